From an optimization exercise on the open Yosys and OpenROAD flow, aimed at small area and a short achievable clock period; shortcuts taken in it are not production practice. Where RTL was checked, it was by simulation tests only, not by an equivalence proof against the original. Runs are listed by start time; runs that overlapped did not see each other's results, and the first one shown may already differ from the original design. Not every run is shown, and edits may drop behaviour that the tests do not exercise. Function not checked in runs 2 to 12, 14, 16 and 24 to 33: the RTL went through the layout flow alone. No activity file was given, so power comes from the tool's default toggle rates.

==> flow/design.v <==
module halfAdder
(
    input logic x,
    input logic y,
    output logic sum,
    output logic cout
);
assign sum = x ^ y;
assign cout = (x & y);
endmodule
module fullAdder
(
    input logic x,
    input logic y,
    input logic cin,
    output logic sum,
    output logic cout
);
assign sum = x ^ y ^ cin;
assign cout = (x & y) | (x & cin) | (y & cin);
endmodule
module compressor_42
(
    input logic x1,
    input logic x2,
    input logic x3,
    input logic x4,
    input logic cin,
    output logic sum,  
    output logic carry,  
    output logic cout  
);
logic xor12;
logic xor34;
logic xor1234;
assign xor12 = x1 ^ x2;
assign xor34 = x3 ^ x4;
assign xor1234 = xor12 ^ xor34;
assign cout = (xor12) ? x3 : x1;    
assign carry = (xor1234) ? cin : x4;
assign sum = xor1234 ^ cin;
endmodule
module boothRecoder3 
(
    input logic [2:0] in,
    output logic zero,
    output logic neg,
    output logic two
);
always_comb
begin
    case (in)
        3'b000 : begin  zero = 1;  neg = 0;  two = 0; end
        3'b001 : begin  zero = 0;  neg = 0;  two = 0; end
        3'b010 : begin  zero = 0;  neg = 0;  two = 0; end
        3'b011 : begin  zero = 0;  neg = 0;  two = 1; end
        3'b100 : begin  zero = 0;  neg = 1;  two = 1; end
        3'b101 : begin  zero = 0;  neg = 1;  two = 0; end
        3'b110 : begin  zero = 0;  neg = 1;  two = 0; end
        3'b111 : begin  zero = 1;  neg = 1;  two = 0; end
    endcase
end
endmodule
module pProd
#(parameter INPUT_SIZE = 16, parameter OUTPUT_SIZE = INPUT_SIZE + 2)
(
	input logic signedFlag,
	input logic [INPUT_SIZE - 1 : 0] in,
	output logic [OUTPUT_SIZE - 1 : 0] out,
	output logic signLow,
	input logic zero,
	input logic neg,
	input logic two
);
logic [OUTPUT_SIZE - 1 : 0] res;
always_comb
begin
	if (zero == 1)
	begin
		out = {OUTPUT_SIZE {1'b0}};
		res = {OUTPUT_SIZE {1'b0}};		
		signLow = 1'b0;
	end
	else
	begin
		if (two == 1)
			res = {{OUTPUT_SIZE - INPUT_SIZE - 1 {signedFlag & in[INPUT_SIZE - 1]}}, in[INPUT_SIZE - 1 : 0], 1'b0};
		else
			res = {{OUTPUT_SIZE - INPUT_SIZE {signedFlag & in[INPUT_SIZE - 1]}}, in}; 
		if (neg == 1)
			res[OUTPUT_SIZE - 1 : 0] = ~res[OUTPUT_SIZE - 1 : 0];
		else
			res[OUTPUT_SIZE - 1 : 0] = res[OUTPUT_SIZE - 1 : 0];
		out[OUTPUT_SIZE - 2 : 0] = res[OUTPUT_SIZE - 2 : 0];
		if (signedFlag == 1)
			out[OUTPUT_SIZE - 1] = neg != in[INPUT_SIZE - 1];
		else
			out[OUTPUT_SIZE - 1] = res[OUTPUT_SIZE - 1];
		signLow = neg;
	end
end
endmodule
module pProdsGen
#(parameter M = 16, parameter N = 16, parameter NPP = N / 2 + 1)
(
	input logic signedFlag,
	input logic [M - 1 : 0] multiplicand,
	input logic [N - 1 : 0] multiplier,
	output logic [0 : NPP - 1][M + 2 - 1 : 0] pprods,
	output logic [0 : NPP - 1] signsLow
);
	localparam msbZeroPadding = 2 - (N % 2);
	logic [N + msbZeroPadding : 0] paddedMultiplier;
	assign paddedMultiplier = {{msbZeroPadding{multiplier[N - 1] && (N % 2 == 1)}}, multiplier, 1'b0};
	genvar i;
	generate
	for (i = 0; i < NPP; i = i + 1)
	begin: pps
		logic zero, neg, two;
		boothRecoder3 br(paddedMultiplier[2 * (i + 1) : 2 * i], zero, neg, two);
		pProd #(.INPUT_SIZE(M), .OUTPUT_SIZE(M + 2)) pp_i (.signedFlag(signedFlag),.in(multiplicand), 
			.out(pprods[i]), .signLow(signsLow[i]), .zero(zero | ((i == (NPP - 1)) & signedFlag & (N % 2 == 0))), .neg(neg), .two(two));
	end
	endgenerate
	endmodule
module claAddSubGen
#(parameter M = 32)
(
    input logic sub,
    input logic cin,
    input logic [M - 1 : 0] x,
    input logic [M - 1 : 0] y,
    output logic [M - 1 : 0] out,
    output logic cout,
    output logic v,
    output logic g,
    output logic p
);
logic [M - 1 : 0] ys;
logic [M : 0] s;
assign ys = y ^ {M{sub}};
assign s = {1'b0, x} + {1'b0, ys} + {{M{1'b0}}, sub | cin};
assign out = s[M - 1 : 0];
assign cout = s[M];
assign v = (x[M - 1] == ys[M - 1]) && (out[M - 1] != x[M - 1]);
assign g = s[M];
assign p = &(x ^ ys);
endmodule
module PipelinedRadix4BoothWallace32
(
    input logic clk,
    input logic run,
    input logic signedFlag,  
    input logic [32 - 1 : 0] multiplicand,
    input logic [32 - 1 : 0] multiplier,
    output logic [64 - 1 : 0] out
);
localparam M = 32;
localparam NPP = M / 2 + 1;
logic [0 : NPP - 1][M + 2 - 1 : 0] pprods;  
logic [0 : NPP - 1][M + 4 - 1 : 0] pprodsExt;
logic [0 : NPP - 1] signsLow;
logic [0 : NPP /4][2 * M - 1 : 0] sum_0;
logic [0 : NPP /4][2 * M - 1 : 0] sum_0_reg;
logic [0 : NPP / 4][2 * M - 1  : 0] carry_0;
logic [0 : NPP / 4][2 * M - 1  : 0] carry_0_reg;
logic [0 : NPP / 4][2 * M - 2 : 0] hor_cout_0;
logic [0 : NPP / 8][2 * M - 1 : 0] sum_1;
logic [0 : NPP / 8][2 * M - 1 : 0] sum_1_reg;
logic [0 : NPP / 8][2 * M - 1  : 0] carry_1;
logic [0 : NPP / 8][2 * M - 1  : 0] carry_1_reg;
logic [0 : NPP / 8][2 * M - 2 : 0] hor_cout_1;
logic [0 : NPP / 16][2 * M - 1 : 0] sum_2;
logic [0 : NPP / 16][2 * M - 1 : 0] sum_2_reg;
logic [0 : NPP / 16][2 * M - 1  : 0] carry_2;
logic [0 : NPP / 16][2 * M - 1  : 0] carry_2_reg;
logic [0 : NPP / 16][2 * M - 2 : 6] hor_cout_2;
logic [0 : NPP / M][2 * M - 1 : 0] sum_3;
logic [0 : NPP / M][2 * M - 1 : 0] sum_3_reg;
logic [0 : NPP / M][2 * M - 1  : 0] carry_3;
logic [0 : NPP / M][2 * M - 1  : 0] carry_3_reg;
logic [0 : NPP / M][M - 3 : 14] hor_cout_3;
logic [2 * M - 1 : 0] out_t;
logic [2 * M - 1 : 0] out_reg;
pProdsGen #(.M(M), .N(M), .NPP(NPP)) pProdsGen(.signedFlag(signedFlag), .multiplicand(multiplicand), 
.multiplier(multiplier), .pprods(pprods), .signsLow(signsLow));
assign pprodsExt[0] = {~pprods[0][M + 1], pprods[0][M + 1], pprods[0][M + 1 : 0]};
genvar i;
generate
for(i = 1; i < NPP; i = i + 1)
begin: pProdsExtGenLoop
    assign pprodsExt[i] = {1'b1, ~pprods[i][M + 1], pprods[i][M : 0]}; 
end
assign out = out_reg;
always_ff @(posedge clk)
begin: pipeline
    if(run)
    begin
        sum_0_reg <= sum_0;
        carry_0_reg <= carry_0;
        sum_1_reg <= sum_1;
        carry_1_reg <= carry_1;
        sum_2_reg <= sum_2;
        carry_2_reg <= carry_2;
        sum_3_reg <= sum_3;
        carry_3_reg <= carry_3;
        out_reg <= out_t;
    end
end
genvar row_0;
for (row_0 = 0; row_0 < NPP / 4; row_0 = row_0 + 1)
begin: row_0_for
    halfAdder ha_row0_0(.x(pprodsExt[row_0 * 4][0]), .y(signsLow[row_0 * 4]), 
        .sum(sum_0[row_0][row_0 * 8]), 
    .cout(carry_0[row_0][row_0 * 8]));
    assign sum_0[row_0][row_0 * 8 + 1] = pprodsExt[row_0 * 4][1];
    fullAdder fa0_2(.x(pprodsExt[row_0 * 4][2]), 
        .y(pprodsExt[row_0 * 4 + 1][0]), .cin(signsLow[row_0 * 4 + 1]), 
        .sum(sum_0[row_0][row_0 * 8 + 2]), 
    .cout(carry_0[row_0][row_0 * 8 + 2]));
    halfAdder ha_row0_3(.x(pprodsExt[row_0 * 4][3]), 
        .y(pprodsExt[row_0 * 4 + 1][1]), 
        .sum(sum_0[row_0][row_0 * 8 + 3]),
    .cout(carry_0[row_0][row_0 * 8 + 3]));
    compressor_42 comp_0_4(.x1(pprodsExt[row_0 * 4][4]), 
        .x2(pprodsExt[row_0 * 4 + 1][2]), 
        .x3(pprodsExt[row_0 * 4 + 2][0]), 
        .x4(signsLow[row_0 * 4 + 2]), .cin(1'b0), 
        .sum(sum_0[row_0][row_0 * 8 + 4]), 
        .carry(carry_0[row_0][row_0 * 8 + 4]), 
    .cout(hor_cout_0[row_0][row_0 * 8 + 4]));
    compressor_42 comp_0_5(.x1(pprodsExt[row_0 * 4][5]), 
        .x2(pprodsExt[row_0 * 4 + 1][3]),
        .x3(pprodsExt[row_0 * 4 + 2][1]), .x4(1'b0), 
        .cin(hor_cout_0[row_0][row_0 * 8 + 4]), 
        .sum(sum_0[row_0][row_0 * 8 + 5]),
        .carry(carry_0[row_0][row_0 * 8 + 5]), 
    .cout(hor_cout_0[row_0][row_0 * 8 + 5]));
    genvar col;
    for (col = 6; col <= M + 3 - row_0 * 8; col = col + 1)
    begin: middle
        compressor_42 comp_mid_col(.x1(pprodsExt[row_0 * 4][col]), 
            .x2(pprodsExt[row_0 * 4 + 1][col - 2]),
            .x3(pprodsExt[row_0 * 4 + 2][col - 4]), 
            .x4(pprodsExt[row_0 * 4 + 3][col - 6]), 
            .cin(hor_cout_0[row_0][row_0 * 8 + col - 1]), 
            .sum(sum_0[row_0][row_0 * 8 + col]),
            .carry(carry_0[row_0][row_0 * 8 + col]), 
        .cout(hor_cout_0[row_0][row_0 * 8 + col]));
    end
    compressor_42 comp_0_0_M_4(
        .x1(pprodsExt[row_0 * 4 + 1][M + 2 - row_0 * 8]), 
        .x2(pprodsExt[row_0 * 4 + 2][M + 2 - row_0 * 8 - 2]), 
        .x3(pprodsExt[row_0 * 4 + 3][M + 2 - row_0 * 8 - 4]), 
        .x4(pprodsExt[row_0 * 4 + 4][M + 2 - row_0 * 8 - 6]), 
        .cin(hor_cout_0[row_0][M + 3]), 
        .sum(sum_0[row_0][M + 4]), 
        .carry(carry_0[row_0][M + 4]),
    .cout(hor_cout_0[row_0][M + 4]));
    genvar j;
    for (j = row_0 * 4 + 2; j <= NPP - 4; j = j + 1)
    begin: comp_tail_level_0_0
        compressor_42 comp_0_2j(.x1(pprodsExt[j][M + 1 - row_0 * 8]), 
            .x2(pprodsExt[j + 1][M + 1 - row_0 * 8 - 2]),
            .x3(pprodsExt[j + 2][M + 1 - row_0 * 8 - 4]), 
            .x4(pprodsExt[j + 3][M + 1 - row_0 * 8 - 6]),
            .cin(hor_cout_0[row_0][M + 5 + ((j - (row_0 * 4 + 2)) * 2) - 1]), 
            .sum(sum_0[row_0][M + 5 + ((j - (row_0 * 4 + 2)) * 2)]), 
            .carry(carry_0[row_0][M + 5 + ((j - (row_0 * 4 + 2)) * 2)]), 
        .cout(hor_cout_0[row_0][M + 5 + ((j - (row_0 * 4 + 2)) * 2)]));
        compressor_42 comp_0_2j_1(.x1(pprodsExt[j][M + 1 - row_0 * 8 + 1]), 
            .x2(pprodsExt[j + 1][M + 1 - row_0 * 8 + 1 - 2]), 
            .x3(pprodsExt[j + 2][M + 1 - row_0 * 8 + 1 - 4]), 
            .x4(pprodsExt[j + 3][M + 1 - row_0 * 8 + 1 - 6]), 
            .cin(hor_cout_0[row_0][M + 5 + ((j - (row_0 * 4 + 2)) * 2)]), 
            .sum(sum_0[row_0][M + 5 + ((j - (row_0 * 4 + 2)) * 2) + 1]), 
            .carry(carry_0[row_0][M + 5 + ((j - (row_0 * 4 + 2)) * 2) + 1]), 
        .cout(hor_cout_0[row_0][M + 5 + ((j - (row_0 * 4 + 2)) * 2) + 1]));
    end
    compressor_42 comp_0_final_0(.x1(pprodsExt[NPP - 3][M + 1 - 8 * row_0]), 
        .x2(pprodsExt[NPP - 2][M + 1 - 8 * row_0 - 2]), 
        .x3(pprodsExt[NPP - 1][M + 1 - 8 * row_0 - 4]), 
        .x4(1'b0), .cin(hor_cout_0[row_0][2 * M - 4 - 8 * row_0]), 
        .sum(sum_0[row_0][2 * M - 3 - 8 * row_0]), 
        .carry(carry_0[row_0][2 * M - 3 - 8 * row_0]), 
    .cout(hor_cout_0[row_0][2 * M - 3 - 8 * row_0]));
    compressor_42 comp_0_final_1(.x1(pprodsExt[NPP - 3][M + 2 - 8 * row_0]), 
        .x2(pprodsExt[NPP - 2][M + 2 - 8 * row_0 - 2]), 
        .x3(pprodsExt[NPP - 1][M + 2 - 8 * row_0 - 4]), 
        .x4(1'b0), .cin(hor_cout_0[row_0][2 * M - 3 - 8 * row_0]), 
        .sum(sum_0[row_0][2 * M - 2 - 8 * row_0]), 
        .carry(carry_0[row_0][2 * M - 2 - 8 * row_0]), 
    .cout(hor_cout_0[row_0][2 * M - 2 - 8 * row_0]));
    fullAdder fa_0_final_0(.x(pprodsExt[NPP - 2][M + 1 - 8 * row_0]), 
        .y(pprodsExt[NPP - 1][M + 1 - 8 * row_0 - 2]), 
        .cin(hor_cout_0[row_0][2 * M - 2 - 8 * row_0]), 
        .sum(sum_0[row_0][2 * M - 1 - 8 * row_0]), 
    .cout(carry_0[row_0][2 * M - 1 - 8 * row_0])); 
    for(j = 0; j < (row_0); j = j + NPP / 4)  
    begin: fm
        halfAdder ha_0_final_0(.x(pprodsExt[NPP - 2][M + 2 - 8 * row_0]), 
            .y(pprodsExt[NPP - 1][M - 8 * (row_0)]),  
            .sum(sum_0[row_0][2 * M - 8 * (row_0)]), 
        .cout(carry_0[row_0][2 * M - 8 * row_0]));
        assign sum_0[row_0][2 * M + 1 - 8 * row_0] 
        = pprodsExt[NPP - 1][M - 7 - 8 * (row_0 - 1)] ;
        assign sum_0[row_0][2 * M + 2 - 8 * row_0] 
        = pprodsExt[NPP - 1][M - 6 - 8 * (row_0 - 1)];
        assign sum_0[row_0][6 + 8 * (row_0 - 1)] = signsLow[4 * row_0 - 1];
    end 
end  
assign carry_0[0][1] = 1'b0;  
assign sum_0[NPP / 4][M - 2] = signsLow[NPP - 2];
genvar j;
for(j = 0; j < 4; j = j + 1) 
begin: level_0_sumEndPassThroughs
    assign sum_0[NPP / 4][M + j] = pprodsExt[NPP - 1][j];
end
for(i = 0; i <= 5; i++)
begin: level_1_sumPassThroughs
    assign sum_1[0][i] = sum_0_reg[0][i];
end
for(i = 0; i <= 4; i++)
begin: level_1_carryPassThroughs
    assign carry_1[0][i] = carry_0_reg[0][i];
end
assign carry_1[0][5] = 1'b0;
genvar row_1;
for(row_1 = 1; row_1 < NPP / 8 ; row_1 = row_1 + 1)
begin: level_1_preambleLoop
    halfAdder ha_pre_row_1_1(.x(sum_0_reg[2 * row_1][16 * row_1 + 1]), 
        .y(carry_0_reg[2 * row_1][16 * row_1]), 
    .sum(sum_1[row_1][16 * row_1 + 1]), .cout(carry_1[row_1][16 * row_1 + 1]));
    for(j = 3; j <= 5; j = j + 1)
    begin: level_1_preambleHaLoop
        halfAdder ha_pre_row_1_3(.x(sum_0_reg[row_1 * 2][j + 16 * row_1]), 
            .y(carry_0_reg[row_1 * 2][j - 1 + 16 * row_1]), 
        .sum(sum_1[row_1][j + 16 * row_1]), .cout(carry_1[row_1][j + 16 * row_1]));
    end
    assign sum_1[row_1][14 + 16 * (row_1 - 1)] = sum_0_reg[2 * row_1][14 + 16 * (row_1 - 1)];  
    assign sum_1[row_1][16 + 16 * (row_1 - 1)] = sum_0_reg[2 * row_1][16 + 16 * (row_1 - 1)];
    assign sum_1[row_1][18 + 16 * (row_1 - 1)] = sum_0_reg[2 * row_1][18 + 16 * (row_1 - 1)];
    assign sum_1[row_1][2 * M - 14 - 16 * (row_1 - 1)] = sum_0_reg[2 * row_1][2 * M - 14 - 16 * (row_1 - 1)];
end
for(row_1 = 0; row_1 < NPP / 8; row_1 = row_1 + 1)
begin: level_1_preambleFaLoop
    fullAdder fa_pre_row_1_6(.x(sum_0_reg[row_1 * 2][6 + 16 * row_1]),
        .y(carry_0_reg[row_1 * 2][6 - 1 + 16 * row_1]), 
        .cin(sum_0_reg[row_1 * 2 + 1][6 + 16 * row_1]), 
        .sum(sum_1[row_1][6 + 16 * row_1]), 
    .cout(carry_1[row_1][6 + 16 * row_1]));
    halfAdder ha_pre_row_1_7(.x(sum_0_reg[row_1 * 2][7 + 16 * row_1]),
        .y(carry_0_reg[row_1 * 2][7 - 1 + 16 * row_1]), 
        .sum(sum_1[row_1][7 + 16 * row_1]), 
    .cout(carry_1[row_1][7 + 16 * row_1]));
    fullAdder fa_pre_row_1_8(.x(sum_0_reg[row_1 * 2][8 + 16 * row_1]),
        .y(carry_0_reg[row_1 * 2][8 - 1 + 16 * row_1]), 
        .cin(sum_0_reg[row_1 * 2 + 1][8 + 16 * row_1]), 
        .sum(sum_1[row_1][8 + 16 * row_1]), 
    .cout(carry_1[row_1][8 + 16 * row_1]));
    compressor_42 ca_pre_row_1_9(.x1(sum_0_reg[row_1 * 2][9 + 16 * row_1]), 
        .x2(carry_0_reg[row_1 * 2][9 - 1 + 16 * row_1]), 
        .x3(sum_0_reg[row_1 * 2 + 1][9 + 16 * row_1]),
        .x4(carry_0_reg[row_1 * 2 + 1][9 - 1 + 16 * row_1]),
        .cin(1'b0),
        .sum(sum_1[row_1][9 + 16 * row_1]), 
        .carry(carry_1[row_1][9 + 16 * row_1]),
    .cout(hor_cout_1[row_1][9 + 16 * row_1]));
    compressor_42 ca_pre_row_1_10(.x1(sum_0_reg[row_1 * 2][10 + 16 * row_1]), 
        .x2(carry_0_reg[row_1 * 2][10 - 1 + 16 * row_1]), 
        .x3(sum_0_reg[row_1 * 2 + 1][10 + 16 * row_1]),
        .x4(1'b0),
        .cin(hor_cout_1[row_1][10 - 1 + 16 * row_1]),
        .sum(sum_1[row_1][10 + 16 * row_1]), 
        .carry(carry_1[row_1][10 + 16 * row_1]),
    .cout(hor_cout_1[row_1][10 + 16 * row_1]));
    for(j = 11 + 16 * row_1; j <= 2 * M - 7 - 16 * row_1; j = j + 1)
    begin: level_1_middleLoop
        compressor_42 comp_1_middle(.x1(sum_0_reg[row_1 * 2][j]),
            .x2(carry_0_reg[row_1 * 2][j - 1]), 
            .x3(sum_0_reg[row_1 * 2 + 1][j]), 
            .x4(carry_0_reg[row_1 * 2 + 1][j - 1]), .cin(hor_cout_1[row_1][j - 1]), 
            .sum(sum_1[row_1][j]), 
        .carry(carry_1[row_1][j]), .cout(hor_cout_1[row_1][j]));
    end
    compressor_42 comp_1_middle_2_M_6(
        .x1(sum_0_reg[row_1 * 2][2 * M - 6 - 16 * row_1]), 
        .x2(carry_0_reg[row_1 * 2][2 * M - 6 - 16 * row_1 - 1]), 
        .x3(sum_0_reg[row_1 * 2 + 1][2 * M - 6 - 16 * row_1]), 
        .x4(1'b0), .cin(hor_cout_1[row_1][2 * M - 6 - 16 * row_1 - 1]), 
        .sum(sum_1[row_1][2 * M - 6 - 16 * row_1]), 
        .carry(carry_1[row_1][2 * M - 6 - 16 * row_1]), 
    .cout(hor_cout_1[row_1][2 * M - 6 - 16 * row_1]));
    fullAdder fa_1_tail_2_M_5(.x(sum_0_reg[row_1 * 2][2 * M - 5 - 16 * row_1]), 
        .y(carry_0_reg[row_1 * 2][2 * M - 5 - 16 * row_1 - 1]), 
        .cin(hor_cout_1[row_1][2 * M - 5 - 16 * row_1 - 1]), 
        .sum(sum_1[row_1][2 * M - 5 - 16 * row_1]), 
    .cout(carry_1[row_1][2 * M - 5 - 16 * row_1]));
    for(j = 2 * M - 4 - 16 * row_1; j <= 2 * M - 1 - 16 * row_1 + 2 * (row_1 > 0); j = j + 1)
    begin: level_1_row_1_loop
        halfAdder ha_1_tail(.x(sum_0_reg[row_1 * 2][j]), .y(carry_0_reg[row_1 * 2][j - 1]), 
            .sum(sum_1[row_1][j]), 
        .cout(carry_1[row_1][j]));
    end
end  
assign sum_1[NPP / 8][M - 2] = sum_0_reg[NPP / 4][M - 2];
for(j = 0; j < 4; j = j + 1) 
begin: level_1_endSumPassThroughs
    assign sum_1[NPP / 8][M + j] = sum_0_reg[NPP / 4][M + j];
end
for(i = 0; i <= 13; i++)
begin: level_2_sumPassThroughs
    assign sum_2[0][i] = sum_1_reg[0][i];
end
for(i = 0; i <= 12; i++)
begin: level_2_carryPassThroughs
    assign carry_2[0][i] = carry_1_reg[0][i];
end
assign carry_2[0][13] = 1'b0;
fullAdder fa_2_pre_14(.x(sum_1_reg[0][14]), .y(carry_1_reg[0][13]),
.cin(sum_1_reg[1][14]), .sum(sum_2[0][14]), .cout(carry_2[0][14]));
halfAdder ha_2_pre_15(.x(sum_1_reg[0][15]), .y(carry_1_reg[0][14]),
.sum(sum_2[0][15]), .cout(carry_2[0][15]));
fullAdder fa_2_pre_16(.x(sum_1_reg[0][16]), .y(carry_1_reg[0][15]),
.cin(sum_1_reg[1][16]), .sum(sum_2[0][16]), .cout(carry_2[0][16]));
fullAdder fa_2_pre_17(.x(sum_1_reg[0][17]), .y(carry_1_reg[0][16]),
.cin(sum_1_reg[1][17]), .sum(sum_2[0][17]), .cout(carry_2[0][17]));
compressor_42 comp_2_pre_18(.x1(sum_1_reg[0][18]), 
    .x2(carry_1_reg[0][17]),
    .x3(sum_1_reg[1][18]), 
    .x4(carry_1_reg[1][17]), 
    .cin(1'b0),
    .sum(sum_2[0][18]), 
    .carry(carry_2[0][18]), 
.cout(hor_cout_2[0][18]));
compressor_42 comp_2_pre_19(.x1(sum_1_reg[0][19]), 
    .x2(carry_1_reg[0][18]),
    .x3(sum_1_reg[1][19]), 
    .x4(1'b0), 
    .cin(hor_cout_2[0][18]),
    .sum(sum_2[0][19]), 
    .carry(carry_2[0][19]), 
.cout(hor_cout_2[0][19]));
for(i = 20; i <= 50; i = i + 1)
begin: comp_2_20_50
    compressor_42 comp_2(.x1(sum_1_reg[0][i]), .x2(carry_1_reg[0][i - 1]),
        .x3(sum_1_reg[1][i]), 
        .x4(carry_1_reg[1][i - 1]), 
        .cin(hor_cout_2[0][i - 1]),
    .sum(sum_2[0][i]), .carry(carry_2[0][i]), .cout(hor_cout_2[0][i]));
end
fullAdder fa_2_pre_51(.x(sum_1_reg[0][51]), .y(carry_1_reg[0][50]),
.cin(hor_cout_2[0][50]), .sum(sum_2[0][51]), .cout(carry_2[0][51]));
for(i = 52; i <= 63; i = i + 1)
begin: level_2_52_63
    halfAdder ha_2_pre_51(.x(sum_1_reg[0][i]), .y(carry_1_reg[0][i - 1]),
    .sum(sum_2[0][i]), .cout(carry_2[0][i]));
end
assign sum_2[NPP / 16][M - 2] = sum_1_reg[NPP / 8][M - 2];  
for(j = 0; j < 4; j = j + 1) 
begin: level_2_endSumPassThroughs
    assign sum_2[NPP / 16][M + j] = sum_1_reg[NPP / 8][M + j];
end
for(i = 0; i <= M - 3; i++)
begin: level_3_sumPassThroughs
    assign sum_3[0][i] = sum_2_reg[0][i];
end
for(i = 0; i <= M - 4; i++)
begin: level_3_carryPassThroughs
    assign carry_3[0][i] = carry_2_reg[0][i];
end
assign carry_3[0][M - 3] = 1'b0;
fullAdder fa_3_M_2(.x(sum_2_reg[0][M - 2]), .y(carry_2_reg[0][M - 3]), 
    .cin(sum_2_reg[1][M - 2]),
.sum(sum_3[0][M - 2]), .cout(carry_3[0][M - 2]));
halfAdder ha_3_M_1(.x(sum_2_reg[0][M - 1]), .y(carry_2_reg[0][M - 2]),
.sum(sum_3[0][M - 1]), .cout(carry_3[0][M - 1]));
for(i = M; i <= M + 3; i = i + 1)
begin: level_3_M_M3
    fullAdder fa_3_pre(.x(sum_2_reg[0][i]), .y(carry_2_reg[0][i - 1]), 
        .cin(sum_2_reg[1][i]),
    .sum(sum_3[0][i]), .cout(carry_3[0][i]));
end
for(i = M + 4; i <= 63; i = i + 1)
begin: level3_M_63
    halfAdder fa_3_pre(.x(sum_2_reg[0][i]), .y(carry_2_reg[0][i - 1]),
    .sum(sum_3[0][i]), .cout(carry_3[0][i]));
end
endgenerate
claAddSubGen #(.M(2 * M)) finalCLAadder64(.sub(1'b0), .cin(1'b0),
    .x({sum_3_reg[0][63 : 0]}), 
    .y({carry_3_reg[0][62 : 0], 1'b0}), 
    .out(out_t[63: 0]), .cout(), .v(),
.g(), .p());
endmodule
==> flow/run.sh <==
#!/bin/bash
# synth_recipe.tcl (not shown) runs the flow's synth.tcl, then flattens the netlist and writes it again
# the make line also repeats each setting of config.mk as NAME=value (left out here)
make -C /OpenROAD-flow-scripts/flow DESIGN_CONFIG=/design/flow/config.mk WORK_HOME=/design/flow/orfs CLKGATE_MAP_FILE= SYNTH_SCRIPT=/design/flow/synth_recipe.tcl finish
==> flow/config.mk <==
export PLATFORM = sky130hd
export DESIGN_NAME = PipelinedRadix4BoothWallace32
export DESIGN_NICKNAME = PipelinedRadix4BoothWallace32
export VERILOG_FILES = /design/flow/design.v
export SDC_FILE = /design/flow/constraint.sdc
export NUM_CORES = 4
export LEC_CHECK = 0
export CAP_MARGIN = 20
export CORE_MARGIN = 2
export CORE_UTILIZATION = 40
export PLACE_DENSITY = 0.6
export SLEW_MARGIN = 20
==> flow/constraint.sdc <==
create_clock -name core_clock -period 4.2 [get_ports {clk}]
set_input_delay 0.8400 -clock core_clock [delete_from_list [all_inputs] [get_ports {clk}]]
set_output_delay 0.8400 -clock core_clock [all_outputs]
set_load 0.01 [all_outputs]
==> run_summary.xml, run 1 <==
<?xml version="1.0" encoding="UTF-8"?>
<metrics>
  <group name="logic_synthesis">
    <metric name="postSynth.topFlopCell" unit="">sky130_fd_sc_hd__edfxtp_1</metric>
    <metric name="synth_seq_cells" unit="">849</metric>
    <metric name="netlist.top_cell.by_area" unit="">sky130_fd_sc_hd__edfxtp_1</metric>
    <metric name="synth_enable_flop_cells" unit="">849</metric>
    <metric name="synth_area_leaders" unit="">sky130_fd_sc_hd__edfxtp_1 (44%), sky130_fd_sc_hd__xnor2_1 (11%), sky130_fd_sc_hd__xor2_1 (11%)</metric>
    <metric name="postSynth.asyncResetShare" unit="">0</metric>
    <metric name="synth-seq-area-share" unit="">0.441</metric>
    <metric name="synth_cell_types" unit="">74</metric>
    <metric name="synth.cell_area" unit="µm²">57800</metric>
    <metric name="yosys_warnings" unit="">612</metric>
    <metric name="post-synth-top-count-cell" unit="">sky130_fd_sc_hd__edfxtp_1</metric>
    <metric name="netlist.area_leader.share" unit="">0.441</metric>
    <metric name="synth_area_per_cell" unit="µm²">10.6</metric>
    <metric name="post_synth_inst_count" unit="">5446</metric>
    <metric name="synth_cell_count_leaders" unit="">sky130_fd_sc_hd__edfxtp_1 (849), sky130_fd_sc_hd__xnor2_1 (750), sky130_fd_sc_hd__xor2_1 (734)</metric>
  </group>
  <group name="placed_design">
    <metric name="detailedPlacementHpwl" unit="µm">123000</metric>
    <metric name="io_buffer_count" unit="">130</metric>
    <metric name="place_worst_setup_slack" unit="ps">345</metric>
    <metric name="place_congestion" unit="">0.945</metric>
  </group>
  <group name="power_and_ir_drop">
    <metric name="pwr_density_cell" unit="nW/µm²">653</metric>
    <metric name="static_leakage" unit="nW">23.1</metric>
    <metric name="switching_power" unit="W">0.0160</metric>
    <metric name="share_comb_of_total_power" unit="">0.432</metric>
    <metric name="clkPwrFrac" unit="">0.199</metric>
    <metric name="cell_internal_power" unit="W">0.0264</metric>
    <metric name="swShare" unit="">0.377</metric>
    <metric name="vdd_ir_drop_max" unit="mV">0.394</metric>
    <metric name="seq_power_share" unit="">0.369</metric>
  </group>
  <group name="floorplan">
    <metric name="floorplan.core_area" unit="µm²">143000</metric>
    <metric name="die_y" unit="µm">384</metric>
    <metric name="rows" unit="">139</metric>
    <metric name="floorplan.initialDensity" unit="">0.403</metric>
    <metric name="ios" unit="">131</metric>
    <metric name="die_width" unit="µm">384</metric>
    <metric name="design.die.area" unit="µm²">148000</metric>
  </group>
  <group name="timing">
    <metric name="tmin_final" unit="ps">3620</metric>
    <metric name="slew_headroom" unit="">0.214</metric>
    <metric name="finalHoldViolations" unit="">0</metric>
    <metric name="finalSetupViolCount" unit="">0</metric>
    <metric name="worst_slew_pin_slew" unit="ps">1170</metric>
    <metric name="fin_crit_sh" unit="">0.862</metric>
    <metric name="tns" unit="ps">0</metric>
    <metric name="skew" unit="ps">40.8</metric>
    <metric name="achievable-frequency" unit="GHz">0.276</metric>
    <metric name="post-route-worst-setup-slack" unit="ps">582</metric>
    <metric name="final_max_slew_viol_count" unit="">0</metric>
    <metric name="rsz_0062_raised_after_global_routing" unit="">no</metric>
  </group>
  <group name="finish">
    <metric name="finalNetCount" unit="">5684</metric>
    <metric name="area_delta_synth_final" unit="%">12.4</metric>
    <metric name="largest_reg_flops" unit="">177</metric>
    <metric name="drive_gt1_frac" unit="">0.0849</metric>
  </group>
  <group name="drt">
    <metric name="drtIter0Drc" unit="">4444</metric>
    <metric name="highest_metal_layer_with_signal_wires" unit="">met5</metric>
    <metric name="finalWirelength" unit="µm">169000</metric>
    <metric name="routed_via_density" unit="">5.56</metric>
    <metric name="antenna_left" unit="">0</metric>
    <metric name="avgRoutedWirePerCell" unit="µm">22.7</metric>
    <metric name="routed-via-count" unit="">41376</metric>
    <metric name="route.met3.wl" unit="µm">14800</metric>
    <metric name="dr_wl_met2" unit="µm">72800</metric>
    <metric name="wl_met1" unit="µm">75100</metric>
    <metric name="drt_drc_violations_left" unit="">0</metric>
    <metric name="drt_pass1_iterations" unit="">8</metric>
  </group>
  <group name="clock_tree">
    <metric name="cts_made_buffers" unit="">95</metric>
    <metric name="clk_pin_slew" unit="ps">60</metric>
    <metric name="clk-insertion-delay-late" unit="ps">730</metric>
    <metric name="cts_root_buf" unit="">sky130_fd_sc_hd__clkbuf_16</metric>
    <metric name="post-cts-setup-buffer-count" unit="">0</metric>
    <metric name="clock_sinks" unit="">849</metric>
    <metric name="cts_tree" unit="">built</metric>
    <metric name="cts.path.max_buffers" unit="">3</metric>
    <metric name="clock_tree.htree_level_count" unit="">3</metric>
    <metric name="post_cts_hold_buffer_count" unit="">0</metric>
    <metric name="post_cts_resize_count" unit="">0</metric>
  </group>
  <group name="grt">
    <metric name="grt_usage" unit="">0.226</metric>
    <metric name="antenna_found_initial" unit="">19</metric>
    <metric name="first_global_vias" unit="">38983</metric>
    <metric name="grt-ovfl-total" unit="">0</metric>
    <metric name="grt_max_degree" unit="">130</metric>
    <metric name="grt_pass1_wl" unit="µm">252000</metric>
  </group>
  <group name="setup_path">
    <metric name="crit_path_largest_cell_delay" unit="ps">570</metric>
    <metric name="worstSetupPathType" unit="">reg -&gt; reg</metric>
    <metric name="worstPathMaxFanout" unit="">7</metric>
    <metric name="endpoint_kind" unit="">flop</metric>
    <metric name="timing.critical_path.required" unit="ps">4660</metric>
    <metric name="arrival" unit="ps">4080</metric>
    <metric name="worstPathCellList" unit="">ha_1 &gt; nand4_1 &gt; a211oi_1 &gt; o311ai_1 &gt; buf_4 &gt; a31oi_1 &gt; o2111ai_2 &gt; a21oi_1 &gt; nor2_1 &gt; o211a_1</metric>
    <metric name="crit_path_start_kind" unit="">flop</metric>
    <metric name="timing.critical_path.slowest_stage_cell" unit="">sky130_fd_sc_hd__a31oi_1</metric>
  </group>
  <group name="min_path">
    <metric name="min-delay-path-class" unit="">reg -&gt; reg</metric>
  </group>
  <group name="run">
    <metric name="timing.max_cap.violations" unit="">0</metric>
  </group>
  <group name="run_status">
    <metric name="run_status" unit="">finished clean</metric>
  </group>
</metrics>
## power by group through the flow
stage               registers, W  clock network [W]  logic (W)
finish                    0.0157            0.00842     0.0183
global route              0.0160            0.00897     0.0199
CTS                       0.0157            0.00864     0.0180
detailed placement        0.0159                  0     0.0180
global placement          0.0158                  0     0.0177
floorplan                 0.0153                  0     0.0122
## cell usage in the layout, fill, tap and decap left out, drive strengths merged, types with 32 or more instances in the layout
cell and count:
ha 127, o21ai 138, nor2b 37, mux2i 102, a221oi 307, a21oi 249
o22ai 32, nor2 633, a21o 41, xor2 734, nor3 41, maj3 233
a22oi 57, buf 284, edfxtp 849, clkdlybuf4s50 80, inv 78, nand2 251
a211oi 76, xnor2 750, clkbuf 117
## stage by stage
step	utilization	instances	area [µm²]	total power [W]	hold slack, ps
2_1_floorplan	-	5446	57800	0.0275	400
3_3_place_gp	0.431	7272	61800	0.0335	400
3_5_place_dp	0.431	7272	61800	0.0338	405
4_1_cts	0.453	7440	64900	0.0424	406
5_1_grt	0.453	7444	65000	0.0448	415
6_report	0.453	7446	65000	0.0424	409
## layout make-up
class                      instances  area (µm²)
sequential                       849       25500
clock buffer                     117        2460
inverter                          75         282
tap                             1903        2380
multi-input combinational       4083       30300
clock inverter                    51         672
fill                           13241       78500
timing repair buffer             364        3320
antenna                            4        10.0
## logic make-up (layout without fill, tap and decap cells)
logic type                 Yosys count  count (layout)  synth area share
AOI/OAI and AO/OA                 1008            1008             0.122
xor gates and xnor gates          1488            1488             0.226
adders and majority gates          382             382            0.0754
buffers and inverters              514             607            0.0367
DFF                                849             849             0.441
muxes                              103             103            0.0179
other                                0               4                 0
and+or+nand+nor                   1102            1102            0.0804
## routing by layer
metal / vias to the layer above / global-route usage
met5: - / 0
met4: 10 / 0.0822
met3: 303 / 0.0474
met2: 1617 / 0.337
met1: 19980 / 0.321
li1: 19466 / -
## worst paths after layout
check / startpoint / end / slack, ps / cells after the start
worst max-delay path: carry_3_reg[10]$_DFFE_PP_ / out_reg[54]$_DFFE_PP_ / 580 / 10
worst min-delay path: sum_2_reg[79]$_DFFE_PP_ / sum_3_reg[15]$_DFFE_PP_ / 410 / 0
worst max register to register: carry_3_reg[10]$_DFFE_PP_ / out_reg[54]$_DFFE_PP_ / 580 / 10
worst min register to register: sum_2_reg[79]$_DFFE_PP_ / sum_3_reg[15]$_DFFE_PP_ / 410 / 0
## critical path: cells and delay by family (launching register included)
family,cells,cell delay [ps]
AOI/OAI and AO/OA,6,2050
adders and majority gates,1,480
buffers and inverters,1,190
DFF,1,360
and+or+nand+nor,2,300
==> run 2: too many edits to list; what changed since run 1 <==
flow/design.v: 495 -> 2249 lines; modules unchanged: 2
  PipelinedRadix4BoothWallace32: edited, 347 -> 2228 lines, shown in part
  removed: compressor_42, boothRecoder3, pProd, pProdsGen, claAddSubGen
==> module PipelinedRadix4BoothWallace32 as of run 2, first 161 of 2228 lines <==
module PipelinedRadix4BoothWallace32
(
    input logic clk,
    input logic run,
    input logic signedFlag,  
    input logic [32 - 1 : 0] multiplicand,
    input logic [32 - 1 : 0] multiplier,
    output logic [64 - 1 : 0] out
);
wire s1;
wire c2;
wire s3;
wire c4;
wire s5;
wire c6;
wire s7;
wire c8;
wire s9;
wire c10;
wire s11;
wire c12;
wire s13;
wire c14;
wire s15;
wire c16;
wire s17;
wire c18;
wire s19;
wire c20;
wire s21;
wire c22;
wire s23;
wire c24;
wire s25;
wire c26;
wire s27;
wire c28;
wire s29;
wire c30;
wire s31;
wire c32;
wire s33;
wire c34;
wire s35;
wire c36;
wire s37;
wire c38;
wire s39;
wire c40;
wire s41;
wire c42;
wire s43;
wire c44;
wire s45;
wire c46;
wire s47;
wire c48;
wire s49;
wire c50;
wire s51;
wire c52;
wire s53;
wire c54;
wire s55;
wire c56;
wire s57;
wire c58;
wire s59;
wire c60;
wire s61;
wire c62;
wire s63;
wire c64;
wire s65;
wire c66;
wire s67;
wire c68;
wire s69;
wire c70;
wire s71;
wire c72;
wire s73;
wire c74;
wire s75;
wire c76;
wire s77;
wire c78;
wire s79;
wire c80;
wire s81;
wire c82;
wire s83;
wire c84;
wire s85;
wire c86;
wire s87;
wire c88;
wire s89;
wire c90;
wire s91;
wire c92;
wire s93;
wire c94;
wire s95;
wire c96;
wire s97;
wire c98;
wire s99;
wire c100;
wire s101;
wire c102;
wire s103;
wire c104;
wire s105;
wire c106;
wire s107;
wire c108;
wire s109;
wire c110;
wire s111;
wire c112;
wire s113;
wire c114;
wire s115;
wire c116;
wire s117;
wire c118;
wire s119;
wire c120;
wire s121;
wire c122;
wire s123;
wire c124;
wire s125;
wire c126;
wire s127;
wire c128;
wire s129;
wire c130;
wire s131;
wire c132;
wire s133;
wire c134;
wire s135;
wire c136;
wire s137;
wire c138;
wire s139;
wire c140;
wire s141;
wire c142;
wire s143;
wire c144;
wire s145;
wire c146;
wire s147;
wire c148;
wire s149;
wire c150;
wire s151;
wire c152;
==> run_summary.xml, run 2 <==
<?xml version="1.0" encoding="UTF-8"?>
<metrics>
  <group name="logic_synthesis">
    <metric name="postSynth.topFlopCell" unit="">sky130_fd_sc_hd__edfxtp_1</metric>
    <metric name="netlist.area_leader.share" unit="">0.381</metric>
    <metric name="yosys_warnings" unit="">1</metric>
    <metric name="postSynth.asyncResetShare" unit="">0</metric>
    <metric name="synth_enable_flop_cells" unit="">538</metric>
    <metric name="synth_area_per_cell" unit="µm²">11.7</metric>
    <metric name="synth-seq-area-share" unit="">0.381</metric>
    <metric name="post-synth-top-count-cell" unit="">sky130_fd_sc_hd__edfxtp_1</metric>
    <metric name="synth.cell_area" unit="µm²">42400</metric>
    <metric name="synth_cell_count_leaders" unit="">sky130_fd_sc_hd__edfxtp_1 (538), sky130_fd_sc_hd__inv_1 (472), sky130_fd_sc_hd__a22oi_1 (465)</metric>
    <metric name="synth_seq_cells" unit="">538</metric>
    <metric name="synth_cell_types" unit="">74</metric>
    <metric name="netlist.top_cell.by_area" unit="">sky130_fd_sc_hd__edfxtp_1</metric>
    <metric name="post_synth_inst_count" unit="">3624</metric>
    <metric name="synth_area_leaders" unit="">sky130_fd_sc_hd__edfxtp_1 (38%), sky130_fd_sc_hd__fa_1 (22%), sky130_fd_sc_hd__a22oi_1 (8.2%)</metric>
  </group>
  <group name="clock_tree">
    <metric name="cts.path.max_buffers" unit="">3</metric>
    <metric name="post_cts_resize_count" unit="">0</metric>
    <metric name="clk_pin_slew" unit="ps">60</metric>
    <metric name="cts_tree" unit="">built</metric>
    <metric name="clk-insertion-delay-late" unit="ps">640</metric>
    <metric name="post-cts-setup-buffer-count" unit="">0</metric>
    <metric name="clock_tree.htree_level_count" unit="">2</metric>
    <metric name="cts_root_buf" unit="">sky130_fd_sc_hd__clkbuf_16</metric>
    <metric name="clock_sinks" unit="">538</metric>
    <metric name="post_cts_hold_buffer_count" unit="">0</metric>
    <metric name="cts_made_buffers" unit="">57</metric>
  </group>
  <group name="placed_design">
    <metric name="detailedPlacementHpwl" unit="µm">84800</metric>
    <metric name="place_congestion" unit="">0.896</metric>
    <metric name="io_buffer_count" unit="">130</metric>
  </group>
  <group name="setup_path">
    <metric name="critical_path.reg2reg.startpoint" unit="">r2[12]$_DFFE_PP_</metric>
    <metric name="regToRegSetupSlack" unit="ps">630</metric>
    <metric name="crit_path_start_kind" unit="">input port</metric>
    <metric name="timing.critical_path.required" unit="ps">4530</metric>
    <metric name="worstPathMaxFanout" unit="">21</metric>
    <metric name="reg2reg_to" unit="">r3[59]$_DFFE_PP_</metric>
    <metric name="endpoint_kind" unit="">flop</metric>
    <metric name="worstSetupPathType" unit="">in -&gt; reg</metric>
    <metric name="rr_worst_depth" unit="">10</metric>
    <metric name="arrival" unit="ps">4090</metric>
  </group>
  <group name="drt">
    <metric name="drtIter0Drc" unit="">3123</metric>
    <metric name="drt_pass1_iterations" unit="">8</metric>
    <metric name="routed-via-count" unit="">28181</metric>
    <metric name="drt_drc_violations_left" unit="">0</metric>
    <metric name="avgRoutedWirePerCell" unit="µm">23.4</metric>
    <metric name="antenna_left" unit="">0</metric>
    <metric name="routed_via_density" unit="">5.47</metric>
    <metric name="finalWirelength" unit="µm">120000</metric>
  </group>
  <group name="floorplan">
    <metric name="rows" unit="">119</metric>
    <metric name="floorplan.core_area" unit="µm²">105000</metric>
    <metric name="ios" unit="">131</metric>
    <metric name="design.die.area" unit="µm²">109000</metric>
    <metric name="floorplan.initialDensity" unit="">0.403</metric>
    <metric name="die_width" unit="µm">330</metric>
    <metric name="die_y" unit="µm">330</metric>
  </group>
  <group name="run_status">
    <metric name="run_status" unit="">finished clean</metric>
  </group>
  <group name="power_and_ir_drop">
    <metric name="static_leakage" unit="nW">19.4</metric>
    <metric name="fin_total_pwr" unit="W">0.0354</metric>
    <metric name="vdd_ir_drop_max" unit="mV">0.392</metric>
    <metric name="pwr_density_cell" unit="nW/µm²">721</metric>
  </group>
  <group name="timing">
    <metric name="finalSetupViolCount" unit="">0</metric>
    <metric name="tmin_final" unit="ps">3760</metric>
    <metric name="slew_headroom" unit="">0.393</metric>
    <metric name="final_max_slew_viol_count" unit="">0</metric>
    <metric name="achievable-frequency" unit="GHz">0.266</metric>
    <metric name="finalHoldViolations" unit="">0</metric>
    <metric name="skew" unit="ps">19.0</metric>
    <metric name="fin_crit_sh" unit="">0.896</metric>
    <metric name="rsz_0062_raised_after_global_routing" unit="">no</metric>
    <metric name="worst_slew_pin_slew" unit="ps">911</metric>
  </group>
  <group name="run">
    <metric name="timing.max_cap.violations" unit="">0</metric>
  </group>
  <group name="grt">
    <metric name="grt_max_degree" unit="">89</metric>
    <metric name="grt_usage" unit="">0.223</metric>
    <metric name="grt-ovfl-total" unit="">0</metric>
    <metric name="grt_pass1_wl" unit="µm">183000</metric>
    <metric name="antenna_found_initial" unit="">1</metric>
    <metric name="first_global_vias" unit="">28629</metric>
  </group>
  <group name="min_path">
    <metric name="worst_hold_startpoint" unit="">r3[5]$_DFFE_PP_</metric>
    <metric name="min-delay-path-class" unit="">reg -&gt; reg</metric>
    <metric name="hold_path_cells" unit="">0</metric>
    <metric name="worst_hold_path.endpoint" unit="">r4[5]$_DFFE_PP_</metric>
  </group>
  <group name="finish">
    <metric name="commonest_non_fill_non_tap_cell_in_the_layout" unit="">sky130_fd_sc_hd__edfxtp_1</metric>
    <metric name="drive_gt1_frac" unit="">0.101</metric>
    <metric name="area_delta_synth_final" unit="%">15.9</metric>
    <metric name="largest_reg_flops" unit="">222</metric>
    <metric name="final_core_density" unit="">0.467</metric>
    <metric name="most-common-layout-cells" unit="">sky130_fd_sc_hd__edfxtp_1 (538), sky130_fd_sc_hd__inv_1 (472), sky130_fd_sc_hd__a22oi_1 (465)</metric>
    <metric name="finalNetCount" unit="">4368</metric>
    <metric name="antennaDiodeCount" unit="">0</metric>
  </group>
</metrics>
[run 2: cell count changes in the layout (fill, tap and decap cells not counted), moves of 124 or more]
cell                       previous run  this run
sky130_fd_sc_hd__nor2_1             623        55
sky130_fd_sc_hd__fa_1                22       461
sky130_fd_sc_hd__xnor2_1            747       309
sky130_fd_sc_hd__xor2_1             722       297
sky130_fd_sc_hd__a22oi_1             57       465
sky130_fd_sc_hd__inv_1               74       472
sky130_fd_sc_hd__edfxtp_1           849       538
sky130_fd_sc_hd__a221oi_1           304         5
sky130_fd_sc_hd__maj3_1             233         0
sky130_fd_sc_hd__a21oi_1            249        89
sky130_fd_sc_hd__nand2_1            251       127
[run 2: worst max-delay path by stage]
stage | startpoint | endpoint | slack (ps) | cells past startpoint
detailed placement | multiplier[11] | r1[84]$_DFFE_PP_ | -150 | 9
global route | multiplier[11] | r1[84]$_DFFE_PP_ | 340 | 9
CTS | multiplier[11] | r1[84]$_DFFE_PP_ | 530 | 9
finish | multiplier[11] | r1[84]$_DFFE_PP_ | 440 | 9
floorplan | multiplier[5] | r1[122]$_DFFE_PP_ | 260 | 10
global placement | multiplier[11] | r1[84]$_DFFE_PP_ | -120 | 9
[run 2: critical path, cell delays in order]
cell,delay (ps)
sky130_fd_sc_hd__clkdlybuf4s50_1,510
sky130_fd_sc_hd__ha_1,440
sky130_fd_sc_hd__buf_4,270
sky130_fd_sc_hd__a22oi_1,250
sky130_fd_sc_hd__xor2_1,190
sky130_fd_sc_hd__fa_1,450
sky130_fd_sc_hd__fa_1,490
sky130_fd_sc_hd__inv_1,50
sky130_fd_sc_hd__fa_1,570
[run 2: power by group]
part	internal (W)	switching, W	leakage, nW
Clock	0.00302	0.00215	0.930
Combinational	0.00790	0.0115	13.2
Sequential	0.0101	0.000792	5.27
Total	0.0210	0.0144	19.4
[run 2: area by class of cell]
| type | instances | area [µm²] |
|---|---|---|
| multi-input combinational | 2282 | 23300 |
| inverter | 474 | 1780 |
| sequential | 538 | 16200 |
| clock buffer | 63 | 1470 |
| fill | 9446 | 56100 |
| tap | 1391 | 1740 |
| clock inverter | 41 | 447 |
| timing repair buffer | 359 | 4240 |
[run 2: logic make-up (layout without fill, tap and decap cells)]
| group | after synthesis | after routing | synth area share |
|---|---|---|---|
| buffers and inverters | 804 | 937 | 0.0727 |
| adders and majority gates | 589 | 589 | 0.255 |
| and+or+nand+nor | 323 | 323 | 0.0375 |
| muxes | 8 | 8 | 0.00198 |
| xor gates and xnor gates | 606 | 606 | 0.125 |
| DFF | 538 | 538 | 0.381 |
| AOI/OAI and AO/OA | 756 | 756 | 0.126 |
[run 2: through the flow]
step                      worst slack, ps  TNS (ps)  std cells  hold slack, ps  instance area (µm²)
after global placement               -119     -1270       5044             401                47200
after detailed placement             -151     -2560       5044             405                47200
after CTS                             531         0       5148             400                49100
after floorplan                       259         0       3624             400                42400
after global routing                  342         0       5148             415                49100
final                                 438         0       5148             413                49100
[run 2: layer usage]
| layer | vias up | track usage | share of wire |
|---|---|---|---|
| met3 | 219 | 0.0640 | 0.12 |
| met2 | 1555 | 0.314 | 0.41 |
| met4 | 2 | 0.0541 | 0.023 |
| met5 | - | 0 | 0.000083 |
| met1 | 13965 | 0.336 | 0.45 |
| li1 | 12440 | - | - |
==> run 3: too many edits to list; what changed since run 2 <==
flow/design.v: 2249 -> 2265 lines; modules unchanged: 0
  halfAdder: edited, 10 -> 10 lines
  fullAdder: edited, 11 -> 11 lines
  PipelinedRadix4BoothWallace32: edited, 2228 -> 2244 lines, shown in part
==> module halfAdder as of run 3 <==
module halfAdder
(
    input logic x,
    input logic y,
    output logic sum,
    output logic cout
);
assign sum = ~(~x ^ y);
assign cout = ~(~x | ~y);
endmodule
==> module fullAdder as of run 3 <==
module fullAdder
(
    input logic x,
    input logic y,
    input logic cin,
    output logic sum,
    output logic cout
);
assign sum = ~(~x ^ y ^ cin);
assign cout = ~((~x & ~y) | (~x & ~cin) | (~y & ~cin));
endmodule
==> module PipelinedRadix4BoothWallace32 as of run 3, first 161 of 2244 lines <==
module PipelinedRadix4BoothWallace32
(
    input logic clk,
    input logic run,
    input logic signedFlag,  
    input logic [32 - 1 : 0] multiplicand,
    input logic [32 - 1 : 0] multiplier,
    output logic [64 - 1 : 0] out
);
wire s1;
wire c2;
wire s3;
wire c4;
wire s5;
wire c6;
wire s7;
wire c8;
wire s9;
wire c10;
wire s11;
wire c12;
wire s13;
wire c14;
wire s15;
wire c16;
wire s17;
wire c18;
wire s19;
wire c20;
wire s21;
wire c22;
wire s23;
wire c24;
wire s25;
wire c26;
wire s27;
wire c28;
wire s29;
wire c30;
wire s31;
wire c32;
wire s33;
wire c34;
wire s35;
wire c36;
wire s37;
wire c38;
wire s39;
wire c40;
wire s41;
wire c42;
wire s43;
wire c44;
wire s45;
wire c46;
wire s47;
wire c48;
wire s49;
wire c50;
wire s51;
wire c52;
wire s53;
wire c54;
wire s55;
wire c56;
wire s57;
wire c58;
wire s59;
wire c60;
wire s61;
wire c62;
wire s63;
wire c64;
wire s65;
wire c66;
wire s67;
wire c68;
wire s69;
wire c70;
wire s71;
wire c72;
wire s73;
wire c74;
wire s75;
wire c76;
wire s77;
wire c78;
wire s79;
wire c80;
wire s81;
wire c82;
wire s83;
wire c84;
wire s85;
wire c86;
wire s87;
wire c88;
wire s89;
wire c90;
wire s91;
wire c92;
wire s93;
wire c94;
wire s95;
wire c96;
wire s97;
wire c98;
wire s99;
wire c100;
wire s101;
wire c102;
wire s103;
wire c104;
wire s105;
wire c106;
wire s107;
wire c108;
wire s109;
wire c110;
wire s111;
wire c112;
wire s113;
wire c114;
wire s115;
wire c116;
wire s117;
wire c118;
wire s119;
wire c120;
wire s121;
wire c122;
wire s123;
wire c124;
wire s125;
wire c126;
wire s127;
wire c128;
wire s129;
wire c130;
wire s131;
wire c132;
wire s133;
wire c134;
wire s135;
wire c136;
wire s137;
wire c138;
wire s139;
wire c140;
wire s141;
wire c142;
wire s143;
wire c144;
wire s145;
wire c146;
wire s147;
wire c148;
wire s149;
wire c150;
wire s151;
wire c152;
--- a/flow/config.mk
+++ b/flow/config.mk
@@ -5,8 +5,12 @@
 export SDC_FILE = /design/flow/constraint.sdc
 export NUM_CORES = 4
 export LEC_CHECK = 0
+export ABC_CLOCK_PERIOD_IN_PS = 2500
 export CAP_MARGIN = 20
 export CORE_MARGIN = 2
 export CORE_UTILIZATION = 40
 export PLACE_DENSITY = 0.6
+export SETUP_SLACK_MARGIN = 1.7
 export SLEW_MARGIN = 20
+export SYNTH_HIERARCHICAL = 1
+export SYNTH_MINIMUM_KEEP_SIZE = 0
==> run_summary.xml, run 3 <==
<?xml version="1.0" encoding="UTF-8"?>
<metrics>
  <group name="run_status">
    <metric name="run_status" unit="">finished clean</metric>
  </group>
  <group name="finish">
    <metric name="commonest_non_fill_non_tap_cell_in_the_layout" unit="">sky130_fd_sc_hd__edfxtp_1</metric>
    <metric name="ff_latch_area" unit="µm²">16200</metric>
    <metric name="final-instance-count-excl-fill" unit="">5102</metric>
    <metric name="largest_reg_flops" unit="">222</metric>
    <metric name="area_delta_synth_final" unit="%">48.3</metric>
    <metric name="nFillCells" unit="">7393</metric>
    <metric name="drive_gt1_frac" unit="">0.478</metric>
    <metric name="most-common-layout-cells" unit="">sky130_fd_sc_hd__edfxtp_1 (538), sky130_fd_sc_hd__buf_4 (268), sky130_fd_sc_hd__fa_2 (265)</metric>
    <metric name="multi_input_comb_area" unit="µm²">30500</metric>
    <metric name="finalNetCount" unit="">4421</metric>
  </group>
  <group name="setup_path">
    <metric name="worstPathMaxFanout" unit="">7</metric>
    <metric name="worst_path_most_repeated_cell" unit="">sky130_fd_sc_hd__fa_2</metric>
    <metric name="worstPathCellList" unit="">buf_6 &gt; buf_12 &gt; buf_4 &gt; nand2b_4 &gt; buf_12 &gt; clkinv_16 &gt; xnor2_1 &gt; o22ai_1 &gt; fa_2 &gt; fa_2 &gt; fa_2</metric>
    <metric name="rr_worst_depth" unit="">10</metric>
    <metric name="regToRegSetupSlack" unit="ps">1340</metric>
    <metric name="reg2reg_to" unit="">r3[61]$_DFFE_PP_</metric>
    <metric name="crit_path_start_kind" unit="">input port</metric>
    <metric name="worstSetupPathType" unit="">in -&gt; reg</metric>
    <metric name="critical_path.reg2reg.startpoint" unit="">r2[40]$_DFFE_PP_</metric>
    <metric name="crit_path_largest_cell_delay" unit="ps">580</metric>
    <metric name="arrival" unit="ps">3560</metric>
    <metric name="timing.critical_path.required" unit="ps">4590</metric>
    <metric name="timing.critical_path.slowest_stage_cell" unit="">sky130_fd_sc_hd__fa_2</metric>
    <metric name="endpoint_kind" unit="">flop</metric>
  </group>
  <group name="logic_synthesis">
    <metric name="yosys_warnings" unit="">7</metric>
    <metric name="synth_cell_types" unit="">75</metric>
    <metric name="netlist.area_leader.share" unit="">0.399</metric>
    <metric name="synth.cell_area" unit="µm²">40500</metric>
    <metric name="postSynth.topFlopCell" unit="">sky130_fd_sc_hd__edfxtp_1</metric>
    <metric name="synth_seq_cells" unit="">538</metric>
    <metric name="synth-seq-area-share" unit="">0.399</metric>
    <metric name="post_synth_inst_count" unit="">3233</metric>
    <metric name="post-synth-top-count-cell" unit="">sky130_fd_sc_hd__edfxtp_1</metric>
    <metric name="synth_enable_flop_cells" unit="">538</metric>
    <metric name="netlist.top_cell.by_area" unit="">sky130_fd_sc_hd__edfxtp_1</metric>
    <metric name="synth_simple_gate_area_share" unit="">0.0390</metric>
    <metric name="yosys.area_share.xor_xnor" unit="">0.127</metric>
    <metric name="synth_area_leaders" unit="">sky130_fd_sc_hd__edfxtp_1 (40%), sky130_fd_sc_hd__fa_1 (23%), sky130_fd_sc_hd__xnor2_1 (12%)</metric>
    <metric name="post_synth_fa_ha_maj_area_fraction" unit="">0.272</metric>
    <metric name="largest_family_of_logic_cells_by_synthesized_area" unit="">adder cells</metric>
    <metric name="synth.mux.area_fraction" unit="">0.000495</metric>
    <metric name="synth_area_per_cell" unit="µm²">12.5</metric>
    <metric name="synth_compound_gate_area_share" unit="">0.130</metric>
    <metric name="synth_cell_count_leaders" unit="">sky130_fd_sc_hd__edfxtp_1 (538), sky130_fd_sc_hd__xnor2_1 (534), sky130_fd_sc_hd__o22ai_1 (483)</metric>
    <metric name="postSynth.asyncResetShare" unit="">0</metric>
  </group>
  <group name="clock_tree">
    <metric name="cts.path.max_buffers" unit="">3</metric>
    <metric name="clock_tree.htree_level_count" unit="">2</metric>
    <metric name="cts_tree" unit="">built</metric>
    <metric name="clock_sinks" unit="">538</metric>
    <metric name="clk-insertion-delay-late" unit="ps">670</metric>
    <metric name="cts_made_buffers" unit="">60</metric>
    <metric name="cts_root_buf" unit="">sky130_fd_sc_hd__clkbuf_16</metric>
    <metric name="clk_pin_slew" unit="ps">60</metric>
    <metric name="post_cts_hold_buffer_count" unit="">0</metric>
  </group>
  <group name="placed_design">
    <metric name="place_worst_setup_slack" unit="ps">-156</metric>
    <metric name="detailedPlacementHpwl" unit="µm">91600</metric>
    <metric name="placedCellCount" unit="">4640</metric>
    <metric name="place_congestion" unit="">0.901</metric>
    <metric name="io_buffer_count" unit="">130</metric>
  </group>
  <group name="grt">
    <metric name="grt_usage" unit="">0.277</metric>
    <metric name="grt_pass1_wl" unit="µm">208000</metric>
    <metric name="first_global_vias" unit="">30493</metric>
    <metric name="grt_max_degree" unit="">95</metric>
    <metric name="antenna_found_initial" unit="">2</metric>
    <metric name="grt-ovfl-total" unit="">0</metric>
  </group>
  <group name="floorplan">
    <metric name="design.die.area" unit="µm²">104000</metric>
    <metric name="ios" unit="">131</metric>
    <metric name="rows" unit="">116</metric>
    <metric name="die_width" unit="µm">322</metric>
    <metric name="die_y" unit="µm">322</metric>
    <metric name="floorplan.core_area" unit="µm²">100000</metric>
    <metric name="floorplan.initialDensity" unit="">0.404</metric>
  </group>
  <group name="drt">
    <metric name="drtIter0Drc" unit="">3312</metric>
    <metric name="route.met3.wl" unit="µm">15100</metric>
    <metric name="finalWirelength" unit="µm">147000</metric>
    <metric name="dr_wl_met2" unit="µm">63500</metric>
    <metric name="wl_met1" unit="µm">57300</metric>
    <metric name="routed-via-count" unit="">30276</metric>
    <metric name="routed_via_density" unit="">5.93</metric>
    <metric name="drt_pass1_iterations" unit="">6</metric>
    <metric name="highest_metal_layer_with_signal_wires" unit="">met5</metric>
    <metric name="avgRoutedWirePerCell" unit="µm">28.8</metric>
    <metric name="antenna_left" unit="">0</metric>
    <metric name="drt_drc_violations_left" unit="">0</metric>
  </group>
  <group name="timing">
    <metric name="rsz_0062_raised_after_global_routing" unit="">yes</metric>
    <metric name="final_max_slew_viol_count" unit="">0</metric>
    <metric name="finalHoldViolations" unit="">0</metric>
    <metric name="finalSetupViolCount" unit="">0</metric>
    <metric name="slew_headroom" unit="">0.325</metric>
    <metric name="achievable-frequency" unit="GHz">0.315</metric>
    <metric name="hold-worst-slack" unit="ps">413</metric>
    <metric name="worst_slew_pin_slew" unit="ps">1010</metric>
    <metric name="skew" unit="ps">28.5</metric>
    <metric name="fin_crit_sh" unit="">0.756</metric>
    <metric name="tmin_final" unit="ps">3180</metric>
    <metric name="post-route-worst-setup-slack" unit="ps">1020</metric>
  </group>
  <group name="power_and_ir_drop">
    <metric name="static_leakage" unit="nW">22.2</metric>
    <metric name="fin_total_pwr" unit="W">0.0396</metric>
    <metric name="vdd_ir_drop_max" unit="mV">0.393</metric>
    <metric name="pwr_density_cell" unit="nW/µm²">660</metric>
  </group>
  <group name="min_path">
    <metric name="worst_hold_startpoint" unit="">r3[30]$_DFFE_PP_</metric>
    <metric name="min-delay-path-class" unit="">reg -&gt; reg</metric>
    <metric name="hold_path_cells" unit="">0</metric>
    <metric name="worst_hold_path.endpoint" unit="">r4[30]$_DFFE_PP_</metric>
  </group>
  <group name="run">
    <metric name="timing.max_cap.violations" unit="">0</metric>
  </group>
</metrics>
==> run 3: cell types whose count changed after synthesis, moves of 48 or more <==
cell	previous run	this run
sky130_fd_sc_hd__a22oi_1	465	2
sky130_fd_sc_hd__buf_1	31	79
sky130_fd_sc_hd__inv_1	472	87
sky130_fd_sc_hd__xor2_1	297	51
sky130_fd_sc_hd__o22ai_1	0	483
sky130_fd_sc_hd__clkbuf_1	273	155
sky130_fd_sc_hd__xnor2_1	309	534
==> run 3: worst max-delay path, delay by kind of cell <==
kind | cells | cell delay [ps]
AO/OA/AOI/OAI | 1 | 270
AND/OR/NAND/NOR | 1 | 120
buffers and inverters | 5 | 600
adder cells (fa/ha/maj) | 3 | 1550
XOR/XNOR | 1 | 150
==> run 3: kinds of logic (layout without fill, tap and decap cells) <==
family / Yosys count / count (layout)
simple gates: 336 / 336
compound gates: 825 / 825
fa+ha+maj: 598 / 598
buf+inv: 349 / 919
xor+xnor: 585 / 585
flops: 538 / 538
mux: 2 / 2
other cells: 0 / 1
==> run 3: per-module statistics from Yosys, one instance, submodules excluded <==
module / flip-flops and latches / times used
PipelinedRadix4BoothWallace32: 538 / 1
fullAdder: 0 / 470
halfAdder: 0 / 40
==> run 3: worst max path at each step <==
stage / start / endpoint / cells after the start
6_report: multiplier[15] / r1[41]$_DFFE_PP_ / 11
5_1_grt: multiplier[25] / r1[134]$_DFFE_PP_ / 11
4_1_cts: multiplier[15] / r1[105]$_DFFE_PP_ / 11
3_5_place_dp: multiplier[13] / r1[174]$_DFFE_PP_ / 9
3_3_place_gp: multiplier[13] / r1[174]$_DFFE_PP_ / 9
2_1_floorplan: multiplier[15] / r1[70]$_DFFE_PP_ / 9
==> run 3: routing by layer <==
metal / global-route usage / up-vias
li1: - / 12873
met1: 0.376 / 15223
met2: 0.406 / 1730
met3: 0.0675 / 448
met4: 0.158 / 2
met5: 0 / -
==> run 3: area by class of cell <==
class / instances / share of cell area
Multi-Input combinational cell: 2346 / 0.509
Sequential cell: 538 / 0.269
Timing Repair Buffer: 685 / 0.148
Tap cell: 1298 / 0.0271
Clock buffer: 73 / 0.0258
Inverter: 103 / 0.00948
Clock inverter: 36 / 0.00625
Timing Repair inverter: 22 / 0.00575
Antenna cell: 1 / 0.0000417
==> run 3: where the power goes <==
group	switching [W]	internal [W]
logic	0.0128	0.0109
registers	0.000983	0.00985
clock network	0.00221	0.00294
==> run 3: repair_timing <==
action,in CTS,in global routing
endpoints found under the setup margin,236,223
setup buffers,220,61
gates cloned,60,11
pin swaps,361,199
gates resized for setup,928,292
==> run 3: per-stage QoR <==
| stage | setup TNS, ps | area, µm² | utilization |
|---|---|---|---|
| after floorplan | 0 | 44800 | - |
| after global placement | -255 | 48500 | 0.484 |
| after detailed placement | -531 | 48500 | 0.484 |
| after CTS | 0 | 57700 | 0.576 |
| after global routing | 0 | 60000 | 0.599 |
| final | 0 | 60000 | 0.599 |
--- run 4: outline of the changes from run 3 ---
flow/design.v: 2265 -> 2280 lines; modules unchanged: 2
  PipelinedRadix4BoothWallace32: edited, 2244 -> 2259 lines, shown in part
==> module PipelinedRadix4BoothWallace32, changes in run 4, first 66 of 2374 lines <==
@@ -7,6 +7,11 @@
     input logic [32 - 1 : 0] multiplier,
     output logic [64 - 1 : 0] out
 );
+reg [15:0] r1_one;
+reg [15:0] r1_two;
+reg [15:0] r1_neg;
+reg [0:0] r1_u16;
+reg [32:0] r1_ax;
 wire s1;
 wire c2;
 wire s3;
@@ -609,6 +614,7 @@
 wire c600;
 wire s601;
 wire c602;
+reg [298:0] r2;
 wire s603;
 wire c604;
 wire s605;
@@ -773,7 +779,6 @@
 wire c764;
 wire s765;
 wire c766;
-reg [221:0] r1;
 wire s767;
 wire c768;
 wire s769;
@@ -966,6 +971,7 @@
 wire c956;
 wire s957;
 wire c958;
+reg [136:0] r3;
 wire s959;
 wire c960;
 wire s961;
@@ -1060,1185 +1066,1194 @@
 wire c1050;
 wire s1051;
 wire c1052;
-reg [123:0] r2;
-reg [63:0] r3;
-reg [63:0] r4;
+reg [32:0] r4_lo;
+reg [31:0] r4_hi;
 reg [63:0] r5;
 wire [32:0] ax = {signedFlag & multiplicand[31], multiplicand};
 wire [34:0] bx = {signedFlag & multiplier[31], signedFlag & multiplier[31], multiplier, 1'b0};
-wire one0 = bx[1] ^ bx[0];
-wire two0 = (bx[2] & ~bx[1] & ~bx[0]) | (~bx[2] & bx[1] & bx[0]);
-wire neg0 = bx[2] & ~(bx[1] & bx[0]);
+wire [15:0] one_e, two_e, neg_e;
+assign one_e[0] = bx[1] ^ bx[0];
+assign two_e[0] = (bx[2] & ~bx[1] & ~bx[0]) | (~bx[2] & bx[1] & bx[0]);
+assign neg_e[0] = bx[2] & ~(bx[1] & bx[0]);
+assign one_e[1] = bx[3] ^ bx[2];
+assign two_e[1] = (bx[4] & ~bx[3] & ~bx[2]) | (~bx[4] & bx[3] & bx[2]);
+assign neg_e[1] = bx[4] & ~(bx[3] & bx[2]);
+assign one_e[2] = bx[5] ^ bx[4];
+assign two_e[2] = (bx[6] & ~bx[5] & ~bx[4]) | (~bx[6] & bx[5] & bx[4]);
+assign neg_e[2] = bx[6] & ~(bx[5] & bx[4]);
+assign one_e[3] = bx[7] ^ bx[6];
+assign two_e[3] = (bx[8] & ~bx[7] & ~bx[6]) | (~bx[8] & bx[7] & bx[6]);
+assign neg_e[3] = bx[8] & ~(bx[7] & bx[6]);
+assign one_e[4] = bx[9] ^ bx[8];
+assign two_e[4] = (bx[10] & ~bx[9] & ~bx[8]) | (~bx[10] & bx[9] & bx[8]);
--- a/flow/config.mk
+++ b/flow/config.mk
@@ -5,12 +5,12 @@
 export SDC_FILE = /design/flow/constraint.sdc
 export NUM_CORES = 4
 export LEC_CHECK = 0
-export ABC_CLOCK_PERIOD_IN_PS = 2500
+export ABC_CLOCK_PERIOD_IN_PS = 2400
 export CAP_MARGIN = 20
 export CORE_MARGIN = 2
 export CORE_UTILIZATION = 40
 export PLACE_DENSITY = 0.6
-export SETUP_SLACK_MARGIN = 1.7
+export SETUP_SLACK_MARGIN = 1.2
 export SLEW_MARGIN = 20
 export SYNTH_HIERARCHICAL = 1
 export SYNTH_MINIMUM_KEEP_SIZE = 0
==> run_summary.xml, run 4 <==
<?xml version="1.0" encoding="UTF-8"?>
<metrics>
  <group name="run">
    <metric name="timing.max_cap.violations" unit="">0</metric>
  </group>
  <group name="clock_tree">
    <metric name="cts_tree" unit="">built</metric>
    <metric name="cts_made_buffers" unit="">73</metric>
    <metric name="clk_pin_slew" unit="ps">60</metric>
    <metric name="clock_sinks" unit="">647</metric>
    <metric name="cts_root_buf" unit="">sky130_fd_sc_hd__clkbuf_16</metric>
    <metric name="cts.path.max_buffers" unit="">3</metric>
    <metric name="clk-insertion-delay-late" unit="ps">650</metric>
    <metric name="clock_tree.htree_level_count" unit="">3</metric>
  </group>
  <group name="logic_synthesis">
    <metric name="netlist.top_cell.by_area" unit="">sky130_fd_sc_hd__edfxtp_1</metric>
    <metric name="synth_compound_gate_area_share" unit="">0.131</metric>
    <metric name="largest_family_of_logic_cells_by_synthesized_area" unit="">adder cells</metric>
    <metric name="synth_area_per_cell" unit="µm²">14.1</metric>
    <metric name="postSynth.asyncResetShare" unit="">0</metric>
    <metric name="synth_cell_count_leaders" unit="">sky130_fd_sc_hd__edfxtp_1 (647), sky130_fd_sc_hd__xor2_1 (564), sky130_fd_sc_hd__a22o_1 (522)</metric>
    <metric name="synth.cell_area" unit="µm²">44200</metric>
    <metric name="synth_cell_types" unit="">60</metric>
    <metric name="post-synth-top-count-cell" unit="">sky130_fd_sc_hd__edfxtp_1</metric>
    <metric name="synth_area_leaders" unit="">sky130_fd_sc_hd__edfxtp_1 (44%), sky130_fd_sc_hd__fa_1 (22%), sky130_fd_sc_hd__xor2_1 (11%)</metric>
    <metric name="synth_simple_gate_area_share" unit="">0.0316</metric>
    <metric name="post_synth_fa_ha_maj_area_fraction" unit="">0.249</metric>
    <metric name="yosys.area_share.xor_xnor" unit="">0.122</metric>
    <metric name="synth.mux.area_fraction" unit="">0</metric>
    <metric name="yosys_warnings" unit="">7</metric>
    <metric name="synth_seq_cells" unit="">647</metric>
    <metric name="synth_enable_flop_cells" unit="">647</metric>
    <metric name="postSynth.topFlopCell" unit="">sky130_fd_sc_hd__edfxtp_1</metric>
    <metric name="synth-seq-area-share" unit="">0.439</metric>
    <metric name="post_synth_inst_count" unit="">3146</metric>
    <metric name="netlist.area_leader.share" unit="">0.439</metric>
  </group>
  <group name="finish">
    <metric name="drive_gt1_frac" unit="">0.0961</metric>
    <metric name="finalNetCount" unit="">3889</metric>
    <metric name="area_delta_synth_final" unit="%">14.3</metric>
    <metric name="most-common-layout-cells" unit="">sky130_fd_sc_hd__edfxtp_1 (647), sky130_fd_sc_hd__xor2_1 (564), sky130_fd_sc_hd__a22o_1 (522)</metric>
    <metric name="commonest_non_fill_non_tap_cell_in_the_layout" unit="">sky130_fd_sc_hd__edfxtp_1</metric>
    <metric name="final-instance-count-excl-fill" unit="">4775</metric>
    <metric name="largest_reg_flops" unit="">299</metric>
    <metric name="antennaDiodeCount" unit="">0</metric>
  </group>
  <group name="power_and_ir_drop">
    <metric name="switching_power" unit="W">0.0156</metric>
    <metric name="pwr_density_cell" unit="nW/µm²">801</metric>
    <metric name="vdd_ir_drop_max" unit="mV">0.439</metric>
    <metric name="swShare" unit="">0.384</metric>
    <metric name="clkPwrFrac" unit="">0.165</metric>
    <metric name="cell_internal_power" unit="W">0.0250</metric>
    <metric name="share_comb_of_total_power" unit="">0.516</metric>
    <metric name="static_leakage" unit="nW">19.4</metric>
    <metric name="seq_power_share" unit="">0.319</metric>
  </group>
  <group name="min_path">
    <metric name="hold_path_cells" unit="">0</metric>
    <metric name="min-delay-path-class" unit="">reg -&gt; reg</metric>
  </group>
  <group name="placed_design">
    <metric name="io_buffer_count" unit="">130</metric>
    <metric name="detailedPlacementHpwl" unit="µm">83400</metric>
    <metric name="placedCellCount" unit="">4598</metric>
    <metric name="place_congestion" unit="">0.857</metric>
    <metric name="place_worst_setup_slack" unit="ps">713</metric>
  </group>
  <group name="floorplan">
    <metric name="design.die.area" unit="µm²">113000</metric>
    <metric name="die_width" unit="µm">337</metric>
    <metric name="floorplan.initialDensity" unit="">0.401</metric>
    <metric name="rows" unit="">122</metric>
    <metric name="die_y" unit="µm">337</metric>
    <metric name="floorplan.core_area" unit="µm²">110000</metric>
    <metric name="ios" unit="">131</metric>
  </group>
  <group name="setup_path">
    <metric name="worstPathCellList" unit="">fa_1 &gt; ha_2 &gt; nand2_1 &gt; o21ai_1 &gt; a2111o_1 &gt; a41o_1 &gt; a221oi_2 &gt; o21bai_1 &gt; xnor2_1</metric>
    <metric name="arrival" unit="ps">3410</metric>
    <metric name="endpoint_kind" unit="">flop</metric>
    <metric name="crit_path_start_kind" unit="">flop</metric>
    <metric name="rr_worst_depth" unit="">9</metric>
    <metric name="crit_path_largest_cell_delay" unit="ps">570</metric>
    <metric name="worstPathMaxFanout" unit="">6</metric>
    <metric name="worstSetupPathType" unit="">reg -&gt; reg</metric>
    <metric name="timing.critical_path.slowest_stage_cell" unit="">sky130_fd_sc_hd__fa_1</metric>
    <metric name="timing.critical_path.required" unit="ps">4600</metric>
  </group>
  <group name="timing">
    <metric name="finalHoldViolations" unit="">0</metric>
    <metric name="slew_headroom" unit="">0.350</metric>
    <metric name="post-route-worst-setup-slack" unit="ps">1190</metric>
    <metric name="fin_crit_sh" unit="">0.717</metric>
    <metric name="skew" unit="ps">36.9</metric>
    <metric name="tns" unit="ps">0</metric>
    <metric name="achievable-frequency" unit="GHz">0.332</metric>
    <metric name="finalSetupViolCount" unit="">0</metric>
    <metric name="final_max_slew_viol_count" unit="">0</metric>
    <metric name="tmin_final" unit="ps">3010</metric>
    <metric name="worst_slew_pin_slew" unit="ps">975</metric>
    <metric name="rsz_0062_raised_after_global_routing" unit="">yes</metric>
    <metric name="hold-worst-slack" unit="ps">416</metric>
  </group>
  <group name="grt">
    <metric name="first_global_vias" unit="">27067</metric>
    <metric name="grt_usage" unit="">0.195</metric>
    <metric name="grt_max_degree" unit="">84</metric>
    <metric name="grt_pass1_wl" unit="µm">168000</metric>
    <metric name="grt-ovfl-total" unit="">0</metric>
    <metric name="antenna_found_initial" unit="">1</metric>
  </group>
  <group name="drt">
    <metric name="finalWirelength" unit="µm">109000</metric>
    <metric name="drtIter0Drc" unit="">2348</metric>
    <metric name="routed_via_density" unit="">5.46</metric>
    <metric name="routed-via-count" unit="">26084</metric>
    <metric name="drt_drc_violations_left" unit="">0</metric>
    <metric name="antenna_left" unit="">0</metric>
    <metric name="drt_pass1_iterations" unit="">7</metric>
    <metric name="avgRoutedWirePerCell" unit="µm">22.9</metric>
  </group>
  <group name="run_status">
    <metric name="run_status" unit="">finished clean</metric>
  </group>
</metrics>
==> run 4: cell count changes in the layout (fill, tap and decap cells not counted), moves of 134 or more <==
cell	before	now
sky130_fd_sc_hd__a22o_1	3	522
sky130_fd_sc_hd__xor2_1	47	564
sky130_fd_sc_hd__fa_1	205	477
sky130_fd_sc_hd__fa_2	265	3
sky130_fd_sc_hd__o22ai_1	248	0
sky130_fd_sc_hd__o22ai_2	225	0
sky130_fd_sc_hd__xnor2_2	225	0
sky130_fd_sc_hd__xnor2_1	200	51
sky130_fd_sc_hd__buf_4	268	130
sky130_fd_sc_hd__buf_12	152	18
==> run 4: path summary, 6_finish.rpt <==
kind	from	to	slack [ps]
setup / recovery	r3[111]$_DFFE_PP_	r4_hi[26]$_DFFE_PP_	1190
hold / removal	r2[1]$_DFFE_PP_	r3[1]$_DFFE_PP_	420
setup reg to reg	r3[111]$_DFFE_PP_	r4_hi[26]$_DFFE_PP_	1190
hold reg to reg	r2[1]$_DFFE_PP_	r3[1]$_DFFE_PP_	420
==> run 4: cell type report <==
cell class              count  area [µm²]
clock buffers              84        1890
clock inverters            48         638
fillers                  9786       59600
inverters                  51         191
multi-input cells        2176       23900
flip-flops and latches    647       19400
well taps                1488        1860
repair buffers            281        2690
==> run 4: logic make-up (layout without fill, tap and decap cells) <==
group,Yosys count,count (layout)
AO/OA/AOI/OAI,715,715
XOR/XNOR,615,615
adder cells (fa/ha/maj),592,592
buffers and inverters,323,464
flip-flops,647,647
AND/OR/NAND/NOR,254,254
==> run 4: critical path: cells and delay by family (launching register included) <==
family	cells	cell delay, ps
AOI/OAI and AO/OA	5	1230
adders and majority gates	2	880
DFF	1	410
xor gates and xnor gates	1	130
and+or+nand+nor	1	110
==> run 4: power groups by stage <==
stage | registers, W | clock network, W | logic [W]
after floorplan | 0.0127 | 0 | 0.0132
after global placement | 0.0131 | 0 | 0.0198
after detailed placement | 0.0132 | 0 | 0.0200
after CTS | 0.0130 | 0.00687 | 0.0205
after global routing | 0.0132 | 0.00708 | 0.0234
final | 0.0129 | 0.00669 | 0.0209
==> run 4: layer usage <==
layer,share of wire,GRT usage
met4,0.020,0.0477
met2,0.44,0.291
met5,0,0
met1,0.48,0.296
met3,0.064,0.0302
==> run 4: per-module statistics from Yosys, one instance, submodules excluded <==
module	flip-flops and latches	cell area [µm²]	copies in the design	cells inside
fullAdder	0	20.0	479	1
PipelinedRadix4BoothWallace32	647	34300	1	2636
halfAdder	0	12.5	31	1
==> run 4: metrics by stage <==
stage	utilization	instance area [µm²]	total power [W]
after global placement	0.429	47300	0.0329
after global routing	0.459	50600	0.0437
after floorplan	-	44200	0.0259
after detailed placement	0.429	47300	0.0332
final	0.459	50600	0.0405
after CTS	0.456	50200	0.0404
==> run 4: repair_timing <==
| action | 4_1_cts | 5_1_grt |
|---|---|---|
| pin swaps | 7 | 17 |
| hold buffers | 0 | 0 |
| endpoints found under the hold margin | 0 | 0 |
| buffers inserted | 28 | 15 |
| gates resized for setup | 25 | 35 |
| setup endpoints to repair | 78 | 27 |
| cloned | 0 | 0 |
==> run 5: changes to the inputs <==
--- a/flow/config.mk
+++ b/flow/config.mk
@@ -10,7 +10,7 @@
 export CORE_MARGIN = 2
 export CORE_UTILIZATION = 40
 export PLACE_DENSITY = 0.6
-export SETUP_SLACK_MARGIN = 1.2
+export SETUP_SLACK_MARGIN = 1.8
 export SLEW_MARGIN = 20
 export SYNTH_HIERARCHICAL = 1
 export SYNTH_MINIMUM_KEEP_SIZE = 0
==> run_summary.xml, run 5 <==
<?xml version="1.0" encoding="UTF-8"?>
<metrics>
  <group name="logic_synthesis">
    <metric name="synth-seq-area-share" unit="">0.439</metric>
    <metric name="synth_area_leaders" unit="">sky130_fd_sc_hd__edfxtp_1 (44%), sky130_fd_sc_hd__fa_1 (22%), sky130_fd_sc_hd__xor2_1 (11%)</metric>
    <metric name="postSynth.topFlopCell" unit="">sky130_fd_sc_hd__edfxtp_1</metric>
    <metric name="yosys_warnings" unit="">7</metric>
    <metric name="synth_seq_cells" unit="">647</metric>
    <metric name="synth_area_per_cell" unit="µm²">14.1</metric>
    <metric name="synth_enable_flop_cells" unit="">647</metric>
    <metric name="synth_cell_count_leaders" unit="">sky130_fd_sc_hd__edfxtp_1 (647), sky130_fd_sc_hd__xor2_1 (564), sky130_fd_sc_hd__a22o_1 (522)</metric>
    <metric name="synth.cell_area" unit="µm²">44200</metric>
    <metric name="post-synth-top-count-cell" unit="">sky130_fd_sc_hd__edfxtp_1</metric>
    <metric name="post_synth_inst_count" unit="">3146</metric>
    <metric name="netlist.area_leader.share" unit="">0.439</metric>
    <metric name="netlist.top_cell.by_area" unit="">sky130_fd_sc_hd__edfxtp_1</metric>
    <metric name="postSynth.asyncResetShare" unit="">0</metric>
    <metric name="synth_cell_types" unit="">60</metric>
  </group>
  <group name="clock_tree">
    <metric name="clk-insertion-delay-late" unit="ps">650</metric>
    <metric name="cts_made_buffers" unit="">73</metric>
    <metric name="cts_tree" unit="">built</metric>
    <metric name="cts.path.max_buffers" unit="">3</metric>
    <metric name="clock_sinks" unit="">647</metric>
    <metric name="clk_pin_slew" unit="ps">60</metric>
    <metric name="post_cts_hold_buffer_count" unit="">0</metric>
    <metric name="clock_tree.htree_level_count" unit="">3</metric>
    <metric name="cts_root_buf" unit="">sky130_fd_sc_hd__clkbuf_16</metric>
  </group>
  <group name="power_and_ir_drop">
    <metric name="vdd_ir_drop_max" unit="mV">0.521</metric>
    <metric name="fin_total_pwr" unit="W">0.0439</metric>
    <metric name="static_leakage" unit="nW">21.0</metric>
    <metric name="pwr_density_cell" unit="nW/µm²">788</metric>
  </group>
  <group name="drt">
    <metric name="drtIter0Drc" unit="">2605</metric>
    <metric name="drt_pass1_iterations" unit="">6</metric>
    <metric name="avgRoutedWirePerCell" unit="µm">25.3</metric>
    <metric name="routed-via-count" unit="">27896</metric>
    <metric name="antenna_left" unit="">0</metric>
    <metric name="drt_drc_violations_left" unit="">0</metric>
    <metric name="finalWirelength" unit="µm">126000</metric>
    <metric name="routed_via_density" unit="">5.60</metric>
  </group>
  <group name="grt">
    <metric name="grt.met1_usage" unit="">0.332</metric>
    <metric name="globalRouteMet3Util" unit="">0.0455</metric>
    <metric name="busiest_layer_in_global_routing" unit="">met1</metric>
    <metric name="grt-ovfl-total" unit="">0</metric>
    <metric name="grt_use_met2" unit="">0.311</metric>
    <metric name="grt_pass1_wl" unit="µm">183000</metric>
    <metric name="antenna_found_initial" unit="">2</metric>
    <metric name="first_global_vias" unit="">28474</metric>
    <metric name="grt_usage" unit="">0.217</metric>
    <metric name="grt_max_degree" unit="">96</metric>
  </group>
  <group name="finish">
    <metric name="commonest_non_fill_non_tap_cell_in_the_layout" unit="">sky130_fd_sc_hd__edfxtp_1</metric>
    <metric name="most-common-layout-cells" unit="">sky130_fd_sc_hd__edfxtp_1 (647), sky130_fd_sc_hd__a22o_1 (522), sky130_fd_sc_hd__xor2_1 (454)</metric>
    <metric name="nFillCells" unit="">9363</metric>
    <metric name="final-instance-count-excl-fill" unit="">4978</metric>
    <metric name="area_delta_synth_final" unit="%">26.0</metric>
    <metric name="finalNetCount" unit="">4094</metric>
    <metric name="largest_reg_flops" unit="">299</metric>
    <metric name="antennaDiodeCount" unit="">0</metric>
    <metric name="drive_gt1_frac" unit="">0.263</metric>
  </group>
  <group name="timing">
    <metric name="achievable-frequency" unit="GHz">0.343</metric>
    <metric name="fin_crit_sh" unit="">0.694</metric>
    <metric name="tns" unit="ps">0</metric>
    <metric name="final_max_slew_viol_count" unit="">0</metric>
    <metric name="worst_slew_pin_slew" unit="ps">1030</metric>
    <metric name="rsz_0062_raised_after_global_routing" unit="">yes</metric>
    <metric name="slew_headroom" unit="">0.310</metric>
    <metric name="post-route-worst-setup-slack" unit="ps">1280</metric>
    <metric name="finalSetupViolCount" unit="">0</metric>
    <metric name="finalHoldViolations" unit="">0</metric>
    <metric name="tmin_final" unit="ps">2920</metric>
    <metric name="skew" unit="ps">34.5</metric>
  </group>
  <group name="placed_design">
    <metric name="placedCellCount" unit="">4604</metric>
    <metric name="io_buffer_count" unit="">130</metric>
    <metric name="place_congestion" unit="">0.880</metric>
    <metric name="place_worst_setup_slack" unit="ps">1150</metric>
    <metric name="detailedPlacementHpwl" unit="µm">85600</metric>
  </group>
  <group name="setup_path">
    <metric name="worstPathMaxFanout" unit="">3</metric>
    <metric name="timing.critical_path.slowest_stage_cell" unit="">sky130_fd_sc_hd__fa_1</metric>
    <metric name="endpoint_kind" unit="">flop</metric>
    <metric name="arrival" unit="ps">3300</metric>
    <metric name="crit_path_start_kind" unit="">flop</metric>
    <metric name="worstPathCellList" unit="">fa_1 &gt; ha_4 &gt; fa_2 &gt; a211oi_4 &gt; o21ai_2 &gt; nand3_2 &gt; nand2_4 &gt; a221oi_4 &gt; o21bai_1 &gt; xnor2_1</metric>
    <metric name="timing.critical_path.required" unit="ps">4580</metric>
    <metric name="regToRegSetupSlack" unit="ps">1280</metric>
    <metric name="worstSetupPathType" unit="">reg -&gt; reg</metric>
    <metric name="crit_path_largest_cell_delay" unit="ps">540</metric>
  </group>
  <group name="floorplan">
    <metric name="design.die.area" unit="µm²">113000</metric>
    <metric name="floorplan.initialDensity" unit="">0.401</metric>
    <metric name="ios" unit="">131</metric>
    <metric name="die_y" unit="µm">337</metric>
    <metric name="floorplan.core_area" unit="µm²">110000</metric>
    <metric name="die_width" unit="µm">337</metric>
    <metric name="rows" unit="">122</metric>
  </group>
  <group name="min_path">
    <metric name="min-delay-path-class" unit="">reg -&gt; reg</metric>
  </group>
  <group name="run_status">
    <metric name="run_status" unit="">finished clean</metric>
  </group>
  <group name="run">
    <metric name="timing.max_cap.violations" unit="">0</metric>
  </group>
</metrics>
[run 5: changes by cell type in the layout (fill, tap and decap cells not counted), moves of 31 or more]
cell | before | now
sky130_fd_sc_hd__buf_4 | 130 | 183
sky130_fd_sc_hd__fa_2 | 3 | 216
sky130_fd_sc_hd__buf_6 | 0 | 60
sky130_fd_sc_hd__fa_1 | 477 | 264
sky130_fd_sc_hd__xor2_2 | 0 | 93
sky130_fd_sc_hd__xor2_1 | 564 | 454
sky130_fd_sc_hd__buf_12 | 18 | 60
sky130_fd_sc_hd__buf_16 | 0 | 33
sky130_fd_sc_hd__clkdlybuf4s50_1 | 129 | 98
[run 5: repair_timing]
item,in CTS,in global routing
endpoints found under the hold margin,0,0
gates resized for setup,431,269
setup endpoints to repair,319,258
gates cloned,30,11
setup buffers,152,51
pin swaps,264,265
[run 5: Yosys stat by module (local to each module, per instance)]
module / times used / flip-flops and latches / cell area, µm²
PipelinedRadix4BoothWallace32: 1 / 647 / 34300
fullAdder: 479 / 0 / 20.0
halfAdder: 31 / 0 / 12.5
[run 5: path summary, 6_finish.rpt]
kind                                        from                   to  cells past startpoint
worst max register to register  r3[65]$_DFFE_PP_  r4_hi[26]$_DFFE_PP_                     10
worst min register to register  r2[33]$_DFFE_PP_     r3[22]$_DFFE_PP_                      0
worst min-delay path            r2[33]$_DFFE_PP_     r3[22]$_DFFE_PP_                      0
worst max-delay path            r3[65]$_DFFE_PP_  r4_hi[26]$_DFFE_PP_                     10
[run 5: routing by layer]
layer | vias to the layer above | routed length [µm]
li1 | 11956 | -
met1 | 14324 | 57000
met4 | 0 | 4230
met3 | 255 | 11900
met5 | - | 0
met2 | 1361 | 52900
[run 5: logic make-up (layout without fill, tap and decap cells)]
family	count (synthesis)	after routing	share of synthesized area
AND/OR/NAND/NOR	254	254	0.0316
flip-flops	647	647	0.439
adder cells (fa/ha/maj)	592	592	0.249
buffers and inverters	323	667	0.0277
AO/OA/AOI/OAI	715	715	0.131
XOR/XNOR	615	615	0.122
[run 5: stage by stage]
step	util	area [µm²]	hold WS [ps]
detailed placement	0.431	47500	405
floorplan	-	45000	400
global route	0.506	55700	427
CTS	0.487	53700	410
global placement	0.431	47500	401
finish	0.506	55700	412
[run 5: area by class of cell]
class | instances | area, µm² | area share
timing repair buffer | 486 | 5850 | 0.105
clock buffer | 84 | 1870 | 0.0335
tap | 1488 | 1860 | 0.0334
sequential | 647 | 19400 | 0.349
inverter | 51 | 194 | 0.00348
clock inverter | 46 | 359 | 0.00644
multi-input combinational | 2176 | 26200 | 0.470
[run 5: critical path: cells and delay by family (launching register included)]
family          cells  cell delay (ps)
compound gates      4              840
flops               1              400
xor+xnor            1              130
fa+ha+maj           3             1100
simple gates        2              200
[run 5: power by group]
part	internal (W)	total [W]	leakage (nW)	switching, W
clock	0.00340	0.00609	1.09	0.00269
combinational	0.0118	0.0248	13.6	0.0131
sequential	0.0116	0.0130	6.35	0.00137
## Run 6: large edit since run 5, in outline
flow/design.v: 2280 -> 2268 lines; modules unchanged: 2
  PipelinedRadix4BoothWallace32: edited, 2259 -> 2247 lines, shown in part
==> module PipelinedRadix4BoothWallace32, changes in run 6, first 60 of 1655 lines <==
@@ -7,11 +7,6 @@
     input logic [32 - 1 : 0] multiplier,
     output logic [64 - 1 : 0] out
 );
-reg [15:0] r1_one;
-reg [15:0] r1_two;
-reg [15:0] r1_neg;
-reg [0:0] r1_u16;
-reg [32:0] r1_ax;
 wire s1;
 wire c2;
 wire s3;
@@ -614,7 +609,7 @@
 wire c600;
 wire s601;
 wire c602;
-reg [298:0] r2;
+reg [298:0] r1;
 wire s603;
 wire c604;
 wire s605;
@@ -971,7 +966,6 @@
 wire c956;
 wire s957;
 wire c958;
-reg [136:0] r3;
 wire s959;
 wire c960;
 wire s961;
@@ -1066,8 +1060,9 @@
 wire c1050;
 wire s1051;
 wire c1052;
-reg [32:0] r4_lo;
-reg [31:0] r4_hi;
+reg [114:0] r2;
+reg [63:0] r3;
+reg [63:0] r4;
 reg [63:0] r5;
 wire [32:0] ax = {signedFlag & multiplicand[31], multiplicand};
 wire [34:0] bx = {signedFlag & multiplier[31], signedFlag & multiplier[31], multiplier, 1'b0};
@@ -1121,595 +1116,590 @@
 assign two_e[15] = (bx[32] & ~bx[31] & ~bx[30]) | (~bx[32] & bx[31] & bx[30]);
 assign neg_e[15] = bx[32] & ~(bx[31] & bx[30]);
 wire u16_e = multiplier[31] & ~signedFlag;
-always_ff @(posedge clk) if (run) r1_one <= one_e;
-always_ff @(posedge clk) if (run) r1_two <= two_e;
-always_ff @(posedge clk) if (run) r1_neg <= neg_e;
-always_ff @(posedge clk) if (run) r1_u16 <= u16_e;
-always_ff @(posedge clk) if (run) r1_ax <= ax;
-wire [33:0] y0 = {r1_ax ^ {33{r1_neg[0]}}, r1_neg[0]};
+wire [33:0] y0 = {ax ^ {33{neg_e[0]}}, neg_e[0]};
 wire [33:0] pp0;
-assign pp0[0] = (r1_one[0] & y0[1]) | (r1_two[0] & y0[0]);
-assign pp0[1] = (r1_one[0] & y0[2]) | (r1_two[0] & y0[1]);
-assign pp0[2] = (r1_one[0] & y0[3]) | (r1_two[0] & y0[2]);
-assign pp0[3] = (r1_one[0] & y0[4]) | (r1_two[0] & y0[3]);
-assign pp0[4] = (r1_one[0] & y0[5]) | (r1_two[0] & y0[4]);
-assign pp0[5] = (r1_one[0] & y0[6]) | (r1_two[0] & y0[5]);
-assign pp0[6] = (r1_one[0] & y0[7]) | (r1_two[0] & y0[6]);
--- a/flow/config.mk
+++ b/flow/config.mk
@@ -5,12 +5,12 @@
 export SDC_FILE = /design/flow/constraint.sdc
 export NUM_CORES = 4
 export LEC_CHECK = 0
-export ABC_CLOCK_PERIOD_IN_PS = 2400
+export ABC_CLOCK_PERIOD_IN_PS = 2900
 export CAP_MARGIN = 20
 export CORE_MARGIN = 2
 export CORE_UTILIZATION = 40
 export PLACE_DENSITY = 0.6
-export SETUP_SLACK_MARGIN = 1.8
+export SETUP_SLACK_MARGIN = 1.3
 export SLEW_MARGIN = 20
 export SYNTH_HIERARCHICAL = 1
 export SYNTH_MINIMUM_KEEP_SIZE = 0
==> run_summary.xml, run 6 <==
<?xml version="1.0" encoding="UTF-8"?>
<metrics>
  <group name="run_status">
    <metric name="run_status" unit="">finished clean</metric>
  </group>
  <group name="logic_synthesis">
    <metric name="post_synth_inst_count" unit="">3223</metric>
    <metric name="synth.cell_area" unit="µm²">42100</metric>
    <metric name="synth-seq-area-share" unit="">0.432</metric>
    <metric name="yosys_warnings" unit="">7</metric>
    <metric name="post-synth-top-count-cell" unit="">sky130_fd_sc_hd__edfxtp_1</metric>
    <metric name="synth_area_leaders" unit="">sky130_fd_sc_hd__edfxtp_1 (43%), sky130_fd_sc_hd__fa_1 (23%), sky130_fd_sc_hd__xnor2_1 (11%)</metric>
    <metric name="synth_enable_flop_cells" unit="">606</metric>
    <metric name="synth_area_per_cell" unit="µm²">13.1</metric>
    <metric name="synth_cell_types" unit="">72</metric>
    <metric name="synth_seq_cells" unit="">606</metric>
    <metric name="netlist.area_leader.share" unit="">0.432</metric>
    <metric name="postSynth.topFlopCell" unit="">sky130_fd_sc_hd__edfxtp_1</metric>
    <metric name="postSynth.asyncResetShare" unit="">0</metric>
    <metric name="synth_cell_count_leaders" unit="">sky130_fd_sc_hd__edfxtp_1 (606), sky130_fd_sc_hd__xnor2_1 (526), sky130_fd_sc_hd__o22ai_1 (485)</metric>
    <metric name="netlist.top_cell.by_area" unit="">sky130_fd_sc_hd__edfxtp_1</metric>
  </group>
  <group name="setup_path">
    <metric name="crit_path_largest_cell_delay" unit="ps">430</metric>
    <metric name="arrival" unit="ps">3370</metric>
    <metric name="crit_path_start_kind" unit="">flop</metric>
    <metric name="regToRegSetupSlack" unit="ps">1240</metric>
    <metric name="worstPathCellList" unit="">ha_4 &gt; o211ai_1 &gt; a211oi_2 &gt; nand3_1 &gt; a21boi_2 &gt; nor2_4 &gt; a21oi_4 &gt; o21ai_1 &gt; buf_4 &gt; o21a_1 &gt; o211a_1</metric>
    <metric name="worstPathMaxFanout" unit="">6</metric>
    <metric name="timing.critical_path.slowest_stage_cell" unit="">sky130_fd_sc_hd__edfxtp_1</metric>
    <metric name="endpoint_kind" unit="">flop</metric>
    <metric name="crit_family" unit="">compound AO/OA/AOI/OAI gates</metric>
    <metric name="worstSetupPathType" unit="">reg -&gt; reg</metric>
    <metric name="crit_buf_inv" unit="">1</metric>
    <metric name="timing.critical_path.required" unit="ps">4600</metric>
  </group>
  <group name="timing">
    <metric name="fin_crit_sh" unit="">0.706</metric>
    <metric name="worst_slew_pin_slew" unit="ps">741</metric>
    <metric name="finalSetupViolCount" unit="">0</metric>
    <metric name="skew" unit="ps">44.7</metric>
    <metric name="rsz_0062_raised_after_global_routing" unit="">yes</metric>
    <metric name="tmin_final" unit="ps">2960</metric>
    <metric name="hold-worst-slack" unit="ps">412</metric>
    <metric name="post-route-worst-setup-slack" unit="ps">1240</metric>
    <metric name="tns" unit="ps">0</metric>
    <metric name="finalHoldViolations" unit="">0</metric>
    <metric name="achievable-frequency" unit="GHz">0.337</metric>
    <metric name="slew_headroom" unit="">0.506</metric>
    <metric name="final_max_slew_viol_count" unit="">0</metric>
  </group>
  <group name="grt">
    <metric name="first_global_vias" unit="">28867</metric>
    <metric name="grt_usage" unit="">0.235</metric>
    <metric name="grt_pass1_wl" unit="µm">187000</metric>
    <metric name="grt-ovfl-total" unit="">0</metric>
    <metric name="grt_max_degree" unit="">137</metric>
    <metric name="antenna_found_initial" unit="">3</metric>
  </group>
  <group name="drt">
    <metric name="routed_via_density" unit="">5.81</metric>
    <metric name="drt_pass1_iterations" unit="">5</metric>
    <metric name="antenna_left" unit="">0</metric>
    <metric name="finalWirelength" unit="µm">128000</metric>
    <metric name="drtIter0Drc" unit="">3190</metric>
    <metric name="routed-via-count" unit="">28343</metric>
    <metric name="drt_drc_violations_left" unit="">0</metric>
    <metric name="avgRoutedWirePerCell" unit="µm">26.3</metric>
  </group>
  <group name="clock_tree">
    <metric name="cts_made_buffers" unit="">71</metric>
    <metric name="cts.path.max_buffers" unit="">3</metric>
    <metric name="clk_pin_slew" unit="ps">60</metric>
    <metric name="clock_sinks" unit="">606</metric>
    <metric name="clk-insertion-delay-late" unit="ps">670</metric>
    <metric name="cts_tree" unit="">built</metric>
    <metric name="clock_tree.htree_level_count" unit="">3</metric>
    <metric name="post_cts_hold_buffer_count" unit="">0</metric>
    <metric name="cts_root_buf" unit="">sky130_fd_sc_hd__clkbuf_16</metric>
  </group>
  <group name="finish">
    <metric name="commonest_non_fill_non_tap_cell_in_the_layout" unit="">sky130_fd_sc_hd__edfxtp_1</metric>
    <metric name="nFillCells" unit="">9037</metric>
    <metric name="drive_gt1_frac" unit="">0.204</metric>
    <metric name="largest_reg_flops" unit="">299</metric>
    <metric name="multi_input_comb_area" unit="µm²">24900</metric>
    <metric name="area_delta_synth_final" unit="%">23.8</metric>
    <metric name="ff_latch_area" unit="µm²">18200</metric>
    <metric name="most-common-layout-cells" unit="">sky130_fd_sc_hd__edfxtp_1 (606), sky130_fd_sc_hd__fa_1 (462), sky130_fd_sc_hd__o22ai_1 (445)</metric>
    <metric name="finalNetCount" unit="">4097</metric>
  </group>
  <group name="power_and_ir_drop">
    <metric name="fin_total_pwr" unit="W">0.0368</metric>
    <metric name="static_leakage" unit="nW">18.8</metric>
    <metric name="vdd_ir_drop_max" unit="mV">0.410</metric>
    <metric name="pwr_density_cell" unit="nW/µm²">705</metric>
  </group>
  <group name="min_path">
    <metric name="min-delay-path-class" unit="">reg -&gt; reg</metric>
  </group>
  <group name="floorplan">
    <metric name="design.die.area" unit="µm²">108000</metric>
    <metric name="rows" unit="">119</metric>
    <metric name="die_y" unit="µm">329</metric>
    <metric name="ios" unit="">131</metric>
    <metric name="floorplan.initialDensity" unit="">0.402</metric>
    <metric name="die_width" unit="µm">329</metric>
    <metric name="floorplan.core_area" unit="µm²">105000</metric>
  </group>
  <group name="run">
    <metric name="timing.max_cap.violations" unit="">0</metric>
  </group>
  <group name="placed_design">
    <metric name="detailedPlacementHpwl" unit="µm">88500</metric>
    <metric name="io_buffer_count" unit="">130</metric>
    <metric name="place_congestion" unit="">0.904</metric>
    <metric name="place_worst_setup_slack" unit="ps">174</metric>
  </group>
</metrics>
==> run 6: path summary, 6_finish.rpt <==
path,from,cells past startpoint,to
worst min register to register,r4[48]$_DFFE_PP_,0,r5[48]$_DFFE_PP_
worst max-delay path,r2[11]$_DFFE_PP_,11,r3[60]$_DFFE_PP_
worst min-delay path,r4[48]$_DFFE_PP_,0,r5[48]$_DFFE_PP_
worst max register to register,r2[11]$_DFFE_PP_,11,r3[60]$_DFFE_PP_
==> run 6: through the flow <==
step                utilization  area (µm²)  instances
floorplan                     -       43500       3223
global placement          0.442       46300       4629
detailed placement        0.442       46300       4629
CTS                       0.485       50800       4840
global route              0.498       52200       4882
finish                    0.498       52200       4882
==> run 6: power by group <==
group,switching (W),internal [W],leakage (nW)
combinational,0.0107,0.00857,11.9
clock,0.00255,0.00313,1.00
sequential,0.00110,0.0107,5.93
==> run 6: repair_timing <==
item / 4_1_cts / 5_1_grt
buffers inserted: 64 / 34
endpoints found under the setup margin: 267 / 220
gates resized for setup: 279 / 168
cloned: 25 / 7
pin swaps: 93 / 53
==> run 6: logic make-up (layout without fill, tap and decap cells) <==
| logic type | after synthesis | in the layout | share of synthesized area |
|---|---|---|---|
| compound gates | 802 | 802 | 0.122 |
| xor+xnor | 585 | 585 | 0.122 |
| fa+ha+maj | 589 | 589 | 0.260 |
| buf+inv | 349 | 616 | 0.0314 |
| flops | 606 | 606 | 0.432 |
| other cells | 0 | 1 | 0 |
| simple gates | 292 | 292 | 0.0330 |
==> run 6: per-layer routing <==
layer,vias up,track usage,wire (µm)
li1,12178,-,-
met1,14401,0.333,54000
met2,1448,0.357,56500
met3,314,0.0561,13400
met4,2,0.0736,4300
met5,-,0,8
==> run 6: final cells by class <==
| cell class | instances | area share |
|---|---|---|
| Timing Repair inverter | 20 | 0.00535 |
| Timing Repair Buffer | 370 | 0.0828 |
| Antenna cell | 1 | 0.0000480 |
| Clock buffer | 86 | 0.0351 |
| Multi-Input combinational cell | 2268 | 0.477 |
| Inverter | 104 | 0.0123 |
| Sequential cell | 606 | 0.349 |
| Tap cell | 1391 | 0.0334 |
| Clock inverter | 36 | 0.00485 |
==> run 6: per-module statistics from Yosys (local to each module, per instance) <==
| module | cells inside | copies in the design | flops+latches | area (µm²) |
|---|---|---|---|---|
| fullAdder | 1 | 479 | 0 | 20.0 |
| PipelinedRadix4BoothWallace32 | 2713 | 1 | 606 | 32100 |
| halfAdder | 1 | 31 | 0 | 12.5 |
--- run 7: outline of the changes from run 6 ---
flow/design.v: 2268 -> 3180 lines; modules unchanged: 2
  PipelinedRadix4BoothWallace32: edited, 2247 -> 3159 lines, shown in part
==> module PipelinedRadix4BoothWallace32, changes in run 7, first 87 of 1363 lines <==
@@ -7,6 +7,9 @@
     input logic [32 - 1 : 0] multiplier,
     output logic [64 - 1 : 0] out
 );
+reg [31:0] r1_a;
+reg [31:0] r1_b;
+reg [0:0] r1_s;
 wire s1;
 wire c2;
 wire s3;
@@ -609,7 +612,7 @@
 wire c600;
 wire s601;
 wire c602;
-reg [298:0] r1;
+reg [298:0] r2;
 wire s603;
 wire c604;
 wire s605;
@@ -966,6 +969,7 @@
 wire c956;
 wire s957;
 wire c958;
+reg [136:0] r3;
 wire s959;
 wire c960;
 wire s961;
@@ -1060,12 +1064,274 @@
 wire c1050;
 wire s1051;
 wire c1052;
-reg [114:0] r2;
-reg [63:0] r3;
-reg [63:0] r4;
+wire [31:0] adl_g, adl_p;
+wire adl_G1, adl_P1;
+wire adl_G2, adl_P2;
+wire adl_G3, adl_P3;
+wire adl_G4, adl_P4;
+wire adl_G5, adl_P5;
+wire adl_G6, adl_P6;
+wire adl_G7, adl_P7;
+wire adl_G8, adl_P8;
+wire adl_G9, adl_P9;
+wire adl_G10, adl_P10;
+wire adl_G11, adl_P11;
+wire adl_G12, adl_P12;
+wire adl_G13, adl_P13;
+wire adl_G14, adl_P14;
+wire adl_G15, adl_P15;
+wire adl_G16, adl_P16;
+wire adl_G17, adl_P17;
+wire adl_G18, adl_P18;
+wire adl_G19, adl_P19;
+wire adl_G20, adl_P20;
+wire adl_G21, adl_P21;
+wire adl_G22, adl_P22;
+wire adl_G23, adl_P23;
+wire adl_G24, adl_P24;
+wire adl_G25, adl_P25;
+wire adl_G26, adl_P26;
+wire adl_G27, adl_P27;
+wire adl_G28, adl_P28;
+wire adl_G29, adl_P29;
+wire adl_G30, adl_P30;
+wire adl_G31, adl_P31;
+wire adl_G32, adl_P32;
+wire adl_G33, adl_P33;
+wire adl_G34, adl_P34;
+wire adl_G35, adl_P35;
+wire adl_G36, adl_P36;
+wire adl_G37, adl_P37;
+wire adl_G38, adl_P38;
+wire adl_G39, adl_P39;
+wire adl_G40, adl_P40;
+wire adl_G41, adl_P41;
+wire adl_G42, adl_P42;
+wire adl_G43, adl_P43;
+wire adl_G44, adl_P44;
+wire adl_G45, adl_P45;
+wire adl_G46, adl_P46;
+wire adl_G47, adl_P47;
+wire adl_G48, adl_P48;
+wire adl_G49, adl_P49;
+wire adl_G50, adl_P50;
+wire adl_G51, adl_P51;
+wire adl_G52, adl_P52;
==> flow/config.mk (replaced) <==
export PLATFORM = sky130hd
export DESIGN_NAME = PipelinedRadix4BoothWallace32
export DESIGN_NICKNAME = PipelinedRadix4BoothWallace32
export VERILOG_FILES = /design/flow/design.v
export SDC_FILE = /design/flow/constraint.sdc
export NUM_CORES = 4
export LEC_CHECK = 0
export ABC_CLOCK_PERIOD_IN_PS = 2000
export CAP_MARGIN = 20
export CORE_MARGIN = 2
export CORE_UTILIZATION = 50
export PLACE_DENSITY = 0.65
export SETUP_SLACK_MARGIN = 1.7
export SLEW_MARGIN = 20
export SYNTH_HIERARCHICAL = 1
export SYNTH_MINIMUM_KEEP_SIZE = 0
==> run_summary.xml, run 7 <==
<?xml version="1.0" encoding="UTF-8"?>
<metrics>
  <group name="floorplan">
    <metric name="floorplan.initialDensity" unit="">0.504</metric>
    <metric name="rows" unit="">107</metric>
    <metric name="design.die.area" unit="µm²">88200</metric>
    <metric name="die_width" unit="µm">297</metric>
    <metric name="ios" unit="">131</metric>
    <metric name="die_y" unit="µm">297</metric>
    <metric name="floorplan.core_area" unit="µm²">85100</metric>
  </group>
  <group name="drt">
    <metric name="routed_via_density" unit="">6.96</metric>
    <metric name="drt_pass1_iterations" unit="">8</metric>
    <metric name="avgRoutedWirePerCell" unit="µm">35.8</metric>
    <metric name="drtIter0Drc" unit="">4543</metric>
    <metric name="drt_drc_violations_left" unit="">0</metric>
    <metric name="antenna_left" unit="">0</metric>
    <metric name="routed-via-count" unit="">34176</metric>
    <metric name="finalWirelength" unit="µm">176000</metric>
  </group>
  <group name="logic_synthesis">
    <metric name="synth_seq_cells" unit="">630</metric>
    <metric name="yosys_warnings" unit="">7</metric>
    <metric name="netlist.top_cell.by_area" unit="">sky130_fd_sc_hd__edfxtp_1</metric>
    <metric name="synth-seq-area-share" unit="">0.441</metric>
    <metric name="synth.cell_area" unit="µm²">42900</metric>
    <metric name="netlist.area_leader.share" unit="">0.441</metric>
    <metric name="postSynth.asyncResetShare" unit="">0</metric>
    <metric name="postSynth.topFlopCell" unit="">sky130_fd_sc_hd__edfxtp_1</metric>
    <metric name="post-synth-top-count-cell" unit="">sky130_fd_sc_hd__edfxtp_1</metric>
    <metric name="post_synth_inst_count" unit="">3239</metric>
    <metric name="synth_cell_types" unit="">68</metric>
    <metric name="synth_cell_count_leaders" unit="">sky130_fd_sc_hd__edfxtp_1 (630), sky130_fd_sc_hd__xnor2_1 (556), sky130_fd_sc_hd__o22ai_1 (484)</metric>
    <metric name="synth_area_leaders" unit="">sky130_fd_sc_hd__edfxtp_1 (44%), sky130_fd_sc_hd__fa_1 (22%), sky130_fd_sc_hd__xnor2_1 (11%)</metric>
    <metric name="synth_enable_flop_cells" unit="">630</metric>
    <metric name="synth_area_per_cell" unit="µm²">13.2</metric>
  </group>
  <group name="finish">
    <metric name="most-common-layout-cells" unit="">sky130_fd_sc_hd__edfxtp_1 (630), sky130_fd_sc_hd__fa_2 (264), sky130_fd_sc_hd__o22ai_2 (256)</metric>
    <metric name="largest_reg_flops" unit="">299</metric>
    <metric name="commonest_non_fill_non_tap_cell_in_the_layout" unit="">sky130_fd_sc_hd__edfxtp_1</metric>
    <metric name="drive_gt1_frac" unit="">0.467</metric>
    <metric name="antennaDiodeCount" unit="">0</metric>
    <metric name="finalNetCount" unit="">4370</metric>
    <metric name="post-route-cell-area" unit="µm²">63000</metric>
    <metric name="area_delta_synth_final" unit="%">46.9</metric>
  </group>
  <group name="setup_path">
    <metric name="worstPathMaxFanout" unit="">7</metric>
    <metric name="arrival" unit="ps">3670</metric>
    <metric name="crit_path_start_kind" unit="">flop</metric>
    <metric name="reg2reg_to" unit="">r2[152]$_DFFE_PP_</metric>
    <metric name="critical_path.reg2reg.startpoint" unit="">r1_b[3]$_DFFE_PP_</metric>
    <metric name="worstSetupPathType" unit="">reg -&gt; reg</metric>
    <metric name="rr_worst_depth" unit="">8</metric>
    <metric name="endpoint_kind" unit="">flop</metric>
    <metric name="timing.critical_path.required" unit="ps">4560</metric>
    <metric name="crit_start" unit="">r1_b[3]$_DFFE_PP_</metric>
    <metric name="regToRegSetupSlack" unit="ps">890</metric>
  </group>
  <group name="placed_design">
    <metric name="place_worst_setup_slack" unit="ps">948</metric>
    <metric name="detailedPlacementHpwl" unit="µm">89300</metric>
    <metric name="postPlaceCellArea" unit="µm²">48600</metric>
    <metric name="io_buffer_count" unit="">130</metric>
    <metric name="place_congestion" unit="">0.940</metric>
  </group>
  <group name="grt">
    <metric name="grt-ovfl-total" unit="">0</metric>
    <metric name="grt_usage" unit="">0.352</metric>
    <metric name="antenna_found_initial" unit="">6</metric>
    <metric name="first_global_vias" unit="">34200</metric>
    <metric name="grt_max_degree" unit="">96</metric>
    <metric name="grt_pass1_wl" unit="µm">227000</metric>
  </group>
  <group name="clock_tree">
    <metric name="clk_pin_slew" unit="ps">60</metric>
    <metric name="cts_made_buffers" unit="">70</metric>
    <metric name="cts_tree" unit="">built</metric>
    <metric name="post_cts_hold_buffer_count" unit="">0</metric>
    <metric name="clk-insertion-delay-late" unit="ps">660</metric>
    <metric name="cts.path.max_buffers" unit="">3</metric>
    <metric name="cts_root_buf" unit="">sky130_fd_sc_hd__clkbuf_16</metric>
    <metric name="clock_sinks" unit="">630</metric>
    <metric name="clock_tree.htree_level_count" unit="">3</metric>
  </group>
  <group name="min_path">
    <metric name="worst_hold_startpoint" unit="">r2[4]$_DFFE_PP_</metric>
    <metric name="worst_hold_path.endpoint" unit="">r3[4]$_DFFE_PP_</metric>
    <metric name="hold_path_cells" unit="">0</metric>
    <metric name="min-delay-path-class" unit="">reg -&gt; reg</metric>
  </group>
  <group name="timing">
    <metric name="tmin_final" unit="ps">3310</metric>
    <metric name="slew_headroom" unit="">0.353</metric>
    <metric name="skew" unit="ps">31.6</metric>
    <metric name="worst_slew_pin_slew" unit="ps">970</metric>
    <metric name="rsz_0062_raised_after_global_routing" unit="">yes</metric>
    <metric name="finalSetupViolCount" unit="">0</metric>
    <metric name="achievable-frequency" unit="GHz">0.302</metric>
    <metric name="finalHoldViolations" unit="">0</metric>
    <metric name="post-route-worst-setup-slack" unit="ps">890</metric>
    <metric name="fin_crit_sh" unit="">0.788</metric>
    <metric name="final_max_slew_viol_count" unit="">0</metric>
    <metric name="tns" unit="ps">0</metric>
  </group>
  <group name="power_and_ir_drop">
    <metric name="pwr_density_cell" unit="nW/µm²">762</metric>
    <metric name="vdd_ir_drop_max" unit="mV">0.617</metric>
    <metric name="static_leakage" unit="nW">22.7</metric>
  </group>
  <group name="run">
    <metric name="timing.max_cap.violations" unit="">0</metric>
  </group>
  <group name="run_status">
    <metric name="run_status" unit="">finished clean</metric>
  </group>
</metrics>
==> run 7: cell types whose count changed in the layout (fill, tap and decap cells not counted), sizes merged, moves of 9 or more <==
cell,change
a21oi,-13
buf,+196
clkdlybuf4s50,+32
dlygate4sd2,-13
dlymetal6s2s,-14
edfxtp,+24
inv,+27
nand2,-17
nand3,+12
o21ai,-9
xnor2,+30
==> run 7: timing repair <==
action | in CTS | in global routing
hold endpoints to repair | 0 | 0
pin swaps | 378 | 212
resized for setup | 1063 | 340
gates cloned | 80 | 3
setup endpoints to repair | 314 | 298
buffers inserted | 253 | 70
==> run 7: worst max-delay path by stage <==
| stage | end | slack (ps) | cells after the start |
|---|---|---|---|
| floorplan | r4_hi[30]$_DFFE_PP_ | 1290 | 10 |
| global placement | r4_hi[30]$_DFFE_PP_ | 960 | 10 |
| detailed placement | r4_hi[30]$_DFFE_PP_ | 950 | 10 |
| CTS | r4_hi[30]$_DFFE_PP_ | 990 | 10 |
| global route | r4_hi[30]$_DFFE_PP_ | 900 | 10 |
| finish | r2[152]$_DFFE_PP_ | 890 | 8 |
==> run 7: layer usage <==
| metal | routed length (µm) | vias to the layer above | global-route usage |
|---|---|---|---|
| li1 | - | 12811 | - |
| met1 | 59300 | 16938 | 0.457 |
| met2 | 74100 | 3135 | 0.507 |
| met3 | 26900 | 1268 | 0.144 |
| met4 | 15000 | 24 | 0.186 |
| met5 | 517 | - | 0.00162 |
==> run 7: cell type report <==
class	count	area [µm²]
Sequential cell	630	18900
Clock inverter	37	428
Inverter	106	728
Clock buffer	88	1840
Timing Repair Buffer	568	6800
Multi-Input combinational cell	2273	31700
Timing Repair inverter	62	1130
Tap cell	1144	1430
Fill cell	4758	22100
==> run 7: worst max-delay path, cell delays in order, from the launching register on <==
cell and delay (ps):
sky130_fd_sc_hd__edfxtp_1 480, sky130_fd_sc_hd__buf_6 200, sky130_fd_sc_hd__nand2b_4 150, sky130_fd_sc_hd__inv_16 70
sky130_fd_sc_hd__buf_4 210, sky130_fd_sc_hd__xnor2_2 530, sky130_fd_sc_hd__o22ai_4 170, sky130_fd_sc_hd__fa_2 750
sky130_fd_sc_hd__fa_2 480
==> run 7: logic make-up after synthesis <==
kind of cell,share of synthesized area
buffers and inverters,0.0302
AO/OA/AOI/OAI,0.113
XOR/XNOR,0.125
flip-flops,0.441
adder cells (fa/ha/maj),0.257
AND/OR/NAND/NOR,0.0336
==> run 7: stage by stage <==
| stage | std cells | hold WS (ps) | total power (W) | utilization |
|---|---|---|---|---|
| floorplan | 3239 | 400 | 0.0275 | - |
| global placement | 4377 | 403 | 0.0346 | 0.571 |
| detailed placement | 4377 | 405 | 0.0351 | 0.571 |
| CTS | 4835 | 417 | 0.0452 | 0.706 |
| global route | 4908 | 427 | 0.0506 | 0.740 |
| finish | 4908 | 416 | 0.0480 | 0.740 |
==> run 7: report_power, final <==
group,internal (W),switching (W),total (W)
Combinational,0.0131,0.0159,0.0290
Clock,0.00358,0.00267,0.00624
Sequential,0.0115,0.00130,0.0128
Total,0.0281,0.0199,0.0480
==> run 7: modules after synthesis, one instance, submodules excluded <==
module / flip-flops and latches / cells
PipelinedRadix4BoothWallace32: 630 / 2729
fullAdder: 0 / 1
halfAdder: 0 / 1
==> run 8: too many edits to list; what changed since run 7 <==
flow/design.v: 3180 -> 3184 lines; modules unchanged: 2
  PipelinedRadix4BoothWallace32: edited, 3159 -> 3163 lines, shown in part
==> module PipelinedRadix4BoothWallace32, changes in run 8, first 46 of 1251 lines <==
@@ -7,9 +7,11 @@
     input logic [32 - 1 : 0] multiplier,
     output logic [64 - 1 : 0] out
 );
-reg [31:0] r1_a;
-reg [31:0] r1_b;
-reg [0:0] r1_s;
+reg [15:0] r1_one;
+reg [15:0] r1_two;
+reg [15:0] r1_neg;
+reg [0:0] r1_u16;
+reg [32:0] r1_ax;
 wire s1;
 wire c2;
 wire s3;
@@ -1327,11 +1329,8 @@
 reg [32:0] r4_lo;
 reg [31:0] r4_hi;
 reg [63:0] r5;
-always_ff @(posedge clk) if (run) r1_a <= multiplicand;
-always_ff @(posedge clk) if (run) r1_b <= multiplier;
-always_ff @(posedge clk) if (run) r1_s <= signedFlag;
-wire [32:0] ax = {r1_s & r1_a[31], r1_a};
-wire [34:0] bx = {r1_s & r1_b[31], r1_s & r1_b[31], r1_b, 1'b0};
+wire [32:0] ax = {signedFlag & multiplicand[31], multiplicand};
+wire [34:0] bx = {signedFlag & multiplier[31], signedFlag & multiplier[31], multiplier, 1'b0};
 wire [15:0] one_e, two_e, neg_e;
 assign one_e[0] = bx[1] ^ bx[0];
 assign two_e[0] = (bx[2] & ~bx[1] & ~bx[0]) | (~bx[2] & bx[1] & bx[0]);
@@ -1381,591 +1380,596 @@
 assign one_e[15] = bx[31] ^ bx[30];
 assign two_e[15] = (bx[32] & ~bx[31] & ~bx[30]) | (~bx[32] & bx[31] & bx[30]);
 assign neg_e[15] = bx[32] & ~(bx[31] & bx[30]);
-wire u16_e = r1_b[31] & ~r1_s;
-wire [33:0] y0 = {ax ^ {33{neg_e[0]}}, neg_e[0]};
+wire u16_e = multiplier[31] & ~signedFlag;
+always_ff @(posedge clk) if (run) r1_one <= one_e;
+always_ff @(posedge clk) if (run) r1_two <= two_e;
+always_ff @(posedge clk) if (run) r1_neg <= neg_e;
+always_ff @(posedge clk) if (run) r1_u16 <= u16_e;
+always_ff @(posedge clk) if (run) r1_ax <= ax;
+wire [33:0] y0 = {r1_ax ^ {33{r1_neg[0]}}, r1_neg[0]};
 wire [33:0] pp0;
-assign pp0[0] = (one_e[0] & y0[1]) | (two_e[0] & y0[0]);
-assign pp0[1] = (one_e[0] & y0[2]) | (two_e[0] & y0[1]);
-assign pp0[2] = (one_e[0] & y0[3]) | (two_e[0] & y0[2]);
==> run_summary.xml, run 8 <==
<?xml version="1.0" encoding="UTF-8"?>
<metrics>
  <group name="placed_design">
    <metric name="io_buffer_count" unit="">130</metric>
    <metric name="place_congestion" unit="">0.890</metric>
    <metric name="detailedPlacementHpwl" unit="µm">82400</metric>
  </group>
  <group name="power_and_ir_drop">
    <metric name="swShare" unit="">0.387</metric>
    <metric name="pwr_density_cell" unit="nW/µm²">809</metric>
    <metric name="clkPwrFrac" unit="">0.151</metric>
    <metric name="static_leakage" unit="nW">20.1</metric>
    <metric name="switching_power" unit="W">0.0164</metric>
    <metric name="seq_power_share" unit="">0.306</metric>
    <metric name="share_comb_of_total_power" unit="">0.543</metric>
    <metric name="cell_internal_power" unit="W">0.0259</metric>
    <metric name="vdd_ir_drop_max" unit="mV">0.523</metric>
  </group>
  <group name="setup_path">
    <metric name="crit_path_start_kind" unit="">flop</metric>
    <metric name="worst_path_most_repeated_cell" unit="">sky130_fd_sc_hd__buf_4</metric>
    <metric name="timing.critical_path.required" unit="ps">4580</metric>
    <metric name="arrival" unit="ps">3600</metric>
    <metric name="endpoint_kind" unit="">flop</metric>
    <metric name="worstSetupPathType" unit="">reg -&gt; reg</metric>
    <metric name="crit_family" unit="">adder cells</metric>
    <metric name="timing.critical_path.slowest_stage_cell" unit="">sky130_fd_sc_hd__fa_1</metric>
    <metric name="crit_buf_inv" unit="">2</metric>
    <metric name="crit_path_largest_cell_delay" unit="ps">530</metric>
    <metric name="worstPathMaxFanout" unit="">4</metric>
    <metric name="worstPathCellList" unit="">fa_1 &gt; ha_4 &gt; fa_2 &gt; a211oi_2 &gt; o21a_1 &gt; o31ai_4 &gt; a221oi_4 &gt; buf_4 &gt; buf_4 &gt; o2111ai_1 &gt; nand2_1 &gt; xnor2_1</metric>
  </group>
  <group name="timing">
    <metric name="finalSetupViolCount" unit="">0</metric>
    <metric name="rsz_0062_raised_after_global_routing" unit="">yes</metric>
    <metric name="worst_slew_pin_slew" unit="ps">1050</metric>
    <metric name="tns" unit="ps">0</metric>
    <metric name="tmin_final" unit="ps">3220</metric>
    <metric name="fin_crit_sh" unit="">0.768</metric>
    <metric name="skew" unit="ps">18.6</metric>
    <metric name="final_max_slew_viol_count" unit="">0</metric>
    <metric name="hold-worst-slack" unit="ps">417</metric>
    <metric name="achievable-frequency" unit="GHz">0.310</metric>
    <metric name="slew_headroom" unit="">0.300</metric>
    <metric name="finalHoldViolations" unit="">0</metric>
  </group>
  <group name="grt">
    <metric name="grt-ovfl-total" unit="">0</metric>
    <metric name="grt_max_degree" unit="">90</metric>
    <metric name="first_global_vias" unit="">29408</metric>
    <metric name="antenna_found_initial" unit="">2</metric>
    <metric name="grt_usage" unit="">0.256</metric>
    <metric name="grt_pass1_wl" unit="µm">177000</metric>
  </group>
  <group name="clock_tree">
    <metric name="clock_tree.htree_level_count" unit="">3</metric>
    <metric name="post_cts_hold_buffer_count" unit="">0</metric>
    <metric name="clk_pin_slew" unit="ps">60</metric>
    <metric name="cts.path.max_buffers" unit="">3</metric>
    <metric name="cts_tree" unit="">built</metric>
    <metric name="cts_made_buffers" unit="">74</metric>
    <metric name="clk-insertion-delay-late" unit="ps">630</metric>
    <metric name="cts_root_buf" unit="">sky130_fd_sc_hd__clkbuf_16</metric>
    <metric name="clock_sinks" unit="">647</metric>
  </group>
  <group name="floorplan">
    <metric name="floorplan.initialDensity" unit="">0.503</metric>
    <metric name="die_y" unit="µm">301</metric>
    <metric name="design.die.area" unit="µm²">90900</metric>
    <metric name="die_width" unit="µm">301</metric>
    <metric name="rows" unit="">109</metric>
    <metric name="ios" unit="">131</metric>
    <metric name="floorplan.core_area" unit="µm²">88000</metric>
  </group>
  <group name="logic_synthesis">
    <metric name="synth_seq_cells" unit="">647</metric>
    <metric name="synth_area_per_cell" unit="µm²">14.1</metric>
    <metric name="synth-seq-area-share" unit="">0.439</metric>
    <metric name="synth_cell_count_leaders" unit="">sky130_fd_sc_hd__edfxtp_1 (647), sky130_fd_sc_hd__xor2_1 (554), sky130_fd_sc_hd__a22o_1 (522)</metric>
    <metric name="netlist.area_leader.share" unit="">0.439</metric>
    <metric name="synth_enable_flop_cells" unit="">647</metric>
    <metric name="postSynth.asyncResetShare" unit="">0</metric>
    <metric name="yosys_warnings" unit="">7</metric>
    <metric name="synth.cell_area" unit="µm²">44200</metric>
    <metric name="synth_area_leaders" unit="">sky130_fd_sc_hd__edfxtp_1 (44%), sky130_fd_sc_hd__fa_1 (22%), sky130_fd_sc_hd__xor2_1 (11%)</metric>
    <metric name="synth_cell_types" unit="">67</metric>
    <metric name="post_synth_inst_count" unit="">3137</metric>
    <metric name="postSynth.topFlopCell" unit="">sky130_fd_sc_hd__edfxtp_1</metric>
    <metric name="netlist.top_cell.by_area" unit="">sky130_fd_sc_hd__edfxtp_1</metric>
    <metric name="post-synth-top-count-cell" unit="">sky130_fd_sc_hd__edfxtp_1</metric>
  </group>
  <group name="drt">
    <metric name="drtIter0Drc" unit="">2980</metric>
    <metric name="antenna_left" unit="">0</metric>
    <metric name="routed-via-count" unit="">27767</metric>
    <metric name="drt_drc_violations_left" unit="">0</metric>
    <metric name="routed_via_density" unit="">6.11</metric>
    <metric name="drt_pass1_iterations" unit="">5</metric>
    <metric name="finalWirelength" unit="µm">119000</metric>
    <metric name="avgRoutedWirePerCell" unit="µm">26.2</metric>
  </group>
  <group name="finish">
    <metric name="most-common-layout-cells" unit="">sky130_fd_sc_hd__edfxtp_1 (647), sky130_fd_sc_hd__xor2_1 (538), sky130_fd_sc_hd__a22o_1 (522)</metric>
    <metric name="largest_reg_flops" unit="">299</metric>
    <metric name="drive_gt1_frac" unit="">0.147</metric>
    <metric name="commonest_non_fill_non_tap_cell_in_the_layout" unit="">sky130_fd_sc_hd__edfxtp_1</metric>
    <metric name="final_core_density" unit="">0.593</metric>
    <metric name="area_delta_synth_final" unit="%">18.0</metric>
    <metric name="finalNetCount" unit="">3980</metric>
  </group>
  <group name="run_status">
    <metric name="run_status" unit="">finished clean</metric>
  </group>
  <group name="min_path">
    <metric name="min-delay-path-class" unit="">reg -&gt; reg</metric>
  </group>
  <group name="run">
    <metric name="timing.max_cap.violations" unit="">0</metric>
  </group>
</metrics>
[run 8: changes by cell type after synthesis, sizes merged, moves of 17 or more]
| cell | previous run | this run |
|---|---|---|
| o22ai | 484 | 3 |
| a21oi | 92 | 39 |
| nand3b | 0 | 19 |
| inv | 104 | 57 |
| buf | 82 | 37 |
| edfxtp | 630 | 647 |
| clkbuf | 148 | 233 |
| o21ai | 82 | 59 |
| a22o | 0 | 522 |
| nand2 | 92 | 49 |
| xor2 | 57 | 554 |
| xnor2 | 556 | 59 |
| nor2 | 70 | 37 |
[run 8: final timing paths]
path	from	end	slack (ps)	cells past startpoint
worst max-delay path	r3[64]$_DFFE_PP_	r4_hi[30]$_DFFE_PP_	980	12
worst max register to register	r3[64]$_DFFE_PP_	r4_hi[30]$_DFFE_PP_	980	12
worst min-delay path	r4_lo[30]$_DFFE_PP_	r5[30]$_DFFE_PP_	420	0
worst min register to register	r4_lo[30]$_DFFE_PP_	r5[30]$_DFFE_PP_	420	0
[run 8: area by class of cell]
cell class | instances | area (µm²)
Clock inverter | 41 | 367
Tap cell | 1165 | 1460
Multi-Input combinational cell | 2163 | 24400
Sequential cell | 647 | 19400
Clock buffer | 92 | 2000
Timing Repair Buffer | 378 | 4300
Antenna cell | 1 | 2.50
Fill cell | 6695 | 35800
Inverter | 57 | 220
[run 8: stage by stage]
step                      power [W]  worst slack, ps  area (µm²)  instances
after floorplan              0.0264             1300       44600       3137
after CTS                    0.0417              976       51000       4479
after detailed placement     0.0337              907       47000       4264
after global placement       0.0332              923       47000       4263
final                        0.0423              976       52200       4544
after global routing         0.0454              835       52200       4543
[run 8: what timing repair did]
action                     in CTS  in global routing
setup endpoints to repair     283                136
gates resized for setup       147                 99
buffers inserted               79                 44
gates cloned                    3                 20
pin swaps                      63                183
[run 8: per-layer routing]
layer	vias to the layer above	wire length, µm	GRT usage
met3	266	11000	0.0499
met1	14243	49800	0.364
met2	1473	54600	0.400
met4	4	3730	0.0801
met5	-	25	0
li1	11781	-	-
[run 8: cells by family (layout without fill, tap and decap cells)]
family | count (synthesis) | after routing | share of synthesized area
AO/OA/AOI/OAI | 715 | 715 | 0.132
flip-flops | 647 | 647 | 0.439
XOR/XNOR | 613 | 613 | 0.121
adder cells (fa/ha/maj) | 592 | 592 | 0.249
buffers and inverters | 327 | 568 | 0.0282
AND/OR/NAND/NOR | 243 | 243 | 0.0300
other | 0 | 1 | 0
[run 8: power by group through the flow]
stage,registers (W),logic [W],clock network (W)
detailed placement,0.0132,0.0205,0
floorplan,0.0127,0.0137,0
global placement,0.0131,0.0201,0
global route,0.0132,0.0254,0.00675
finish,0.0129,0.0229,0.00638
CTS,0.0130,0.0223,0.00651
[run 8: per-module statistics from Yosys, one instance, submodules excluded]
module / flops+latches / area, µm² / cells inside
halfAdder: 0 / 12.5 / 1
fullAdder: 0 / 20.0 / 1
PipelinedRadix4BoothWallace32: 647 / 34300 / 2627
[run 8: worst register-to-register path: cells and delay by family, from the launching register on]
kind	cells	cell delay, ps
flops	1	390
buf+inv	2	260
simple gates	1	100
fa+ha+maj	3	1100
compound gates	5	1060
xor+xnor	1	60
==> run 9: changes to the inputs <==
--- a/flow/config.mk
+++ b/flow/config.mk
@@ -5,7 +5,7 @@
 export SDC_FILE = /design/flow/constraint.sdc
 export NUM_CORES = 4
 export LEC_CHECK = 0
-export ABC_CLOCK_PERIOD_IN_PS = 2000
+export ABC_CLOCK_PERIOD_IN_PS = 1000
 export CAP_MARGIN = 20
 export CORE_MARGIN = 2
 export CORE_UTILIZATION = 50
==> run_summary.xml, run 9 <==
<?xml version="1.0" encoding="UTF-8"?>
<metrics>
  <group name="logic_synthesis">
    <metric name="post_synth_fa_ha_maj_area_fraction" unit="">0.249</metric>
    <metric name="netlist.top_cell.by_area" unit="">sky130_fd_sc_hd__edfxtp_1</metric>
    <metric name="synth_cell_types" unit="">67</metric>
    <metric name="netlist.area_leader.share" unit="">0.439</metric>
    <metric name="synth_area_leaders" unit="">sky130_fd_sc_hd__edfxtp_1 (44%), sky130_fd_sc_hd__fa_1 (22%), sky130_fd_sc_hd__xor2_1 (11%)</metric>
    <metric name="synth_cell_count_leaders" unit="">sky130_fd_sc_hd__edfxtp_1 (647), sky130_fd_sc_hd__xor2_1 (554), sky130_fd_sc_hd__a22o_1 (522)</metric>
    <metric name="synth.cell_area" unit="µm²">44200</metric>
    <metric name="postSynth.topFlopCell" unit="">sky130_fd_sc_hd__edfxtp_1</metric>
    <metric name="yosys_warnings" unit="">7</metric>
    <metric name="postSynth.asyncResetShare" unit="">0</metric>
    <metric name="synth_compound_gate_area_share" unit="">0.132</metric>
    <metric name="largest_family_of_logic_cells_by_synthesized_area" unit="">adder cells</metric>
    <metric name="synth-seq-area-share" unit="">0.439</metric>
    <metric name="yosys.area_share.xor_xnor" unit="">0.121</metric>
    <metric name="post_synth_inst_count" unit="">3137</metric>
    <metric name="synth_enable_flop_cells" unit="">647</metric>
    <metric name="post-synth-top-count-cell" unit="">sky130_fd_sc_hd__edfxtp_1</metric>
    <metric name="synth.mux.area_fraction" unit="">0</metric>
    <metric name="synth_area_per_cell" unit="µm²">14.1</metric>
    <metric name="synth_seq_cells" unit="">647</metric>
    <metric name="synth_simple_gate_area_share" unit="">0.0300</metric>
  </group>
  <group name="placed_design">
    <metric name="detailedPlacementHpwl" unit="µm">82400</metric>
    <metric name="place_worst_setup_slack" unit="ps">907</metric>
    <metric name="io_buffer_count" unit="">130</metric>
    <metric name="postPlaceCellArea" unit="µm²">47000</metric>
    <metric name="place_congestion" unit="">0.890</metric>
  </group>
  <group name="timing">
    <metric name="rsz_0062_raised_after_global_routing" unit="">yes</metric>
    <metric name="finalSetupViolCount" unit="">0</metric>
    <metric name="worst_slew_pin_slew" unit="ps">1050</metric>
    <metric name="tmin_final" unit="ps">3220</metric>
    <metric name="post-route-worst-setup-slack" unit="ps">976</metric>
    <metric name="tns" unit="ps">0</metric>
    <metric name="final_max_slew_viol_count" unit="">0</metric>
    <metric name="slew_headroom" unit="">0.300</metric>
    <metric name="finalHoldViolations" unit="">0</metric>
    <metric name="fin_crit_sh" unit="">0.768</metric>
    <metric name="achievable-frequency" unit="GHz">0.310</metric>
    <metric name="skew" unit="ps">18.6</metric>
  </group>
  <group name="setup_path">
    <metric name="worstPathMaxFanout" unit="">4</metric>
    <metric name="reg2reg_to" unit="">r4_hi[30]$_DFFE_PP_</metric>
    <metric name="rr_worst_depth" unit="">12</metric>
    <metric name="critical_path.reg2reg.startpoint" unit="">r3[64]$_DFFE_PP_</metric>
    <metric name="crit_path_start_kind" unit="">flop</metric>
    <metric name="timing.critical_path.required" unit="ps">4580</metric>
    <metric name="endpoint_kind" unit="">flop</metric>
    <metric name="regToRegSetupSlack" unit="ps">980</metric>
    <metric name="arrival" unit="ps">3600</metric>
    <metric name="worstSetupPathType" unit="">reg -&gt; reg</metric>
  </group>
  <group name="drt">
    <metric name="routed-via-count" unit="">27767</metric>
    <metric name="antenna_left" unit="">0</metric>
    <metric name="finalWirelength" unit="µm">119000</metric>
    <metric name="avgRoutedWirePerCell" unit="µm">26.2</metric>
    <metric name="drt_drc_violations_left" unit="">0</metric>
    <metric name="routed_via_density" unit="">6.11</metric>
    <metric name="drt_pass1_iterations" unit="">5</metric>
    <metric name="drtIter0Drc" unit="">2980</metric>
  </group>
  <group name="finish">
    <metric name="drive_gt1_frac" unit="">0.147</metric>
    <metric name="area_delta_synth_final" unit="%">18.0</metric>
    <metric name="most-common-layout-cells" unit="">sky130_fd_sc_hd__edfxtp_1 (647), sky130_fd_sc_hd__xor2_1 (538), sky130_fd_sc_hd__a22o_1 (522)</metric>
    <metric name="final_core_density" unit="">0.593</metric>
    <metric name="nFillCells" unit="">6695</metric>
    <metric name="commonest_non_fill_non_tap_cell_in_the_layout" unit="">sky130_fd_sc_hd__edfxtp_1</metric>
    <metric name="finalNetCount" unit="">3980</metric>
    <metric name="largest_reg_flops" unit="">299</metric>
    <metric name="post-route-cell-area" unit="µm²">52200</metric>
  </group>
  <group name="floorplan">
    <metric name="design.die.area" unit="µm²">90900</metric>
    <metric name="floorplan.initialDensity" unit="">0.503</metric>
    <metric name="die_width" unit="µm">301</metric>
    <metric name="die_y" unit="µm">301</metric>
    <metric name="floorplan.core_area" unit="µm²">88000</metric>
    <metric name="rows" unit="">109</metric>
    <metric name="ios" unit="">131</metric>
  </group>
  <group name="min_path">
    <metric name="worst_hold_startpoint" unit="">r4_lo[30]$_DFFE_PP_</metric>
    <metric name="min-delay-path-class" unit="">reg -&gt; reg</metric>
    <metric name="worst_hold_path.endpoint" unit="">r5[30]$_DFFE_PP_</metric>
    <metric name="hold_path_cells" unit="">0</metric>
  </group>
  <group name="run">
    <metric name="timing.max_cap.violations" unit="">0</metric>
  </group>
  <group name="clock_tree">
    <metric name="cts.path.max_buffers" unit="">3</metric>
    <metric name="cts_tree" unit="">built</metric>
    <metric name="cts_root_buf" unit="">sky130_fd_sc_hd__clkbuf_16</metric>
    <metric name="post_cts_hold_buffer_count" unit="">0</metric>
    <metric name="clk_pin_slew" unit="ps">60</metric>
    <metric name="clock_sinks" unit="">647</metric>
    <metric name="clock_tree.htree_level_count" unit="">3</metric>
    <metric name="clk-insertion-delay-late" unit="ps">630</metric>
    <metric name="cts_made_buffers" unit="">74</metric>
  </group>
  <group name="grt">
    <metric name="first_global_vias" unit="">29408</metric>
    <metric name="antenna_found_initial" unit="">2</metric>
    <metric name="grt-ovfl-total" unit="">0</metric>
    <metric name="grt_pass1_wl" unit="µm">177000</metric>
    <metric name="grt_max_degree" unit="">90</metric>
    <metric name="grt_usage" unit="">0.256</metric>
  </group>
  <group name="run_status">
    <metric name="run_status" unit="">finished clean</metric>
  </group>
  <group name="power_and_ir_drop">
    <metric name="static_leakage" unit="nW">20.1</metric>
    <metric name="pwr_density_cell" unit="nW/µm²">809</metric>
    <metric name="vdd_ir_drop_max" unit="mV">0.523</metric>
    <metric name="fin_total_pwr" unit="W">0.0423</metric>
  </group>
</metrics>
[run 9: cell counts after synthesis]
Identical to the previous run, type by type.
[run 9: layout make-up]
cell class | count | area (µm²) | share of cell area
repair buffers | 378 | 4300 | 0.0824
multi-input cells | 2163 | 24400 | 0.468
diodes | 1 | 2.50 | 0.0000479
clock buffers | 92 | 2000 | 0.0384
flip-flops and latches | 647 | 19400 | 0.372
clock inverters | 41 | 367 | 0.00702
well taps | 1165 | 1460 | 0.0279
inverters | 57 | 220 | 0.00422
[run 9: how the worst max path moves through the flow]
stage | end | start
3_3_place_gp | r4_hi[29]$_DFFE_PP_ | r3[67]$_DFFE_PP_
5_1_grt | r4_hi[24]$_DFFE_PP_ | r3[64]$_DFFE_PP_
3_5_place_dp | r4_hi[29]$_DFFE_PP_ | r3[67]$_DFFE_PP_
4_1_cts | r4_hi[26]$_DFFE_PP_ | r3[64]$_DFFE_PP_
2_1_floorplan | r4_hi[24]$_DFFE_PP_ | r3[64]$_DFFE_PP_
6_report | r4_hi[30]$_DFFE_PP_ | r3[64]$_DFFE_PP_
[run 9: through the flow]
step | instances | hold slack [ps]
6_report | 4544 | 417
2_1_floorplan | 3137 | 400
3_3_place_gp | 4263 | 403
3_5_place_dp | 4264 | 405
5_1_grt | 4543 | 426
4_1_cts | 4479 | 417
[run 9: metal layers]
layer	part of all wire	vias to the layer above	global-route usage
met4	0.031	4	0.0801
met1	0.42	14243	0.364
li1	-	11781	-
met5	0.00021	-	0
met3	0.092	266	0.0499
met2	0.46	1473	0.400
[run 9: cells by family (layout without fill, tap and decap cells)]
group	Yosys count	in the layout
compound gates	715	715
simple gates	243	243
xor+xnor	613	613
flops	647	647
fa+ha+maj	592	592
other cells	0	1
buf+inv	327	568
[run 9: Yosys stat by module, one instance, submodules excluded]
module / flip-flops and latches / cell area (µm²) / times used / cells
PipelinedRadix4BoothWallace32: 647 / 34300 / 1 / 2627
fullAdder: 0 / 20.0 / 479 / 1
halfAdder: 0 / 12.5 / 31 / 1
[run 9: worst max-delay path, stage by stage (launching register included)]
cell	delay, ps
sky130_fd_sc_hd__edfxtp_1	390
sky130_fd_sc_hd__fa_1	530
sky130_fd_sc_hd__ha_4	190
sky130_fd_sc_hd__fa_2	370
sky130_fd_sc_hd__a211oi_2	230
sky130_fd_sc_hd__o21a_1	220
sky130_fd_sc_hd__o31ai_4	120
sky130_fd_sc_hd__a221oi_4	400
sky130_fd_sc_hd__buf_4	170
sky130_fd_sc_hd__buf_4	90
sky130_fd_sc_hd__o2111ai_1	90
sky130_fd_sc_hd__nand2_1	100
sky130_fd_sc_hd__xnor2_1	60
[run 9: what timing repair did]
| item | 4_1_cts | 5_1_grt |
|---|---|---|
| endpoints found under the setup margin | 283 | 136 |
| setup buffers | 79 | 44 |
| pin swaps | 63 | 183 |
| cloned | 3 | 20 |
| gates resized for setup | 147 | 99 |
[run 9: report_power, final]
| group | leakage [nW] | total (W) | switching [W] | internal, W |
|---|---|---|---|---|
| clock | 1.16 | 0.00638 | 0.00267 | 0.00371 |
| sequential | 6.35 | 0.0129 | 0.00130 | 0.0116 |
| combinational | 12.6 | 0.0229 | 0.0124 | 0.0105 |
==> run 10: changes to the inputs <==
--- a/flow/design.v
+++ b/flow/design.v
@@ -1087,268 +1087,8 @@
 wire c1050;
 wire s1051;
 wire c1052;
-wire [31:0] adl_g, adl_p;
-wire adl_G1, adl_P1;
-wire adl_G2, adl_P2;
-wire adl_G3, adl_P3;
-wire adl_G4, adl_P4;
-wire adl_G5, adl_P5;
-wire adl_G6, adl_P6;
-wire adl_G7, adl_P7;
-wire adl_G8, adl_P8;
-wire adl_G9, adl_P9;
-wire adl_G10, adl_P10;
-wire adl_G11, adl_P11;
-wire adl_G12, adl_P12;
-wire adl_G13, adl_P13;
-wire adl_G14, adl_P14;
-wire adl_G15, adl_P15;
-wire adl_G16, adl_P16;
-wire adl_G17, adl_P17;
-wire adl_G18, adl_P18;
-wire adl_G19, adl_P19;
-wire adl_G20, adl_P20;
-wire adl_G21, adl_P21;
-wire adl_G22, adl_P22;
-wire adl_G23, adl_P23;
-wire adl_G24, adl_P24;
-wire adl_G25, adl_P25;
-wire adl_G26, adl_P26;
-wire adl_G27, adl_P27;
-wire adl_G28, adl_P28;
-wire adl_G29, adl_P29;
-wire adl_G30, adl_P30;
-wire adl_G31, adl_P31;
-wire adl_G32, adl_P32;
-wire adl_G33, adl_P33;
-wire adl_G34, adl_P34;
-wire adl_G35, adl_P35;
-wire adl_G36, adl_P36;
-wire adl_G37, adl_P37;
-wire adl_G38, adl_P38;
-wire adl_G39, adl_P39;
-wire adl_G40, adl_P40;
-wire adl_G41, adl_P41;
-wire adl_G42, adl_P42;
-wire adl_G43, adl_P43;
-wire adl_G44, adl_P44;
-wire adl_G45, adl_P45;
-wire adl_G46, adl_P46;
-wire adl_G47, adl_P47;
-wire adl_G48, adl_P48;
-wire adl_G49, adl_P49;
-wire adl_G50, adl_P50;
-wire adl_G51, adl_P51;
-wire adl_G52, adl_P52;
-wire adl_G53, adl_P53;
-wire adl_G54, adl_P54;
-wire adl_G55, adl_P55;
-wire adl_G56, adl_P56;
-wire adl_G57, adl_P57;
-wire adl_G58, adl_P58;
-wire adl_G59, adl_P59;
-wire adl_G60, adl_P60;
-wire adl_G61, adl_P61;
-wire adl_G62, adl_P62;
-wire adl_G63, adl_P63;
-wire adl_G64, adl_P64;
-wire adl_G65, adl_P65;
-wire adl_G66, adl_P66;
-wire adl_G67, adl_P67;
-wire adl_G68, adl_P68;
-wire adl_G69, adl_P69;
-wire adl_G70, adl_P70;
-wire adl_G71, adl_P71;
-wire adl_G72, adl_P72;
-wire adl_G73, adl_P73;
-wire adl_G74, adl_P74;
-wire adl_G75, adl_P75;
-wire adl_G76, adl_P76;
-wire adl_G77, adl_P77;
-wire adl_G78, adl_P78;
-wire adl_G79, adl_P79;
-wire adl_G80, adl_P80;
-wire adl_G81, adl_P81;
-wire adl_G82, adl_P82;
-wire adl_G83, adl_P83;
-wire adl_G84, adl_P84;
-wire adl_G85, adl_P85;
-wire adl_G86, adl_P86;
-wire adl_G87, adl_P87;
-wire adl_G88, adl_P88;
-wire adl_G89, adl_P89;
-wire adl_G90, adl_P90;
-wire adl_G91, adl_P91;
-wire adl_G92, adl_P92;
-wire adl_G93, adl_P93;
-wire adl_G94, adl_P94;
-wire adl_G95, adl_P95;
-wire adl_G96, adl_P96;
-wire adl_G97, adl_P97;
-wire adl_G98, adl_P98;
-wire adl_G99, adl_P99;
-wire adl_G100, adl_P100;
-wire adl_G101, adl_P101;
-wire adl_G102, adl_P102;
-wire adl_G103, adl_P103;
-wire adl_G104, adl_P104;
-wire adl_G105, adl_P105;
-wire adl_G106, adl_P106;
-wire adl_G107, adl_P107;
-wire adl_G108, adl_P108;
-wire adl_G109, adl_P109;
-wire adl_G110, adl_P110;
-wire adl_G111, adl_P111;
-wire adl_G112, adl_P112;
-wire adl_G113, adl_P113;
-wire adl_G114, adl_P114;
-wire adl_G115, adl_P115;
-wire adl_G116, adl_P116;
-wire adl_G117, adl_P117;
-wire adl_G118, adl_P118;
-wire adl_G119, adl_P119;
-wire adl_G120, adl_P120;
-wire adl_G121, adl_P121;
-wire adl_G122, adl_P122;
-wire adl_G123, adl_P123;
-wire adl_G124, adl_P124;
-wire adl_G125, adl_P125;
-wire adl_G126, adl_P126;
-wire adl_G127, adl_P127;
-wire adl_G128, adl_P128;
-wire adl_G129, adl_P129;
-wire [31:0] adh_g, adh_p;
-wire adh_G1, adh_P1;
-wire adh_G2, adh_P2;
-wire adh_G3, adh_P3;
-wire adh_G4, adh_P4;
-wire adh_G5, adh_P5;
-wire adh_G6, adh_P6;
-wire adh_G7, adh_P7;
-wire adh_G8, adh_P8;
-wire adh_G9, adh_P9;
-wire adh_G10, adh_P10;
-wire adh_G11, adh_P11;
-wire adh_G12, adh_P12;
-wire adh_G13, adh_P13;
-wire adh_G14, adh_P14;
-wire adh_G15, adh_P15;
-wire adh_G16, adh_P16;
-wire adh_G17, adh_P17;
-wire adh_G18, adh_P18;
-wire adh_G19, adh_P19;
-wire adh_G20, adh_P20;
-wire adh_G21, adh_P21;
-wire adh_G22, adh_P22;
-wire adh_G23, adh_P23;
-wire adh_G24, adh_P24;
-wire adh_G25, adh_P25;
-wire adh_G26, adh_P26;
-wire adh_G27, adh_P27;
-wire adh_G28, adh_P28;
-wire adh_G29, adh_P29;
-wire adh_G30, adh_P30;
-wire adh_G31, adh_P31;
-wire adh_G32, adh_P32;
-wire adh_G33, adh_P33;
-wire adh_G34, adh_P34;
-wire adh_G35, adh_P35;
-wire adh_G36, adh_P36;
-wire adh_G37, adh_P37;
-wire adh_G38, adh_P38;
-wire adh_G39, adh_P39;
-wire adh_G40, adh_P40;
-wire adh_G41, adh_P41;
-wire adh_G42, adh_P42;
-wire adh_G43, adh_P43;
-wire adh_G44, adh_P44;
-wire adh_G45, adh_P45;
-wire adh_G46, adh_P46;
-wire adh_G47, adh_P47;
-wire adh_G48, adh_P48;
-wire adh_G49, adh_P49;
-wire adh_G50, adh_P50;
-wire adh_G51, adh_P51;
-wire adh_G52, adh_P52;
-wire adh_G53, adh_P53;
-wire adh_G54, adh_P54;
-wire adh_G55, adh_P55;
-wire adh_G56, adh_P56;
-wire adh_G57, adh_P57;
-wire adh_G58, adh_P58;
-wire adh_G59, adh_P59;
-wire adh_G60, adh_P60;
-wire adh_G61, adh_P61;
-wire adh_G62, adh_P62;
-wire adh_G63, adh_P63;
-wire adh_G64, adh_P64;
-wire adh_G65, adh_P65;
-wire adh_G66, adh_P66;
-wire adh_G67, adh_P67;
-wire adh_G68, adh_P68;
-wire adh_G69, adh_P69;
-wire adh_G70, adh_P70;
-wire adh_G71, adh_P71;
-wire adh_G72, adh_P72;
-wire adh_G73, adh_P73;
-wire adh_G74, adh_P74;
-wire adh_G75, adh_P75;
-wire adh_G76, adh_P76;
-wire adh_G77, adh_P77;
-wire adh_G78, adh_P78;
-wire adh_G79, adh_P79;
-wire adh_G80, adh_P80;
-wire adh_G81, adh_P81;
-wire adh_G82, adh_P82;
-wire adh_G83, adh_P83;
-wire adh_G84, adh_P84;
-wire adh_G85, adh_P85;
-wire adh_G86, adh_P86;
-wire adh_G87, adh_P87;
-wire adh_G88, adh_P88;
-wire adh_G89, adh_P89;
-wire adh_G90, adh_P90;
-wire adh_G91, adh_P91;
-wire adh_G92, adh_P92;
-wire adh_G93, adh_P93;
-wire adh_G94, adh_P94;
-wire adh_G95, adh_P95;
-wire adh_G96, adh_P96;
-wire adh_G97, adh_P97;
-wire adh_G98, adh_P98;
-wire adh_G99, adh_P99;
-wire adh_G100, adh_P100;
-wire adh_G101, adh_P101;
-wire adh_G102, adh_P102;
-wire adh_G103, adh_P103;
-wire adh_G104, adh_P104;
-wire adh_G105, adh_P105;
-wire adh_G106, adh_P106;
-wire adh_G107, adh_P107;
-wire adh_G108, adh_P108;
-wire adh_G109, adh_P109;
-wire adh_G110, adh_P110;
-wire adh_G111, adh_P111;
-wire adh_G112, adh_P112;
-wire adh_G113, adh_P113;
-wire adh_G114, adh_P114;
-wire adh_G115, adh_P115;
-wire adh_G116, adh_P116;
-wire adh_G117, adh_P117;
-wire adh_G118, adh_P118;
-wire adh_G119, adh_P119;
-wire adh_G120, adh_P120;
-wire adh_G121, adh_P121;
-wire adh_G122, adh_P122;
-wire adh_G123, adh_P123;
-wire adh_G124, adh_P124;
-wire adh_G125, adh_P125;
-wire adh_G126, adh_P126;
-wire adh_G127, adh_P127;
-wire adh_G128, adh_P128;
-wire adh_G129, adh_P129;
-reg [32:0] r4_lo;
-reg [31:0] r4_hi;
+reg [63:0] r4_s;
+reg [6:0] r4_c;
 reg [63:0] r5;
 wire [32:0] ax = {signedFlag & multiplicand[31], multiplicand};
 wire [34:0] bx = {signedFlag & multiplier[31], signedFlag & multiplier[31], multiplier, 1'b0};
@@ -2530,655 +2270,26 @@
 fullAdder fa_l6_479 (.x(r3[124]), .y(r3[125]), .cin(r3[126]), .sum(s1051), .cout(c1052));
 wire [63:0] opx = {r3[135], r3[134], r3[132], r3[131], r3[129], r3[128], c1052, s1051, c1050, s1049, c1048, s1047, c1046, c1044, c1042, c1040, c1038, c1036, c1034, c1032, c1030, c1028, c1026, c1024, c1022, c1020, c1018, c1016, c1014, c1012, c1010, c1008, c1006, c1004, c1002, c1000, c998, c996, c994, c992, c990, c988, c986, c984, c982, c980, c978, c976, c974, c972, c970, c968, c966, c964, c962, c960, s959, r3[7], r3[6], r3[5], r3[4], r3[3], r3[2], r3[0]};
 wire [63:0] opy = {r3[136], 1'b0, r3[133], 1'b0, r3[130], 1'b0, r3[127], 1'b0, r3[123], 1'b0, r3[119], 1'b0, r3[115], s1045, s1043, s1041, s1039, s1037, s1035, s1033, s1031, s1029, s1027, s1025, s1023, s1021, s1019, s1017, s1015, s1013, s1011, s1009, s1007, s1005, s1003, s1001, s999, s997, s995, s993, s991, s989, s987, s985, s983, s981, s979, s977, s975, s973, s971, s969, s967, s965, s963, s961, 1'b0, 1'b0, 1'b0, 1'b0, 1'b0, 1'b0, 1'b0, r3[1]};
-assign adl_g[0] = opx[0] & opy[0];
-assign adl_p[0] = opx[0] ^ opy[0];
-assign adl_g[1] = opx[1] & opy[1];
-assign adl_p[1] = opx[1] ^ opy[1];
-assign adl_g[2] = opx[2] & opy[2];
-assign adl_p[2] = opx[2] ^ opy[2];
-assign adl_g[3] = opx[3] & opy[3];
-assign adl_p[3] = opx[3] ^ opy[3];
-assign adl_g[4] = opx[4] & opy[4];
-assign adl_p[4] = opx[4] ^ opy[4];
-assign adl_g[5] = opx[5] & opy[5];
-assign adl_p[5] = opx[5] ^ opy[5];
-assign adl_g[6] = opx[6] & opy[6];
-assign adl_p[6] = opx[6] ^ opy[6];
-assign adl_g[7] = opx[7] & opy[7];
-assign adl_p[7] = opx[7] ^ opy[7];
-assign adl_g[8] = opx[8] & opy[8];
-assign adl_p[8] = opx[8] ^ opy[8];
-assign adl_g[9] = opx[9] & opy[9];
-assign adl_p[9] = opx[9] ^ opy[9];
-assign adl_g[10] = opx[10] & opy[10];
-assign adl_p[10] = opx[10] ^ opy[10];
-assign adl_g[11] = opx[11] & opy[11];
-assign adl_p[11] = opx[11] ^ opy[11];
-assign adl_g[12] = opx[12] & opy[12];
-assign adl_p[12] = opx[12] ^ opy[12];
-assign adl_g[13] = opx[13] & opy[13];
-assign adl_p[13] = opx[13] ^ opy[13];
-assign adl_g[14] = opx[14] & opy[14];
-assign adl_p[14] = opx[14] ^ opy[14];
-assign adl_g[15] = opx[15] & opy[15];
-assign adl_p[15] = opx[15] ^ opy[15];
-assign adl_g[16] = opx[16] & opy[16];
-assign adl_p[16] = opx[16] ^ opy[16];
-assign adl_g[17] = opx[17] & opy[17];
-assign adl_p[17] = opx[17] ^ opy[17];
-assign adl_g[18] = opx[18] & opy[18];
-assign adl_p[18] = opx[18] ^ opy[18];
-assign adl_g[19] = opx[19] & opy[19];
-assign adl_p[19] = opx[19] ^ opy[19];
-assign adl_g[20] = opx[20] & opy[20];
-assign adl_p[20] = opx[20] ^ opy[20];
-assign adl_g[21] = opx[21] & opy[21];
-assign adl_p[21] = opx[21] ^ opy[21];
-assign adl_g[22] = opx[22] & opy[22];
-assign adl_p[22] = opx[22] ^ opy[22];
-assign adl_g[23] = opx[23] & opy[23];
-assign adl_p[23] = opx[23] ^ opy[23];
-assign adl_g[24] = opx[24] & opy[24];
-assign adl_p[24] = opx[24] ^ opy[24];
-assign adl_g[25] = opx[25] & opy[25];
-assign adl_p[25] = opx[25] ^ opy[25];
-assign adl_g[26] = opx[26] & opy[26];
-assign adl_p[26] = opx[26] ^ opy[26];
-assign adl_g[27] = opx[27] & opy[27];
-assign adl_p[27] = opx[27] ^ opy[27];
-assign adl_g[28] = opx[28] & opy[28];
-assign adl_p[28] = opx[28] ^ opy[28];
-assign adl_g[29] = opx[29] & opy[29];
-assign adl_p[29] = opx[29] ^ opy[29];
-assign adl_g[30] = opx[30] & opy[30];
-assign adl_p[30] = opx[30] ^ opy[30];
-assign adl_g[31] = opx[31] & opy[31];
-assign adl_p[31] = opx[31] ^ opy[31];
-assign adl_G1 = adl_g[1] | (adl_p[1] & adl_g[0]);
-assign adl_P1 = adl_p[1] & adl_p[0];
-assign adl_G2 = adl_g[2] | (adl_p[2] & adl_g[1]);
-assign adl_P2 = adl_p[2] & adl_p[1];
-assign adl_G3 = adl_g[3] | (adl_p[3] & adl_g[2]);
-assign adl_P3 = adl_p[3] & adl_p[2];
-assign adl_G4 = adl_g[4] | (adl_p[4] & adl_g[3]);
-assign adl_P4 = adl_p[4] & adl_p[3];
-assign adl_G5 = adl_g[5] | (adl_p[5] & adl_g[4]);
-assign adl_P5 = adl_p[5] & adl_p[4];
-assign adl_G6 = adl_g[6] | (adl_p[6] & adl_g[5]);
-assign adl_P6 = adl_p[6] & adl_p[5];
-assign adl_G7 = adl_g[7] | (adl_p[7] & adl_g[6]);
-assign adl_P7 = adl_p[7] & adl_p[6];
-assign adl_G8 = adl_g[8] | (adl_p[8] & adl_g[7]);
-assign adl_P8 = adl_p[8] & adl_p[7];
-assign adl_G9 = adl_g[9] | (adl_p[9] & adl_g[8]);
-assign adl_P9 = adl_p[9] & adl_p[8];
-assign adl_G10 = adl_g[10] | (adl_p[10] & adl_g[9]);
-assign adl_P10 = adl_p[10] & adl_p[9];
-assign adl_G11 = adl_g[11] | (adl_p[11] & adl_g[10]);
-assign adl_P11 = adl_p[11] & adl_p[10];
-assign adl_G12 = adl_g[12] | (adl_p[12] & adl_g[11]);
-assign adl_P12 = adl_p[12] & adl_p[11];
-assign adl_G13 = adl_g[13] | (adl_p[13] & adl_g[12]);
-assign adl_P13 = adl_p[13] & adl_p[12];
-assign adl_G14 = adl_g[14] | (adl_p[14] & adl_g[13]);
-assign adl_P14 = adl_p[14] & adl_p[13];
-assign adl_G15 = adl_g[15] | (adl_p[15] & adl_g[14]);
-assign adl_P15 = adl_p[15] & adl_p[14];
-assign adl_G16 = adl_g[16] | (adl_p[16] & adl_g[15]);
-assign adl_P16 = adl_p[16] & adl_p[15];
-assign adl_G17 = adl_g[17] | (adl_p[17] & adl_g[16]);
-assign adl_P17 = adl_p[17] & adl_p[16];
-assign adl_G18 = adl_g[18] | (adl_p[18] & adl_g[17]);
-assign adl_P18 = adl_p[18] & adl_p[17];
-assign adl_G19 = adl_g[19] | (adl_p[19] & adl_g[18]);
-assign adl_P19 = adl_p[19] & adl_p[18];
-assign adl_G20 = adl_g[20] | (adl_p[20] & adl_g[19]);
-assign adl_P20 = adl_p[20] & adl_p[19];
-assign adl_G21 = adl_g[21] | (adl_p[21] & adl_g[20]);
-assign adl_P21 = adl_p[21] & adl_p[20];
-assign adl_G22 = adl_g[22] | (adl_p[22] & adl_g[21]);
-assign adl_P22 = adl_p[22] & adl_p[21];
-assign adl_G23 = adl_g[23] | (adl_p[23] & adl_g[22]);
-assign adl_P23 = adl_p[23] & adl_p[22];
-assign adl_G24 = adl_g[24] | (adl_p[24] & adl_g[23]);
-assign adl_P24 = adl_p[24] & adl_p[23];
-assign adl_G25 = adl_g[25] | (adl_p[25] & adl_g[24]);
-assign adl_P25 = adl_p[25] & adl_p[24];
-assign adl_G26 = adl_g[26] | (adl_p[26] & adl_g[25]);
-assign adl_P26 = adl_p[26] & adl_p[25];
-assign adl_G27 = adl_g[27] | (adl_p[27] & adl_g[26]);
-assign adl_P27 = adl_p[27] & adl_p[26];
-assign adl_G28 = adl_g[28] | (adl_p[28] & adl_g[27]);
-assign adl_P28 = adl_p[28] & adl_p[27];
-assign adl_G29 = adl_g[29] | (adl_p[29] & adl_g[28]);
-assign adl_P29 = adl_p[29] & adl_p[28];
-assign adl_G30 = adl_g[30] | (adl_p[30] & adl_g[29]);
-assign adl_P30 = adl_p[30] & adl_p[29];
-assign adl_G31 = adl_g[31] | (adl_p[31] & adl_g[30]);
-assign adl_P31 = adl_p[31] & adl_p[30];
-assign adl_G32 = adl_G2 | (adl_P2 & adl_g[0]);
-assign adl_P32 = adl_P2 & adl_p[0];
-assign adl_G33 = adl_G3 | (adl_P3 & adl_G1);
-assign adl_P33 = adl_P3 & adl_P1;
-assign adl_G34 = adl_G4 | (adl_P4 & adl_G2);
-assign adl_P34 = adl_P4 & adl_P2;
-assign adl_G35 = adl_G5 | (adl_P5 & adl_G3);
-assign adl_P35 = adl_P5 & adl_P3;
-assign adl_G36 = adl_G6 | (adl_P6 & adl_G4);
-assign adl_P36 = adl_P6 & adl_P4;
-assign adl_G37 = adl_G7 | (adl_P7 & adl_G5);
-assign adl_P37 = adl_P7 & adl_P5;
-assign adl_G38 = adl_G8 | (adl_P8 & adl_G6);
-assign adl_P38 = adl_P8 & adl_P6;
-assign adl_G39 = adl_G9 | (adl_P9 & adl_G7);
-assign adl_P39 = adl_P9 & adl_P7;
-assign adl_G40 = adl_G10 | (adl_P10 & adl_G8);
-assign adl_P40 = adl_P10 & adl_P8;
-assign adl_G41 = adl_G11 | (adl_P11 & adl_G9);
-assign adl_P41 = adl_P11 & adl_P9;
-assign adl_G42 = adl_G12 | (adl_P12 & adl_G10);
-assign adl_P42 = adl_P12 & adl_P10;
-assign adl_G43 = adl_G13 | (adl_P13 & adl_G11);
-assign adl_P43 = adl_P13 & adl_P11;
-assign adl_G44 = adl_G14 | (adl_P14 & adl_G12);
-assign adl_P44 = adl_P14 & adl_P12;
-assign adl_G45 = adl_G15 | (adl_P15 & adl_G13);
-assign adl_P45 = adl_P15 & adl_P13;
-assign adl_G46 = adl_G16 | (adl_P16 & adl_G14);
-assign adl_P46 = adl_P16 & adl_P14;
-assign adl_G47 = adl_G17 | (adl_P17 & adl_G15);
-assign adl_P47 = adl_P17 & adl_P15;
-assign adl_G48 = adl_G18 | (adl_P18 & adl_G16);
-assign adl_P48 = adl_P18 & adl_P16;
-assign adl_G49 = adl_G19 | (adl_P19 & adl_G17);
-assign adl_P49 = adl_P19 & adl_P17;
-assign adl_G50 = adl_G20 | (adl_P20 & adl_G18);
-assign adl_P50 = adl_P20 & adl_P18;
-assign adl_G51 = adl_G21 | (adl_P21 & adl_G19);
-assign adl_P51 = adl_P21 & adl_P19;
-assign adl_G52 = adl_G22 | (adl_P22 & adl_G20);
-assign adl_P52 = adl_P22 & adl_P20;
-assign adl_G53 = adl_G23 | (adl_P23 & adl_G21);
-assign adl_P53 = adl_P23 & adl_P21;
-assign adl_G54 = adl_G24 | (adl_P24 & adl_G22);
-assign adl_P54 = adl_P24 & adl_P22;
-assign adl_G55 = adl_G25 | (adl_P25 & adl_G23);
-assign adl_P55 = adl_P25 & adl_P23;
-assign adl_G56 = adl_G26 | (adl_P26 & adl_G24);
-assign adl_P56 = adl_P26 & adl_P24;
-assign adl_G57 = adl_G27 | (adl_P27 & adl_G25);
-assign adl_P57 = adl_P27 & adl_P25;
-assign adl_G58 = adl_G28 | (adl_P28 & adl_G26);
-assign adl_P58 = adl_P28 & adl_P26;
-assign adl_G59 = adl_G29 | (adl_P29 & adl_G27);
-assign adl_P59 = adl_P29 & adl_P27;
-assign adl_G60 = adl_G30 | (adl_P30 & adl_G28);
-assign adl_P60 = adl_P30 & adl_P28;
-assign adl_G61 = adl_G31 | (adl_P31 & adl_G29);
-assign adl_P61 = adl_P31 & adl_P29;
-assign adl_G62 = adl_G34 | (adl_P34 & adl_g[0]);
-assign adl_P62 = adl_P34 & adl_p[0];
-assign adl_G63 = adl_G35 | (adl_P35 & adl_G1);
-assign adl_P63 = adl_P35 & adl_P1;
-assign adl_G64 = adl_G36 | (adl_P36 & adl_G32);
-assign adl_P64 = adl_P36 & adl_P32;
-assign adl_G65 = adl_G37 | (adl_P37 & adl_G33);
-assign adl_P65 = adl_P37 & adl_P33;
-assign adl_G66 = adl_G38 | (adl_P38 & adl_G34);
-assign adl_P66 = adl_P38 & adl_P34;
-assign adl_G67 = adl_G39 | (adl_P39 & adl_G35);
-assign adl_P67 = adl_P39 & adl_P35;
-assign adl_G68 = adl_G40 | (adl_P40 & adl_G36);
-assign adl_P68 = adl_P40 & adl_P36;
-assign adl_G69 = adl_G41 | (adl_P41 & adl_G37);
-assign adl_P69 = adl_P41 & adl_P37;
-assign adl_G70 = adl_G42 | (adl_P42 & adl_G38);
-assign adl_P70 = adl_P42 & adl_P38;
-assign adl_G71 = adl_G43 | (adl_P43 & adl_G39);
-assign adl_P71 = adl_P43 & adl_P39;
-assign adl_G72 = adl_G44 | (adl_P44 & adl_G40);
-assign adl_P72 = adl_P44 & adl_P40;
-assign adl_G73 = adl_G45 | (adl_P45 & adl_G41);
-assign adl_P73 = adl_P45 & adl_P41;
-assign adl_G74 = adl_G46 | (adl_P46 & adl_G42);
-assign adl_P74 = adl_P46 & adl_P42;
-assign adl_G75 = adl_G47 | (adl_P47 & adl_G43);
-assign adl_P75 = adl_P47 & adl_P43;
-assign adl_G76 = adl_G48 | (adl_P48 & adl_G44);
-assign adl_P76 = adl_P48 & adl_P44;
-assign adl_G77 = adl_G49 | (adl_P49 & adl_G45);
-assign adl_P77 = adl_P49 & adl_P45;
-assign adl_G78 = adl_G50 | (adl_P50 & adl_G46);
-assign adl_P78 = adl_P50 & adl_P46;
-assign adl_G79 = adl_G51 | (adl_P51 & adl_G47);
-assign adl_P79 = adl_P51 & adl_P47;
-assign adl_G80 = adl_G52 | (adl_P52 & adl_G48);
-assign adl_P80 = adl_P52 & adl_P48;
-assign adl_G81 = adl_G53 | (adl_P53 & adl_G49);
-assign adl_P81 = adl_P53 & adl_P49;
-assign adl_G82 = adl_G54 | (adl_P54 & adl_G50);
-assign adl_P82 = adl_P54 & adl_P50;
-assign adl_G83 = adl_G55 | (adl_P55 & adl_G51);
-assign adl_P83 = adl_P55 & adl_P51;
-assign adl_G84 = adl_G56 | (adl_P56 & adl_G52);
-assign adl_P84 = adl_P56 & adl_P52;
-assign adl_G85 = adl_G57 | (adl_P57 & adl_G53);
-assign adl_P85 = adl_P57 & adl_P53;
-assign adl_G86 = adl_G58 | (adl_P58 & adl_G54);
-assign adl_P86 = adl_P58 & adl_P54;
-assign adl_G87 = adl_G59 | (adl_P59 & adl_G55);
-assign adl_P87 = adl_P59 & adl_P55;
-assign adl_G88 = adl_G60 | (adl_P60 & adl_G56);
-assign adl_P88 = adl_P60 & adl_P56;
-assign adl_G89 = adl_G61 | (adl_P61 & adl_G57);
-assign adl_P89 = adl_P61 & adl_P57;
-assign adl_G90 = adl_G66 | (adl_P66 & adl_g[0]);
-assign adl_P90 = adl_P66 & adl_p[0];
-assign adl_G91 = adl_G67 | (adl_P67 & adl_G1);
-assign adl_P91 = adl_P67 & adl_P1;
-assign adl_G92 = adl_G68 | (adl_P68 & adl_G32);
-assign adl_P92 = adl_P68 & adl_P32;
-assign adl_G93 = adl_G69 | (adl_P69 & adl_G33);
-assign adl_P93 = adl_P69 & adl_P33;
-assign adl_G94 = adl_G70 | (adl_P70 & adl_G62);
-assign adl_P94 = adl_P70 & adl_P62;
-assign adl_G95 = adl_G71 | (adl_P71 & adl_G63);
-assign adl_P95 = adl_P71 & adl_P63;
-assign adl_G96 = adl_G72 | (adl_P72 & adl_G64);
-assign adl_P96 = adl_P72 & adl_P64;
-assign adl_G97 = adl_G73 | (adl_P73 & adl_G65);
-assign adl_P97 = adl_P73 & adl_P65;
-assign adl_G98 = adl_G74 | (adl_P74 & adl_G66);
-assign adl_P98 = adl_P74 & adl_P66;
-assign adl_G99 = adl_G75 | (adl_P75 & adl_G67);
-assign adl_P99 = adl_P75 & adl_P67;
-assign adl_G100 = adl_G76 | (adl_P76 & adl_G68);
-assign adl_P100 = adl_P76 & adl_P68;
-assign adl_G101 = adl_G77 | (adl_P77 & adl_G69);
-assign adl_P101 = adl_P77 & adl_P69;
-assign adl_G102 = adl_G78 | (adl_P78 & adl_G70);
-assign adl_P102 = adl_P78 & adl_P70;
-assign adl_G103 = adl_G79 | (adl_P79 & adl_G71);
-assign adl_P103 = adl_P79 & adl_P71;
-assign adl_G104 = adl_G80 | (adl_P80 & adl_G72);
-assign adl_P104 = adl_P80 & adl_P72;
-assign adl_G105 = adl_G81 | (adl_P81 & adl_G73);
-assign adl_P105 = adl_P81 & adl_P73;
-assign adl_G106 = adl_G82 | (adl_P82 & adl_G74);
-assign adl_P106 = adl_P82 & adl_P74;
-assign adl_G107 = adl_G83 | (adl_P83 & adl_G75);
-assign adl_P107 = adl_P83 & adl_P75;
-assign adl_G108 = adl_G84 | (adl_P84 & adl_G76);
-assign adl_P108 = adl_P84 & adl_P76;
-assign adl_G109 = adl_G85 | (adl_P85 & adl_G77);
-assign adl_P109 = adl_P85 & adl_P77;
-assign adl_G110 = adl_G86 | (adl_P86 & adl_G78);
-assign adl_P110 = adl_P86 & adl_P78;
-assign adl_G111 = adl_G87 | (adl_P87 & adl_G79);
-assign adl_P111 = adl_P87 & adl_P79;
-assign adl_G112 = adl_G88 | (adl_P88 & adl_G80);
-assign adl_P112 = adl_P88 & adl_P80;
-assign adl_G113 = adl_G89 | (adl_P89 & adl_G81);
-assign adl_P113 = adl_P89 & adl_P81;
-assign adl_G114 = adl_G98 | (adl_P98 & adl_g[0]);
-assign adl_P114 = adl_P98 & adl_p[0];
-assign adl_G115 = adl_G99 | (adl_P99 & adl_G1);
-assign adl_P115 = adl_P99 & adl_P1;
-assign adl_G116 = adl_G100 | (adl_P100 & adl_G32);
-assign adl_P116 = adl_P100 & adl_P32;
-assign adl_G117 = adl_G101 | (adl_P101 & adl_G33);
-assign adl_P117 = adl_P101 & adl_P33;
-assign adl_G118 = adl_G102 | (adl_P102 & adl_G62);
-assign adl_P118 = adl_P102 & adl_P62;
-assign adl_G119 = adl_G103 | (adl_P103 & adl_G63);
-assign adl_P119 = adl_P103 & adl_P63;
-assign adl_G120 = adl_G104 | (adl_P104 & adl_G64);
-assign adl_P120 = adl_P104 & adl_P64;
-assign adl_G121 = adl_G105 | (adl_P105 & adl_G65);
-assign adl_P121 = adl_P105 & adl_P65;
-assign adl_G122 = adl_G106 | (adl_P106 & adl_G90);
-assign adl_P122 = adl_P106 & adl_P90;
-assign adl_G123 = adl_G107 | (adl_P107 & adl_G91);
-assign adl_P123 = adl_P107 & adl_P91;
-assign adl_G124 = adl_G108 | (adl_P108 & adl_G92);
-assign adl_P124 = adl_P108 & adl_P92;
-assign adl_G125 = adl_G109 | (adl_P109 & adl_G93);
-assign adl_P125 = adl_P109 & adl_P93;
-assign adl_G126 = adl_G110 | (adl_P110 & adl_G94);
-assign adl_P126 = adl_P110 & adl_P94;
-assign adl_G127 = adl_G111 | (adl_P111 & adl_G95);
-assign adl_P127 = adl_P111 & adl_P95;
-assign adl_G128 = adl_G112 | (adl_P112 & adl_G96);
-assign adl_P128 = adl_P112 & adl_P96;
-assign adl_G129 = adl_G113 | (adl_P113 & adl_G97);
-assign adl_P129 = adl_P113 & adl_P97;
-wire [32:0] sum_lo = {adl_G129, (adl_p[31] ^ adl_G128), (adl_p[30] ^ adl_G127), (adl_p[29] ^ adl_G126), (adl_p[28] ^ adl_G125), (adl_p[27] ^ adl_G124), (adl_p[26] ^ adl_G123), (adl_p[25] ^ adl_G122), (adl_p[24] ^ adl_G121), (adl_p[23] ^ adl_G120), (adl_p[22] ^ adl_G119), (adl_p[21] ^ adl_G118), (adl_p[20] ^ adl_G117), (adl_p[19] ^ adl_G116), (adl_p[18] ^ adl_G115), (adl_p[17] ^ adl_G114), (adl_p[16] ^ adl_G97), (adl_p[15] ^ adl_G96), (adl_p[14] ^ adl_G95), (adl_p[13] ^ adl_G94), (adl_p[12] ^ adl_G93), (adl_p[11] ^ adl_G92), (adl_p[10] ^ adl_G91), (adl_p[9] ^ adl_G90), (adl_p[8] ^ adl_G65), (adl_p[7] ^ adl_G64), (adl_p[6] ^ adl_G63), (adl_p[5] ^ adl_G62), (adl_p[4] ^ adl_G33), (adl_p[3] ^ adl_G32), (adl_p[2] ^ adl_G1), (adl_p[1] ^ adl_g[0]), adl_p[0]};
-assign adh_g[0] = opx[32] & opy[32];
-assign adh_p[0] = opx[32] ^ opy[32];
-assign adh_g[1] = opx[33] & opy[33];
-assign adh_p[1] = opx[33] ^ opy[33];
-assign adh_g[2] = opx[34] & opy[34];
-assign adh_p[2] = opx[34] ^ opy[34];
-assign adh_g[3] = opx[35] & opy[35];
-assign adh_p[3] = opx[35] ^ opy[35];
-assign adh_g[4] = opx[36] & opy[36];
-assign adh_p[4] = opx[36] ^ opy[36];
-assign adh_g[5] = opx[37] & opy[37];
-assign adh_p[5] = opx[37] ^ opy[37];
-assign adh_g[6] = opx[38] & opy[38];
-assign adh_p[6] = opx[38] ^ opy[38];
-assign adh_g[7] = opx[39] & opy[39];
-assign adh_p[7] = opx[39] ^ opy[39];
-assign adh_g[8] = opx[40] & opy[40];
-assign adh_p[8] = opx[40] ^ opy[40];
-assign adh_g[9] = opx[41] & opy[41];
-assign adh_p[9] = opx[41] ^ opy[41];
-assign adh_g[10] = opx[42] & opy[42];
-assign adh_p[10] = opx[42] ^ opy[42];
-assign adh_g[11] = opx[43] & opy[43];
-assign adh_p[11] = opx[43] ^ opy[43];
-assign adh_g[12] = opx[44] & opy[44];
-assign adh_p[12] = opx[44] ^ opy[44];
-assign adh_g[13] = opx[45] & opy[45];
-assign adh_p[13] = opx[45] ^ opy[45];
-assign adh_g[14] = opx[46] & opy[46];
-assign adh_p[14] = opx[46] ^ opy[46];
-assign adh_g[15] = opx[47] & opy[47];
-assign adh_p[15] = opx[47] ^ opy[47];
-assign adh_g[16] = opx[48] & opy[48];
-assign adh_p[16] = opx[48] ^ opy[48];
-assign adh_g[17] = opx[49] & opy[49];
-assign adh_p[17] = opx[49] ^ opy[49];
-assign adh_g[18] = opx[50] & opy[50];
-assign adh_p[18] = opx[50] ^ opy[50];
-assign adh_g[19] = opx[51] & opy[51];
-assign adh_p[19] = opx[51] ^ opy[51];
-assign adh_g[20] = opx[52] & opy[52];
-assign adh_p[20] = opx[52] ^ opy[52];
-assign adh_g[21] = opx[53] & opy[53];
-assign adh_p[21] = opx[53] ^ opy[53];
-assign adh_g[22] = opx[54] & opy[54];
-assign adh_p[22] = opx[54] ^ opy[54];
-assign adh_g[23] = opx[55] & opy[55];
-assign adh_p[23] = opx[55] ^ opy[55];
-assign adh_g[24] = opx[56] & opy[56];
-assign adh_p[24] = opx[56] ^ opy[56];
-assign adh_g[25] = opx[57] & opy[57];
-assign adh_p[25] = opx[57] ^ opy[57];
-assign adh_g[26] = opx[58] & opy[58];
-assign adh_p[26] = opx[58] ^ opy[58];
-assign adh_g[27] = opx[59] & opy[59];
-assign adh_p[27] = opx[59] ^ opy[59];
-assign adh_g[28] = opx[60] & opy[60];
-assign adh_p[28] = opx[60] ^ opy[60];
-assign adh_g[29] = opx[61] & opy[61];
-assign adh_p[29] = opx[61] ^ opy[61];
-assign adh_g[30] = opx[62] & opy[62];
-assign adh_p[30] = opx[62] ^ opy[62];
-assign adh_g[31] = opx[63] & opy[63];
-assign adh_p[31] = opx[63] ^ opy[63];
-assign adh_G1 = adh_g[1] | (adh_p[1] & adh_g[0]);
-assign adh_P1 = adh_p[1] & adh_p[0];
-assign adh_G2 = adh_g[2] | (adh_p[2] & adh_g[1]);
-assign adh_P2 = adh_p[2] & adh_p[1];
-assign adh_G3 = adh_g[3] | (adh_p[3] & adh_g[2]);
-assign adh_P3 = adh_p[3] & adh_p[2];
-assign adh_G4 = adh_g[4] | (adh_p[4] & adh_g[3]);
-assign adh_P4 = adh_p[4] & adh_p[3];
-assign adh_G5 = adh_g[5] | (adh_p[5] & adh_g[4]);
-assign adh_P5 = adh_p[5] & adh_p[4];
-assign adh_G6 = adh_g[6] | (adh_p[6] & adh_g[5]);
-assign adh_P6 = adh_p[6] & adh_p[5];
-assign adh_G7 = adh_g[7] | (adh_p[7] & adh_g[6]);
-assign adh_P7 = adh_p[7] & adh_p[6];
-assign adh_G8 = adh_g[8] | (adh_p[8] & adh_g[7]);
-assign adh_P8 = adh_p[8] & adh_p[7];
-assign adh_G9 = adh_g[9] | (adh_p[9] & adh_g[8]);
-assign adh_P9 = adh_p[9] & adh_p[8];
-assign adh_G10 = adh_g[10] | (adh_p[10] & adh_g[9]);
-assign adh_P10 = adh_p[10] & adh_p[9];
-assign adh_G11 = adh_g[11] | (adh_p[11] & adh_g[10]);
-assign adh_P11 = adh_p[11] & adh_p[10];
-assign adh_G12 = adh_g[12] | (adh_p[12] & adh_g[11]);
-assign adh_P12 = adh_p[12] & adh_p[11];
-assign adh_G13 = adh_g[13] | (adh_p[13] & adh_g[12]);
-assign adh_P13 = adh_p[13] & adh_p[12];
-assign adh_G14 = adh_g[14] | (adh_p[14] & adh_g[13]);
-assign adh_P14 = adh_p[14] & adh_p[13];
-assign adh_G15 = adh_g[15] | (adh_p[15] & adh_g[14]);
-assign adh_P15 = adh_p[15] & adh_p[14];
-assign adh_G16 = adh_g[16] | (adh_p[16] & adh_g[15]);
-assign adh_P16 = adh_p[16] & adh_p[15];
-assign adh_G17 = adh_g[17] | (adh_p[17] & adh_g[16]);
-assign adh_P17 = adh_p[17] & adh_p[16];
-assign adh_G18 = adh_g[18] | (adh_p[18] & adh_g[17]);
-assign adh_P18 = adh_p[18] & adh_p[17];
-assign adh_G19 = adh_g[19] | (adh_p[19] & adh_g[18]);
-assign adh_P19 = adh_p[19] & adh_p[18];
-assign adh_G20 = adh_g[20] | (adh_p[20] & adh_g[19]);
-assign adh_P20 = adh_p[20] & adh_p[19];
-assign adh_G21 = adh_g[21] | (adh_p[21] & adh_g[20]);
-assign adh_P21 = adh_p[21] & adh_p[20];
-assign adh_G22 = adh_g[22] | (adh_p[22] & adh_g[21]);
-assign adh_P22 = adh_p[22] & adh_p[21];
-assign adh_G23 = adh_g[23] | (adh_p[23] & adh_g[22]);
-assign adh_P23 = adh_p[23] & adh_p[22];
-assign adh_G24 = adh_g[24] | (adh_p[24] & adh_g[23]);
-assign adh_P24 = adh_p[24] & adh_p[23];
-assign adh_G25 = adh_g[25] | (adh_p[25] & adh_g[24]);
-assign adh_P25 = adh_p[25] & adh_p[24];
-assign adh_G26 = adh_g[26] | (adh_p[26] & adh_g[25]);
-assign adh_P26 = adh_p[26] & adh_p[25];
-assign adh_G27 = adh_g[27] | (adh_p[27] & adh_g[26]);
-assign adh_P27 = adh_p[27] & adh_p[26];
-assign adh_G28 = adh_g[28] | (adh_p[28] & adh_g[27]);
-assign adh_P28 = adh_p[28] & adh_p[27];
-assign adh_G29 = adh_g[29] | (adh_p[29] & adh_g[28]);
-assign adh_P29 = adh_p[29] & adh_p[28];
-assign adh_G30 = adh_g[30] | (adh_p[30] & adh_g[29]);
-assign adh_P30 = adh_p[30] & adh_p[29];
-assign adh_G31 = adh_g[31] | (adh_p[31] & adh_g[30]);
-assign adh_P31 = adh_p[31] & adh_p[30];
-assign adh_G32 = adh_G2 | (adh_P2 & adh_g[0]);
-assign adh_P32 = adh_P2 & adh_p[0];
-assign adh_G33 = adh_G3 | (adh_P3 & adh_G1);
-assign adh_P33 = adh_P3 & adh_P1;
-assign adh_G34 = adh_G4 | (adh_P4 & adh_G2);
-assign adh_P34 = adh_P4 & adh_P2;
-assign adh_G35 = adh_G5 | (adh_P5 & adh_G3);
-assign adh_P35 = adh_P5 & adh_P3;
-assign adh_G36 = adh_G6 | (adh_P6 & adh_G4);
-assign adh_P36 = adh_P6 & adh_P4;
-assign adh_G37 = adh_G7 | (adh_P7 & adh_G5);
-assign adh_P37 = adh_P7 & adh_P5;
-assign adh_G38 = adh_G8 | (adh_P8 & adh_G6);
-assign adh_P38 = adh_P8 & adh_P6;
-assign adh_G39 = adh_G9 | (adh_P9 & adh_G7);
-assign adh_P39 = adh_P9 & adh_P7;
-assign adh_G40 = adh_G10 | (adh_P10 & adh_G8);
-assign adh_P40 = adh_P10 & adh_P8;
-assign adh_G41 = adh_G11 | (adh_P11 & adh_G9);
-assign adh_P41 = adh_P11 & adh_P9;
-assign adh_G42 = adh_G12 | (adh_P12 & adh_G10);
-assign adh_P42 = adh_P12 & adh_P10;
-assign adh_G43 = adh_G13 | (adh_P13 & adh_G11);
-assign adh_P43 = adh_P13 & adh_P11;
-assign adh_G44 = adh_G14 | (adh_P14 & adh_G12);
-assign adh_P44 = adh_P14 & adh_P12;
-assign adh_G45 = adh_G15 | (adh_P15 & adh_G13);
-assign adh_P45 = adh_P15 & adh_P13;
-assign adh_G46 = adh_G16 | (adh_P16 & adh_G14);
-assign adh_P46 = adh_P16 & adh_P14;
-assign adh_G47 = adh_G17 | (adh_P17 & adh_G15);
-assign adh_P47 = adh_P17 & adh_P15;
-assign adh_G48 = adh_G18 | (adh_P18 & adh_G16);
-assign adh_P48 = adh_P18 & adh_P16;
-assign adh_G49 = adh_G19 | (adh_P19 & adh_G17);
-assign adh_P49 = adh_P19 & adh_P17;
-assign adh_G50 = adh_G20 | (adh_P20 & adh_G18);
-assign adh_P50 = adh_P20 & adh_P18;
-assign adh_G51 = adh_G21 | (adh_P21 & adh_G19);
-assign adh_P51 = adh_P21 & adh_P19;
-assign adh_G52 = adh_G22 | (adh_P22 & adh_G20);
-assign adh_P52 = adh_P22 & adh_P20;
-assign adh_G53 = adh_G23 | (adh_P23 & adh_G21);
-assign adh_P53 = adh_P23 & adh_P21;
-assign adh_G54 = adh_G24 | (adh_P24 & adh_G22);
-assign adh_P54 = adh_P24 & adh_P22;
-assign adh_G55 = adh_G25 | (adh_P25 & adh_G23);
-assign adh_P55 = adh_P25 & adh_P23;
-assign adh_G56 = adh_G26 | (adh_P26 & adh_G24);
-assign adh_P56 = adh_P26 & adh_P24;
-assign adh_G57 = adh_G27 | (adh_P27 & adh_G25);
-assign adh_P57 = adh_P27 & adh_P25;
-assign adh_G58 = adh_G28 | (adh_P28 & adh_G26);
-assign adh_P58 = adh_P28 & adh_P26;
-assign adh_G59 = adh_G29 | (adh_P29 & adh_G27);
-assign adh_P59 = adh_P29 & adh_P27;
-assign adh_G60 = adh_G30 | (adh_P30 & adh_G28);
-assign adh_P60 = adh_P30 & adh_P28;
-assign adh_G61 = adh_G31 | (adh_P31 & adh_G29);
-assign adh_P61 = adh_P31 & adh_P29;
-assign adh_G62 = adh_G34 | (adh_P34 & adh_g[0]);
-assign adh_P62 = adh_P34 & adh_p[0];
-assign adh_G63 = adh_G35 | (adh_P35 & adh_G1);
-assign adh_P63 = adh_P35 & adh_P1;
-assign adh_G64 = adh_G36 | (adh_P36 & adh_G32);
-assign adh_P64 = adh_P36 & adh_P32;
-assign adh_G65 = adh_G37 | (adh_P37 & adh_G33);
-assign adh_P65 = adh_P37 & adh_P33;
-assign adh_G66 = adh_G38 | (adh_P38 & adh_G34);
-assign adh_P66 = adh_P38 & adh_P34;
-assign adh_G67 = adh_G39 | (adh_P39 & adh_G35);
-assign adh_P67 = adh_P39 & adh_P35;
-assign adh_G68 = adh_G40 | (adh_P40 & adh_G36);
-assign adh_P68 = adh_P40 & adh_P36;
-assign adh_G69 = adh_G41 | (adh_P41 & adh_G37);
-assign adh_P69 = adh_P41 & adh_P37;
-assign adh_G70 = adh_G42 | (adh_P42 & adh_G38);
-assign adh_P70 = adh_P42 & adh_P38;
-assign adh_G71 = adh_G43 | (adh_P43 & adh_G39);
-assign adh_P71 = adh_P43 & adh_P39;
-assign adh_G72 = adh_G44 | (adh_P44 & adh_G40);
-assign adh_P72 = adh_P44 & adh_P40;
-assign adh_G73 = adh_G45 | (adh_P45 & adh_G41);
-assign adh_P73 = adh_P45 & adh_P41;
-assign adh_G74 = adh_G46 | (adh_P46 & adh_G42);
-assign adh_P74 = adh_P46 & adh_P42;
-assign adh_G75 = adh_G47 | (adh_P47 & adh_G43);
-assign adh_P75 = adh_P47 & adh_P43;
-assign adh_G76 = adh_G48 | (adh_P48 & adh_G44);
-assign adh_P76 = adh_P48 & adh_P44;
-assign adh_G77 = adh_G49 | (adh_P49 & adh_G45);
-assign adh_P77 = adh_P49 & adh_P45;
-assign adh_G78 = adh_G50 | (adh_P50 & adh_G46);
-assign adh_P78 = adh_P50 & adh_P46;
-assign adh_G79 = adh_G51 | (adh_P51 & adh_G47);
-assign adh_P79 = adh_P51 & adh_P47;
-assign adh_G80 = adh_G52 | (adh_P52 & adh_G48);
-assign adh_P80 = adh_P52 & adh_P48;
-assign adh_G81 = adh_G53 | (adh_P53 & adh_G49);
-assign adh_P81 = adh_P53 & adh_P49;
-assign adh_G82 = adh_G54 | (adh_P54 & adh_G50);
-assign adh_P82 = adh_P54 & adh_P50;
-assign adh_G83 = adh_G55 | (adh_P55 & adh_G51);
-assign adh_P83 = adh_P55 & adh_P51;
-assign adh_G84 = adh_G56 | (adh_P56 & adh_G52);
-assign adh_P84 = adh_P56 & adh_P52;
-assign adh_G85 = adh_G57 | (adh_P57 & adh_G53);
-assign adh_P85 = adh_P57 & adh_P53;
-assign adh_G86 = adh_G58 | (adh_P58 & adh_G54);
-assign adh_P86 = adh_P58 & adh_P54;
-assign adh_G87 = adh_G59 | (adh_P59 & adh_G55);
-assign adh_P87 = adh_P59 & adh_P55;
-assign adh_G88 = adh_G60 | (adh_P60 & adh_G56);
-assign adh_P88 = adh_P60 & adh_P56;
-assign adh_G89 = adh_G61 | (adh_P61 & adh_G57);
-assign adh_P89 = adh_P61 & adh_P57;
-assign adh_G90 = adh_G66 | (adh_P66 & adh_g[0]);
-assign adh_P90 = adh_P66 & adh_p[0];
-assign adh_G91 = adh_G67 | (adh_P67 & adh_G1);
-assign adh_P91 = adh_P67 & adh_P1;
-assign adh_G92 = adh_G68 | (adh_P68 & adh_G32);
-assign adh_P92 = adh_P68 & adh_P32;
-assign adh_G93 = adh_G69 | (adh_P69 & adh_G33);
-assign adh_P93 = adh_P69 & adh_P33;
-assign adh_G94 = adh_G70 | (adh_P70 & adh_G62);
-assign adh_P94 = adh_P70 & adh_P62;
-assign adh_G95 = adh_G71 | (adh_P71 & adh_G63);
-assign adh_P95 = adh_P71 & adh_P63;
-assign adh_G96 = adh_G72 | (adh_P72 & adh_G64);
-assign adh_P96 = adh_P72 & adh_P64;
-assign adh_G97 = adh_G73 | (adh_P73 & adh_G65);
-assign adh_P97 = adh_P73 & adh_P65;
-assign adh_G98 = adh_G74 | (adh_P74 & adh_G66);
-assign adh_P98 = adh_P74 & adh_P66;
-assign adh_G99 = adh_G75 | (adh_P75 & adh_G67);
-assign adh_P99 = adh_P75 & adh_P67;
-assign adh_G100 = adh_G76 | (adh_P76 & adh_G68);
-assign adh_P100 = adh_P76 & adh_P68;
-assign adh_G101 = adh_G77 | (adh_P77 & adh_G69);
-assign adh_P101 = adh_P77 & adh_P69;
-assign adh_G102 = adh_G78 | (adh_P78 & adh_G70);
-assign adh_P102 = adh_P78 & adh_P70;
-assign adh_G103 = adh_G79 | (adh_P79 & adh_G71);
-assign adh_P103 = adh_P79 & adh_P71;
-assign adh_G104 = adh_G80 | (adh_P80 & adh_G72);
-assign adh_P104 = adh_P80 & adh_P72;
-assign adh_G105 = adh_G81 | (adh_P81 & adh_G73);
-assign adh_P105 = adh_P81 & adh_P73;
-assign adh_G106 = adh_G82 | (adh_P82 & adh_G74);
-assign adh_P106 = adh_P82 & adh_P74;
-assign adh_G107 = adh_G83 | (adh_P83 & adh_G75);
-assign adh_P107 = adh_P83 & adh_P75;
-assign adh_G108 = adh_G84 | (adh_P84 & adh_G76);
-assign adh_P108 = adh_P84 & adh_P76;
-assign adh_G109 = adh_G85 | (adh_P85 & adh_G77);
-assign adh_P109 = adh_P85 & adh_P77;
-assign adh_G110 = adh_G86 | (adh_P86 & adh_G78);
-assign adh_P110 = adh_P86 & adh_P78;
-assign adh_G111 = adh_G87 | (adh_P87 & adh_G79);
-assign adh_P111 = adh_P87 & adh_P79;
-assign adh_G112 = adh_G88 | (adh_P88 & adh_G80);
-assign adh_P112 = adh_P88 & adh_P80;
-assign adh_G113 = adh_G89 | (adh_P89 & adh_G81);
-assign adh_P113 = adh_P89 & adh_P81;
-assign adh_G114 = adh_G98 | (adh_P98 & adh_g[0]);
-assign adh_P114 = adh_P98 & adh_p[0];
-assign adh_G115 = adh_G99 | (adh_P99 & adh_G1);
-assign adh_P115 = adh_P99 & adh_P1;
-assign adh_G116 = adh_G100 | (adh_P100 & adh_G32);
-assign adh_P116 = adh_P100 & adh_P32;
-assign adh_G117 = adh_G101 | (adh_P101 & adh_G33);
-assign adh_P117 = adh_P101 & adh_P33;
-assign adh_G118 = adh_G102 | (adh_P102 & adh_G62);
-assign adh_P118 = adh_P102 & adh_P62;
-assign adh_G119 = adh_G103 | (adh_P103 & adh_G63);
-assign adh_P119 = adh_P103 & adh_P63;
-assign adh_G120 = adh_G104 | (adh_P104 & adh_G64);
-assign adh_P120 = adh_P104 & adh_P64;
-assign adh_G121 = adh_G105 | (adh_P105 & adh_G65);
-assign adh_P121 = adh_P105 & adh_P65;
-assign adh_G122 = adh_G106 | (adh_P106 & adh_G90);
-assign adh_P122 = adh_P106 & adh_P90;
-assign adh_G123 = adh_G107 | (adh_P107 & adh_G91);
-assign adh_P123 = adh_P107 & adh_P91;
-assign adh_G124 = adh_G108 | (adh_P108 & adh_G92);
-assign adh_P124 = adh_P108 & adh_P92;
-assign adh_G125 = adh_G109 | (adh_P109 & adh_G93);
-assign adh_P125 = adh_P109 & adh_P93;
-assign adh_G126 = adh_G110 | (adh_P110 & adh_G94);
-assign adh_P126 = adh_P110 & adh_P94;
-assign adh_G127 = adh_G111 | (adh_P111 & adh_G95);
-assign adh_P127 = adh_P111 & adh_P95;
-assign adh_G128 = adh_G112 | (adh_P112 & adh_G96);
-assign adh_P128 = adh_P112 & adh_P96;
-assign adh_G129 = adh_G113 | (adh_P113 & adh_G97);
-assign adh_P129 = adh_P113 & adh_P97;
-wire [31:0] sum_hi = {(adh_p[31] ^ adh_G128), (adh_p[30] ^ adh_G127), (adh_p[29] ^ adh_G126), (adh_p[28] ^ adh_G125), (adh_p[27] ^ adh_G124), (adh_p[26] ^ adh_G123), (adh_p[25] ^ adh_G122), (adh_p[24] ^ adh_G121), (adh_p[23] ^ adh_G120), (adh_p[22] ^ adh_G119), (adh_p[21] ^ adh_G118), (adh_p[20] ^ adh_G117), (adh_p[19] ^ adh_G116), (adh_p[18] ^ adh_G115), (adh_p[17] ^ adh_G114), (adh_p[16] ^ adh_G97), (adh_p[15] ^ adh_G96), (adh_p[14] ^ adh_G95), (adh_p[13] ^ adh_G94), (adh_p[12] ^ adh_G93), (adh_p[11] ^ adh_G92), (adh_p[10] ^ adh_G91), (adh_p[9] ^ adh_G90), (adh_p[8] ^ adh_G65), (adh_p[7] ^ adh_G64), (adh_p[6] ^ adh_G63), (adh_p[5] ^ adh_G62), (adh_p[4] ^ adh_G33), (adh_p[3] ^ adh_G32), (adh_p[2] ^ adh_G1), (adh_p[1] ^ adh_g[0]), adh_p[0]};
-always_ff @(posedge clk) if (run) r4_lo <= sum_lo;
-always_ff @(posedge clk) if (run) r4_hi <= sum_hi;
-wire [63:0] prod = {r4_hi + {31'b0, r4_lo[32]}, r4_lo[31:0]};
+wire [8:0] bs0 = {1'b0, opx[7:0]} + {1'b0, opy[7:0]};
+wire [8:0] bs1 = {1'b0, opx[15:8]} + {1'b0, opy[15:8]};
+wire [8:0] bs2 = {1'b0, opx[23:16]} + {1'b0, opy[23:16]};
+wire [8:0] bs3 = {1'b0, opx[31:24]} + {1'b0, opy[31:24]};
+wire [8:0] bs4 = {1'b0, opx[39:32]} + {1'b0, opy[39:32]};
+wire [8:0] bs5 = {1'b0, opx[47:40]} + {1'b0, opy[47:40]};
+wire [8:0] bs6 = {1'b0, opx[55:48]} + {1'b0, opy[55:48]};
+wire [8:0] bs7 = {1'b0, opx[63:56]} + {1'b0, opy[63:56]};
+always_ff @(posedge clk) if (run) r4_s <= {bs7[7:0], bs6[7:0], bs5[7:0], bs4[7:0], bs3[7:0], bs2[7:0], bs1[7:0], bs0[7:0]};
+always_ff @(posedge clk) if (run) r4_c <= {bs6[8], bs5[8], bs4[8], bs3[8], bs2[8], bs1[8], bs0[8]};
+wire [7:0] bcin;
+assign bcin[0] = 1'b0;
+assign bcin[1] = r4_c[0] | ((&r4_s[7:0]) & bcin[0]);
+assign bcin[2] = r4_c[1] | ((&r4_s[15:8]) & bcin[1]);
+assign bcin[3] = r4_c[2] | ((&r4_s[23:16]) & bcin[2]);
+assign bcin[4] = r4_c[3] | ((&r4_s[31:24]) & bcin[3]);
+assign bcin[5] = r4_c[4] | ((&r4_s[39:32]) & bcin[4]);
+assign bcin[6] = r4_c[5] | ((&r4_s[47:40]) & bcin[5]);
+assign bcin[7] = r4_c[6] | ((&r4_s[55:48]) & bcin[6]);
+wire [63:0] prod = {(r4_s[63:56] + {7'b0, bcin[7]}), (r4_s[55:48] + {7'b0, bcin[6]}), (r4_s[47:40] + {7'b0, bcin[5]}), (r4_s[39:32] + {7'b0, bcin[4]}), (r4_s[31:24] + {7'b0, bcin[3]}), (r4_s[23:16] + {7'b0, bcin[2]}), (r4_s[15:8] + {7'b0, bcin[1]}), (r4_s[7:0] + {7'b0, bcin[0]})};
 always_ff @(posedge clk) if (run) r5 <= prod;
 assign out = r5;
 endmodule
--- a/flow/config.mk
+++ b/flow/config.mk
@@ -5,7 +5,6 @@
 export SDC_FILE = /design/flow/constraint.sdc
 export NUM_CORES = 4
 export LEC_CHECK = 0
-export ABC_CLOCK_PERIOD_IN_PS = 1000
 export CAP_MARGIN = 20
 export CORE_MARGIN = 2
 export CORE_UTILIZATION = 50
==> run_summary.xml, run 10 <==
<?xml version="1.0" encoding="UTF-8"?>
<metrics>
  <group name="power_and_ir_drop">
    <metric name="fin_total_pwr" unit="W">0.0375</metric>
    <metric name="pwr_density_cell" unit="nW/µm²">730</metric>
    <metric name="vdd_ir_drop_max" unit="mV">0.426</metric>
    <metric name="static_leakage" unit="nW">19.9</metric>
  </group>
  <group name="grt">
    <metric name="antenna_found_initial" unit="">7</metric>
    <metric name="first_global_vias" unit="">28405</metric>
    <metric name="grt_pass1_wl" unit="µm">169000</metric>
    <metric name="grt_max_degree" unit="">100</metric>
    <metric name="grt-ovfl-total" unit="">0</metric>
    <metric name="grt_usage" unit="">0.244</metric>
  </group>
  <group name="logic_synthesis">
    <metric name="postSynth.topFlopCell" unit="">sky130_fd_sc_hd__edfxtp_1</metric>
    <metric name="synth_enable_flop_cells" unit="">653</metric>
    <metric name="synth.cell_area" unit="µm²">44100</metric>
    <metric name="synth_area_per_cell" unit="µm²">14.4</metric>
    <metric name="post-synth-top-count-cell" unit="">sky130_fd_sc_hd__edfxtp_1</metric>
    <metric name="synth.mux.area_fraction" unit="">0.000227</metric>
    <metric name="netlist.top_cell.by_area" unit="">sky130_fd_sc_hd__edfxtp_1</metric>
    <metric name="synth_area_leaders" unit="">sky130_fd_sc_hd__edfxtp_1 (44%), sky130_fd_sc_hd__fa_1 (22%), sky130_fd_sc_hd__xor2_1 (11%)</metric>
    <metric name="postSynth.asyncResetShare" unit="">0</metric>
    <metric name="synth_cell_types" unit="">46</metric>
    <metric name="largest_family_of_logic_cells_by_synthesized_area" unit="">adder cells</metric>
    <metric name="netlist.area_leader.share" unit="">0.445</metric>
    <metric name="post_synth_inst_count" unit="">3054</metric>
    <metric name="post_synth_fa_ha_maj_area_fraction" unit="">0.256</metric>
    <metric name="synth_compound_gate_area_share" unit="">0.121</metric>
    <metric name="yosys_warnings" unit="">7</metric>
    <metric name="synth_seq_cells" unit="">653</metric>
    <metric name="synth_cell_count_leaders" unit="">sky130_fd_sc_hd__edfxtp_1 (653), sky130_fd_sc_hd__xor2_1 (548), sky130_fd_sc_hd__a22o_1 (522)</metric>
    <metric name="synth_simple_gate_area_share" unit="">0.0258</metric>
    <metric name="yosys.area_share.xor_xnor" unit="">0.121</metric>
    <metric name="synth-seq-area-share" unit="">0.445</metric>
  </group>
  <group name="finish">
    <metric name="finalNetCount" unit="">3912</metric>
    <metric name="area_delta_synth_final" unit="%">16.4</metric>
    <metric name="drive_gt1_frac" unit="">0.132</metric>
    <metric name="most-common-layout-cells" unit="">sky130_fd_sc_hd__edfxtp_1 (653), sky130_fd_sc_hd__xor2_1 (524), sky130_fd_sc_hd__a22o_1 (522)</metric>
    <metric name="antennaDiodeCount" unit="">0</metric>
    <metric name="largest_reg_flops" unit="">299</metric>
    <metric name="commonest_non_fill_non_tap_cell_in_the_layout" unit="">sky130_fd_sc_hd__edfxtp_1</metric>
  </group>
  <group name="timing">
    <metric name="finalHoldViolations" unit="">0</metric>
    <metric name="fin_crit_sh" unit="">0.671</metric>
    <metric name="worst_slew_pin_slew" unit="ps">1040</metric>
    <metric name="slew_headroom" unit="">0.305</metric>
    <metric name="tns" unit="ps">0</metric>
    <metric name="tmin_final" unit="ps">2820</metric>
    <metric name="achievable-frequency" unit="GHz">0.355</metric>
    <metric name="finalSetupViolCount" unit="">0</metric>
    <metric name="rsz_0062_raised_after_global_routing" unit="">yes</metric>
    <metric name="skew" unit="ps">29.9</metric>
    <metric name="post-route-worst-setup-slack" unit="ps">1380</metric>
    <metric name="final_max_slew_viol_count" unit="">0</metric>
  </group>
  <group name="setup_path">
    <metric name="worstPathMaxFanout" unit="">3</metric>
    <metric name="crit_path_start_kind" unit="">flop</metric>
    <metric name="crit_buf_inv" unit="">1</metric>
    <metric name="crit_family" unit="">compound AO/OA/AOI/OAI gates</metric>
    <metric name="crit_cells" unit="">11</metric>
    <metric name="crit_path_largest_cell_delay" unit="ps">400</metric>
    <metric name="arrival" unit="ps">3190</metric>
    <metric name="timing.critical_path.slowest_stage_cell" unit="">sky130_fd_sc_hd__o31ai_4</metric>
    <metric name="timing.critical_path.required" unit="ps">4570</metric>
    <metric name="worstSetupPathType" unit="">reg -&gt; reg</metric>
    <metric name="worst_path_most_repeated_cell" unit="">sky130_fd_sc_hd__and3_4</metric>
    <metric name="endpoint_kind" unit="">flop</metric>
    <metric name="worstPathCellList" unit="">and3_4 &gt; a31oi_4 &gt; a211oi_4 &gt; buf_12 &gt; a21oi_4 &gt; o31ai_4 &gt; ha_4 &gt; and3_4 &gt; nand3_2 &gt; or2_4 &gt; xnor2_1</metric>
    <metric name="rr_worst_depth" unit="">11</metric>
  </group>
  <group name="clock_tree">
    <metric name="clock_tree.htree_level_count" unit="">3</metric>
    <metric name="cts.path.max_buffers" unit="">3</metric>
    <metric name="clk-insertion-delay-late" unit="ps">630</metric>
    <metric name="cts_root_buf" unit="">sky130_fd_sc_hd__clkbuf_16</metric>
    <metric name="clock_sinks" unit="">653</metric>
    <metric name="cts_made_buffers" unit="">76</metric>
    <metric name="post_cts_hold_buffer_count" unit="">0</metric>
    <metric name="clk_pin_slew" unit="ps">60</metric>
    <metric name="cts_tree" unit="">built</metric>
  </group>
  <group name="placed_design">
    <metric name="io_buffer_count" unit="">130</metric>
    <metric name="place_congestion" unit="">0.904</metric>
    <metric name="place_worst_setup_slack" unit="ps">557</metric>
    <metric name="detailedPlacementHpwl" unit="µm">77700</metric>
  </group>
  <group name="run_status">
    <metric name="run_status" unit="">finished clean</metric>
  </group>
  <group name="min_path">
    <metric name="hold_path_cells" unit="">0</metric>
    <metric name="min-delay-path-class" unit="">reg -&gt; reg</metric>
  </group>
  <group name="floorplan">
    <metric name="design.die.area" unit="µm²">90600</metric>
    <metric name="die_width" unit="µm">301</metric>
    <metric name="floorplan.core_area" unit="µm²">87000</metric>
    <metric name="ios" unit="">131</metric>
    <metric name="floorplan.initialDensity" unit="">0.507</metric>
    <metric name="die_y" unit="µm">301</metric>
    <metric name="rows" unit="">108</metric>
  </group>
  <group name="drt">
    <metric name="drt_drc_violations_left" unit="">0</metric>
    <metric name="drtIter0Drc" unit="">2448</metric>
    <metric name="finalWirelength" unit="µm">114000</metric>
    <metric name="avgRoutedWirePerCell" unit="µm">25.6</metric>
    <metric name="antenna_left" unit="">0</metric>
    <metric name="routed-via-count" unit="">26935</metric>
    <metric name="drt_pass1_iterations" unit="">5</metric>
    <metric name="routed_via_density" unit="">6.06</metric>
  </group>
  <group name="run">
    <metric name="timing.max_cap.violations" unit="">0</metric>
  </group>
</metrics>
-- run 10: cell types whose count changed after synthesis, sizes merged, moves of 11 or more --
cell,delta
o21ai,-12
clkbuf,-131
ha,+13
a21o,-11
a21oi,-24
inv,+20
nand2,-24
buf,+122
-- run 10: power by group --
group	internal [W]	switching (W)	total, W	leakage, nW
combinational	0.00854	0.00954	0.0181	12.4
clock	0.00368	0.00261	0.00628	1.14
sequential	0.0118	0.00137	0.0131	6.41
-- run 10: final cells by class --
class                      instances  area (µm²)
fill                            6712       35700
multi-input combinational       2063       23500
sequential                       653       19600
timing repair buffer             364        4100
clock buffer                      93        1990
tap                             1155        1450
clock inverter                    41         367
inverter                          77         289
-- run 10: cell families after synthesis --
logic type      after synthesis
compound gates              640
buf+inv                     338
mux                           1
fa+ha+maj                   610
xor+xnor                    607
flops                       653
simple gates                205
-- run 10: per-stage QoR --
step	utilization	area, µm²	instances	hold slack, ps
after CTS	0.574	50000	4390	416
after detailed placement	0.536	46600	4183	408
after global placement	0.536	46600	4183	404
after floorplan	-	44100	3054	400
final	0.590	51300	4446	418
after global routing	0.590	51300	4446	421
-- run 10: metal layers --
metal / wire length, µm / vias up / track usage
met3: 9970 / 282 / 0.0504
met5: 80 / - / 0
met2: 52900 / 1279 / 0.385
met1: 47200 / 13977 / 0.341
met4: 3730 / 12 / 0.0791
li1: - / 11385 / -
-- run 10: worst paths after layout --
| path | startpoint | endpoint | slack (ps) |
|---|---|---|---|
| setup reg to reg | r4_s[14]$_DFFE_PP_ | r5[63]$_DFFE_PP_ | 1380 |
| setup / recovery | r4_s[14]$_DFFE_PP_ | r5[63]$_DFFE_PP_ | 1380 |
| hold reg to reg | r4_s[4]$_DFFE_PP_ | r5[4]$_DFFE_PP_ | 420 |
| hold / removal | r4_s[4]$_DFFE_PP_ | r5[4]$_DFFE_PP_ | 420 |
-- run 10: timing repair --
item                                    CTS  global route
resized for setup                        68           129
gates cloned                              1            20
endpoints found under the setup margin  280           123
hold endpoints to repair                  0             0
setup buffers                            72            36
pin swaps                                23           145
-- run 10: Yosys stat by module (local to each module, per instance) --
module,cells,cell area [µm²]
fullAdder,1,20.0
PipelinedRadix4BoothWallace32,2544,34100
halfAdder,1,12.5
==> run 11: changes to the inputs <==
--- a/flow/design.v
+++ b/flow/design.v
@@ -1088,7 +1088,7 @@
 wire s1051;
 wire c1052;
 reg [63:0] r4_s;
-reg [6:0] r4_c;
+reg [2:0] r4_c;
 reg [63:0] r5;
 wire [32:0] ax = {signedFlag & multiplicand[31], multiplicand};
 wire [34:0] bx = {signedFlag & multiplier[31], signedFlag & multiplier[31], multiplier, 1'b0};
@@ -2270,26 +2270,18 @@
 fullAdder fa_l6_479 (.x(r3[124]), .y(r3[125]), .cin(r3[126]), .sum(s1051), .cout(c1052));
 wire [63:0] opx = {r3[135], r3[134], r3[132], r3[131], r3[129], r3[128], c1052, s1051, c1050, s1049, c1048, s1047, c1046, c1044, c1042, c1040, c1038, c1036, c1034, c1032, c1030, c1028, c1026, c1024, c1022, c1020, c1018, c1016, c1014, c1012, c1010, c1008, c1006, c1004, c1002, c1000, c998, c996, c994, c992, c990, c988, c986, c984, c982, c980, c978, c976, c974, c972, c970, c968, c966, c964, c962, c960, s959, r3[7], r3[6], r3[5], r3[4], r3[3], r3[2], r3[0]};
 wire [63:0] opy = {r3[136], 1'b0, r3[133], 1'b0, r3[130], 1'b0, r3[127], 1'b0, r3[123], 1'b0, r3[119], 1'b0, r3[115], s1045, s1043, s1041, s1039, s1037, s1035, s1033, s1031, s1029, s1027, s1025, s1023, s1021, s1019, s1017, s1015, s1013, s1011, s1009, s1007, s1005, s1003, s1001, s999, s997, s995, s993, s991, s989, s987, s985, s983, s981, s979, s977, s975, s973, s971, s969, s967, s965, s963, s961, 1'b0, 1'b0, 1'b0, 1'b0, 1'b0, 1'b0, 1'b0, r3[1]};
-wire [8:0] bs0 = {1'b0, opx[7:0]} + {1'b0, opy[7:0]};
-wire [8:0] bs1 = {1'b0, opx[15:8]} + {1'b0, opy[15:8]};
-wire [8:0] bs2 = {1'b0, opx[23:16]} + {1'b0, opy[23:16]};
-wire [8:0] bs3 = {1'b0, opx[31:24]} + {1'b0, opy[31:24]};
-wire [8:0] bs4 = {1'b0, opx[39:32]} + {1'b0, opy[39:32]};
-wire [8:0] bs5 = {1'b0, opx[47:40]} + {1'b0, opy[47:40]};
-wire [8:0] bs6 = {1'b0, opx[55:48]} + {1'b0, opy[55:48]};
-wire [8:0] bs7 = {1'b0, opx[63:56]} + {1'b0, opy[63:56]};
-always_ff @(posedge clk) if (run) r4_s <= {bs7[7:0], bs6[7:0], bs5[7:0], bs4[7:0], bs3[7:0], bs2[7:0], bs1[7:0], bs0[7:0]};
-always_ff @(posedge clk) if (run) r4_c <= {bs6[8], bs5[8], bs4[8], bs3[8], bs2[8], bs1[8], bs0[8]};
-wire [7:0] bcin;
+wire [16:0] bs0 = {1'b0, opx[15:0]} + {1'b0, opy[15:0]};
+wire [16:0] bs1 = {1'b0, opx[31:16]} + {1'b0, opy[31:16]};
+wire [16:0] bs2 = {1'b0, opx[47:32]} + {1'b0, opy[47:32]};
+wire [16:0] bs3 = {1'b0, opx[63:48]} + {1'b0, opy[63:48]};
+always_ff @(posedge clk) if (run) r4_s <= {bs3[15:0], bs2[15:0], bs1[15:0], bs0[15:0]};
+always_ff @(posedge clk) if (run) r4_c <= {bs2[16], bs1[16], bs0[16]};
+wire [3:0] bcin;
 assign bcin[0] = 1'b0;
-assign bcin[1] = r4_c[0] | ((&r4_s[7:0]) & bcin[0]);
-assign bcin[2] = r4_c[1] | ((&r4_s[15:8]) & bcin[1]);
-assign bcin[3] = r4_c[2] | ((&r4_s[23:16]) & bcin[2]);
-assign bcin[4] = r4_c[3] | ((&r4_s[31:24]) & bcin[3]);
-assign bcin[5] = r4_c[4] | ((&r4_s[39:32]) & bcin[4]);
-assign bcin[6] = r4_c[5] | ((&r4_s[47:40]) & bcin[5]);
-assign bcin[7] = r4_c[6] | ((&r4_s[55:48]) & bcin[6]);
-wire [63:0] prod = {(r4_s[63:56] + {7'b0, bcin[7]}), (r4_s[55:48] + {7'b0, bcin[6]}), (r4_s[47:40] + {7'b0, bcin[5]}), (r4_s[39:32] + {7'b0, bcin[4]}), (r4_s[31:24] + {7'b0, bcin[3]}), (r4_s[23:16] + {7'b0, bcin[2]}), (r4_s[15:8] + {7'b0, bcin[1]}), (r4_s[7:0] + {7'b0, bcin[0]})};
+assign bcin[1] = r4_c[0] | ((&r4_s[15:0]) & bcin[0]);
+assign bcin[2] = r4_c[1] | ((&r4_s[31:16]) & bcin[1]);
+assign bcin[3] = r4_c[2] | ((&r4_s[47:32]) & bcin[2]);
+wire [63:0] prod = {(r4_s[63:48] + {15'b0, bcin[3]}), (r4_s[47:32] + {15'b0, bcin[2]}), (r4_s[31:16] + {15'b0, bcin[1]}), (r4_s[15:0] + {15'b0, bcin[0]})};
 always_ff @(posedge clk) if (run) r5 <= prod;
 assign out = r5;
 endmodule
==> run_summary.xml, run 11 <==
<?xml version="1.0" encoding="UTF-8"?>
<metrics>
  <group name="finish">
    <metric name="largest_reg_flops" unit="">299</metric>
    <metric name="final_core_density" unit="">0.603</metric>
    <metric name="multi_input_comb_area" unit="µm²">24200</metric>
    <metric name="finalNetCount" unit="">4019</metric>
    <metric name="drive_gt1_frac" unit="">0.167</metric>
    <metric name="most-common-layout-cells" unit="">sky130_fd_sc_hd__edfxtp_1 (649), sky130_fd_sc_hd__xor2_1 (531), sky130_fd_sc_hd__a22o_1 (522)</metric>
    <metric name="commonest_non_fill_non_tap_cell_in_the_layout" unit="">sky130_fd_sc_hd__edfxtp_1</metric>
    <metric name="ff_latch_area" unit="µm²">19500</metric>
    <metric name="area_delta_synth_final" unit="%">19.1</metric>
    <metric name="nFillCells" unit="">6505</metric>
  </group>
  <group name="logic_synthesis">
    <metric name="post-synth-top-count-cell" unit="">sky130_fd_sc_hd__edfxtp_1</metric>
    <metric name="synth_cell_types" unit="">52</metric>
    <metric name="synth_enable_flop_cells" unit="">649</metric>
    <metric name="synth_area_leaders" unit="">sky130_fd_sc_hd__edfxtp_1 (44%), sky130_fd_sc_hd__fa_1 (22%), sky130_fd_sc_hd__xor2_1 (11%)</metric>
    <metric name="postSynth.topFlopCell" unit="">sky130_fd_sc_hd__edfxtp_1</metric>
    <metric name="postSynth.asyncResetShare" unit="">0</metric>
    <metric name="synth_simple_gate_area_share" unit="">0.0275</metric>
    <metric name="synth_seq_cells" unit="">649</metric>
    <metric name="post_synth_inst_count" unit="">3098</metric>
    <metric name="synth-seq-area-share" unit="">0.441</metric>
    <metric name="netlist.area_leader.share" unit="">0.441</metric>
    <metric name="synth_area_per_cell" unit="µm²">14.3</metric>
    <metric name="synth_cell_count_leaders" unit="">sky130_fd_sc_hd__edfxtp_1 (649), sky130_fd_sc_hd__xor2_1 (557), sky130_fd_sc_hd__a22o_1 (522)</metric>
    <metric name="yosys_warnings" unit="">7</metric>
    <metric name="largest_family_of_logic_cells_by_synthesized_area" unit="">adder cells</metric>
    <metric name="synth.mux.area_fraction" unit="">0</metric>
    <metric name="netlist.top_cell.by_area" unit="">sky130_fd_sc_hd__edfxtp_1</metric>
    <metric name="yosys.area_share.xor_xnor" unit="">0.124</metric>
    <metric name="synth_compound_gate_area_share" unit="">0.127</metric>
    <metric name="post_synth_fa_ha_maj_area_fraction" unit="">0.252</metric>
    <metric name="synth.cell_area" unit="µm²">44200</metric>
  </group>
  <group name="timing">
    <metric name="worst_slew_pin_slew" unit="ps">844</metric>
    <metric name="final_max_slew_viol_count" unit="">0</metric>
    <metric name="slew_headroom" unit="">0.438</metric>
    <metric name="rsz_0062_raised_after_global_routing" unit="">yes</metric>
    <metric name="tns" unit="ps">0</metric>
    <metric name="finalHoldViolations" unit="">0</metric>
    <metric name="finalSetupViolCount" unit="">0</metric>
    <metric name="fin_crit_sh" unit="">0.664</metric>
    <metric name="post-route-worst-setup-slack" unit="ps">1410</metric>
    <metric name="tmin_final" unit="ps">2790</metric>
    <metric name="skew" unit="ps">26.5</metric>
    <metric name="achievable-frequency" unit="GHz">0.359</metric>
  </group>
  <group name="drt">
    <metric name="drt_pass1_iterations" unit="">6</metric>
    <metric name="drt_drc_violations_left" unit="">0</metric>
    <metric name="avgRoutedWirePerCell" unit="µm">26.0</metric>
    <metric name="routed_via_density" unit="">6.11</metric>
    <metric name="antenna_left" unit="">0</metric>
    <metric name="finalWirelength" unit="µm">119000</metric>
    <metric name="routed-via-count" unit="">27869</metric>
    <metric name="drtIter0Drc" unit="">2768</metric>
  </group>
  <group name="clock_tree">
    <metric name="cts_made_buffers" unit="">74</metric>
    <metric name="cts_root_buf" unit="">sky130_fd_sc_hd__clkbuf_16</metric>
    <metric name="clock_tree.htree_level_count" unit="">3</metric>
    <metric name="clk_pin_slew" unit="ps">60</metric>
    <metric name="clock_sinks" unit="">649</metric>
    <metric name="cts_tree" unit="">built</metric>
    <metric name="clk-insertion-delay-late" unit="ps">630</metric>
    <metric name="cts.path.max_buffers" unit="">3</metric>
  </group>
  <group name="floorplan">
    <metric name="floorplan.core_area" unit="µm²">87200</metric>
    <metric name="ios" unit="">131</metric>
    <metric name="floorplan.initialDensity" unit="">0.507</metric>
    <metric name="die_width" unit="µm">301</metric>
    <metric name="die_y" unit="µm">301</metric>
    <metric name="design.die.area" unit="µm²">90700</metric>
    <metric name="rows" unit="">108</metric>
  </group>
  <group name="setup_path">
    <metric name="cp-endpoint" unit="">r4_s[46]$_DFFE_PP_</metric>
    <metric name="crit_path_start_kind" unit="">flop</metric>
    <metric name="arrival" unit="ps">3160</metric>
    <metric name="reg2reg_to" unit="">r4_s[46]$_DFFE_PP_</metric>
    <metric name="crit_start" unit="">r3[68]$_DFFE_PP_</metric>
    <metric name="critical_path.reg2reg.startpoint" unit="">r3[68]$_DFFE_PP_</metric>
    <metric name="timing.critical_path.slowest_stage_cell" unit="">sky130_fd_sc_hd__fa_1</metric>
    <metric name="worstSetupPathType" unit="">reg -&gt; reg</metric>
    <metric name="timing.critical_path.required" unit="ps">4570</metric>
    <metric name="crit_family" unit="">adder cells</metric>
    <metric name="crit_buf_inv" unit="">1</metric>
    <metric name="crit_path_largest_cell_delay" unit="ps">550</metric>
    <metric name="worstPathCellList" unit="">fa_1 &gt; buf_6 &gt; fa_2 &gt; a21o_1 &gt; a221oi_4 &gt; nand2_2 &gt; a31oi_4 &gt; a21oi_1 &gt; xor2_1</metric>
    <metric name="crit_cells" unit="">9</metric>
    <metric name="rr_worst_depth" unit="">9</metric>
    <metric name="worstPathMaxFanout" unit="">3</metric>
    <metric name="regToRegSetupSlack" unit="ps">1410</metric>
    <metric name="endpoint_kind" unit="">flop</metric>
  </group>
  <group name="power_and_ir_drop">
    <metric name="seq_power_share" unit="">0.326</metric>
    <metric name="switching_power" unit="W">0.0149</metric>
    <metric name="swShare" unit="">0.374</metric>
    <metric name="pwr_density_cell" unit="nW/µm²">759</metric>
    <metric name="share_comb_of_total_power" unit="">0.518</metric>
    <metric name="clkPwrFrac" unit="">0.156</metric>
    <metric name="vdd_ir_drop_max" unit="mV">0.455</metric>
    <metric name="static_leakage" unit="nW">20.4</metric>
    <metric name="cell_internal_power" unit="W">0.0250</metric>
  </group>
  <group name="min_path">
    <metric name="worst_hold_startpoint" unit="">r2[13]$_DFFE_PP_</metric>
    <metric name="min-delay-path-class" unit="">reg -&gt; reg</metric>
  </group>
  <group name="grt">
    <metric name="grt_usage" unit="">0.247</metric>
    <metric name="grt_max_degree" unit="">81</metric>
    <metric name="first_global_vias" unit="">29201</metric>
    <metric name="grt-ovfl-total" unit="">0</metric>
    <metric name="antenna_found_initial" unit="">10</metric>
    <metric name="grt_pass1_wl" unit="µm">172000</metric>
  </group>
  <group name="placed_design">
    <metric name="detailedPlacementHpwl" unit="µm">78000</metric>
    <metric name="io_buffer_count" unit="">130</metric>
    <metric name="place_congestion" unit="">0.869</metric>
    <metric name="place_worst_setup_slack" unit="ps">908</metric>
  </group>
  <group name="run_status">
    <metric name="run_status" unit="">finished clean</metric>
  </group>
  <group name="run">
    <metric name="timing.max_cap.violations" unit="">0</metric>
  </group>
</metrics>
[run 11: cell type report]
type | count | share of cell area
clock buffers | 90 | 0.0376
diodes | 2 | 0.0000952
well taps | 1155 | 0.0275
clock inverters | 40 | 0.00614
inverters | 56 | 0.00400
flip-flops and latches | 649 | 0.371
multi-input cells | 2127 | 0.460
repair buffers | 445 | 0.0940
[run 11: Yosys stat by module, one instance, submodules excluded]
module	flip-flops and latches	area, µm²
PipelinedRadix4BoothWallace32	649	34200
fullAdder	0	20.0
halfAdder	0	12.5
[run 11: routing by layer]
layer,routed length (µm),global-route usage
met5,75,0
met1,48400,0.341
met3,11000,0.0478
met2,54500,0.393
met4,4720,0.0873
[run 11: what timing repair did]
action                                  4_1_cts  5_1_grt
gates cloned                                  0       31
setup buffers                               109       71
pin swaps                                    59      199
endpoints found under the setup margin      291      126
hold buffers                                  0        0
gates resized for setup                     112      153
[run 11: cells by family (layout without fill, tap and decap cells)]
logic type	count (synthesis)	after routing
AO/OA/AOI/OAI	681	681
XOR/XNOR	623	623
adder cells (fa/ha/maj)	599	599
buffers and inverters	322	631
flip-flops	649	649
other	0	2
AND/OR/NAND/NOR	224	224
[run 11: power groups by stage]
stage,combinational [W],clock [W],sequential (W)
floorplan,0.0125,0,0.0128
global placement,0.0179,0,0.0133
detailed placement,0.0183,0,0.0134
CTS,0.0198,0.00634,0.0130
global route,0.0231,0.00659,0.0133
finish,0.0207,0.00621,0.0130
[run 11: worst min-delay path by stage]
stage	end	slack [ps]	cells past startpoint
floorplan	r3[0]$_DFFE_PP_	400	0
global placement	r5[14]$_DFFE_PP_	400	0
detailed placement	r3[10]$_DFFE_PP_	400	0
CTS	r3[10]$_DFFE_PP_	410	0
global route	r3[10]$_DFFE_PP_	420	0
finish	r3[10]$_DFFE_PP_	410	0
[run 11: through the flow]
stage	area (µm²)	instances	hold WS [ps]	total power (W)
2_1_floorplan	44200	3098	400	0.0253
3_3_place_gp	46700	4221	403	0.0312
3_5_place_dp	46700	4221	405	0.0317
4_1_cts	50700	4460	409	0.0391
5_1_grt	52600	4564	419	0.0430
6_report	52600	4564	409	0.0399
## Run 12: large edit since run 11, in outline
flow/design.v: 2287 -> 2352 lines; modules unchanged: 2
  PipelinedRadix4BoothWallace32: edited, 2266 -> 2331 lines, shown in part
==> module PipelinedRadix4BoothWallace32, changes in run 12, first 41 of 806 lines <==
@@ -12,6 +12,9 @@
 reg [15:0] r1_neg;
 reg [0:0] r1_u16;
 reg [32:0] r1_ax;
+reg [15:0] r1_one_n;
+reg [15:0] r1_two_n;
+reg [15:0] r1_neg_n;
 wire s1;
 wire c2;
 wire s3;
@@ -1067,7 +1070,21 @@
 wire s1051;
 wire c1052;
 reg [63:0] r4_s;
-reg [2:0] r4_c;
+reg [6:0] r4_c;
+wire bg1, bp1;
+wire bg2, bp2;
+wire bg3, bp3;
+wire bg4, bp4;
+wire bg5, bp5;
+wire bg6, bp6;
+wire bg7, bp7;
+wire bg8, bp8;
+wire bg9, bp9;
+wire bg10, bp10;
+wire bg11, bp11;
+wire bg12, bp12;
+wire bg13, bp13;
+wire bg14, bp14;
 reg [63:0] r5;
 wire [32:0] ax = {signedFlag & multiplicand[31], multiplicand};
 wire [34:0] bx = {signedFlag & multiplier[31], signedFlag & multiplier[31], multiplier, 1'b0};
@@ -1126,7 +1143,10 @@
 always_ff @(posedge clk) if (run) r1_neg <= neg_e;
 always_ff @(posedge clk) if (run) r1_u16 <= u16_e;
 always_ff @(posedge clk) if (run) r1_ax <= ax;
-wire [33:0] y0 = {r1_ax ^ {33{r1_neg[0]}}, r1_neg[0]};
+always_ff @(posedge clk) if (run) r1_one_n <= ~one_e;
+always_ff @(posedge clk) if (run) r1_two_n <= ~two_e;
+always_ff @(posedge clk) if (run) r1_neg_n <= ~neg_e;
==> run_summary.xml, run 12 <==
<?xml version="1.0" encoding="UTF-8"?>
<metrics>
  <group name="run_status">
    <metric name="run_status" unit="">finished clean</metric>
  </group>
  <group name="logic_synthesis">
    <metric name="postSynth.asyncResetShare" unit="">0</metric>
    <metric name="synth-seq-area-share" unit="">0.446</metric>
    <metric name="netlist.top_cell.by_area" unit="">sky130_fd_sc_hd__edfxtp_1</metric>
    <metric name="synth_area_leaders" unit="">sky130_fd_sc_hd__edfxtp_1 (45%), sky130_fd_sc_hd__fa_1 (21%), sky130_fd_sc_hd__xor2_1 (5.8%)</metric>
    <metric name="largest_family_of_logic_cells_by_synthesized_area" unit="">adder cells</metric>
    <metric name="post_synth_inst_count" unit="">3626</metric>
    <metric name="synth_cell_count_leaders" unit="">sky130_fd_sc_hd__edfxtp_1 (701), sky130_fd_sc_hd__fa_1 (485), sky130_fd_sc_hd__clkbuf_1 (344)</metric>
    <metric name="synth_area_per_cell" unit="µm²">13.0</metric>
    <metric name="synth_enable_flop_cells" unit="">701</metric>
    <metric name="synth_compound_gate_area_share" unit="">0.156</metric>
    <metric name="yosys_warnings" unit="">7</metric>
    <metric name="yosys.area_share.xor_xnor" unit="">0.0712</metric>
    <metric name="postSynth.topFlopCell" unit="">sky130_fd_sc_hd__edfxtp_1</metric>
    <metric name="synth_simple_gate_area_share" unit="">0.0460</metric>
    <metric name="synth_seq_cells" unit="">701</metric>
    <metric name="post-synth-top-count-cell" unit="">sky130_fd_sc_hd__edfxtp_1</metric>
    <metric name="post_synth_fa_ha_maj_area_fraction" unit="">0.237</metric>
    <metric name="synth.mux.area_fraction" unit="">0</metric>
    <metric name="netlist.area_leader.share" unit="">0.446</metric>
    <metric name="synth.cell_area" unit="µm²">47200</metric>
    <metric name="synth_cell_types" unit="">45</metric>
  </group>
  <group name="grt">
    <metric name="grt_usage" unit="">0.278</metric>
    <metric name="grt-ovfl-total" unit="">0</metric>
    <metric name="grt_max_degree" unit="">101</metric>
    <metric name="first_global_vias" unit="">32014</metric>
    <metric name="grt_pass1_wl" unit="µm">203000</metric>
    <metric name="antenna_found_initial" unit="">5</metric>
  </group>
  <group name="timing">
    <metric name="finalSetupViolCount" unit="">0</metric>
    <metric name="finalHoldViolations" unit="">0</metric>
    <metric name="tns" unit="ps">0</metric>
    <metric name="rsz_0062_raised_after_global_routing" unit="">yes</metric>
    <metric name="achievable-frequency" unit="GHz">0.388</metric>
    <metric name="fin_crit_sh" unit="">0.614</metric>
    <metric name="worst_slew_pin_slew" unit="ps">796</metric>
    <metric name="skew" unit="ps">37.8</metric>
    <metric name="slew_headroom" unit="">0.469</metric>
    <metric name="tmin_final" unit="ps">2580</metric>
    <metric name="final_max_slew_viol_count" unit="">0</metric>
  </group>
  <group name="placed_design">
    <metric name="detailedPlacementHpwl" unit="µm">93800</metric>
    <metric name="placedCellCount" unit="">4728</metric>
    <metric name="place_congestion" unit="">0.936</metric>
    <metric name="postPlaceCellArea" unit="µm²">49700</metric>
    <metric name="io_buffer_count" unit="">130</metric>
  </group>
  <group name="floorplan">
    <metric name="design.die.area" unit="µm²">97000</metric>
    <metric name="rows" unit="">112</metric>
    <metric name="floorplan.initialDensity" unit="">0.505</metric>
    <metric name="die_width" unit="µm">311</metric>
    <metric name="ios" unit="">131</metric>
    <metric name="floorplan.core_area" unit="µm²">93500</metric>
    <metric name="die_y" unit="µm">311</metric>
  </group>
  <group name="clock_tree">
    <metric name="cts_tree" unit="">built</metric>
    <metric name="post_cts_hold_buffer_count" unit="">0</metric>
    <metric name="clock_tree.htree_level_count" unit="">3</metric>
    <metric name="cts_root_buf" unit="">sky130_fd_sc_hd__clkbuf_16</metric>
    <metric name="clk-insertion-delay-late" unit="ps">680</metric>
    <metric name="clk_pin_slew" unit="ps">60</metric>
    <metric name="clock_sinks" unit="">701</metric>
    <metric name="cts.path.max_buffers" unit="">3</metric>
    <metric name="cts_made_buffers" unit="">79</metric>
  </group>
  <group name="finish">
    <metric name="finalNetCount" unit="">4439</metric>
    <metric name="nFillCells" unit="">7123</metric>
    <metric name="commonest_non_fill_non_tap_cell_in_the_layout" unit="">sky130_fd_sc_hd__edfxtp_1</metric>
    <metric name="final_core_density" unit="">0.604</metric>
    <metric name="most-common-layout-cells" unit="">sky130_fd_sc_hd__edfxtp_1 (701), sky130_fd_sc_hd__fa_1 (434), sky130_fd_sc_hd__xor2_1 (295)</metric>
    <metric name="area_delta_synth_final" unit="%">19.5</metric>
    <metric name="largest_reg_flops" unit="">299</metric>
    <metric name="post-route-cell-area" unit="µm²">56500</metric>
    <metric name="drive_gt1_frac" unit="">0.254</metric>
    <metric name="final-instance-count-excl-fill" unit="">5090</metric>
  </group>
  <group name="drt">
    <metric name="antenna_left" unit="">0</metric>
    <metric name="routed-via-count" unit="">32701</metric>
    <metric name="drt_drc_violations_left" unit="">0</metric>
    <metric name="avgRoutedWirePerCell" unit="µm">27.2</metric>
    <metric name="finalWirelength" unit="µm">139000</metric>
    <metric name="drt_pass1_iterations" unit="">6</metric>
    <metric name="drtIter0Drc" unit="">4616</metric>
    <metric name="routed_via_density" unit="">6.42</metric>
  </group>
  <group name="setup_path">
    <metric name="worstPathMaxFanout" unit="">2</metric>
    <metric name="critical_path.reg2reg.startpoint" unit="">r3[63]$_DFFE_PP_</metric>
    <metric name="regToRegSetupSlack" unit="ps">1620</metric>
    <metric name="crit_path_start_kind" unit="">flop</metric>
    <metric name="endpoint_kind" unit="">flop</metric>
    <metric name="worstSetupPathType" unit="">reg -&gt; reg</metric>
    <metric name="reg2reg_to" unit="">r4_c[4]$_DFFE_PP_</metric>
    <metric name="crit_path_largest_cell_delay" unit="ps">500</metric>
    <metric name="worstPathCellList" unit="">fa_2 &gt; ha_4 &gt; fa_2 &gt; a21o_1 &gt; a21oi_2 &gt; o21bai_1 &gt; a21oi_2 &gt; nor2b_1 &gt; o21ai_1 &gt; nand2b_1</metric>
    <metric name="timing.critical_path.required" unit="ps">4600</metric>
    <metric name="arrival" unit="ps">2980</metric>
    <metric name="rr_worst_depth" unit="">10</metric>
    <metric name="crit_family" unit="">adder cells</metric>
    <metric name="crit_buf_inv" unit="">0</metric>
    <metric name="timing.critical_path.slowest_stage_cell" unit="">sky130_fd_sc_hd__fa_2</metric>
  </group>
  <group name="min_path">
    <metric name="worst_hold_startpoint" unit="">r2[236]$_DFFE_PP_</metric>
    <metric name="hold_path_cells" unit="">0</metric>
    <metric name="min-delay-path-class" unit="">reg -&gt; reg</metric>
    <metric name="worst_hold_path.endpoint" unit="">r3[102]$_DFFE_PP_</metric>
  </group>
  <group name="power_and_ir_drop">
    <metric name="vdd_ir_drop_max" unit="mV">0.401</metric>
    <metric name="static_leakage" unit="nW">20.8</metric>
    <metric name="pwr_density_cell" unit="nW/µm²">702</metric>
  </group>
  <group name="run">
    <metric name="timing.max_cap.violations" unit="">0</metric>
  </group>
</metrics>
==> run 12: layout make-up <==
type / count / area, µm² / area share
Sequential cell: 701 / 21100 / 0.373
Antenna cell: 4 / 10.0 / 0.000177
Tap cell: 1254 / 1570 / 0.0278
Clock inverter: 54 / 582 / 0.0103
Timing Repair Buffer: 464 / 5020 / 0.0889
Timing Repair inverter: 4 / 30.0 / 0.000532
Multi-Input combinational cell: 2367 / 25500 / 0.451
Inverter: 152 / 674 / 0.0119
Clock buffer: 90 / 2060 / 0.0365
==> run 12: how the worst max path moves through the flow <==
stage                               from  slack [ps]  cells past startpoint                end
global route            r3[63]$_DFFE_PP_        1490                     10  r4_c[4]$_DFFE_PP_
floorplan            r1_one[8]$_DFFE_PP_        1700                      7   r2[70]$_DFFE_PP_
CTS                     r3[65]$_DFFE_PP_        1520                     10  r4_c[4]$_DFFE_PP_
detailed placement  r1_two[15]$_DFFE_PP_         760                      5  r2[212]$_DFFE_PP_
global placement    r1_two[15]$_DFFE_PP_         820                      5  r2[212]$_DFFE_PP_
finish                  r3[63]$_DFFE_PP_        1620                     10  r4_c[4]$_DFFE_PP_
==> run 12: where the power goes <==
part | total, W | switching, W | leakage (nW) | internal, W
Sequential | 0.0139 | 0.00165 | 6.88 | 0.0122
Clock | 0.00712 | 0.00296 | 1.27 | 0.00416
Combinational | 0.0186 | 0.0101 | 12.7 | 0.00855
==> run 12: cell families after synthesis <==
logic type                 after synthesis
AOI/OAI and AO/OA                      890
DFF                                    701
adders and majority gates              603
buffers and inverters                  558
and+or+nand+nor                        490
xor gates and xnor gates               384
==> run 12: per-module statistics from Yosys (local to each module, per instance) <==
module	flops+latches	area, µm²	times used	cells inside
halfAdder	0	12.5	31	1
PipelinedRadix4BoothWallace32	701	37300	1	3116
fullAdder	0	20.0	479	1
==> run 12: metrics by stage <==
| step | setup WS [ps] | power (W) | hold WS, ps |
|---|---|---|---|
| global route | 1490 | 0.0424 | 427 |
| CTS | 1520 | 0.0389 | 416 |
| finish | 1620 | 0.0396 | 417 |
| global placement | 817 | 0.0305 | 402 |
| detailed placement | 762 | 0.0310 | 405 |
| floorplan | 1700 | 0.0244 | 400 |
==> run 12: repair_timing <==
item,4_1_cts,5_1_grt
hold endpoints to repair,0,0
setup buffers,159,48
cloned,2,5
setup endpoints to repair,289,154
gates resized for setup,82,308
pin swaps,25,90
==> run 12: layer usage <==
metal | share of wire | up-vias | global-route usage
met5 | 0.00085 | - | 0.00840
met4 | 0.028 | 6 | 0.0711
met3 | 0.15 | 354 | 0.109
met2 | 0.42 | 2259 | 0.387
met1 | 0.40 | 16274 | 0.404
li1 | - | 13808 | -
## Run 13: large edit since run 12, in outline
flow/design.v: 2352 -> 2346 lines; modules unchanged: 2
  PipelinedRadix4BoothWallace32: edited, 2331 -> 2325 lines, shown in part
==> module PipelinedRadix4BoothWallace32, changes in run 13, first 25 of 708 lines <==
@@ -12,9 +12,6 @@
 reg [15:0] r1_neg;
 reg [0:0] r1_u16;
 reg [32:0] r1_ax;
-reg [15:0] r1_one_n;
-reg [15:0] r1_two_n;
-reg [15:0] r1_neg_n;
 wire s1;
 wire c2;
 wire s3;
@@ -1143,10 +1140,7 @@
 always_ff @(posedge clk) if (run) r1_neg <= neg_e;
 always_ff @(posedge clk) if (run) r1_u16 <= u16_e;
 always_ff @(posedge clk) if (run) r1_ax <= ax;
-always_ff @(posedge clk) if (run) r1_one_n <= ~one_e;
-always_ff @(posedge clk) if (run) r1_two_n <= ~two_e;
-always_ff @(posedge clk) if (run) r1_neg_n <= ~neg_e;
-wire [33:0] y0 = {~(r1_ax[32] ^ r1_neg_n[0]), ~(r1_ax[31] ^ r1_neg_n[0]), ~(r1_ax[30] ^ r1_neg_n[0]), ~(r1_ax[29] ^ r1_neg_n[0]), ~(r1_ax[28] ^ r1_neg_n[0]), ~(r1_ax[27] ^ r1_neg_n[0]), ~(r1_ax[26] ^ r1_neg_n[0]), ~(r1_ax[25] ^ r1_neg_n[0]), ~(r1_ax[24] ^ r1_neg_n[0]), ~(r1_ax[23] ^ r1_neg_n[0]), ~(r1_ax[22] ^ r1_neg_n[0]), ~(r1_ax[21] ^ r1_neg_n[0]), ~(r1_ax[20] ^ r1_neg_n[0]), ~(r1_ax[19] ^ r1_neg_n[0]), ~(r1_ax[18] ^ r1_neg_n[0]), ~(r1_ax[17] ^ r1_neg_n[0]), ~(r1_ax[16] ^ r1_neg_n[0]), (r1_ax[15] ^ r1_neg[0]), (r1_ax[14] ^ r1_neg[0]), (r1_ax[13] ^ r1_neg[0]), (r1_ax[12] ^ r1_neg[0]), (r1_ax[11] ^ r1_neg[0]), (r1_ax[10] ^ r1_neg[0]), (r1_ax[9] ^ r1_neg[0]), (r1_ax[8] ^ r1_neg[0]), (r1_ax[7] ^ r1_neg[0]), (r1_ax[6] ^ r1_neg[0]), (r1_ax[5] ^ r1_neg[0]), (r1_ax[4] ^ r1_neg[0]), (r1_ax[3] ^ r1_neg[0]), (r1_ax[2] ^ r1_neg[0]), (r1_ax[1] ^ r1_neg[0]), (r1_ax[0] ^ r1_neg[0]), r1_neg[0]};
+wire [33:0] y0 = {r1_ax ^ {33{r1_neg[0]}}, r1_neg[0]};
 wire [33:0] pp0;
 assign pp0[0] = (r1_one[0] & y0[1]) | (r1_two[0] & y0[0]);
 assign pp0[1] = (r1_one[0] & y0[2]) | (r1_two[0] & y0[1]);
@@ -1165,24 +1159,24 @@
 assign pp0[14] = (r1_one[0] & y0[15]) | (r1_two[0] & y0[14]);
 assign pp0[15] = (r1_one[0] & y0[16]) | (r1_two[0] & y0[15]);
==> run_summary.xml, run 13 <==
<?xml version="1.0" encoding="UTF-8"?>
<metrics>
  <group name="timing">
    <metric name="slew_headroom" unit="">0.479</metric>
    <metric name="tns" unit="ps">0</metric>
    <metric name="final_max_slew_viol_count" unit="">0</metric>
    <metric name="finalHoldViolations" unit="">0</metric>
    <metric name="worst_slew_pin_slew" unit="ps">781</metric>
    <metric name="post-route-worst-setup-slack" unit="ps">1660</metric>
    <metric name="fin_crit_sh" unit="">0.604</metric>
    <metric name="tmin_final" unit="ps">2540</metric>
    <metric name="rsz_0062_raised_after_global_routing" unit="">yes</metric>
    <metric name="finalSetupViolCount" unit="">0</metric>
    <metric name="achievable-frequency" unit="GHz">0.394</metric>
    <metric name="skew" unit="ps">34.6</metric>
  </group>
  <group name="placed_design">
    <metric name="place_congestion" unit="">0.881</metric>
    <metric name="place_worst_setup_slack" unit="ps">1100</metric>
    <metric name="io_buffer_count" unit="">130</metric>
    <metric name="postPlaceCellArea" unit="µm²">46500</metric>
    <metric name="detailedPlacementHpwl" unit="µm">78000</metric>
  </group>
  <group name="logic_synthesis">
    <metric name="post-synth-top-count-cell" unit="">sky130_fd_sc_hd__edfxtp_1</metric>
    <metric name="postSynth.asyncResetShare" unit="">0</metric>
    <metric name="synth_area_leaders" unit="">sky130_fd_sc_hd__edfxtp_1 (45%), sky130_fd_sc_hd__fa_1 (22%), sky130_fd_sc_hd__xor2_1 (11%)</metric>
    <metric name="synth_enable_flop_cells" unit="">653</metric>
    <metric name="synth_cell_count_leaders" unit="">sky130_fd_sc_hd__edfxtp_1 (653), sky130_fd_sc_hd__xor2_1 (562), sky130_fd_sc_hd__a22o_1 (522)</metric>
    <metric name="synth_cell_types" unit="">41</metric>
    <metric name="postSynth.topFlopCell" unit="">sky130_fd_sc_hd__edfxtp_1</metric>
    <metric name="yosys_warnings" unit="">7</metric>
    <metric name="netlist.top_cell.by_area" unit="">sky130_fd_sc_hd__edfxtp_1</metric>
    <metric name="netlist.area_leader.share" unit="">0.447</metric>
    <metric name="synth_seq_cells" unit="">653</metric>
    <metric name="synth.cell_area" unit="µm²">43900</metric>
    <metric name="synth_area_per_cell" unit="µm²">14.5</metric>
    <metric name="post_synth_inst_count" unit="">3028</metric>
    <metric name="synth-seq-area-share" unit="">0.447</metric>
  </group>
  <group name="grt">
    <metric name="globalRouteMet3Util" unit="">0.0464</metric>
    <metric name="grt_pass1_wl" unit="µm">165000</metric>
    <metric name="grt.met1_usage" unit="">0.346</metric>
    <metric name="busiest_layer_in_global_routing" unit="">met2</metric>
    <metric name="grt_usage" unit="">0.240</metric>
    <metric name="first_global_vias" unit="">27703</metric>
    <metric name="grt_use_met2" unit="">0.372</metric>
    <metric name="antenna_found_initial" unit="">7</metric>
    <metric name="grt-ovfl-total" unit="">0</metric>
    <metric name="grt_max_degree" unit="">93</metric>
  </group>
  <group name="setup_path">
    <metric name="endpoint_kind" unit="">flop</metric>
    <metric name="arrival" unit="ps">2920</metric>
    <metric name="regToRegSetupSlack" unit="ps">1660</metric>
    <metric name="critical_path.reg2reg.startpoint" unit="">r1_neg[14]$_DFFE_PP_</metric>
    <metric name="reg2reg_to" unit="">r2[191]$_DFFE_PP_</metric>
    <metric name="worst_path_most_repeated_cell" unit="">sky130_fd_sc_hd__fa_1</metric>
    <metric name="cp-endpoint" unit="">r2[191]$_DFFE_PP_</metric>
    <metric name="crit_path_start_kind" unit="">flop</metric>
    <metric name="crit_buf_inv" unit="">3</metric>
    <metric name="crit_path_largest_cell_delay" unit="ps">530</metric>
    <metric name="crit_family" unit="">adder cells</metric>
    <metric name="crit_start" unit="">r1_neg[14]$_DFFE_PP_</metric>
    <metric name="timing.critical_path.slowest_stage_cell" unit="">sky130_fd_sc_hd__fa_1</metric>
    <metric name="worstSetupPathType" unit="">reg -&gt; reg</metric>
    <metric name="rr_worst_depth" unit="">7</metric>
    <metric name="timing.critical_path.required" unit="ps">4590</metric>
    <metric name="worstPathMaxFanout" unit="">8</metric>
    <metric name="worstPathCellList" unit="">buf_6 &gt; clkbuf_16 &gt; buf_12 &gt; xor2_1 &gt; a22o_1 &gt; fa_1 &gt; fa_1</metric>
    <metric name="crit_cells" unit="">7</metric>
  </group>
  <group name="finish">
    <metric name="post-route-cell-area" unit="µm²">51300</metric>
    <metric name="area_delta_synth_final" unit="%">16.9</metric>
    <metric name="commonest_non_fill_non_tap_cell_in_the_layout" unit="">sky130_fd_sc_hd__edfxtp_1</metric>
    <metric name="final_core_density" unit="">0.590</metric>
    <metric name="multi_input_comb_area" unit="µm²">23400</metric>
    <metric name="nFillCells" unit="">6589</metric>
    <metric name="antennaDiodeCount" unit="">0</metric>
    <metric name="largest_reg_flops" unit="">299</metric>
    <metric name="most-common-layout-cells" unit="">sky130_fd_sc_hd__edfxtp_1 (653), sky130_fd_sc_hd__xor2_1 (542), sky130_fd_sc_hd__a22o_1 (521)</metric>
    <metric name="drive_gt1_frac" unit="">0.138</metric>
    <metric name="finalNetCount" unit="">3882</metric>
    <metric name="ff_latch_area" unit="µm²">19600</metric>
  </group>
  <group name="power_and_ir_drop">
    <metric name="cell_internal_power" unit="W">0.0241</metric>
    <metric name="swShare" unit="">0.354</metric>
    <metric name="vdd_ir_drop_max" unit="mV">0.387</metric>
    <metric name="pwr_density_cell" unit="nW/µm²">729</metric>
    <metric name="seq_power_share" unit="">0.353</metric>
    <metric name="static_leakage" unit="nW">20.0</metric>
    <metric name="share_comb_of_total_power" unit="">0.468</metric>
    <metric name="fin_total_pwr" unit="W">0.0374</metric>
    <metric name="switching_power" unit="W">0.0132</metric>
    <metric name="clkPwrFrac" unit="">0.178</metric>
  </group>
  <group name="clock_tree">
    <metric name="clock_tree.htree_level_count" unit="">3</metric>
    <metric name="cts_root_buf" unit="">sky130_fd_sc_hd__clkbuf_16</metric>
    <metric name="cts_made_buffers" unit="">75</metric>
    <metric name="cts_tree" unit="">built</metric>
    <metric name="clk-insertion-delay-late" unit="ps">650</metric>
    <metric name="clock_sinks" unit="">653</metric>
    <metric name="post_cts_hold_buffer_count" unit="">0</metric>
    <metric name="cts.path.max_buffers" unit="">3</metric>
    <metric name="clk_pin_slew" unit="ps">60</metric>
  </group>
  <group name="drt">
    <metric name="drt_drc_violations_left" unit="">0</metric>
    <metric name="avgRoutedWirePerCell" unit="µm">25.0</metric>
    <metric name="finalWirelength" unit="µm">111000</metric>
    <metric name="antenna_left" unit="">0</metric>
    <metric name="drtIter0Drc" unit="">2575</metric>
    <metric name="routed_via_density" unit="">5.96</metric>
    <metric name="routed-via-count" unit="">26364</metric>
    <metric name="drt_pass1_iterations" unit="">5</metric>
  </group>
  <group name="min_path">
    <metric name="min-delay-path-class" unit="">reg -&gt; reg</metric>
    <metric name="hold_path_cells" unit="">0</metric>
  </group>
  <group name="floorplan">
    <metric name="ios" unit="">131</metric>
    <metric name="floorplan.core_area" unit="µm²">86900</metric>
    <metric name="rows" unit="">108</metric>
    <metric name="die_width" unit="µm">300</metric>
    <metric name="floorplan.initialDensity" unit="">0.505</metric>
    <metric name="die_y" unit="µm">300</metric>
    <metric name="design.die.area" unit="µm²">90100</metric>
  </group>
  <group name="run_status">
    <metric name="run_status" unit="">finished clean</metric>
  </group>
  <group name="run">
    <metric name="timing.max_cap.violations" unit="">0</metric>
  </group>
</metrics>
run 13: cell types whose count changed in the layout (fill, tap and decap cells not counted), sizes merged, moves of 106 or more:
cell    previous run  this run
a22o               0       522
nor2             276        14
o22ai            254         0
xor2             313       562
a221oi           237         0
o221a            237         0
buf              333       227
run 13: logic make-up after synthesis:
kind of cell / after synthesis / synth area share
compound gates: 636 / 0.120
xor+xnor: 623 / 0.124
fa+ha+maj: 603 / 0.255
buf+inv: 327 / 0.0287
flops: 653 / 0.447
simple gates: 186 / 0.0244
run 13: timing repair:
action | 4_1_cts | 5_1_grt
pin swaps | 31 | 163
setup buffers | 63 | 53
setup endpoints to repair | 255 | 128
gates resized for setup | 75 | 113
gates cloned | 3 | 17
run 13: final cells by class:
type / count / share of cell area
well taps: 1155 / 0.0282
multi-input cells: 2048 / 0.456
clock buffers: 92 / 0.0395
repair buffers: 370 / 0.0796
inverters: 64 / 0.00469
clock inverters: 45 / 0.00957
flip-flops and latches: 653 / 0.383
run 13: worst min-delay path by stage:
stage / start / end / slack, ps
2_1_floorplan: r2[0]$_DFFE_PP_ / r3[0]$_DFFE_PP_ / 400
3_3_place_gp: r2[13]$_DFFE_PP_ / r3[10]$_DFFE_PP_ / 400
3_5_place_dp: r2[225]$_DFFE_PP_ / r3[97]$_DFFE_PP_ / 400
4_1_cts: r2[225]$_DFFE_PP_ / r3[97]$_DFFE_PP_ / 420
5_1_grt: r2[1]$_DFFE_PP_ / r3[1]$_DFFE_PP_ / 420
6_report: r2[225]$_DFFE_PP_ / r3[97]$_DFFE_PP_ / 420
run 13: metal layers:
metal | wire length [µm] | share of wire | up-vias
li1 | - | - | 11287
met2 | 49800 | 0.45 | 1264
met4 | 3330 | 0.030 | 12
met5 | 75 | 0.00068 | -
met1 | 47000 | 0.42 | 13558
met3 | 10600 | 0.096 | 243
run 13: Yosys stat by module (local to each module, per instance):
module	area, µm²	copies in the design	cells	flops+latches
fullAdder	20.0	479	1	0
halfAdder	12.5	31	1	0
PipelinedRadix4BoothWallace32	33900	1	2518	653
run 13: power groups by stage:
| stage | Clock [W] | Sequential (W) | Combinational, W |
|---|---|---|---|
| 6_report | 0.00667 | 0.0132 | 0.0175 |
| 5_1_grt | 0.00707 | 0.0135 | 0.0199 |
| 4_1_cts | 0.00681 | 0.0132 | 0.0172 |
| 3_5_place_dp | 0 | 0.0135 | 0.0164 |
| 3_3_place_gp | 0 | 0.0134 | 0.0161 |
| 2_1_floorplan | 0 | 0.0129 | 0.0112 |
run 13: metrics by stage:
step                hold WS [ps]  instances
detailed placement           405       4154
global route                 420       4427
CTS                          418       4357
finish                       418       4427
global placement             404       4154
floorplan                    400       3028
==> run 14: too many edits to list; what changed since run 13 <==
flow/design.v: 2346 -> 2357 lines; modules unchanged: 2
  boothSel: new, 10 lines
  PipelinedRadix4BoothWallace32: edited, 2325 -> 2326 lines, shown in part
==> module boothSel as of run 14 <==
module boothSel
(
    input logic onen,
    input logic twon,
    input logic yn1,
    input logic yn0,
    output logic pp
);
assign pp = ~((onen | yn1) & (twon | yn0));
endmodule
==> module PipelinedRadix4BoothWallace32, changes in run 14, first 32 of 1151 lines <==
@@ -1135,587 +1135,588 @@
 assign two_e[15] = (bx[32] & ~bx[31] & ~bx[30]) | (~bx[32] & bx[31] & bx[30]);
 assign neg_e[15] = bx[32] & ~(bx[31] & bx[30]);
 wire u16_e = multiplier[31] & ~signedFlag;
-always_ff @(posedge clk) if (run) r1_one <= one_e;
-always_ff @(posedge clk) if (run) r1_two <= two_e;
+wire [15:0] onen_e = ~one_e, twon_e = ~two_e;
+always_ff @(posedge clk) if (run) r1_one <= onen_e;
+always_ff @(posedge clk) if (run) r1_two <= twon_e;
 always_ff @(posedge clk) if (run) r1_neg <= neg_e;
 always_ff @(posedge clk) if (run) r1_u16 <= u16_e;
 always_ff @(posedge clk) if (run) r1_ax <= ax;
-wire [33:0] y0 = {r1_ax ^ {33{r1_neg[0]}}, r1_neg[0]};
+wire [33:0] yn0 = {~(r1_ax ^ {33{r1_neg[0]}}), ~r1_neg[0]};
 wire [33:0] pp0;
-assign pp0[0] = (r1_one[0] & y0[1]) | (r1_two[0] & y0[0]);
-assign pp0[1] = (r1_one[0] & y0[2]) | (r1_two[0] & y0[1]);
-assign pp0[2] = (r1_one[0] & y0[3]) | (r1_two[0] & y0[2]);
-assign pp0[3] = (r1_one[0] & y0[4]) | (r1_two[0] & y0[3]);
-assign pp0[4] = (r1_one[0] & y0[5]) | (r1_two[0] & y0[4]);
-assign pp0[5] = (r1_one[0] & y0[6]) | (r1_two[0] & y0[5]);
-assign pp0[6] = (r1_one[0] & y0[7]) | (r1_two[0] & y0[6]);
-assign pp0[7] = (r1_one[0] & y0[8]) | (r1_two[0] & y0[7]);
-assign pp0[8] = (r1_one[0] & y0[9]) | (r1_two[0] & y0[8]);
-assign pp0[9] = (r1_one[0] & y0[10]) | (r1_two[0] & y0[9]);
-assign pp0[10] = (r1_one[0] & y0[11]) | (r1_two[0] & y0[10]);
-assign pp0[11] = (r1_one[0] & y0[12]) | (r1_two[0] & y0[11]);
-assign pp0[12] = (r1_one[0] & y0[13]) | (r1_two[0] & y0[12]);
-assign pp0[13] = (r1_one[0] & y0[14]) | (r1_two[0] & y0[13]);
-assign pp0[14] = (r1_one[0] & y0[15]) | (r1_two[0] & y0[14]);
-assign pp0[15] = (r1_one[0] & y0[16]) | (r1_two[0] & y0[15]);
-assign pp0[16] = (r1_one[0] & y0[17]) | (r1_two[0] & y0[16]);
==> run_summary.xml, run 14 <==
<?xml version="1.0" encoding="UTF-8"?>
<metrics>
  <group name="setup_path">
    <metric name="timing.critical_path.required" unit="ps">4570</metric>
    <metric name="timing.critical_path.slowest_stage_cell" unit="">sky130_fd_sc_hd__fa_1</metric>
    <metric name="worstSetupPathType" unit="">reg -&gt; reg</metric>
    <metric name="arrival" unit="ps">3020</metric>
    <metric name="endpoint_kind" unit="">flop</metric>
    <metric name="crit_path_start_kind" unit="">flop</metric>
    <metric name="worst_path_most_repeated_cell" unit="">sky130_fd_sc_hd__a21oi_2</metric>
    <metric name="worstPathCellList" unit="">fa_1 &gt; ha_2 &gt; fa_2 &gt; a21o_1 &gt; a21oi_2 &gt; o21bai_1 &gt; a21oi_2 &gt; nor2b_1 &gt; o21ai_1 &gt; nand2b_1</metric>
    <metric name="crit_path_largest_cell_delay" unit="ps">520</metric>
    <metric name="worstPathMaxFanout" unit="">2</metric>
  </group>
  <group name="timing">
    <metric name="finalHoldViolations" unit="">0</metric>
    <metric name="achievable-frequency" unit="GHz">0.378</metric>
    <metric name="slew_headroom" unit="">0.416</metric>
    <metric name="worst_slew_pin_slew" unit="ps">876</metric>
    <metric name="tmin_final" unit="ps">2640</metric>
    <metric name="post-route-worst-setup-slack" unit="ps">1560</metric>
    <metric name="finalSetupViolCount" unit="">0</metric>
    <metric name="tns" unit="ps">0</metric>
    <metric name="final_max_slew_viol_count" unit="">0</metric>
    <metric name="skew" unit="ps">33.3</metric>
    <metric name="fin_crit_sh" unit="">0.630</metric>
    <metric name="rsz_0062_raised_after_global_routing" unit="">yes</metric>
  </group>
  <group name="finish">
    <metric name="commonest_non_fill_non_tap_cell_in_the_layout" unit="">sky130_fd_sc_hd__edfxtp_1</metric>
    <metric name="largest_reg_flops" unit="">299</metric>
    <metric name="finalNetCount" unit="">3854</metric>
    <metric name="area_delta_synth_final" unit="%">17.5</metric>
    <metric name="most-common-layout-cells" unit="">sky130_fd_sc_hd__edfxtp_1 (653), sky130_fd_sc_hd__o22ai_1 (513), sky130_fd_sc_hd__xnor2_1 (492)</metric>
    <metric name="drive_gt1_frac" unit="">0.143</metric>
  </group>
  <group name="clock_tree">
    <metric name="clk_pin_slew" unit="ps">60</metric>
    <metric name="cts_tree" unit="">built</metric>
    <metric name="post_cts_hold_buffer_count" unit="">0</metric>
    <metric name="clock_sinks" unit="">653</metric>
    <metric name="clk-insertion-delay-late" unit="ps">650</metric>
    <metric name="cts_made_buffers" unit="">72</metric>
    <metric name="clock_tree.htree_level_count" unit="">3</metric>
    <metric name="cts_root_buf" unit="">sky130_fd_sc_hd__clkbuf_16</metric>
    <metric name="cts.path.max_buffers" unit="">3</metric>
  </group>
  <group name="drt">
    <metric name="antenna_left" unit="">0</metric>
    <metric name="drtIter0Drc" unit="">3140</metric>
    <metric name="dr_wl_met2" unit="µm">48100</metric>
    <metric name="finalWirelength" unit="µm">110000</metric>
    <metric name="drt_pass1_iterations" unit="">7</metric>
    <metric name="routed_via_density" unit="">6.21</metric>
    <metric name="highest_metal_layer_with_signal_wires" unit="">met5</metric>
    <metric name="avgRoutedWirePerCell" unit="µm">25.5</metric>
    <metric name="route.met3.wl" unit="µm">13100</metric>
    <metric name="drt_drc_violations_left" unit="">0</metric>
    <metric name="wl_met1" unit="µm">44600</metric>
    <metric name="routed-via-count" unit="">26809</metric>
  </group>
  <group name="logic_synthesis">
    <metric name="synth-seq-area-share" unit="">0.465</metric>
    <metric name="synth_enable_flop_cells" unit="">653</metric>
    <metric name="synth_seq_cells" unit="">653</metric>
    <metric name="synth_cell_types" unit="">36</metric>
    <metric name="netlist.top_cell.by_area" unit="">sky130_fd_sc_hd__edfxtp_1</metric>
    <metric name="synth_area_per_cell" unit="µm²">14.3</metric>
    <metric name="synth_area_leaders" unit="">sky130_fd_sc_hd__edfxtp_1 (47%), sky130_fd_sc_hd__fa_1 (23%), sky130_fd_sc_hd__xnor2_1 (12%)</metric>
    <metric name="post_synth_inst_count" unit="">2943</metric>
    <metric name="postSynth.asyncResetShare" unit="">0</metric>
    <metric name="post-synth-top-count-cell" unit="">sky130_fd_sc_hd__edfxtp_1</metric>
    <metric name="synth.cell_area" unit="µm²">42200</metric>
    <metric name="synth_cell_count_leaders" unit="">sky130_fd_sc_hd__edfxtp_1 (653), sky130_fd_sc_hd__xnor2_1 (596), sky130_fd_sc_hd__o22ai_1 (528)</metric>
    <metric name="netlist.area_leader.share" unit="">0.465</metric>
    <metric name="postSynth.topFlopCell" unit="">sky130_fd_sc_hd__edfxtp_1</metric>
    <metric name="yosys_warnings" unit="">7</metric>
  </group>
  <group name="run">
    <metric name="timing.max_cap.violations" unit="">0</metric>
  </group>
  <group name="placed_design">
    <metric name="detailedPlacementHpwl" unit="µm">76300</metric>
    <metric name="place_congestion" unit="">0.945</metric>
    <metric name="place_worst_setup_slack" unit="ps">1180</metric>
    <metric name="io_buffer_count" unit="">130</metric>
  </group>
  <group name="power_and_ir_drop">
    <metric name="swShare" unit="">0.365</metric>
    <metric name="clkPwrFrac" unit="">0.162</metric>
    <metric name="pwr_density_cell" unit="nW/µm²">754</metric>
    <metric name="seq_power_share" unit="">0.351</metric>
    <metric name="vdd_ir_drop_max" unit="mV">0.458</metric>
    <metric name="cell_internal_power" unit="W">0.0237</metric>
    <metric name="static_leakage" unit="nW">17.6</metric>
    <metric name="switching_power" unit="W">0.0136</metric>
    <metric name="share_comb_of_total_power" unit="">0.487</metric>
  </group>
  <group name="floorplan">
    <metric name="ios" unit="">131</metric>
    <metric name="floorplan.initialDensity" unit="">0.505</metric>
    <metric name="floorplan.core_area" unit="µm²">83600</metric>
    <metric name="die_width" unit="µm">294</metric>
    <metric name="die_y" unit="µm">294</metric>
    <metric name="design.die.area" unit="µm²">86700</metric>
    <metric name="rows" unit="">106</metric>
  </group>
  <group name="grt">
    <metric name="grt_usage" unit="">0.258</metric>
    <metric name="grt-ovfl-total" unit="">0</metric>
    <metric name="antenna_found_initial" unit="">9</metric>
    <metric name="grt_max_degree" unit="">86</metric>
    <metric name="first_global_vias" unit="">27620</metric>
    <metric name="grt_pass1_wl" unit="µm">169000</metric>
  </group>
  <group name="run_status">
    <metric name="run_status" unit="">finished clean</metric>
  </group>
  <group name="min_path">
    <metric name="min-delay-path-class" unit="">reg -&gt; reg</metric>
  </group>
</metrics>
run 14: power groups by stage:
stage | sequential [W] | combinational (W) | clock, W
2_1_floorplan | 0.0131 | 0.0109 | 0
3_5_place_dp | 0.0133 | 0.0169 | 0
5_1_grt | 0.0134 | 0.0204 | 0.00644
3_3_place_gp | 0.0132 | 0.0164 | 0
6_report | 0.0131 | 0.0182 | 0.00606
4_1_cts | 0.0131 | 0.0178 | 0.00619
run 14: worst paths after layout:
| check | from | end | slack [ps] | cells after the start |
|---|---|---|---|---|
| max | r3[89]$_DFFE_PP_ | r4_c[5]$_DFFE_PP_ | 1560 | 10 |
| min | r2[1]$_DFFE_PP_ | r3[1]$_DFFE_PP_ | 420 | 0 |
| max reg2reg | r3[89]$_DFFE_PP_ | r4_c[5]$_DFFE_PP_ | 1560 | 10 |
| min reg2reg | r2[1]$_DFFE_PP_ | r3[1]$_DFFE_PP_ | 420 | 0 |
run 14: per-stage QoR:
stage	cells	hold slack, ps	util	area, µm²	total power, W
3_5_place_dp	4121	405	0.541	45200	0.0302
4_1_cts	4300	405	0.577	48200	0.0371
6_report	4315	415	0.593	49600	0.0374
2_1_floorplan	2943	400	-	42400	0.0241
3_3_place_gp	4121	401	0.541	45200	0.0296
5_1_grt	4313	414	0.593	49500	0.0403
run 14: layer usage:
| layer | GRT usage | vias to the layer above |
|---|---|---|
| met5 | 0.00454 | - |
| met4 | 0.0959 | 16 |
| li1 | - | 11306 |
| met3 | 0.0771 | 388 |
| met1 | 0.365 | 13294 |
| met2 | 0.379 | 1805 |
run 14: logic make-up after synthesis:
| kind of cell | Yosys count | synth area share |
|---|---|---|
| xor gates and xnor gates | 625 | 0.130 |
| and+or+nand+nor | 194 | 0.0240 |
| adders and majority gates | 603 | 0.265 |
| DFF | 653 | 0.465 |
| AOI/OAI and AO/OA | 635 | 0.0949 |
| buffers and inverters | 233 | 0.0208 |
run 14: worst max-delay path, delay by kind of cell (launching register included):
kind,cells,cell delay (ps)
AO/OA/AOI/OAI,5,780
adder cells (fa/ha/maj),3,1080
flip-flops,1,400
AND/OR/NAND/NOR,2,130
run 14: timing repair:
item,4_1_cts,5_1_grt
pin swaps,30,54
gates cloned,0,0
buffers inserted,56,13
gates resized for setup,64,216
setup endpoints to repair,279,161
run 14: cell type report:
class / instances / area, µm²
clock inverter: 40 / 350
antenna: 2 / 5.00
inverter: 98 / 368
clock buffer: 83 / 1860
timing repair buffer: 302 / 3080
fill: 6372 / 34000
multi-input combinational: 2057 / 22900
tap: 1080 / 1350
sequential: 653 / 19600
run 14: Yosys stat by module (local to each module, per instance):
module / area (µm²) / flops+latches
PipelinedRadix4BoothWallace32: 28900 / 653
fullAdder: 20.0 / 0
halfAdder: 12.5 / 0
boothSel: 6.26 / 0
==> run 15: changes to the inputs <==
==> flow/design.v: back to that of run 13 <==
--- a/flow/config.mk
+++ b/flow/config.mk
@@ -8,6 +8,8 @@
 export CAP_MARGIN = 20
 export CORE_MARGIN = 2
 export CORE_UTILIZATION = 50
+export CTS_BUF_LIST = sky130_fd_sc_hd__clkbuf_4 sky130_fd_sc_hd__clkbuf_8
+export CTS_CLUSTER_SIZE = 30
 export PLACE_DENSITY = 0.65
 export SETUP_SLACK_MARGIN = 1.7
 export SLEW_MARGIN = 20
==> run_summary.xml, run 15 <==
<?xml version="1.0" encoding="UTF-8"?>
<metrics>
  <group name="run_status">
    <metric name="run_status" unit="">finished clean</metric>
  </group>
  <group name="drt">
    <metric name="antenna_left" unit="">0</metric>
    <metric name="drt_drc_violations_left" unit="">0</metric>
    <metric name="routed_via_density" unit="">5.88</metric>
    <metric name="routed-via-count" unit="">26340</metric>
    <metric name="avgRoutedWirePerCell" unit="µm">24.2</metric>
    <metric name="finalWirelength" unit="µm">109000</metric>
    <metric name="drtIter0Drc" unit="">2456</metric>
    <metric name="drt_pass1_iterations" unit="">6</metric>
  </group>
  <group name="clock_tree">
    <metric name="cts_made_buffers" unit="">114</metric>
    <metric name="clk_pin_slew" unit="ps">70</metric>
    <metric name="cts_root_buf" unit="">sky130_fd_sc_hd__clkbuf_8</metric>
    <metric name="cts.path.max_buffers" unit="">3</metric>
    <metric name="cts_tree" unit="">built</metric>
    <metric name="clk-insertion-delay-late" unit="ps">780</metric>
    <metric name="clock_sinks" unit="">653</metric>
    <metric name="clock_tree.htree_level_count" unit="">3</metric>
  </group>
  <group name="logic_synthesis">
    <metric name="netlist.top_cell.by_area" unit="">sky130_fd_sc_hd__edfxtp_1</metric>
    <metric name="netlist.area_leader.share" unit="">0.447</metric>
    <metric name="synth.mux.area_fraction" unit="">0</metric>
    <metric name="postSynth.topFlopCell" unit="">sky130_fd_sc_hd__edfxtp_1</metric>
    <metric name="synth_compound_gate_area_share" unit="">0.120</metric>
    <metric name="largest_family_of_logic_cells_by_synthesized_area" unit="">adder cells</metric>
    <metric name="postSynth.asyncResetShare" unit="">0</metric>
    <metric name="synth_enable_flop_cells" unit="">653</metric>
    <metric name="post_synth_inst_count" unit="">3028</metric>
    <metric name="synth_cell_types" unit="">41</metric>
    <metric name="yosys_warnings" unit="">7</metric>
    <metric name="post-synth-top-count-cell" unit="">sky130_fd_sc_hd__edfxtp_1</metric>
    <metric name="synth_area_per_cell" unit="µm²">14.5</metric>
    <metric name="synth_seq_cells" unit="">653</metric>
    <metric name="yosys.area_share.xor_xnor" unit="">0.124</metric>
    <metric name="synth.cell_area" unit="µm²">43900</metric>
    <metric name="synth-seq-area-share" unit="">0.447</metric>
    <metric name="synth_simple_gate_area_share" unit="">0.0244</metric>
    <metric name="synth_cell_count_leaders" unit="">sky130_fd_sc_hd__edfxtp_1 (653), sky130_fd_sc_hd__xor2_1 (562), sky130_fd_sc_hd__a22o_1 (522)</metric>
    <metric name="post_synth_fa_ha_maj_area_fraction" unit="">0.255</metric>
    <metric name="synth_area_leaders" unit="">sky130_fd_sc_hd__edfxtp_1 (45%), sky130_fd_sc_hd__fa_1 (22%), sky130_fd_sc_hd__xor2_1 (11%)</metric>
  </group>
  <group name="setup_path">
    <metric name="cp-endpoint" unit="">r2[198]$_DFFE_PP_</metric>
    <metric name="timing.critical_path.required" unit="ps">4700</metric>
    <metric name="arrival" unit="ps">3070</metric>
    <metric name="critical_path.reg2reg.startpoint" unit="">r1_neg[10]$_DFFE_PP_</metric>
    <metric name="rr_worst_depth" unit="">6</metric>
    <metric name="worstSetupPathType" unit="">reg -&gt; reg</metric>
    <metric name="endpoint_kind" unit="">flop</metric>
    <metric name="crit_path_start_kind" unit="">flop</metric>
    <metric name="regToRegSetupSlack" unit="ps">1640</metric>
    <metric name="worstPathMaxFanout" unit="">6</metric>
    <metric name="crit_start" unit="">r1_neg[10]$_DFFE_PP_</metric>
    <metric name="reg2reg_to" unit="">r2[198]$_DFFE_PP_</metric>
  </group>
  <group name="power_and_ir_drop">
    <metric name="vdd_ir_drop_max" unit="mV">0.410</metric>
    <metric name="static_leakage" unit="nW">19.9</metric>
    <metric name="fin_total_pwr" unit="W">0.0362</metric>
    <metric name="pwr_density_cell" unit="nW/µm²">717</metric>
  </group>
  <group name="floorplan">
    <metric name="die_y" unit="µm">300</metric>
    <metric name="rows" unit="">108</metric>
    <metric name="design.die.area" unit="µm²">90100</metric>
    <metric name="ios" unit="">131</metric>
    <metric name="floorplan.initialDensity" unit="">0.505</metric>
    <metric name="floorplan.core_area" unit="µm²">86900</metric>
    <metric name="die_width" unit="µm">300</metric>
  </group>
  <group name="grt">
    <metric name="antenna_found_initial" unit="">7</metric>
    <metric name="grt.met1_usage" unit="">0.346</metric>
    <metric name="grt_usage" unit="">0.240</metric>
    <metric name="grt_max_degree" unit="">93</metric>
    <metric name="grt_use_met2" unit="">0.374</metric>
    <metric name="globalRouteMet3Util" unit="">0.0491</metric>
    <metric name="grt_pass1_wl" unit="µm">166000</metric>
    <metric name="first_global_vias" unit="">27921</metric>
    <metric name="busiest_layer_in_global_routing" unit="">met2</metric>
    <metric name="grt-ovfl-total" unit="">0</metric>
  </group>
  <group name="timing">
    <metric name="fin_crit_sh" unit="">0.610</metric>
    <metric name="skew" unit="ps">42.3</metric>
    <metric name="tns" unit="ps">0</metric>
    <metric name="achievable-frequency" unit="GHz">0.390</metric>
    <metric name="rsz_0062_raised_after_global_routing" unit="">yes</metric>
    <metric name="slew_headroom" unit="">0.476</metric>
    <metric name="finalSetupViolCount" unit="">0</metric>
    <metric name="final_max_slew_viol_count" unit="">0</metric>
    <metric name="worst_slew_pin_slew" unit="ps">786</metric>
    <metric name="tmin_final" unit="ps">2560</metric>
    <metric name="finalHoldViolations" unit="">0</metric>
    <metric name="post-route-worst-setup-slack" unit="ps">1640</metric>
  </group>
  <group name="placed_design">
    <metric name="place_worst_setup_slack" unit="ps">1100</metric>
    <metric name="postPlaceCellArea" unit="µm²">46500</metric>
    <metric name="detailedPlacementHpwl" unit="µm">78000</metric>
    <metric name="io_buffer_count" unit="">130</metric>
    <metric name="place_congestion" unit="">0.881</metric>
  </group>
  <group name="run">
    <metric name="timing.max_cap.violations" unit="">0</metric>
  </group>
  <group name="finish">
    <metric name="finalNetCount" unit="">3903</metric>
    <metric name="post-route-cell-area" unit="µm²">50500</metric>
    <metric name="most-common-layout-cells" unit="">sky130_fd_sc_hd__edfxtp_1 (653), sky130_fd_sc_hd__xor2_1 (555), sky130_fd_sc_hd__a22o_1 (522)</metric>
    <metric name="nFillCells" unit="">6752</metric>
    <metric name="final_core_density" unit="">0.581</metric>
    <metric name="area_delta_synth_final" unit="%">15.1</metric>
    <metric name="largest_reg_flops" unit="">299</metric>
    <metric name="commonest_non_fill_non_tap_cell_in_the_layout" unit="">sky130_fd_sc_hd__edfxtp_1</metric>
    <metric name="drive_gt1_frac" unit="">0.145</metric>
  </group>
  <group name="min_path">
    <metric name="min-delay-path-class" unit="">reg -&gt; reg</metric>
  </group>
</metrics>
[run 15: cell count changes in the layout (fill, tap and decap cells not counted), sizes merged, moves of 17 or more]
cell,change
xnor2,-535
xor2,+533
o22ai,-528
a22o,+522
clkbuf,+71
clkdlybuf4s50,-54
dlygate4sd2,+47
o21ai,+41
buf,+40
inv,-37
nor2,-22
clkinv,+20
a21oi,-17
[run 15: logic make-up (layout without fill, tap and decap cells)]
group / after synthesis / after routing
xor gates and xnor gates: 623 / 623
and+or+nand+nor: 186 / 186
buffers and inverters: 327 / 620
AOI/OAI and AO/OA: 636 / 636
other: 0 / 4
adders and majority gates: 603 / 603
DFF: 653 / 653
[run 15: worst max-delay path, stage by stage (launching register included)]
cell	delay [ps]
sky130_fd_sc_hd__edfxtp_1	460
sky130_fd_sc_hd__buf_4	210
sky130_fd_sc_hd__buf_12	150
sky130_fd_sc_hd__xor2_1	170
sky130_fd_sc_hd__a22o_1	290
sky130_fd_sc_hd__fa_1	580
sky130_fd_sc_hd__fa_1	440
[run 15: through the flow]
stage | instances | hold WS, ps
final | 4480 | 410
after global placement | 4154 | 404
after global routing | 4480 | 421
after detailed placement | 4154 | 405
after CTS | 4429 | 418
after floorplan | 3028 | 400
[run 15: report_power, final]
part / internal [W] / switching (W)
registers: 0.0118 / 0.00142
logic: 0.00819 / 0.00911
clock network: 0.00301 / 0.00266
total: 0.0230 / 0.0132
[run 15: worst min-delay path by stage]
stage,from,to,depth (start not counted)
global route,r2[60]$_DFFE_PP_,r3[34]$_DFFE_PP_,0
global placement,r2[13]$_DFFE_PP_,r3[10]$_DFFE_PP_,0
CTS,r2[225]$_DFFE_PP_,r3[97]$_DFFE_PP_,0
detailed placement,r2[225]$_DFFE_PP_,r3[97]$_DFFE_PP_,0
finish,r2[2]$_DFFE_PP_,r3[2]$_DFFE_PP_,0
floorplan,r2[0]$_DFFE_PP_,r3[0]$_DFFE_PP_,0
[run 15: metal layers]
metal,up-vias,share of wire
li1,11356,-
met1,13588,0.43
met2,1151,0.45
met3,235,0.085
met4,10,0.026
met5,-,0.00057
[run 15: Yosys stat by module (local to each module, per instance)]
| module | cells inside | times used |
|---|---|---|
| fullAdder | 1 | 479 |
| PipelinedRadix4BoothWallace32 | 2518 | 1 |
| halfAdder | 1 | 31 |
[run 15: layout make-up]
cell class / instances / area (µm²) / area share
Multi-Input combinational cell: 2048 / 23200 / 0.461
Inverter: 64 / 240 / 0.00476
Clock buffer: 145 / 1810 / 0.0358
Sequential cell: 653 / 19600 / 0.389
Tap cell: 1155 / 1450 / 0.0286
Timing Repair Buffer: 352 / 3720 / 0.0738
Antenna cell: 4 / 10.0 / 0.000198
Clock inverter: 59 / 382 / 0.00756
[run 15: repair_timing]
| action | 4_1_cts | 5_1_grt |
|---|---|---|
| pin swaps | 31 | 106 |
| resized for setup | 111 | 95 |
| setup buffers | 68 | 37 |
| cloned | 3 | 10 |
| endpoints found under the setup margin | 302 | 124 |
| hold buffers | 0 | 0 |
| hold endpoints to repair | 0 | 0 |
## Run 16: large edit since run 15, in outline
flow/design.v: 2346 -> 2474 lines; modules unchanged: 2
  boothSel: new, 10 lines
  PipelinedRadix4BoothWallace32: edited, 2325 -> 2443 lines, shown in part
==> module boothSel as of run 16 <==
module boothSel
(
    input logic onen,
    input logic twon,
    input logic yn1,
    input logic yn0,
    output logic pp
);
assign pp = ~((onen | yn1) & (twon | yn0));
endmodule
==> module PipelinedRadix4BoothWallace32, changes in run 16, first 63 of 1385 lines <==
@@ -1067,7 +1067,7 @@
 wire s1051;
 wire c1052;
 reg [63:0] r4_s;
-reg [6:0] r4_c;
+reg [14:0] r4_c;
 wire bg1, bp1;
 wire bg2, bp2;
 wire bg3, bp3;
@@ -1082,6 +1082,37 @@
 wire bg12, bp12;
 wire bg13, bp13;
 wire bg14, bp14;
+wire bg15, bp15;
+wire bg16, bp16;
+wire bg17, bp17;
+wire bg18, bp18;
+wire bg19, bp19;
+wire bg20, bp20;
+wire bg21, bp21;
+wire bg22, bp22;
+wire bg23, bp23;
+wire bg24, bp24;
+wire bg25, bp25;
+wire bg26, bp26;
+wire bg27, bp27;
+wire bg28, bp28;
+wire bg29, bp29;
+wire bg30, bp30;
+wire bg31, bp31;
+wire bg32, bp32;
+wire bg33, bp33;
+wire bg34, bp34;
+wire bg35, bp35;
+wire bg36, bp36;
+wire bg37, bp37;
+wire bg38, bp38;
+wire bg39, bp39;
+wire bg40, bp40;
+wire bg41, bp41;
+wire bg42, bp42;
+wire bg43, bp43;
+wire bg44, bp44;
+wire bg45, bp45;
 reg [63:0] r5;
 wire [32:0] ax = {signedFlag & multiplicand[31], multiplicand};
 wire [34:0] bx = {signedFlag & multiplier[31], signedFlag & multiplier[31], multiplier, 1'b0};
@@ -1135,587 +1166,588 @@
 assign two_e[15] = (bx[32] & ~bx[31] & ~bx[30]) | (~bx[32] & bx[31] & bx[30]);
 assign neg_e[15] = bx[32] & ~(bx[31] & bx[30]);
 wire u16_e = multiplier[31] & ~signedFlag;
-always_ff @(posedge clk) if (run) r1_one <= one_e;
-always_ff @(posedge clk) if (run) r1_two <= two_e;
+wire [15:0] onen_e = ~one_e, twon_e = ~two_e;
+always_ff @(posedge clk) if (run) r1_one <= onen_e;
+always_ff @(posedge clk) if (run) r1_two <= twon_e;
 always_ff @(posedge clk) if (run) r1_neg <= neg_e;
 always_ff @(posedge clk) if (run) r1_u16 <= u16_e;
 always_ff @(posedge clk) if (run) r1_ax <= ax;
-wire [33:0] y0 = {r1_ax ^ {33{r1_neg[0]}}, r1_neg[0]};
+wire [33:0] yn0 = {~(r1_ax ^ {33{r1_neg[0]}}), ~r1_neg[0]};
 wire [33:0] pp0;
-assign pp0[0] = (r1_one[0] & y0[1]) | (r1_two[0] & y0[0]);
==> run_summary.xml, run 16 <==
<?xml version="1.0" encoding="UTF-8"?>
<metrics>
  <group name="logic_synthesis">
    <metric name="synth_simple_gate_area_share" unit="">0.0269</metric>
    <metric name="yosys_warnings" unit="">7</metric>
    <metric name="largest_family_of_logic_cells_by_synthesized_area" unit="">adder cells</metric>
    <metric name="synth_compound_gate_area_share" unit="">0.0950</metric>
    <metric name="synth_cell_types" unit="">53</metric>
    <metric name="netlist.top_cell.by_area" unit="">sky130_fd_sc_hd__edfxtp_1</metric>
    <metric name="synth_area_leaders" unit="">sky130_fd_sc_hd__edfxtp_1 (46%), sky130_fd_sc_hd__fa_1 (23%), sky130_fd_sc_hd__xnor2_1 (12%)</metric>
    <metric name="postSynth.topFlopCell" unit="">sky130_fd_sc_hd__edfxtp_1</metric>
    <metric name="synth_cell_count_leaders" unit="">sky130_fd_sc_hd__edfxtp_1 (660), sky130_fd_sc_hd__xnor2_1 (570), sky130_fd_sc_hd__o22ai_1 (528)</metric>
    <metric name="post-synth-top-count-cell" unit="">sky130_fd_sc_hd__edfxtp_1</metric>
    <metric name="synth_area_per_cell" unit="µm²">14.3</metric>
    <metric name="postSynth.asyncResetShare" unit="">0</metric>
    <metric name="synth_seq_cells" unit="">660</metric>
    <metric name="post_synth_inst_count" unit="">2985</metric>
    <metric name="synth_enable_flop_cells" unit="">660</metric>
    <metric name="synth.cell_area" unit="µm²">42700</metric>
    <metric name="post_synth_fa_ha_maj_area_fraction" unit="">0.267</metric>
    <metric name="yosys.area_share.xor_xnor" unit="">0.123</metric>
    <metric name="synth.mux.area_fraction" unit="">0</metric>
    <metric name="synth-seq-area-share" unit="">0.464</metric>
    <metric name="netlist.area_leader.share" unit="">0.464</metric>
  </group>
  <group name="finish">
    <metric name="finalNetCount" unit="">3981</metric>
    <metric name="final_core_density" unit="">0.593</metric>
    <metric name="most-common-layout-cells" unit="">sky130_fd_sc_hd__edfxtp_1 (660), sky130_fd_sc_hd__o22ai_1 (508), sky130_fd_sc_hd__fa_1 (476)</metric>
    <metric name="largest_reg_flops" unit="">299</metric>
    <metric name="post-route-cell-area" unit="µm²">50400</metric>
    <metric name="area_delta_synth_final" unit="%">17.9</metric>
    <metric name="commonest_non_fill_non_tap_cell_in_the_layout" unit="">sky130_fd_sc_hd__edfxtp_1</metric>
    <metric name="drive_gt1_frac" unit="">0.164</metric>
  </group>
  <group name="grt">
    <metric name="grt_max_degree" unit="">117</metric>
    <metric name="grt_pass1_wl" unit="µm">180000</metric>
    <metric name="first_global_vias" unit="">28799</metric>
    <metric name="antenna_found_initial" unit="">6</metric>
    <metric name="grt-ovfl-total" unit="">0</metric>
    <metric name="grt_usage" unit="">0.280</metric>
  </group>
  <group name="floorplan">
    <metric name="rows" unit="">107</metric>
    <metric name="floorplan.initialDensity" unit="">0.503</metric>
    <metric name="die_y" unit="µm">296</metric>
    <metric name="ios" unit="">131</metric>
    <metric name="die_width" unit="µm">296</metric>
    <metric name="design.die.area" unit="µm²">87700</metric>
    <metric name="floorplan.core_area" unit="µm²">84900</metric>
  </group>
  <group name="clock_tree">
    <metric name="cts_root_buf" unit="">sky130_fd_sc_hd__clkbuf_8</metric>
    <metric name="cts.path.max_buffers" unit="">3</metric>
    <metric name="cts_made_buffers" unit="">111</metric>
    <metric name="clock_tree.htree_level_count" unit="">3</metric>
    <metric name="cts_tree" unit="">built</metric>
    <metric name="clock_sinks" unit="">660</metric>
    <metric name="post_cts_hold_buffer_count" unit="">0</metric>
    <metric name="clk_pin_slew" unit="ps">60</metric>
    <metric name="clk-insertion-delay-late" unit="ps">800</metric>
  </group>
  <group name="setup_path">
    <metric name="worstSetupPathType" unit="">reg -&gt; reg</metric>
    <metric name="worstPathMaxFanout" unit="">6</metric>
    <metric name="arrival" unit="ps">3070</metric>
    <metric name="timing.critical_path.required" unit="ps">4700</metric>
    <metric name="crit_path_start_kind" unit="">flop</metric>
    <metric name="endpoint_kind" unit="">flop</metric>
  </group>
  <group name="drt">
    <metric name="drtIter0Drc" unit="">3394</metric>
    <metric name="drt_drc_violations_left" unit="">0</metric>
    <metric name="finalWirelength" unit="µm">121000</metric>
    <metric name="avgRoutedWirePerCell" unit="µm">26.8</metric>
    <metric name="drt_pass1_iterations" unit="">6</metric>
    <metric name="antenna_left" unit="">0</metric>
    <metric name="routed_via_density" unit="">6.14</metric>
    <metric name="routed-via-count" unit="">27805</metric>
  </group>
  <group name="power_and_ir_drop">
    <metric name="switching_power" unit="W">0.0141</metric>
    <metric name="vdd_ir_drop_max" unit="mV">0.395</metric>
    <metric name="fin_total_pwr" unit="W">0.0373</metric>
    <metric name="cell_internal_power" unit="W">0.0232</metric>
    <metric name="seq_power_share" unit="">0.361</metric>
    <metric name="pwr_density_cell" unit="nW/µm²">740</metric>
    <metric name="share_comb_of_total_power" unit="">0.481</metric>
    <metric name="swShare" unit="">0.378</metric>
    <metric name="clkPwrFrac" unit="">0.158</metric>
    <metric name="static_leakage" unit="nW">18.4</metric>
  </group>
  <group name="placed_design">
    <metric name="place_congestion" unit="">0.971</metric>
    <metric name="io_buffer_count" unit="">130</metric>
    <metric name="detailedPlacementHpwl" unit="µm">85900</metric>
    <metric name="postPlaceCellArea" unit="µm²">45900</metric>
    <metric name="place_worst_setup_slack" unit="ps">1040</metric>
  </group>
  <group name="timing">
    <metric name="fin_crit_sh" unit="">0.612</metric>
    <metric name="post-route-worst-setup-slack" unit="ps">1630</metric>
    <metric name="achievable-frequency" unit="GHz">0.389</metric>
    <metric name="skew" unit="ps">73.1</metric>
    <metric name="finalHoldViolations" unit="">0</metric>
    <metric name="tmin_final" unit="ps">2570</metric>
    <metric name="final_max_slew_viol_count" unit="">0</metric>
    <metric name="rsz_0062_raised_after_global_routing" unit="">yes</metric>
    <metric name="worst_slew_pin_slew" unit="ps">924</metric>
    <metric name="tns" unit="ps">0</metric>
    <metric name="finalSetupViolCount" unit="">0</metric>
    <metric name="slew_headroom" unit="">0.384</metric>
  </group>
  <group name="run_status">
    <metric name="run_status" unit="">finished clean</metric>
  </group>
  <group name="run">
    <metric name="timing.max_cap.violations" unit="">0</metric>
  </group>
  <group name="min_path">
    <metric name="min-delay-path-class" unit="">reg -&gt; reg</metric>
  </group>
</metrics>
==> run 16: layer usage <==
layer	vias up	wire length, µm	GRT usage
met5	-	0	0
met4	0	5580	0.114
met3	410	15400	0.0909
met2	1877	50800	0.397
met1	13899	49600	0.400
li1	11619	-	-
==> run 16: per-module statistics from Yosys (local to each module, per instance) <==
module                         flops+latches  cells
halfAdder                                  0      1
fullAdder                                  0      1
boothSel                                   0      1
PipelinedRadix4BoothWallace32            660   1947
==> run 16: area by class of cell <==
type,count,area [µm²]
Tap cell,1144,1430
Clock buffer,154,1860
Multi-Input combinational cell,2063,23100
Clock inverter,47,398
Antenna cell,2,5.00
Inverter,128,480
Fill cell,6582,34500
Timing Repair Buffer,332,3310
Sequential cell,660,19800
==> run 16: stage by stage <==
step | hold slack, ps | instances
after CTS | 421 | 4525
after detailed placement | 405 | 4244
after global routing | 426 | 4530
after floorplan | 400 | 2985
final | 418 | 4530
after global placement | 403 | 4243
==> run 16: power by group through the flow <==
| stage | Combinational (W) | Sequential, W | Clock, W |
|---|---|---|---|
| final | 0.0179 | 0.0134 | 0.00589 |
| after global routing | 0.0201 | 0.0137 | 0.00632 |
| after CTS | 0.0176 | 0.0134 | 0.00604 |
| after detailed placement | 0.0173 | 0.0137 | 0 |
| after global placement | 0.0167 | 0.0136 | 0 |
| after floorplan | 0.0104 | 0.0133 | 0 |
==> run 16: final timing paths <==
kind                       start  slack [ps]           endpoint  depth (start not counted)
max          r1_neg[7]$_DFFE_PP_        1630  r2[161]$_DFFE_PP_                          6
min            r4_s[0]$_DFFE_PP_         420    r5[0]$_DFFE_PP_                          0
min reg2reg    r4_s[0]$_DFFE_PP_         420    r5[0]$_DFFE_PP_                          0
max reg2reg  r1_neg[7]$_DFFE_PP_        1630  r2[161]$_DFFE_PP_                          6
==> run 16: logic make-up after synthesis <==
group / after synthesis
xor+xnor: 601
flops: 660
fa+ha+maj: 618
buf+inv: 262
compound gates: 640
simple gates: 204
==> run 16: critical path, stage by stage (launching register included) <==
cell and delay, ps:
sky130_fd_sc_hd__edfxtp_1 490, sky130_fd_sc_hd__buf_4 210, sky130_fd_sc_hd__buf_4 190, sky130_fd_sc_hd__xnor2_2 200, sky130_fd_sc_hd__o22ai_1 160, sky130_fd_sc_hd__fa_1 640, sky130_fd_sc_hd__fa_1 440
==> run 16: timing repair <==
item,4_1_cts,5_1_grt
endpoints found under the hold margin,0,0
buffers inserted,80,3
resized for setup,81,175
pin swaps,0,16
setup endpoints to repair,315,138
gates cloned,0,0
==> run 17: too many edits to list; what changed since run 16 <==
flow/design.v: 2474 -> 2463 lines; modules unchanged: 2
  PipelinedRadix4BoothWallace32: edited, 2443 -> 2442 lines, shown in part
  removed: boothSel
==> module PipelinedRadix4BoothWallace32 as of run 17, first 157 of 2442 lines <==
module PipelinedRadix4BoothWallace32
(
    input logic clk,
    input logic run,
    input logic signedFlag,  
    input logic [32 - 1 : 0] multiplicand,
    input logic [32 - 1 : 0] multiplier,
    output logic [64 - 1 : 0] out
);
reg [15:0] r1_one;
reg [15:0] r1_two;
reg [15:0] r1_neg;
reg [0:0] r1_u16;
reg [32:0] r1_ax;
wire s1;
wire c2;
wire s3;
wire c4;
wire s5;
wire c6;
wire s7;
wire c8;
wire s9;
wire c10;
wire s11;
wire c12;
wire s13;
wire c14;
wire s15;
wire c16;
wire s17;
wire c18;
wire s19;
wire c20;
wire s21;
wire c22;
wire s23;
wire c24;
wire s25;
wire c26;
wire s27;
wire c28;
wire s29;
wire c30;
wire s31;
wire c32;
wire s33;
wire c34;
wire s35;
wire c36;
wire s37;
wire c38;
wire s39;
wire c40;
wire s41;
wire c42;
wire s43;
wire c44;
wire s45;
wire c46;
wire s47;
wire c48;
wire s49;
wire c50;
wire s51;
wire c52;
wire s53;
wire c54;
wire s55;
wire c56;
wire s57;
wire c58;
wire s59;
wire c60;
wire s61;
wire c62;
wire s63;
wire c64;
wire s65;
wire c66;
wire s67;
wire c68;
wire s69;
wire c70;
wire s71;
wire c72;
wire s73;
wire c74;
wire s75;
wire c76;
wire s77;
wire c78;
wire s79;
wire c80;
wire s81;
wire c82;
wire s83;
wire c84;
wire s85;
wire c86;
wire s87;
wire c88;
wire s89;
wire c90;
wire s91;
wire c92;
wire s93;
wire c94;
wire s95;
wire c96;
wire s97;
wire c98;
wire s99;
wire c100;
wire s101;
wire c102;
wire s103;
wire c104;
wire s105;
wire c106;
wire s107;
wire c108;
wire s109;
wire c110;
wire s111;
wire c112;
wire s113;
wire c114;
wire s115;
wire c116;
wire s117;
wire c118;
wire s119;
wire c120;
wire s121;
wire c122;
wire s123;
wire c124;
wire s125;
wire c126;
wire s127;
wire c128;
wire s129;
wire c130;
wire s131;
wire c132;
wire s133;
wire c134;
wire s135;
wire c136;
wire s137;
wire c138;
wire s139;
wire c140;
wire s141;
wire c142;
wire s143;
--- a/flow/config.mk
+++ b/flow/config.mk
@@ -7,10 +7,10 @@
 export LEC_CHECK = 0
 export CAP_MARGIN = 20
 export CORE_MARGIN = 2
-export CORE_UTILIZATION = 50
+export CORE_UTILIZATION = 62
 export CTS_BUF_LIST = sky130_fd_sc_hd__clkbuf_4 sky130_fd_sc_hd__clkbuf_8
 export CTS_CLUSTER_SIZE = 30
-export PLACE_DENSITY = 0.65
+export PLACE_DENSITY = 0.72
 export SETUP_SLACK_MARGIN = 1.7
 export SLEW_MARGIN = 20
 export SYNTH_HIERARCHICAL = 1
==> run_summary.xml, run 17 <==
<?xml version="1.0" encoding="UTF-8"?>
<metrics>
  <group name="drt">
    <metric name="route.met3.wl" unit="µm">14100</metric>
    <metric name="routed-via-count" unit="">27132</metric>
    <metric name="drt_drc_violations_left" unit="">0</metric>
    <metric name="finalWirelength" unit="µm">113000</metric>
    <metric name="antenna_left" unit="">0</metric>
    <metric name="wl_met1" unit="µm">47600</metric>
    <metric name="routed_via_density" unit="">6.36</metric>
    <metric name="drtIter0Drc" unit="">3533</metric>
    <metric name="avgRoutedWirePerCell" unit="µm">26.6</metric>
    <metric name="drt_pass1_iterations" unit="">6</metric>
    <metric name="dr_wl_met2" unit="µm">48500</metric>
    <metric name="highest_metal_layer_with_signal_wires" unit="">met5</metric>
  </group>
  <group name="logic_synthesis">
    <metric name="post_synth_inst_count" unit="">3064</metric>
    <metric name="synth_seq_cells" unit="">660</metric>
    <metric name="synth_area_per_cell" unit="µm²">14.5</metric>
    <metric name="synth_enable_flop_cells" unit="">660</metric>
    <metric name="synth.cell_area" unit="µm²">44400</metric>
    <metric name="yosys_warnings" unit="">7</metric>
    <metric name="synth_area_leaders" unit="">sky130_fd_sc_hd__edfxtp_1 (45%), sky130_fd_sc_hd__fa_1 (22%), sky130_fd_sc_hd__xor2_1 (11%)</metric>
    <metric name="post-synth-top-count-cell" unit="">sky130_fd_sc_hd__edfxtp_1</metric>
    <metric name="synth_cell_types" unit="">47</metric>
    <metric name="netlist.area_leader.share" unit="">0.447</metric>
    <metric name="synth_cell_count_leaders" unit="">sky130_fd_sc_hd__edfxtp_1 (660), sky130_fd_sc_hd__xor2_1 (560), sky130_fd_sc_hd__a22o_1 (522)</metric>
    <metric name="synth-seq-area-share" unit="">0.447</metric>
    <metric name="netlist.top_cell.by_area" unit="">sky130_fd_sc_hd__edfxtp_1</metric>
    <metric name="postSynth.topFlopCell" unit="">sky130_fd_sc_hd__edfxtp_1</metric>
    <metric name="postSynth.asyncResetShare" unit="">0</metric>
  </group>
  <group name="floorplan">
    <metric name="floorplan.initialDensity" unit="">0.624</metric>
    <metric name="die_width" unit="µm">271</metric>
    <metric name="die_y" unit="µm">271</metric>
    <metric name="rows" unit="">98</metric>
    <metric name="floorplan.core_area" unit="µm²">71100</metric>
    <metric name="ios" unit="">131</metric>
    <metric name="design.die.area" unit="µm²">73700</metric>
  </group>
  <group name="clock_tree">
    <metric name="clock_tree.htree_level_count" unit="">3</metric>
    <metric name="clk_pin_slew" unit="ps">60</metric>
    <metric name="clock_sinks" unit="">660</metric>
    <metric name="cts_tree" unit="">built</metric>
    <metric name="cts_root_buf" unit="">sky130_fd_sc_hd__clkbuf_8</metric>
    <metric name="cts.path.max_buffers" unit="">3</metric>
    <metric name="clk-insertion-delay-late" unit="ps">740</metric>
    <metric name="cts_made_buffers" unit="">106</metric>
    <metric name="post_cts_hold_buffer_count" unit="">0</metric>
  </group>
  <group name="timing">
    <metric name="final_max_slew_viol_count" unit="">0</metric>
    <metric name="skew" unit="ps">42.1</metric>
    <metric name="tns" unit="ps">0</metric>
    <metric name="slew_headroom" unit="">0.513</metric>
    <metric name="achievable-frequency" unit="GHz">0.394</metric>
    <metric name="tmin_final" unit="ps">2540</metric>
    <metric name="finalSetupViolCount" unit="">0</metric>
    <metric name="worst_slew_pin_slew" unit="ps">731</metric>
    <metric name="rsz_0062_raised_after_global_routing" unit="">yes</metric>
    <metric name="hold-worst-slack" unit="ps">400</metric>
    <metric name="fin_crit_sh" unit="">0.605</metric>
    <metric name="finalHoldViolations" unit="">0</metric>
  </group>
  <group name="setup_path">
    <metric name="crit_path_start_kind" unit="">flop</metric>
    <metric name="endpoint_kind" unit="">flop</metric>
    <metric name="worstSetupPathType" unit="">reg -&gt; reg</metric>
    <metric name="crit_start" unit="">r1_ax[13]$_DFFE_PP_</metric>
    <metric name="critical_path.reg2reg.startpoint" unit="">r1_ax[13]$_DFFE_PP_</metric>
    <metric name="timing.critical_path.slowest_stage_cell" unit="">sky130_fd_sc_hd__fa_2</metric>
    <metric name="crit_path_largest_cell_delay" unit="ps">650</metric>
    <metric name="rr_worst_depth" unit="">5</metric>
    <metric name="timing.critical_path.required" unit="ps">4670</metric>
    <metric name="worstPathMaxFanout" unit="">8</metric>
    <metric name="arrival" unit="ps">3010</metric>
    <metric name="worstPathCellList" unit="">buf_4 &gt; xor2_2 &gt; a22o_1 &gt; fa_2 &gt; fa_1</metric>
  </group>
  <group name="min_path">
    <metric name="worst_hold_startpoint" unit="">r2[298]$_DFFE_PP_</metric>
    <metric name="min-delay-path-class" unit="">reg -&gt; reg</metric>
    <metric name="hold_path_cells" unit="">0</metric>
  </group>
  <group name="power_and_ir_drop">
    <metric name="pwr_density_cell" unit="nW/µm²">731</metric>
    <metric name="share_comb_of_total_power" unit="">0.480</metric>
    <metric name="vdd_ir_drop_max" unit="mV">0.385</metric>
    <metric name="clkPwrFrac" unit="">0.154</metric>
    <metric name="static_leakage" unit="nW">19.9</metric>
    <metric name="switching_power" unit="W">0.0137</metric>
    <metric name="fin_total_pwr" unit="W">0.0368</metric>
    <metric name="seq_power_share" unit="">0.365</metric>
    <metric name="swShare" unit="">0.373</metric>
    <metric name="cell_internal_power" unit="W">0.0231</metric>
  </group>
  <group name="grt">
    <metric name="first_global_vias" unit="">28156</metric>
    <metric name="grt_max_degree" unit="">105</metric>
    <metric name="antenna_found_initial" unit="">5</metric>
    <metric name="grt_usage" unit="">0.311</metric>
    <metric name="grt-ovfl-total" unit="">0</metric>
    <metric name="grt_pass1_wl" unit="µm">171000</metric>
  </group>
  <group name="run">
    <metric name="timing.max_cap.violations" unit="">0</metric>
  </group>
  <group name="finish">
    <metric name="nFillCells" unit="">4684</metric>
    <metric name="final_core_density" unit="">0.707</metric>
    <metric name="drive_gt1_frac" unit="">0.132</metric>
    <metric name="final-instance-count-excl-fill" unit="">4265</metric>
    <metric name="most-common-layout-cells" unit="">sky130_fd_sc_hd__edfxtp_1 (660), sky130_fd_sc_hd__xor2_1 (546), sky130_fd_sc_hd__a22o_1 (521)</metric>
    <metric name="commonest_non_fill_non_tap_cell_in_the_layout" unit="">sky130_fd_sc_hd__edfxtp_1</metric>
    <metric name="finalNetCount" unit="">3915</metric>
    <metric name="largest_reg_flops" unit="">299</metric>
    <metric name="area_delta_synth_final" unit="%">13.4</metric>
  </group>
  <group name="placed_design">
    <metric name="detailedPlacementHpwl" unit="µm">82700</metric>
    <metric name="io_buffer_count" unit="">130</metric>
    <metric name="place_congestion" unit="">0.925</metric>
    <metric name="placedCellCount" unit="">3986</metric>
  </group>
  <group name="run_status">
    <metric name="run_status" unit="">finished clean</metric>
  </group>
</metrics>
-- run 17: worst paths after layout --
| check | end | slack, ps |
|---|---|---|
| max | r2[101]$_DFFE_PP_ | 1660 |
| min | r3[136]$_DFFE_PP_ | 400 |
| max reg2reg | r2[101]$_DFFE_PP_ | 1660 |
| min reg2reg | r3[136]$_DFFE_PP_ | 400 |
-- run 17: cell families after synthesis --
| kind of cell | Yosys count | synth area share |
|---|---|---|
| compound gates | 638 | 0.120 |
| xor+xnor | 601 | 0.119 |
| simple gates | 191 | 0.0259 |
| buf+inv | 356 | 0.0319 |
| fa+ha+maj | 618 | 0.257 |
| flops | 660 | 0.447 |
-- run 17: repair_timing --
item,in CTS,in global routing
pin swaps,17,51
gates cloned,1,4
setup endpoints to repair,256,101
resized for setup,71,92
buffers inserted,69,12
-- run 17: modules after synthesis, one instance, submodules excluded --
module | cell area (µm²) | flip-flops and latches
halfAdder | 12.5 | 0
PipelinedRadix4BoothWallace32 | 34400 | 660
fullAdder | 20.0 | 0
-- run 17: power by group through the flow --
stage / clock (W) / sequential [W] / combinational (W)
after floorplan: 0 / 0.0131 / 0.0107
after global placement: 0 / 0.0136 / 0.0162
after detailed placement: 0 / 0.0137 / 0.0170
after CTS: 0.00580 / 0.0134 / 0.0175
after global routing: 0.00608 / 0.0137 / 0.0198
final: 0.00568 / 0.0134 / 0.0177
-- run 17: critical path, delay by kind of cell, from the launching register on --
kind	cells	cell delay [ps]
compound gates	1	280
buf+inv	1	240
flops	1	450
fa+ha+maj	2	1090
xor+xnor	1	220
-- run 17: layout make-up --
cell class / instances / area [µm²] / share of cell area
timing repair buffer: 321 / 3410 / 0.0678
inverter: 93 / 349 / 0.00694
clock inverter: 50 / 435 / 0.00865
tap: 950 / 1190 / 0.0236
sequential: 660 / 19800 / 0.394
clock buffer: 141 / 1730 / 0.0343
antenna: 2 / 5.00 / 0.0000995
multi-input combinational: 2048 / 23400 / 0.465
-- run 17: layer usage --
metal / vias up / track usage
met5: - / 0
met1: 13751 / 0.465
met3: 254 / 0.0870
met4: 2 / 0.0946
met2: 1751 / 0.447
li1: 11374 / -
-- run 17: metrics by stage --
| stage | cell area, µm² | worst slack (ps) |
|---|---|---|
| final | 50300 | 1660 |
| after global routing | 50300 | 1670 |
| after CTS | 49800 | 1650 |
| after detailed placement | 46700 | 1070 |
| after global placement | 46700 | 1090 |
| after floorplan | 44400 | 1700 |
==> run 18: changes to the inputs <==
--- a/flow/config.mk
+++ b/flow/config.mk
@@ -7,11 +7,11 @@
 export LEC_CHECK = 0
 export CAP_MARGIN = 20
 export CORE_MARGIN = 2
-export CORE_UTILIZATION = 62
+export CORE_UTILIZATION = 50
 export CTS_BUF_LIST = sky130_fd_sc_hd__clkbuf_4 sky130_fd_sc_hd__clkbuf_8
 export CTS_CLUSTER_SIZE = 30
-export PLACE_DENSITY = 0.72
-export SETUP_SLACK_MARGIN = 1.7
+export PLACE_DENSITY = 0.65
+export SETUP_SLACK_MARGIN = 1.9
 export SLEW_MARGIN = 20
 export SYNTH_HIERARCHICAL = 1
 export SYNTH_MINIMUM_KEEP_SIZE = 0
==> run_summary.xml, run 18 <==
<?xml version="1.0" encoding="UTF-8"?>
<metrics>
  <group name="finish">
    <metric name="drive_gt1_frac" unit="">0.287</metric>
    <metric name="final_core_density" unit="">0.631</metric>
    <metric name="most-common-layout-cells" unit="">sky130_fd_sc_hd__edfxtp_1 (660), sky130_fd_sc_hd__a22o_1 (521), sky130_fd_sc_hd__xor2_1 (402)</metric>
    <metric name="post-route-cell-area" unit="µm²">55600</metric>
    <metric name="largest_reg_flops" unit="">299</metric>
    <metric name="finalNetCount" unit="">4110</metric>
    <metric name="commonest_non_fill_non_tap_cell_in_the_layout" unit="">sky130_fd_sc_hd__edfxtp_1</metric>
    <metric name="area_delta_synth_final" unit="%">25.3</metric>
  </group>
  <group name="floorplan">
    <metric name="die_y" unit="µm">302</metric>
    <metric name="design.die.area" unit="µm²">91100</metric>
    <metric name="floorplan.initialDensity" unit="">0.504</metric>
    <metric name="die_width" unit="µm">302</metric>
    <metric name="floorplan.core_area" unit="µm²">88100</metric>
    <metric name="ios" unit="">131</metric>
    <metric name="rows" unit="">109</metric>
  </group>
  <group name="timing">
    <metric name="achievable-frequency" unit="GHz">0.387</metric>
    <metric name="worst_slew_pin_slew" unit="ps">718</metric>
    <metric name="rsz_0062_raised_after_global_routing" unit="">yes</metric>
    <metric name="fin_crit_sh" unit="">0.615</metric>
    <metric name="hold-worst-slack" unit="ps">419</metric>
    <metric name="tmin_final" unit="ps">2580</metric>
    <metric name="finalHoldViolations" unit="">0</metric>
    <metric name="final_max_slew_viol_count" unit="">0</metric>
    <metric name="slew_headroom" unit="">0.521</metric>
    <metric name="finalSetupViolCount" unit="">0</metric>
    <metric name="tns" unit="ps">0</metric>
    <metric name="skew" unit="ps">55.5</metric>
  </group>
  <group name="setup_path">
    <metric name="worstPathMaxFanout" unit="">4</metric>
    <metric name="timing.critical_path.required" unit="ps">4700</metric>
    <metric name="crit_path_largest_cell_delay" unit="ps">670</metric>
    <metric name="endpoint_kind" unit="">flop</metric>
    <metric name="arrival" unit="ps">3080</metric>
    <metric name="regToRegSetupSlack" unit="ps">1620</metric>
    <metric name="worstSetupPathType" unit="">reg -&gt; reg</metric>
    <metric name="rr_worst_depth" unit="">6</metric>
    <metric name="timing.critical_path.slowest_stage_cell" unit="">sky130_fd_sc_hd__fa_2</metric>
    <metric name="crit_path_start_kind" unit="">flop</metric>
    <metric name="worstPathCellList" unit="">buf_6 &gt; clkbuf_16 &gt; xor2_1 &gt; o21ai_0 &gt; fa_2 &gt; fa_2</metric>
    <metric name="reg2reg_to" unit="">r2[152]$_DFFE_PP_</metric>
    <metric name="critical_path.reg2reg.startpoint" unit="">r1_neg[0]$_DFFE_PP_</metric>
    <metric name="crit_buf_inv" unit="">2</metric>
    <metric name="worst_path_most_repeated_cell" unit="">sky130_fd_sc_hd__fa_2</metric>
    <metric name="crit_family" unit="">adder cells</metric>
  </group>
  <group name="grt">
    <metric name="grt_use_met2" unit="">0.402</metric>
    <metric name="grt_max_degree" unit="">84</metric>
    <metric name="antenna_found_initial" unit="">4</metric>
    <metric name="grt_usage" unit="">0.279</metric>
    <metric name="grt-ovfl-total" unit="">0</metric>
    <metric name="grt.met1_usage" unit="">0.401</metric>
    <metric name="grt_pass1_wl" unit="µm">187000</metric>
    <metric name="first_global_vias" unit="">29510</metric>
    <metric name="globalRouteMet3Util" unit="">0.0763</metric>
    <metric name="busiest_layer_in_global_routing" unit="">met2</metric>
  </group>
  <group name="logic_synthesis">
    <metric name="yosys_warnings" unit="">7</metric>
    <metric name="synth_cell_count_leaders" unit="">sky130_fd_sc_hd__edfxtp_1 (660), sky130_fd_sc_hd__xor2_1 (560), sky130_fd_sc_hd__a22o_1 (522)</metric>
    <metric name="postSynth.asyncResetShare" unit="">0</metric>
    <metric name="synth-seq-area-share" unit="">0.447</metric>
    <metric name="synth_area_per_cell" unit="µm²">14.5</metric>
    <metric name="post-synth-top-count-cell" unit="">sky130_fd_sc_hd__edfxtp_1</metric>
    <metric name="synth_cell_types" unit="">47</metric>
    <metric name="post_synth_inst_count" unit="">3064</metric>
    <metric name="synth.cell_area" unit="µm²">44400</metric>
    <metric name="postSynth.topFlopCell" unit="">sky130_fd_sc_hd__edfxtp_1</metric>
    <metric name="synth_area_leaders" unit="">sky130_fd_sc_hd__edfxtp_1 (45%), sky130_fd_sc_hd__fa_1 (22%), sky130_fd_sc_hd__xor2_1 (11%)</metric>
    <metric name="netlist.area_leader.share" unit="">0.447</metric>
    <metric name="synth_seq_cells" unit="">660</metric>
    <metric name="netlist.top_cell.by_area" unit="">sky130_fd_sc_hd__edfxtp_1</metric>
    <metric name="synth_enable_flop_cells" unit="">660</metric>
  </group>
  <group name="clock_tree">
    <metric name="clock_sinks" unit="">660</metric>
    <metric name="clk-insertion-delay-late" unit="ps">790</metric>
    <metric name="cts_tree" unit="">built</metric>
    <metric name="cts.path.max_buffers" unit="">3</metric>
    <metric name="clk_pin_slew" unit="ps">60</metric>
    <metric name="cts_root_buf" unit="">sky130_fd_sc_hd__clkbuf_8</metric>
    <metric name="cts_made_buffers" unit="">113</metric>
    <metric name="clock_tree.htree_level_count" unit="">3</metric>
    <metric name="post_cts_hold_buffer_count" unit="">0</metric>
  </group>
  <group name="power_and_ir_drop">
    <metric name="vdd_ir_drop_max" unit="mV">0.340</metric>
    <metric name="pwr_density_cell" unit="nW/µm²">696</metric>
    <metric name="static_leakage" unit="nW">21.4</metric>
  </group>
  <group name="min_path">
    <metric name="worst_hold_startpoint" unit="">r4_s[1]$_DFFE_PP_</metric>
    <metric name="hold_path_cells" unit="">0</metric>
    <metric name="worst_hold_path.endpoint" unit="">r5[1]$_DFFE_PP_</metric>
    <metric name="min-delay-path-class" unit="">reg -&gt; reg</metric>
  </group>
  <group name="placed_design">
    <metric name="place_congestion" unit="">0.923</metric>
    <metric name="io_buffer_count" unit="">130</metric>
    <metric name="postPlaceCellArea" unit="µm²">47000</metric>
    <metric name="detailedPlacementHpwl" unit="µm">85700</metric>
  </group>
  <group name="drt">
    <metric name="routed-via-count" unit="">28608</metric>
    <metric name="antenna_left" unit="">0</metric>
    <metric name="routed_via_density" unit="">6.11</metric>
    <metric name="avgRoutedWirePerCell" unit="µm">28.3</metric>
    <metric name="drtIter0Drc" unit="">3451</metric>
    <metric name="drt_pass1_iterations" unit="">8</metric>
    <metric name="finalWirelength" unit="µm">133000</metric>
    <metric name="drt_drc_violations_left" unit="">0</metric>
  </group>
  <group name="run_status">
    <metric name="run_status" unit="">finished clean</metric>
  </group>
  <group name="run">
    <metric name="timing.max_cap.violations" unit="">0</metric>
  </group>
</metrics>
-- run 18: cell counts after synthesis --
No cell type changed its count.
-- run 18: layout make-up --
type                       count  area, µm²
multi-input combinational   2048      25400
fill                        6297      32500
inverter                      93        353
sequential                   660      19800
clock inverter                66        515
antenna                        2       5.00
clock buffer                 140       1760
tap                         1165       1460
timing repair buffer         509       6300
-- run 18: logic make-up after synthesis --
| family | count (synthesis) | share of synthesized area |
|---|---|---|
| DFF | 660 | 0.447 |
| buffers and inverters | 356 | 0.0319 |
| xor gates and xnor gates | 601 | 0.119 |
| AOI/OAI and AO/OA | 638 | 0.120 |
| and+or+nand+nor | 191 | 0.0259 |
| adders and majority gates | 618 | 0.257 |
-- run 18: modules after synthesis (local to each module, per instance) --
module                         cells inside  flops+latches
PipelinedRadix4BoothWallace32          2554            660
fullAdder                                 1              0
halfAdder                                 1              0
-- run 18: worst max-delay path by stage --
stage	start	end	cells past startpoint
2_1_floorplan	r1_neg[7]$_DFFE_PP_	r2[177]$_DFFE_PP_	6
3_3_place_gp	r1_neg[5]$_DFFE_PP_	r2[120]$_DFFE_PP_	5
3_5_place_dp	r1_neg[5]$_DFFE_PP_	r2[120]$_DFFE_PP_	5
4_1_cts	r1_neg[1]$_DFFE_PP_	r2[21]$_DFFE_PP_	6
5_1_grt	r1_neg[0]$_DFFE_PP_	r2[152]$_DFFE_PP_	6
6_report	r1_neg[0]$_DFFE_PP_	r2[152]$_DFFE_PP_	6
-- run 18: per-stage QoR --
stage	power [W]	setup slack (ps)	std cells
global route	0.0415	1570	4682
detailed placement	0.0308	1120	4209
CTS	0.0379	1700	4589
floorplan	0.0240	1880	3064
global placement	0.0301	1150	4209
finish	0.0387	1620	4683
-- run 18: report_power, final --
group          total [W]  switching [W]  internal, W
clock network    0.00597        0.00278      0.00319
logic             0.0193         0.0103      0.00901
registers         0.0134        0.00152       0.0119
-- run 18: worst reg2reg max path: cells and delay by family (launching register included) --
kind                       cells  cell delay [ps]
buffers and inverters          2              320
DFF                            1              390
AOI/OAI and AO/OA              1              210
xor gates and xnor gates       1              240
adders and majority gates      2             1150
-- run 18: timing repair --
item / in CTS / in global routing
resized for setup: 504 / 293
cloned: 27 / 28
buffers inserted: 147 / 64
endpoints found under the setup margin: 358 / 258
pin swaps: 256 / 293
-- run 18: metal layers --
metal	up-vias	part of all wire
met5	-	0.000098
met4	2	0.051
met3	442	0.12
met2	1940	0.43
met1	14528	0.40
li1	11696	-
==> run 19: changes to the inputs <==
--- a/flow/config.mk
+++ b/flow/config.mk
@@ -11,7 +11,7 @@
 export CTS_BUF_LIST = sky130_fd_sc_hd__clkbuf_4 sky130_fd_sc_hd__clkbuf_8
 export CTS_CLUSTER_SIZE = 30
 export PLACE_DENSITY = 0.65
-export SETUP_SLACK_MARGIN = 1.9
+export SETUP_SLACK_MARGIN = 1.6
 export SLEW_MARGIN = 20
 export SYNTH_HIERARCHICAL = 1
 export SYNTH_MINIMUM_KEEP_SIZE = 0
==> run_summary.xml, run 19 <==
<?xml version="1.0" encoding="UTF-8"?>
<metrics>
  <group name="run_status">
    <metric name="run_status" unit="">finished clean</metric>
  </group>
  <group name="floorplan">
    <metric name="rows" unit="">109</metric>
    <metric name="floorplan.initialDensity" unit="">0.504</metric>
    <metric name="design.die.area" unit="µm²">91100</metric>
    <metric name="ios" unit="">131</metric>
    <metric name="die_width" unit="µm">302</metric>
    <metric name="die_y" unit="µm">302</metric>
    <metric name="floorplan.core_area" unit="µm²">88100</metric>
  </group>
  <group name="timing">
    <metric name="post-route-worst-setup-slack" unit="ps">1600</metric>
    <metric name="final_max_slew_viol_count" unit="">0</metric>
    <metric name="achievable-frequency" unit="GHz">0.385</metric>
    <metric name="tmin_final" unit="ps">2600</metric>
    <metric name="finalSetupViolCount" unit="">0</metric>
    <metric name="fin_crit_sh" unit="">0.618</metric>
    <metric name="rsz_0062_raised_after_global_routing" unit="">yes</metric>
    <metric name="tns" unit="ps">0</metric>
    <metric name="finalHoldViolations" unit="">0</metric>
    <metric name="worst_slew_pin_slew" unit="ps">823</metric>
    <metric name="skew" unit="ps">39.7</metric>
    <metric name="slew_headroom" unit="">0.452</metric>
  </group>
  <group name="logic_synthesis">
    <metric name="synth_compound_gate_area_share" unit="">0.120</metric>
    <metric name="synth_cell_count_leaders" unit="">sky130_fd_sc_hd__edfxtp_1 (660), sky130_fd_sc_hd__xor2_1 (560), sky130_fd_sc_hd__a22o_1 (522)</metric>
    <metric name="post-synth-top-count-cell" unit="">sky130_fd_sc_hd__edfxtp_1</metric>
    <metric name="yosys.area_share.xor_xnor" unit="">0.119</metric>
    <metric name="yosys_warnings" unit="">7</metric>
    <metric name="postSynth.asyncResetShare" unit="">0</metric>
    <metric name="synth_cell_types" unit="">47</metric>
    <metric name="synth_area_leaders" unit="">sky130_fd_sc_hd__edfxtp_1 (45%), sky130_fd_sc_hd__fa_1 (22%), sky130_fd_sc_hd__xor2_1 (11%)</metric>
    <metric name="synth.cell_area" unit="µm²">44400</metric>
    <metric name="post_synth_fa_ha_maj_area_fraction" unit="">0.257</metric>
    <metric name="synth_enable_flop_cells" unit="">660</metric>
    <metric name="synth_area_per_cell" unit="µm²">14.5</metric>
    <metric name="synth-seq-area-share" unit="">0.447</metric>
    <metric name="synth_seq_cells" unit="">660</metric>
    <metric name="postSynth.topFlopCell" unit="">sky130_fd_sc_hd__edfxtp_1</metric>
    <metric name="netlist.top_cell.by_area" unit="">sky130_fd_sc_hd__edfxtp_1</metric>
    <metric name="synth_simple_gate_area_share" unit="">0.0259</metric>
    <metric name="post_synth_inst_count" unit="">3064</metric>
    <metric name="synth.mux.area_fraction" unit="">0</metric>
    <metric name="largest_family_of_logic_cells_by_synthesized_area" unit="">adder cells</metric>
    <metric name="netlist.area_leader.share" unit="">0.447</metric>
  </group>
  <group name="placed_design">
    <metric name="detailedPlacementHpwl" unit="µm">83700</metric>
    <metric name="io_buffer_count" unit="">130</metric>
    <metric name="place_worst_setup_slack" unit="ps">1010</metric>
    <metric name="postPlaceCellArea" unit="µm²">46900</metric>
    <metric name="place_congestion" unit="">0.907</metric>
    <metric name="placedCellCount" unit="">4200</metric>
  </group>
  <group name="finish">
    <metric name="most-common-layout-cells" unit="">sky130_fd_sc_hd__edfxtp_1 (660), sky130_fd_sc_hd__xor2_1 (560), sky130_fd_sc_hd__a22o_1 (522)</metric>
    <metric name="ff_latch_area" unit="µm²">19800</metric>
    <metric name="nFillCells" unit="">6944</metric>
    <metric name="largest_reg_flops" unit="">299</metric>
    <metric name="multi_input_comb_area" unit="µm²">23200</metric>
    <metric name="drive_gt1_frac" unit="">0.111</metric>
    <metric name="final-instance-count-excl-fill" unit="">4471</metric>
    <metric name="post-route-cell-area" unit="µm²">50000</metric>
    <metric name="finalNetCount" unit="">3904</metric>
    <metric name="commonest_non_fill_non_tap_cell_in_the_layout" unit="">sky130_fd_sc_hd__edfxtp_1</metric>
    <metric name="area_delta_synth_final" unit="%">12.7</metric>
  </group>
  <group name="power_and_ir_drop">
    <metric name="clkPwrFrac" unit="">0.153</metric>
    <metric name="vdd_ir_drop_max" unit="mV">0.361</metric>
    <metric name="cell_internal_power" unit="W">0.0226</metric>
    <metric name="swShare" unit="">0.372</metric>
    <metric name="pwr_density_cell" unit="nW/µm²">721</metric>
    <metric name="seq_power_share" unit="">0.372</metric>
    <metric name="static_leakage" unit="nW">19.7</metric>
    <metric name="share_comb_of_total_power" unit="">0.475</metric>
    <metric name="switching_power" unit="W">0.0134</metric>
  </group>
  <group name="drt">
    <metric name="antenna_left" unit="">0</metric>
    <metric name="drtIter0Drc" unit="">2917</metric>
    <metric name="drt_pass1_iterations" unit="">6</metric>
    <metric name="drt_drc_violations_left" unit="">0</metric>
    <metric name="finalWirelength" unit="µm">114000</metric>
    <metric name="routed_via_density" unit="">5.97</metric>
    <metric name="avgRoutedWirePerCell" unit="µm">25.4</metric>
    <metric name="routed-via-count" unit="">26692</metric>
  </group>
  <group name="clock_tree">
    <metric name="clk-insertion-delay-late" unit="ps">760</metric>
    <metric name="cts.path.max_buffers" unit="">3</metric>
    <metric name="clk_pin_slew" unit="ps">70</metric>
    <metric name="cts_root_buf" unit="">sky130_fd_sc_hd__clkbuf_8</metric>
    <metric name="cts_made_buffers" unit="">111</metric>
    <metric name="clock_tree.htree_level_count" unit="">3</metric>
    <metric name="post_cts_hold_buffer_count" unit="">0</metric>
    <metric name="clock_sinks" unit="">660</metric>
    <metric name="cts_tree" unit="">built</metric>
  </group>
  <group name="setup_path">
    <metric name="endpoint_kind" unit="">flop</metric>
    <metric name="worstSetupPathType" unit="">reg -&gt; reg</metric>
    <metric name="worstPathMaxFanout" unit="">17</metric>
    <metric name="crit_path_start_kind" unit="">flop</metric>
    <metric name="arrival" unit="ps">3080</metric>
    <metric name="timing.critical_path.required" unit="ps">4690</metric>
  </group>
  <group name="min_path">
    <metric name="min-delay-path-class" unit="">reg -&gt; reg</metric>
  </group>
  <group name="grt">
    <metric name="grt_max_degree" unit="">100</metric>
    <metric name="grt-ovfl-total" unit="">0</metric>
    <metric name="grt_usage" unit="">0.252</metric>
    <metric name="antenna_found_initial" unit="">4</metric>
    <metric name="first_global_vias" unit="">28131</metric>
    <metric name="grt_pass1_wl" unit="µm">171000</metric>
  </group>
  <group name="run">
    <metric name="timing.max_cap.violations" unit="">0</metric>
  </group>
</metrics>
[run 19: cell count changes in the layout (fill, tap and decap cells not counted), moves of 46 or more]
cell / change
sky130_fd_sc_hd__clkdlybuf4s50_1: +63
sky130_fd_sc_hd__buf_4: -56
sky130_fd_sc_hd__xor2_2: -136
sky130_fd_sc_hd__xor2_1: +158
sky130_fd_sc_hd__buf_6: -46
sky130_fd_sc_hd__fa_1: +240
sky130_fd_sc_hd__fa_2: -240
[run 19: modules after synthesis, one instance, submodules excluded]
module,area (µm²),cells,times used
PipelinedRadix4BoothWallace32,34400,2554,1
fullAdder,20.0,1,479
halfAdder,12.5,1,31
[run 19: cells by family after synthesis]
family / after synthesis
DFF: 660
AOI/OAI and AO/OA: 638
adders and majority gates: 618
xor gates and xnor gates: 601
buffers and inverters: 356
and+or+nand+nor: 191
[run 19: area by class of cell]
type | count | area share
multi-input cells | 2048 | 0.463
flip-flops and latches | 660 | 0.396
repair buffers | 305 | 0.0622
clock buffers | 135 | 0.0344
well taps | 1165 | 0.0291
clock inverters | 61 | 0.00751
inverters | 93 | 0.00698
diodes | 4 | 0.000200
[run 19: layer usage]
metal	vias up	part of all wire	track usage
met5	-	0	0
met4	0	0.034	0.0899
met3	292	0.094	0.0512
met2	1455	0.43	0.374
li1	11361	-	-
met1	13584	0.44	0.372
[run 19: final timing paths]
check	start	end	slack [ps]	cells after the start
setup reg to reg	r1_ax[20]$_DFFE_PP_	r2[122]$_DFFE_PP_	1600	5
hold / removal	r2[3]$_DFFE_PP_	r3[3]$_DFFE_PP_	410	0
setup / recovery	r1_ax[20]$_DFFE_PP_	r2[122]$_DFFE_PP_	1600	5
hold reg to reg	r2[3]$_DFFE_PP_	r3[3]$_DFFE_PP_	410	0
[run 19: critical path, stage by stage (launching register included)]
cell and delay, ps:
sky130_fd_sc_hd__edfxtp_1 320, sky130_fd_sc_hd__buf_4 380, sky130_fd_sc_hd__xor2_1 150, sky130_fd_sc_hd__a22o_1 280, sky130_fd_sc_hd__fa_1 690, sky130_fd_sc_hd__fa_1 470
[run 19: timing repair]
action	CTS	global route
pin swaps	2	1
setup endpoints to repair	245	47
buffers inserted	52	19
resized for setup	18	26
[run 19: power groups by stage]
stage               clock network, W  logic, W  registers [W]
floorplan                          0    0.0107         0.0131
global placement                   0    0.0162         0.0136
detailed placement                 0    0.0168         0.0137
CTS                          0.00567    0.0171         0.0135
global route                 0.00594    0.0193         0.0137
finish                       0.00552    0.0171         0.0134
[run 19: stage by stage]
step | utilization | hold slack (ps) | total power, W
floorplan | - | 400 | 0.0238
global placement | 0.532 | 402 | 0.0298
detailed placement | 0.533 | 405 | 0.0305
CTS | 0.564 | 408 | 0.0363
global route | 0.568 | 424 | 0.0389
finish | 0.568 | 409 | 0.0360
==> run 20: changes to the inputs <==
--- a/flow/config.mk
+++ b/flow/config.mk
@@ -11,7 +11,7 @@
 export CTS_BUF_LIST = sky130_fd_sc_hd__clkbuf_4 sky130_fd_sc_hd__clkbuf_8
 export CTS_CLUSTER_SIZE = 30
 export PLACE_DENSITY = 0.65
-export SETUP_SLACK_MARGIN = 1.6
+export SETUP_SLACK_MARGIN = 1.5
 export SLEW_MARGIN = 20
 export SYNTH_HIERARCHICAL = 1
 export SYNTH_MINIMUM_KEEP_SIZE = 0
==> run_summary.xml, run 20 <==
<?xml version="1.0" encoding="UTF-8"?>
<metrics>
  <group name="clock_tree">
    <metric name="cts_root_buf" unit="">sky130_fd_sc_hd__clkbuf_8</metric>
    <metric name="cts.path.max_buffers" unit="">3</metric>
    <metric name="clock_sinks" unit="">660</metric>
    <metric name="post_cts_hold_buffer_count" unit="">0</metric>
    <metric name="clock_tree.htree_level_count" unit="">3</metric>
    <metric name="clk-insertion-delay-late" unit="ps">770</metric>
    <metric name="clk_pin_slew" unit="ps">60</metric>
    <metric name="cts_tree" unit="">built</metric>
    <metric name="cts_made_buffers" unit="">112</metric>
  </group>
  <group name="grt">
    <metric name="grt_max_degree" unit="">127</metric>
    <metric name="antenna_found_initial" unit="">3</metric>
    <metric name="grt_pass1_wl" unit="µm">172000</metric>
    <metric name="first_global_vias" unit="">28041</metric>
    <metric name="grt_usage" unit="">0.252</metric>
    <metric name="grt-ovfl-total" unit="">0</metric>
  </group>
  <group name="setup_path">
    <metric name="arrival" unit="ps">3170</metric>
    <metric name="critical_path.reg2reg.startpoint" unit="">r1_one[10]$_DFFE_PP_</metric>
    <metric name="rr_worst_depth" unit="">4</metric>
    <metric name="cp-endpoint" unit="">r2[158]$_DFFE_PP_</metric>
    <metric name="timing.critical_path.slowest_stage_cell" unit="">sky130_fd_sc_hd__edfxtp_1</metric>
    <metric name="reg2reg_to" unit="">r2[158]$_DFFE_PP_</metric>
    <metric name="endpoint_kind" unit="">flop</metric>
    <metric name="worstPathCellList" unit="">buf_4 &gt; a22o_1 &gt; fa_1 &gt; fa_1</metric>
    <metric name="worstPathMaxFanout" unit="">23</metric>
    <metric name="worst_path_most_repeated_cell" unit="">sky130_fd_sc_hd__fa_1</metric>
    <metric name="crit_start" unit="">r1_one[10]$_DFFE_PP_</metric>
    <metric name="worstSetupPathType" unit="">reg -&gt; reg</metric>
    <metric name="crit_cells" unit="">4</metric>
    <metric name="crit_path_start_kind" unit="">flop</metric>
    <metric name="crit_family" unit="">adder cells</metric>
    <metric name="regToRegSetupSlack" unit="ps">1480</metric>
    <metric name="crit_path_largest_cell_delay" unit="ps">770</metric>
    <metric name="crit_buf_inv" unit="">1</metric>
    <metric name="timing.critical_path.required" unit="ps">4660</metric>
  </group>
  <group name="logic_synthesis">
    <metric name="synth_area_per_cell" unit="µm²">14.5</metric>
    <metric name="synth_cell_types" unit="">47</metric>
    <metric name="post-synth-top-count-cell" unit="">sky130_fd_sc_hd__edfxtp_1</metric>
    <metric name="synth.cell_area" unit="µm²">44400</metric>
    <metric name="postSynth.asyncResetShare" unit="">0</metric>
    <metric name="post_synth_inst_count" unit="">3064</metric>
    <metric name="yosys_warnings" unit="">7</metric>
    <metric name="netlist.area_leader.share" unit="">0.447</metric>
    <metric name="postSynth.topFlopCell" unit="">sky130_fd_sc_hd__edfxtp_1</metric>
    <metric name="synth_cell_count_leaders" unit="">sky130_fd_sc_hd__edfxtp_1 (660), sky130_fd_sc_hd__xor2_1 (560), sky130_fd_sc_hd__a22o_1 (522)</metric>
    <metric name="synth_area_leaders" unit="">sky130_fd_sc_hd__edfxtp_1 (45%), sky130_fd_sc_hd__fa_1 (22%), sky130_fd_sc_hd__xor2_1 (11%)</metric>
    <metric name="netlist.top_cell.by_area" unit="">sky130_fd_sc_hd__edfxtp_1</metric>
    <metric name="synth_seq_cells" unit="">660</metric>
    <metric name="synth-seq-area-share" unit="">0.447</metric>
    <metric name="synth_enable_flop_cells" unit="">660</metric>
  </group>
  <group name="timing">
    <metric name="skew" unit="ps">52.7</metric>
    <metric name="tns" unit="ps">0</metric>
    <metric name="post-route-worst-setup-slack" unit="ps">1480</metric>
    <metric name="achievable-frequency" unit="GHz">0.368</metric>
    <metric name="hold-worst-slack" unit="ps">418</metric>
    <metric name="rsz_0062_raised_after_global_routing" unit="">yes</metric>
    <metric name="fin_crit_sh" unit="">0.647</metric>
    <metric name="finalSetupViolCount" unit="">0</metric>
    <metric name="tmin_final" unit="ps">2720</metric>
    <metric name="slew_headroom" unit="">0.384</metric>
    <metric name="worst_slew_pin_slew" unit="ps">924</metric>
    <metric name="final_max_slew_viol_count" unit="">0</metric>
    <metric name="finalHoldViolations" unit="">0</metric>
  </group>
  <group name="min_path">
    <metric name="hold_path_cells" unit="">0</metric>
    <metric name="min-delay-path-class" unit="">reg -&gt; reg</metric>
  </group>
  <group name="finish">
    <metric name="finalNetCount" unit="">3898</metric>
    <metric name="final-instance-count-excl-fill" unit="">4478</metric>
    <metric name="commonest_non_fill_non_tap_cell_in_the_layout" unit="">sky130_fd_sc_hd__edfxtp_1</metric>
    <metric name="most-common-layout-cells" unit="">sky130_fd_sc_hd__edfxtp_1 (660), sky130_fd_sc_hd__xor2_1 (559), sky130_fd_sc_hd__a22o_1 (522)</metric>
    <metric name="final_core_density" unit="">0.570</metric>
    <metric name="largest_reg_flops" unit="">299</metric>
    <metric name="area_delta_synth_final" unit="%">13.2</metric>
    <metric name="drive_gt1_frac" unit="">0.111</metric>
  </group>
  <group name="drt">
    <metric name="routed_via_density" unit="">5.94</metric>
    <metric name="avgRoutedWirePerCell" unit="µm">25.3</metric>
    <metric name="drtIter0Drc" unit="">2949</metric>
    <metric name="drt_drc_violations_left" unit="">0</metric>
    <metric name="finalWirelength" unit="µm">113000</metric>
    <metric name="drt_pass1_iterations" unit="">6</metric>
    <metric name="antenna_left" unit="">0</metric>
    <metric name="routed-via-count" unit="">26586</metric>
  </group>
  <group name="placed_design">
    <metric name="place_worst_setup_slack" unit="ps">1010</metric>
    <metric name="detailedPlacementHpwl" unit="µm">84000</metric>
    <metric name="place_congestion" unit="">0.904</metric>
    <metric name="io_buffer_count" unit="">130</metric>
    <metric name="placedCellCount" unit="">4201</metric>
  </group>
  <group name="floorplan">
    <metric name="floorplan.core_area" unit="µm²">88100</metric>
    <metric name="die_y" unit="µm">302</metric>
    <metric name="floorplan.initialDensity" unit="">0.504</metric>
    <metric name="die_width" unit="µm">302</metric>
    <metric name="rows" unit="">109</metric>
    <metric name="design.die.area" unit="µm²">91100</metric>
    <metric name="ios" unit="">131</metric>
  </group>
  <group name="run_status">
    <metric name="run_status" unit="">finished clean</metric>
  </group>
  <group name="run">
    <metric name="timing.max_cap.violations" unit="">0</metric>
  </group>
  <group name="power_and_ir_drop">
    <metric name="pwr_density_cell" unit="nW/µm²">734</metric>
    <metric name="static_leakage" unit="nW">19.8</metric>
    <metric name="vdd_ir_drop_max" unit="mV">0.455</metric>
  </group>
</metrics>
==> run 20: how the worst min path moves through the flow <==
stage                                 start                 to  slack, ps
after floorplan             r2[0]$_DFFE_PP_    r3[0]$_DFFE_PP_        400
after global placement      r2[0]$_DFFE_PP_    r3[0]$_DFFE_PP_        400
after detailed placement  r2[236]$_DFFE_PP_  r3[102]$_DFFE_PP_        410
after CTS                 r2[236]$_DFFE_PP_  r3[102]$_DFFE_PP_        420
after global routing        r3[7]$_DFFE_PP_  r4_s[6]$_DFFE_PP_        430
final                       r2[2]$_DFFE_PP_    r3[2]$_DFFE_PP_        420
==> run 20: routing by layer <==
layer  global-route usage  share of wire  vias up
met5                    0              0        -
met2                0.373           0.43     1424
met1                0.374           0.44    13540
li1                     -              -    11354
met3               0.0526          0.091      268
met4               0.0845          0.032        0
==> run 20: what timing repair did <==
action | CTS | global route
setup endpoints to repair | 242 | 47
hold endpoints to repair | 0 | 0
gates resized for setup | 7 | 9
setup buffers | 49 | 10
==> run 20: logic make-up after synthesis <==
logic type | after synthesis | share of synthesized area
xor+xnor | 601 | 0.119
buf+inv | 356 | 0.0319
fa+ha+maj | 618 | 0.257
flops | 660 | 0.447
simple gates | 191 | 0.0259
compound gates | 638 | 0.120
==> run 20: where the power goes <==
part	switching [W]	leakage [nW]	internal, W
registers	0.00154	6.49	0.0119
clock network	0.00269	1.23	0.00346
logic	0.00938	12.0	0.00789
total	0.0136	19.8	0.0233
==> run 20: area by class of cell <==
cell class / instances / area (µm²)
fill: 6959 / 37900
multi-input combinational: 2048 / 23200
sequential: 660 / 19800
timing repair buffer: 298 / 3030
clock buffer: 141 / 1770
tap: 1165 / 1460
clock inverter: 68 / 633
inverter: 93 / 349
antenna: 5 / 12.5
==> run 20: per-stage QoR <==
| step | instance area, µm² | total power (W) |
|---|---|---|
| floorplan | 44400 | 0.0238 |
| global placement | 47000 | 0.0299 |
| detailed placement | 47000 | 0.0307 |
| CTS | 50000 | 0.0371 |
| global route | 50200 | 0.0399 |
| finish | 50200 | 0.0369 |
==> run 20: modules after synthesis, one instance, submodules excluded <==
module | cells | flops+latches | area (µm²)
PipelinedRadix4BoothWallace32 | 2554 | 660 | 34400
fullAdder | 1 | 0 | 20.0
halfAdder | 1 | 0 | 12.5
==> run 21: changes to the inputs <==
--- a/flow/config.mk
+++ b/flow/config.mk
@@ -5,13 +5,13 @@
 export SDC_FILE = /design/flow/constraint.sdc
 export NUM_CORES = 4
 export LEC_CHECK = 0
-export CAP_MARGIN = 20
+export CAP_MARGIN = 0
 export CORE_MARGIN = 2
 export CORE_UTILIZATION = 50
 export CTS_BUF_LIST = sky130_fd_sc_hd__clkbuf_4 sky130_fd_sc_hd__clkbuf_8
 export CTS_CLUSTER_SIZE = 30
 export PLACE_DENSITY = 0.65
-export SETUP_SLACK_MARGIN = 1.5
-export SLEW_MARGIN = 20
+export SETUP_SLACK_MARGIN = 1.7
+export SLEW_MARGIN = 0
 export SYNTH_HIERARCHICAL = 1
 export SYNTH_MINIMUM_KEEP_SIZE = 0
==> run_summary.xml, run 21 <==
<?xml version="1.0" encoding="UTF-8"?>
<metrics>
  <group name="run_status">
    <metric name="run_status" unit="">finished clean</metric>
  </group>
  <group name="finish">
    <metric name="area_delta_synth_final" unit="%">14.5</metric>
    <metric name="largest_reg_flops" unit="">299</metric>
    <metric name="finalNetCount" unit="">3940</metric>
    <metric name="final-instance-count-excl-fill" unit="">4510</metric>
    <metric name="most-common-layout-cells" unit="">sky130_fd_sc_hd__edfxtp_1 (660), sky130_fd_sc_hd__xor2_1 (553), sky130_fd_sc_hd__a22o_1 (521)</metric>
    <metric name="commonest_non_fill_non_tap_cell_in_the_layout" unit="">sky130_fd_sc_hd__edfxtp_1</metric>
    <metric name="drive_gt1_frac" unit="">0.135</metric>
  </group>
  <group name="logic_synthesis">
    <metric name="synth_cell_types" unit="">47</metric>
    <metric name="synth.mux.area_fraction" unit="">0</metric>
    <metric name="synth_seq_cells" unit="">660</metric>
    <metric name="post_synth_inst_count" unit="">3064</metric>
    <metric name="synth_simple_gate_area_share" unit="">0.0259</metric>
    <metric name="yosys_warnings" unit="">7</metric>
    <metric name="post_synth_fa_ha_maj_area_fraction" unit="">0.257</metric>
    <metric name="largest_family_of_logic_cells_by_synthesized_area" unit="">adder cells</metric>
    <metric name="synth_area_per_cell" unit="µm²">14.5</metric>
    <metric name="synth_enable_flop_cells" unit="">660</metric>
    <metric name="synth_area_leaders" unit="">sky130_fd_sc_hd__edfxtp_1 (45%), sky130_fd_sc_hd__fa_1 (22%), sky130_fd_sc_hd__xor2_1 (11%)</metric>
    <metric name="postSynth.topFlopCell" unit="">sky130_fd_sc_hd__edfxtp_1</metric>
    <metric name="post-synth-top-count-cell" unit="">sky130_fd_sc_hd__edfxtp_1</metric>
    <metric name="synth_compound_gate_area_share" unit="">0.120</metric>
    <metric name="postSynth.asyncResetShare" unit="">0</metric>
    <metric name="synth-seq-area-share" unit="">0.447</metric>
    <metric name="netlist.area_leader.share" unit="">0.447</metric>
    <metric name="synth_cell_count_leaders" unit="">sky130_fd_sc_hd__edfxtp_1 (660), sky130_fd_sc_hd__xor2_1 (560), sky130_fd_sc_hd__a22o_1 (522)</metric>
    <metric name="yosys.area_share.xor_xnor" unit="">0.119</metric>
    <metric name="netlist.top_cell.by_area" unit="">sky130_fd_sc_hd__edfxtp_1</metric>
    <metric name="synth.cell_area" unit="µm²">44400</metric>
  </group>
  <group name="setup_path">
    <metric name="timing.critical_path.required" unit="ps">4700</metric>
    <metric name="endpoint_kind" unit="">flop</metric>
    <metric name="arrival" unit="ps">3060</metric>
    <metric name="crit_path_start_kind" unit="">flop</metric>
    <metric name="worstPathMaxFanout" unit="">10</metric>
    <metric name="worstSetupPathType" unit="">reg -&gt; reg</metric>
  </group>
  <group name="grt">
    <metric name="grt_pass1_wl" unit="µm">176000</metric>
    <metric name="grt_max_degree" unit="">88</metric>
    <metric name="grt_usage" unit="">0.256</metric>
    <metric name="grt-ovfl-total" unit="">0</metric>
    <metric name="first_global_vias" unit="">28634</metric>
    <metric name="antenna_found_initial" unit="">3</metric>
  </group>
  <group name="min_path">
    <metric name="min-delay-path-class" unit="">reg -&gt; reg</metric>
  </group>
  <group name="floorplan">
    <metric name="design.die.area" unit="µm²">91100</metric>
    <metric name="floorplan.core_area" unit="µm²">88100</metric>
    <metric name="floorplan.initialDensity" unit="">0.504</metric>
    <metric name="die_width" unit="µm">302</metric>
    <metric name="ios" unit="">131</metric>
    <metric name="die_y" unit="µm">302</metric>
    <metric name="rows" unit="">109</metric>
  </group>
  <group name="timing">
    <metric name="finalHoldViolations" unit="">0</metric>
    <metric name="finalSetupViolCount" unit="">0</metric>
    <metric name="fin_crit_sh" unit="">0.610</metric>
    <metric name="worst_slew_pin_slew" unit="ps">881</metric>
    <metric name="rsz_0062_raised_after_global_routing" unit="">yes</metric>
    <metric name="tns" unit="ps">0</metric>
    <metric name="slew_headroom" unit="">0.412</metric>
    <metric name="post-route-worst-setup-slack" unit="ps">1640</metric>
    <metric name="final_max_slew_viol_count" unit="">0</metric>
    <metric name="achievable-frequency" unit="GHz">0.390</metric>
    <metric name="skew" unit="ps">45.8</metric>
    <metric name="hold-worst-slack" unit="ps">410</metric>
    <metric name="tmin_final" unit="ps">2560</metric>
  </group>
  <group name="drt">
    <metric name="drt_drc_violations_left" unit="">0</metric>
    <metric name="routed_via_density" unit="">5.97</metric>
    <metric name="avgRoutedWirePerCell" unit="µm">25.8</metric>
    <metric name="antenna_left" unit="">0</metric>
    <metric name="drtIter0Drc" unit="">2836</metric>
    <metric name="drt_pass1_iterations" unit="">5</metric>
    <metric name="finalWirelength" unit="µm">116000</metric>
    <metric name="routed-via-count" unit="">26937</metric>
  </group>
  <group name="clock_tree">
    <metric name="clk_pin_slew" unit="ps">60</metric>
    <metric name="cts_root_buf" unit="">sky130_fd_sc_hd__clkbuf_8</metric>
    <metric name="cts.path.max_buffers" unit="">3</metric>
    <metric name="clock_tree.htree_level_count" unit="">3</metric>
    <metric name="clk-insertion-delay-late" unit="ps">800</metric>
    <metric name="cts_made_buffers" unit="">113</metric>
    <metric name="post_cts_hold_buffer_count" unit="">0</metric>
    <metric name="cts_tree" unit="">built</metric>
    <metric name="clock_sinks" unit="">660</metric>
  </group>
  <group name="placed_design">
    <metric name="place_worst_setup_slack" unit="ps">1020</metric>
    <metric name="place_congestion" unit="">0.922</metric>
    <metric name="placedCellCount" unit="">4213</metric>
    <metric name="detailedPlacementHpwl" unit="µm">84500</metric>
    <metric name="io_buffer_count" unit="">130</metric>
  </group>
  <group name="run">
    <metric name="timing.max_cap.violations" unit="">0</metric>
  </group>
  <group name="power_and_ir_drop">
    <metric name="static_leakage" unit="nW">20.1</metric>
    <metric name="pwr_density_cell" unit="nW/µm²">724</metric>
    <metric name="fin_total_pwr" unit="W">0.0368</metric>
    <metric name="vdd_ir_drop_max" unit="mV">0.377</metric>
  </group>
</metrics>
## run 21: cell counts after synthesis
Identical to the previous run, type by type.
## run 21: layout make-up
class / instances / area, µm²
Antenna cell: 2 / 5.00
Clock buffer: 134 / 1710
Clock inverter: 69 / 606
Fill cell: 6979 / 37300
Inverter: 93 / 349
Multi-Input combinational cell: 2048 / 23300
Sequential cell: 660 / 19800
Tap cell: 1165 / 1460
Timing Repair Buffer: 339 / 3510
## run 21: cell families after synthesis
kind of cell	after synthesis
flops	660
fa+ha+maj	618
compound gates	638
buf+inv	356
simple gates	191
xor+xnor	601
## run 21: modules after synthesis, one instance, submodules excluded
module,cells inside,times used
halfAdder,1,31
fullAdder,1,479
PipelinedRadix4BoothWallace32,2554,1
## run 21: worst paths after layout
kind         slack, ps                start                 to  cells past startpoint
max               1640  r1_ax[24]$_DFFE_PP_  r2[121]$_DFFE_PP_                      6
min reg2reg        410    r2[298]$_DFFE_PP_  r3[136]$_DFFE_PP_                      0
min                410    r2[298]$_DFFE_PP_  r3[136]$_DFFE_PP_                      0
max reg2reg       1640  r1_ax[24]$_DFFE_PP_  r2[121]$_DFFE_PP_                      6
## run 21: metal layers
metal / share of wire / wire length (µm) / up-vias / global-route usage
met5: 0.00011 / 13 / - / 0
met4: 0.033 / 3870 / 2 / 0.0912
met3: 0.10 / 11600 / 263 / 0.0593
met2: 0.43 / 50100 / 1447 / 0.376
met1: 0.44 / 50800 / 13771 / 0.377
li1: - / - / 11454 / -
## run 21: metrics by stage
step / area, µm² / util
5_1_grt: 50800 / 0.577
2_1_floorplan: 44400 / -
6_report: 50800 / 0.577
4_1_cts: 50200 / 0.570
3_5_place_dp: 47100 / 0.534
3_3_place_gp: 47100 / 0.534
## run 21: repair_timing
action                                  4_1_cts  5_1_grt
resized for setup                           109       87
pin swaps                                    10       60
cloned                                        0        6
buffers inserted                             66       20
endpoints found under the setup margin      315      100
## run 21: worst max-delay path, stage by stage, from the launching register on
cell,delay (ps)
sky130_fd_sc_hd__edfxtp_1,410
sky130_fd_sc_hd__buf_12,170
sky130_fd_sc_hd__buf_4,160
sky130_fd_sc_hd__xor2_1,260
sky130_fd_sc_hd__a22o_1,250
sky130_fd_sc_hd__fa_2,490
sky130_fd_sc_hd__fa_1,510
## run 21: where the power goes
part	switching, W	internal (W)
clock network	0.00275	0.00329
registers	0.00151	0.0119
logic	0.00942	0.00789
total	0.0137	0.0231
==> run 22: changes to the inputs <==
--- a/flow/config.mk
+++ b/flow/config.mk
@@ -5,13 +5,13 @@
 export SDC_FILE = /design/flow/constraint.sdc
 export NUM_CORES = 4
 export LEC_CHECK = 0
-export CAP_MARGIN = 0
+export CAP_MARGIN = 20
 export CORE_MARGIN = 2
 export CORE_UTILIZATION = 50
 export CTS_BUF_LIST = sky130_fd_sc_hd__clkbuf_4 sky130_fd_sc_hd__clkbuf_8
 export CTS_CLUSTER_SIZE = 30
 export PLACE_DENSITY = 0.65
-export SETUP_SLACK_MARGIN = 1.7
-export SLEW_MARGIN = 0
+export SETUP_SLACK_MARGIN = 1.8
+export SLEW_MARGIN = 20
 export SYNTH_HIERARCHICAL = 1
 export SYNTH_MINIMUM_KEEP_SIZE = 0
==> run_summary.xml, run 22 <==
<?xml version="1.0" encoding="UTF-8"?>
<metrics>
  <group name="finish">
    <metric name="finalNetCount" unit="">4048</metric>
    <metric name="ff_latch_area" unit="µm²">19800</metric>
    <metric name="most-common-layout-cells" unit="">sky130_fd_sc_hd__edfxtp_1 (660), sky130_fd_sc_hd__a22o_1 (522), sky130_fd_sc_hd__xor2_1 (469)</metric>
    <metric name="area_delta_synth_final" unit="%">21.9</metric>
    <metric name="multi_input_comb_area" unit="µm²">24600</metric>
    <metric name="largest_reg_flops" unit="">299</metric>
    <metric name="commonest_non_fill_non_tap_cell_in_the_layout" unit="">sky130_fd_sc_hd__edfxtp_1</metric>
    <metric name="drive_gt1_frac" unit="">0.227</metric>
    <metric name="post-route-cell-area" unit="µm²">54100</metric>
    <metric name="nFillCells" unit="">6495</metric>
    <metric name="final_core_density" unit="">0.614</metric>
  </group>
  <group name="logic_synthesis">
    <metric name="yosys_warnings" unit="">7</metric>
    <metric name="post_synth_fa_ha_maj_area_fraction" unit="">0.257</metric>
    <metric name="synth_cell_count_leaders" unit="">sky130_fd_sc_hd__edfxtp_1 (660), sky130_fd_sc_hd__xor2_1 (560), sky130_fd_sc_hd__a22o_1 (522)</metric>
    <metric name="yosys.area_share.xor_xnor" unit="">0.119</metric>
    <metric name="netlist.top_cell.by_area" unit="">sky130_fd_sc_hd__edfxtp_1</metric>
    <metric name="synth_seq_cells" unit="">660</metric>
    <metric name="synth-seq-area-share" unit="">0.447</metric>
    <metric name="postSynth.topFlopCell" unit="">sky130_fd_sc_hd__edfxtp_1</metric>
    <metric name="synth_simple_gate_area_share" unit="">0.0259</metric>
    <metric name="synth_enable_flop_cells" unit="">660</metric>
    <metric name="netlist.area_leader.share" unit="">0.447</metric>
    <metric name="synth.mux.area_fraction" unit="">0</metric>
    <metric name="post-synth-top-count-cell" unit="">sky130_fd_sc_hd__edfxtp_1</metric>
    <metric name="synth_cell_types" unit="">47</metric>
    <metric name="synth_area_leaders" unit="">sky130_fd_sc_hd__edfxtp_1 (45%), sky130_fd_sc_hd__fa_1 (22%), sky130_fd_sc_hd__xor2_1 (11%)</metric>
    <metric name="synth_compound_gate_area_share" unit="">0.120</metric>
    <metric name="postSynth.asyncResetShare" unit="">0</metric>
    <metric name="synth.cell_area" unit="µm²">44400</metric>
    <metric name="post_synth_inst_count" unit="">3064</metric>
    <metric name="largest_family_of_logic_cells_by_synthesized_area" unit="">adder cells</metric>
    <metric name="synth_area_per_cell" unit="µm²">14.5</metric>
  </group>
  <group name="placed_design">
    <metric name="postPlaceCellArea" unit="µm²">46900</metric>
    <metric name="place_worst_setup_slack" unit="ps">1120</metric>
    <metric name="detailedPlacementHpwl" unit="µm">84300</metric>
    <metric name="io_buffer_count" unit="">130</metric>
    <metric name="place_congestion" unit="">0.890</metric>
  </group>
  <group name="run_status">
    <metric name="run_status" unit="">finished clean</metric>
  </group>
  <group name="drt">
    <metric name="routed-via-count" unit="">28548</metric>
    <metric name="drtIter0Drc" unit="">3412</metric>
    <metric name="routed_via_density" unit="">6.17</metric>
    <metric name="antenna_left" unit="">0</metric>
    <metric name="avgRoutedWirePerCell" unit="µm">28.6</metric>
    <metric name="drt_pass1_iterations" unit="">9</metric>
    <metric name="drt_drc_violations_left" unit="">0</metric>
    <metric name="finalWirelength" unit="µm">132000</metric>
  </group>
  <group name="power_and_ir_drop">
    <metric name="pwr_density_cell" unit="nW/µm²">701</metric>
    <metric name="vdd_ir_drop_max" unit="mV">0.427</metric>
    <metric name="static_leakage" unit="nW">21.1</metric>
  </group>
  <group name="timing">
    <metric name="finalSetupViolCount" unit="">0</metric>
    <metric name="hold-worst-slack" unit="ps">409</metric>
    <metric name="skew" unit="ps">50.1</metric>
    <metric name="rsz_0062_raised_after_global_routing" unit="">yes</metric>
    <metric name="achievable-frequency" unit="GHz">0.384</metric>
    <metric name="worst_slew_pin_slew" unit="ps">801</metric>
    <metric name="tmin_final" unit="ps">2600</metric>
    <metric name="slew_headroom" unit="">0.466</metric>
    <metric name="final_max_slew_viol_count" unit="">0</metric>
    <metric name="tns" unit="ps">0</metric>
    <metric name="post-route-worst-setup-slack" unit="ps">1600</metric>
    <metric name="finalHoldViolations" unit="">0</metric>
    <metric name="fin_crit_sh" unit="">0.620</metric>
  </group>
  <group name="floorplan">
    <metric name="die_y" unit="µm">302</metric>
    <metric name="rows" unit="">109</metric>
    <metric name="floorplan.initialDensity" unit="">0.504</metric>
    <metric name="floorplan.core_area" unit="µm²">88100</metric>
    <metric name="design.die.area" unit="µm²">91100</metric>
    <metric name="ios" unit="">131</metric>
    <metric name="die_width" unit="µm">302</metric>
  </group>
  <group name="setup_path">
    <metric name="timing.critical_path.required" unit="ps">4710</metric>
    <metric name="critical_path.reg2reg.startpoint" unit="">r1_neg[9]$_DFFE_PP_</metric>
    <metric name="reg2reg_to" unit="">r2[235]$_DFFE_PP_</metric>
    <metric name="endpoint_kind" unit="">flop</metric>
    <metric name="worstPathMaxFanout" unit="">8</metric>
    <metric name="arrival" unit="ps">3110</metric>
    <metric name="regToRegSetupSlack" unit="ps">1600</metric>
    <metric name="rr_worst_depth" unit="">7</metric>
    <metric name="crit_path_start_kind" unit="">flop</metric>
    <metric name="worstSetupPathType" unit="">reg -&gt; reg</metric>
  </group>
  <group name="grt">
    <metric name="first_global_vias" unit="">29518</metric>
    <metric name="grt-ovfl-total" unit="">0</metric>
    <metric name="grt_max_degree" unit="">92</metric>
    <metric name="globalRouteMet3Util" unit="">0.0779</metric>
    <metric name="grt.met1_usage" unit="">0.390</metric>
    <metric name="busiest_layer_in_global_routing" unit="">met2</metric>
    <metric name="grt_pass1_wl" unit="µm">187000</metric>
    <metric name="antenna_found_initial" unit="">3</metric>
    <metric name="grt_usage" unit="">0.279</metric>
    <metric name="grt_use_met2" unit="">0.412</metric>
  </group>
  <group name="clock_tree">
    <metric name="clk-insertion-delay-late" unit="ps">780</metric>
    <metric name="cts.path.max_buffers" unit="">3</metric>
    <metric name="cts_made_buffers" unit="">114</metric>
    <metric name="clock_sinks" unit="">660</metric>
    <metric name="cts_tree" unit="">built</metric>
    <metric name="cts_root_buf" unit="">sky130_fd_sc_hd__clkbuf_8</metric>
    <metric name="clock_tree.htree_level_count" unit="">3</metric>
    <metric name="post_cts_hold_buffer_count" unit="">0</metric>
    <metric name="clk_pin_slew" unit="ps">60</metric>
  </group>
  <group name="min_path">
    <metric name="hold_path_cells" unit="">0</metric>
    <metric name="min-delay-path-class" unit="">reg -&gt; reg</metric>
    <metric name="worst_hold_path.endpoint" unit="">r4_s[60]$_DFFE_PP_</metric>
    <metric name="worst_hold_startpoint" unit="">r3[131]$_DFFE_PP_</metric>
  </group>
  <group name="run">
    <metric name="timing.max_cap.violations" unit="">0</metric>
  </group>
</metrics>
## run 22: cell counts after synthesis
No cell type changed its count.
## run 22: kinds of logic (layout without fill, tap and decap cells)
family,after synthesis,after routing
DFF,660,660
AOI/OAI and AO/OA,638,638
adders and majority gates,618,618
xor gates and xnor gates,601,601
buffers and inverters,356,748
and+or+nand+nor,191,191
other,0,3
## run 22: critical path, cell delays in order (launching register included)
cell                       delay [ps]
sky130_fd_sc_hd__edfxtp_1         410
sky130_fd_sc_hd__buf_12           180
sky130_fd_sc_hd__buf_12           140
sky130_fd_sc_hd__buf_16           160
sky130_fd_sc_hd__xor2_2           170
sky130_fd_sc_hd__a22o_1           260
sky130_fd_sc_hd__fa_2             560
sky130_fd_sc_hd__fa_2             430
## run 22: area by class of cell
type	instances	area share
antenna	3	0.000139
clock buffer	146	0.0334
clock inverter	63	0.00948
inverter	93	0.00645
multi-input combinational	2048	0.454
sequential	660	0.366
tap	1165	0.0269
timing repair buffer	446	0.103
## run 22: metrics by stage
stage,power (W),std cells
2_1_floorplan,0.0239,3064
3_3_place_gp,0.0299,4192
3_5_place_dp,0.0306,4194
4_1_cts,0.0374,4545
5_1_grt,0.0406,4622
6_report,0.0379,4624
## run 22: what timing repair did
item / CTS / global route
buffers inserted: 110 / 59
resized for setup: 334 / 219
gates cloned: 32 / 17
setup endpoints to repair: 342 / 217
hold endpoints to repair: 0 / 0
pin swaps: 188 / 201
## run 22: where the power goes
group          leakage [nW]  total (W)  internal (W)  switching (W)
registers              6.49     0.0134        0.0119        0.00148
clock network          1.21    0.00605       0.00332        0.00273
logic                  13.4     0.0185       0.00849        0.00997
## run 22: how the worst max path moves through the flow
stage / startpoint / to / slack (ps) / depth (start not counted)
after floorplan: r1_neg[7]$_DFFE_PP_ / r2[107]$_DFFE_PP_ / 1800 / 6
after global placement: r1_neg[15]$_DFFE_PP_ / r2[206]$_DFFE_PP_ / 1110 / 5
after detailed placement: r1_neg[15]$_DFFE_PP_ / r2[206]$_DFFE_PP_ / 1120 / 5
after CTS: r1_neg[9]$_DFFE_PP_ / r2[198]$_DFFE_PP_ / 1640 / 7
after global routing: r1_ax[30]$_DFFE_PP_ / r2[190]$_DFFE_PP_ / 1580 / 6
final: r1_neg[9]$_DFFE_PP_ / r2[235]$_DFFE_PP_ / 1600 / 7
## run 22: routing by layer
layer / vias to the layer above / routed length [µm]
met5: - / 0
met4: 0 / 7060
met3: 452 / 16100
met2: 1975 / 56700
met1: 14491 / 52200
li1: 11630 / -
## run 22: modules after synthesis (local to each module, per instance)
module	flops+latches	area (µm²)	copies in the design
PipelinedRadix4BoothWallace32	660	34400	1
fullAdder	0	20.0	479
halfAdder	0	12.5	31
==> run 23: changes to the inputs <==
--- a/flow/config.mk
+++ b/flow/config.mk
@@ -11,7 +11,7 @@
 export CTS_BUF_LIST = sky130_fd_sc_hd__clkbuf_4 sky130_fd_sc_hd__clkbuf_8
 export CTS_CLUSTER_SIZE = 30
 export PLACE_DENSITY = 0.65
-export SETUP_SLACK_MARGIN = 1.8
+export SETUP_SLACK_MARGIN = 1.7
 export SLEW_MARGIN = 20
 export SYNTH_HIERARCHICAL = 1
 export SYNTH_MINIMUM_KEEP_SIZE = 0
==> run_summary.xml, run 23 <==
<?xml version="1.0" encoding="UTF-8"?>
<metrics>
  <group name="run_status">
    <metric name="run_status" unit="">finished clean</metric>
  </group>
  <group name="logic_synthesis">
    <metric name="postSynth.topFlopCell" unit="">sky130_fd_sc_hd__edfxtp_1</metric>
    <metric name="synth_area_per_cell" unit="µm²">14.5</metric>
    <metric name="post_synth_inst_count" unit="">3064</metric>
    <metric name="synth-seq-area-share" unit="">0.447</metric>
    <metric name="post-synth-top-count-cell" unit="">sky130_fd_sc_hd__edfxtp_1</metric>
    <metric name="synth.cell_area" unit="µm²">44400</metric>
    <metric name="synth_seq_cells" unit="">660</metric>
    <metric name="synth_enable_flop_cells" unit="">660</metric>
    <metric name="postSynth.asyncResetShare" unit="">0</metric>
    <metric name="synth_cell_types" unit="">47</metric>
    <metric name="yosys_warnings" unit="">7</metric>
    <metric name="netlist.area_leader.share" unit="">0.447</metric>
    <metric name="synth_cell_count_leaders" unit="">sky130_fd_sc_hd__edfxtp_1 (660), sky130_fd_sc_hd__xor2_1 (560), sky130_fd_sc_hd__a22o_1 (522)</metric>
    <metric name="netlist.top_cell.by_area" unit="">sky130_fd_sc_hd__edfxtp_1</metric>
    <metric name="synth_area_leaders" unit="">sky130_fd_sc_hd__edfxtp_1 (45%), sky130_fd_sc_hd__fa_1 (22%), sky130_fd_sc_hd__xor2_1 (11%)</metric>
  </group>
  <group name="floorplan">
    <metric name="die_width" unit="µm">302</metric>
    <metric name="ios" unit="">131</metric>
    <metric name="design.die.area" unit="µm²">91100</metric>
    <metric name="floorplan.core_area" unit="µm²">88100</metric>
    <metric name="die_y" unit="µm">302</metric>
    <metric name="rows" unit="">109</metric>
    <metric name="floorplan.initialDensity" unit="">0.504</metric>
  </group>
  <group name="power_and_ir_drop">
    <metric name="pwr_density_cell" unit="nW/µm²">721</metric>
    <metric name="static_leakage" unit="nW">20.0</metric>
    <metric name="vdd_ir_drop_max" unit="mV">0.344</metric>
    <metric name="fin_total_pwr" unit="W">0.0364</metric>
  </group>
  <group name="setup_path">
    <metric name="worstSetupPathType" unit="">reg -&gt; reg</metric>
    <metric name="worstPathMaxFanout" unit="">7</metric>
    <metric name="crit_path_largest_cell_delay" unit="ps">640</metric>
    <metric name="timing.critical_path.required" unit="ps">4680</metric>
    <metric name="crit_path_start_kind" unit="">flop</metric>
    <metric name="crit_start" unit="">r1_ax[28]$_DFFE_PP_</metric>
    <metric name="rr_worst_depth" unit="">6</metric>
    <metric name="arrival" unit="ps">3000</metric>
    <metric name="crit_cells" unit="">6</metric>
    <metric name="worstPathCellList" unit="">buf_6 &gt; buf_12 &gt; xor2_1 &gt; a22o_1 &gt; fa_2 &gt; fa_1</metric>
    <metric name="cp-endpoint" unit="">r2[246]$_DFFE_PP_</metric>
    <metric name="critical_path.reg2reg.startpoint" unit="">r1_ax[28]$_DFFE_PP_</metric>
    <metric name="regToRegSetupSlack" unit="ps">1680</metric>
    <metric name="reg2reg_to" unit="">r2[246]$_DFFE_PP_</metric>
    <metric name="crit_family" unit="">adder cells</metric>
    <metric name="crit_buf_inv" unit="">2</metric>
    <metric name="timing.critical_path.slowest_stage_cell" unit="">sky130_fd_sc_hd__fa_2</metric>
    <metric name="endpoint_kind" unit="">flop</metric>
  </group>
  <group name="finish">
    <metric name="largest_reg_flops" unit="">299</metric>
    <metric name="drive_gt1_frac" unit="">0.127</metric>
    <metric name="most-common-layout-cells" unit="">sky130_fd_sc_hd__edfxtp_1 (660), sky130_fd_sc_hd__xor2_1 (556), sky130_fd_sc_hd__a22o_1 (521)</metric>
    <metric name="commonest_non_fill_non_tap_cell_in_the_layout" unit="">sky130_fd_sc_hd__edfxtp_1</metric>
    <metric name="finalNetCount" unit="">3928</metric>
    <metric name="area_delta_synth_final" unit="%">13.8</metric>
  </group>
  <group name="timing">
    <metric name="achievable-frequency" unit="GHz">0.396</metric>
    <metric name="final_max_slew_viol_count" unit="">0</metric>
    <metric name="finalSetupViolCount" unit="">0</metric>
    <metric name="slew_headroom" unit="">0.413</metric>
    <metric name="skew" unit="ps">45.3</metric>
    <metric name="finalHoldViolations" unit="">0</metric>
    <metric name="rsz_0062_raised_after_global_routing" unit="">yes</metric>
    <metric name="fin_crit_sh" unit="">0.601</metric>
    <metric name="tns" unit="ps">0</metric>
    <metric name="worst_slew_pin_slew" unit="ps">880</metric>
    <metric name="tmin_final" unit="ps">2520</metric>
  </group>
  <group name="clock_tree">
    <metric name="cts_made_buffers" unit="">113</metric>
    <metric name="clk-insertion-delay-late" unit="ps">770</metric>
    <metric name="clk_pin_slew" unit="ps">60</metric>
    <metric name="cts_root_buf" unit="">sky130_fd_sc_hd__clkbuf_8</metric>
    <metric name="cts_tree" unit="">built</metric>
    <metric name="clock_sinks" unit="">660</metric>
    <metric name="post_cts_hold_buffer_count" unit="">0</metric>
    <metric name="cts.path.max_buffers" unit="">3</metric>
    <metric name="clock_tree.htree_level_count" unit="">3</metric>
  </group>
  <group name="placed_design">
    <metric name="io_buffer_count" unit="">130</metric>
    <metric name="place_congestion" unit="">0.922</metric>
    <metric name="detailedPlacementHpwl" unit="µm">85100</metric>
  </group>
  <group name="grt">
    <metric name="grt_max_degree" unit="">88</metric>
    <metric name="first_global_vias" unit="">28311</metric>
    <metric name="antenna_found_initial" unit="">3</metric>
    <metric name="grt_usage" unit="">0.252</metric>
    <metric name="grt-ovfl-total" unit="">0</metric>
    <metric name="grt_pass1_wl" unit="µm">173000</metric>
  </group>
  <group name="run">
    <metric name="timing.max_cap.violations" unit="">0</metric>
  </group>
  <group name="drt">
    <metric name="routed-via-count" unit="">26830</metric>
    <metric name="drt_drc_violations_left" unit="">0</metric>
    <metric name="drt_pass1_iterations" unit="">5</metric>
    <metric name="antenna_left" unit="">0</metric>
    <metric name="avgRoutedWirePerCell" unit="µm">25.5</metric>
    <metric name="routed_via_density" unit="">5.97</metric>
    <metric name="finalWirelength" unit="µm">115000</metric>
    <metric name="drtIter0Drc" unit="">2555</metric>
  </group>
  <group name="min_path">
    <metric name="min-delay-path-class" unit="">reg -&gt; reg</metric>
  </group>
</metrics>
==> run 23: cell types whose count changed in the layout (fill, tap and decap cells not counted), sizes merged, moves of 3 or more <==
cell,change
dlygate4sd2,-7
bufbuf,-3
bufinv,-4
clkbuf,-15
buf,-105
clkdlybuf4s50,+7
==> run 23: per-layer routing <==
metal / up-vias / share of wire / track usage
met5: - / 0 / 0
met4: 0 / 0.031 / 0.0859
met3: 260 / 0.098 / 0.0576
met2: 1467 / 0.43 / 0.372
met1: 13678 / 0.44 / 0.371
li1: 11425 / - / -
==> run 23: power by group <==
part / internal (W) / leakage [nW] / switching, W / total (W)
registers: 0.0119 / 6.49 / 0.00150 / 0.0134
clock network: 0.00303 / 1.17 / 0.00266 / 0.00570
logic: 0.00789 / 12.3 / 0.00941 / 0.0173
==> run 23: cells by family after synthesis <==
logic type,share of synthesized area
DFF,0.447
AOI/OAI and AO/OA,0.120
buffers and inverters,0.0319
adders and majority gates,0.257
and+or+nand+nor,0.0259
xor gates and xnor gates,0.119
==> run 23: worst register-to-register path, stage by stage (launching register included) <==
cell	delay, ps
sky130_fd_sc_hd__edfxtp_1	390
sky130_fd_sc_hd__buf_6	160
sky130_fd_sc_hd__buf_12	170
sky130_fd_sc_hd__xor2_1	200
sky130_fd_sc_hd__a22o_1	270
sky130_fd_sc_hd__fa_2	640
sky130_fd_sc_hd__fa_1	440
==> run 23: worst min-delay path by stage <==
stage,from,endpoint,cells after the start
2_1_floorplan,r2[0]$_DFFE_PP_,r3[0]$_DFFE_PP_,0
3_3_place_gp,r2[0]$_DFFE_PP_,r3[0]$_DFFE_PP_,0
3_5_place_dp,r2[3]$_DFFE_PP_,r3[3]$_DFFE_PP_,0
4_1_cts,r3[131]$_DFFE_PP_,r4_s[60]$_DFFE_PP_,0
5_1_grt,r3[131]$_DFFE_PP_,r4_s[60]$_DFFE_PP_,0
6_report,r3[131]$_DFFE_PP_,r4_s[60]$_DFFE_PP_,0
==> run 23: area by class of cell <==
| class | count | area (µm²) |
|---|---|---|
| fill | 7034 | 37600 |
| multi-input combinational | 2048 | 23300 |
| sequential | 660 | 19800 |
| timing repair buffer | 327 | 3370 |
| clock buffer | 142 | 1770 |
| tap | 1165 | 1460 |
| clock inverter | 59 | 418 |
| inverter | 93 | 349 |
| antenna | 2 | 5.00 |
==> run 23: per-stage QoR <==
stage / hold WS [ps] / utilization / instance area, µm² / worst slack [ps] / cells
2_1_floorplan: 400 / - / 44400 / 1700 / 3064
5_1_grt: 420 / 0.573 / 50500 / 1620 / 4496
3_3_place_gp: 404 / 0.534 / 47100 / 1070 / 4213
4_1_cts: 404 / 0.568 / 50000 / 1680 / 4474
3_5_place_dp: 405 / 0.535 / 47200 / 1180 / 4219
6_report: 402 / 0.573 / 50500 / 1680 / 4496
==> run 23: modules after synthesis (local to each module, per instance) <==
module | cells | copies in the design
PipelinedRadix4BoothWallace32 | 2554 | 1
halfAdder | 1 | 31
fullAdder | 1 | 479
==> run 23: timing repair <==
action                     4_1_cts  5_1_grt
hold endpoints to repair         0        0
resized for setup               98       69
cloned                           0        2
pin swaps                        2       36
setup endpoints to repair      306       95
buffers inserted                54       18
## Run 24: large edit since run 23, in outline
flow/design.v: 2463 -> 2510 lines; modules unchanged: 2
  PipelinedRadix4BoothWallace32: edited, 2442 -> 2489 lines, shown in part
==> module PipelinedRadix4BoothWallace32 as of run 24, first 157 of 2489 lines <==
module PipelinedRadix4BoothWallace32
(
    input logic clk,
    input logic run,
    input logic signedFlag,  
    input logic [32 - 1 : 0] multiplicand,
    input logic [32 - 1 : 0] multiplier,
    output logic [64 - 1 : 0] out
);
reg [15:0] r1_one;
reg [15:0] r1_two;
reg [15:0] r1_neg;
reg [0:0] r1_u16;
reg [32:0] r1_ax;
wire s1;
wire c2;
wire s3;
wire c4;
wire s5;
wire c6;
wire s7;
wire c8;
wire s9;
wire c10;
wire s11;
wire c12;
wire s13;
wire c14;
wire s15;
wire c16;
wire s17;
wire c18;
wire s19;
wire c20;
wire s21;
wire c22;
wire s23;
wire c24;
wire s25;
wire c26;
wire s27;
wire c28;
wire s29;
wire c30;
wire s31;
wire c32;
wire s33;
wire c34;
wire s35;
wire c36;
wire s37;
wire c38;
wire s39;
wire c40;
wire s41;
wire c42;
wire s43;
wire c44;
wire s45;
wire c46;
wire s47;
wire c48;
wire s49;
wire c50;
wire s51;
wire c52;
wire s53;
wire c54;
wire s55;
wire c56;
wire s57;
wire c58;
wire s59;
wire c60;
wire s61;
wire c62;
wire s63;
wire c64;
wire s65;
wire c66;
wire s67;
wire c68;
wire s69;
wire c70;
wire s71;
wire c72;
wire s73;
wire c74;
wire s75;
wire c76;
wire s77;
wire c78;
wire s79;
wire c80;
wire s81;
wire c82;
wire s83;
wire c84;
wire s85;
wire c86;
wire s87;
wire c88;
wire s89;
wire c90;
wire s91;
wire c92;
wire s93;
wire c94;
wire s95;
wire c96;
wire s97;
wire c98;
wire s99;
wire c100;
wire s101;
wire c102;
wire s103;
wire c104;
wire s105;
wire c106;
wire s107;
wire c108;
wire s109;
wire c110;
wire s111;
wire c112;
wire s113;
wire c114;
wire s115;
wire c116;
wire s117;
wire c118;
wire s119;
wire c120;
wire s121;
wire c122;
wire s123;
wire c124;
wire s125;
wire c126;
wire s127;
wire c128;
wire s129;
wire c130;
wire s131;
wire c132;
wire s133;
wire c134;
wire s135;
wire c136;
wire s137;
wire c138;
wire s139;
wire c140;
wire s141;
wire c142;
wire s143;
==> run_summary.xml, run 24 <==
<?xml version="1.0" encoding="UTF-8"?>
<metrics>
  <group name="run_status">
    <metric name="run_status" unit="">finished clean</metric>
  </group>
  <group name="logic_synthesis">
    <metric name="post_synth_inst_count" unit="">3164</metric>
    <metric name="postSynth.topFlopCell" unit="">sky130_fd_sc_hd__edfxtp_1</metric>
    <metric name="netlist.area_leader.share" unit="">0.450</metric>
    <metric name="synth_cell_types" unit="">55</metric>
    <metric name="synth_seq_cells" unit="">660</metric>
    <metric name="synth_area_leaders" unit="">sky130_fd_sc_hd__edfxtp_1 (45%), sky130_fd_sc_hd__fa_1 (22%), sky130_fd_sc_hd__xor2_1 (11%)</metric>
    <metric name="postSynth.asyncResetShare" unit="">0</metric>
    <metric name="yosys_warnings" unit="">7</metric>
    <metric name="synth_cell_count_leaders" unit="">sky130_fd_sc_hd__edfxtp_1 (660), sky130_fd_sc_hd__xor2_1 (549), sky130_fd_sc_hd__a22oi_1 (512)</metric>
    <metric name="synth_enable_flop_cells" unit="">660</metric>
    <metric name="synth-seq-area-share" unit="">0.450</metric>
    <metric name="synth.cell_area" unit="µm²">44100</metric>
    <metric name="synth_area_per_cell" unit="µm²">13.9</metric>
    <metric name="netlist.top_cell.by_area" unit="">sky130_fd_sc_hd__edfxtp_1</metric>
    <metric name="post-synth-top-count-cell" unit="">sky130_fd_sc_hd__edfxtp_1</metric>
  </group>
  <group name="setup_path">
    <metric name="worstPathMaxFanout" unit="">17</metric>
    <metric name="worstSetupPathType" unit="">reg -&gt; reg</metric>
    <metric name="arrival" unit="ps">3060</metric>
    <metric name="crit_path_start_kind" unit="">flop</metric>
    <metric name="timing.critical_path.required" unit="ps">4680</metric>
    <metric name="endpoint_kind" unit="">flop</metric>
  </group>
  <group name="clock_tree">
    <metric name="cts_made_buffers" unit="">112</metric>
    <metric name="cts.path.max_buffers" unit="">3</metric>
    <metric name="clock_sinks" unit="">660</metric>
    <metric name="clock_tree.htree_level_count" unit="">3</metric>
    <metric name="post_cts_hold_buffer_count" unit="">0</metric>
    <metric name="clk-insertion-delay-late" unit="ps">780</metric>
    <metric name="cts_tree" unit="">built</metric>
    <metric name="cts_root_buf" unit="">sky130_fd_sc_hd__clkbuf_8</metric>
    <metric name="clk_pin_slew" unit="ps">70</metric>
  </group>
  <group name="timing">
    <metric name="achievable-frequency" unit="GHz">0.387</metric>
    <metric name="finalHoldViolations" unit="">0</metric>
    <metric name="skew" unit="ps">46.2</metric>
    <metric name="slew_headroom" unit="">0.418</metric>
    <metric name="fin_crit_sh" unit="">0.615</metric>
    <metric name="tmin_final" unit="ps">2580</metric>
    <metric name="final_max_slew_viol_count" unit="">0</metric>
    <metric name="tns" unit="ps">0</metric>
    <metric name="rsz_0062_raised_after_global_routing" unit="">yes</metric>
    <metric name="finalSetupViolCount" unit="">0</metric>
    <metric name="worst_slew_pin_slew" unit="ps">865</metric>
  </group>
  <group name="placed_design">
    <metric name="io_buffer_count" unit="">130</metric>
    <metric name="placedCellCount" unit="">4300</metric>
    <metric name="postPlaceCellArea" unit="µm²">46700</metric>
    <metric name="place_congestion" unit="">0.945</metric>
    <metric name="detailedPlacementHpwl" unit="µm">85900</metric>
  </group>
  <group name="floorplan">
    <metric name="die_width" unit="µm">301</metric>
    <metric name="floorplan.core_area" unit="µm²">87000</metric>
    <metric name="rows" unit="">108</metric>
    <metric name="design.die.area" unit="µm²">90500</metric>
    <metric name="ios" unit="">131</metric>
    <metric name="die_y" unit="µm">301</metric>
    <metric name="floorplan.initialDensity" unit="">0.506</metric>
  </group>
  <group name="drt">
    <metric name="avgRoutedWirePerCell" unit="µm">26.8</metric>
    <metric name="drt_drc_violations_left" unit="">0</metric>
    <metric name="routed_via_density" unit="">6.04</metric>
    <metric name="antenna_left" unit="">0</metric>
    <metric name="finalWirelength" unit="µm">124000</metric>
    <metric name="drtIter0Drc" unit="">3203</metric>
    <metric name="drt_pass1_iterations" unit="">6</metric>
    <metric name="routed-via-count" unit="">27799</metric>
  </group>
  <group name="finish">
    <metric name="nFillCells" unit="">6688</metric>
    <metric name="area_delta_synth_final" unit="%">17.2</metric>
    <metric name="most-common-layout-cells" unit="">sky130_fd_sc_hd__edfxtp_1 (660), sky130_fd_sc_hd__xor2_1 (467), sky130_fd_sc_hd__fa_1 (466)</metric>
    <metric name="drive_gt1_frac" unit="">0.177</metric>
    <metric name="finalNetCount" unit="">4036</metric>
    <metric name="final-instance-count-excl-fill" unit="">4605</metric>
    <metric name="commonest_non_fill_non_tap_cell_in_the_layout" unit="">sky130_fd_sc_hd__edfxtp_1</metric>
    <metric name="post-route-cell-area" unit="µm²">51600</metric>
    <metric name="largest_reg_flops" unit="">299</metric>
  </group>
  <group name="grt">
    <metric name="grt_max_degree" unit="">103</metric>
    <metric name="grt-ovfl-total" unit="">0</metric>
    <metric name="grt_usage" unit="">0.268</metric>
    <metric name="busiest_layer_in_global_routing" unit="">met1</metric>
    <metric name="grt_use_met2" unit="">0.374</metric>
    <metric name="antenna_found_initial" unit="">4</metric>
    <metric name="first_global_vias" unit="">29299</metric>
    <metric name="grt.met1_usage" unit="">0.398</metric>
    <metric name="grt_pass1_wl" unit="µm">181000</metric>
    <metric name="globalRouteMet3Util" unit="">0.0823</metric>
  </group>
  <group name="power_and_ir_drop">
    <metric name="swShare" unit="">0.382</metric>
    <metric name="clkPwrFrac" unit="">0.159</metric>
    <metric name="switching_power" unit="W">0.0141</metric>
    <metric name="static_leakage" unit="nW">19.8</metric>
    <metric name="pwr_density_cell" unit="nW/µm²">716</metric>
    <metric name="seq_power_share" unit="">0.363</metric>
    <metric name="vdd_ir_drop_max" unit="mV">0.337</metric>
    <metric name="share_comb_of_total_power" unit="">0.478</metric>
    <metric name="cell_internal_power" unit="W">0.0229</metric>
  </group>
  <group name="run">
    <metric name="timing.max_cap.violations" unit="">0</metric>
  </group>
  <group name="min_path">
    <metric name="min-delay-path-class" unit="">reg -&gt; reg</metric>
  </group>
</metrics>
==> run 24: per-layer routing <==
layer | part of all wire | wire length, µm
met1 | 0.42 | 51600
met2 | 0.42 | 52000
met3 | 0.12 | 15200
met4 | 0.038 | 4700
met5 | 0.00093 | 115
==> run 24: per-stage QoR <==
stage / power, W / setup WS (ps) / hold slack [ps] / utilization
floorplan: 0.0237 / 1690 / 400 / -
detailed placement: 0.0307 / 1190 / 406 / 0.537
global route: 0.0400 / 1610 / 425 / 0.593
global placement: 0.0300 / 1210 / 404 / 0.537
finish: 0.0370 / 1620 / 424 / 0.593
CTS: 0.0368 / 1690 / 424 / 0.574
==> run 24: logic make-up after synthesis <==
| kind of cell | Yosys count | synth area share |
|---|---|---|
| adders and majority gates | 618 | 0.259 |
| xor gates and xnor gates | 601 | 0.120 |
| buffers and inverters | 428 | 0.0379 |
| and+or+nand+nor | 226 | 0.0285 |
| DFF | 660 | 0.450 |
| AOI/OAI and AO/OA | 631 | 0.105 |
==> run 24: per-module statistics from Yosys, one instance, submodules excluded <==
module / flops+latches / times used / cells inside / area [µm²]
PipelinedRadix4BoothWallace32: 660 / 1 / 2685 / 34500
fullAdder: 0 / 479 / 1 / 20.0
==> run 24: repair_timing <==
item	4_1_cts	5_1_grt
pin swaps	12	53
resized for setup	131	236
endpoints found under the setup margin	331	126
endpoints found under the hold margin	0	0
buffers inserted	64	18
cloned	0	10
==> run 24: area by class of cell <==
type | count | area (µm²) | area share
multi-input combinational | 2076 | 23900 | 0.463
inverter | 166 | 623 | 0.0121
timing repair buffer | 335 | 3590 | 0.0696
sequential | 660 | 19800 | 0.384
tap | 1155 | 1450 | 0.0280
antenna | 3 | 7.51 | 0.000145
clock buffer | 138 | 1740 | 0.0336
clock inverter | 72 | 531 | 0.0103
==> run 24: worst paths after layout <==
check	start	end	slack (ps)	cells after the start
worst max-delay path	r1_ax[14]$_DFFE_PP_	r2[94]$_DFFE_PP_	1620	5
worst min-delay path	r2[2]$_DFFE_PP_	r3[2]$_DFFE_PP_	420	0
worst max register to register	r1_ax[14]$_DFFE_PP_	r2[94]$_DFFE_PP_	1620	5
worst min register to register	r2[2]$_DFFE_PP_	r3[2]$_DFFE_PP_	420	0
==> run 24: worst max-delay path, stage by stage (launching register included) <==
cell,delay [ps]
sky130_fd_sc_hd__edfxtp_1,350
sky130_fd_sc_hd__buf_6,310
sky130_fd_sc_hd__xor2_1,310
sky130_fd_sc_hd__a22oi_1,160
sky130_fd_sc_hd__fa_2,630
sky130_fd_sc_hd__fa_1,450
==> run 24: power by group through the flow <==
stage	sequential, W	combinational [W]	clock (W)
finish	0.0134	0.0177	0.00589
CTS	0.0134	0.0173	0.00603
global placement	0.0136	0.0165	0
global route	0.0137	0.0199	0.00633
floorplan	0.0131	0.0106	0
detailed placement	0.0137	0.0170	0
==> run 25: changes to the inputs <==
--- a/flow/design.v
+++ b/flow/design.v
@@ -2360,9 +2360,9 @@
 fullAdder fa_l6_477 (.x(r3[116]), .y(r3[117]), .cin(r3[118]), .sum(s1047), .cout(c1048));
 fullAdder fa_l6_478 (.x(r3[120]), .y(r3[121]), .cin(r3[122]), .sum(s1049), .cout(c1050));
 fullAdder fa_l6_479 (.x(r3[124]), .y(r3[125]), .cin(r3[126]), .sum(s1051), .cout(c1052));
-wire [63:0] opx = {~r3[135], ~r3[134], ~r3[132], ~r3[131], ~r3[129], ~r3[128], ~c1052, ~s1051, ~c1050, ~s1049, ~c1048, ~s1047, ~c1046, ~c1044, ~c1042, ~c1040, ~c1038, ~c1036, ~c1034, ~c1032, ~c1030, ~c1028, ~c1026, ~c1024, ~c1022, ~c1020, ~c1018, ~c1016, ~c1014, ~c1012, ~c1010, ~c1008, ~c1006, ~c1004, ~c1002, ~c1000, ~c998, ~c996, ~c994, ~c992, ~c990, ~c988, ~c986, ~c984, ~c982, ~c980, ~c978, ~c976, ~c974, ~c972, ~c970, ~c968, ~c966, ~c964, ~c962, ~c960, ~s959, ~r3[7], ~r3[6], ~r3[5], ~r3[4], ~r3[3], ~r3[2], ~r3[0]};
-wire [63:0] opy = {~r3[136], 1'b0, ~r3[133], 1'b0, ~r3[130], 1'b0, ~r3[127], 1'b0, ~r3[123], 1'b0, ~r3[119], 1'b0, ~r3[115], ~s1045, ~s1043, ~s1041, ~s1039, ~s1037, ~s1035, ~s1033, ~s1031, ~s1029, ~s1027, ~s1025, ~s1023, ~s1021, ~s1019, ~s1017, ~s1015, ~s1013, ~s1011, ~s1009, ~s1007, ~s1005, ~s1003, ~s1001, ~s999, ~s997, ~s995, ~s993, ~s991, ~s989, ~s987, ~s985, ~s983, ~s981, ~s979, ~s977, ~s975, ~s973, ~s971, ~s969, ~s967, ~s965, ~s963, ~s961, 1'b0, 1'b0, 1'b0, 1'b0, 1'b0, 1'b0, 1'b0, ~r3[1]};
-wire [4:0] bs0 = {1'b0, opx[3:0]} + {1'b0, opy[3:0]};
+wire [63:0] opx = {r3[135], r3[134], r3[132], r3[131], r3[129], r3[128], c1052, s1051, c1050, s1049, c1048, s1047, c1046, c1044, c1042, c1040, c1038, c1036, c1034, c1032, c1030, c1028, c1026, c1024, c1022, c1020, c1018, c1016, c1014, c1012, c1010, c1008, c1006, c1004, c1002, c1000, c998, c996, c994, c992, c990, c988, c986, c984, c982, c980, c978, c976, c974, c972, c970, c968, c966, c964, c962, c960, s959, r3[7], r3[6], r3[5], r3[4], r3[3], r3[2], r3[0]};
+wire [63:0] opy = {r3[136], 1'b1, r3[133], 1'b1, r3[130], 1'b1, r3[127], 1'b1, r3[123], 1'b1, r3[119], 1'b1, r3[115], s1045, s1043, s1041, s1039, s1037, s1035, s1033, s1031, s1029, s1027, s1025, s1023, s1021, s1019, s1017, s1015, s1013, s1011, s1009, s1007, s1005, s1003, s1001, s999, s997, s995, s993, s991, s989, s987, s985, s983, s981, s979, s977, s975, s973, s971, s969, s967, s965, s963, s961, 1'b1, 1'b1, 1'b1, 1'b1, 1'b1, 1'b1, 1'b1, r3[1]};
+wire [4:0] bs0 = {1'b0, opx[3:0]} + {1'b0, opy[3:0]} + 1'b1;
 wire [4:0] bs1 = {1'b0, opx[7:4]} + {1'b0, opy[7:4]};
 wire [4:0] bs2 = {1'b0, opx[11:8]} + {1'b0, opy[11:8]};
 wire [4:0] bs3 = {1'b0, opx[15:12]} + {1'b0, opy[15:12]};
@@ -2504,7 +2504,7 @@
 assign bcin[13] = bg43;
 assign bcin[14] = bg44;
 assign bcin[15] = bg45;
-wire [63:0] prod = {(r4_s[63] ^ (bcin[15] & (&r4_s[62:60]))), (r4_s[62] ^ (bcin[15] & (&r4_s[61:60]))), (r4_s[61] ^ (bcin[15] & (&r4_s[60:60]))), (r4_s[60] ^ bcin[15]), (r4_s[59] ^ (bcin[14] & (&r4_s[58:56]))), (r4_s[58] ^ (bcin[14] & (&r4_s[57:56]))), (r4_s[57] ^ (bcin[14] & (&r4_s[56:56]))), (r4_s[56] ^ bcin[14]), (r4_s[55] ^ (bcin[13] & (&r4_s[54:52]))), (r4_s[54] ^ (bcin[13] & (&r4_s[53:52]))), (r4_s[53] ^ (bcin[13] & (&r4_s[52:52]))), (r4_s[52] ^ bcin[13]), (r4_s[51] ^ (bcin[12] & (&r4_s[50:48]))), (r4_s[50] ^ (bcin[12] & (&r4_s[49:48]))), (r4_s[49] ^ (bcin[12] & (&r4_s[48:48]))), (r4_s[48] ^ bcin[12]), (r4_s[47] ^ (bcin[11] & (&r4_s[46:44]))), (r4_s[46] ^ (bcin[11] & (&r4_s[45:44]))), (r4_s[45] ^ (bcin[11] & (&r4_s[44:44]))), (r4_s[44] ^ bcin[11]), (r4_s[43] ^ (bcin[10] & (&r4_s[42:40]))), (r4_s[42] ^ (bcin[10] & (&r4_s[41:40]))), (r4_s[41] ^ (bcin[10] & (&r4_s[40:40]))), (r4_s[40] ^ bcin[10]), (r4_s[39] ^ (bcin[9] & (&r4_s[38:36]))), (r4_s[38] ^ (bcin[9] & (&r4_s[37:36]))), (r4_s[37] ^ (bcin[9] & (&r4_s[36:36]))), (r4_s[36] ^ bcin[9]), (r4_s[35] ^ (bcin[8] & (&r4_s[34:32]))), (r4_s[34] ^ (bcin[8] & (&r4_s[33:32]))), (r4_s[33] ^ (bcin[8] & (&r4_s[32:32]))), (r4_s[32] ^ bcin[8]), (r4_s[31] ^ (bcin[7] & (&r4_s[30:28]))), (r4_s[30] ^ (bcin[7] & (&r4_s[29:28]))), (r4_s[29] ^ (bcin[7] & (&r4_s[28:28]))), (r4_s[28] ^ bcin[7]), (r4_s[27] ^ (bcin[6] & (&r4_s[26:24]))), (r4_s[26] ^ (bcin[6] & (&r4_s[25:24]))), (r4_s[25] ^ (bcin[6] & (&r4_s[24:24]))), (r4_s[24] ^ bcin[6]), (r4_s[23] ^ (bcin[5] & (&r4_s[22:20]))), (r4_s[22] ^ (bcin[5] & (&r4_s[21:20]))), (r4_s[21] ^ (bcin[5] & (&r4_s[20:20]))), (r4_s[20] ^ bcin[5]), (r4_s[19] ^ (bcin[4] & (&r4_s[18:16]))), (r4_s[18] ^ (bcin[4] & (&r4_s[17:16]))), (r4_s[17] ^ (bcin[4] & (&r4_s[16:16]))), (r4_s[16] ^ bcin[4]), (r4_s[15] ^ (bcin[3] & (&r4_s[14:12]))), (r4_s[14] ^ (bcin[3] & (&r4_s[13:12]))), (r4_s[13] ^ (bcin[3] & (&r4_s[12:12]))), (r4_s[12] ^ bcin[3]), (r4_s[11] ^ (bcin[2] & (&r4_s[10:8]))), (r4_s[10] ^ (bcin[2] & (&r4_s[9:8]))), (r4_s[9] ^ (bcin[2] & (&r4_s[8:8]))), (r4_s[8] ^ bcin[2]), (r4_s[7] ^ (bcin[1] & (&r4_s[6:4]))), (r4_s[6] ^ (bcin[1] & (&r4_s[5:4]))), (r4_s[5] ^ (bcin[1] & (&r4_s[4:4]))), (r4_s[4] ^ bcin[1]), (r4_s[3] ^ (bcin[0] & (&r4_s[2:0]))), (r4_s[2] ^ (bcin[0] & (&r4_s[1:0]))), (r4_s[1] ^ (bcin[0] & (&r4_s[0:0]))), (r4_s[0] ^ bcin[0])};
+wire [63:0] prod = {~(r4_s[63] ^ (bcin[15] & (&r4_s[62:60]))), ~(r4_s[62] ^ (bcin[15] & (&r4_s[61:60]))), ~(r4_s[61] ^ (bcin[15] & (&r4_s[60:60]))), ~(r4_s[60] ^ bcin[15]), ~(r4_s[59] ^ (bcin[14] & (&r4_s[58:56]))), ~(r4_s[58] ^ (bcin[14] & (&r4_s[57:56]))), ~(r4_s[57] ^ (bcin[14] & (&r4_s[56:56]))), ~(r4_s[56] ^ bcin[14]), ~(r4_s[55] ^ (bcin[13] & (&r4_s[54:52]))), ~(r4_s[54] ^ (bcin[13] & (&r4_s[53:52]))), ~(r4_s[53] ^ (bcin[13] & (&r4_s[52:52]))), ~(r4_s[52] ^ bcin[13]), ~(r4_s[51] ^ (bcin[12] & (&r4_s[50:48]))), ~(r4_s[50] ^ (bcin[12] & (&r4_s[49:48]))), ~(r4_s[49] ^ (bcin[12] & (&r4_s[48:48]))), ~(r4_s[48] ^ bcin[12]), ~(r4_s[47] ^ (bcin[11] & (&r4_s[46:44]))), ~(r4_s[46] ^ (bcin[11] & (&r4_s[45:44]))), ~(r4_s[45] ^ (bcin[11] & (&r4_s[44:44]))), ~(r4_s[44] ^ bcin[11]), ~(r4_s[43] ^ (bcin[10] & (&r4_s[42:40]))), ~(r4_s[42] ^ (bcin[10] & (&r4_s[41:40]))), ~(r4_s[41] ^ (bcin[10] & (&r4_s[40:40]))), ~(r4_s[40] ^ bcin[10]), ~(r4_s[39] ^ (bcin[9] & (&r4_s[38:36]))), ~(r4_s[38] ^ (bcin[9] & (&r4_s[37:36]))), ~(r4_s[37] ^ (bcin[9] & (&r4_s[36:36]))), ~(r4_s[36] ^ bcin[9]), ~(r4_s[35] ^ (bcin[8] & (&r4_s[34:32]))), ~(r4_s[34] ^ (bcin[8] & (&r4_s[33:32]))), ~(r4_s[33] ^ (bcin[8] & (&r4_s[32:32]))), ~(r4_s[32] ^ bcin[8]), ~(r4_s[31] ^ (bcin[7] & (&r4_s[30:28]))), ~(r4_s[30] ^ (bcin[7] & (&r4_s[29:28]))), ~(r4_s[29] ^ (bcin[7] & (&r4_s[28:28]))), ~(r4_s[28] ^ bcin[7]), ~(r4_s[27] ^ (bcin[6] & (&r4_s[26:24]))), ~(r4_s[26] ^ (bcin[6] & (&r4_s[25:24]))), ~(r4_s[25] ^ (bcin[6] & (&r4_s[24:24]))), ~(r4_s[24] ^ bcin[6]), ~(r4_s[23] ^ (bcin[5] & (&r4_s[22:20]))), ~(r4_s[22] ^ (bcin[5] & (&r4_s[21:20]))), ~(r4_s[21] ^ (bcin[5] & (&r4_s[20:20]))), ~(r4_s[20] ^ bcin[5]), ~(r4_s[19] ^ (bcin[4] & (&r4_s[18:16]))), ~(r4_s[18] ^ (bcin[4] & (&r4_s[17:16]))), ~(r4_s[17] ^ (bcin[4] & (&r4_s[16:16]))), ~(r4_s[16] ^ bcin[4]), ~(r4_s[15] ^ (bcin[3] & (&r4_s[14:12]))), ~(r4_s[14] ^ (bcin[3] & (&r4_s[13:12]))), ~(r4_s[13] ^ (bcin[3] & (&r4_s[12:12]))), ~(r4_s[12] ^ bcin[3]), ~(r4_s[11] ^ (bcin[2] & (&r4_s[10:8]))), ~(r4_s[10] ^ (bcin[2] & (&r4_s[9:8]))), ~(r4_s[9] ^ (bcin[2] & (&r4_s[8:8]))), ~(r4_s[8] ^ bcin[2]), ~(r4_s[7] ^ (bcin[1] & (&r4_s[6:4]))), ~(r4_s[6] ^ (bcin[1] & (&r4_s[5:4]))), ~(r4_s[5] ^ (bcin[1] & (&r4_s[4:4]))), ~(r4_s[4] ^ bcin[1]), ~(r4_s[3] ^ (bcin[0] & (&r4_s[2:0]))), ~(r4_s[2] ^ (bcin[0] & (&r4_s[1:0]))), ~(r4_s[1] ^ (bcin[0] & (&r4_s[0:0]))), ~(r4_s[0] ^ bcin[0])};
 always_ff @(posedge clk) if (run) r5 <= prod;
 assign out = r5;
 endmodule
==> run_summary.xml, run 25 <==
<?xml version="1.0" encoding="UTF-8"?>
<metrics>
  <group name="drt">
    <metric name="antenna_left" unit="">0</metric>
    <metric name="drt_drc_violations_left" unit="">0</metric>
    <metric name="avgRoutedWirePerCell" unit="µm">24.4</metric>
    <metric name="drtIter0Drc" unit="">2839</metric>
    <metric name="routed_via_density" unit="">5.86</metric>
    <metric name="routed-via-count" unit="">26932</metric>
    <metric name="finalWirelength" unit="µm">112000</metric>
    <metric name="drt_pass1_iterations" unit="">7</metric>
  </group>
  <group name="timing">
    <metric name="fin_crit_sh" unit="">0.599</metric>
    <metric name="final_max_slew_viol_count" unit="">0</metric>
    <metric name="achievable-frequency" unit="GHz">0.397</metric>
    <metric name="worst_slew_pin_slew" unit="ps">901</metric>
    <metric name="finalSetupViolCount" unit="">0</metric>
    <metric name="slew_headroom" unit="">0.399</metric>
    <metric name="skew" unit="ps">40.1</metric>
    <metric name="tmin_final" unit="ps">2520</metric>
    <metric name="rsz_0062_raised_after_global_routing" unit="">yes</metric>
    <metric name="finalHoldViolations" unit="">0</metric>
    <metric name="tns" unit="ps">0</metric>
  </group>
  <group name="grt">
    <metric name="grt_pass1_wl" unit="µm">170000</metric>
    <metric name="grt-ovfl-total" unit="">0</metric>
    <metric name="grt_max_degree" unit="">85</metric>
    <metric name="first_global_vias" unit="">28947</metric>
    <metric name="antenna_found_initial" unit="">5</metric>
    <metric name="grt_usage" unit="">0.248</metric>
  </group>
  <group name="logic_synthesis">
    <metric name="synth_area_per_cell" unit="µm²">13.8</metric>
    <metric name="synth_area_leaders" unit="">sky130_fd_sc_hd__edfxtp_1 (45%), sky130_fd_sc_hd__fa_1 (22%), sky130_fd_sc_hd__xor2_1 (11%)</metric>
    <metric name="synth_seq_cells" unit="">661</metric>
    <metric name="synth_enable_flop_cells" unit="">661</metric>
    <metric name="synth-seq-area-share" unit="">0.450</metric>
    <metric name="netlist.top_cell.by_area" unit="">sky130_fd_sc_hd__edfxtp_1</metric>
    <metric name="netlist.area_leader.share" unit="">0.450</metric>
    <metric name="yosys_warnings" unit="">7</metric>
    <metric name="post_synth_inst_count" unit="">3183</metric>
    <metric name="postSynth.asyncResetShare" unit="">0</metric>
    <metric name="postSynth.topFlopCell" unit="">sky130_fd_sc_hd__edfxtp_1</metric>
    <metric name="synth_cell_count_leaders" unit="">sky130_fd_sc_hd__edfxtp_1 (661), sky130_fd_sc_hd__xor2_1 (546), sky130_fd_sc_hd__a22oi_1 (512)</metric>
    <metric name="post-synth-top-count-cell" unit="">sky130_fd_sc_hd__edfxtp_1</metric>
    <metric name="synth.cell_area" unit="µm²">44100</metric>
    <metric name="synth_cell_types" unit="">53</metric>
  </group>
  <group name="setup_path">
    <metric name="worstPathCellList" unit="">buf_4 &gt; clkbuf_16 &gt; xor2_1 &gt; a22oi_1 &gt; fa_2 &gt; fa_1</metric>
    <metric name="worstPathMaxFanout" unit="">17</metric>
    <metric name="timing.critical_path.slowest_stage_cell" unit="">sky130_fd_sc_hd__fa_2</metric>
    <metric name="crit_path_largest_cell_delay" unit="ps">540</metric>
    <metric name="arrival" unit="ps">3010</metric>
    <metric name="worstSetupPathType" unit="">reg -&gt; reg</metric>
    <metric name="endpoint_kind" unit="">flop</metric>
    <metric name="crit_path_start_kind" unit="">flop</metric>
    <metric name="rr_worst_depth" unit="">6</metric>
    <metric name="timing.critical_path.required" unit="ps">4690</metric>
  </group>
  <group name="placed_design">
    <metric name="detailedPlacementHpwl" unit="µm">79500</metric>
    <metric name="io_buffer_count" unit="">130</metric>
    <metric name="place_congestion" unit="">0.892</metric>
  </group>
  <group name="finish">
    <metric name="final_core_density" unit="">0.582</metric>
    <metric name="largest_reg_flops" unit="">299</metric>
    <metric name="most-common-layout-cells" unit="">sky130_fd_sc_hd__edfxtp_1 (661), sky130_fd_sc_hd__xor2_1 (524), sky130_fd_sc_hd__fa_1 (479)</metric>
    <metric name="area_delta_synth_final" unit="%">15.0</metric>
    <metric name="finalNetCount" unit="">4024</metric>
    <metric name="commonest_non_fill_non_tap_cell_in_the_layout" unit="">sky130_fd_sc_hd__edfxtp_1</metric>
    <metric name="drive_gt1_frac" unit="">0.135</metric>
  </group>
  <group name="clock_tree">
    <metric name="cts_root_buf" unit="">sky130_fd_sc_hd__clkbuf_8</metric>
    <metric name="clock_tree.htree_level_count" unit="">3</metric>
    <metric name="clock_sinks" unit="">661</metric>
    <metric name="clk_pin_slew" unit="ps">60</metric>
    <metric name="cts.path.max_buffers" unit="">3</metric>
    <metric name="clk-insertion-delay-late" unit="ps">780</metric>
    <metric name="cts_made_buffers" unit="">116</metric>
    <metric name="post_cts_hold_buffer_count" unit="">0</metric>
    <metric name="cts_tree" unit="">built</metric>
  </group>
  <group name="power_and_ir_drop">
    <metric name="static_leakage" unit="nW">19.3</metric>
    <metric name="fin_total_pwr" unit="W">0.0368</metric>
    <metric name="pwr_density_cell" unit="nW/µm²">726</metric>
    <metric name="vdd_ir_drop_max" unit="mV">0.442</metric>
  </group>
  <group name="floorplan">
    <metric name="die_y" unit="µm">301</metric>
    <metric name="floorplan.initialDensity" unit="">0.506</metric>
    <metric name="design.die.area" unit="µm²">90500</metric>
    <metric name="floorplan.core_area" unit="µm²">87000</metric>
    <metric name="rows" unit="">108</metric>
    <metric name="ios" unit="">131</metric>
    <metric name="die_width" unit="µm">301</metric>
  </group>
  <group name="min_path">
    <metric name="hold_path_cells" unit="">0</metric>
    <metric name="min-delay-path-class" unit="">reg -&gt; reg</metric>
  </group>
  <group name="run">
    <metric name="timing.max_cap.violations" unit="">0</metric>
  </group>
  <group name="run_status">
    <metric name="run_status" unit="">finished clean</metric>
  </group>
</metrics>
==> run 25: critical path: cells and delay by family (launching register included) <==
family	cells	cell delay [ps]
adder cells (fa/ha/maj)	2	1050
flip-flops	1	430
buffers and inverters	2	360
AO/OA/AOI/OAI	1	240
XOR/XNOR	1	170
==> run 25: area by class of cell <==
| class | count | area [µm²] |
|---|---|---|
| Antenna cell | 1 | 2.50 |
| Clock buffer | 147 | 1850 |
| Clock inverter | 66 | 462 |
| Fill cell | 6820 | 36400 |
| Inverter | 197 | 742 |
| Multi-Input combinational cell | 2064 | 23000 |
| Sequential cell | 661 | 19800 |
| Tap cell | 1155 | 1450 |
| Timing Repair Buffer | 306 | 3320 |
==> run 25: routing by layer <==
layer / wire (µm) / share of wire / GRT usage
met2: 51100 / 0.46 / 0.383
met5: 58 / 0.00052 / 0
met1: 46500 / 0.42 / 0.344
met4: 3610 / 0.032 / 0.0827
met3: 10700 / 0.095 / 0.0623
==> run 25: power breakdown <==
group          switching (W)  total (W)  internal (W)
logic                0.00950     0.0173       0.00781
registers            0.00144     0.0135        0.0120
clock network        0.00274    0.00599       0.00325
==> run 25: path summary, 6_finish.rpt <==
kind	from	slack, ps	to
min reg2reg	r2[0]$_DFFE_PP_	420	r3[0]$_DFFE_PP_
max	r1_neg[1]$_DFFE_PP_	1680	r2[114]$_DFFE_PP_
max reg2reg	r1_neg[1]$_DFFE_PP_	1680	r2[114]$_DFFE_PP_
min	r2[0]$_DFFE_PP_	420	r3[0]$_DFFE_PP_
==> run 25: cell families after synthesis <==
kind of cell / synth area share
adder cells (fa/ha/maj): 0.257
AO/OA/AOI/OAI: 0.104
AND/OR/NAND/NOR: 0.0271
buffers and inverters: 0.0391
XOR/XNOR: 0.122
flip-flops: 0.450
==> run 25: stage by stage <==
step           setup slack (ps)  instance area (µm²)  hold WS (ps)  cells
5_1_grt                    1640                50700           436   4597
3_5_place_dp               1200                46800           405   4313
2_1_floorplan              1700                44200           400   3183
6_report                   1680                50700           421   4597
3_3_place_gp               1240                46800           402   4313
4_1_cts                    1690                49700           416   4573
==> run 25: modules after synthesis (local to each module, per instance) <==
module                         cell area, µm²  flops+latches  times used
PipelinedRadix4BoothWallace32           34500            661           1
fullAdder                                20.0              0         479
==> run 25: repair_timing <==
item	4_1_cts	5_1_grt
resized for setup	112	133
gates cloned	0	6
endpoints found under the setup margin	311	113
pin swaps	3	23
buffers inserted	47	17
## Run 26: large edit since run 25, in outline
flow/design.v: 2510 -> 2447 lines; modules unchanged: 2
  PipelinedRadix4BoothWallace32: edited, 2489 -> 2426 lines, shown in part
==> module PipelinedRadix4BoothWallace32 as of run 26, first 157 of 2426 lines <==
module PipelinedRadix4BoothWallace32
(
    input logic clk,
    input logic run,
    input logic signedFlag,  
    input logic [32 - 1 : 0] multiplicand,
    input logic [32 - 1 : 0] multiplier,
    output logic [64 - 1 : 0] out
);
reg [15:0] r1_one;
reg [15:0] r1_two;
reg [15:0] r1_neg;
reg [0:0] r1_u16;
reg [32:0] r1_ax;
wire s1;
wire c2;
wire s3;
wire c4;
wire s5;
wire c6;
wire s7;
wire c8;
wire s9;
wire c10;
wire s11;
wire c12;
wire s13;
wire c14;
wire s15;
wire c16;
wire s17;
wire c18;
wire s19;
wire c20;
wire s21;
wire c22;
wire s23;
wire c24;
wire s25;
wire c26;
wire s27;
wire c28;
wire s29;
wire c30;
wire s31;
wire c32;
wire s33;
wire c34;
wire s35;
wire c36;
wire s37;
wire c38;
wire s39;
wire c40;
wire s41;
wire c42;
wire s43;
wire c44;
wire s45;
wire c46;
wire s47;
wire c48;
wire s49;
wire c50;
wire s51;
wire c52;
wire s53;
wire c54;
wire s55;
wire c56;
wire s57;
wire c58;
wire s59;
wire c60;
wire s61;
wire c62;
wire s63;
wire c64;
wire s65;
wire c66;
wire s67;
wire c68;
wire s69;
wire c70;
wire s71;
wire c72;
wire s73;
wire c74;
wire s75;
wire c76;
wire s77;
wire c78;
wire s79;
wire c80;
wire s81;
wire c82;
wire s83;
wire c84;
wire s85;
wire c86;
wire s87;
wire c88;
wire s89;
wire c90;
wire s91;
wire c92;
wire s93;
wire c94;
wire s95;
wire c96;
wire s97;
wire c98;
wire s99;
wire c100;
wire s101;
wire c102;
wire s103;
wire c104;
wire s105;
wire c106;
wire s107;
wire c108;
wire s109;
wire c110;
wire s111;
wire c112;
wire s113;
wire c114;
wire s115;
wire c116;
wire s117;
wire c118;
wire s119;
wire c120;
wire s121;
wire c122;
wire s123;
wire c124;
wire s125;
wire c126;
wire s127;
wire c128;
wire s129;
wire c130;
wire s131;
wire c132;
wire s133;
wire c134;
wire s135;
wire c136;
wire s137;
wire c138;
wire s139;
wire c140;
wire s141;
wire c142;
wire s143;
==> run_summary.xml, run 26 <==
<?xml version="1.0" encoding="UTF-8"?>
<metrics>
  <group name="logic_synthesis">
    <metric name="synth-seq-area-share" unit="">0.451</metric>
    <metric name="synth_cell_types" unit="">45</metric>
    <metric name="netlist.area_leader.share" unit="">0.451</metric>
    <metric name="postSynth.topFlopCell" unit="">sky130_fd_sc_hd__edfxtp_1</metric>
    <metric name="synth_cell_count_leaders" unit="">sky130_fd_sc_hd__edfxtp_1 (660), sky130_fd_sc_hd__xnor2_1 (563), sky130_fd_sc_hd__a22oi_1 (512)</metric>
    <metric name="netlist.top_cell.by_area" unit="">sky130_fd_sc_hd__edfxtp_1</metric>
    <metric name="synth.cell_area" unit="µm²">44000</metric>
    <metric name="synth_enable_flop_cells" unit="">660</metric>
    <metric name="post-synth-top-count-cell" unit="">sky130_fd_sc_hd__edfxtp_1</metric>
    <metric name="synth_area_leaders" unit="">sky130_fd_sc_hd__edfxtp_1 (45%), sky130_fd_sc_hd__fa_1 (22%), sky130_fd_sc_hd__xnor2_1 (11%)</metric>
    <metric name="synth_seq_cells" unit="">660</metric>
    <metric name="postSynth.asyncResetShare" unit="">0</metric>
    <metric name="yosys_warnings" unit="">7</metric>
    <metric name="post_synth_inst_count" unit="">3145</metric>
    <metric name="synth_area_per_cell" unit="µm²">14.0</metric>
  </group>
  <group name="drt">
    <metric name="avgRoutedWirePerCell" unit="µm">27.5</metric>
    <metric name="drt_pass1_iterations" unit="">7</metric>
    <metric name="drt_drc_violations_left" unit="">0</metric>
    <metric name="antenna_left" unit="">0</metric>
    <metric name="routed_via_density" unit="">6.14</metric>
    <metric name="finalWirelength" unit="µm">124000</metric>
    <metric name="drtIter0Drc" unit="">3461</metric>
    <metric name="routed-via-count" unit="">27737</metric>
  </group>
  <group name="setup_path">
    <metric name="crit_cells" unit="">5</metric>
    <metric name="rr_worst_depth" unit="">5</metric>
    <metric name="endpoint_kind" unit="">flop</metric>
    <metric name="arrival" unit="ps">3000</metric>
    <metric name="regToRegSetupSlack" unit="ps">1670</metric>
    <metric name="crit_path_start_kind" unit="">flop</metric>
    <metric name="timing.critical_path.slowest_stage_cell" unit="">sky130_fd_sc_hd__fa_2</metric>
    <metric name="crit_family" unit="">adder cells</metric>
    <metric name="crit_buf_inv" unit="">1</metric>
    <metric name="crit_path_largest_cell_delay" unit="ps">550</metric>
    <metric name="worstPathCellList" unit="">buf_12 &gt; a22oi_1 &gt; xnor2_1 &gt; fa_2 &gt; fa_1</metric>
    <metric name="critical_path.reg2reg.startpoint" unit="">r1_ax[22]$_DFFE_PP_</metric>
    <metric name="worstSetupPathType" unit="">reg -&gt; reg</metric>
    <metric name="timing.critical_path.required" unit="ps">4670</metric>
    <metric name="reg2reg_to" unit="">r2[81]$_DFFE_PP_</metric>
    <metric name="worstPathMaxFanout" unit="">33</metric>
  </group>
  <group name="clock_tree">
    <metric name="cts_made_buffers" unit="">114</metric>
    <metric name="clock_sinks" unit="">660</metric>
    <metric name="clk_pin_slew" unit="ps">60</metric>
    <metric name="clk-insertion-delay-late" unit="ps">800</metric>
    <metric name="cts.path.max_buffers" unit="">3</metric>
    <metric name="cts_tree" unit="">built</metric>
    <metric name="clock_tree.htree_level_count" unit="">3</metric>
    <metric name="cts_root_buf" unit="">sky130_fd_sc_hd__clkbuf_8</metric>
  </group>
  <group name="finish">
    <metric name="largest_reg_flops" unit="">299</metric>
    <metric name="final-instance-count-excl-fill" unit="">4520</metric>
    <metric name="commonest_non_fill_non_tap_cell_in_the_layout" unit="">sky130_fd_sc_hd__edfxtp_1</metric>
    <metric name="finalNetCount" unit="">3958</metric>
    <metric name="nFillCells" unit="">6748</metric>
    <metric name="area_delta_synth_final" unit="%">14.1</metric>
    <metric name="most-common-layout-cells" unit="">sky130_fd_sc_hd__edfxtp_1 (660), sky130_fd_sc_hd__xnor2_1 (556), sky130_fd_sc_hd__fa_1 (482)</metric>
    <metric name="drive_gt1_frac" unit="">0.134</metric>
  </group>
  <group name="power_and_ir_drop">
    <metric name="pwr_density_cell" unit="nW/µm²">743</metric>
    <metric name="vdd_ir_drop_max" unit="mV">0.338</metric>
    <metric name="static_leakage" unit="nW">18.1</metric>
  </group>
  <group name="timing">
    <metric name="tmin_final" unit="ps">2530</metric>
    <metric name="tns" unit="ps">0</metric>
    <metric name="worst_slew_pin_slew" unit="ps">843</metric>
    <metric name="final_max_slew_viol_count" unit="">0</metric>
    <metric name="fin_crit_sh" unit="">0.602</metric>
    <metric name="finalSetupViolCount" unit="">0</metric>
    <metric name="rsz_0062_raised_after_global_routing" unit="">yes</metric>
    <metric name="slew_headroom" unit="">0.438</metric>
    <metric name="skew" unit="ps">62.5</metric>
    <metric name="achievable-frequency" unit="GHz">0.395</metric>
    <metric name="finalHoldViolations" unit="">0</metric>
  </group>
  <group name="min_path">
    <metric name="worst_hold_startpoint" unit="">r3[6]$_DFFE_PP_</metric>
    <metric name="worst_hold_path.endpoint" unit="">r4_s[5]$_DFFE_PP_</metric>
    <metric name="hold_path_cells" unit="">0</metric>
    <metric name="min-delay-path-class" unit="">reg -&gt; reg</metric>
  </group>
  <group name="grt">
    <metric name="first_global_vias" unit="">29973</metric>
    <metric name="grt-ovfl-total" unit="">0</metric>
    <metric name="antenna_found_initial" unit="">3</metric>
    <metric name="grt_max_degree" unit="">131</metric>
    <metric name="grt_pass1_wl" unit="µm">187000</metric>
    <metric name="grt_usage" unit="">0.278</metric>
  </group>
  <group name="floorplan">
    <metric name="floorplan.core_area" unit="µm²">86900</metric>
    <metric name="rows" unit="">108</metric>
    <metric name="die_y" unit="µm">300</metric>
    <metric name="die_width" unit="µm">300</metric>
    <metric name="ios" unit="">131</metric>
    <metric name="design.die.area" unit="µm²">90300</metric>
    <metric name="floorplan.initialDensity" unit="">0.506</metric>
  </group>
  <group name="placed_design">
    <metric name="placedCellCount" unit="">4228</metric>
    <metric name="place_congestion" unit="">0.873</metric>
    <metric name="io_buffer_count" unit="">130</metric>
    <metric name="detailedPlacementHpwl" unit="µm">79900</metric>
  </group>
  <group name="run_status">
    <metric name="run_status" unit="">finished clean</metric>
  </group>
  <group name="run">
    <metric name="timing.max_cap.violations" unit="">0</metric>
  </group>
</metrics>
-- run 26: changes by cell type after synthesis, sizes merged, moves of 15 or more --
cell,before,now
nor2b,43,28
inv,197,93
o21ai,25,45
nor2,48,9
nand2,55,39
xnor2,67,563
clkbuf,194,315
xor2,546,54
buf,67,13
and2,1,31
-- run 26: area by class of cell --
type                       count  area (µm²)  share of cell area
sequential                   660       19800               0.395
tap                         1155        1450              0.0288
antenna                        4        10.0            0.000200
multi-input combinational   2064       22800               0.455
timing repair buffer         340        3500              0.0698
clock inverter                63         422             0.00841
inverter                      93         349             0.00696
clock buffer                 141        1770              0.0353
-- run 26: Yosys stat by module, one instance, submodules excluded --
module                         cells inside  times used
fullAdder                                 1         479
halfAdder                                 1          31
PipelinedRadix4BoothWallace32          2635           1
-- run 26: stage by stage --
step           power (W)  instance area (µm²)   util  hold WS [ps]  setup WS [ps]
2_1_floorplan     0.0245                44000      -           400           1690
6_report          0.0373                50200  0.577           416           1670
4_1_cts           0.0374                49700  0.572           417           1650
5_1_grt           0.0403                50100  0.577           426           1640
3_5_place_dp      0.0315                46500  0.536           405            846
3_3_place_gp      0.0306                46500  0.536           404            911
-- run 26: repair_timing --
| action | CTS | global route |
|---|---|---|
| hold buffers | 0 | 0 |
| pin swaps | 2 | 37 |
| endpoints found under the setup margin | 324 | 113 |
| gates resized for setup | 111 | 96 |
| cloned | 0 | 1 |
| setup buffers | 82 | 1 |
-- run 26: per-layer routing --
| layer | vias to the layer above | track usage | wire length [µm] |
|---|---|---|---|
| met5 | - | 0.00106 | 13 |
| met2 | 1842 | 0.414 | 55100 |
| met3 | 430 | 0.0882 | 15400 |
| met4 | 2 | 0.130 | 5540 |
| met1 | 14018 | 0.374 | 48300 |
| li1 | 11445 | - | - |
-- run 26: worst max-delay path by stage --
stage	startpoint	endpoint	slack (ps)
floorplan	r1_neg[7]$_DFFE_PP_	r2[107]$_DFFE_PP_	1690
global placement	r4_s[14]$_DFFE_PP_	r5[61]$_DFFE_PP_	910
detailed placement	r4_s[14]$_DFFE_PP_	r5[61]$_DFFE_PP_	850
CTS	r4_s[22]$_DFFE_PP_	r5[61]$_DFFE_PP_	1650
global route	r1_ax[31]$_DFFE_PP_	r2[281]$_DFFE_PP_	1640
finish	r1_ax[22]$_DFFE_PP_	r2[81]$_DFFE_PP_	1670
-- run 26: power breakdown --
part / leakage (nW) / total [W] / switching (W) / internal [W]
clock: 1.14 / 0.00576 / 0.00274 / 0.00302
sequential: 6.47 / 0.0137 / 0.00153 / 0.0121
combinational: 10.5 / 0.0178 / 0.00982 / 0.00802
-- run 26: kinds of logic (layout without fill, tap and decap cells) --
logic type,Yosys count,count (layout),share of synthesized area
flops,660,660,0.451
compound gates,622,622,0.103
fa+ha+maj,618,618,0.260
xor+xnor,617,617,0.123
buf+inv,421,637,0.0360
simple gates,207,207,0.0276
other cells,0,4,0
==> run 27: changes to the inputs <==
--- a/flow/config.mk
+++ b/flow/config.mk
@@ -11,7 +11,7 @@
 export CTS_BUF_LIST = sky130_fd_sc_hd__clkbuf_4 sky130_fd_sc_hd__clkbuf_8
 export CTS_CLUSTER_SIZE = 30
 export PLACE_DENSITY = 0.65
-export SETUP_SLACK_MARGIN = 1.7
+export SETUP_SLACK_MARGIN = 1.8
 export SLEW_MARGIN = 20
 export SYNTH_HIERARCHICAL = 1
 export SYNTH_MINIMUM_KEEP_SIZE = 0
==> run_summary.xml, run 27 <==
<?xml version="1.0" encoding="UTF-8"?>
<metrics>
  <group name="setup_path">
    <metric name="arrival" unit="ps">3040</metric>
    <metric name="crit_buf_inv" unit="">2</metric>
    <metric name="crit_path_start_kind" unit="">flop</metric>
    <metric name="crit_family" unit="">adder cells</metric>
    <metric name="endpoint_kind" unit="">flop</metric>
    <metric name="worstSetupPathType" unit="">reg -&gt; reg</metric>
    <metric name="timing.critical_path.slowest_stage_cell" unit="">sky130_fd_sc_hd__fa_2</metric>
    <metric name="crit_path_largest_cell_delay" unit="ps">630</metric>
    <metric name="worstPathCellList" unit="">buf_6 &gt; buf_4 &gt; a22oi_1 &gt; xnor2_1 &gt; fa_2 &gt; fa_1</metric>
    <metric name="worstPathMaxFanout" unit="">7</metric>
    <metric name="timing.critical_path.required" unit="ps">4750</metric>
  </group>
  <group name="min_path">
    <metric name="min-delay-path-class" unit="">reg -&gt; reg</metric>
  </group>
  <group name="clock_tree">
    <metric name="post_cts_hold_buffer_count" unit="">0</metric>
    <metric name="cts_root_buf" unit="">sky130_fd_sc_hd__clkbuf_8</metric>
    <metric name="clk-insertion-delay-late" unit="ps">810</metric>
    <metric name="cts_made_buffers" unit="">115</metric>
    <metric name="clk_pin_slew" unit="ps">60</metric>
    <metric name="clock_tree.htree_level_count" unit="">3</metric>
    <metric name="clock_sinks" unit="">660</metric>
    <metric name="cts_tree" unit="">built</metric>
    <metric name="cts.path.max_buffers" unit="">3</metric>
  </group>
  <group name="placed_design">
    <metric name="detailedPlacementHpwl" unit="µm">79600</metric>
    <metric name="io_buffer_count" unit="">130</metric>
    <metric name="place_congestion" unit="">0.878</metric>
  </group>
  <group name="finish">
    <metric name="multi_input_comb_area" unit="µm²">23600</metric>
    <metric name="most-common-layout-cells" unit="">sky130_fd_sc_hd__edfxtp_1 (660), sky130_fd_sc_hd__xnor2_1 (537), sky130_fd_sc_hd__fa_1 (453)</metric>
    <metric name="nFillCells" unit="">6738</metric>
    <metric name="ff_latch_area" unit="µm²">19800</metric>
    <metric name="commonest_non_fill_non_tap_cell_in_the_layout" unit="">sky130_fd_sc_hd__edfxtp_1</metric>
    <metric name="final_core_density" unit="">0.587</metric>
    <metric name="area_delta_synth_final" unit="%">16.1</metric>
    <metric name="finalNetCount" unit="">3943</metric>
    <metric name="largest_reg_flops" unit="">299</metric>
    <metric name="drive_gt1_frac" unit="">0.176</metric>
  </group>
  <group name="logic_synthesis">
    <metric name="synth_seq_cells" unit="">660</metric>
    <metric name="postSynth.topFlopCell" unit="">sky130_fd_sc_hd__edfxtp_1</metric>
    <metric name="post_synth_inst_count" unit="">3145</metric>
    <metric name="netlist.area_leader.share" unit="">0.451</metric>
    <metric name="postSynth.asyncResetShare" unit="">0</metric>
    <metric name="synth_enable_flop_cells" unit="">660</metric>
    <metric name="synth_cell_count_leaders" unit="">sky130_fd_sc_hd__edfxtp_1 (660), sky130_fd_sc_hd__xnor2_1 (563), sky130_fd_sc_hd__a22oi_1 (512)</metric>
    <metric name="post-synth-top-count-cell" unit="">sky130_fd_sc_hd__edfxtp_1</metric>
    <metric name="synth_cell_types" unit="">45</metric>
    <metric name="synth_area_leaders" unit="">sky130_fd_sc_hd__edfxtp_1 (45%), sky130_fd_sc_hd__fa_1 (22%), sky130_fd_sc_hd__xnor2_1 (11%)</metric>
    <metric name="yosys_warnings" unit="">7</metric>
    <metric name="synth-seq-area-share" unit="">0.451</metric>
    <metric name="netlist.top_cell.by_area" unit="">sky130_fd_sc_hd__edfxtp_1</metric>
    <metric name="synth.cell_area" unit="µm²">44000</metric>
    <metric name="synth_area_per_cell" unit="µm²">14.0</metric>
  </group>
  <group name="timing">
    <metric name="skew" unit="ps">61.5</metric>
    <metric name="finalHoldViolations" unit="">0</metric>
    <metric name="slew_headroom" unit="">0.442</metric>
    <metric name="fin_crit_sh" unit="">0.592</metric>
    <metric name="tns" unit="ps">0</metric>
    <metric name="rsz_0062_raised_after_global_routing" unit="">yes</metric>
    <metric name="final_max_slew_viol_count" unit="">0</metric>
    <metric name="achievable-frequency" unit="GHz">0.402</metric>
    <metric name="finalSetupViolCount" unit="">0</metric>
    <metric name="worst_slew_pin_slew" unit="ps">837</metric>
    <metric name="tmin_final" unit="ps">2480</metric>
  </group>
  <group name="drt">
    <metric name="antenna_left" unit="">0</metric>
    <metric name="routed_via_density" unit="">6.21</metric>
    <metric name="drt_drc_violations_left" unit="">0</metric>
    <metric name="finalWirelength" unit="µm">126000</metric>
    <metric name="drt_pass1_iterations" unit="">9</metric>
    <metric name="routed-via-count" unit="">27956</metric>
    <metric name="drtIter0Drc" unit="">3807</metric>
    <metric name="avgRoutedWirePerCell" unit="µm">28.1</metric>
  </group>
  <group name="floorplan">
    <metric name="ios" unit="">131</metric>
    <metric name="design.die.area" unit="µm²">90300</metric>
    <metric name="floorplan.initialDensity" unit="">0.506</metric>
    <metric name="die_y" unit="µm">300</metric>
    <metric name="floorplan.core_area" unit="µm²">86900</metric>
    <metric name="die_width" unit="µm">300</metric>
    <metric name="rows" unit="">108</metric>
  </group>
  <group name="grt">
    <metric name="grt_max_degree" unit="">110</metric>
    <metric name="antenna_found_initial" unit="">5</metric>
    <metric name="grt-ovfl-total" unit="">0</metric>
    <metric name="grt_pass1_wl" unit="µm">190000</metric>
    <metric name="grt_usage" unit="">0.283</metric>
    <metric name="first_global_vias" unit="">30247</metric>
  </group>
  <group name="run_status">
    <metric name="run_status" unit="">finished clean</metric>
  </group>
  <group name="run">
    <metric name="timing.max_cap.violations" unit="">0</metric>
  </group>
  <group name="power_and_ir_drop">
    <metric name="vdd_ir_drop_max" unit="mV">0.408</metric>
    <metric name="pwr_density_cell" unit="nW/µm²">744</metric>
    <metric name="static_leakage" unit="nW">18.3</metric>
  </group>
</metrics>
-- run 27: Yosys stat by module, one instance, submodules excluded --
module                         cells inside  cell area, µm²
PipelinedRadix4BoothWallace32          2635           34000
fullAdder                                 1            20.0
halfAdder                                 1            12.5
-- run 27: cells by family after synthesis --
family,Yosys count,synth area share
compound gates,622,0.103
xor+xnor,617,0.123
fa+ha+maj,618,0.260
buf+inv,421,0.0360
flops,660,0.451
simple gates,207,0.0276
-- run 27: area by class of cell --
cell class | instances | area share
Clock buffer | 148 | 0.0360
Multi-Input combinational cell | 2064 | 0.462
Tap cell | 1155 | 0.0283
Inverter | 93 | 0.00684
Sequential cell | 660 | 0.388
Antenna cell | 1 | 0.0000490
Timing Repair Buffer | 324 | 0.0714
Clock inverter | 58 | 0.00704
-- run 27: report_power, final --
part | leakage [nW] | total, W | internal (W) | switching, W
Combinational | 10.7 | 0.0184 | 0.00832 | 0.0101
Sequential | 6.47 | 0.0138 | 0.0122 | 0.00160
Clock | 1.16 | 0.00581 | 0.00304 | 0.00277
-- run 27: through the flow --
| stage | setup slack, ps | total power [W] | area [µm²] | cells | hold WS, ps |
|---|---|---|---|---|---|
| after global routing | 1690 | 0.0409 | 51000 | 4503 | 432 |
| after CTS | 1710 | 0.0377 | 49800 | 4482 | 401 |
| final | 1720 | 0.0380 | 51000 | 4503 | 405 |
| after global placement | 1020 | 0.0309 | 46300 | 4205 | 404 |
| after floorplan | 1880 | 0.0245 | 44000 | 3145 | 400 |
| after detailed placement | 1070 | 0.0317 | 46400 | 4206 | 405 |
-- run 27: final timing paths --
path	start	endpoint	slack (ps)	depth (start not counted)
worst max-delay path	r1_ax[32]$_DFFE_PP_	r2[144]$_DFFE_PP_	1720	6
worst max register to register	r1_ax[32]$_DFFE_PP_	r2[144]$_DFFE_PP_	1720	6
worst min-delay path	r2[225]$_DFFE_PP_	r3[97]$_DFFE_PP_	410	0
worst min register to register	r2[225]$_DFFE_PP_	r3[97]$_DFFE_PP_	410	0
-- run 27: repair_timing --
| action | in CTS | in global routing |
|---|---|---|
| cloned | 1 | 5 |
| endpoints found under the setup margin | 338 | 148 |
| pin swaps | 70 | 135 |
| buffers inserted | 69 | 15 |
| gates resized for setup | 221 | 255 |
-- run 27: per-layer routing --
metal | share of wire | routed length [µm] | up-vias | global-route usage
li1 | - | - | 11426 | -
met1 | 0.39 | 49100 | 14120 | 0.389
met2 | 0.44 | 55300 | 2012 | 0.419
met3 | 0.13 | 16900 | 394 | 0.0934
met4 | 0.040 | 5080 | 4 | 0.108
met5 | 0.00066 | 83 | - | 0
==> run 28: changes to the inputs <==
--- a/flow/config.mk
+++ b/flow/config.mk
@@ -7,11 +7,11 @@
 export LEC_CHECK = 0
 export CAP_MARGIN = 20
 export CORE_MARGIN = 2
-export CORE_UTILIZATION = 50
+export CORE_UTILIZATION = 55
 export CTS_BUF_LIST = sky130_fd_sc_hd__clkbuf_4 sky130_fd_sc_hd__clkbuf_8
 export CTS_CLUSTER_SIZE = 30
-export PLACE_DENSITY = 0.65
-export SETUP_SLACK_MARGIN = 1.8
+export PLACE_DENSITY = 0.72
+export SETUP_SLACK_MARGIN = 1.7
 export SLEW_MARGIN = 20
 export SYNTH_HIERARCHICAL = 1
 export SYNTH_MINIMUM_KEEP_SIZE = 0
==> run_summary.xml, run 28 <==
<?xml version="1.0" encoding="UTF-8"?>
<metrics>
  <group name="finish">
    <metric name="largest_reg_flops" unit="">299</metric>
    <metric name="drive_gt1_frac" unit="">0.135</metric>
    <metric name="final-instance-count-excl-fill" unit="">4421</metric>
    <metric name="nFillCells" unit="">5685</metric>
    <metric name="most-common-layout-cells" unit="">sky130_fd_sc_hd__edfxtp_1 (660), sky130_fd_sc_hd__xnor2_1 (557), sky130_fd_sc_hd__a22oi_1 (489)</metric>
    <metric name="finalNetCount" unit="">3965</metric>
    <metric name="area_delta_synth_final" unit="%">14.3</metric>
    <metric name="final_core_density" unit="">0.636</metric>
    <metric name="multi_input_comb_area" unit="µm²">22800</metric>
    <metric name="commonest_non_fill_non_tap_cell_in_the_layout" unit="">sky130_fd_sc_hd__edfxtp_1</metric>
    <metric name="ff_latch_area" unit="µm²">19800</metric>
    <metric name="post-route-cell-area" unit="µm²">50200</metric>
  </group>
  <group name="setup_path">
    <metric name="crit_path_start_kind" unit="">flop</metric>
    <metric name="critical_path.reg2reg.startpoint" unit="">r1_ax[5]$_DFFE_PP_</metric>
    <metric name="timing.critical_path.slowest_stage_cell" unit="">sky130_fd_sc_hd__fa_1</metric>
    <metric name="crit_path_largest_cell_delay" unit="ps">490</metric>
    <metric name="crit_start" unit="">r1_ax[5]$_DFFE_PP_</metric>
    <metric name="timing.critical_path.required" unit="ps">4680</metric>
    <metric name="worstPathMaxFanout" unit="">8</metric>
    <metric name="worst_path_most_repeated_cell" unit="">sky130_fd_sc_hd__buf_4</metric>
    <metric name="worstPathCellList" unit="">buf_4 &gt; buf_4 &gt; clkbuf_16 &gt; a22oi_1 &gt; xnor2_1 &gt; fa_2 &gt; fa_1</metric>
    <metric name="crit_family" unit="">adder cells</metric>
    <metric name="reg2reg_to" unit="">r2[101]$_DFFE_PP_</metric>
    <metric name="crit_buf_inv" unit="">3</metric>
    <metric name="arrival" unit="ps">3040</metric>
    <metric name="regToRegSetupSlack" unit="ps">1640</metric>
    <metric name="rr_worst_depth" unit="">7</metric>
    <metric name="endpoint_kind" unit="">flop</metric>
    <metric name="worstSetupPathType" unit="">reg -&gt; reg</metric>
  </group>
  <group name="timing">
    <metric name="finalSetupViolCount" unit="">0</metric>
    <metric name="tmin_final" unit="ps">2560</metric>
    <metric name="slew_headroom" unit="">0.470</metric>
    <metric name="post-route-worst-setup-slack" unit="ps">1640</metric>
    <metric name="worst_slew_pin_slew" unit="ps">795</metric>
    <metric name="rsz_0062_raised_after_global_routing" unit="">yes</metric>
    <metric name="final_max_slew_viol_count" unit="">0</metric>
    <metric name="finalHoldViolations" unit="">0</metric>
    <metric name="tns" unit="ps">0</metric>
    <metric name="fin_crit_sh" unit="">0.609</metric>
    <metric name="achievable-frequency" unit="GHz">0.391</metric>
    <metric name="skew" unit="ps">49.6</metric>
  </group>
  <group name="placed_design">
    <metric name="detailedPlacementHpwl" unit="µm">79400</metric>
    <metric name="place_congestion" unit="">0.931</metric>
    <metric name="placedCellCount" unit="">4110</metric>
    <metric name="io_buffer_count" unit="">130</metric>
    <metric name="place_worst_setup_slack" unit="ps">1090</metric>
    <metric name="postPlaceCellArea" unit="µm²">46400</metric>
  </group>
  <group name="grt">
    <metric name="grt_max_degree" unit="">95</metric>
    <metric name="antenna_found_initial" unit="">2</metric>
    <metric name="grt-ovfl-total" unit="">0</metric>
    <metric name="grt_usage" unit="">0.303</metric>
    <metric name="first_global_vias" unit="">30334</metric>
    <metric name="grt_pass1_wl" unit="µm">185000</metric>
  </group>
  <group name="power_and_ir_drop">
    <metric name="seq_power_share" unit="">0.360</metric>
    <metric name="cell_internal_power" unit="W">0.0238</metric>
    <metric name="swShare" unit="">0.377</metric>
    <metric name="static_leakage" unit="nW">18.2</metric>
    <metric name="switching_power" unit="W">0.0144</metric>
    <metric name="pwr_density_cell" unit="nW/µm²">760</metric>
    <metric name="vdd_ir_drop_max" unit="mV">0.331</metric>
    <metric name="clkPwrFrac" unit="">0.158</metric>
    <metric name="share_comb_of_total_power" unit="">0.481</metric>
  </group>
  <group name="clock_tree">
    <metric name="clock_sinks" unit="">660</metric>
    <metric name="clock_tree.htree_level_count" unit="">3</metric>
    <metric name="cts_made_buffers" unit="">113</metric>
    <metric name="cts_tree" unit="">built</metric>
    <metric name="clk-insertion-delay-late" unit="ps">760</metric>
    <metric name="cts_root_buf" unit="">sky130_fd_sc_hd__clkbuf_8</metric>
    <metric name="cts.path.max_buffers" unit="">3</metric>
    <metric name="clk_pin_slew" unit="ps">60</metric>
  </group>
  <group name="floorplan">
    <metric name="rows" unit="">103</metric>
    <metric name="floorplan.initialDensity" unit="">0.556</metric>
    <metric name="ios" unit="">131</metric>
    <metric name="die_width" unit="µm">287</metric>
    <metric name="die_y" unit="µm">287</metric>
    <metric name="design.die.area" unit="µm²">82200</metric>
    <metric name="floorplan.core_area" unit="µm²">79000</metric>
  </group>
  <group name="run_status">
    <metric name="run_status" unit="">finished clean</metric>
  </group>
  <group name="drt">
    <metric name="drt_drc_violations_left" unit="">0</metric>
    <metric name="antenna_left" unit="">0</metric>
    <metric name="avgRoutedWirePerCell" unit="µm">28.1</metric>
    <metric name="routed-via-count" unit="">28449</metric>
    <metric name="drtIter0Drc" unit="">4259</metric>
    <metric name="routed_via_density" unit="">6.43</metric>
    <metric name="drt_pass1_iterations" unit="">6</metric>
    <metric name="finalWirelength" unit="µm">124000</metric>
  </group>
  <group name="logic_synthesis">
    <metric name="largest_family_of_logic_cells_by_synthesized_area" unit="">adder cells</metric>
    <metric name="synth_enable_flop_cells" unit="">660</metric>
    <metric name="post_synth_inst_count" unit="">3145</metric>
    <metric name="synth_area_leaders" unit="">sky130_fd_sc_hd__edfxtp_1 (45%), sky130_fd_sc_hd__fa_1 (22%), sky130_fd_sc_hd__xnor2_1 (11%)</metric>
    <metric name="synth_cell_count_leaders" unit="">sky130_fd_sc_hd__edfxtp_1 (660), sky130_fd_sc_hd__xnor2_1 (563), sky130_fd_sc_hd__a22oi_1 (512)</metric>
    <metric name="synth_simple_gate_area_share" unit="">0.0276</metric>
    <metric name="postSynth.asyncResetShare" unit="">0</metric>
    <metric name="post_synth_fa_ha_maj_area_fraction" unit="">0.260</metric>
    <metric name="synth_cell_types" unit="">45</metric>
    <metric name="synth.mux.area_fraction" unit="">0</metric>
    <metric name="synth.cell_area" unit="µm²">44000</metric>
    <metric name="postSynth.topFlopCell" unit="">sky130_fd_sc_hd__edfxtp_1</metric>
    <metric name="yosys.area_share.xor_xnor" unit="">0.123</metric>
    <metric name="synth_compound_gate_area_share" unit="">0.103</metric>
    <metric name="post-synth-top-count-cell" unit="">sky130_fd_sc_hd__edfxtp_1</metric>
    <metric name="synth-seq-area-share" unit="">0.451</metric>
    <metric name="synth_seq_cells" unit="">660</metric>
    <metric name="yosys_warnings" unit="">7</metric>
    <metric name="synth_area_per_cell" unit="µm²">14.0</metric>
    <metric name="netlist.area_leader.share" unit="">0.451</metric>
    <metric name="netlist.top_cell.by_area" unit="">sky130_fd_sc_hd__edfxtp_1</metric>
  </group>
  <group name="min_path">
    <metric name="worst_hold_startpoint" unit="">r3[5]$_DFFE_PP_</metric>
    <metric name="min-delay-path-class" unit="">reg -&gt; reg</metric>
    <metric name="worst_hold_path.endpoint" unit="">r4_s[4]$_DFFE_PP_</metric>
    <metric name="hold_path_cells" unit="">0</metric>
  </group>
  <group name="run">
    <metric name="timing.max_cap.violations" unit="">0</metric>
  </group>
</metrics>
==> run 28: cell types whose count changed in the layout (fill, tap and decap cells not counted), sizes merged <==
cell / delta
clkinv: -4
clkbuf: +2
clkinvlp: -1
inv: -2
bufinv: +5
diode: +1
clkdlybuf4s50: +26
dlymetal6s2s: +7
buf: +22
dlygate4sd2: -33
==> run 28: how the worst max path moves through the flow <==
stage                         to  slack (ps)  depth (start not counted)
3_5_place_dp    r2[10]$_DFFE_PP_        1090                          5
2_1_floorplan  r2[107]$_DFFE_PP_        1690                          5
5_1_grt        r2[101]$_DFFE_PP_        1640                          7
4_1_cts         r2[10]$_DFFE_PP_        1690                          6
6_report       r2[101]$_DFFE_PP_        1640                          7
3_3_place_gp    r2[45]$_DFFE_PP_         980                          4
==> run 28: layout make-up <==
type | instances | share of cell area
clock inverters | 56 | 0.00962
diodes | 2 | 0.0000997
well taps | 1050 | 0.0262
inverters | 93 | 0.00695
clock buffers | 148 | 0.0363
multi-input cells | 2064 | 0.454
flip-flops and latches | 660 | 0.395
repair buffers | 348 | 0.0723
==> run 28: metal layers <==
metal | track usage | share of wire | vias up
li1 | - | - | 11436
met1 | 0.408 | 0.37 | 14154
met2 | 0.442 | 0.43 | 2352
met3 | 0.111 | 0.15 | 503
met4 | 0.135 | 0.049 | 4
met5 | 0.00930 | 0.00093 | -
==> run 28: power by group through the flow <==
stage | Sequential [W] | Clock (W) | Combinational (W)
3_5_place_dp | 0.0140 | 0 | 0.0177
4_1_cts | 0.0137 | 0.00616 | 0.0181
6_report | 0.0137 | 0.00605 | 0.0184
5_1_grt | 0.0140 | 0.00644 | 0.0205
2_1_floorplan | 0.0134 | 0 | 0.0111
3_3_place_gp | 0.0139 | 0 | 0.0168
==> run 28: cell families after synthesis <==
logic type / after synthesis
AO/OA/AOI/OAI: 622
XOR/XNOR: 617
adder cells (fa/ha/maj): 618
buffers and inverters: 421
flip-flops: 660
AND/OR/NAND/NOR: 207
==> run 28: per-stage QoR <==
stage	hold slack, ps	power (W)
3_5_place_dp	405	0.0317
2_1_floorplan	400	0.0245
5_1_grt	419	0.0409
4_1_cts	420	0.0380
6_report	419	0.0382
3_3_place_gp	404	0.0306
==> run 28: per-module statistics from Yosys, one instance, submodules excluded <==
module | flip-flops and latches | cell area [µm²] | cells | times used
fullAdder | 0 | 20.0 | 1 | 479
PipelinedRadix4BoothWallace32 | 660 | 34000 | 2635 | 1
halfAdder | 0 | 12.5 | 1 | 31
==> run 28: worst reg2reg max path: stages (launching register included) <==
cell and delay [ps]:
sky130_fd_sc_hd__edfxtp_1 360, sky130_fd_sc_hd__buf_4 190, sky130_fd_sc_hd__buf_4 170, sky130_fd_sc_hd__clkbuf_16 170, sky130_fd_sc_hd__a22oi_1 240, sky130_fd_sc_hd__xnor2_1 190
sky130_fd_sc_hd__fa_2 480, sky130_fd_sc_hd__fa_1 490
==> run 28: what timing repair did <==
item / CTS / global route
pin swaps: 3 / 26
cloned: 0 / 3
setup buffers: 92 / 10
hold buffers: 0 / 0
gates resized for setup: 76 / 78
endpoints found under the setup margin: 285 / 84
==> run 29: changes to the inputs <==
--- a/flow/config.mk
+++ b/flow/config.mk
@@ -7,10 +7,11 @@
 export LEC_CHECK = 0
 export CAP_MARGIN = 20
 export CORE_MARGIN = 2
-export CORE_UTILIZATION = 55
+export CORE_UTILIZATION = 50
 export CTS_BUF_LIST = sky130_fd_sc_hd__clkbuf_4 sky130_fd_sc_hd__clkbuf_8
 export CTS_CLUSTER_SIZE = 30
-export PLACE_DENSITY = 0.72
+export GPL_ROUTABILITY_DRIVEN = 0
+export PLACE_DENSITY = 0.65
 export SETUP_SLACK_MARGIN = 1.7
 export SLEW_MARGIN = 20
 export SYNTH_HIERARCHICAL = 1
==> run_summary.xml, run 29 <==
<?xml version="1.0" encoding="UTF-8"?>
<metrics>
  <group name="timing">
    <metric name="tmin_final" unit="ps">2530</metric>
    <metric name="fin_crit_sh" unit="">0.602</metric>
    <metric name="skew" unit="ps">62.5</metric>
    <metric name="finalHoldViolations" unit="">0</metric>
    <metric name="tns" unit="ps">0</metric>
    <metric name="final_max_slew_viol_count" unit="">0</metric>
    <metric name="achievable-frequency" unit="GHz">0.395</metric>
    <metric name="rsz_0062_raised_after_global_routing" unit="">yes</metric>
    <metric name="post-route-worst-setup-slack" unit="ps">1670</metric>
    <metric name="slew_headroom" unit="">0.438</metric>
    <metric name="finalSetupViolCount" unit="">0</metric>
    <metric name="worst_slew_pin_slew" unit="ps">843</metric>
  </group>
  <group name="power_and_ir_drop">
    <metric name="fin_total_pwr" unit="W">0.0373</metric>
    <metric name="vdd_ir_drop_max" unit="mV">0.338</metric>
    <metric name="pwr_density_cell" unit="nW/µm²">743</metric>
    <metric name="static_leakage" unit="nW">18.1</metric>
  </group>
  <group name="grt">
    <metric name="grt-ovfl-total" unit="">0</metric>
    <metric name="grt_pass1_wl" unit="µm">187000</metric>
    <metric name="grt_usage" unit="">0.278</metric>
    <metric name="grt_max_degree" unit="">131</metric>
    <metric name="antenna_found_initial" unit="">3</metric>
    <metric name="first_global_vias" unit="">29973</metric>
  </group>
  <group name="logic_synthesis">
    <metric name="netlist.top_cell.by_area" unit="">sky130_fd_sc_hd__edfxtp_1</metric>
    <metric name="synth_cell_types" unit="">45</metric>
    <metric name="yosys_warnings" unit="">7</metric>
    <metric name="synth_enable_flop_cells" unit="">660</metric>
    <metric name="synth.cell_area" unit="µm²">44000</metric>
    <metric name="synth-seq-area-share" unit="">0.451</metric>
    <metric name="synth_cell_count_leaders" unit="">sky130_fd_sc_hd__edfxtp_1 (660), sky130_fd_sc_hd__xnor2_1 (563), sky130_fd_sc_hd__a22oi_1 (512)</metric>
    <metric name="synth_area_leaders" unit="">sky130_fd_sc_hd__edfxtp_1 (45%), sky130_fd_sc_hd__fa_1 (22%), sky130_fd_sc_hd__xnor2_1 (11%)</metric>
    <metric name="synth_seq_cells" unit="">660</metric>
    <metric name="postSynth.asyncResetShare" unit="">0</metric>
    <metric name="postSynth.topFlopCell" unit="">sky130_fd_sc_hd__edfxtp_1</metric>
    <metric name="netlist.area_leader.share" unit="">0.451</metric>
    <metric name="post-synth-top-count-cell" unit="">sky130_fd_sc_hd__edfxtp_1</metric>
    <metric name="synth_area_per_cell" unit="µm²">14.0</metric>
    <metric name="post_synth_inst_count" unit="">3145</metric>
  </group>
  <group name="run_status">
    <metric name="run_status" unit="">finished clean</metric>
  </group>
  <group name="drt">
    <metric name="drtIter0Drc" unit="">3461</metric>
    <metric name="drt_pass1_iterations" unit="">7</metric>
    <metric name="finalWirelength" unit="µm">124000</metric>
    <metric name="avgRoutedWirePerCell" unit="µm">27.5</metric>
    <metric name="routed-via-count" unit="">27737</metric>
    <metric name="drt_drc_violations_left" unit="">0</metric>
    <metric name="routed_via_density" unit="">6.14</metric>
    <metric name="antenna_left" unit="">0</metric>
  </group>
  <group name="setup_path">
    <metric name="endpoint_kind" unit="">flop</metric>
    <metric name="timing.critical_path.required" unit="ps">4670</metric>
    <metric name="crit_path_start_kind" unit="">flop</metric>
    <metric name="arrival" unit="ps">3000</metric>
    <metric name="crit_path_largest_cell_delay" unit="ps">550</metric>
    <metric name="worstSetupPathType" unit="">reg -&gt; reg</metric>
    <metric name="timing.critical_path.slowest_stage_cell" unit="">sky130_fd_sc_hd__fa_2</metric>
    <metric name="worstPathCellList" unit="">buf_12 &gt; a22oi_1 &gt; xnor2_1 &gt; fa_2 &gt; fa_1</metric>
    <metric name="worstPathMaxFanout" unit="">33</metric>
  </group>
  <group name="clock_tree">
    <metric name="clock_sinks" unit="">660</metric>
    <metric name="post_cts_hold_buffer_count" unit="">0</metric>
    <metric name="cts_tree" unit="">built</metric>
    <metric name="cts_made_buffers" unit="">114</metric>
    <metric name="clk-insertion-delay-late" unit="ps">800</metric>
    <metric name="clock_tree.htree_level_count" unit="">3</metric>
    <metric name="cts.path.max_buffers" unit="">3</metric>
    <metric name="cts_root_buf" unit="">sky130_fd_sc_hd__clkbuf_8</metric>
    <metric name="clk_pin_slew" unit="ps">60</metric>
  </group>
  <group name="run">
    <metric name="timing.max_cap.violations" unit="">0</metric>
  </group>
  <group name="finish">
    <metric name="multi_input_comb_area" unit="µm²">22800</metric>
    <metric name="nFillCells" unit="">6748</metric>
    <metric name="final-instance-count-excl-fill" unit="">4520</metric>
    <metric name="drive_gt1_frac" unit="">0.134</metric>
    <metric name="area_delta_synth_final" unit="%">14.1</metric>
    <metric name="most-common-layout-cells" unit="">sky130_fd_sc_hd__edfxtp_1 (660), sky130_fd_sc_hd__xnor2_1 (556), sky130_fd_sc_hd__fa_1 (482)</metric>
    <metric name="finalNetCount" unit="">3958</metric>
    <metric name="largest_reg_flops" unit="">299</metric>
    <metric name="ff_latch_area" unit="µm²">19800</metric>
    <metric name="post-route-cell-area" unit="µm²">50200</metric>
    <metric name="commonest_non_fill_non_tap_cell_in_the_layout" unit="">sky130_fd_sc_hd__edfxtp_1</metric>
  </group>
  <group name="placed_design">
    <metric name="place_worst_setup_slack" unit="ps">846</metric>
    <metric name="postPlaceCellArea" unit="µm²">46500</metric>
    <metric name="detailedPlacementHpwl" unit="µm">79900</metric>
    <metric name="io_buffer_count" unit="">130</metric>
    <metric name="placedCellCount" unit="">4228</metric>
  </group>
  <group name="floorplan">
    <metric name="floorplan.initialDensity" unit="">0.506</metric>
    <metric name="die_width" unit="µm">300</metric>
    <metric name="floorplan.core_area" unit="µm²">86900</metric>
    <metric name="ios" unit="">131</metric>
    <metric name="design.die.area" unit="µm²">90300</metric>
    <metric name="die_y" unit="µm">300</metric>
    <metric name="rows" unit="">108</metric>
  </group>
  <group name="min_path">
    <metric name="min-delay-path-class" unit="">reg -&gt; reg</metric>
  </group>
</metrics>
[run 29: cell counts after synthesis]
No cell type changed its count.
[run 29: area by class of cell]
type,count,share of cell area
Clock inverter,63,0.00841
Antenna cell,4,0.000200
Clock buffer,141,0.0353
Tap cell,1155,0.0288
Inverter,93,0.00696
Timing Repair Buffer,340,0.0698
Multi-Input combinational cell,2064,0.455
Sequential cell,660,0.395
[run 29: final timing paths]
path                                           from                end  slack, ps  depth (start not counted)
worst max-delay path            r1_ax[22]$_DFFE_PP_   r2[81]$_DFFE_PP_       1670                          5
worst max register to register  r1_ax[22]$_DFFE_PP_   r2[81]$_DFFE_PP_       1670                          5
worst min-delay path                r3[6]$_DFFE_PP_  r4_s[5]$_DFFE_PP_        420                          0
worst min register to register      r3[6]$_DFFE_PP_  r4_s[5]$_DFFE_PP_        420                          0
[run 29: layer usage]
layer / vias up / GRT usage / part of all wire
li1: 11445 / - / -
met1: 14018 / 0.374 / 0.39
met2: 1842 / 0.414 / 0.44
met3: 430 / 0.0882 / 0.12
met4: 2 / 0.130 / 0.045
met5: - / 0.00106 / 0.00010
[run 29: critical path: cells and delay by family (launching register included)]
kind                       cells  cell delay [ps]
AOI/OAI and AO/OA              1              150
xor gates and xnor gates       1              290
adders and majority gates      2             1070
buffers and inverters          1              250
DFF                            1              400
[run 29: logic make-up (layout without fill, tap and decap cells)]
group           count (synthesis)  after routing  share of synthesized area
compound gates                622            622                      0.103
flops                         660            660                      0.451
buf+inv                       421            637                     0.0360
simple gates                  207            207                     0.0276
other cells                     0              4                          0
xor+xnor                      617            617                      0.123
fa+ha+maj                     618            618                      0.260
[run 29: stage by stage]
stage	hold slack, ps	utilization
after floorplan	400	-
after global placement	404	0.536
after global routing	426	0.577
final	416	0.577
after detailed placement	405	0.536
after CTS	417	0.572
[run 29: repair_timing]
item / CTS / global route
hold endpoints to repair: 0 / 0
gates cloned: 0 / 1
setup buffers: 82 / 1
pin swaps: 2 / 37
setup endpoints to repair: 324 / 113
gates resized for setup: 111 / 96
[run 29: power breakdown]
part	leakage, nW	switching (W)	internal (W)	total, W
Sequential	6.47	0.00153	0.0121	0.0137
Clock	1.14	0.00274	0.00302	0.00576
Combinational	10.5	0.00982	0.00802	0.0178
[run 29: modules after synthesis (local to each module, per instance)]
module | flops+latches | cells | times used | area [µm²]
PipelinedRadix4BoothWallace32 | 660 | 2635 | 1 | 34000
fullAdder | 0 | 1 | 479 | 20.0
halfAdder | 0 | 1 | 31 | 12.5
==> run 30: too many edits to list; what changed since run 29 <==
flow/design.v: 2447 -> 1890 lines; modules unchanged: 2
  mul3Adder: new, 254 lines, not shown
  pgNode: new, 12 lines
  PipelinedRadix4BoothWallace32: edited, 2426 -> 1603 lines, shown in part
==> module pgNode as of run 30 <==
module pgNode
(
    input logic gh,
    input logic ph,
    input logic gl,
    input logic pl,
    output logic g,
    output logic p
);
assign g = gh | (ph & gl);
assign p = ph & pl;
endmodule
==> module PipelinedRadix4BoothWallace32, changes in run 30, first 135 of 2624 lines <==
@@ -7,11 +7,13 @@
     input logic [32 - 1 : 0] multiplier,
     output logic [64 - 1 : 0] out
 );
-reg [15:0] r1_one;
-reg [15:0] r1_two;
-reg [15:0] r1_neg;
-reg [0:0] r1_u16;
+reg [10:0] r1_one;
+reg [10:0] r1_two;
+reg [10:0] r1_three;
+reg [10:0] r1_four;
+reg [10:0] r1_neg;
 reg [32:0] r1_ax;
+reg [34:0] r1_a3;
 wire s1;
 wire c2;
 wire s3;
@@ -406,6 +408,7 @@
 wire c392;
 wire s393;
 wire c394;
+reg [213:0] r2;
 wire s395;
 wire c396;
 wire s397;
@@ -614,7 +617,6 @@
 wire c600;
 wire s601;
 wire c602;
-reg [298:0] r2;
 wire s603;
 wire c604;
 wire s605;
@@ -693,381 +695,9 @@
 wire c678;
 wire s679;
 wire c680;
-wire s681;
-wire c682;
-wire s683;
-wire c684;
-wire s685;
-wire c686;
-wire s687;
-wire c688;
-wire s689;
-wire c690;
-wire s691;
-wire c692;
-wire s693;
-wire c694;
-wire s695;
-wire c696;
-wire s697;
-wire c698;
-wire s699;
-wire c700;
-wire s701;
-wire c702;
-wire s703;
-wire c704;
-wire s705;
-wire c706;
-wire s707;
-wire c708;
-wire s709;
-wire c710;
-wire s711;
-wire c712;
-wire s713;
-wire c714;
-wire s715;
-wire c716;
-wire s717;
-wire c718;
-wire s719;
-wire c720;
-wire s721;
-wire c722;
-wire s723;
-wire c724;
-wire s725;
-wire c726;
-wire s727;
-wire c728;
-wire s729;
-wire c730;
-wire s731;
-wire c732;
-wire s733;
-wire c734;
-wire s735;
-wire c736;
-wire s737;
-wire c738;
-wire s739;
-wire c740;
-wire s741;
-wire c742;
-wire s743;
-wire c744;
-wire s745;
-wire c746;
-wire s747;
-wire c748;
-wire s749;
-wire c750;
-wire s751;
-wire c752;
-wire s753;
-wire c754;
-wire s755;
-wire c756;
-wire s757;
-wire c758;
-wire s759;
-wire c760;
-wire s761;
-wire c762;
-wire s763;
-wire c764;
-wire s765;
-wire c766;
-wire s767;
-wire c768;
-wire s769;
-wire c770;
-wire s771;
-wire c772;
-wire s773;
-wire c774;
-wire s775;
-wire c776;
-wire s777;
--- a/flow/config.mk
+++ b/flow/config.mk
@@ -10,7 +10,6 @@
 export CORE_UTILIZATION = 50
 export CTS_BUF_LIST = sky130_fd_sc_hd__clkbuf_4 sky130_fd_sc_hd__clkbuf_8
 export CTS_CLUSTER_SIZE = 30
-export GPL_ROUTABILITY_DRIVEN = 0
 export PLACE_DENSITY = 0.65
 export SETUP_SLACK_MARGIN = 1.7
 export SLEW_MARGIN = 20
==> run_summary.xml, run 30 <==
<?xml version="1.0" encoding="UTF-8"?>
<metrics>
  <group name="logic_synthesis">
    <metric name="synth_area_per_cell" unit="µm²">12.9</metric>
    <metric name="post_synth_inst_count" unit="">3139</metric>
    <metric name="synth.cell_area" unit="µm²">40600</metric>
    <metric name="yosys_warnings" unit="">7</metric>
  </group>
  <group name="timing">
    <metric name="fin_crit_sh" unit="">0.661</metric>
    <metric name="skew" unit="ps">34.8</metric>
    <metric name="tmin_final" unit="ps">2780</metric>
    <metric name="finalHoldViolations" unit="">0</metric>
    <metric name="tns" unit="ps">0</metric>
    <metric name="achievable-frequency" unit="GHz">0.360</metric>
    <metric name="slew_headroom" unit="">0.336</metric>
    <metric name="finalSetupViolCount" unit="">0</metric>
    <metric name="rsz_0062_raised_after_global_routing" unit="">yes</metric>
    <metric name="final_max_slew_viol_count" unit="">0</metric>
    <metric name="worst_slew_pin_slew" unit="ps">996</metric>
  </group>
  <group name="setup_path">
    <metric name="worstSetupPathType" unit="">reg -&gt; reg</metric>
    <metric name="worstPathCellList" unit="">buf_6 &gt; clkbuf_16 &gt; buf_4 &gt; a221oi_2 &gt; xnor2_1 &gt; fa_2 &gt; fa_1</metric>
    <metric name="arrival" unit="ps">3220</metric>
    <metric name="endpoint_kind" unit="">flop</metric>
    <metric name="timing.critical_path.required" unit="ps">4650</metric>
    <metric name="crit_path_largest_cell_delay" unit="ps">610</metric>
    <metric name="timing.critical_path.slowest_stage_cell" unit="">sky130_fd_sc_hd__fa_2</metric>
    <metric name="crit_path_start_kind" unit="">flop</metric>
    <metric name="worstPathMaxFanout" unit="">6</metric>
  </group>
  <group name="grt">
    <metric name="grt_max_degree" unit="">107</metric>
    <metric name="grt_pass1_wl" unit="µm">186000</metric>
    <metric name="first_global_vias" unit="">30044</metric>
    <metric name="grt_usage" unit="">0.296</metric>
    <metric name="antenna_found_initial" unit="">6</metric>
    <metric name="grt-ovfl-total" unit="">0</metric>
  </group>
  <group name="finish">
    <metric name="commonest_non_fill_non_tap_cell_in_the_layout" unit="">sky130_fd_sc_hd__edfxtp_1</metric>
    <metric name="drive_gt1_frac" unit="">0.299</metric>
    <metric name="area_delta_synth_final" unit="%">27.4</metric>
    <metric name="finalNetCount" unit="">3919</metric>
    <metric name="most-common-layout-cells" unit="">sky130_fd_sc_hd__edfxtp_1 (587), sky130_fd_sc_hd__xnor2_1 (392), sky130_fd_sc_hd__a22o_1 (340)</metric>
    <metric name="largest_reg_flops" unit="">214</metric>
  </group>
  <group name="drt">
    <metric name="drt_pass1_iterations" unit="">7</metric>
    <metric name="routed_via_density" unit="">6.75</metric>
    <metric name="routed-via-count" unit="">30686</metric>
    <metric name="antenna_left" unit="">0</metric>
    <metric name="drt_drc_violations_left" unit="">0</metric>
    <metric name="avgRoutedWirePerCell" unit="µm">29.3</metric>
    <metric name="finalWirelength" unit="µm">133000</metric>
    <metric name="drtIter0Drc" unit="">4522</metric>
  </group>
  <group name="placed_design">
    <metric name="detailedPlacementHpwl" unit="µm">76400</metric>
    <metric name="io_buffer_count" unit="">130</metric>
    <metric name="place_congestion" unit="">0.925</metric>
  </group>
  <group name="min_path">
    <metric name="min-delay-path-class" unit="">reg -&gt; reg</metric>
  </group>
  <group name="power_and_ir_drop">
    <metric name="vdd_ir_drop_max" unit="mV">0.301</metric>
    <metric name="static_leakage" unit="nW">19.4</metric>
    <metric name="fin_total_pwr" unit="W">0.0328</metric>
    <metric name="pwr_density_cell" unit="nW/µm²">634</metric>
  </group>
  <group name="clock_tree">
    <metric name="clock_tree.htree_level_count" unit="">3</metric>
    <metric name="cts.path.max_buffers" unit="">3</metric>
    <metric name="post_cts_hold_buffer_count" unit="">0</metric>
    <metric name="clock_sinks" unit="">587</metric>
    <metric name="clk-insertion-delay-late" unit="ps">720</metric>
    <metric name="cts_tree" unit="">built</metric>
    <metric name="clk_pin_slew" unit="ps">60</metric>
    <metric name="cts_root_buf" unit="">sky130_fd_sc_hd__clkbuf_8</metric>
    <metric name="cts_made_buffers" unit="">98</metric>
  </group>
  <group name="floorplan">
    <metric name="rows" unit="">104</metric>
    <metric name="die_y" unit="µm">289</metric>
    <metric name="ios" unit="">131</metric>
    <metric name="die_width" unit="µm">289</metric>
    <metric name="design.die.area" unit="µm²">83600</metric>
    <metric name="floorplan.core_area" unit="µm²">80500</metric>
    <metric name="floorplan.initialDensity" unit="">0.505</metric>
  </group>
  <group name="run_status">
    <metric name="run_status" unit="">finished clean</metric>
  </group>
  <group name="run">
    <metric name="timing.max_cap.violations" unit="">0</metric>
  </group>
</metrics>
## run 30: per-stage QoR
| stage | std cells | utilization | setup slack [ps] | hold WS (ps) | area [µm²] |
|---|---|---|---|---|---|
| 2_1_floorplan | 3141 | - | 1680 | 400 | 41100 |
| 3_3_place_gp | 4086 | 0.536 | 875 | 403 | 43200 |
| 3_5_place_dp | 4088 | 0.537 | 878 | 405 | 43200 |
| 4_1_cts | 4438 | 0.607 | 1570 | 418 | 48900 |
| 5_1_grt | 4542 | 0.643 | 1430 | 429 | 51800 |
| 6_report | 4543 | 0.643 | 1420 | 421 | 51800 |
## run 30: worst paths after layout
kind                            from                 to  slack [ps]  cells after the start
hold reg to reg    r2[210]$_DFFE_PP_  r3[112]$_DFFE_PP_         420                      0
setup / recovery  r1_ax[6]$_DFFE_PP_   r2[24]$_DFFE_PP_        1420                      7
hold / removal     r2[210]$_DFFE_PP_  r3[112]$_DFFE_PP_         420                      0
setup reg to reg  r1_ax[6]$_DFFE_PP_   r2[24]$_DFFE_PP_        1420                      7
## run 30: repair_timing
item                                    CTS  global route
gates resized for setup                 367           345
pin swaps                               130           185
cloned                                   12            23
endpoints found under the setup margin  215           176
buffers inserted                        165            80
## run 30: area by class of cell
cell class                      count  area [µm²]
Clock inverter                     50         409
Tap cell                         1060        1330
Antenna cell                        2        5.00
Fill cell                        5734       28800
Multi-Input combinational cell   2110       24200
Clock buffer                      123        1540
Sequential cell                   587       17600
Timing Repair Buffer              536        6340
Inverter                           75         282
## run 30: per-layer routing
layer  share of wire  routed length (µm)  track usage
met1            0.37               48600        0.381
met2            0.42               55900        0.439
met4           0.063                8390        0.132
met5         0.00058                  77            0
met3            0.15               20100        0.122
## run 30: worst max-delay path, delay by kind of cell (launching register included)
kind | cells | cell delay, ps
AOI/OAI and AO/OA | 1 | 270
DFF | 1 | 480
xor gates and xnor gates | 1 | 150
buffers and inverters | 3 | 550
adders and majority gates | 2 | 1060
## run 30: where the power goes
part	internal, W	total [W]	switching, W	leakage (nW)
combinational	0.00762	0.0163	0.00872	12.6
sequential	0.0103	0.0114	0.00111	5.74
clock	0.00274	0.00505	0.00231	1.02
==> run 31: changes to the inputs <==
==> flow/design.v: back to that of run 26 <==
--- a/flow/config.mk
+++ b/flow/config.mk
@@ -8,7 +8,6 @@
 export CAP_MARGIN = 20
 export CORE_MARGIN = 2
 export CORE_UTILIZATION = 50
-export CTS_BUF_LIST = sky130_fd_sc_hd__clkbuf_4 sky130_fd_sc_hd__clkbuf_8
 export CTS_CLUSTER_SIZE = 30
 export PLACE_DENSITY = 0.65
 export SETUP_SLACK_MARGIN = 1.7
==> run_summary.xml, run 31 <==
<?xml version="1.0" encoding="UTF-8"?>
<metrics>
  <group name="timing">
    <metric name="hold-worst-slack" unit="ps">418</metric>
    <metric name="finalHoldViolations" unit="">0</metric>
    <metric name="fin_crit_sh" unit="">0.602</metric>
    <metric name="worst_slew_pin_slew" unit="ps">808</metric>
    <metric name="final_max_slew_viol_count" unit="">0</metric>
    <metric name="skew" unit="ps">33.5</metric>
    <metric name="tmin_final" unit="ps">2530</metric>
    <metric name="post-route-worst-setup-slack" unit="ps">1670</metric>
    <metric name="finalSetupViolCount" unit="">0</metric>
    <metric name="rsz_0062_raised_after_global_routing" unit="">yes</metric>
    <metric name="achievable-frequency" unit="GHz">0.395</metric>
    <metric name="tns" unit="ps">0</metric>
    <metric name="slew_headroom" unit="">0.461</metric>
  </group>
  <group name="setup_path">
    <metric name="critical_path.reg2reg.startpoint" unit="">r1_one[4]$_DFFE_PP_</metric>
    <metric name="reg2reg_to" unit="">r2[69]$_DFFE_PP_</metric>
    <metric name="worstPathMaxFanout" unit="">11</metric>
    <metric name="crit_path_start_kind" unit="">flop</metric>
    <metric name="endpoint_kind" unit="">flop</metric>
    <metric name="crit_start" unit="">r1_one[4]$_DFFE_PP_</metric>
    <metric name="rr_worst_depth" unit="">6</metric>
    <metric name="timing.critical_path.slowest_stage_cell" unit="">sky130_fd_sc_hd__fa_1</metric>
    <metric name="crit_path_largest_cell_delay" unit="ps">520</metric>
    <metric name="worst_path_most_repeated_cell" unit="">sky130_fd_sc_hd__fa_1</metric>
    <metric name="arrival" unit="ps">2890</metric>
    <metric name="worstPathCellList" unit="">buf_12 &gt; buf_4 &gt; a22oi_1 &gt; xnor2_1 &gt; fa_1 &gt; fa_1</metric>
    <metric name="timing.critical_path.required" unit="ps">4560</metric>
    <metric name="regToRegSetupSlack" unit="ps">1670</metric>
    <metric name="worstSetupPathType" unit="">reg -&gt; reg</metric>
    <metric name="cp-endpoint" unit="">r2[69]$_DFFE_PP_</metric>
  </group>
  <group name="power_and_ir_drop">
    <metric name="static_leakage" unit="nW">18.1</metric>
    <metric name="swShare" unit="">0.367</metric>
    <metric name="clkPwrFrac" unit="">0.180</metric>
    <metric name="switching_power" unit="W">0.0142</metric>
    <metric name="pwr_density_cell" unit="nW/µm²">765</metric>
    <metric name="seq_power_share" unit="">0.353</metric>
    <metric name="share_comb_of_total_power" unit="">0.467</metric>
    <metric name="cell_internal_power" unit="W">0.0245</metric>
    <metric name="vdd_ir_drop_max" unit="mV">0.362</metric>
  </group>
  <group name="drt">
    <metric name="drt_drc_violations_left" unit="">0</metric>
    <metric name="drt_pass1_iterations" unit="">6</metric>
    <metric name="routed-via-count" unit="">27492</metric>
    <metric name="finalWirelength" unit="µm">124000</metric>
    <metric name="antenna_left" unit="">0</metric>
    <metric name="routed_via_density" unit="">6.17</metric>
    <metric name="avgRoutedWirePerCell" unit="µm">27.7</metric>
    <metric name="drtIter0Drc" unit="">3649</metric>
  </group>
  <group name="logic_synthesis">
    <metric name="synth_area_leaders" unit="">sky130_fd_sc_hd__edfxtp_1 (45%), sky130_fd_sc_hd__fa_1 (22%), sky130_fd_sc_hd__xnor2_1 (11%)</metric>
    <metric name="synth_area_per_cell" unit="µm²">14.0</metric>
    <metric name="synth_seq_cells" unit="">660</metric>
    <metric name="synth-seq-area-share" unit="">0.451</metric>
    <metric name="postSynth.asyncResetShare" unit="">0</metric>
    <metric name="synth_cell_types" unit="">45</metric>
    <metric name="postSynth.topFlopCell" unit="">sky130_fd_sc_hd__edfxtp_1</metric>
    <metric name="synth.mux.area_fraction" unit="">0</metric>
    <metric name="netlist.area_leader.share" unit="">0.451</metric>
    <metric name="synth.cell_area" unit="µm²">44000</metric>
    <metric name="synth_cell_count_leaders" unit="">sky130_fd_sc_hd__edfxtp_1 (660), sky130_fd_sc_hd__xnor2_1 (563), sky130_fd_sc_hd__a22oi_1 (512)</metric>
    <metric name="synth_enable_flop_cells" unit="">660</metric>
    <metric name="netlist.top_cell.by_area" unit="">sky130_fd_sc_hd__edfxtp_1</metric>
    <metric name="yosys_warnings" unit="">7</metric>
    <metric name="post_synth_fa_ha_maj_area_fraction" unit="">0.260</metric>
    <metric name="largest_family_of_logic_cells_by_synthesized_area" unit="">adder cells</metric>
    <metric name="post-synth-top-count-cell" unit="">sky130_fd_sc_hd__edfxtp_1</metric>
    <metric name="post_synth_inst_count" unit="">3145</metric>
    <metric name="synth_compound_gate_area_share" unit="">0.103</metric>
    <metric name="yosys.area_share.xor_xnor" unit="">0.123</metric>
    <metric name="synth_simple_gate_area_share" unit="">0.0276</metric>
  </group>
  <group name="run_status">
    <metric name="run_status" unit="">finished clean</metric>
  </group>
  <group name="grt">
    <metric name="grt-ovfl-total" unit="">0</metric>
    <metric name="grt_usage" unit="">0.277</metric>
    <metric name="antenna_found_initial" unit="">1</metric>
    <metric name="grt_max_degree" unit="">131</metric>
    <metric name="grt_pass1_wl" unit="µm">186000</metric>
    <metric name="first_global_vias" unit="">29557</metric>
  </group>
  <group name="floorplan">
    <metric name="die_width" unit="µm">300</metric>
    <metric name="floorplan.core_area" unit="µm²">86900</metric>
    <metric name="design.die.area" unit="µm²">90300</metric>
    <metric name="floorplan.initialDensity" unit="">0.506</metric>
    <metric name="rows" unit="">108</metric>
    <metric name="ios" unit="">131</metric>
    <metric name="die_y" unit="µm">300</metric>
  </group>
  <group name="clock_tree">
    <metric name="post_cts_hold_buffer_count" unit="">0</metric>
    <metric name="cts_root_buf" unit="">sky130_fd_sc_hd__clkbuf_16</metric>
    <metric name="clk-insertion-delay-late" unit="ps">660</metric>
    <metric name="cts_tree" unit="">built</metric>
    <metric name="clk_pin_slew" unit="ps">60</metric>
    <metric name="clock_sinks" unit="">660</metric>
    <metric name="cts_made_buffers" unit="">77</metric>
    <metric name="clock_tree.htree_level_count" unit="">3</metric>
    <metric name="cts.path.max_buffers" unit="">3</metric>
  </group>
  <group name="finish">
    <metric name="commonest_non_fill_non_tap_cell_in_the_layout" unit="">sky130_fd_sc_hd__edfxtp_1</metric>
    <metric name="drive_gt1_frac" unit="">0.117</metric>
    <metric name="antennaDiodeCount" unit="">0</metric>
    <metric name="final_core_density" unit="">0.582</metric>
    <metric name="nFillCells" unit="">6654</metric>
    <metric name="most-common-layout-cells" unit="">sky130_fd_sc_hd__edfxtp_1 (660), sky130_fd_sc_hd__xnor2_1 (560), sky130_fd_sc_hd__a22oi_1 (493)</metric>
    <metric name="largest_reg_flops" unit="">299</metric>
    <metric name="area_delta_synth_final" unit="%">15.0</metric>
    <metric name="finalNetCount" unit="">3924</metric>
  </group>
  <group name="min_path">
    <metric name="min-delay-path-class" unit="">reg -&gt; reg</metric>
  </group>
  <group name="placed_design">
    <metric name="io_buffer_count" unit="">130</metric>
    <metric name="place_congestion" unit="">0.873</metric>
    <metric name="detailedPlacementHpwl" unit="µm">79900</metric>
    <metric name="place_worst_setup_slack" unit="ps">846</metric>
  </group>
  <group name="run">
    <metric name="timing.max_cap.violations" unit="">0</metric>
  </group>
</metrics>
==> run 31: routing by layer <==
metal  GRT usage  vias up  wire [µm]
met5     0.00423        -        118
met4       0.118        6       5080
met3      0.0828      355      15100
met2       0.416     1794      55000
met1       0.377    13983      48200
li1            -    11354          -
==> run 31: cells by family (layout without fill, tap and decap cells) <==
| logic type | after synthesis | after routing |
|---|---|---|
| AO/OA/AOI/OAI | 622 | 622 |
| XOR/XNOR | 617 | 617 |
| adder cells (fa/ha/maj) | 618 | 618 |
| buffers and inverters | 421 | 575 |
| flip-flops | 660 | 660 |
| AND/OR/NAND/NOR | 207 | 207 |
==> run 31: power by group through the flow <==
stage | combinational [W] | sequential [W] | clock, W
finish | 0.0181 | 0.0137 | 0.00695
global route | 0.0204 | 0.0139 | 0.00736
CTS | 0.0181 | 0.0137 | 0.00708
detailed placement | 0.0175 | 0.0140 | 0
global placement | 0.0168 | 0.0138 | 0
floorplan | 0.0111 | 0.0134 | 0
==> run 31: timing repair <==
action	4_1_cts	5_1_grt
pin swaps	2	18
setup endpoints to repair	267	103
resized for setup	51	71
buffers inserted	82	5
==> run 31: worst min-delay path by stage <==
stage / to / depth (start not counted) / start / slack [ps]
after floorplan: r3[0]$_DFFE_PP_ / 0 / r2[0]$_DFFE_PP_ / 400
after global placement: r3[1]$_DFFE_PP_ / 0 / r2[1]$_DFFE_PP_ / 400
after detailed placement: r3[102]$_DFFE_PP_ / 0 / r2[236]$_DFFE_PP_ / 400
after CTS: r3[102]$_DFFE_PP_ / 0 / r2[236]$_DFFE_PP_ / 420
after global routing: r3[102]$_DFFE_PP_ / 0 / r2[236]$_DFFE_PP_ / 430
final: r3[102]$_DFFE_PP_ / 0 / r2[236]$_DFFE_PP_ / 420
==> run 31: cell type report <==
class | instances | area (µm²) | area share
multi-input cells | 2064 | 22800 | 0.450
well taps | 1155 | 1450 | 0.0286
inverters | 93 | 349 | 0.00690
clock inverters | 51 | 632 | 0.0125
clock buffers | 88 | 1990 | 0.0393
repair buffers | 343 | 3580 | 0.0707
flip-flops and latches | 660 | 19800 | 0.392
==> run 31: Yosys stat by module, one instance, submodules excluded <==
module,copies in the design,flip-flops and latches
fullAdder,479,0
halfAdder,31,0
PipelinedRadix4BoothWallace32,1,660
==> run 31: through the flow <==
stage	cell area (µm²)	cells	total power (W)
6_report	50600	4454	0.0387
5_1_grt	50600	4454	0.0417
4_1_cts	50300	4449	0.0388
3_5_place_dp	46500	4228	0.0315
3_3_place_gp	46500	4228	0.0306
2_1_floorplan	44000	3145	0.0245
==> run 31: worst max-delay path: cells and delay by family, from the launching register on <==
kind / cells / cell delay [ps]
buf+inv: 2 / 360
xor+xnor: 1 / 200
compound gates: 1 / 250
fa+ha+maj: 2 / 990
flops: 1 / 430
==> run 32: changes to the inputs <==
--- a/flow/config.mk
+++ b/flow/config.mk
@@ -8,7 +8,9 @@
 export CAP_MARGIN = 20
 export CORE_MARGIN = 2
 export CORE_UTILIZATION = 50
-export CTS_CLUSTER_SIZE = 30
+export CTS_BUF_LIST = sky130_fd_sc_hd__clkbuf_8
+export CTS_CLUSTER_DIAMETER = 40
+export CTS_CLUSTER_SIZE = 40
 export PLACE_DENSITY = 0.65
 export SETUP_SLACK_MARGIN = 1.7
 export SLEW_MARGIN = 20
==> run_summary.xml, run 32 <==
<?xml version="1.0" encoding="UTF-8"?>
<metrics>
  <group name="setup_path">
    <metric name="arrival" unit="ps">3020</metric>
    <metric name="worstPathMaxFanout" unit="">14</metric>
    <metric name="crit_family" unit="">adder cells</metric>
    <metric name="crit_buf_inv" unit="">2</metric>
    <metric name="timing.critical_path.required" unit="ps">4710</metric>
    <metric name="critical_path.reg2reg.startpoint" unit="">r1_ax[27]$_DFFE_PP_</metric>
    <metric name="crit_path_start_kind" unit="">flop</metric>
    <metric name="rr_worst_depth" unit="">6</metric>
    <metric name="crit_path_largest_cell_delay" unit="ps">520</metric>
    <metric name="worstPathCellList" unit="">buf_4 &gt; buf_4 &gt; a22oi_1 &gt; xnor2_1 &gt; fa_1 &gt; fa_1</metric>
    <metric name="worstSetupPathType" unit="">reg -&gt; reg</metric>
    <metric name="reg2reg_to" unit="">r2[128]$_DFFE_PP_</metric>
    <metric name="crit_cells" unit="">6</metric>
    <metric name="endpoint_kind" unit="">flop</metric>
    <metric name="regToRegSetupSlack" unit="ps">1680</metric>
    <metric name="timing.critical_path.slowest_stage_cell" unit="">sky130_fd_sc_hd__fa_1</metric>
  </group>
  <group name="logic_synthesis">
    <metric name="postSynth.asyncResetShare" unit="">0</metric>
    <metric name="postSynth.topFlopCell" unit="">sky130_fd_sc_hd__edfxtp_1</metric>
    <metric name="synth_enable_flop_cells" unit="">660</metric>
    <metric name="synth_area_leaders" unit="">sky130_fd_sc_hd__edfxtp_1 (45%), sky130_fd_sc_hd__fa_1 (22%), sky130_fd_sc_hd__xnor2_1 (11%)</metric>
    <metric name="netlist.top_cell.by_area" unit="">sky130_fd_sc_hd__edfxtp_1</metric>
    <metric name="post_synth_inst_count" unit="">3145</metric>
    <metric name="synth-seq-area-share" unit="">0.451</metric>
    <metric name="synth.cell_area" unit="µm²">44000</metric>
    <metric name="netlist.area_leader.share" unit="">0.451</metric>
    <metric name="yosys_warnings" unit="">7</metric>
    <metric name="synth_seq_cells" unit="">660</metric>
    <metric name="synth_cell_types" unit="">45</metric>
    <metric name="synth_cell_count_leaders" unit="">sky130_fd_sc_hd__edfxtp_1 (660), sky130_fd_sc_hd__xnor2_1 (563), sky130_fd_sc_hd__a22oi_1 (512)</metric>
    <metric name="post-synth-top-count-cell" unit="">sky130_fd_sc_hd__edfxtp_1</metric>
    <metric name="synth_area_per_cell" unit="µm²">14.0</metric>
  </group>
  <group name="clock_tree">
    <metric name="post_cts_hold_buffer_count" unit="">0</metric>
    <metric name="cts.path.max_buffers" unit="">3</metric>
    <metric name="clock_tree.htree_level_count" unit="">3</metric>
    <metric name="clock_sinks" unit="">660</metric>
    <metric name="cts_made_buffers" unit="">105</metric>
    <metric name="cts_tree" unit="">built</metric>
    <metric name="clk-insertion-delay-late" unit="ps">800</metric>
    <metric name="clk_pin_slew" unit="ps">70</metric>
    <metric name="cts_root_buf" unit="">sky130_fd_sc_hd__clkbuf_8</metric>
  </group>
  <group name="drt">
    <metric name="antenna_left" unit="">0</metric>
    <metric name="route.met3.wl" unit="µm">15600</metric>
    <metric name="dr_wl_met2" unit="µm">55100</metric>
    <metric name="routed-via-count" unit="">27680</metric>
    <metric name="highest_metal_layer_with_signal_wires" unit="">met5</metric>
    <metric name="drt_pass1_iterations" unit="">8</metric>
    <metric name="avgRoutedWirePerCell" unit="µm">27.5</metric>
    <metric name="finalWirelength" unit="µm">124000</metric>
    <metric name="drtIter0Drc" unit="">3327</metric>
    <metric name="routed_via_density" unit="">6.12</metric>
    <metric name="wl_met1" unit="µm">48000</metric>
    <metric name="drt_drc_violations_left" unit="">0</metric>
  </group>
  <group name="power_and_ir_drop">
    <metric name="cell_internal_power" unit="W">0.0234</metric>
    <metric name="static_leakage" unit="nW">18.2</metric>
    <metric name="swShare" unit="">0.382</metric>
    <metric name="pwr_density_cell" unit="nW/µm²">750</metric>
    <metric name="seq_power_share" unit="">0.361</metric>
    <metric name="clkPwrFrac" unit="">0.165</metric>
    <metric name="share_comb_of_total_power" unit="">0.474</metric>
    <metric name="switching_power" unit="W">0.0144</metric>
    <metric name="vdd_ir_drop_max" unit="mV">0.339</metric>
  </group>
  <group name="run_status">
    <metric name="run_status" unit="">finished clean</metric>
  </group>
  <group name="timing">
    <metric name="finalHoldViolations" unit="">0</metric>
    <metric name="tns" unit="ps">0</metric>
    <metric name="fin_crit_sh" unit="">0.599</metric>
    <metric name="skew" unit="ps">80.8</metric>
    <metric name="finalSetupViolCount" unit="">0</metric>
    <metric name="achievable-frequency" unit="GHz">0.398</metric>
    <metric name="final_max_slew_viol_count" unit="">0</metric>
    <metric name="slew_headroom" unit="">0.463</metric>
    <metric name="rsz_0062_raised_after_global_routing" unit="">yes</metric>
    <metric name="tmin_final" unit="ps">2520</metric>
    <metric name="worst_slew_pin_slew" unit="ps">806</metric>
  </group>
  <group name="grt">
    <metric name="grt_max_degree" unit="">131</metric>
    <metric name="first_global_vias" unit="">29845</metric>
    <metric name="antenna_found_initial" unit="">3</metric>
    <metric name="grt_pass1_wl" unit="µm">187000</metric>
    <metric name="grt_usage" unit="">0.278</metric>
    <metric name="grt-ovfl-total" unit="">0</metric>
  </group>
  <group name="floorplan">
    <metric name="floorplan.core_area" unit="µm²">86900</metric>
    <metric name="die_y" unit="µm">300</metric>
    <metric name="rows" unit="">108</metric>
    <metric name="floorplan.initialDensity" unit="">0.506</metric>
    <metric name="design.die.area" unit="µm²">90300</metric>
    <metric name="ios" unit="">131</metric>
    <metric name="die_width" unit="µm">300</metric>
  </group>
  <group name="min_path">
    <metric name="worst_hold_path.endpoint" unit="">r4_s[5]$_DFFE_PP_</metric>
    <metric name="worst_hold_startpoint" unit="">r3[6]$_DFFE_PP_</metric>
    <metric name="hold_path_cells" unit="">0</metric>
    <metric name="min-delay-path-class" unit="">reg -&gt; reg</metric>
  </group>
  <group name="run">
    <metric name="timing.max_cap.violations" unit="">0</metric>
  </group>
  <group name="finish">
    <metric name="drive_gt1_frac" unit="">0.142</metric>
    <metric name="commonest_non_fill_non_tap_cell_in_the_layout" unit="">sky130_fd_sc_hd__edfxtp_1</metric>
    <metric name="finalNetCount" unit="">3955</metric>
    <metric name="most-common-layout-cells" unit="">sky130_fd_sc_hd__edfxtp_1 (660), sky130_fd_sc_hd__xnor2_1 (560), sky130_fd_sc_hd__fa_1 (478)</metric>
    <metric name="final-instance-count-excl-fill" unit="">4520</metric>
    <metric name="post-route-cell-area" unit="µm²">50400</metric>
    <metric name="nFillCells" unit="">6701</metric>
    <metric name="area_delta_synth_final" unit="%">14.7</metric>
    <metric name="largest_reg_flops" unit="">299</metric>
  </group>
  <group name="placed_design">
    <metric name="place_congestion" unit="">0.873</metric>
    <metric name="placedCellCount" unit="">4228</metric>
    <metric name="detailedPlacementHpwl" unit="µm">79900</metric>
    <metric name="postPlaceCellArea" unit="µm²">46500</metric>
    <metric name="io_buffer_count" unit="">130</metric>
  </group>
</metrics>
[run 32: cell type report]
class / instances / area, µm² / area share
diodes: 3 / 7.51 / 0.000149
clock inverters: 92 / 933 / 0.0185
inverters: 93 / 349 / 0.00693
repair buffers: 346 / 3500 / 0.0695
flip-flops and latches: 660 / 19800 / 0.393
multi-input cells: 2064 / 22900 / 0.454
clock buffers: 107 / 1470 / 0.0292
well taps: 1155 / 1450 / 0.0287
[run 32: metrics by stage]
| step | total power [W] | hold WS, ps | setup slack, ps | util |
|---|---|---|---|---|
| after floorplan | 0.0245 | 400 | 1690 | - |
| after global placement | 0.0306 | 404 | 911 | 0.536 |
| after detailed placement | 0.0315 | 405 | 846 | 0.536 |
| after CTS | 0.0379 | 423 | 1650 | 0.575 |
| after global routing | 0.0408 | 430 | 1640 | 0.580 |
| final | 0.0378 | 421 | 1680 | 0.580 |
[run 32: routing by layer]
layer  global-route usage  up-vias
li1                     -    11442
met1                0.373    14009
met2                0.419     1830
met3               0.0872      395
met4                0.120        4
met5              0.00317        -
[run 32: power by group through the flow]
stage                     registers, W  logic, W  clock network [W]
after floorplan                 0.0134    0.0111                  0
after global placement          0.0138    0.0168                  0
after detailed placement        0.0140    0.0175                  0
after CTS                       0.0137    0.0179            0.00638
after global routing            0.0139    0.0202            0.00666
final                           0.0137    0.0179            0.00624
[run 32: repair_timing]
| item | in CTS | in global routing |
|---|---|---|
| hold endpoints to repair | 0 | 0 |
| resized for setup | 123 | 106 |
| setup endpoints to repair | 324 | 87 |
| pin swaps | 3 | 35 |
| setup buffers | 84 | 5 |
| cloned | 0 | 1 |
[run 32: cell families (layout without fill, tap and decap cells)]
kind of cell,Yosys count,in the layout,share of synthesized area
flops,660,660,0.451
xor+xnor,617,617,0.123
other cells,0,3,0
compound gates,622,622,0.103
fa+ha+maj,618,618,0.260
buf+inv,421,638,0.0360
simple gates,207,207,0.0276
[run 32: worst max path at each step]
stage	from	end	slack (ps)
after floorplan	r1_neg[7]$_DFFE_PP_	r2[107]$_DFFE_PP_	1690
after global placement	r4_s[14]$_DFFE_PP_	r5[61]$_DFFE_PP_	910
after detailed placement	r4_s[14]$_DFFE_PP_	r5[61]$_DFFE_PP_	850
after CTS	r4_s[22]$_DFFE_PP_	r5[61]$_DFFE_PP_	1650
after global routing	r1_ax[10]$_DFFE_PP_	r2[88]$_DFFE_PP_	1640
final	r1_ax[27]$_DFFE_PP_	r2[128]$_DFFE_PP_	1680
[run 32: Yosys stat by module (local to each module, per instance)]
module | times used | cells inside | area, µm²
PipelinedRadix4BoothWallace32 | 1 | 2635 | 34000
fullAdder | 479 | 1 | 20.0
halfAdder | 31 | 1 | 12.5
==> run 33: changes to the inputs <==
--- a/flow/config.mk
+++ b/flow/config.mk
@@ -9,8 +9,7 @@
 export CORE_MARGIN = 2
 export CORE_UTILIZATION = 50
 export CTS_BUF_LIST = sky130_fd_sc_hd__clkbuf_8
-export CTS_CLUSTER_DIAMETER = 40
-export CTS_CLUSTER_SIZE = 40
+export CTS_CLUSTER_SIZE = 30
 export PLACE_DENSITY = 0.65
 export SETUP_SLACK_MARGIN = 1.7
 export SLEW_MARGIN = 20
==> run_summary.xml, run 33 <==
<?xml version="1.0" encoding="UTF-8"?>
<metrics>
  <group name="floorplan">
    <metric name="die_y" unit="µm">300</metric>
    <metric name="floorplan.core_area" unit="µm²">86900</metric>
    <metric name="die_width" unit="µm">300</metric>
    <metric name="rows" unit="">108</metric>
    <metric name="ios" unit="">131</metric>
    <metric name="floorplan.initialDensity" unit="">0.506</metric>
    <metric name="design.die.area" unit="µm²">90300</metric>
  </group>
  <group name="setup_path">
    <metric name="worstPathCellList" unit="">buf_6 &gt; a22oi_1 &gt; xnor2_1 &gt; fa_1 &gt; fa_1</metric>
    <metric name="crit_buf_inv" unit="">1</metric>
    <metric name="worstSetupPathType" unit="">reg -&gt; reg</metric>
    <metric name="timing.critical_path.slowest_stage_cell" unit="">sky130_fd_sc_hd__fa_1</metric>
    <metric name="endpoint_kind" unit="">flop</metric>
    <metric name="crit_path_start_kind" unit="">flop</metric>
    <metric name="timing.critical_path.required" unit="ps">4670</metric>
    <metric name="crit_family" unit="">adder cells</metric>
    <metric name="regToRegSetupSlack" unit="ps">1650</metric>
    <metric name="worst_path_most_repeated_cell" unit="">sky130_fd_sc_hd__fa_1</metric>
    <metric name="arrival" unit="ps">3010</metric>
    <metric name="worstPathMaxFanout" unit="">33</metric>
    <metric name="crit_path_largest_cell_delay" unit="ps">570</metric>
  </group>
  <group name="drt">
    <metric name="drt_pass1_iterations" unit="">6</metric>
    <metric name="drtIter0Drc" unit="">3450</metric>
    <metric name="finalWirelength" unit="µm">125000</metric>
    <metric name="routed_via_density" unit="">6.15</metric>
    <metric name="routed-via-count" unit="">27788</metric>
    <metric name="antenna_left" unit="">0</metric>
    <metric name="avgRoutedWirePerCell" unit="µm">27.6</metric>
    <metric name="drt_drc_violations_left" unit="">0</metric>
  </group>
  <group name="clock_tree">
    <metric name="cts_root_buf" unit="">sky130_fd_sc_hd__clkbuf_8</metric>
    <metric name="cts_made_buffers" unit="">114</metric>
    <metric name="post_cts_hold_buffer_count" unit="">0</metric>
    <metric name="clock_sinks" unit="">660</metric>
    <metric name="clock_tree.htree_level_count" unit="">3</metric>
    <metric name="clk_pin_slew" unit="ps">60</metric>
    <metric name="cts_tree" unit="">built</metric>
    <metric name="clk-insertion-delay-late" unit="ps">800</metric>
    <metric name="cts.path.max_buffers" unit="">3</metric>
  </group>
  <group name="timing">
    <metric name="final_max_slew_viol_count" unit="">0</metric>
    <metric name="achievable-frequency" unit="GHz">0.392</metric>
    <metric name="skew" unit="ps">67.5</metric>
    <metric name="worst_slew_pin_slew" unit="ps">855</metric>
    <metric name="finalSetupViolCount" unit="">0</metric>
    <metric name="fin_crit_sh" unit="">0.607</metric>
    <metric name="tmin_final" unit="ps">2550</metric>
    <metric name="slew_headroom" unit="">0.430</metric>
    <metric name="rsz_0062_raised_after_global_routing" unit="">yes</metric>
    <metric name="finalHoldViolations" unit="">0</metric>
    <metric name="tns" unit="ps">0</metric>
  </group>
  <group name="finish">
    <metric name="post-route-cell-area" unit="µm²">50000</metric>
    <metric name="area_delta_synth_final" unit="%">13.9</metric>
    <metric name="finalNetCount" unit="">3958</metric>
    <metric name="final-instance-count-excl-fill" unit="">4519</metric>
    <metric name="commonest_non_fill_non_tap_cell_in_the_layout" unit="">sky130_fd_sc_hd__edfxtp_1</metric>
    <metric name="most-common-layout-cells" unit="">sky130_fd_sc_hd__edfxtp_1 (660), sky130_fd_sc_hd__xnor2_1 (556), sky130_fd_sc_hd__fa_1 (482)</metric>
    <metric name="final_core_density" unit="">0.576</metric>
    <metric name="largest_reg_flops" unit="">299</metric>
    <metric name="drive_gt1_frac" unit="">0.126</metric>
  </group>
  <group name="power_and_ir_drop">
    <metric name="pwr_density_cell" unit="nW/µm²">740</metric>
    <metric name="static_leakage" unit="nW">18.1</metric>
    <metric name="vdd_ir_drop_max" unit="mV">0.336</metric>
    <metric name="fin_total_pwr" unit="W">0.0370</metric>
  </group>
  <group name="grt">
    <metric name="grt_max_degree" unit="">131</metric>
    <metric name="antenna_found_initial" unit="">3</metric>
    <metric name="grt-ovfl-total" unit="">0</metric>
    <metric name="grt_usage" unit="">0.278</metric>
    <metric name="grt_pass1_wl" unit="µm">187000</metric>
    <metric name="first_global_vias" unit="">29951</metric>
  </group>
  <group name="placed_design">
    <metric name="io_buffer_count" unit="">130</metric>
    <metric name="postPlaceCellArea" unit="µm²">46500</metric>
    <metric name="detailedPlacementHpwl" unit="µm">79900</metric>
    <metric name="placedCellCount" unit="">4228</metric>
    <metric name="place_congestion" unit="">0.873</metric>
  </group>
  <group name="logic_synthesis">
    <metric name="netlist.area_leader.share" unit="">0.451</metric>
    <metric name="synth_cell_count_leaders" unit="">sky130_fd_sc_hd__edfxtp_1 (660), sky130_fd_sc_hd__xnor2_1 (563), sky130_fd_sc_hd__a22oi_1 (512)</metric>
    <metric name="yosys_warnings" unit="">7</metric>
    <metric name="netlist.top_cell.by_area" unit="">sky130_fd_sc_hd__edfxtp_1</metric>
    <metric name="postSynth.asyncResetShare" unit="">0</metric>
    <metric name="post-synth-top-count-cell" unit="">sky130_fd_sc_hd__edfxtp_1</metric>
    <metric name="synth.cell_area" unit="µm²">44000</metric>
    <metric name="postSynth.topFlopCell" unit="">sky130_fd_sc_hd__edfxtp_1</metric>
    <metric name="synth_seq_cells" unit="">660</metric>
    <metric name="synth_cell_types" unit="">45</metric>
    <metric name="synth_enable_flop_cells" unit="">660</metric>
    <metric name="synth_area_per_cell" unit="µm²">14.0</metric>
    <metric name="synth_area_leaders" unit="">sky130_fd_sc_hd__edfxtp_1 (45%), sky130_fd_sc_hd__fa_1 (22%), sky130_fd_sc_hd__xnor2_1 (11%)</metric>
    <metric name="post_synth_inst_count" unit="">3145</metric>
    <metric name="synth-seq-area-share" unit="">0.451</metric>
  </group>
  <group name="run">
    <metric name="timing.max_cap.violations" unit="">0</metric>
  </group>
  <group name="min_path">
    <metric name="min-delay-path-class" unit="">reg -&gt; reg</metric>
  </group>
  <group name="run_status">
    <metric name="run_status" unit="">finished clean</metric>
  </group>
</metrics>
[run 33: cell counts after synthesis]
No cell type changed its count.
[run 33: through the flow]
step                hold WS (ps)  setup slack [ps]
floorplan                    400              1690
global placement             404               911
detailed placement           405               846
CTS                          417              1650
global route                 426              1640
finish                       416              1650
[run 33: per-layer routing]
layer / up-vias / track usage / part of all wire
li1: 11432 / - / -
met1: 14073 / 0.376 / 0.39
met2: 1874 / 0.416 / 0.45
met3: 405 / 0.0848 / 0.12
met4: 4 / 0.126 / 0.041
met5: - / 0.00106 / 0.00018
[run 33: cells by family (layout without fill, tap and decap cells)]
family | after synthesis | after routing | synth area share
simple gates | 207 | 207 | 0.0276
fa+ha+maj | 618 | 618 | 0.260
buf+inv | 421 | 637 | 0.0360
xor+xnor | 617 | 617 | 0.123
flops | 660 | 660 | 0.451
other cells | 0 | 3 | 0
compound gates | 622 | 622 | 0.103
[run 33: where the power goes]
part / total [W] / leakage, nW / switching (W) / internal, W
registers: 0.0137 / 6.47 / 0.00153 / 0.0121
logic: 0.0178 / 10.5 / 0.00983 / 0.00801
clock network: 0.00553 / 1.16 / 0.00275 / 0.00278
[run 33: worst register-to-register path, cell delays in order (launching register included)]
cell and delay [ps]:
sky130_fd_sc_hd__edfxtp_1 340, sky130_fd_sc_hd__buf_6 410, sky130_fd_sc_hd__a22oi_1 200, sky130_fd_sc_hd__xnor2_1 240, sky130_fd_sc_hd__fa_1 480, sky130_fd_sc_hd__fa_1 570
[run 33: worst paths after layout]
path / startpoint / to / cells past startpoint
worst max-delay path: r1_two[9]$_DFFE_PP_ / r2[174]$_DFFE_PP_ / 5
worst min-delay path: r3[6]$_DFFE_PP_ / r4_s[5]$_DFFE_PP_ / 0
worst max register to register: r1_two[9]$_DFFE_PP_ / r2[174]$_DFFE_PP_ / 5
worst min register to register: r3[6]$_DFFE_PP_ / r4_s[5]$_DFFE_PP_ / 0
[run 33: layout make-up]
class / instances / area (µm²)
well taps: 1155 / 1450
diodes: 3 / 7.51
flip-flops and latches: 660 / 19800
fillers: 6769 / 36800
clock buffers: 114 / 1570
clock inverters: 90 / 523
inverters: 93 / 349
repair buffers: 340 / 3500
multi-input cells: 2064 / 22800
[run 33: timing repair]
item | in CTS | in global routing
pin swaps | 2 | 37
endpoints found under the hold margin | 0 | 0
buffers inserted | 82 | 1
cloned | 0 | 1
resized for setup | 112 | 95
setup endpoints to repair | 325 | 113
[run 33: Yosys stat by module (local to each module, per instance)]
module	flip-flops and latches	cell area, µm²
halfAdder	0	12.5
fullAdder	0	20.0
PipelinedRadix4BoothWallace32	660	34000
==> run 34: changes to the inputs <==
==> flow/design.v: back to that of run 17 <==
--- a/flow/config.mk
+++ b/flow/config.mk
@@ -7,10 +7,10 @@
 export LEC_CHECK = 0
 export CAP_MARGIN = 20
 export CORE_MARGIN = 2
-export CORE_UTILIZATION = 50
-export CTS_BUF_LIST = sky130_fd_sc_hd__clkbuf_8
+export CORE_UTILIZATION = 45
+export CTS_BUF_LIST = sky130_fd_sc_hd__clkbuf_4 sky130_fd_sc_hd__clkbuf_8
 export CTS_CLUSTER_SIZE = 30
-export PLACE_DENSITY = 0.65
+export PLACE_DENSITY = 0.6
 export SETUP_SLACK_MARGIN = 1.7
 export SLEW_MARGIN = 20
 export SYNTH_HIERARCHICAL = 1
==> run_summary.xml, run 34 <==
<?xml version="1.0" encoding="UTF-8"?>
<metrics>
  <group name="placed_design">
    <metric name="place_worst_setup_slack" unit="ps">1100</metric>
    <metric name="place_congestion" unit="">0.902</metric>
    <metric name="detailedPlacementHpwl" unit="µm">88000</metric>
    <metric name="io_buffer_count" unit="">130</metric>
    <metric name="placedCellCount" unit="">4338</metric>
  </group>
  <group name="logic_synthesis">
    <metric name="yosys_warnings" unit="">7</metric>
    <metric name="synth.cell_area" unit="µm²">44400</metric>
    <metric name="synth-seq-area-share" unit="">0.447</metric>
    <metric name="synth_enable_flop_cells" unit="">660</metric>
    <metric name="netlist.top_cell.by_area" unit="">sky130_fd_sc_hd__edfxtp_1</metric>
    <metric name="synth_seq_cells" unit="">660</metric>
    <metric name="synth_area_leaders" unit="">sky130_fd_sc_hd__edfxtp_1 (45%), sky130_fd_sc_hd__fa_1 (22%), sky130_fd_sc_hd__xor2_1 (11%)</metric>
    <metric name="postSynth.topFlopCell" unit="">sky130_fd_sc_hd__edfxtp_1</metric>
    <metric name="synth_cell_types" unit="">47</metric>
    <metric name="postSynth.asyncResetShare" unit="">0</metric>
    <metric name="post-synth-top-count-cell" unit="">sky130_fd_sc_hd__edfxtp_1</metric>
    <metric name="synth_area_per_cell" unit="µm²">14.5</metric>
    <metric name="post_synth_inst_count" unit="">3064</metric>
    <metric name="synth_cell_count_leaders" unit="">sky130_fd_sc_hd__edfxtp_1 (660), sky130_fd_sc_hd__xor2_1 (560), sky130_fd_sc_hd__a22o_1 (522)</metric>
    <metric name="netlist.area_leader.share" unit="">0.447</metric>
  </group>
  <group name="finish">
    <metric name="area_delta_synth_final" unit="%">15.5</metric>
    <metric name="nFillCells" unit="">8005</metric>
    <metric name="final-instance-count-excl-fill" unit="">4648</metric>
    <metric name="commonest_non_fill_non_tap_cell_in_the_layout" unit="">sky130_fd_sc_hd__edfxtp_1</metric>
    <metric name="multi_input_comb_area" unit="µm²">23400</metric>
    <metric name="finalNetCount" unit="">3950</metric>
    <metric name="largest_reg_flops" unit="">299</metric>
    <metric name="drive_gt1_frac" unit="">0.134</metric>
    <metric name="most-common-layout-cells" unit="">sky130_fd_sc_hd__edfxtp_1 (660), sky130_fd_sc_hd__xor2_1 (549), sky130_fd_sc_hd__a22o_1 (522)</metric>
    <metric name="final_core_density" unit="">0.523</metric>
    <metric name="ff_latch_area" unit="µm²">19800</metric>
  </group>
  <group name="setup_path">
    <metric name="rr_worst_depth" unit="">5</metric>
    <metric name="crit_start" unit="">r1_neg[12]$_DFFE_PP_</metric>
    <metric name="worstSetupPathType" unit="">reg -&gt; reg</metric>
    <metric name="worstPathCellList" unit="">buf_12 &gt; xor2_1 &gt; a22o_1 &gt; fa_1 &gt; fa_1</metric>
    <metric name="crit_buf_inv" unit="">1</metric>
    <metric name="crit_path_start_kind" unit="">flop</metric>
    <metric name="reg2reg_to" unit="">r2[184]$_DFFE_PP_</metric>
    <metric name="worstPathMaxFanout" unit="">23</metric>
    <metric name="arrival" unit="ps">3030</metric>
    <metric name="regToRegSetupSlack" unit="ps">1690</metric>
    <metric name="timing.critical_path.required" unit="ps">4720</metric>
    <metric name="endpoint_kind" unit="">flop</metric>
    <metric name="timing.critical_path.slowest_stage_cell" unit="">sky130_fd_sc_hd__fa_1</metric>
    <metric name="crit_path_largest_cell_delay" unit="ps">570</metric>
    <metric name="crit_family" unit="">adder cells</metric>
    <metric name="worst_path_most_repeated_cell" unit="">sky130_fd_sc_hd__fa_1</metric>
    <metric name="critical_path.reg2reg.startpoint" unit="">r1_neg[12]$_DFFE_PP_</metric>
  </group>
  <group name="timing">
    <metric name="finalSetupViolCount" unit="">0</metric>
    <metric name="tns" unit="ps">0</metric>
    <metric name="finalHoldViolations" unit="">0</metric>
    <metric name="rsz_0062_raised_after_global_routing" unit="">yes</metric>
    <metric name="fin_crit_sh" unit="">0.598</metric>
    <metric name="achievable-frequency" unit="GHz">0.398</metric>
    <metric name="post-route-worst-setup-slack" unit="ps">1690</metric>
    <metric name="skew" unit="ps">70.3</metric>
    <metric name="worst_slew_pin_slew" unit="ps">994</metric>
    <metric name="slew_headroom" unit="">0.337</metric>
    <metric name="tmin_final" unit="ps">2510</metric>
    <metric name="final_max_slew_viol_count" unit="">0</metric>
  </group>
  <group name="drt">
    <metric name="avgRoutedWirePerCell" unit="µm">26.2</metric>
    <metric name="drtIter0Drc" unit="">2893</metric>
    <metric name="drt_pass1_iterations" unit="">5</metric>
    <metric name="routed-via-count" unit="">27142</metric>
    <metric name="drt_drc_violations_left" unit="">0</metric>
    <metric name="routed_via_density" unit="">5.84</metric>
    <metric name="antenna_left" unit="">0</metric>
    <metric name="finalWirelength" unit="µm">122000</metric>
  </group>
  <group name="clock_tree">
    <metric name="post_cts_hold_buffer_count" unit="">0</metric>
    <metric name="clock_tree.htree_level_count" unit="">3</metric>
    <metric name="cts_made_buffers" unit="">114</metric>
    <metric name="cts_tree" unit="">built</metric>
    <metric name="cts_root_buf" unit="">sky130_fd_sc_hd__clkbuf_8</metric>
    <metric name="cts.path.max_buffers" unit="">3</metric>
    <metric name="clock_sinks" unit="">660</metric>
    <metric name="clk_pin_slew" unit="ps">60</metric>
    <metric name="clk-insertion-delay-late" unit="ps">810</metric>
  </group>
  <group name="min_path">
    <metric name="hold_path_cells" unit="">0</metric>
    <metric name="worst_hold_startpoint" unit="">r2[0]$_DFFE_PP_</metric>
    <metric name="min-delay-path-class" unit="">reg -&gt; reg</metric>
    <metric name="worst_hold_path.endpoint" unit="">r3[0]$_DFFE_PP_</metric>
  </group>
  <group name="power_and_ir_drop">
    <metric name="pwr_density_cell" unit="nW/µm²">727</metric>
    <metric name="fin_total_pwr" unit="W">0.0373</metric>
    <metric name="vdd_ir_drop_max" unit="mV">0.440</metric>
    <metric name="static_leakage" unit="nW">20.2</metric>
  </group>
  <group name="floorplan">
    <metric name="die_width" unit="µm">318</metric>
    <metric name="design.die.area" unit="µm²">101000</metric>
    <metric name="floorplan.core_area" unit="µm²">98000</metric>
    <metric name="rows" unit="">115</metric>
    <metric name="die_y" unit="µm">318</metric>
    <metric name="ios" unit="">131</metric>
    <metric name="floorplan.initialDensity" unit="">0.453</metric>
  </group>
  <group name="grt">
    <metric name="first_global_vias" unit="">28812</metric>
    <metric name="antenna_found_initial" unit="">5</metric>
    <metric name="grt_max_degree" unit="">97</metric>
    <metric name="grt_usage" unit="">0.235</metric>
    <metric name="grt_pass1_wl" unit="µm">179000</metric>
    <metric name="grt-ovfl-total" unit="">0</metric>
  </group>
  <group name="run">
    <metric name="timing.max_cap.violations" unit="">0</metric>
  </group>
  <group name="run_status">
    <metric name="run_status" unit="">finished clean</metric>
  </group>
</metrics>
run 34: cell count changes in the layout (fill, tap and decap cells not counted), sizes merged, moves of 6 or more:
| cell | previous run | this run |
|---|---|---|
| nand2 | 39 | 23 |
| a22o | 0 | 522 |
| clkbuf | 120 | 150 |
| a22oi | 512 | 6 |
| xnor2 | 563 | 41 |
| clkinv | 50 | 56 |
| inv | 123 | 97 |
| dlygate4sd2 | 58 | 64 |
| xor2 | 54 | 560 |
run 34: timing repair:
action / 4_1_cts / 5_1_grt
pin swaps: 1 / 109
buffers inserted: 69 / 16
resized for setup: 119 / 88
setup endpoints to repair: 328 / 93
gates cloned: 0 / 13
run 34: cell type report:
class / count / share of cell area
diodes: 3 / 0.000147
clock buffers: 141 / 0.0346
clock inverters: 68 / 0.0106
inverters: 93 / 0.00681
multi-input cells: 2048 / 0.456
flip-flops and latches: 660 / 0.387
well taps: 1287 / 0.0314
repair buffers: 348 / 0.0736
run 34: cells by family after synthesis:
group,Yosys count,synth area share
xor gates and xnor gates,601,0.119
DFF,660,0.447
and+or+nand+nor,191,0.0259
adders and majority gates,618,0.257
buffers and inverters,356,0.0319
AOI/OAI and AO/OA,638,0.120
run 34: metrics by stage:
step | instance area [µm²] | hold slack, ps
after CTS | 50500 | 421
after detailed placement | 47300 | 405
after global placement | 47300 | 404
after global routing | 51200 | 429
final | 51200 | 422
after floorplan | 44400 | 400
run 34: power by group:
part	total (W)	internal (W)	switching (W)
clock	0.00601	0.00323	0.00278
sequential	0.0134	0.0119	0.00148
combinational	0.0179	0.00799	0.00986
total	0.0373	0.0231	0.0141
run 34: per-layer routing:
| metal | vias up | part of all wire | track usage |
|---|---|---|---|
| li1 | 11464 | - | - |
| met1 | 13868 | 0.43 | 0.335 |
| met2 | 1485 | 0.43 | 0.351 |
| met3 | 325 | 0.10 | 0.0553 |
| met4 | 0 | 0.039 | 0.0889 |
| met5 | - | 0 | 0 |
run 34: worst max path at each step:
stage,to,cells past startpoint
after detailed placement,r5[53]$_DFFE_PP_,8
after global placement,r5[53]$_DFFE_PP_,8
after global routing,r2[184]$_DFFE_PP_,5
after floorplan,r2[107]$_DFFE_PP_,6
final,r2[184]$_DFFE_PP_,5
after CTS,r2[121]$_DFFE_PP_,5
run 34: modules after synthesis (local to each module, per instance):
module | flops+latches | times used | area (µm²) | cells
PipelinedRadix4BoothWallace32 | 660 | 1 | 34400 | 2554
fullAdder | 0 | 479 | 20.0 | 1
halfAdder | 0 | 31 | 12.5 | 1
==> run 35: changes to the inputs <==
--- a/flow/config.mk
+++ b/flow/config.mk
@@ -7,10 +7,11 @@
 export LEC_CHECK = 0
 export CAP_MARGIN = 20
 export CORE_MARGIN = 2
-export CORE_UTILIZATION = 45
+export CORE_UTILIZATION = 50
 export CTS_BUF_LIST = sky130_fd_sc_hd__clkbuf_4 sky130_fd_sc_hd__clkbuf_8
 export CTS_CLUSTER_SIZE = 30
-export PLACE_DENSITY = 0.6
+export GPL_TIMING_DRIVEN = 0
+export PLACE_DENSITY = 0.65
 export SETUP_SLACK_MARGIN = 1.7
 export SLEW_MARGIN = 20
 export SYNTH_HIERARCHICAL = 1
==> run_summary.xml, run 35 <==
<?xml version="1.0" encoding="UTF-8"?>
<metrics>
  <group name="floorplan">
    <metric name="die_width" unit="µm">302</metric>
    <metric name="floorplan.core_area" unit="µm²">88100</metric>
    <metric name="rows" unit="">109</metric>
    <metric name="floorplan.initialDensity" unit="">0.504</metric>
    <metric name="design.die.area" unit="µm²">91100</metric>
    <metric name="die_y" unit="µm">302</metric>
    <metric name="ios" unit="">131</metric>
  </group>
  <group name="drt">
    <metric name="routed_via_density" unit="">6.05</metric>
    <metric name="routed-via-count" unit="">28657</metric>
    <metric name="drtIter0Drc" unit="">3158</metric>
    <metric name="drt_pass1_iterations" unit="">6</metric>
    <metric name="finalWirelength" unit="µm">146000</metric>
    <metric name="antenna_left" unit="">0</metric>
    <metric name="drt_drc_violations_left" unit="">0</metric>
    <metric name="avgRoutedWirePerCell" unit="µm">30.8</metric>
  </group>
  <group name="logic_synthesis">
    <metric name="synth_seq_cells" unit="">660</metric>
    <metric name="synth_cell_count_leaders" unit="">sky130_fd_sc_hd__edfxtp_1 (660), sky130_fd_sc_hd__xor2_1 (560), sky130_fd_sc_hd__a22o_1 (522)</metric>
    <metric name="netlist.top_cell.by_area" unit="">sky130_fd_sc_hd__edfxtp_1</metric>
    <metric name="netlist.area_leader.share" unit="">0.447</metric>
    <metric name="synth_area_per_cell" unit="µm²">14.5</metric>
    <metric name="synth_cell_types" unit="">47</metric>
    <metric name="postSynth.asyncResetShare" unit="">0</metric>
    <metric name="yosys_warnings" unit="">7</metric>
    <metric name="synth_enable_flop_cells" unit="">660</metric>
    <metric name="post_synth_inst_count" unit="">3064</metric>
    <metric name="synth_area_leaders" unit="">sky130_fd_sc_hd__edfxtp_1 (45%), sky130_fd_sc_hd__fa_1 (22%), sky130_fd_sc_hd__xor2_1 (11%)</metric>
    <metric name="synth.cell_area" unit="µm²">44400</metric>
    <metric name="synth-seq-area-share" unit="">0.447</metric>
    <metric name="post-synth-top-count-cell" unit="">sky130_fd_sc_hd__edfxtp_1</metric>
    <metric name="postSynth.topFlopCell" unit="">sky130_fd_sc_hd__edfxtp_1</metric>
  </group>
  <group name="setup_path">
    <metric name="timing.critical_path.slowest_stage_cell" unit="">sky130_fd_sc_hd__fa_2</metric>
    <metric name="timing.critical_path.required" unit="ps">4730</metric>
    <metric name="worstPathCellList" unit="">buf_8 &gt; buf_12 &gt; xor2_2 &gt; a22o_1 &gt; fa_2 &gt; fa_2</metric>
    <metric name="endpoint_kind" unit="">flop</metric>
    <metric name="crit_path_start_kind" unit="">flop</metric>
    <metric name="worstSetupPathType" unit="">reg -&gt; reg</metric>
    <metric name="worstPathMaxFanout" unit="">7</metric>
    <metric name="crit_path_largest_cell_delay" unit="ps">600</metric>
    <metric name="arrival" unit="ps">3200</metric>
    <metric name="worst_path_most_repeated_cell" unit="">sky130_fd_sc_hd__fa_2</metric>
  </group>
  <group name="power_and_ir_drop">
    <metric name="clkPwrFrac" unit="">0.151</metric>
    <metric name="seq_power_share" unit="">0.337</metric>
    <metric name="switching_power" unit="W">0.0152</metric>
    <metric name="share_comb_of_total_power" unit="">0.512</metric>
    <metric name="swShare" unit="">0.386</metric>
    <metric name="static_leakage" unit="nW">21.8</metric>
    <metric name="vdd_ir_drop_max" unit="mV">0.537</metric>
    <metric name="pwr_density_cell" unit="nW/µm²">714</metric>
    <metric name="cell_internal_power" unit="W">0.0242</metric>
  </group>
  <group name="timing">
    <metric name="skew" unit="ps">48.8</metric>
    <metric name="finalHoldViolations" unit="">0</metric>
    <metric name="rsz_0062_raised_after_global_routing" unit="">yes</metric>
    <metric name="slew_headroom" unit="">0.492</metric>
    <metric name="tmin_final" unit="ps">2670</metric>
    <metric name="finalSetupViolCount" unit="">0</metric>
    <metric name="worst_slew_pin_slew" unit="ps">756</metric>
    <metric name="fin_crit_sh" unit="">0.636</metric>
    <metric name="post-route-worst-setup-slack" unit="ps">1530</metric>
    <metric name="tns" unit="ps">0</metric>
    <metric name="final_max_slew_viol_count" unit="">0</metric>
    <metric name="achievable-frequency" unit="GHz">0.374</metric>
  </group>
  <group name="finish">
    <metric name="area_delta_synth_final" unit="%">24.3</metric>
    <metric name="ff_latch_area" unit="µm²">19800</metric>
    <metric name="commonest_non_fill_non_tap_cell_in_the_layout" unit="">sky130_fd_sc_hd__edfxtp_1</metric>
    <metric name="drive_gt1_frac" unit="">0.243</metric>
    <metric name="largest_reg_flops" unit="">299</metric>
    <metric name="finalNetCount" unit="">4167</metric>
    <metric name="nFillCells" unit="">6687</metric>
    <metric name="most-common-layout-cells" unit="">sky130_fd_sc_hd__edfxtp_1 (660), sky130_fd_sc_hd__a22o_1 (517), sky130_fd_sc_hd__xor2_1 (451)</metric>
    <metric name="multi_input_comb_area" unit="µm²">24600</metric>
  </group>
  <group name="placed_design">
    <metric name="place_congestion" unit="">0.964</metric>
    <metric name="place_worst_setup_slack" unit="ps">349</metric>
    <metric name="io_buffer_count" unit="">130</metric>
    <metric name="detailedPlacementHpwl" unit="µm">108000</metric>
  </group>
  <group name="clock_tree">
    <metric name="post_cts_hold_buffer_count" unit="">0</metric>
    <metric name="clock_sinks" unit="">660</metric>
    <metric name="clock_tree.htree_level_count" unit="">3</metric>
    <metric name="cts_root_buf" unit="">sky130_fd_sc_hd__clkbuf_8</metric>
    <metric name="clk_pin_slew" unit="ps">60</metric>
    <metric name="cts_tree" unit="">built</metric>
    <metric name="clk-insertion-delay-late" unit="ps">790</metric>
    <metric name="cts_made_buffers" unit="">112</metric>
    <metric name="cts.path.max_buffers" unit="">3</metric>
  </group>
  <group name="grt">
    <metric name="first_global_vias" unit="">29543</metric>
    <metric name="grt_max_degree" unit="">115</metric>
    <metric name="antenna_found_initial" unit="">10</metric>
    <metric name="grt_pass1_wl" unit="µm">205000</metric>
    <metric name="grt-ovfl-total" unit="">0</metric>
    <metric name="grt_usage" unit="">0.319</metric>
  </group>
  <group name="run_status">
    <metric name="run_status" unit="">finished clean</metric>
  </group>
  <group name="run">
    <metric name="timing.max_cap.violations" unit="">0</metric>
  </group>
  <group name="min_path">
    <metric name="min-delay-path-class" unit="">reg -&gt; reg</metric>
  </group>
</metrics>
## run 35: cell counts after synthesis
Identical to the previous run, type by type.
## run 35: worst paths after layout
kind                                            from                end  slack [ps]  cells after the start
worst max register to register  r1_neg[13]$_DFFE_PP_  r2[198]$_DFFE_PP_        1530                      6
worst min register to register      r2[14]$_DFFE_PP_   r3[11]$_DFFE_PP_         410                      0
worst min-delay path                r2[14]$_DFFE_PP_   r3[11]$_DFFE_PP_         410                      0
worst max-delay path            r1_neg[13]$_DFFE_PP_  r2[198]$_DFFE_PP_        1530                      6
## run 35: worst max-delay path: cells and delay by family (launching register included)
family / cells / cell delay, ps
flip-flops: 1 / 550
AO/OA/AOI/OAI: 1 / 260
buffers and inverters: 2 / 400
adder cells (fa/ha/maj): 2 / 1050
XOR/XNOR: 1 / 180
## run 35: modules after synthesis (local to each module, per instance)
module	times used	area (µm²)
fullAdder	479	20.0
PipelinedRadix4BoothWallace32	1	34400
halfAdder	31	12.5
## run 35: area by class of cell
type / count / area share
diodes: 2 / 0.0000908
clock inverters: 44 / 0.00699
inverters: 93 / 0.00633
clock buffers: 155 / 0.0342
flip-flops and latches: 660 / 0.359
multi-input cells: 2048 / 0.447
repair buffers: 304 / 0.0614
plain buffers: 263 / 0.0586
well taps: 1165 / 0.0264
## run 35: kinds of logic after synthesis
logic type / share of synthesized area
xor gates and xnor gates: 0.119
buffers and inverters: 0.0319
adders and majority gates: 0.257
and+or+nand+nor: 0.0259
AOI/OAI and AO/OA: 0.120
DFF: 0.447
## run 35: metrics by stage
stage	std cells	hold slack [ps]	area (µm²)	total power [W]	utilization
global route	4733	426	55100	0.0420	0.626
CTS	4672	418	53300	0.0389	0.606
global placement	4359	404	47200	0.0319	0.536
floorplan	3064	400	44400	0.0238	-
finish	4734	414	55100	0.0394	0.626
detailed placement	4365	405	47400	0.0322	0.538
## run 35: per-layer routing
layer	routed length (µm)	up-vias	track usage
met5	40	-	0
met4	6830	6	0.131
met3	15000	301	0.0751
met2	61900	1535	0.460
met1	62200	14951	0.466
li1	-	11864	-
## run 35: power by group through the flow
stage	Combinational (W)	Sequential (W)	Clock (W)
after global routing	0.0221	0.0136	0.00635
after CTS	0.0195	0.0133	0.00608
after floorplan	0.0107	0.0131	0
final	0.0202	0.0133	0.00595
after global placement	0.0183	0.0136	0
after detailed placement	0.0187	0.0134	0
## run 35: timing repair
item | CTS | global route
setup buffers | 98 | 41
pin swaps | 218 | 183
setup endpoints to repair | 346 | 185
gates cloned | 10 | 19
gates resized for setup | 725 | 230
==> run 36: changes to the inputs <==
--- a/flow/config.mk
+++ b/flow/config.mk
@@ -10,9 +10,8 @@
 export CORE_UTILIZATION = 50
 export CTS_BUF_LIST = sky130_fd_sc_hd__clkbuf_4 sky130_fd_sc_hd__clkbuf_8
 export CTS_CLUSTER_SIZE = 30
-export GPL_TIMING_DRIVEN = 0
 export PLACE_DENSITY = 0.65
-export SETUP_SLACK_MARGIN = 1.7
+export SETUP_SLACK_MARGIN = 1.75
 export SLEW_MARGIN = 20
 export SYNTH_HIERARCHICAL = 1
 export SYNTH_MINIMUM_KEEP_SIZE = 0
==> run_summary.xml, run 36 <==
<?xml version="1.0" encoding="UTF-8"?>
<metrics>
  <group name="finish">
    <metric name="post-route-cell-area" unit="µm²">51600</metric>
    <metric name="drive_gt1_frac" unit="">0.154</metric>
    <metric name="area_delta_synth_final" unit="%">16.4</metric>
    <metric name="most-common-layout-cells" unit="">sky130_fd_sc_hd__edfxtp_1 (660), sky130_fd_sc_hd__xor2_1 (526), sky130_fd_sc_hd__a22o_1 (522)</metric>
    <metric name="finalNetCount" unit="">3964</metric>
    <metric name="commonest_non_fill_non_tap_cell_in_the_layout" unit="">sky130_fd_sc_hd__edfxtp_1</metric>
    <metric name="largest_reg_flops" unit="">299</metric>
  </group>
  <group name="grt">
    <metric name="first_global_vias" unit="">28914</metric>
    <metric name="grt_usage" unit="">0.260</metric>
    <metric name="grt-ovfl-total" unit="">0</metric>
    <metric name="antenna_found_initial" unit="">5</metric>
    <metric name="grt_max_degree" unit="">86</metric>
    <metric name="grt_pass1_wl" unit="µm">177000</metric>
  </group>
  <group name="setup_path">
    <metric name="crit_path_largest_cell_delay" unit="ps">640</metric>
    <metric name="worstSetupPathType" unit="">reg -&gt; reg</metric>
    <metric name="worstPathMaxFanout" unit="">11</metric>
    <metric name="timing.critical_path.required" unit="ps">4680</metric>
    <metric name="endpoint_kind" unit="">flop</metric>
    <metric name="arrival" unit="ps">3020</metric>
    <metric name="timing.critical_path.slowest_stage_cell" unit="">sky130_fd_sc_hd__fa_1</metric>
    <metric name="crit_start" unit="">r1_ax[23]$_DFFE_PP_</metric>
    <metric name="critical_path.reg2reg.startpoint" unit="">r1_ax[23]$_DFFE_PP_</metric>
    <metric name="crit_path_start_kind" unit="">flop</metric>
    <metric name="worstPathCellList" unit="">buf_12 &gt; xor2_1 &gt; a22o_1 &gt; fa_1 &gt; fa_2</metric>
  </group>
  <group name="placed_design">
    <metric name="place_congestion" unit="">0.901</metric>
    <metric name="place_worst_setup_slack" unit="ps">1210</metric>
    <metric name="detailedPlacementHpwl" unit="µm">84800</metric>
    <metric name="io_buffer_count" unit="">130</metric>
    <metric name="postPlaceCellArea" unit="µm²">47000</metric>
  </group>
  <group name="clock_tree">
    <metric name="post_cts_hold_buffer_count" unit="">0</metric>
    <metric name="clk-insertion-delay-late" unit="ps">750</metric>
    <metric name="clk_pin_slew" unit="ps">60</metric>
    <metric name="cts_made_buffers" unit="">112</metric>
    <metric name="clock_sinks" unit="">660</metric>
    <metric name="cts_tree" unit="">built</metric>
    <metric name="cts.path.max_buffers" unit="">3</metric>
    <metric name="clock_tree.htree_level_count" unit="">3</metric>
    <metric name="cts_root_buf" unit="">sky130_fd_sc_hd__clkbuf_8</metric>
  </group>
  <group name="drt">
    <metric name="routed-via-count" unit="">27472</metric>
    <metric name="antenna_left" unit="">0</metric>
    <metric name="drtIter0Drc" unit="">2936</metric>
    <metric name="drt_pass1_iterations" unit="">5</metric>
    <metric name="finalWirelength" unit="µm">122000</metric>
    <metric name="avgRoutedWirePerCell" unit="µm">26.8</metric>
    <metric name="routed_via_density" unit="">6.06</metric>
    <metric name="drt_drc_violations_left" unit="">0</metric>
  </group>
  <group name="power_and_ir_drop">
    <metric name="static_leakage" unit="nW">20.4</metric>
    <metric name="vdd_ir_drop_max" unit="mV">0.337</metric>
    <metric name="pwr_density_cell" unit="nW/µm²">714</metric>
  </group>
  <group name="floorplan">
    <metric name="die_y" unit="µm">302</metric>
    <metric name="die_width" unit="µm">302</metric>
    <metric name="ios" unit="">131</metric>
    <metric name="floorplan.core_area" unit="µm²">88100</metric>
    <metric name="floorplan.initialDensity" unit="">0.504</metric>
    <metric name="rows" unit="">109</metric>
    <metric name="design.die.area" unit="µm²">91100</metric>
  </group>
  <group name="logic_synthesis">
    <metric name="post-synth-top-count-cell" unit="">sky130_fd_sc_hd__edfxtp_1</metric>
    <metric name="synth_cell_types" unit="">47</metric>
    <metric name="synth_cell_count_leaders" unit="">sky130_fd_sc_hd__edfxtp_1 (660), sky130_fd_sc_hd__xor2_1 (560), sky130_fd_sc_hd__a22o_1 (522)</metric>
    <metric name="synth-seq-area-share" unit="">0.447</metric>
    <metric name="synth_area_per_cell" unit="µm²">14.5</metric>
    <metric name="post_synth_inst_count" unit="">3064</metric>
    <metric name="synth_area_leaders" unit="">sky130_fd_sc_hd__edfxtp_1 (45%), sky130_fd_sc_hd__fa_1 (22%), sky130_fd_sc_hd__xor2_1 (11%)</metric>
    <metric name="netlist.area_leader.share" unit="">0.447</metric>
    <metric name="postSynth.topFlopCell" unit="">sky130_fd_sc_hd__edfxtp_1</metric>
    <metric name="synth_enable_flop_cells" unit="">660</metric>
    <metric name="yosys_warnings" unit="">7</metric>
    <metric name="postSynth.asyncResetShare" unit="">0</metric>
    <metric name="synth_seq_cells" unit="">660</metric>
    <metric name="netlist.top_cell.by_area" unit="">sky130_fd_sc_hd__edfxtp_1</metric>
    <metric name="synth.cell_area" unit="µm²">44400</metric>
  </group>
  <group name="min_path">
    <metric name="min-delay-path-class" unit="">reg -&gt; reg</metric>
    <metric name="worst_hold_startpoint" unit="">r2[14]$_DFFE_PP_</metric>
  </group>
  <group name="timing">
    <metric name="skew" unit="ps">41.9</metric>
    <metric name="slew_headroom" unit="">0.399</metric>
    <metric name="tns" unit="ps">0</metric>
    <metric name="finalHoldViolations" unit="">0</metric>
    <metric name="worst_slew_pin_slew" unit="ps">901</metric>
    <metric name="rsz_0062_raised_after_global_routing" unit="">yes</metric>
    <metric name="achievable-frequency" unit="GHz">0.393</metric>
    <metric name="finalSetupViolCount" unit="">0</metric>
    <metric name="final_max_slew_viol_count" unit="">0</metric>
    <metric name="fin_crit_sh" unit="">0.605</metric>
    <metric name="tmin_final" unit="ps">2540</metric>
    <metric name="post-route-worst-setup-slack" unit="ps">1660</metric>
  </group>
  <group name="run_status">
    <metric name="run_status" unit="">finished clean</metric>
  </group>
  <group name="run">
    <metric name="timing.max_cap.violations" unit="">0</metric>
  </group>
</metrics>
==> run 36: where the power goes <==
part | leakage [nW] | switching, W | internal [W]
clock network | 1.17 | 0.00264 | 0.00317
registers | 6.49 | 0.00144 | 0.0119
logic | 12.7 | 0.00965 | 0.00803
total | 20.4 | 0.0137 | 0.0231
==> run 36: timing repair <==
item                                    4_1_cts  5_1_grt
gates cloned                                  1       24
pin swaps                                    44      190
endpoints found under the setup margin      324      129
gates resized for setup                     163      131
buffers inserted                             77       20
==> run 36: Yosys stat by module, one instance, submodules excluded <==
module | flops+latches | times used
PipelinedRadix4BoothWallace32 | 660 | 1
halfAdder | 0 | 31
fullAdder | 0 | 479
==> run 36: per-stage QoR <==
stage,hold WS (ps),total power (W),utilization,std cells
finish,416,0.0368,0.586,4536
global route,421,0.0397,0.586,4535
CTS,415,0.0368,0.572,4489
detailed placement,406,0.0307,0.534,4208
global placement,401,0.0299,0.534,4208
floorplan,400,0.0239,-,3064
==> run 36: worst paths after layout <==
| path | depth (start not counted) | slack, ps | end |
|---|---|---|---|
| max | 5 | 1660 | r2[87]$_DFFE_PP_ |
| min | 0 | 420 | r3[11]$_DFFE_PP_ |
| max reg2reg | 5 | 1660 | r2[87]$_DFFE_PP_ |
| min reg2reg | 0 | 420 | r3[11]$_DFFE_PP_ |
==> run 36: cells by family after synthesis <==
logic type / count (synthesis) / share of synthesized area
compound gates: 638 / 0.120
xor+xnor: 601 / 0.119
fa+ha+maj: 618 / 0.257
buf+inv: 356 / 0.0319
flops: 660 / 0.447
simple gates: 191 / 0.0259
==> run 36: layer usage <==
layer / wire length (µm) / global-route usage
met1: 50100 / 0.371
met2: 52100 / 0.380
met3: 14100 / 0.0720
met4: 5510 / 0.103
met5: 0 / 0.00311
==> run 36: layout make-up <==
class,instances,area [µm²]
Timing Repair Buffer,364,4130
Multi-Input combinational cell,2048,23600
Sequential cell,660,19800
Fill cell,6829,36500
Antenna cell,3,7.51
Clock buffer,139,1750
Inverter,93,349
Clock inverter,64,479
Tap cell,1165,1460
==> run 36: worst max-delay path, delay by kind of cell (launching register included) <==
| family | cells | cell delay, ps |
|---|---|---|
| compound gates | 1 | 280 |
| buf+inv | 1 | 210 |
| xor+xnor | 1 | 190 |
| flops | 1 | 500 |
| fa+ha+maj | 2 | 1080 |
==> run 37: changes to the inputs <==
--- a/flow/config.mk
+++ b/flow/config.mk
@@ -11,7 +11,7 @@
 export CTS_BUF_LIST = sky130_fd_sc_hd__clkbuf_4 sky130_fd_sc_hd__clkbuf_8
 export CTS_CLUSTER_SIZE = 30
 export PLACE_DENSITY = 0.65
-export SETUP_SLACK_MARGIN = 1.75
+export SETUP_SLACK_MARGIN = 1.65
 export SLEW_MARGIN = 20
 export SYNTH_HIERARCHICAL = 1
 export SYNTH_MINIMUM_KEEP_SIZE = 0
==> run_summary.xml, run 37 <==
<?xml version="1.0" encoding="UTF-8"?>
<metrics>
  <group name="timing">
    <metric name="rsz_0062_raised_after_global_routing" unit="">no</metric>
    <metric name="tns" unit="ps">0</metric>
    <metric name="skew" unit="ps">35.8</metric>
    <metric name="slew_headroom" unit="">0.475</metric>
    <metric name="achievable-frequency" unit="GHz">0.393</metric>
    <metric name="finalHoldViolations" unit="">0</metric>
    <metric name="fin_crit_sh" unit="">0.605</metric>
    <metric name="finalSetupViolCount" unit="">0</metric>
    <metric name="worst_slew_pin_slew" unit="ps">787</metric>
    <metric name="hold-worst-slack" unit="ps">409</metric>
    <metric name="tmin_final" unit="ps">2540</metric>
    <metric name="final_max_slew_viol_count" unit="">0</metric>
    <metric name="post-route-worst-setup-slack" unit="ps">1660</metric>
  </group>
  <group name="logic_synthesis">
    <metric name="netlist.top_cell.by_area" unit="">sky130_fd_sc_hd__edfxtp_1</metric>
    <metric name="synth_area_leaders" unit="">sky130_fd_sc_hd__edfxtp_1 (45%), sky130_fd_sc_hd__fa_1 (22%), sky130_fd_sc_hd__xor2_1 (11%)</metric>
    <metric name="synth_cell_types" unit="">47</metric>
    <metric name="post-synth-top-count-cell" unit="">sky130_fd_sc_hd__edfxtp_1</metric>
    <metric name="synth_cell_count_leaders" unit="">sky130_fd_sc_hd__edfxtp_1 (660), sky130_fd_sc_hd__xor2_1 (560), sky130_fd_sc_hd__a22o_1 (522)</metric>
    <metric name="synth.cell_area" unit="µm²">44400</metric>
    <metric name="postSynth.asyncResetShare" unit="">0</metric>
    <metric name="synth_seq_cells" unit="">660</metric>
    <metric name="synth_area_per_cell" unit="µm²">14.5</metric>
    <metric name="yosys_warnings" unit="">7</metric>
    <metric name="postSynth.topFlopCell" unit="">sky130_fd_sc_hd__edfxtp_1</metric>
    <metric name="post_synth_inst_count" unit="">3064</metric>
    <metric name="synth-seq-area-share" unit="">0.447</metric>
    <metric name="netlist.area_leader.share" unit="">0.447</metric>
    <metric name="synth_enable_flop_cells" unit="">660</metric>
  </group>
  <group name="grt">
    <metric name="antenna_found_initial" unit="">4</metric>
    <metric name="first_global_vias" unit="">28208</metric>
    <metric name="grt_max_degree" unit="">100</metric>
    <metric name="grt_usage" unit="">0.254</metric>
    <metric name="grt-ovfl-total" unit="">0</metric>
    <metric name="grt_pass1_wl" unit="µm">173000</metric>
  </group>
  <group name="setup_path">
    <metric name="rr_worst_depth" unit="">5</metric>
    <metric name="regToRegSetupSlack" unit="ps">1660</metric>
    <metric name="critical_path.reg2reg.startpoint" unit="">r1_ax[16]$_DFFE_PP_</metric>
    <metric name="timing.critical_path.required" unit="ps">4700</metric>
    <metric name="crit_path_start_kind" unit="">flop</metric>
    <metric name="endpoint_kind" unit="">flop</metric>
    <metric name="worstSetupPathType" unit="">reg -&gt; reg</metric>
    <metric name="reg2reg_to" unit="">r2[107]$_DFFE_PP_</metric>
    <metric name="worstPathMaxFanout" unit="">17</metric>
    <metric name="arrival" unit="ps">3040</metric>
    <metric name="cp-endpoint" unit="">r2[107]$_DFFE_PP_</metric>
    <metric name="crit_start" unit="">r1_ax[16]$_DFFE_PP_</metric>
  </group>
  <group name="drt">
    <metric name="drt_pass1_iterations" unit="">6</metric>
    <metric name="drtIter0Drc" unit="">2834</metric>
    <metric name="avgRoutedWirePerCell" unit="µm">25.5</metric>
    <metric name="routed_via_density" unit="">5.97</metric>
    <metric name="drt_drc_violations_left" unit="">0</metric>
    <metric name="routed-via-count" unit="">26681</metric>
    <metric name="antenna_left" unit="">0</metric>
    <metric name="finalWirelength" unit="µm">114000</metric>
  </group>
  <group name="min_path">
    <metric name="min-delay-path-class" unit="">reg -&gt; reg</metric>
  </group>
  <group name="placed_design">
    <metric name="place_congestion" unit="">0.907</metric>
    <metric name="io_buffer_count" unit="">130</metric>
    <metric name="detailedPlacementHpwl" unit="µm">83700</metric>
    <metric name="place_worst_setup_slack" unit="ps">1010</metric>
  </group>
  <group name="finish">
    <metric name="finalNetCount" unit="">3905</metric>
    <metric name="largest_reg_flops" unit="">299</metric>
    <metric name="most-common-layout-cells" unit="">sky130_fd_sc_hd__edfxtp_1 (660), sky130_fd_sc_hd__xor2_1 (557), sky130_fd_sc_hd__a22o_1 (522)</metric>
    <metric name="area_delta_synth_final" unit="%">13.0</metric>
    <metric name="nFillCells" unit="">6943</metric>
    <metric name="drive_gt1_frac" unit="">0.114</metric>
    <metric name="multi_input_comb_area" unit="µm²">23200</metric>
    <metric name="commonest_non_fill_non_tap_cell_in_the_layout" unit="">sky130_fd_sc_hd__edfxtp_1</metric>
    <metric name="ff_latch_area" unit="µm²">19800</metric>
  </group>
  <group name="clock_tree">
    <metric name="post_cts_hold_buffer_count" unit="">0</metric>
    <metric name="cts_tree" unit="">built</metric>
    <metric name="clock_sinks" unit="">660</metric>
    <metric name="clk-insertion-delay-late" unit="ps">770</metric>
    <metric name="clk_pin_slew" unit="ps">70</metric>
    <metric name="cts.path.max_buffers" unit="">3</metric>
    <metric name="cts_root_buf" unit="">sky130_fd_sc_hd__clkbuf_8</metric>
    <metric name="clock_tree.htree_level_count" unit="">3</metric>
    <metric name="cts_made_buffers" unit="">111</metric>
  </group>
  <group name="power_and_ir_drop">
    <metric name="pwr_density_cell" unit="nW/µm²">720</metric>
    <metric name="vdd_ir_drop_max" unit="mV">0.360</metric>
    <metric name="static_leakage" unit="nW">19.7</metric>
    <metric name="fin_total_pwr" unit="W">0.0361</metric>
  </group>
  <group name="floorplan">
    <metric name="ios" unit="">131</metric>
    <metric name="floorplan.initialDensity" unit="">0.504</metric>
    <metric name="floorplan.core_area" unit="µm²">88100</metric>
    <metric name="design.die.area" unit="µm²">91100</metric>
    <metric name="rows" unit="">109</metric>
    <metric name="die_y" unit="µm">302</metric>
    <metric name="die_width" unit="µm">302</metric>
  </group>
  <group name="run">
    <metric name="timing.max_cap.violations" unit="">0</metric>
  </group>
  <group name="run_status">
    <metric name="run_status" unit="">finished clean</metric>
  </group>
</metrics>
-- run 37: cell count changes in the layout (fill, tap and decap cells not counted), sizes merged, moves of 2 or more --
cell	delta
buf	-43
bufinv	-4
clkbuf	-19
clkdlybuf4s50	+54
clkinvlp	+2
dlygate4sd2	-54
-- run 37: per-module statistics from Yosys (local to each module, per instance) --
module	copies in the design	area, µm²	flip-flops and latches	cells
PipelinedRadix4BoothWallace32	1	34400	660	2554
fullAdder	479	20.0	0	1
halfAdder	31	12.5	0	1
-- run 37: kinds of logic (layout without fill, tap and decap cells) --
group,Yosys count,in the layout,share of synthesized area
buf+inv,356,595,0.0319
xor+xnor,601,601,0.119
simple gates,191,191,0.0259
other cells,0,4,0
fa+ha+maj,618,618,0.257
flops,660,660,0.447
compound gates,638,638,0.120
-- run 37: worst min path at each step --
stage	from	endpoint	slack [ps]	cells after the start
after floorplan	r2[0]$_DFFE_PP_	r3[0]$_DFFE_PP_	400	0
after global placement	r2[4]$_DFFE_PP_	r3[4]$_DFFE_PP_	400	0
after detailed placement	r2[0]$_DFFE_PP_	r3[0]$_DFFE_PP_	400	0
after CTS	r2[3]$_DFFE_PP_	r3[3]$_DFFE_PP_	410	0
after global routing	r2[0]$_DFFE_PP_	r3[0]$_DFFE_PP_	420	0
final	r2[3]$_DFFE_PP_	r3[3]$_DFFE_PP_	410	0
-- run 37: worst max-delay path, cell delays in order (launching register included) --
cell and delay, ps:
sky130_fd_sc_hd__edfxtp_1 360, sky130_fd_sc_hd__buf_4 270, sky130_fd_sc_hd__xor2_1 230, sky130_fd_sc_hd__a22o_1 280, sky130_fd_sc_hd__fa_1 650, sky130_fd_sc_hd__fa_1 460
-- run 37: cell type report --
cell class,instances,share of cell area
clock buffer,135,0.0343
clock inverter,61,0.00749
multi-input combinational,2048,0.463
antenna,4,0.000200
sequential,660,0.395
timing repair buffer,306,0.0631
inverter,93,0.00697
tap,1165,0.0291
-- run 37: per-layer routing --
metal / wire [µm] / vias up / part of all wire / track usage
li1: - / 11350 / - / -
met1: 49800 / 13611 / 0.44 / 0.373
met2: 49500 / 1432 / 0.43 / 0.376
met3: 11100 / 288 / 0.097 / 0.0554
met4: 3880 / 0 / 0.034 / 0.0924
met5: 0 / - / 0 / 0
-- run 37: what timing repair did --
item | CTS | global route
endpoints found under the setup margin | 261 | 80
pin swaps | 0 | 13
setup buffers | 65 | 7
gates resized for setup | 36 | 46
-- run 37: report_power, final --
part	internal (W)	leakage, nW	switching, W
Combinational	0.00784	12.1	0.00933
Clock	0.00288	1.10	0.00263
Sequential	0.0119	6.49	0.00148
-- run 37: through the flow --
step	cells	instance area (µm²)	util
2_1_floorplan	3064	44400	-
3_3_place_gp	4198	46900	0.532
3_5_place_dp	4200	46900	0.533
4_1_cts	4461	49900	0.566
5_1_grt	4471	50100	0.569
6_report	4472	50100	0.569

## re-timing with driven ports
How much do the figures lean on ideal ports? The routed layouts below were timed once more, with nothing changed but the port constraints. Step 1 (the two cells are an assumption about what drives the block):
set clk [get_ports {clk}]
set_driving_cell -lib_cell sky130_fd_sc_hd__clkbuf_16 $clk
set_driving_cell -lib_cell sky130_fd_sc_hd__buf_2 [delete_from_list [all_inputs] $clk]
Step 2 also shifts input and output timing later by t, the mid clock arrival at the registers, as if the neighbouring blocks saw the same clock. Slacks: ideal ports / drivers / drivers and shift; pairs: ideal ports / drivers.
| run | t, ns | slack for setup (ns) | worst slew at a driven data input, ns |
|---|---|---|---|
| run 1 | 0.788 | 0.582 / 0.582 / 0.173 | 0.17 |
| run 2 | 0.693 | 0.438 / 0.481 / -0.212 | 0.05 |
| run 3 | 0.731 | 1.024 / 1.063 / 0.332 | 0.08 |
| run 4 | 0.709 | 1.190 / 1.190 / 1.190 | 0.06 |
| run 5 | 0.711 | 1.285 / 1.285 / 1.285 | 0.06 |
| run 6 | 0.716 | 1.235 / 1.235 / 0.623 | 0.06 |
| run 7 | 0.712 | 0.890 / 0.890 / 0.890 | 0.06 |
| run 8 | 0.694 | 0.976 / 0.976 / 0.976 | 0.07 |
| run 9 | 0.694 | 0.976 / 0.976 / 0.976 | 0.07 |
| run 10 | 0.685 | 1.381 / 1.381 / 1.381 | 0.08 |
| run 11 | 0.693 | 1.412 / 1.412 / 1.412 | 0.10 |
| run 12 | 0.739 | 1.620 / 1.620 / 1.620 | 0.05 |
| run 13 | 0.702 | 1.665 / 1.665 / 1.665 | 0.08 |
| run 14 | 0.704 | 1.556 / 1.556 / 1.556 | 0.10 |
| run 15 | 0.818 | 1.636 / 1.636 / 1.636 | 0.08 |
| run 16 | 0.819 | 1.630 / 1.630 / 1.630 | 0.05 |
| run 17 | 0.786 | 1.660 / 1.660 / 1.660 | 0.05 |
| run 18 | 0.822 | 1.619 / 1.619 / 1.619 | 0.05 |
| run 19 | 0.809 | 1.605 / 1.605 / 1.605 | 0.05 |
| run 20 | 0.800 | 1.484 / 1.484 / 1.484 | 0.06 |
| run 21 | 0.849 | 1.639 / 1.639 / 1.639 | 0.06 |
| run 22 | 0.816 | 1.596 / 1.596 / 1.596 | 0.06 |
| run 23 | 0.810 | 1.676 / 1.676 / 1.676 | 0.06 |
| run 24 | 0.822 | 1.617 / 1.617 / 1.617 | 0.05 |
| run 25 | 0.822 | 1.684 / 1.684 / 1.684 | 0.11 |
| run 26 | 0.834 | 1.670 / 1.670 / 1.670 | 0.06 |
| run 27 | 0.845 | 1.715 / 1.715 / 1.561 | 0.05 |
| run 28 | 0.806 | 1.643 / 1.643 / 1.643 | 0.05 |
| run 29 | 0.834 | 1.670 / 1.670 / 1.670 | 0.06 |
| run 30 | 0.773 | 1.425 / 1.425 / 1.020 | 0.08 |
| run 31 | 0.708 | 1.670 / 1.670 / 1.670 | 0.06 |
| run 32 | 0.823 | 1.684 / 1.684 / 1.684 | 0.06 |
| run 33 | 0.832 | 1.652 / 1.652 / 1.652 | 0.06 |
| run 34 | 0.846 | 1.690 / 1.690 / 1.690 | 0.05 |
| run 35 | 0.829 | 1.529 / 1.529 / 1.219 | 0.05 |
| run 36 | 0.792 | 1.658 / 1.658 / 1.658 | 0.05 |
| run 37 | 0.814 | 1.658 / 1.655 / 1.658 | 0.05 |
Met with ideal ports but missed after step 2: setup timing in run 2. For run 3, which loses most, drivers alone change the setup slack by +0.039 ns; drivers and shift together by -0.692 ns.
